This design comes from an exercise in tuning for small area on the open sky130 flow, not from production work.
Where RTL was checked, it was by simulation tests only, not by an equivalence proof against the original.
Runs are listed by start time; runs that overlapped did not see each other's results, and the first one shown may already differ from the original design.
Not every run is shown, and edits may drop behaviour that the tests do not exercise.
Only the layout flow was run in runs 4 to 7 and 11 to 14; the RTL was not checked for function there.
No activity file was given, so power comes from the tool's default toggle rates.

===== flow/design.v =====
module finalproject(clk,rst,keypad_row,keypad_col,dot_row,dot_col,seven_seg);
	input clk,rst;
	output [3:0] keypad_row;
	input [3:0] keypad_col;
	output reg [7:0] dot_row,dot_col;
	output reg [6:0] seven_seg;
	reg [31:0] cnt_div,cnt_dot;
	reg [7:0] dot_col_buf[0:7];
	reg [3:0] keypad_buf;
	reg [2:0] row_count;
	wire clk_div, clk_dot, clk_spn;  
	clk_divide div(.clk(clk), .rst(rst), .div_clk(clk_div), .frequency(32'd24));
	clk_divide dot(.clk(clk), .rst(rst), .div_clk(clk_dot), .frequency(32'd4));
	clk_divide spn(.clk(clk), .rst(rst), .div_clk(clk_spn), .frequency(32'd2499));
	assign keypad_row = 4'b0000;
	reg [7:0] rnd_seq;
	reg [7:0] rnd_num;
	always @(rnd_seq) begin
		rnd_num = (rnd_seq[6:3] * rnd_seq[4:1]);
		rnd_num[3:0] = {rnd_seq[7], rnd_num[3], rnd_num[5], rnd_seq[0]};
	end
	always @(posedge clk or negedge rst) begin		
	if (~rst)
		rnd_seq <= 8'd1; 
	else if (clk_spn)
		rnd_seq <= {rnd_seq[6:0], rnd_seq[7] ^ rnd_seq[5] ^ rnd_seq[4] ^ rnd_seq[3]};
	end
	integer it;
	always@ (posedge clk or negedge rst)
	begin
		if (~rst)
		begin
			dot_row <= 8'd0;
			dot_col <= 8'd0;
			row_count <= 3'd0;
		end
		else if (clk_dot)
		begin
		    row_count <= row_count + 1;
		    dot_col <= dot_col_buf[row_count];
		    case (row_count)
				3'd0: dot_row <= 8'b01111111;
				3'd1: dot_row <= 8'b10111111;
				3'd2: dot_row <= 8'b11011111;
				3'd3: dot_row <= 8'b11101111;
				3'd4: dot_row <= 8'b11110111;
				3'd5: dot_row <= 8'b11111011;
				3'd6: dot_row <= 8'b11111101;
				3'd7: dot_row <= 8'b11111110;
			endcase
		end
	end
	reg [15:0] signal;
	reg [31:0] count [15:0];
	always@(posedge clk or negedge rst)
	begin
		if (~rst)
		begin
			signal <= 16'd0;
			for(it=0;it<16;it=it+1)
				count[it] <= 32'd0;
			dot_col_buf[0] <= 8'd0;
			dot_col_buf[1] <= 8'd0;
			dot_col_buf[2] <= 8'd0;
			dot_col_buf[3] <= 8'd0;
			dot_col_buf[4] <= 8'd0;
			dot_col_buf[5] <= 8'd0;
			dot_col_buf[6] <= 8'd0;
			dot_col_buf[7] <= 8'd0;
		end
		else if (clk_div)
		begin
			case(rnd_num[5:2])
				4'hf:begin
					signal[0]<=1'b1;
					dot_col_buf[0]<=8'b11000000|dot_col_buf[0];
					dot_col_buf[1]<=8'b11000000|dot_col_buf[1];
				end
				4'he:begin
					signal[1]<=1'b1;
					dot_col_buf[0]<=8'b00110000|dot_col_buf[0];
					dot_col_buf[1]<=8'b00110000|dot_col_buf[1];
				end
				4'hd:begin
					signal[2]<=1'b1;
					dot_col_buf[0]<=8'b00001100|dot_col_buf[0];
					dot_col_buf[1]<=8'b00001100|dot_col_buf[1];
				end
				4'hc:begin
					signal[3]<=1'b1;
					dot_col_buf[0]<=8'b00000011|dot_col_buf[0];
					dot_col_buf[1]<=8'b00000011|dot_col_buf[1];
				end
				4'hb:begin
					signal[4]<=1'b1;
					dot_col_buf[2]<=8'b11000000|dot_col_buf[2];
					dot_col_buf[3]<=8'b11000000|dot_col_buf[3];
				end
				4'h3:begin
					signal[5]<=1'b1;
					dot_col_buf[2]<=8'b00110000|dot_col_buf[2];
					dot_col_buf[3]<=8'b00110000|dot_col_buf[3];
				end
				4'h6:begin
					signal[6]<=1'b1;
					dot_col_buf[2]<=8'b00001100|dot_col_buf[2];
					dot_col_buf[3]<=8'b00001100|dot_col_buf[3];
				end
				4'h9:begin
					signal[7]<=1'b1;
					dot_col_buf[2]<=8'b00000011|dot_col_buf[2];
					dot_col_buf[3]<=8'b00000011|dot_col_buf[3];
				end
				4'ha:begin
					signal[8]<=1'b1;
					dot_col_buf[4]<=8'b11000000|dot_col_buf[4];
					dot_col_buf[5]<=8'b11000000|dot_col_buf[5];
				end
				4'h2:begin
					signal[9]<=1'b1;
					dot_col_buf[4]<=8'b00110000|dot_col_buf[4];
					dot_col_buf[5]<=8'b00110000|dot_col_buf[5];
				end
				4'h5:begin
					signal[10]<=1'b1;
					dot_col_buf[4]<=8'b00001100|dot_col_buf[4];
					dot_col_buf[5]<=8'b00001100|dot_col_buf[5];
				end
				4'h8:begin
					signal[11]<=1'b1;
					dot_col_buf[4]<=8'b00000011|dot_col_buf[4];
					dot_col_buf[5]<=8'b00000011|dot_col_buf[5];
				end
				4'h0:begin
					signal[12]<=1'b1;
					dot_col_buf[6]<=8'b11000000|dot_col_buf[6];
					dot_col_buf[7]<=8'b11000000|dot_col_buf[7];
				end
				4'h1:begin
					signal[13]<=1'b1;
					dot_col_buf[6]<=8'b00110000|dot_col_buf[6];
					dot_col_buf[7]<=8'b00110000|dot_col_buf[7];
				end
				4'h4:begin
					signal[14]<=1'b1;
					dot_col_buf[6]<=8'b00001100|dot_col_buf[6];
					dot_col_buf[7]<=8'b00001100|dot_col_buf[7];
				end
				4'h7:begin
					signal[15]<=1'b1;
					dot_col_buf[6]<=8'b00000011|dot_col_buf[6];
					dot_col_buf[7]<=8'b00000011|dot_col_buf[7];
				end
			endcase
			for(it=0;it<16;it=it+1) begin
				if(signal[it]==1'b1) begin
					if(count[it]==32'd500) begin
						count[it]<=32'd0;
						case(it)
							0:begin
								signal[0]<=1'b0;
								dot_col_buf[0]<=8'b00111111&dot_col_buf[0];
								dot_col_buf[1]<=8'b00111111&dot_col_buf[1];
							end
							1:begin
								signal[1]<=1'b0;
								dot_col_buf[0]<=8'b11001111&dot_col_buf[0];
								dot_col_buf[1]<=8'b11001111&dot_col_buf[1];
							end
							2:begin
								signal[2]<=1'b0;
								dot_col_buf[0]<=8'b11110011&dot_col_buf[0];
								dot_col_buf[1]<=8'b11110011&dot_col_buf[1];
							end
							3:begin
								signal[3]<=1'b0;
								dot_col_buf[0]<=8'b11111100&dot_col_buf[0];
								dot_col_buf[1]<=8'b11111100&dot_col_buf[1];
							end
							4:begin
								signal[4]<=1'b0;
								dot_col_buf[2]<=8'b00111111&dot_col_buf[2];
								dot_col_buf[3]<=8'b00111111&dot_col_buf[3];
							end
							5:begin
								signal[5]<=1'b0;
								dot_col_buf[2]<=8'b11001111&dot_col_buf[2];
								dot_col_buf[3]<=8'b11001111&dot_col_buf[3];
							end
							6:begin
								signal[6]<=1'b0;
								dot_col_buf[2]<=8'b11110011&dot_col_buf[2];
								dot_col_buf[3]<=8'b11110011&dot_col_buf[3];
							end
							7:begin
								signal[7]<=1'b0;
								dot_col_buf[2]<=8'b11111100&dot_col_buf[2];
								dot_col_buf[3]<=8'b11111100&dot_col_buf[3];
							end
							8:begin
								signal[8]<=1'b0;
								dot_col_buf[4]<=8'b00111111&dot_col_buf[4];
								dot_col_buf[5]<=8'b00111111&dot_col_buf[5];
							end
							9:begin
								signal[9]<=1'b0;
								dot_col_buf[4]<=8'b11001111&dot_col_buf[4];
								dot_col_buf[5]<=8'b11001111&dot_col_buf[5];
							end
							10:begin
								signal[10]<=1'b0;
								dot_col_buf[4]<=8'b11110011&dot_col_buf[4];
								dot_col_buf[5]<=8'b11110011&dot_col_buf[5];
							end
							11:begin
								signal[11]<=1'b0;
								dot_col_buf[4]<=8'b11111100&dot_col_buf[4];
								dot_col_buf[5]<=8'b11111100&dot_col_buf[5];
							end
							12:begin
								signal[12]<=1'b0;
								dot_col_buf[6]<=8'b00111111&dot_col_buf[6];
								dot_col_buf[7]<=8'b00111111&dot_col_buf[7];
							end
							13:begin
								signal[13]<=1'b0;
								dot_col_buf[6]<=8'b11001111&dot_col_buf[6];
								dot_col_buf[7]<=8'b11001111&dot_col_buf[7];
							end
							14:begin
								signal[14]<=1'b0;
								dot_col_buf[6]<=8'b11110011&dot_col_buf[6];
								dot_col_buf[7]<=8'b11110011&dot_col_buf[7];
							end
							15:begin
								signal[15]<=1'b0;
								dot_col_buf[6]<=8'b11111100&dot_col_buf[6];
								dot_col_buf[7]<=8'b11111100&dot_col_buf[7];
							end
						endcase
					end	
					else begin
						count[it] <= count[it] + 32'd1;
					end
				end
				else begin end
			end
		end
	end
	always@(*)
	begin
		case(rnd_num[5:2])
		4'h0:seven_seg = 7'b1000000;
		4'h1:seven_seg = 7'b1111001;
		4'h2:seven_seg = 7'b0100100;
		4'h3:seven_seg = 7'b0110000;
		4'h4:seven_seg = 7'b0011001;
		4'h5:seven_seg = 7'b0010010;
		4'h6:seven_seg = 7'b0000010;
		4'h7:seven_seg = 7'b1111000;
		4'h8:seven_seg = 7'b0000000;
		4'h9:seven_seg = 7'b0010000;
		4'ha:seven_seg = 7'b0001000;
		4'hb:seven_seg = 7'b0000011;
		4'hc:seven_seg = 7'b1000110;
		4'hd:seven_seg = 7'b0100001;
		4'he:seven_seg = 7'b0000110;
		4'hf:seven_seg = 7'b0001110;
		endcase
	end
endmodule
module clk_divide(clk, rst, div_clk, frequency);
input clk, rst;
input [31:0] frequency;
output div_clk;
reg div_q;
reg [31:0] count;
assign div_clk = (count==frequency) & ~div_q;
always@(posedge clk)
begin
	if(!rst)
	begin
		count <= 32'd0;
		div_q <= 1'b0;
	end
	else
	begin
		if(count==frequency)
		begin
			count <= 32'd0;
			div_q <= ~div_q;
		end
		else
		begin
			count <= count + 32'd1;
		end
	end
end
endmodule

===== flow/run.sh =====
#!/bin/bash
# synth_recipe.tcl (not shown) runs the flow's synth.tcl, then flattens the netlist and writes it again
# the make line also repeats each setting of config.mk as NAME=value (left out here)
make -C /OpenROAD-flow-scripts/flow DESIGN_CONFIG=/design/flow/config.mk WORK_HOME=/design/flow/orfs CLKGATE_MAP_FILE= SYNTH_SCRIPT=/design/flow/synth_recipe.tcl finish

===== flow/config.mk =====
export PLATFORM = sky130hd
export DESIGN_NAME = finalproject
export DESIGN_NICKNAME = finalproject
export VERILOG_FILES = /design/flow/design.v
export SDC_FILE = /design/flow/constraint.sdc
export NUM_CORES = 4
export LEC_CHECK = 0
export CAP_MARGIN = 20
export CORE_MARGIN = 2
export CORE_UTILIZATION = 40
export PLACE_DENSITY = 0.6
export SLEW_MARGIN = 20

===== flow/constraint.sdc =====
create_clock -name core_clock -period 10.0 [get_ports {clk}]
set_input_delay 2.0000 -clock core_clock [delete_from_list [all_inputs] [get_ports {clk}]]
set_output_delay 2.0000 -clock core_clock [all_outputs]
set_load 0.01 [all_outputs]

==> key figures, run 1 <==
Final layout
  – Final nets: 3644
  – Share of layout cells above drive strength 1: 6.91%
  – Antenna Diode Count: 0
  – P&R area growth vs syn: 12.6%
  – Commonest non-fill, non-tap cell in the layout: dfrtp_1
  – Most frequent cells in the layout: dfrtp_1 (618), nand2_1 (331), xnor2_1 (324), nor2_1 (301), nand3_1 (232)

Yosys
  – Netlist cell types: 77
  – Top cell type by total area after synthesis: dfrtp_1
  – Mean Syn Cell Area: 9.90 µm²
  – Async SR Flop Fraction: 86.2%
  – Synth Flop Type: dfrtp_1
  – Ys Warns: 4
  – Number of flops mapped to enable cells by yosys: 0
  – Cell area after synthesis: 35100 µm²
  – Flops & latches, synth: 718
  – Sequential area share after synthesis: 49.8%
  – Synth area leaders: dfrtp_1 (44%), xnor2_1 (8.1%), dfxtp_1 (5.7%)
  – Mapped Cells: 3542
  – Share of the synthesized area in the top cell type: 44.1%

Routing
  – DRT antenna net count: 0
  – Drt drc: 0
  – DRT Wirelength: 77300 µm
  – Pre-antenna DRT Iters: 6
  – Detailed-route via count: 26.0k
  – WL/cell: 16.1 µm
  – Post-DR vias/cell: 5.40
  – Initial drt markers: 1834

Die
  – Initial Utilization: 40.4%
  – Die height: 300 µm
  – Rows: 108
  – Core Area: 86800 µm²
  – DIE WIDTH: 300 µm
  – Io pins: 33
  – Die area: 90000 µm²

Critical path
  – Startpoint Class: flop
  – Crit. path cell count: 12
  – Worst path buffer plus inverter count: 2
  – Critical Path Most Common Cell: ha_1
  – Crit path max-delay cell type: clkdlybuf4s50_1
  – Cell family with most CP delay: adder cells
  – WS Path Type: flop to primary output
  – Worst r2r dst: dot_col_buf[4][0]
  – Worst R2R Path Depth: 11
  – Crit path from: rnd_seq[3]
  – Worst reg2reg setup slack: 5820 ps
  – Max FO, Critical Path: 7
  – Crit-path max cell delay: 670 ps
  – Worst endpoint data arrival time: 5040 ps
  – R2r startpoint: rnd_seq[3]
  – Critical path capture point type: primary output
  – Critical path cell sequence: nand2_1, fa_1, inv_1, ha_1, ha_1, a21o_1, a41o_1, xnor2_1, nor2_1, nor3_1, a221oi_1, clkdlybuf4s50_1
  – CP required: 8000 ps

CTS
  – Clock Tree Buf Depth: 3
  – Post-CTS setup buffer count: 0
  – H-tree lvl count: 3
  – CTS tree: built
  – Root Driver: clkbuf_16
  – Clk latency of the worst-skew pair: 650 ps
  – Resize count post-CTS: 0
  – Hold-fix buffers, CTS: 0
  – CTS clk-pin slew, worst paths: 60 ps
  – Clock sink count: 718
  – Num CTS Buffers: 79

Placed design
  – Post-DP HPWL: 51800 µm
  – Final weighted congestion in routability-driven placement: 0.828
  – # port buffers: 24
  – Placement Setup Slack: 3780 ps

STA
  – Final Critical Period: 7040 ps
  – Normalized max-slew margin: 26.9%
  – Fin Clk Skew: 34.0 ps
  – Final period util: 70.4%
  – FMAX: 142 MHz
  – Worst-Margin Slew: 1090 ps
  – Setup TNS: 0 ps
  – Final hold violation count: 0
  – Final setup vio count: 0
  – Pins Over Slew Limit: 0
  – RSZ-0062 raised after global routing: no
  – Slack of the critical path: 2960 ps

Power and ir drop
  – Peak VDD IR: 0.171 mV
  – Switching share of power: 23.2%
  – Combinational fraction of design power: 4.5%
  – Internal: 4.95 mW
  – Switch Pwr: 1.50 mW
  – Pwr Density: 163 nW/µm²
  – Leak: 16.6 nW
  – Clock Power Share: 49.2%
  – Register share of total power: 46.3%

Worst hold path
  – Hold_sp: spn.count[0]
  – Min-delay worst type: flop to flop
  – Hold path depth: 1
  – WHS Endpoint: spn.count[0]

Global route
  – Initial antenna violation count: 0
  – Global-route wire length before repair: 129000 µm
  – Vias in the first global route: 24.5k
  – Largest net degree at the start of global routing: 130
  – GRT Residual Overflow: 0
  – GRT Resource Usage Total: 17.3%

Outcome
  – Outcome: finished clean

Job
  – Max Cap Violations: 0
==> kinds of logic after synthesis <==
| family | Yosys count | share of synthesized area [%] |
|---|---|---|
| AOI/OAI and AO/OA | 378 | 6.53 |
| xor gates and xnor gates | 490 | 12.3 |
| adders and majority gates | 56 | 2.06 |
| buffers and inverters | 216 | 2.46 |
| DFF | 718 | 49.8 |
| muxes | 16 | 0.539 |
| other | 1 | 0.0107 |
| and+or+nand+nor | 1667 | 26.3 |
==> registers in the layout, indices dropped and copies added, names as in the netlist <==
signal	count
rnd_seq	8
signal	16
spn.count	32
div.div_q	1
row_count	3
div.count	32
dot.count	32
spn.div_q	1
count	512
dot.div_q	1
dot_col_buf	64
dot_col	8
dot_row	8
==> layer usage <==
| metal | track usage (%) | wire [µm] | part of all wire [%] |
|---|---|---|---|
| met4 | 4.67 | 1610 | 2.1 |
| met1 | 25.8 | 38200 | 49 |
| met3 | 2.62 | 3620 | 4.7 |
| met5 | 0 | 0 | 0 |
| met2 | 26.1 | 33800 | 44 |
==> cell type report <==
type	instances	area, µm²
clock buffer	102	2180
clock inverter	45	683
fill	8283	47300
inverter	118	443
multi-input combinational	2611	16800
sequential	718	17500
tap	1155	1450
timing repair buffer	54	483
==> power groups by stage <==
stage          logic [mW]  clock network, mW  registers (mW)
2_1_floorplan       0.123                  0            3.03
3_3_place_gp        0.296                  0            3.03
3_5_place_dp        0.298                  0            3.04
4_1_cts             0.300               3.26            2.98
5_1_grt             0.328               3.38            2.99
6_report            0.293               3.17            2.98
==> worst max path at each step <==
| stage | slack [ps] | end |
|---|---|---|
| floorplan | 4740 | seven_seg[3] |
| global placement | 3750 | seven_seg[2] |
| detailed placement | 3780 | seven_seg[0] |
| CTS | 3080 | seven_seg[0] |
| global route | 2730 | seven_seg[2] |
| finish | 2960 | seven_seg[0] |
==> through the flow <==
step | instance area, µm² | std cells | hold slack [ps] | util (%) | total power [mW]
floorplan | 35100 | 3545 | 418 | - | 3.16
global placement | 36600 | 4656 | 431 | 42.2 | 3.33
detailed placement | 36600 | 4656 | 441 | 42.2 | 3.34
CTS | 39500 | 4803 | 449 | 45.5 | 6.54
global route | 39500 | 4803 | 473 | 45.5 | 6.70
finish | 39500 | 4803 | 448 | 45.5 | 6.45
==> cell usage after synthesis, types with 31 or more instances <==
master / n
nor4b_1: 34
o21ai_0: 140
and3_1: 89
nand3_1: 232
clkbuf_1: 66
ha_1: 53
nor3_1: 103
nand4_1: 192
or3_1: 31
xor2_1: 165
inv_1: 118
nand2_1: 331
and2_1: 40
nor4_1: 108
and4_1: 71
xnor2_1: 324
nor2_1: 301
dfrtp_1: 618
dfxtp_1: 99
a21oi_1: 84
o21a_1: 34
==> run 2: changes to the inputs <==
==> flow/design.v (replaced) <==
module finalproject(clk,rst,keypad_row,keypad_col,dot_row,dot_col,seven_seg);
	input clk,rst;
	output [3:0] keypad_row;
	input [3:0] keypad_col;
	output [7:0] dot_row,dot_col;
	output [6:0] seven_seg;
	assign keypad_row = 4'b0000;
	function [3:0] dig(input [7:0] x);
		reg [7:0] p;
		begin
			p = x[6:3] * x[4:1];
			dig = {p[5], p[4], x[7], p[3]};
		end
	endfunction
	function [3:0] hole(input [3:0] d);
		case (d)
			4'hf: hole = 4'd0;  4'he: hole = 4'd1;  4'hd: hole = 4'd2;  4'hc: hole = 4'd3;
			4'hb: hole = 4'd4;  4'h3: hole = 4'd5;  4'h6: hole = 4'd6;  4'h9: hole = 4'd7;
			4'ha: hole = 4'd8;  4'h2: hole = 4'd9;  4'h5: hole = 4'd10; 4'h8: hole = 4'd11;
			4'h0: hole = 4'd12; 4'h1: hole = 4'd13; 4'h4: hole = 4'd14; default: hole = 4'd15;
		endcase
	endfunction
	function [7:0] back(input [7:0] x);
		back = {x[0] ^ x[6] ^ x[5] ^ x[4], x[7:1]};
	endfunction
	reg [3:0] c10;		 
	reg [2:0] c5;		 
	reg [6:0] ph;		 
	reg [2:0] q;		 
	reg started;
	reg [7:0] r;
	reg [15:0] f;
	reg [2:0] e0, e1, e2, e3, e4, e5;
	wire scan = (c10 == 4'd4);
	wire upd = scan & (c5 == 3'd3);
	wire step = (c10 == 4'd9) & (c5 == 3'd0) & (ph == 7'd0);
	wire [3:0] d = dig(r);
	wire [3:0] k = hole(d);
	wire [3:0] x = hole(dig(back(back(back(back(back(r)))))));
	wire clr = ~(e5[1] & e5[0]) & ph[0] & (ph[2:1] == e5[1:0]) & (ph[6:3] == {1'b0, e5[2], e5[2], 1'b0});
	wire setnow = ~f[k];
	always @(posedge clk or negedge rst) begin
		if (~rst) begin
			c10 <= 4'd0;
			c5 <= 3'd0;
			ph <= 7'd50;
			q <= 3'd7;
			started <= 1'b0;
			r <= 8'd1;
			f <= 16'd0;
			e0 <= 3'd3; e1 <= 3'd3; e2 <= 3'd3; e3 <= 3'd3; e4 <= 3'd3; e5 <= 3'd3;
		end else begin
			c10 <= (c10 == 4'd9) ? 4'd0 : c10 + 4'd1;
			if (scan) begin
				c5 <= (c5 == 3'd4) ? 3'd0 : c5 + 3'd1;
				q <= q + 3'd1;
				started <= 1'b1;
			end
			if (upd) begin
				ph <= (ph == 7'd99) ? 7'd0 : ph + 7'd1;
				if (setnow) e0 <= {ph[5], ph[2:1]};
			end
			if (step) begin
				r <= {r[6:0], r[7] ^ r[5] ^ r[4] ^ r[3]};
				e0 <= 3'd3; e1 <= e0; e2 <= e1; e3 <= e2; e4 <= e3; e5 <= e4;
			end
			if (upd) f <= (f & ~({15'd0, clr} << x)) | ({15'd0, setnow} << k);
		end
	end
	assign dot_row = started ? ~(8'h80 >> q) : 8'h00;
	wire [3:0] g = f >> {q[2:1], 2'b00};
	assign dot_col = {g[0], g[0], g[1], g[1], g[2], g[2], g[3], g[3]};
	reg [6:0] seg;
	always @(*) begin
		case (d)
		4'h0: seg = 7'b1000000;
		4'h1: seg = 7'b1111001;
		4'h2: seg = 7'b0100100;
		4'h3: seg = 7'b0110000;
		4'h4: seg = 7'b0011001;
		4'h5: seg = 7'b0010010;
		4'h6: seg = 7'b0000010;
		4'h7: seg = 7'b1111000;
		4'h8: seg = 7'b0000000;
		4'h9: seg = 7'b0010000;
		4'ha: seg = 7'b0001000;
		4'hb: seg = 7'b0000011;
		4'hc: seg = 7'b1000110;
		4'hd: seg = 7'b0100001;
		4'he: seg = 7'b0000110;
		default: seg = 7'b0001110;
		endcase
	end
	assign seven_seg = seg;
endmodule
==> key figures, run 2 <==
Yosys
  – Number of flops mapped to enable cells by yosys: 0 (unchanged)
  – Mapped Cells: 459 (-87%)
  – Mean Syn Cell Area: 9.13 µm² (-7.8%)
  – Synth Flop Type: dfrtp_1
  – Share of the synthesized area in the top cell type: 24.5% (-20 points)
  – Sequential area share after synthesis: 36.4% (-13 points)
  – Synth top cells by count: nand2_1 (106), dfrtp_1 (41), o21ai_0 (35)
  – Ys Warns: 1 (-3)
  – Cell with the most instances after synthesis: nand2_1
  – Flops & latches, synth: 60 (-92%)
  – Synth area leaders: dfrtp_1 (24%), dfstp_2 (12%), nand2_1 (9.5%)
  – Async SR Flop Fraction: 100% (+14 points)
  – Cell area after synthesis: 4190 µm² (-88%)
  – Netlist cell types: 53 (-31%)
  – Top cell type by total area after synthesis: dfrtp_1

Global route
  – GRT Residual Overflow: 0 (unchanged)
  – Global-route met3 utilization: 3.49% (+0.87 points)
  – Vias in the first global route: 3125 (-87%)
  – Met2 usage: 26.8% (+0.70 points)
  – Largest net degree at the start of global routing: 61 (-53%)
  – GRT Max-Usage Layer: met2
  – Global-route wire length before repair: 14800 µm (-89%)
  – GRT Resource Usage Total: 16.1% (-1.2 points)
  – Initial antenna violation count: 0 (unchanged)
  – M1 GR Usage: 21.2% (-4.6 points)

CTS
  – CTS clk-pin slew, worst paths: 70 ps (about the same)
  – Clock Tree Buf Depth: 2 (-1)
  – H-tree lvl count: 3 (unchanged)
  – Clock sink count: 60 (-92%)
  – Clk latency of the worst-skew pair: 330 ps (-320 ps)
  – Num CTS Buffers: 9 (-89%)
  – CTS tree: built
  – Resize count post-CTS: 0 (unchanged)
  – Hold-fix buffers, CTS: 0 (unchanged)
  – Root Driver: clkbuf_8
  – Post-CTS setup buffer count: 0 (unchanged)

Placed design
  – # port buffers: 24 (unchanged)
  – Final weighted congestion in routability-driven placement: 0.827 (-0.21%)
  – Placement Setup Slack: 4260 ps (+485 ps)
  – Post-DP HPWL: 5860 µm (-89%)

Critical path
  – Worst path buffer plus inverter count: 1 (-1)
  – Worst R2R Path Depth: 14 (+3)
  – Cell family with most CP delay: adder cells
  – WS Path Type: flop to primary output
  – Worst reg2reg setup slack: 4860 ps (-960 ps)
  – Critical path capture point type: primary output
  – Crit path max-delay cell type: dfrtp_1
  – Worst endpoint data arrival time: 4070 ps (-970 ps)
  – Critical Path Most Common Cell: ha_1
  – Crit. path cell count: 11 (-1)
  – Crit-path max cell delay: 500 ps (-170 ps)
  – Startpoint Class: flop
  – Max FO, Critical Path: 16 (+9)
  – Critical path cell sequence: and2_1, fa_1, ha_1, ha_1, nand4_1, o21ai_1, xor2_4, nor2_1, o21a_1, a221o_1, clkdlybuf4s50_1
  – CP required: 8000 ps (about the same)

Final layout
  – P&R area growth vs syn: 11.7%
  – Share of layout cells above drive strength 1: 13.0% (+6.1 points)
  – Antenna Diode Count: 0 (unchanged)
  – Biggest register: f
  – Max reg flops: 16 (-97%)
  – Final nets: 512 (-86%)
  – Most frequent cells in the layout: nand2_1 (106), dfrtp_1 (41), o21ai_0 (35), ha_1 (28), inv_1 (27)
  – Fillcell total: 1009 (-88%)
  – Largest regs: f x16, r x8, ph x7
  – Commonest non-fill, non-tap cell in the layout: nand2_1

STA
  – Normalized max-slew margin: 39.0% (+12 points)
  – Worst hold slack: 452 ps (+4.11 ps)
  – Slack of the critical path: 3930 ps (+971 ps)
  – RSZ-0062 raised after global routing: no
  – Worst-Margin Slew: 915 ps (-178 ps)
  – Final hold violation count: 0 (unchanged)
  – Pins Over Slew Limit: 0 (unchanged)
  – Final Critical Period: 6070 ps (-971 ps)
  – Fin Clk Skew: 3.86 ps (-30.2 ps)
  – Final period util: 60.7% (-9.7 points)
  – Setup TNS: 0 ps (unchanged)
  – Final setup vio count: 0 (unchanged)
  – FMAX: 165 MHz (+16%)

Worst hold path
  – Hold path depth: 2 (+1)
  – Min-delay worst type: flop to flop

Outcome
  – Outcome: finished clean

Die
  – DIE WIDTH: 106 µm (-65%)
  – Io pins: 33 (unchanged)
  – Die height: 106 µm (-65%)
  – Rows: 37 (-66%)
  – Die area: 11300 µm² (-87%)
  – Core Area: 10200 µm² (-88%)
  – Initial Utilization: 40.9% (+0.54 points)

Routing
  – WL/cell: 13.5 µm (-16%)
  – Post-DR vias/cell: 5.09 (-5.8%)
  – Initial drt markers: 105 (-94%)
  – DRT antenna net count: 0 (unchanged)
  – DRT Wirelength: 8260 µm (-89%)
  – Drt drc: 0 (unchanged)
  – Pre-antenna DRT Iters: 4 (-2)
  – Detailed-route via count: 3122 (-88%)

Job
  – Max Cap Violations: 0 (unchanged)
[run 2: cell count changes after synthesis, moves of 105 or more]
cell,previous run,this run
nor2_1,301,18
nand2_1,331,106
xor2_1,165,7
o21ai_0,140,35
nand3_1,232,9
nand4_1,192,3
xnor2_1,324,20
dfrtp_1,618,41
[run 2: routing by layer]
metal / wire, µm / vias up
met5: 0 / -
met4: 115 / 0
met3: 296 / 14
met2: 3960 / 61
met1: 3890 / 1485
li1: - / 1562
[run 2: worst min-delay path, stage by stage, from the launching register on]
cell and delay [ps]:
dfstp_2 370, nand2_1 40, nand2_1 40
[run 2: per-stage QoR]
stage / cells / cell area, µm² / utilization (%)
after CTS: 613 / 4680 / 45.7
after floorplan: 462 / 4200 / -
after global placement: 597 / 4480 / 43.8
after detailed placement: 597 / 4480 / 43.8
final: 613 / 4680 / 45.7
after global routing: 613 / 4680 / 45.7
[run 2: final cells by class]
type	count	area [µm²]	area share (%)
Multi-Input combinational cell	348	2430	52.0
Sequential cell	60	1530	32.6
Timing Repair Buffer	26	250	5.35
Tap cell	136	170	3.64
Clock buffer	14	163	3.48
Inverter	27	101	2.17
Clock inverter	2	35.0	0.749
[run 2: logic make-up after synthesis]
family,share of synthesized area [%]
other,0.0895
XOR/XNOR,7.41
AND/OR/NAND/NOR,19.3
adder cells (fa/ha/maj),11.2
AO/OA/AOI/OAI,13.3
flip-flops,36.4
buffers and inverters,5.88
multiplexers,6.42
[run 2: worst paths after layout]
kind,startpoint,to
setup / recovery,r[3],seven_seg[0]
hold / removal,e4[1],e4[1]
setup reg to reg,r[4],f[12]
hold reg to reg,e4[1],e4[1]
max in group asynchronous,rst,f[4]
min in group asynchronous,rst,r[5]
Power of run 2 is not shown: the default activity estimate is doubtful for this run.
==> run 3: changes to the inputs <==
==> flow/design.v (replaced) <==
module finalproject(clk,rst,keypad_row,keypad_col,dot_row,dot_col,seven_seg);
	input clk,rst;
	output [3:0] keypad_row;
	input [3:0] keypad_col;
	output [7:0] dot_row,dot_col;
	output [6:0] seven_seg;
	assign keypad_row = 4'b0000;
	function [3:0] dig(input [7:0] x);
		reg [7:0] p;
		begin
			p = x[6:3] * x[4:1];
			dig = {p[5], p[4], x[7], p[3]};
		end
	endfunction
	function [7:0] back(input [7:0] x);
		back = {x[0] ^ x[6] ^ x[5] ^ x[4], x[7:1]};
	endfunction
	reg [3:0] c10;		 
	reg [2:0] c5;		 
	reg [6:0] ph;		 
	reg [2:0] q;		 
	reg [7:0] r;
	reg [15:0] f;
	reg fp;			 
	wire scan = (c10 == 4'd4);
	wire upd = scan & (c5 == 3'd3);
	wire step = (c10 == 4'd9) & (c5 == 3'd5) & (ph == 7'd0);
	wire [3:0] d = dig(r);
	wire [3:0] x = dig(back(back(back(back(back(r))))));
	wire [7:0] y = {r[7], r[6], r[5], r[4], r[3], r[2], r[1], r[0]};
	wire ta = (y[0] & y[2] & ~y[3] & ~y[4] & y[6] & y[7]) | (y[1] & ~y[3] & y[4] & ~y[5] & ~y[6] & ~y[7]) | (~y[0] & y[1] & y[2] & ~y[3] & y[4] & y[5] & y[6]) | (~y[0] & y[2] & y[3] & y[4] & ~y[5] & ~y[6] & ~y[7]) | (y[1] & y[2] & y[3] & ~y[4] & ~y[5] & ~y[6] & y[7]) | (y[0] & y[1] & y[2] & ~y[3] & ~y[4] & y[6]) | (y[0] & ~y[1] & ~y[2] & ~y[3] & y[4] & ~y[5] & ~y[7]) | (~y[0] & y[1] & ~y[2] & y[4] & y[5] & y[6] & y[7]) | (y[0] & y[1] & ~y[2] & ~y[4] & y[5] & ~y[6] & ~y[7]) | (y[0] & y[1] & y[2] & ~y[4] & y[5] & y[6] & ~y[7]) | (y[0] & ~y[1] & ~y[2] & ~y[3] & y[5] & y[6] & ~y[7]) | (y[0] & y[1] & ~y[2] & ~y[3] & ~y[4] & ~y[5] & ~y[6]) | (~y[0] & ~y[1] & ~y[3] & ~y[4] & ~y[5] & ~y[6] & ~y[7]) | (~y[0] & ~y[1] & y[2] & y[3] & ~y[4] & y[5] & y[7]) | (~y[0] & y[1] & y[2] & y[3] & y[4] & ~y[6] & ~y[7]) | (y[0] & ~y[2] & ~y[3] & y[4] & y[5] & ~y[6] & y[7]) | (~y[0] & y[1] & y[2] & y[3] & ~y[4] & ~y[6] & y[7]) | (~y[0] & y[1] & y[2] & y[3] & ~y[4] & y[6] & ~y[7]) | (~y[0] & y[1] & ~y[2] & ~y[3] & ~y[4] & ~y[5] & y[6]) | (~y[0] & ~y[1] & ~y[2] & ~y[3] & ~y[4] & y[5] & y[6] & y[7]) | (y[0] & ~y[1] & y[2] & y[3] & ~y[4] & ~y[5] & ~y[6] & ~y[7]) | (~y[0] & ~y[1] & ~y[2] & y[3] & ~y[4] & ~y[5] & y[6] & ~y[7]);
	wire tb = (~y[0] & y[1] & y[2] & y[3] & ~y[4] & ~y[6] & y[7]) | (y[0] & ~y[2] & y[4] & ~y[5] & ~y[6] & ~y[7]) | (y[0] & y[1] & y[2] & ~y[3] & ~y[4] & y[6] & ~y[7]) | (~y[0] & ~y[1] & y[2] & y[3] & y[4] & ~y[5] & y[6]) | (y[0] & ~y[1] & ~y[2] & ~y[3] & y[4] & ~y[5] & ~y[7]) | (y[0] & y[1] & ~y[2] & ~y[4] & y[5] & ~y[6] & ~y[7]) | (y[0] & y[1] & ~y[2] & ~y[3] & ~y[4] & ~y[5] & ~y[6]) | (y[0] & ~y[2] & ~y[3] & y[4] & y[5] & ~y[6] & y[7]) | (~y[0] & y[1] & y[2] & y[3] & ~y[4] & y[6] & ~y[7]) | (~y[0] & y[1] & y[2] & ~y[3] & y[4] & y[5] & y[6] & ~y[7]) | (~y[0] & y[1] & y[2] & y[3] & y[4] & y[5] & ~y[6] & ~y[7]) | (y[0] & ~y[1] & y[2] & y[3] & ~y[4] & ~y[5] & ~y[6] & ~y[7]);
	wire ov_n = fp & ((r == 8'd8) | (r == 8'd28));
	wire ov_51 = fp & (r == 8'd35);
	wire ov_53 = fp & (r == 8'd113);
	wire hi = ov_51 | ov_53;
	wire t1 = ov_n | ov_51 | (~ov_53 & ta);
	wire t2 = ov_n | ov_53 | (~ov_51 & tb);
	wire clr = ~(t1 & t2) & ph[0] & (ph[2:1] == {t2, t1}) & (ph[6:3] == {1'b0, hi, hi, 1'b0});
	wire [15:0] sel = 16'd1 << d;
	wire [15:0] xs = 16'd1 << x;
	always @(posedge clk or negedge rst) begin
		if (~rst) begin
			c10 <= 4'd0;
			c5 <= 3'd0;
			ph <= 7'd50;
			q <= 3'd7;
			r <= 8'd1;
			f <= 16'd0;
			fp <= 1'b1;
		end else begin
			c10 <= (c10 == 4'd9) ? 4'd0 : c10 + 4'd1;
			if (scan) begin
				c5 <= (c5 == 3'd5) ? 3'd1 : c5 + 3'd1;
				q <= q + 3'd1;
			end
			if (upd) begin
				ph <= (ph == 7'd99) ? 7'd0 : ph + 7'd1;
				f <= (f & ~(xs & {16{clr}})) | (sel & ~f);
			end
			if (step) begin
				r <= {r[6:0], r[7] ^ r[5] ^ r[4] ^ r[3]};
				if (ov_53) fp <= 1'b0;
			end
		end
	end
	assign dot_row = (c5 != 3'd0) ? ~(8'h80 >> q) : 8'h00;
	wire [3:0] cg0 = {f[0], f[10], f[11], f[15]};
	wire [3:0] cg1 = {f[1], f[2], f[3], f[14]};
	wire [3:0] cg2 = {f[4], f[5], f[6], f[13]};
	wire [3:0] cg3 = {f[7], f[8], f[9], f[12]};
	wire [3:0] g = {cg0[q[2:1]], cg1[q[2:1]], cg2[q[2:1]], cg3[q[2:1]]};
	assign dot_col = {g[3], g[3], g[2], g[2], g[1], g[1], g[0], g[0]};
	reg [6:0] seg;
	always @(*) begin
		case (d)
		4'h0: seg = 7'b1000000;
		4'h1: seg = 7'b1111001;
		4'h2: seg = 7'b0100100;
		4'h3: seg = 7'b0110000;
		4'h4: seg = 7'b0011001;
		4'h5: seg = 7'b0010010;
		4'h6: seg = 7'b0000010;
		4'h7: seg = 7'b1111000;
		4'h8: seg = 7'b0000000;
		4'h9: seg = 7'b0010000;
		4'ha: seg = 7'b0001000;
		4'hb: seg = 7'b0000011;
		4'hc: seg = 7'b1000110;
		4'hd: seg = 7'b0100001;
		4'he: seg = 7'b0000110;
		default: seg = 7'b0001110;
		endcase
	end
	assign seven_seg = seg;
endmodule
==> key figures, run 3 <==
Outcome
  – Outcome: finished clean

Routing
  – DRT antenna net count: 0 (unchanged)
  – WL/cell: 15.7 µm (+16%)
  – Initial drt markers: 146 (+39%)
  – Pre-antenna DRT Iters: 4 (unchanged)
  – DRT Wirelength: 8180 µm (-1.1%)
  – Detailed-route via count: 2989 (-4.3%)
  – Drt drc: 0 (unchanged)
  – Post-DR vias/cell: 5.74 (+13%)

Yosys
  – Ys Warns: 1 (unchanged)
  – Flops & latches, synth: 42 (-30%)
  – Share of the synthesized area in the top cell type: 22.7% (-1.8 points)
  – Number of flops mapped to enable cells by yosys: 0 (unchanged)
  – Top cell type by total area after synthesis: dfrtp_1
  – Netlist cell types: 60 (+13%)
  – Async SR Flop Fraction: 100% (unchanged)
  – Mapped Cells: 406 (-12%)
  – Synth area leaders: dfrtp_1 (23%), ha_1 (9.0%), dfstp_2 (5.6%)
  – Synth Flop Type: dfrtp_1
  – Mean Syn Cell Area: 9.22 µm² (+1.1%)
  – Synth top cells by count: dfrtp_1 (34), nor2_1 (31), ha_1 (27)
  – Cell with the most instances after synthesis: dfrtp_1
  – Sequential area share after synthesis: 28.3% (-8.1 points)
  – Cell area after synthesis: 3740 µm² (-11%)

Critical path
  – Crit path from: r[2]
  – WS Path Type: flop to primary output
  – Max FO, Critical Path: 27 (+11)
  – R2r startpoint: r[5]
  – Worst r2r dst: f[3]
  – Startpoint Class: flop
  – Worst R2R Path Depth: 13 (-1)
  – Worst reg2reg setup slack: 4960 ps (+100 ps)
  – Critical path capture point type: primary output
  – Worst endpoint data arrival time: 4160 ps (+90 ps)
  – CP required: 8000 ps (about the same)

Final layout
  – Antenna Diode Count: 0 (unchanged)
  – Register area: 1060 µm² (-30%)
  – Largest regs: f x16, r x8, ph x7
  – Commonest non-fill, non-tap cell in the layout: dfrtp_1
  – Max reg flops: 16 (unchanged)
  – Share of layout cells above drive strength 1: 11.2% (-1.8 points)
  – Multi-input gate area: 2440 µm² (+0.31%)
  – Most frequent cells in the layout: dfrtp_1 (34), nor2_1 (31), ha_1 (27), clkdlybuf4s50_1 (23)
  – Final nets: 448 (-13%)
  – P&R area growth vs syn: 8.99%
  – Post-layout util: 44.6% (-1.1 points)
  – Fillcell total: 884 (-12%)
  – Biggest register: f

CTS
  – Clock Tree Buf Depth: 2 (unchanged)
  – Clock sink count: 42 (-30%)
  – Num CTS Buffers: 5 (-4)
  – Clk latency of the worst-skew pair: 300 ps (-30 ps)
  – CTS clk-pin slew, worst paths: 80 ps (about the same)
  – CTS tree: built
  – Hold-fix buffers, CTS: 0 (unchanged)
  – Post-CTS setup buffer count: 0 (unchanged)
  – Resize count post-CTS: 0 (unchanged)
  – Root Driver: clkbuf_8
  – H-tree lvl count: 2 (-1)

Worst hold path
  – WHS Endpoint: fp
  – Hold path depth: 1 (-1)
  – Hold_sp: fp
  – Min-delay worst type: flop to flop

Die
  – Die area: 10200 µm² (-10%)
  – Io pins: 33 (unchanged)
  – Initial Utilization: 40.9% (about the same)
  – DIE WIDTH: 101 µm (-5.2%)
  – Die height: 101 µm (-5.2%)
  – Core Area: 9150 µm² (-11%)
  – Rows: 35 (-5.4%)

Global route
  – Vias in the first global route: 2814 (-10%)
  – Initial antenna violation count: 0 (unchanged)
  – Global-route wire length before repair: 14000 µm (-4.9%)
  – GRT Resource Usage Total: 16.9% (+0.78 points)
  – Largest net degree at the start of global routing: 43 (-30%)
  – GRT Residual Overflow: 0 (unchanged)

STA
  – Final hold violation count: 0 (unchanged)
  – FMAX: 162 MHz (-1.4%)
  – Final setup vio count: 0 (unchanged)
  – Pins Over Slew Limit: 0 (unchanged)
  – Setup TNS: 0 ps (unchanged)
  – Normalized max-slew margin: 35.3% (-3.6 points)
  – RSZ-0062 raised after global routing: no
  – Final period util: 61.6% (+0.85 points)
  – Final Critical Period: 6160 ps (+85.5 ps)
  – Worst-Margin Slew: 968 ps (+52.1 ps)
  – Fin Clk Skew: 7.61 ps (+3.75 ps)

Placed design
  – Post-DP HPWL: 5640 µm (-3.9%)
  – Final weighted congestion in routability-driven placement: 0.807 (-2.4%)
  – # port buffers: 24 (unchanged)

Job
  – Max Cap Violations: 0 (unchanged)
run 3: cell count changes in the layout (fill, tap and decap cells not counted), sizes merged, moves of 11 or more:
| cell | previous run | this run |
|---|---|---|
| nor2 | 18 | 32 |
| o21ai | 46 | 13 |
| a31oi | 0 | 14 |
| dfstp | 19 | 8 |
| a41oi | 0 | 12 |
| nand2 | 106 | 20 |
run 3: critical path: stages, from the launching register on:
cell,delay [ps]
dfrtp_1,830
and2_1,270
fa_1,430
ha_1,290
ha_1,370
a21oi_1,180
xor2_1,160
buf_4,220
and2_0,310
inv_1,80
o22ai_1,150
clkdlybuf4s50_1,550
run 3: area by class of cell:
cell class                      count  share of cell area (%)
Multi-Input combinational cell    311                    59.8
Sequential cell                    42                    26.0
Timing Repair Buffer               29                    6.68
Tap cell                          111                    3.40
Clock buffer                        7                    2.12
Inverter                           20                    1.84
Clock inverter                      1                   0.123
run 3: cell families after synthesis:
kind of cell,count (synthesis),synth area share (%)
AO/OA/AOI/OAI,86,16.3
XOR/XNOR,33,8.49
adder cells (fa/ha/maj),33,12.2
buffers and inverters,56,6.95
flip-flops,42,28.3
multiplexers,15,5.91
other,1,0.100
AND/OR/NAND/NOR,140,21.7
run 3: worst max path at each step:
stage / depth (start not counted) / slack [ps] / endpoint
floorplan: 11 / 4780 / seven_seg[3]
detailed placement: 9 / 3990 / seven_seg[1]
global route: 12 / 3520 / seven_seg[2]
finish: 11 / 3840 / seven_seg[2]
CTS: 9 / 3660 / seven_seg[1]
global placement: 9 / 4030 / seven_seg[1]
run 3: metrics by stage:
| stage | hold WS (ps) | setup WS, ps | cells | instance area [µm²] |
|---|---|---|---|---|
| finish | 494 | 3840 | 521 | 4080 |
| global route | 516 | 3520 | 521 | 4080 |
| CTS | 492 | 3660 | 521 | 4070 |
| detailed placement | 480 | 3990 | 513 | 3980 |
| global placement | 476 | 4030 | 513 | 3980 |
| floorplan | 463 | 4780 | 409 | 3760 |
run 3: layer usage:
layer	share of wire, %	wire [µm]	vias to the layer above	GRT usage [%]
li1	-	-	1469	-
met1	48	3950	1451	24.1
met2	48	3890	62	27.1
met3	3.3	272	7	2.70
met4	0.72	59	0	3.90
met5	0	0	-	0
Power of run 3 is not shown: the default activity estimate is doubtful for this run.
==> run 4: changes to the inputs <==
==> flow/design.v (replaced) <==
module finalproject(clk,rst,keypad_row,keypad_col,dot_row,dot_col,seven_seg);
	input clk,rst;
	output [3:0] keypad_row;
	input [3:0] keypad_col;
	output [7:0] dot_row,dot_col;
	output [6:0] seven_seg;
	assign keypad_row = 4'b0000;
	function [3:0] dig(input [7:0] x);
		reg [7:0] p;
		begin
			p = x[6:3] * x[4:1];
			dig = {p[5], p[4], x[7], p[3]};
		end
	endfunction
	function [7:0] back(input [7:0] x);
		back = {x[0] ^ x[6] ^ x[5] ^ x[4], x[7:1]};
	endfunction
	reg [3:0] c10;		 
	reg [2:0] c5;		 
	reg [6:0] ph;		 
	reg [2:0] q;		 
	reg [7:0] r;
	reg [15:0] f;
	reg fp;			 
	wire scan = (c10 == 4'd4);
	wire upd = scan & (c5 == 3'd3);
	wire step = (c10 == 4'd9) & (c5 == 3'd5) & (ph == 7'd0);
	wire [3:0] d = dig(r);
	wire [3:0] x = dig(back(back(back(back(back(r))))));
	wire [8:0] y = {fp, r[7], r[6], r[5], r[4], r[3], r[2], r[1], r[0]};
	wire ta = (~y[4] & y[8]) |
		(~y[0] & y[2] & y[3] & y[4] & ~y[5] & ~y[6] & ~y[7]) |
		(y[0] & y[1] & y[2] & ~y[3] & ~y[4] & y[6]) |
		(y[1] & ~y[3] & y[4] & ~y[5] & ~y[6] & ~y[7]) |
		(y[1] & y[2] & y[3] & ~y[4] & ~y[5] & ~y[6] & y[7]) |
		(~y[0] & y[1] & y[2] & ~y[3] & y[4] & y[5] & y[6]) |
		(y[0] & ~y[1] & y[2] & ~y[3] & y[6] & y[7]) |
		(~y[0] & y[2] & y[3] & ~y[4] & y[5] & ~y[6] & y[7]) |
		(~y[0] & y[1] & ~y[2] & y[4] & y[5] & y[6] & y[7]) |
		(y[0] & y[1] & ~y[2] & ~y[4] & y[5] & ~y[6] & ~y[7]) |
		(y[0] & y[1] & y[2] & ~y[4] & y[5] & y[6] & ~y[7]) |
		(y[0] & y[1] & ~y[2] & ~y[3] & ~y[4] & ~y[5] & ~y[6]) |
		(~y[0] & ~y[1] & y[2] & y[3] & ~y[4] & y[5] & y[7]) |
		(~y[0] & y[1] & y[2] & y[3] & ~y[4] & y[6] & ~y[7]) |
		(~y[0] & y[1] & ~y[2] & ~y[3] & ~y[4] & ~y[5] & y[6]) |
		(y[0] & ~y[1] & ~y[2] & ~y[3] & y[4] & ~y[5] & ~y[7]) |
		(~y[0] & ~y[1] & ~y[3] & ~y[4] & ~y[5] & ~y[6] & ~y[7]) |
		(~y[0] & y[1] & y[2] & y[3] & y[4] & ~y[6] & ~y[7]) |
		(y[0] & ~y[2] & ~y[3] & y[4] & y[5] & ~y[6] & y[7]) |
		(~y[0] & ~y[1] & ~y[2] & y[3] & ~y[4] & ~y[5] & y[6] & ~y[7]) |
		(y[0] & ~y[1] & y[2] & y[3] & ~y[4] & ~y[5] & ~y[6] & ~y[7]) |
		(y[0] & ~y[1] & ~y[2] & ~y[3] & y[5] & y[6] & ~y[7] & ~y[8]) |
		(~y[0] & ~y[1] & ~y[2] & ~y[3] & ~y[4] & y[5] & y[6] & y[7]);
	wire tb = (~y[5] & y[8]) |
		(y[0] & ~y[1] & ~y[2] & ~y[3] & y[4] & y[6] & ~y[7]) |
		(~y[0] & y[1] & y[2] & y[3] & ~y[4] & ~y[6] & y[7]) |
		(y[0] & ~y[2] & y[4] & ~y[5] & ~y[6] & ~y[7]) |
		(y[0] & y[1] & y[2] & ~y[3] & ~y[4] & y[6] & ~y[7]) |
		(~y[0] & ~y[1] & y[2] & y[3] & y[4] & ~y[5] & y[6]) |
		(y[0] & y[1] & ~y[2] & ~y[3] & ~y[4] & ~y[5] & ~y[6]) |
		(y[0] & ~y[2] & ~y[3] & y[4] & y[5] & ~y[6] & y[7]) |
		(~y[0] & y[1] & y[2] & y[3] & ~y[4] & y[6] & ~y[7]) |
		(~y[0] & y[1] & y[2] & ~y[3] & y[4] & y[5] & y[6] & ~y[7]) |
		(y[0] & y[1] & ~y[2] & ~y[4] & y[5] & ~y[6] & ~y[7] & ~y[8]) |
		(~y[0] & y[1] & y[2] & y[3] & y[4] & y[5] & ~y[6] & ~y[7]) |
		(y[0] & ~y[1] & y[2] & y[3] & ~y[4] & ~y[5] & ~y[6] & ~y[7]);
	wire hi = (~y[3] & y[8]);
	wire clr = ~(ta & tb) & ph[0] & (ph[2:1] == {tb, ta}) & (ph[6:3] == {1'b0, hi, hi, 1'b0});
	wire [15:0] sel = 16'd1 << d;
	wire [15:0] xs = 16'd1 << x;
	always @(posedge clk or negedge rst) begin
		if (~rst) begin
			c10 <= 4'd0;
			c5 <= 3'd0;
			ph <= 7'd50;
			q <= 3'd7;
			r <= 8'd1;
			f <= 16'd0;
			fp <= 1'b1;
		end else begin
			c10 <= (c10 == 4'd9) ? 4'd0 : c10 + 4'd1;
			if (scan) begin
				c5 <= (c5 == 3'd5) ? 3'd1 : c5 + 3'd1;
				q <= q + 3'd1;
			end
			if (upd) begin
				ph <= (ph == 7'd99) ? 7'd0 : ph + 7'd1;
				f <= (f | sel) & ~(xs & {16{clr}});
				if (clr & hi & ph[2]) fp <= 1'b0;
			end
			if (step)
				r <= {r[6:0], r[7] ^ r[5] ^ r[4] ^ r[3]};
		end
	end
	assign dot_row = (c5 != 3'd0) ? ~(8'h80 >> q) : 8'h00;
	wire [3:0] cg0 = {f[0], f[10], f[11], f[15]};
	wire [3:0] cg1 = {f[1], f[2], f[3], f[14]};
	wire [3:0] cg2 = {f[4], f[5], f[6], f[13]};
	wire [3:0] cg3 = {f[7], f[8], f[9], f[12]};
	wire [3:0] g = {cg0[q[2:1]], cg1[q[2:1]], cg2[q[2:1]], cg3[q[2:1]]};
	assign dot_col = {g[3], g[3], g[2], g[2], g[1], g[1], g[0], g[0]};
	reg [6:0] seg;
	always @(*) begin
		case (d)
		4'h0: seg = 7'b1000000;
		4'h1: seg = 7'b1111001;
		4'h2: seg = 7'b0100100;
		4'h3: seg = 7'b0110000;
		4'h4: seg = 7'b0011001;
		4'h5: seg = 7'b0010010;
		4'h6: seg = 7'b0000010;
		4'h7: seg = 7'b1111000;
		4'h8: seg = 7'b0000000;
		4'h9: seg = 7'b0010000;
		4'ha: seg = 7'b0001000;
		4'hb: seg = 7'b0000011;
		4'hc: seg = 7'b1000110;
		4'hd: seg = 7'b0100001;
		4'he: seg = 7'b0000110;
		default: seg = 7'b0001110;
		endcase
	end
	assign seven_seg = seg;
endmodule
==> flow/flow/run.sh (new file) <==
#!/bin/bash
set -euo pipefail
bash standard.sh "BUFFER_PORTS_ARGS=-buffer_cell sky130_fd_sc_hd__buf_1" finish > standard_flow.log 2>&1
==> flow/standard.sh (new file) <==
#!/bin/bash
# synth_recipe.tcl (not shown) runs the flow's synth.tcl, then flattens the netlist and writes it again
# the make line also repeats each setting of config.mk as NAME=value (left out here)
make -C /OpenROAD-flow-scripts/flow DESIGN_CONFIG=/design/flow/config.mk WORK_HOME=/design/flow/orfs CLKGATE_MAP_FILE= SYNTH_SCRIPT=/design/flow/synth_recipe.tcl "${@:-finish}"
removed: flow/run.sh
==> key figures, run 4 <==
Outcome
  – Outcome: finished clean

Die
  – Core Area: 9150 µm² (unchanged)
  – Die height: 101 µm (-0.14%)
  – Rows: 35 (unchanged)
  – Io pins: 33 (unchanged)
  – Die area: 10100 µm² (-0.29%)
  – Initial Utilization: 40.8% (-0.12 points)
  – DIE WIDTH: 101 µm (-0.14%)

Critical path
  – Worst path buffer plus inverter count: 1 (-2)
  – WS Path Type: flop to primary output
  – Critical path cell sequence: and2_1, ha_1, ha_1, and3_1, nand3_1, fa_1, xor2_2, nor2_1, a22o_1, buf_1
  – Crit-path max cell delay: 850 ps (+20 ps)
  – Critical path capture point type: primary output
  – Critical Path Most Common Cell: ha_1
  – Worst endpoint data arrival time: 3950 ps (-210 ps)
  – CP required: 8000 ps (about the same)
  – Max FO, Critical Path: 23 (-15%)
  – Cell family with most CP delay: adder cells
  – Startpoint Class: flop
  – Crit path max-delay cell type: dfrtp_1

STA
  – Final setup vio count: 0 (unchanged)
  – Normalized max-slew margin: 43.2% (+7.8 points)
  – Final Critical Period: 5950 ps (-208 ps)
  – Pins Over Slew Limit: 0 (unchanged)
  – FMAX: 168 MHz (+3.5%)
  – Fin Clk Skew: 14.3 ps (+6.71 ps)
  – Final period util: 59.5% (-2.1 points)
  – Final hold violation count: 0 (unchanged)
  – Slack of the critical path: 4050 ps (+208 ps)
  – Setup TNS: 0 ps (unchanged)
  – RSZ-0062 raised after global routing: no
  – Worst-Margin Slew: 853 ps (-115 ps)

CTS
  – Clock Tree Buf Depth: 2 (unchanged)
  – CTS tree: built
  – Resize count post-CTS: 0 (unchanged)
  – Post-CTS setup buffer count: 0 (unchanged)
  – Clk latency of the worst-skew pair: 300 ps (about the same)
  – Num CTS Buffers: 5 (unchanged)
  – Clock sink count: 42 (unchanged)
  – H-tree lvl count: 2 (unchanged)
  – Hold-fix buffers, CTS: 0 (unchanged)
  – Root Driver: clkbuf_8
  – CTS clk-pin slew, worst paths: 80 ps (about the same)

Routing
  – DRT antenna net count: 0 (unchanged)
  – Drt drc: 0 (unchanged)
  – Pre-antenna DRT Iters: 4 (unchanged)
  – Post-DR vias/cell: 5.77 (+0.62%)
  – DRT Wirelength: 8010 µm (-2.0%)
  – Initial drt markers: 108 (-26%)
  – Detailed-route via count: 2996 (+0.23%)
  – WL/cell: 15.4 µm (-1.7%)

Final layout
  – Final nets: 446 (-0.45%)
  – Post-layout util: 42.5% (-2.1 points)
  – Largest regs: f x16, r x8, ph x7
  – Share of layout cells above drive strength 1: 12.0% (+0.79 points)
  – Most frequent cells in the layout: a31oi_1 (35), nand2_1 (34), dfrtp_1 (34), ha_1 (27)
  – Max reg flops: 16 (unchanged)
  – P&R area growth vs syn: 4.26%
  – Fin cells: 519 (-0.38%)
  – Fillcell total: 916 (+3.6%)
  – Biggest register: f
  – Antenna Diode Count: 0 (unchanged)
  – Commonest non-fill, non-tap cell in the layout: a31oi_1

Yosys
  – Mean Syn Cell Area: 9.17 µm² (-0.55%)
  – Synth Flop Type: dfrtp_1
  – Netlist cell types: 64 (+6.7%)
  – Share of the synthesized area in the top cell type: 22.8% (+0.069 points)
  – Synth area leaders: dfrtp_1 (23%), ha_1 (9.0%), a31oi_1 (5.9%)
  – Synth top cells by count: a31oi_1 (35), dfrtp_1 (34), nand2_1 (34)
  – Cell with the most instances after synthesis: a31oi_1
  – Sequential area share after synthesis: 28.4% (+0.085 points)
  – Flops & latches, synth: 42 (unchanged)
  – Mapped Cells: 407 (+0.25%)
  – Number of flops mapped to enable cells by yosys: 0 (unchanged)
  – Ys Warns: 1 (unchanged)
  – Top cell type by total area after synthesis: dfrtp_1
  – Async SR Flop Fraction: 100% (unchanged)
  – Cell area after synthesis: 3730 µm² (-0.30%)

Global route
  – GRT Residual Overflow: 0 (unchanged)
  – Largest net degree at the start of global routing: 43 (unchanged)
  – Initial antenna violation count: 0 (unchanged)
  – Vias in the first global route: 2723 (-3.2%)
  – Global-route wire length before repair: 13300 µm (-5.3%)
  – GRT Resource Usage Total: 16.0% (-0.88 points)

Placed design
  – Final weighted congestion in routability-driven placement: 0.809 (+0.24%)
  – Post-DP HPWL: 5760 µm (+2.3%)
  – Placed Cells: 511 (-0.39%)
  – # port buffers: 24 (unchanged)
  – Placement Setup Slack: 4080 ps (+95.8 ps)

Job
  – Max Cap Violations: 0 (unchanged)

Worst hold path
  – Min-delay worst type: flop to flop
-- run 4: cell count changes in the layout (fill, tap and decap cells not counted), moves of 5 or more --
cell	previous run	this run
a21oi_1	16	11
nand2_1	20	34
buf_1	0	23
clkdlybuf4s50_1	23	0
xnor2_2	2	7
xor2_1	10	3
a31oi_1	14	35
a41oi_1	12	0
nand2b_1	1	6
nor2_1	31	23
-- run 4: cells by family (layout without fill, tap and decap cells) --
group / Yosys count / in the layout / synth area share [%]
DFF: 42 / 42 / 28.4
AOI/OAI and AO/OA: 97 / 97 / 18.2
muxes: 13 / 13 / 5.16
xor gates and xnor gates: 32 / 32 / 9.32
and+or+nand+nor: 133 / 133 / 19.1
buffers and inverters: 56 / 54 / 7.44
other: 1 / 4 / 0.100
adders and majority gates: 33 / 33 / 12.3
-- run 4: worst paths after layout --
| kind | startpoint | endpoint | slack (ps) | cells past startpoint |
|---|---|---|---|---|
| worst max register to register | r[4] | f[3] | 5360 | 13 |
| worst min-delay path | c10[2] | c10[2] | 520 | 1 |
| max in group asynchronous | rst | r[0] | 7840 | 2 |
| worst max-delay path | r[4] | seven_seg[5] | 4050 | 10 |
| min in group asynchronous | rst | f[15] | 1760 | 2 |
| worst min register to register | c10[2] | c10[2] | 520 | 1 |
-- run 4: routing by layer --
| layer | up-vias | track usage, % | wire length, µm |
|---|---|---|---|
| met3 | 5 | 2.57 | 305 |
| li1 | 1458 | - | - |
| met4 | 0 | 3.16 | 40 |
| met5 | - | 0 | 0 |
| met1 | 1469 | 22.5 | 3900 |
| met2 | 64 | 26.3 | 3770 |
-- run 4: stage by stage --
step           instance area (µm²)  hold slack (ps)
3_3_place_gp                  3790              502
6_report                      3890              522
3_5_place_dp                  3790              511
2_1_floorplan                 3740              479
4_1_cts                       3880              528
5_1_grt                       3890              548
-- run 4: final cells by class --
cell class                 count  area [µm²]  share of cell area (%)
tap                          111         139                    3.57
clock buffer                   5        68.8                    1.77
sequential                    42        1060                    27.3
inverter                      20        75.1                    1.93
timing repair buffer          26         106                    2.73
multi-input combinational    312        2420                    62.2
clock inverter                 3        21.3                   0.546
Power of run 4 is not shown: the default activity estimate is doubtful for this run.
==> run 5: changes to the inputs <==
==> flow/run.sh (new file) <==
#!/bin/bash
# synth_recipe.tcl (not shown) runs the flow's synth.tcl, then flattens the netlist and writes it again
# the make line also repeats each setting of config.mk as NAME=value (left out here)
make -C /OpenROAD-flow-scripts/flow DESIGN_CONFIG=/design/flow/config.mk WORK_HOME=/design/flow/orfs CLKGATE_MAP_FILE= SYNTH_SCRIPT=/design/flow/synth_recipe.tcl finish
removed: flow/flow/run.sh
removed: flow/standard.sh
==> key figures, run 5 <==
CTS
  – Clk latency of the worst-skew pair: 300 ps (about the same)
  – CTS clk-pin slew, worst paths: 90 ps (about the same)
  – Clock Tree Buf Depth: 2 (unchanged)
  – Num CTS Buffers: 5 (unchanged)
  – Hold-fix buffers, CTS: 0 (unchanged)
  – Root Driver: clkbuf_8
  – Post-CTS setup buffer count: 0 (unchanged)
  – CTS tree: built
  – Resize count post-CTS: 0 (unchanged)
  – Clock sink count: 42 (unchanged)
  – H-tree lvl count: 2 (unchanged)

Yosys
  – Share of the synthesized area in the top cell type: 22.8% (unchanged)
  – Top cell type by total area after synthesis: dfrtp_1
  – Ys Warns: 1 (unchanged)
  – Mean Syn Cell Area: 9.17 µm² (unchanged)
  – Sequential area share after synthesis: 28.4% (unchanged)
  – Netlist cell types: 64 (unchanged)
  – Synth area leaders: dfrtp_1 (23%), ha_1 (9.0%), a31oi_1 (5.9%)
  – Async SR Flop Fraction: 100% (unchanged)
  – Number of flops mapped to enable cells by yosys: 0 (unchanged)
  – Cell area after synthesis: 3730 µm² (unchanged)
  – Cell with the most instances after synthesis: a31oi_1
  – Mapped Cells: 407 (unchanged)
  – Synth top cells by count: a31oi_1 (35), dfrtp_1 (34), nand2_1 (34)
  – Synth Flop Type: dfrtp_1
  – Flops & latches, synth: 42 (unchanged)

STA
  – Pins Over Slew Limit: 0 (unchanged)
  – Final hold violation count: 0 (unchanged)
  – Normalized max-slew margin: 28.3% (-15 points)
  – RSZ-0062 raised after global routing: no
  – FMAX: 153 MHz (-9.1%)
  – Final setup vio count: 0 (unchanged)
  – Worst-Margin Slew: 1070 ps (+215 ps)
  – Setup TNS: 0 ps (unchanged)
  – Final Critical Period: 6550 ps (+596 ps)
  – Fin Clk Skew: 12.0 ps (-2.32 ps)
  – Final period util: 65.5% (+6.0 points)

Die
  – DIE WIDTH: 101 µm (unchanged)
  – Initial Utilization: 40.8% (unchanged)
  – Die area: 10100 µm² (unchanged)
  – Rows: 35 (unchanged)
  – Io pins: 33 (unchanged)
  – Die height: 101 µm (unchanged)
  – Core Area: 9150 µm² (unchanged)

Critical path
  – Critical path capture point type: primary output
  – Max FO, Critical Path: 24 (+4.3%)
  – CP required: 8000 ps (about the same)
  – Startpoint Class: flop
  – R2r startpoint: r[5]
  – WS Path Type: flop to primary output
  – Critical path cell sequence: and2_1, ha_1, ha_1, and3_1, nand3_1, fa_1, xnor2_1, nand2_1, and3_1, a31oi_1, clkdlybuf4s50_1
  – Worst endpoint data arrival time: 4550 ps (+600 ps)
  – Crit-path max cell delay: 880 ps (+30 ps)
  – Crit path max-delay cell type: xnor2_1
  – Worst path buffer plus inverter count: 1 (unchanged)
  – Crit path from: r[2]
  – Cell family with most CP delay: adder cells

Routing
  – WL/cell: 15.4 µm (about the same)
  – Initial drt markers: 152 (+41%)
  – Drt drc: 0 (unchanged)
  – DRT Wirelength: 8020 µm (+0.12%)
  – Post-DR vias/cell: 5.74 (-0.63%)
  – Detailed-route via count: 2983 (-0.43%)
  – Pre-antenna DRT Iters: 5 (+1)
  – DRT antenna net count: 0 (unchanged)

Final layout
  – Most frequent cells in the layout: a31oi_1 (35), nand2_1 (34), dfrtp_1 (34), ha_1 (27)
  – Biggest register: f
  – Final nets: 447 (+0.22%)
  – Share of layout cells above drive strength 1: 12.0% (-0.029 points)
  – Commonest non-fill, non-tap cell in the layout: a31oi_1
  – Fillcell total: 895 (-2.3%)
  – Max reg flops: 16 (unchanged)
  – Antenna Diode Count: 0 (unchanged)
  – Largest regs: f x16, r x8, ph x7
  – P&R area growth vs syn: 8.71%

Placed design
  – # port buffers: 24 (unchanged)
  – Post-DP HPWL: 5790 µm (+0.39%)
  – Final weighted congestion in routability-driven placement: 0.824 (+1.9%)

Global route
  – GRT Residual Overflow: 0 (unchanged)
  – GRT Resource Usage Total: 16.9% (+0.82 points)
  – Global-route wire length before repair: 13900 µm (+4.8%)
  – Initial antenna violation count: 0 (unchanged)
  – Largest net degree at the start of global routing: 43 (unchanged)
  – Vias in the first global route: 2815 (+3.4%)

Worst hold path
  – Min-delay worst type: flop to flop
  – Hold_sp: c10[2]

Outcome
  – Outcome: finished clean

Job
  – Max Cap Violations: 0 (unchanged)
[run 5: worst register-to-register path, cell delays in order (launching register included)]
cell and delay, ps:
dfrtp_1 800, xor2_2 220, xnor2_2 390, xnor2_1 130, ha_1 340, or2_2 330, fa_1 500, inv_1 40
ha_1 270, ha_1 340, xnor2_1 330, nand2_1 120, nor4_1 360, a31oi_1 150
[run 5: logic make-up (layout without fill, tap and decap cells)]
| group | after synthesis | count (layout) | share of synthesized area [%] |
|---|---|---|---|
| DFF | 42 | 42 | 28.4 |
| muxes | 13 | 13 | 5.16 |
| adders and majority gates | 33 | 33 | 12.3 |
| and+or+nand+nor | 133 | 133 | 19.1 |
| buffers and inverters | 56 | 55 | 7.44 |
| xor gates and xnor gates | 32 | 32 | 9.32 |
| other | 1 | 4 | 0.100 |
| AOI/OAI and AO/OA | 97 | 97 | 18.2 |
[run 5: layout make-up]
| cell class | instances | area (µm²) | share of cell area [%] |
|---|---|---|---|
| clock buffers | 5 | 68.8 | 1.70 |
| clock inverters | 3 | 43.8 | 1.08 |
| inverters | 20 | 75.1 | 1.85 |
| multi-input cells | 312 | 2410 | 59.5 |
| flip-flops and latches | 42 | 1060 | 26.1 |
| well taps | 111 | 139 | 3.42 |
| repair buffers | 27 | 258 | 6.35 |
[run 5: final timing paths]
path | end | slack, ps | cells after the start
max reg2reg | f[3] | 5530 | 13
min in group asynchronous | f[1] | 1830 | 1
max in group asynchronous | r[2] | 7590 | 1
min | c10[2] | 520 | 1
min reg2reg | c10[2] | 520 | 1
max | seven_seg[3] | 3450 | 11
[run 5: layer usage]
metal  vias up  share of wire [%]  wire (µm)  track usage (%)
met5         -                  0          0                0
met1      1443                 48       3890             23.7
met4         0               0.71         57             4.11
met3         6                3.9        312             2.36
met2        78                 47       3760             27.4
li1       1456                  -          -                -
[run 5: through the flow]
stage	util [%]	hold WS (ps)	instance area, µm²	worst slack [ps]	std cells
6_report	44.3	523	4060	3450	520
5_1_grt	44.3	559	4060	3180	520
4_1_cts	44.3	528	4050	3470	520
3_5_place_dp	43.0	512	3940	3820	512
3_3_place_gp	43.0	502	3940	3840	512
2_1_floorplan	-	479	3740	4800	410
Power of run 5 is not shown: the default activity estimate is doubtful for this run.
==> run 6: changes to the inputs <==
==> flow/flow/run.sh (new file) <==
#!/bin/bash
set -euo pipefail
bash standard.sh "BUFFER_PORTS_ARGS=-buffer_cell sky130_fd_sc_hd__buf_1" finish > standard_flow.log 2>&1
==> flow/standard.sh (new file) <==
#!/bin/bash
# synth_recipe.tcl (not shown) runs the flow's synth.tcl, then flattens the netlist and writes it again
# the make line also repeats each setting of config.mk as NAME=value (left out here)
make -C /OpenROAD-flow-scripts/flow DESIGN_CONFIG=/design/flow/config.mk WORK_HOME=/design/flow/orfs CLKGATE_MAP_FILE= SYNTH_SCRIPT=/design/flow/synth_recipe.tcl "${@:-finish}"
--- a/flow/config.mk
+++ b/flow/config.mk
@@ -10,2 +10,5 @@
 export CORE_UTILIZATION = 40
+export CTS_BUF_LIST = sky130_fd_sc_hd__clkbuf_16
+export CTS_CLUSTER_DIAMETER = 200
+export CTS_CLUSTER_SIZE = 50
 export PLACE_DENSITY = 0.6
removed: flow/run.sh
==> key figures, run 6 <==
Die
  – Io pins: 33 (unchanged)
  – Rows: 35 (unchanged)
  – Initial Utilization: 40.8% (unchanged)
  – Die area: 10100 µm² (unchanged)
  – Die height: 101 µm (unchanged)
  – DIE WIDTH: 101 µm (unchanged)
  – Core Area: 9150 µm² (unchanged)

Critical path
  – Max FO, Critical Path: 23 (-4.2%)
  – WS Path Type: flop to primary output
  – Worst r2r dst: f[3]
  – R2r startpoint: r[4]
  – Worst endpoint data arrival time: 3940 ps (-610 ps)
  – Startpoint Class: flop
  – Worst reg2reg setup slack: 5370 ps (-160 ps)
  – CP required: 8000 ps (about the same)
  – Critical path capture point type: primary output
  – Worst R2R Path Depth: 13 (unchanged)

Yosys
  – Share of the synthesized area in the top cell type: 22.8% (unchanged)
  – Sequential area share after synthesis: 28.4% (unchanged)
  – Cell area after synthesis: 3730 µm² (unchanged)
  – Mapped Cells: 407 (unchanged)
  – Ys Warns: 1 (unchanged)
  – Synth Flop Type: dfrtp_1
  – Async SR Flop Fraction: 100% (unchanged)
  – Synth top cells by count: a31oi_1 (35), dfrtp_1 (34), nand2_1 (34)
  – Synth area leaders: dfrtp_1 (23%), ha_1 (9.0%), a31oi_1 (5.9%)
  – Netlist cell types: 64 (unchanged)
  – Mean Syn Cell Area: 9.17 µm² (unchanged)
  – Number of flops mapped to enable cells by yosys: 0 (unchanged)
  – Top cell type by total area after synthesis: dfrtp_1
  – Flops & latches, synth: 42 (unchanged)
  – Cell with the most instances after synthesis: a31oi_1

CTS
  – Clock Tree Buf Depth: 2 (unchanged)
  – Hold-fix buffers, CTS: 0 (unchanged)
  – Root Driver: clkbuf_16
  – H-tree lvl count: 2 (unchanged)
  – Clock sink count: 42 (unchanged)
  – Resize count post-CTS: 0 (unchanged)
  – CTS tree: built
  – Num CTS Buffers: 5 (unchanged)
  – Clk latency of the worst-skew pair: 280 ps (-20 ps)
  – Post-CTS setup buffer count: 0 (unchanged)
  – CTS clk-pin slew, worst paths: 60 ps (-30 ps)

Global route
  – Vias in the first global route: 2747 (-2.4%)
  – Global-route met3 utilization: 2.43% (+0.069 points)
  – Initial antenna violation count: 0 (unchanged)
  – Met2 usage: 26.7% (-0.72 points)
  – GRT Residual Overflow: 0 (unchanged)
  – GRT Max-Usage Layer: met2
  – Global-route wire length before repair: 13400 µm (-4.0%)
  – GRT Resource Usage Total: 16.1% (-0.76 points)
  – M1 GR Usage: 22.4% (-1.3 points)
  – Largest net degree at the start of global routing: 43 (unchanged)

STA
  – FMAX: 168 MHz (+10%)
  – Final hold violation count: 0 (unchanged)
  – Final period util: 59.4% (-6.1 points)
  – Worst-Margin Slew: 855 ps (-213 ps)
  – Final Critical Period: 5940 ps (-606 ps)
  – Fin Clk Skew: 6.66 ps (-5.34 ps)
  – RSZ-0062 raised after global routing: no
  – Final setup vio count: 0 (unchanged)
  – Setup TNS: 0 ps (unchanged)
  – Pins Over Slew Limit: 0 (unchanged)
  – Normalized max-slew margin: 43.0% (+15 points)
  – Worst hold slack: 519 ps (-4.08 ps)

Routing
  – WL/cell: 15.4 µm (-0.17%)
  – Initial drt markers: 111 (-27%)
  – Drt drc: 0 (unchanged)
  – Pre-antenna DRT Iters: 4 (-1)
  – Post-DR vias/cell: 5.78 (+0.70%)
  – DRT Wirelength: 7990 µm (-0.36%)
  – DRT antenna net count: 0 (unchanged)
  – Detailed-route via count: 2998 (+0.50%)

Final layout
  – Register area: 1060 µm² (unchanged)
  – Biggest register: f
  – P&R area growth vs syn: 5.76%
  – Most frequent cells in the layout: a31oi_1 (35), nand2_1 (34), dfrtp_1 (34), ha_1 (27)
  – Fillcell total: 909 (+1.6%)
  – Antenna Diode Count: 0 (unchanged)
  – Multi-input gate area: 2420 µm² (+0.31%)
  – Commonest non-fill, non-tap cell in the layout: a31oi_1
  – Max reg flops: 16 (unchanged)
  – Final nets: 446 (-0.22%)
  – Post-layout util: 43.1% (-1.2 points)
  – Share of layout cells above drive strength 1: 12.0% (+0.029 points)
  – Largest regs: f x16, r x8, ph x7

Placed design
  – Post-DP HPWL: 5760 µm (-0.39%)
  – # port buffers: 24 (unchanged)
  – Final weighted congestion in routability-driven placement: 0.809 (-1.9%)

Outcome
  – Outcome: finished clean

Worst hold path
  – Hold_sp: c10[2]
  – WHS Endpoint: c10[2]
  – Hold path depth: 1 (unchanged)
  – Min-delay worst type: flop to flop

Job
  – Max Cap Violations: 0 (unchanged)
[run 6: kinds of logic after synthesis]
logic type	share of synthesized area, %
AO/OA/AOI/OAI	18.2
XOR/XNOR	9.32
adder cells (fa/ha/maj)	12.3
buffers and inverters	7.44
flip-flops	28.4
multiplexers	5.16
other	0.100
AND/OR/NAND/NOR	19.1
[run 6: cell type report]
type                       count  share of cell area, %
clock buffer                   5                   3.17
inverter                      20                   1.90
multi-input combinational    312                   61.3
tap                          111                   3.52
clock inverter                 3                  0.539
sequential                    42                   26.9
timing repair buffer          26                   2.69
[run 6: routing by layer]
metal  vias to the layer above  routed length, µm
li1                       1459                  -
met1                      1472               3770
met2                        63               3850
met3                         4                330
met4                         0                 40
met5                         -                  0
[run 6: worst max path at each step]
stage | from | endpoint | slack (ps) | cells past startpoint
2_1_floorplan | r[2] | seven_seg[4] | 4800 | 12
3_3_place_gp | r[4] | seven_seg[6] | 4140 | 10
3_5_place_dp | r[4] | seven_seg[3] | 4080 | 11
4_1_cts | r[4] | seven_seg[3] | 3760 | 11
5_1_grt | r[4] | seven_seg[5] | 3800 | 10
6_report | r[4] | seven_seg[5] | 4060 | 10
[run 6: worst max-delay path, stage by stage (launching register included)]
cell and delay [ps]:
dfrtp_1 840, and2_1 230, ha_1 230, ha_1 270, and3_1 170, nand3_1 100, fa_1 510, xor2_2 600
nor2_1 240, a22o_1 320, buf_1 140
[run 6: metrics by stage]
| stage | setup slack [ps] | area [µm²] | std cells |
|---|---|---|---|
| finish | 4060 | 3950 | 519 |
| CTS | 3760 | 3930 | 519 |
| detailed placement | 4080 | 3790 | 511 |
| floorplan | 4800 | 3740 | 410 |
| global placement | 4140 | 3790 | 511 |
| global route | 3800 | 3950 | 519 |
Power of run 6 is not shown: the default activity estimate is doubtful for this run.
==> run 7: changes to the inputs <==
--- a/flow/config.mk
+++ b/flow/config.mk
@@ -10,5 +10,5 @@
 export CORE_UTILIZATION = 40
-export CTS_BUF_LIST = sky130_fd_sc_hd__clkbuf_16
+export CTS_BUF_LIST = sky130_fd_sc_hd__clkbuf_8
 export CTS_CLUSTER_DIAMETER = 200
-export CTS_CLUSTER_SIZE = 50
+export CTS_CLUSTER_SIZE = 25
 export PLACE_DENSITY = 0.6
==> key figures, run 7 <==
STA
  – Setup TNS: 0 ps (unchanged)
  – Worst hold slack: 522 ps (+3.18 ps)
  – RSZ-0062 raised after global routing: no
  – FMAX: 168 MHz (-0.17%)
  – Fin Clk Skew: 14.3 ps (+7.66 ps)
  – Final hold violation count: 0 (unchanged)
  – Final Critical Period: 5950 ps (+9.93 ps)
  – Worst-Margin Slew: 853 ps (-2.04 ps)
  – Normalized max-slew margin: 43.2% (+0.14 points)
  – Final setup vio count: 0 (unchanged)
  – Pins Over Slew Limit: 0 (unchanged)
  – Final period util: 59.5% (+0.099 points)

Routing
  – DRT antenna net count: 0 (unchanged)
  – Post-DR vias/cell: 5.77 (about the same)
  – Pre-antenna DRT Iters: 4 (unchanged)
  – Detailed-route via count: 2996 (-0.067%)
  – Drt drc: 0 (unchanged)
  – DRT Wirelength: 8010 µm (+0.24%)
  – Initial drt markers: 108 (-2.7%)
  – WL/cell: 15.4 µm (+0.24%)

Yosys
  – Mean Syn Cell Area: 9.17 µm² (unchanged)
  – Flops & latches, synth: 42 (unchanged)
  – Async SR Flop Fraction: 100% (unchanged)
  – Ys Warns: 1 (unchanged)
  – Mapped Cells: 407 (unchanged)
  – Number of flops mapped to enable cells by yosys: 0 (unchanged)
  – Cell with the most instances after synthesis: a31oi_1
  – Netlist cell types: 64 (unchanged)
  – Synth top cells by count: a31oi_1 (35), dfrtp_1 (34), nand2_1 (34)
  – Sequential area share after synthesis: 28.4% (unchanged)
  – Share of the synthesized area in the top cell type: 22.8% (unchanged)
  – Top cell type by total area after synthesis: dfrtp_1
  – Cell area after synthesis: 3730 µm² (unchanged)
  – Synth Flop Type: dfrtp_1
  – Synth area leaders: dfrtp_1 (23%), ha_1 (9.0%), a31oi_1 (5.9%)

Critical path
  – Worst r2r dst: f[3]
  – Startpoint Class: flop
  – Max FO, Critical Path: 23 (unchanged)
  – CP required: 8000 ps (about the same)
  – Worst R2R Path Depth: 13 (unchanged)
  – Worst reg2reg setup slack: 5360 ps (about the same)
  – Critical path capture point type: primary output
  – R2r startpoint: r[4]
  – WS Path Type: flop to primary output
  – Worst endpoint data arrival time: 3950 ps (about the same)

Die
  – Core Area: 9150 µm² (unchanged)
  – DIE WIDTH: 101 µm (unchanged)
  – Initial Utilization: 40.8% (unchanged)
  – Die height: 101 µm (unchanged)
  – Die area: 10100 µm² (unchanged)
  – Io pins: 33 (unchanged)
  – Rows: 35 (unchanged)

CTS
  – Clock sink count: 42 (unchanged)
  – Clk latency of the worst-skew pair: 300 ps (+20 ps)
  – Root Driver: clkbuf_8
  – Hold-fix buffers, CTS: 0 (unchanged)
  – CTS clk-pin slew, worst paths: 80 ps (+20 ps)
  – CTS tree: built
  – Post-CTS setup buffer count: 0 (unchanged)
  – H-tree lvl count: 2 (unchanged)
  – Resize count post-CTS: 0 (unchanged)
  – Clock Tree Buf Depth: 2 (unchanged)
  – Num CTS Buffers: 5 (unchanged)

Global route
  – GRT Residual Overflow: 0 (unchanged)
  – Global-route wire length before repair: 13300 µm (-0.57%)
  – Initial antenna violation count: 0 (unchanged)
  – GRT Resource Usage Total: 16.0% (-0.059 points)
  – Largest net degree at the start of global routing: 43 (unchanged)
  – Vias in the first global route: 2723 (-0.87%)

Final layout
  – Fin cells: 519 (unchanged)
  – P&R area growth vs syn: 4.26%
  – Multi-input gate area: 2420 µm² (unchanged)
  – Commonest non-fill, non-tap cell in the layout: a31oi_1
  – Fillcell total: 916 (+0.77%)
  – Biggest register: f
  – Share of layout cells above drive strength 1: 12.0% (unchanged)
  – Register area: 1060 µm² (unchanged)
  – Most frequent cells in the layout: a31oi_1 (35), nand2_1 (34), dfrtp_1 (34), ha_1 (27)
  – Antenna Diode Count: 0 (unchanged)
  – Final nets: 446 (unchanged)
  – Final Cell Area: 3890 µm² (-1.4%)
  – Max reg flops: 16 (unchanged)
  – Largest regs: f x16, r x8, ph x7

Placed design
  – Final weighted congestion in routability-driven placement: 0.809 (unchanged)
  – # port buffers: 24 (unchanged)
  – Post-DP HPWL: 5760 µm (unchanged)
  – Dpl cell area: 3790 µm² (unchanged)
  – Placed Cells: 511 (unchanged)

Worst hold path
  – Hold_sp: c10[2]
  – Min-delay worst type: flop to flop
  – WHS Endpoint: c10[2]
  – Hold path depth: 1 (unchanged)

Job
  – Max Cap Violations: 0 (unchanged)

Outcome
  – Outcome: finished clean
==> run 7: how the worst max path moves through the flow <==
stage               startpoint  depth (start not counted)           end  slack [ps]
finish                    r[4]                         10  seven_seg[5]        4050
global route              r[4]                         10  seven_seg[5]        3770
CTS                       r[4]                         11  seven_seg[3]        3730
detailed placement        r[4]                         11  seven_seg[3]        4080
global placement          r[4]                         10  seven_seg[6]        4140
floorplan                 r[2]                         12  seven_seg[4]        4800
==> run 7: per-layer routing <==
metal	vias to the layer above	GRT usage, %	share of wire [%]
met1	1469	22.5	49
li1	1458	-	-
met2	64	26.3	47
met4	0	3.16	0.50
met3	5	2.57	3.8
met5	-	0	0
==> run 7: worst max-delay path, stage by stage, from the launching register on <==
cell	delay [ps]
dfrtp_1	850
and2_1	230
ha_1	230
ha_1	270
and3_1	170
nand3_1	100
fa_1	510
xor2_2	590
nor2_1	240
a22o_1	320
buf_1	140
==> run 7: kinds of logic after synthesis <==
family                   share of synthesized area (%)
other                                            0.100
AO/OA/AOI/OAI                                     18.2
XOR/XNOR                                          9.32
flip-flops                                        28.4
multiplexers                                      5.16
buffers and inverters                             7.44
AND/OR/NAND/NOR                                   19.1
adder cells (fa/ha/maj)                           12.3
==> run 7: final cells by class <==
type / count / area share, %
inverters: 20 / 1.93
multi-input cells: 312 / 62.2
clock buffers: 5 / 1.77
well taps: 111 / 3.57
repair buffers: 26 / 2.73
clock inverters: 3 / 0.546
flip-flops and latches: 42 / 27.3
==> run 7: through the flow <==
step / worst slack [ps] / utilization (%)
final: 4050 / 42.5
after global routing: 3770 / 42.5
after CTS: 3730 / 42.4
after detailed placement: 4080 / 41.4
after global placement: 4140 / 41.4
after floorplan: 4800 / -
Power of run 7 is not shown: the default activity estimate is doubtful for this run.
==> run 8: changes to the inputs <==
==> flow/design.v (replaced) <==
module finalproject(clk,rst,keypad_row,keypad_col,dot_row,dot_col,seven_seg);
	input clk,rst;
	output [3:0] keypad_row;
	input [3:0] keypad_col;
	output [7:0] dot_row,dot_col;
	output [6:0] seven_seg;
	assign keypad_row = 4'b0000;
	reg [3:0] c10;		 
	reg [2:0] c5;		 
	reg [6:0] ph;		 
	reg [2:0] q;		 
	reg [7:0] r;		 
	reg [15:0] f;		 
	reg fp;			 
	wire [3:0] n_c10;
	wire [2:0] n_c5;
	wire [6:0] n_ph;
	wire [2:0] n_q;
	wire [7:0] n_r;
	wire [15:0] n_f;
	wire n_fp;
	fp_next nx(.c10(c10), .c5(c5), .ph(ph), .q(q), .r(r), .f(f), .fp(fp),
		.n_c10(n_c10), .n_c5(n_c5), .n_ph(n_ph), .n_q(n_q), .n_r(n_r), .n_f(n_f), .n_fp(n_fp),
		.dot_row(dot_row), .dot_col(dot_col), .seven_seg(seven_seg));
	always @(posedge clk or negedge rst) begin
		if (~rst) begin
			c10 <= 4'd0;
			c5 <= 3'd0;
			ph <= 7'd50;
			q <= 3'd7;
			r <= 8'd1;
			f <= 16'd0;
			fp <= 1'b1;
		end else begin
			c10 <= n_c10;
			c5 <= n_c5;
			ph <= n_ph;
			q <= n_q;
			r <= n_r;
			f <= n_f;
			fp <= n_fp;
		end
	end
endmodule
module fp_next(c10, c5, ph, q, r, f, fp,
	n_c10, n_c5, n_ph, n_q, n_r, n_f, n_fp, dot_row, dot_col, seven_seg);
	input [3:0] c10;
	input [2:0] c5;
	input [6:0] ph;
	input [2:0] q;
	input [7:0] r;
	input [15:0] f;
	input fp;
	output [3:0] n_c10;
	output [2:0] n_c5;
	output [6:0] n_ph;
	output [2:0] n_q;
	output [7:0] n_r;
	output [15:0] n_f;
	output n_fp;
	output [7:0] dot_row;
	output [7:0] dot_col;
	output [6:0] seven_seg;
	wire w0, w1, w2, w3, w4, w5, w6, w7, w8, w9, w10, w11, w12, w13, w14, w15, w16, w17, w18, w19, w20, w21, w22, w23, w24, w25, w26, w27, w28, w29, w30, w31, w32, w33, w34, w35, w36, w37, w38, w39, w40, w41, w42, w43, w44, w45, w46, w47, w48, w49, w50, w51, w52, w53, w54, w55, w56, w57, w58, w59, w60, w61, w62, w63, w64, w65, w66, w67, w68, w69, w70, w71, w72, w73, w74, w75, w76, w77, w78, w79, w80, w81, w82, w83, w84, w85, w86, w87, w88, w89, w90, w91, w92, w93, w94, w95, w96, w97, w98, w99, w100, w101, w102, w103, w104, w105, w106, w107, w108, w109, w110, w111, w112, w113, w114, w115, w116, w117, w118, w119, w120, w121, w122, w123, w124, w125, w126, w127, w128, w129, w130, w131, w132, w133, w134, w135, w136, w137, w138, w139, w140, w141, w142, w143, w144, w145, w146, w147, w148, w149, w150, w151, w152, w153, w154, w155, w156, w157, w158, w159, w160, w161, w162, w163, w164, w165, w166, w167, w168, w169, w170, w171, w172, w173, w174, w175, w176, w177, w178, w179, w180, w181, w182, w183, w184, w185, w186, w187, w188, w189, w190, w191, w192, w193, w194, w195, w196, w197, w198, w199, w200, w201, w202, w203, w204, w205, w206, w207, w208, w209, w210, w211, w212, w213, w214, w215, w216, w217, w218, w219, w220, w221, w222, w223, w224, w225, w226, w227, w228, w229, w230, w231, w232, w233, w234, w235, w236, w237, w238, w239, w240, w241, w242, w243, w244, w245, w246, w247, w248, w249, w250, w251, w252, w253, w254, w255, w256, w257, w258, w259, w260, w261, w262, w263, w264, w265, w266, w267, w268, w269, w270, w271, w272, w273, w274, w275, w276, w277, w278, w279, w280, w281, w282, w283, w284, w285, w286, w287, w288, w289, w290, w291, w292, w293, w294, w295, w296, w297, w298, w299, w300, w301, w302, w303, w304, w305, w306, w307, w308, w309, w310, w311, w312, w313, w314, w315, w316, w317, w318, w319, w320, w321, w322, w323, w324, w325, w326, w327, w328, w329, w330, w331, w332, w333, w334, w335, w336, w337, w338, w339, w340, w341, w342, w343, w344, w345, w346, w347, w348, w349, w350, w351, w352, w353, w354, w355, w356, w357, w358, w359, w360, w361, w362, w363, w364, w365, w366, w367, w368, w369, w370, w371, w372, w373, w374, w375, w376, w377, w378, w379, w380, w381, w382, w383, w384, w385, w386, w387, w388, w389, w390, w391, w392, w393, w394, w395, w396, w397, w398, w399, w400, w401, w402, w403, w404, w405, w406, w407, w408, w409, w410, w411, w412, w413, w414, w415, w416, w417, w418, w419, w420, w421, w422, w423, w424, w425, w426, w427, w428, w429, w430, w431, w432, w433, w434, w435, w436, w437, w438, w439, w440, w441, w442, w443, w444, w445, w446, w447, w448, w449, w450, w451, w452, w453, w454, w455, w456, w457, w458, w459, w460, w461, w462;
	assign w0 = ~c10[2] & c10[3];
	assign w1 = ~c10[1] & w0;
	assign w2 = ~c10[0] & ~c10[1];
	assign w3 = c10[0] & c10[1];
	assign w4 = ~w2 & ~w3;
	assign n_c10[1] = ~w1 & w4;
	assign w5 = c10[2] & ~w3;
	assign w6 = ~c10[2] & w3;
	assign n_c10[2] = ~(~w5 & ~w6);
	assign w7 = c10[2] & ~c10[3];
	assign w8 = c10[0] & w7;
	assign w9 = ~w0 & ~w8;
	assign w10 = c10[1] & ~w9;
	assign w11 = c10[0] & ~w5;
	assign w12 = c10[3] & ~w11;
	assign n_c10[3] = ~(~w10 & ~w12);
	assign w13 = c5[0] & ~c5[1];
	assign w14 = c5[2] & w13;
	assign w15 = w2 & w7;
	assign w16 = ~c5[0] & ~w15;
	assign w17 = c5[0] & w15;
	assign w18 = ~w16 & ~w17;
	assign n_c5[0] = ~(~w14 & ~w18);
	assign w19 = ~c5[1] & ~c5[2];
	assign w20 = w17 & ~w19;
	assign w21 = ~c5[1] & ~w17;
	assign n_c5[1] = ~w20 & ~w21;
	assign w22 = c5[2] & ~w17;
	assign w23 = c5[1] & ~c5[2];
	assign w24 = w17 & w23;
	assign n_c5[2] = ~(~w22 & ~w24);
	assign w25 = ph[0] & w24;
	assign w26 = ~ph[0] & ~w24;
	assign n_ph[0] = ~w25 & ~w26;
	assign w27 = ph[1] & w25;
	assign w28 = ~ph[1] & ~w25;
	assign n_ph[1] = ~w27 & ~w28;
	assign w29 = ~ph[2] & ~w27;
	assign w30 = ~ph[2] & ~ph[3];
	assign w31 = ~ph[4] & w30;
	assign w32 = ph[5] & ph[6];
	assign w33 = w31 & w32;
	assign w34 = w27 & w33;
	assign w35 = ph[2] & w27;
	assign w36 = ~w34 & ~w35;
	assign n_ph[2] = ~w29 & w36;
	assign w37 = ph[3] & w35;
	assign w38 = ~ph[3] & ~w35;
	assign n_ph[3] = ~w37 & ~w38;
	assign w39 = ph[4] & w37;
	assign w40 = ~ph[4] & ~w37;
	assign n_ph[4] = ~w39 & ~w40;
	assign w41 = ph[5] & w39;
	assign w42 = ~ph[5] & ~w39;
	assign w43 = ~w34 & ~w42;
	assign n_ph[5] = ~w41 & w43;
	assign w44 = ph[6] & w41;
	assign w45 = ~ph[6] & ~w41;
	assign w46 = ~w34 & ~w45;
	assign n_ph[6] = ~w44 & w46;
	assign w47 = q[0] & w15;
	assign w48 = ~q[0] & ~w15;
	assign n_q[0] = ~w47 & ~w48;
	assign w49 = q[1] & w47;
	assign w50 = ~q[1] & ~w47;
	assign n_q[1] = ~w49 & ~w50;
	assign w51 = q[2] & ~w49;
	assign w52 = q[1] & ~q[2];
	assign w53 = q[0] & w52;
	assign w54 = w15 & w53;
	assign n_q[2] = ~(~w51 & ~w54);
	assign w55 = c10[0] & ~ph[0];
	assign w56 = ~ph[1] & ~ph[5];
	assign w57 = ~ph[6] & w56;
	assign w58 = w55 & w57;
	assign w59 = w1 & w14;
	assign w60 = w31 & w59;
	assign w61 = w58 & w60;
	assign w62 = r[3] & ~r[7];
	assign w63 = ~r[3] & r[7];
	assign w64 = ~w62 & ~w63;
	assign w65 = ~r[4] & ~r[5];
	assign w66 = r[4] & r[5];
	assign w67 = ~w65 & ~w66;
	assign w68 = w64 & w67;
	assign w69 = ~w64 & ~w67;
	assign w70 = ~w68 & ~w69;
	assign w71 = w61 & ~w70;
	assign w72 = r[0] & ~w61;
	assign n_r[0] = ~(~w71 & ~w72);
	assign w73 = r[1] & ~w61;
	assign w74 = r[0] & w61;
	assign n_r[1] = ~(~w73 & ~w74);
	assign w75 = r[2] & ~w61;
	assign w76 = r[1] & w61;
	assign n_r[2] = ~(~w75 & ~w76);
	assign w77 = r[3] & ~w61;
	assign w78 = r[2] & w61;
	assign n_r[3] = ~(~w77 & ~w78);
	assign w79 = r[4] & ~w61;
	assign w80 = r[3] & w61;
	assign n_r[4] = ~(~w79 & ~w80);
	assign w81 = r[5] & ~w61;
	assign w82 = r[4] & w61;
	assign n_r[5] = ~(~w81 & ~w82);
	assign w83 = r[6] & ~w61;
	assign w84 = r[5] & w61;
	assign n_r[6] = ~(~w83 & ~w84);
	assign w85 = r[7] & ~w61;
	assign w86 = r[6] & w61;
	assign n_r[7] = ~(~w85 & ~w86);
	assign w87 = r[1] & r[5];
	assign w88 = r[2] & r[4];
	assign w89 = ~r[3] & ~w88;
	assign w90 = w87 & ~w89;
	assign w91 = r[1] & r[6];
	assign w92 = r[3] & r[5];
	assign w93 = r[4] & w92;
	assign w94 = r[3] & r[4];
	assign w95 = ~r[5] & ~w94;
	assign w96 = r[2] & ~w95;
	assign w97 = ~w93 & w96;
	assign w98 = ~w91 & ~w97;
	assign w99 = w91 & w97;
	assign w100 = ~w98 & ~w99;
	assign w101 = w90 & w100;
	assign w102 = r[2] & r[6];
	assign w103 = ~r[4] & ~w102;
	assign w104 = r[4] & w102;
	assign w105 = ~w103 & ~w104;
	assign w106 = ~w92 & w105;
	assign w107 = w92 & ~w105;
	assign w108 = ~w106 & ~w107;
	assign w109 = w94 & ~w108;
	assign w110 = ~w94 & w108;
	assign w111 = ~w109 & ~w110;
	assign w112 = r[2] & r[3];
	assign w113 = w66 & w112;
	assign w114 = ~w99 & ~w113;
	assign w115 = w111 & ~w114;
	assign w116 = ~w101 & ~w115;
	assign w117 = r[3] & r[6];
	assign w118 = ~r[3] & r[4];
	assign w119 = r[5] & w118;
	assign w120 = ~w117 & ~w119;
	assign w121 = w102 & w108;
	assign w122 = ~w120 & ~w121;
	assign w123 = w95 & w104;
	assign w124 = ~w122 & ~w123;
	assign w125 = w109 & ~w124;
	assign w126 = ~w109 & w124;
	assign w127 = ~w125 & ~w126;
	assign w128 = w116 & w127;
	assign w129 = ~w116 & ~w127;
	assign w130 = ~w128 & ~w129;
	assign w131 = w24 & w130;
	assign w132 = ~w90 & ~w100;
	assign w133 = ~w101 & ~w132;
	assign w134 = ~w111 & w114;
	assign w135 = w116 & ~w134;
	assign w136 = ~r[7] & ~w135;
	assign w137 = ~w133 & w136;
	assign w138 = w131 & w137;
	assign w139 = ~f[0] & ~w138;
	assign w140 = ~r[6] & r[7];
	assign w141 = r[6] & ~r[7];
	assign w142 = ~w140 & ~w141;
	assign w143 = ~r[1] & ~r[5];
	assign w144 = ~w87 & ~w143;
	assign w145 = w142 & w144;
	assign w146 = ~w142 & ~w144;
	assign w147 = ~w145 & ~w146;
	assign w148 = r[0] & ~r[4];
	assign w149 = ~r[0] & r[4];
	assign w150 = ~w148 & ~w149;
	assign w151 = ~r[5] & ~r[6];
	assign w152 = r[5] & r[6];
	assign w153 = ~w151 & ~w152;
	assign w154 = w150 & w153;
	assign w155 = ~w150 & ~w153;
	assign w156 = ~w154 & ~w155;
	assign w157 = ~w147 & ~w156;
	assign w158 = ~r[2] & ~w142;
	assign w159 = r[2] & w142;
	assign w160 = ~w158 & ~w159;
	assign w161 = ~w156 & ~w160;
	assign w162 = w156 & w160;
	assign w163 = ~w161 & ~w162;
	assign w164 = ~w157 & ~w163;
	assign w165 = w147 & w156;
	assign w166 = ~w157 & ~w165;
	assign w167 = w64 & w166;
	assign w168 = ~w64 & ~w166;
	assign w169 = ~w167 & ~w168;
	assign w170 = r[6] & ~w169;
	assign w171 = w157 & w163;
	assign w172 = ~w170 & ~w171;
	assign w173 = ~w164 & ~w172;
	assign w174 = r[7] & w173;
	assign w175 = r[7] & ~w169;
	assign w176 = ~w161 & ~w165;
	assign w177 = w175 & ~w176;
	assign w178 = ~w175 & w176;
	assign w179 = ~w177 & ~w178;
	assign w180 = w174 & ~w179;
	assign w181 = r[7] & ~w164;
	assign w182 = ~w171 & w181;
	assign w183 = ~w170 & ~w182;
	assign w184 = w173 & w182;
	assign w185 = ~w183 & ~w184;
	assign w186 = ~w145 & w156;
	assign w187 = r[6] & ~w186;
	assign w188 = w163 & w187;
	assign w189 = w185 & w188;
	assign w190 = ~w180 & ~w189;
	assign w191 = ~w165 & w175;
	assign w192 = ~w164 & w191;
	assign w193 = ~w147 & w163;
	assign w194 = w64 & ~w156;
	assign w195 = ~w193 & ~w194;
	assign w196 = w193 & w194;
	assign w197 = ~w195 & ~w196;
	assign w198 = ~w191 & ~w197;
	assign w199 = ~w192 & ~w198;
	assign w200 = ~w190 & w199;
	assign w201 = w190 & ~w199;
	assign w202 = ~w200 & ~w201;
	assign w203 = ~r[0] & ~r[1];
	assign w204 = w110 & w203;
	assign w205 = w122 & w204;
	assign w206 = ~r[3] & w151;
	assign w207 = r[1] & r[4];
	assign w208 = ~r[4] & w203;
	assign w209 = ~w207 & ~w208;
	assign w210 = w206 & ~w209;
	assign w211 = r[0] & ~r[1];
	assign w212 = r[2] & w211;
	assign w213 = r[3] & ~r[6];
	assign w214 = w65 & w213;
	assign w215 = w212 & w214;
	assign w216 = r[1] & ~r[4];
	assign w217 = r[0] & ~r[2];
	assign w218 = w216 & w217;
	assign w219 = r[5] & ~r[6];
	assign w220 = w218 & w219;
	assign w221 = ~r[7] & ~w220;
	assign w222 = ~w215 & w221;
	assign w223 = ~w210 & w222;
	assign w224 = r[4] & ~r[5];
	assign w225 = ~r[0] & w112;
	assign w226 = ~r[6] & w225;
	assign w227 = ~r[1] & ~r[3];
	assign w228 = w217 & w227;
	assign w229 = ~w226 & ~w228;
	assign w230 = w224 & ~w229;
	assign w231 = ~fp & w228;
	assign w232 = r[1] & r[2];
	assign w233 = w148 & w232;
	assign w234 = ~w231 & ~w233;
	assign w235 = w152 & ~w234;
	assign w236 = ~w230 & ~w235;
	assign w237 = w223 & w236;
	assign w238 = ~w205 & w237;
	assign w239 = ~w91 & w225;
	assign w240 = ~r[3] & r[6];
	assign w241 = ~r[2] & w240;
	assign w242 = w203 & w241;
	assign w243 = ~w239 & ~w242;
	assign w244 = ~r[4] & r[5];
	assign w245 = ~w243 & w244;
	assign w246 = w212 & w240;
	assign w247 = ~r[0] & r[1];
	assign w248 = ~r[2] & r[6];
	assign w249 = w66 & w248;
	assign w250 = w247 & w249;
	assign w251 = r[7] & ~w250;
	assign w252 = ~w246 & w251;
	assign w253 = ~w245 & w252;
	assign w254 = ~w238 & ~w253;
	assign w255 = ~r[7] & w207;
	assign w256 = w226 & w255;
	assign w257 = ~w224 & w240;
	assign w258 = w232 & w257;
	assign w259 = ~w150 & w258;
	assign w260 = ~w142 & w216;
	assign w261 = w225 & w260;
	assign w262 = ~w259 & ~w261;
	assign w263 = ~w256 & w262;
	assign w264 = w241 & w247;
	assign w265 = r[1] & w112;
	assign w266 = w140 & w265;
	assign w267 = ~w264 & ~w266;
	assign w268 = w65 & ~w267;
	assign w269 = w206 & w218;
	assign w270 = w140 & w217;
	assign w271 = w119 & w270;
	assign w272 = ~w269 & ~w271;
	assign w273 = ~r[4] & fp;
	assign w274 = w272 & ~w273;
	assign w275 = ~w268 & w274;
	assign w276 = w263 & w275;
	assign w277 = ~w254 & w276;
	assign w278 = w94 & w203;
	assign w279 = w121 & w278;
	assign w280 = ~fp & w220;
	assign w281 = ~w215 & ~w280;
	assign w282 = r[4] & w151;
	assign w283 = ~r[1] & r[6];
	assign w284 = w118 & w283;
	assign w285 = ~w282 & ~w284;
	assign w286 = w217 & ~w285;
	assign w287 = ~w259 & ~w286;
	assign w288 = w281 & w287;
	assign w289 = ~r[7] & ~w288;
	assign w290 = r[5] & w256;
	assign w291 = ~r[5] & fp;
	assign w292 = w272 & ~w291;
	assign w293 = ~w261 & w292;
	assign w294 = ~w290 & w293;
	assign w295 = ~w289 & w294;
	assign w296 = ~w279 & w295;
	assign w297 = ph[1] & w296;
	assign w298 = ~w277 & ~w297;
	assign w299 = ph[1] & w277;
	assign w300 = ph[2] & ~w296;
	assign w301 = ~ph[2] & w296;
	assign w302 = ~w300 & ~w301;
	assign w303 = ~r[3] & fp;
	assign w304 = ph[4] & ph[5];
	assign w305 = w303 & ~w304;
	assign w306 = ~ph[4] & ~ph[5];
	assign w307 = ~w303 & ~w306;
	assign w308 = ~ph[3] & ~ph[6];
	assign w309 = ~w307 & w308;
	assign w310 = ~w305 & w309;
	assign w311 = w25 & w310;
	assign w312 = ~w302 & w311;
	assign w313 = ~w299 & w312;
	assign w314 = ~w298 & w313;
	assign w315 = ~w202 & w314;
	assign w316 = ~w174 & w179;
	assign w317 = w190 & ~w316;
	assign w318 = ~w185 & ~w188;
	assign w319 = ~w189 & ~w318;
	assign w320 = r[4] & ~w147;
	assign w321 = ~r[4] & w147;
	assign w322 = ~w320 & ~w321;
	assign w323 = w160 & w322;
	assign w324 = ~w160 & ~w322;
	assign w325 = ~w323 & ~w324;
	assign w326 = ~w319 & w325;
	assign w327 = ~w317 & w326;
	assign w328 = w315 & w327;
	assign n_f[0] = ~w139 & ~w328;
	assign w329 = w319 & w325;
	assign w330 = ~w317 & w329;
	assign w331 = w315 & w330;
	assign w332 = w133 & w136;
	assign w333 = w131 & w332;
	assign w334 = ~f[1] & ~w333;
	assign n_f[1] = ~w331 & ~w334;
	assign w335 = ~w319 & ~w325;
	assign w336 = ~w317 & w335;
	assign w337 = w315 & w336;
	assign w338 = r[7] & ~w133;
	assign w339 = ~w135 & w338;
	assign w340 = w131 & w339;
	assign w341 = ~f[2] & ~w340;
	assign n_f[2] = ~w337 & ~w341;
	assign w342 = w319 & ~w325;
	assign w343 = ~w317 & w342;
	assign w344 = w315 & w343;
	assign w345 = r[7] & w133;
	assign w346 = ~w135 & w345;
	assign w347 = w131 & w346;
	assign w348 = ~f[3] & ~w347;
	assign n_f[3] = ~w344 & ~w348;
	assign w349 = ~w130 & ~w136;
	assign w350 = ~w137 & ~w338;
	assign seven_seg[4] = ~w349 & w350;
	assign w351 = w132 & seven_seg[4];
	assign w352 = w24 & w351;
	assign w353 = ~f[4] & ~w352;
	assign w354 = w317 & w326;
	assign w355 = w315 & w354;
	assign n_f[4] = ~w353 & ~w355;
	assign w356 = ~r[7] & w133;
	assign w357 = w135 & w356;
	assign w358 = w131 & w357;
	assign w359 = ~f[5] & ~w358;
	assign w360 = w317 & w329;
	assign w361 = w315 & w360;
	assign n_f[5] = ~w359 & ~w361;
	assign w362 = w314 & w317;
	assign w363 = w335 & w362;
	assign w364 = ~w199 & w363;
	assign w365 = w135 & w338;
	assign w366 = w131 & w365;
	assign w367 = ~f[6] & ~w366;
	assign n_f[6] = ~w364 & ~w367;
	assign w368 = w135 & w345;
	assign w369 = w131 & w368;
	assign w370 = ~f[7] & ~w369;
	assign w371 = w317 & w342;
	assign w372 = w315 & w371;
	assign n_f[7] = ~w370 & ~w372;
	assign w373 = w24 & ~w130;
	assign w374 = w137 & w373;
	assign w375 = ~f[8] & ~w374;
	assign w376 = w202 & w314;
	assign w377 = w327 & w376;
	assign n_f[8] = ~w375 & ~w377;
	assign w378 = w332 & w373;
	assign w379 = ~f[9] & ~w378;
	assign w380 = w330 & w376;
	assign n_f[9] = ~w379 & ~w380;
	assign w381 = w336 & w376;
	assign w382 = ~w130 & w339;
	assign w383 = w24 & w382;
	assign w384 = ~f[10] & ~w383;
	assign n_f[10] = ~w381 & ~w384;
	assign w385 = w343 & w376;
	assign w386 = ~w130 & w346;
	assign w387 = w24 & w386;
	assign w388 = ~f[11] & ~w387;
	assign n_f[11] = ~w385 & ~w388;
	assign w389 = ~r[7] & ~w133;
	assign w390 = w127 & w135;
	assign w391 = w389 & w390;
	assign w392 = w24 & w391;
	assign w393 = ~f[12] & ~w392;
	assign w394 = w354 & w376;
	assign n_f[12] = ~w393 & ~w394;
	assign w395 = w357 & w373;
	assign w396 = ~f[13] & ~w395;
	assign w397 = w360 & w376;
	assign n_f[13] = ~w396 & ~w397;
	assign w398 = w199 & w363;
	assign w399 = w365 & w373;
	assign w400 = ~f[14] & ~w399;
	assign n_f[14] = ~w398 & ~w400;
	assign w401 = w368 & w373;
	assign w402 = ~f[15] & ~w401;
	assign w403 = w371 & w376;
	assign n_f[15] = ~w402 & ~w403;
	assign w404 = ph[2] & ~r[3];
	assign w405 = w314 & w404;
	assign n_fp = fp & ~w405;
	assign w406 = ~c5[0] & w19;
	assign w407 = q[1] & q[2];
	assign w408 = q[0] & w407;
	assign dot_row[0] = ~w406 & ~w408;
	assign w409 = ~q[0] & w407;
	assign dot_row[1] = ~w406 & ~w409;
	assign w410 = ~q[1] & q[2];
	assign w411 = q[0] & w410;
	assign dot_row[2] = ~w406 & ~w411;
	assign w412 = ~q[0] & w410;
	assign dot_row[3] = ~w406 & ~w412;
	assign dot_row[4] = ~w53 & ~w406;
	assign w413 = ~q[0] & w52;
	assign dot_row[5] = ~w406 & ~w413;
	assign w414 = ~q[1] & ~q[2];
	assign w415 = q[0] & w414;
	assign dot_row[6] = ~w406 & ~w415;
	assign w416 = ~q[0] & w414;
	assign dot_row[7] = ~w406 & ~w416;
	assign w417 = q[1] & ~f[7];
	assign w418 = ~q[1] & ~f[8];
	assign w419 = q[2] & ~w418;
	assign w420 = ~w417 & w419;
	assign w421 = q[1] & ~f[9];
	assign w422 = ~q[1] & ~f[12];
	assign w423 = ~q[2] & ~w422;
	assign w424 = ~w421 & w423;
	assign dot_col[0] = ~(~w420 & ~w424);
	assign w425 = q[1] & ~f[4];
	assign w426 = ~q[1] & ~f[5];
	assign w427 = q[2] & ~w426;
	assign w428 = ~w425 & w427;
	assign w429 = q[1] & ~f[6];
	assign w430 = ~q[1] & ~f[13];
	assign w431 = ~q[2] & ~w430;
	assign w432 = ~w429 & w431;
	assign dot_col[2] = ~(~w428 & ~w432);
	assign w433 = q[1] & ~f[1];
	assign w434 = ~q[1] & ~f[2];
	assign w435 = q[2] & ~w434;
	assign w436 = ~w433 & w435;
	assign w437 = q[1] & ~f[3];
	assign w438 = ~q[1] & ~f[14];
	assign w439 = ~q[2] & ~w438;
	assign w440 = ~w437 & w439;
	assign dot_col[4] = ~(~w436 & ~w440);
	assign w441 = q[1] & ~f[0];
	assign w442 = ~q[1] & ~f[10];
	assign w443 = q[2] & ~w442;
	assign w444 = ~w441 & w443;
	assign w445 = q[1] & ~f[11];
	assign w446 = ~q[1] & ~f[15];
	assign w447 = ~q[2] & ~w446;
	assign w448 = ~w445 & w447;
	assign dot_col[6] = ~(~w444 & ~w448);
	assign w449 = w130 & w332;
	assign w450 = ~w351 & ~w449;
	assign w451 = w127 & w357;
	assign w452 = ~w386 & ~w451;
	assign seven_seg[0] = ~(w450 & w452);
	assign w453 = ~w357 & ~w365;
	assign w454 = w130 & ~w453;
	assign w455 = ~w356 & w390;
	assign w456 = ~w386 & ~w455;
	assign seven_seg[1] = ~(~w454 & w456);
	assign w457 = w130 & w339;
	assign seven_seg[2] = ~(~w455 & ~w457);
	assign w458 = ~w368 & ~w382;
	assign seven_seg[3] = ~(w450 & w458);
	assign w459 = w130 & ~w389;
	assign w460 = w453 & w459;
	assign seven_seg[5] = ~(~w451 & ~w460);
	assign w461 = ~w136 & ~w368;
	assign w462 = w130 & ~w461;
	assign seven_seg[6] = ~(~w391 & ~w462);
	assign n_c10[0] = ~c10[0];
	assign dot_col[1] = dot_col[0];
	assign dot_col[3] = dot_col[2];
	assign dot_col[5] = dot_col[4];
	assign dot_col[7] = dot_col[6];
endmodule
--- a/flow/config.mk
+++ b/flow/config.mk
@@ -10,5 +10,2 @@
 export CORE_UTILIZATION = 40
-export CTS_BUF_LIST = sky130_fd_sc_hd__clkbuf_8
-export CTS_CLUSTER_DIAMETER = 200
-export CTS_CLUSTER_SIZE = 25
 export PLACE_DENSITY = 0.6
==> key figures, run 8 <==
Outcome
  – Outcome: finished clean

STA
  – Worst-Margin Slew: 962 ps (+109 ps)
  – Normalized max-slew margin: 35.9% (-7.3 points)
  – Setup TNS: 0 ps (unchanged)
  – Final setup vio count: 0 (unchanged)
  – Slack of the critical path: 3950 ps (-104 ps)
  – Final Critical Period: 6050 ps (+104 ps)
  – Final hold violation count: 0 (unchanged)
  – Pins Over Slew Limit: 0 (unchanged)
  – Final period util: 60.5% (+1.0 points)
  – Fin Clk Skew: 7.13 ps (-7.19 ps)
  – FMAX: 165 MHz (-1.7%)
  – RSZ-0062 raised after global routing: no

Routing
  – Detailed-route via count: 3290 (+9.8%)
  – Initial drt markers: 224 (+110%)
  – Max Used Layer: met4
  – WL/cell: 16.8 µm (+9.1%)
  – Pre-antenna DRT Iters: 5 (+1)
  – Metal1 wirelength: 4170 µm (+6.9%)
  – DRT Wirelength: 9060 µm (+13%)
  – Met3 wire length: 480 µm (+57%)
  – Drt drc: 0 (unchanged)
  – Post-DR vias/cell: 6.12 (+5.9%)
  – Routed length on met2: 4330 µm (+15%)
  – DRT antenna net count: 0 (unchanged)

CTS
  – CTS tree: built
  – Clk latency of the worst-skew pair: 300 ps (about the same)
  – H-tree lvl count: 2 (unchanged)
  – Clock Tree Buf Depth: 2 (unchanged)
  – Resize count post-CTS: 0 (unchanged)
  – Root Driver: clkbuf_8
  – Post-CTS setup buffer count: 0 (unchanged)
  – Hold-fix buffers, CTS: 0 (unchanged)
  – Clock sink count: 42 (unchanged)
  – Num CTS Buffers: 5 (unchanged)
  – CTS clk-pin slew, worst paths: 90 ps (about the same)

Yosys
  – Flops & latches, synth: 42 (unchanged)
  – Netlist cell types: 75 (+17%)
  – Ys Warns: 1 (unchanged)
  – Mean Syn Cell Area: 8.68 µm² (-5.4%)
  – Synth area leaders: dfrtp_1 (23%), ha_1 (9.5%), a31oi_1 (5.9%)
  – Cell with the most instances after synthesis: a31oi_1
  – Top cell type by total area after synthesis: dfrtp_1
  – Number of flops mapped to enable cells by yosys: 0 (unchanged)
  – Cell area after synthesis: 3680 µm² (-1.4%)
  – Mapped Cells: 424 (+4.2%)
  – Synth top cells by count: a31oi_1 (35), dfrtp_1 (34), nand2_1 (32)
  – Sequential area share after synthesis: 28.8% (+0.41 points)
  – Synth Flop Type: dfrtp_1
  – Share of the synthesized area in the top cell type: 23.1% (+0.33 points)
  – Async SR Flop Fraction: 100% (unchanged)

Worst hold path
  – Hold_sp: ph[0]
  – Min-delay worst type: flop to flop

Critical path
  – Worst endpoint data arrival time: 4050 ps (+100 ps)
  – Max FO, Critical Path: 27 (+17%)
  – Startpoint Class: flop
  – WS Path Type: flop to primary output
  – Crit path max-delay cell type: dfrtp_1
  – Crit-path max cell delay: 910 ps (+60 ps)
  – CP required: 8000 ps (about the same)
  – Critical path capture point type: primary output
  – Critical Path Most Common Cell: inv_1
  – Critical path cell sequence: nand2_1, inv_1, xnor2_1, and2_1, ha_1, inv_1, ha_1, inv_1, nor2_1, a41oi_1, a21oi_1, a211o_1, buf_1

Global route
  – Largest net degree at the start of global routing: 43 (unchanged)
  – GRT Residual Overflow: 0 (unchanged)
  – Vias in the first global route: 2984 (+9.6%)
  – GRT Resource Usage Total: 18.6% (+2.6 points)
  – Initial antenna violation count: 0 (unchanged)
  – Global-route wire length before repair: 15000 µm (+13%)

Die
  – Io pins: 33 (unchanged)
  – Core Area: 9060 µm² (-0.96%)
  – DIE WIDTH: 99.9 µm (-0.68%)
  – Initial Utilization: 40.6% (-0.19 points)
  – Rows: 35 (unchanged)
  – Die area: 9990 µm² (-1.3%)
  – Die height: 99.9 µm (-0.68%)

Final layout
  – Final Cell Area: 3850 µm² (-1.1%)
  – Share of layout cells above drive strength 1: 9.37% (-2.6 points)
  – Antenna Diode Count: 0 (unchanged)
  – Post-layout util: 42.5% (-0.045 points)
  – Most frequent cells in the layout: a31oi_1 (35), dfrtp_1 (34), nand2_1 (32), nor2_1 (29), ha_1 (28)
  – Fillcell total: 919 (+0.33%)
  – P&R area growth vs syn: 4.62%
  – Final nets: 460 (+3.1%)
  – Commonest non-fill, non-tap cell in the layout: a31oi_1

Placed design
  – Post-DP HPWL: 6470 µm (+12%)
  – Dpl cell area: 3710 µm² (-1.9%)
  – # port buffers: 24 (unchanged)
  – Placement Setup Slack: 4350 ps (+268 ps)
  – Final weighted congestion in routability-driven placement: 0.891 (+10%)

Job
  – Max Cap Violations: 0 (unchanged)
[run 8: cell types whose count changed after synthesis, sizes merged, moves of 4 or more]
cell    before  now
inv         20   27
nor2        23   29
nand4        8    4
xor2         7    3
xnor2       25   14
nand3        8   12
a41oi        0    4
nor3         8   13
fa           6    0
nor4bb       4    0
o21ai       18   24
a21oi       13   19
[run 8: cell type report]
type,instances,area [µm²],area share (%)
flip-flops and latches,42,1060,27.6
clock inverters,3,68.8,1.79
inverters,27,101,2.63
well taps,111,139,3.61
repair buffers,24,91.3,2.37
multi-input cells,326,2320,60.3
clock buffers,5,68.8,1.79
[run 8: per-stage QoR]
stage	hold WS, ps	instances
global route	542	538
CTS	517	538
floorplan	463	427
global placement	493	530
finish	509	538
detailed placement	498	530
[run 8: logic make-up after synthesis]
family | Yosys count | share of synthesized area (%)
other | 1 | 0.102
AOI/OAI and AO/OA | 127 | 23.5
xor gates and xnor gates | 18 | 5.27
muxes | 11 | 4.49
DFF | 42 | 28.8
buffers and inverters | 59 | 8.43
adders and majority gates | 28 | 9.52
and+or+nand+nor | 138 | 19.9
[run 8: path summary, 6_finish.rpt]
path | endpoint | slack, ps | depth (start not counted)
worst max-delay path | seven_seg[3] | 3950 | 13
worst min-delay path | ph[0] | 510 | 1
worst max register to register | f[7] | 5880 | 12
worst min register to register | ph[0] | 510 | 1
max in group asynchronous | f[14] | 7560 | 1
min in group asynchronous | ph[3] | 1850 | 1
[run 8: metal layers]
layer | GRT usage [%] | vias to the layer above
met5 | 0 | -
met4 | 4.32 | 0
met3 | 2.51 | 9
met2 | 30.2 | 92
met1 | 26.6 | 1619
li1 | - | 1570
[run 8: critical path, delay by kind of cell (launching register included)]
family | cells | cell delay [ps]
buf+inv | 4 | 630
compound gates | 3 | 430
xor+xnor | 1 | 70
fa+ha+maj | 2 | 970
flops | 1 | 910
simple gates | 3 | 750
Power of run 8 is not shown: the default activity estimate is doubtful for this run.
==> run 9: changes to the inputs <==
==> flow/flow/run.sh (replaced) <==
#!/bin/bash
set -euo pipefail
bash standard.sh "BUFFER_PORTS_ARGS=-buffer_cell sky130_fd_sc_hd__buf_1" "CTS_ARGS=-sink_clustering_enable -repair_clock_nets -dont_use_dummy_load" finish > standard_flow.log 2>&1
==> key figures, run 9 <==
Die
  – Die area: 9990 µm² (unchanged)
  – Io pins: 33 (unchanged)
  – Core Area: 9060 µm² (unchanged)
  – Rows: 35 (unchanged)
  – Die height: 99.9 µm (unchanged)
  – Initial Utilization: 40.6% (unchanged)
  – DIE WIDTH: 99.9 µm (unchanged)

Final layout
  – Register area: 1060 µm² (unchanged)
  – Post-layout util: 41.7% (-0.76 points)
  – P&R area growth vs syn: 2.75%
  – Antenna Diode Count: 0 (unchanged)
  – Final nets: 460 (unchanged)
  – Multi-input gate area: 2320 µm² (unchanged)
  – Most frequent cells in the layout: a31oi_1 (35), dfrtp_1 (34), nand2_1 (32), nor2_1 (29), ha_1 (28)
  – Fillcell total: 927 (+0.87%)
  – Share of layout cells above drive strength 1: 8.73% (-0.64 points)
  – Commonest non-fill, non-tap cell in the layout: a31oi_1

Yosys
  – Sequential area share after synthesis: 28.8% (unchanged)
  – Synth area leaders: dfrtp_1 (23%), ha_1 (9.5%), a31oi_1 (5.9%)
  – Cell area after synthesis: 3680 µm² (unchanged)
  – Ys Warns: 1 (unchanged)
  – Number of flops mapped to enable cells by yosys: 0 (unchanged)
  – Synth top cells by count: a31oi_1 (35), dfrtp_1 (34), nand2_1 (32)
  – Async SR Flop Fraction: 100% (unchanged)
  – Flops & latches, synth: 42 (unchanged)
  – Share of the synthesized area in the top cell type: 23.1% (unchanged)
  – Mapped Cells: 424 (unchanged)
  – Netlist cell types: 75 (unchanged)
  – Top cell type by total area after synthesis: dfrtp_1
  – Cell with the most instances after synthesis: a31oi_1
  – Mean Syn Cell Area: 8.68 µm² (unchanged)
  – Synth Flop Type: dfrtp_1

CTS
  – Resize count post-CTS: 0 (unchanged)
  – Post-CTS setup buffer count: 0 (unchanged)
  – Root Driver: clkbuf_8
  – Clk latency of the worst-skew pair: 300 ps (about the same)
  – Hold-fix buffers, CTS: 0 (unchanged)
  – Clock sink count: 42 (unchanged)
  – H-tree lvl count: 2 (unchanged)
  – Clock Tree Buf Depth: 2 (unchanged)
  – CTS clk-pin slew, worst paths: 70 ps (-20 ps)
  – Num CTS Buffers: 5 (unchanged)
  – CTS tree: built

Critical path
  – WS Path Type: flop to primary output
  – Worst path buffer plus inverter count: 4 (unchanged)
  – Crit. path cell count: 13 (unchanged)
  – CP required: 8000 ps (about the same)
  – Cell family with most CP delay: adder cells
  – Crit path max-delay cell type: dfrtp_1
  – Startpoint Class: flop
  – Worst R2R Path Depth: 12 (unchanged)
  – Crit-path max cell delay: 890 ps (-20 ps)
  – Critical path cell sequence: nand2_1, inv_1, xnor2_1, and2_1, ha_1, inv_1, ha_1, inv_1, nor2_1, a41oi_1, a21oi_1, a211o_1, buf_1
  – Worst endpoint data arrival time: 3990 ps (-60 ps)
  – Critical Path Most Common Cell: inv_1
  – Max FO, Critical Path: 27 (unchanged)
  – Critical path capture point type: primary output

Routing
  – Post-DR vias/cell: 6.11 (-0.14%)
  – Initial drt markers: 238 (+6.3%)
  – Drt drc: 0 (unchanged)
  – WL/cell: 16.9 µm (+0.12%)
  – DRT antenna net count: 0 (unchanged)
  – DRT Wirelength: 9020 µm (-0.44%)
  – Detailed-route via count: 3267 (-0.70%)
  – Pre-antenna DRT Iters: 5 (unchanged)

Global route
  – Vias in the first global route: 2987 (+0.10%)
  – GRT Residual Overflow: 0 (unchanged)
  – GRT Resource Usage Total: 18.6% (-0.091 points)
  – Largest net degree at the start of global routing: 43 (unchanged)
  – Global-route wire length before repair: 15000 µm (-0.41%)
  – Initial antenna violation count: 0 (unchanged)

STA
  – Fin Clk Skew: 16.2 ps (+9.08 ps)
  – Final period util: 59.9% (-0.66 points)
  – Pins Over Slew Limit: 0 (unchanged)
  – RSZ-0062 raised after global routing: no
  – Final hold violation count: 0 (unchanged)
  – Slack of the critical path: 4010 ps (+66.4 ps)
  – FMAX: 167 MHz (+1.1%)
  – Worst-Margin Slew: 959 ps (-2.17 ps)
  – Normalized max-slew margin: 36.0% (+0.14 points)
  – Final Critical Period: 5990 ps (-66.4 ps)
  – Setup TNS: 0 ps (unchanged)
  – Final setup vio count: 0 (unchanged)

Placed design
  – Final weighted congestion in routability-driven placement: 0.891 (unchanged)
  – # port buffers: 24 (unchanged)
  – Post-DP HPWL: 6470 µm (unchanged)
  – Placement Setup Slack: 4350 ps (unchanged)

Worst hold path
  – Hold path depth: 1 (unchanged)
  – Min-delay worst type: flop to flop

Outcome
  – Outcome: finished clean

Job
  – Max Cap Violations: 0 (unchanged)
run 9: logic make-up (layout without fill, tap and decap cells):
group,Yosys count,count (layout),synth area share [%]
muxes,11,11,4.49
AOI/OAI and AO/OA,127,127,23.5
and+or+nand+nor,138,138,19.9
xor gates and xnor gates,18,18,5.27
buffers and inverters,59,56,8.43
DFF,42,42,28.8
adders and majority gates,28,28,9.52
other,1,4,0.102
run 9: metrics by stage:
stage          cells  hold WS [ps]  area [µm²]
3_5_place_dp     530           498        3710
6_report         535           504        3780
5_1_grt          535           537        3780
3_3_place_gp     530           493        3710
4_1_cts          535           513        3780
2_1_floorplan    427           463        3690
run 9: routing by layer:
layer | vias to the layer above | global-route usage [%] | routed length (µm)
met5 | - | 0 | 0
met4 | 0 | 4.00 | 87
met1 | 1603 | 26.5 | 4140
met3 | 8 | 2.51 | 481
met2 | 90 | 30.2 | 4310
li1 | 1566 | - | -
run 9: cell type report:
cell class | count | area share (%)
Tap cell | 111 | 3.67
Sequential cell | 42 | 28.1
Multi-Input combinational cell | 326 | 61.4
Timing Repair Buffer | 24 | 2.41
Inverter | 27 | 2.68
Clock buffer | 5 | 1.82
run 9: final timing paths:
kind	to	slack [ps]	start
setup / recovery	seven_seg[3]	4010	flop
hold reg to reg	ph[0]	500	ph[0]
hold / removal	ph[0]	500	ph[0]
setup reg to reg	f[7]	5830	flop
max in group asynchronous	f[14]	7560	rst
min in group asynchronous	c10[3]	1850	rst
run 9: worst register-to-register path, stage by stage, from the launching register on:
cell and delay, ps:
dfrtp_1 720, inv_1 360, ha_1 490, ha_1 470
xnor3_1 410, xnor2_1 150, o22ai_1 90, a22o_1 230
ha_1 320, inv_1 40, or2_2 290, nor2_1 310
a31oi_1 150
Power of run 9 is not shown: the default activity estimate is doubtful for this run.
==> run 10: changes to the inputs <==
==> flow/flow/run.sh (replaced) <==
#!/bin/bash
set -euo pipefail
bash standard.sh "BUFFER_PORTS_ARGS=-buffer_cell sky130_fd_sc_hd__buf_1" "CTS_ARGS=-sink_clustering_enable -repair_clock_nets -dont_use_dummy_load -buf_list sky130_fd_sc_hd__clkbuf_8 -sink_clustering_size 30 -sink_clustering_max_diameter 150" finish > standard_flow.log 2>&1
==> key figures, run 10 <==
Outcome
  – Outcome: finished clean

Final layout
  – Antenna Diode Count: 0 (unchanged)
  – P&R area growth vs syn: 2.75% (unchanged)
  – Final nets: 460 (unchanged)
  – Share of layout cells above drive strength 1: 8.73% (unchanged)
  – Commonest non-fill, non-tap cell in the layout: a31oi_1
  – Most frequent cells in the layout: a31oi_1 (35), dfrtp_1 (34), nand2_1 (32), nor2_1 (29), ha_1 (28)

Routing
  – Drt drc: 0 (unchanged)
  – Detailed-route via count: 3267 (unchanged)
  – WL/cell: 16.9 µm (unchanged)
  – Pre-antenna DRT Iters: 5 (unchanged)
  – DRT antenna net count: 0 (unchanged)
  – DRT Wirelength: 9020 µm (unchanged)
  – Initial drt markers: 238 (unchanged)
  – Post-DR vias/cell: 6.11 (unchanged)

Critical path
  – Critical path cell sequence: nand2_1, inv_1, xnor2_1, and2_1, ha_1, inv_1, ha_1, inv_1, nor2_1, a41oi_1, a21oi_1, a211o_1, buf_1
  – WS Path Type: flop to primary output
  – Crit path max-delay cell type: dfrtp_1
  – Max FO, Critical Path: 27 (unchanged)
  – Cell family with most CP delay: adder cells
  – Startpoint Class: flop
  – CP required: 8000 ps (about the same)
  – Critical path capture point type: primary output
  – Crit-path max cell delay: 890 ps (about the same)
  – Worst endpoint data arrival time: 3990 ps (about the same)
  – Worst path buffer plus inverter count: 4 (unchanged)
  – Critical Path Most Common Cell: inv_1

Yosys
  – Share of the synthesized area in the top cell type: 23.1% (unchanged)
  – Synth top cells by count: a31oi_1 (35), dfrtp_1 (34), nand2_1 (32)
  – Synth area leaders: dfrtp_1 (23%), ha_1 (9.5%), a31oi_1 (5.9%)
  – Cell area after synthesis: 3680 µm² (unchanged)
  – Top cell type by total area after synthesis: dfrtp_1
  – Netlist cell types: 75 (unchanged)
  – Sequential area share after synthesis: 28.8% (unchanged)
  – Flops & latches, synth: 42 (unchanged)
  – Mapped Cells: 424 (unchanged)
  – Synth Flop Type: dfrtp_1
  – Cell with the most instances after synthesis: a31oi_1
  – Mean Syn Cell Area: 8.68 µm² (unchanged)
  – Number of flops mapped to enable cells by yosys: 0 (unchanged)
  – Ys Warns: 1 (unchanged)
  – Async SR Flop Fraction: 100% (unchanged)

CTS
  – Clk latency of the worst-skew pair: 300 ps (about the same)
  – Clock Tree Buf Depth: 2 (unchanged)
  – Resize count post-CTS: 0 (unchanged)
  – Root Driver: clkbuf_8
  – Num CTS Buffers: 5 (unchanged)
  – H-tree lvl count: 2 (unchanged)
  – CTS tree: built
  – Clock sink count: 42 (unchanged)
  – Hold-fix buffers, CTS: 0 (unchanged)
  – Post-CTS setup buffer count: 0 (unchanged)
  – CTS clk-pin slew, worst paths: 70 ps (about the same)

Worst hold path
  – Min-delay worst type: flop to flop

STA
  – Worst-Margin Slew: 959 ps (unchanged)
  – Final setup vio count: 0 (unchanged)
  – FMAX: 167 MHz (unchanged)
  – RSZ-0062 raised after global routing: no
  – Pins Over Slew Limit: 0 (unchanged)
  – Setup TNS: 0 ps (unchanged)
  – Final period util: 59.9% (unchanged)
  – Fin Clk Skew: 16.2 ps (unchanged)
  – Final Critical Period: 5990 ps (unchanged)
  – Final hold violation count: 0 (unchanged)
  – Normalized max-slew margin: 36.0% (unchanged)

Die
  – Core Area: 9060 µm² (unchanged)
  – Io pins: 33 (unchanged)
  – Die height: 99.9 µm (unchanged)
  – Initial Utilization: 40.6% (unchanged)
  – Rows: 35 (unchanged)
  – Die area: 9990 µm² (unchanged)
  – DIE WIDTH: 99.9 µm (unchanged)

Global route
  – GRT Residual Overflow: 0 (unchanged)
  – Vias in the first global route: 2987 (unchanged)
  – Largest net degree at the start of global routing: 43 (unchanged)
  – GRT Resource Usage Total: 18.6% (unchanged)
  – Initial antenna violation count: 0 (unchanged)
  – Global-route wire length before repair: 15000 µm (unchanged)

Placed design
  – # port buffers: 24 (unchanged)
  – Final weighted congestion in routability-driven placement: 0.891 (unchanged)
  – Post-DP HPWL: 6470 µm (unchanged)

Job
  – Max Cap Violations: 0 (unchanged)
## run 10: cell counts in the layout (fill, tap and decap cells not counted)
No cell type changed its count.
## run 10: cells by family after synthesis
group,after synthesis,synth area share (%)
multiplexers,11,4.49
other,1,0.102
adder cells (fa/ha/maj),28,9.52
AND/OR/NAND/NOR,138,19.9
flip-flops,42,28.8
AO/OA/AOI/OAI,127,23.5
buffers and inverters,59,8.43
XOR/XNOR,18,5.27
## run 10: through the flow
step | area, µm² | worst slack, ps | utilization [%] | std cells | hold slack [ps]
6_report | 3780 | 4010 | 41.7 | 535 | 504
5_1_grt | 3780 | 3710 | 41.7 | 535 | 537
4_1_cts | 3780 | 4050 | 41.7 | 535 | 513
3_5_place_dp | 3710 | 4350 | 41.0 | 530 | 498
3_3_place_gp | 3710 | 4390 | 41.0 | 530 | 493
2_1_floorplan | 3690 | 5260 | - | 427 | 463
## run 10: layout make-up
| type | instances | area, µm² |
|---|---|---|
| Inverter | 27 | 101 |
| Fill cell | 927 | 5280 |
| Multi-Input combinational cell | 326 | 2320 |
| Sequential cell | 42 | 1060 |
| Timing Repair Buffer | 24 | 91.3 |
| Clock buffer | 5 | 68.8 |
| Tap cell | 111 | 139 |
## run 10: final timing paths
path | endpoint | cells past startpoint | startpoint | slack, ps
worst max-delay path | seven_seg[3] | 13 | flop | 4010
worst min-delay path | ph[0] | 1 | ph[0] | 500
worst max register to register | f[7] | 12 | flop | 5830
worst min register to register | ph[0] | 1 | ph[0] | 500
max in group asynchronous | f[14] | 1 | rst | 7560
min in group asynchronous | c10[3] | 1 | rst | 1850
## run 10: worst register-to-register path, delay by kind of cell (launching register included)
kind            cells  cell delay, ps
fa+ha+maj           3            1280
simple gates        2             600
compound gates      3             470
flops               1             720
xor+xnor            2             560
buf+inv             2             400
## run 10: metal layers
| metal | GRT usage [%] | up-vias | routed length (µm) |
|---|---|---|---|
| met2 | 30.2 | 90 | 4310 |
| li1 | - | 1566 | - |
| met1 | 26.5 | 1603 | 4140 |
| met3 | 2.51 | 8 | 481 |
| met4 | 4.00 | 0 | 87 |
| met5 | 0 | - | 0 |
Power of run 10 is not shown: the default activity estimate is doubtful for this run.
==> run 11: changes to the inputs <==
==> flow/design.v (replaced) <==
module finalproject(clk,rst,keypad_row,keypad_col,dot_row,dot_col,seven_seg);
	input clk,rst;
	output [3:0] keypad_row;
	input [3:0] keypad_col;
	output [7:0] dot_row,dot_col;
	output [6:0] seven_seg;
	assign keypad_row = 4'b0000;
	reg [3:0] c10;		 
	reg [2:0] c5;		 
	reg [6:0] ph;		 
	reg [2:0] q;		 
	reg [7:0] r;		 
	reg [15:0] f;		 
	reg fp;			 
	wire [3:0] n_c10;
	wire [2:0] n_c5;
	wire [6:0] n_ph;
	wire [2:0] n_q;
	wire [7:0] n_r;
	wire [15:0] n_f;
	wire n_fp;
	fp_next nx(.c10(c10), .c5(c5), .ph(ph), .q(q), .r(r), .f(f), .fp(fp),
		.n_c10(n_c10), .n_c5(n_c5), .n_ph(n_ph), .n_q(n_q), .n_r(n_r), .n_f(n_f), .n_fp(n_fp),
		.dot_row(dot_row), .dot_col(dot_col), .seven_seg(seven_seg));
	always @(posedge clk or negedge rst) begin
		if (~rst) begin
			c10 <= 4'd0;
			c5 <= 3'd0;
			ph <= 7'd50;
			q <= 3'd7;
			r <= 8'd1;
			f <= 16'd0;
			fp <= 1'b1;
		end else begin
			c10 <= n_c10;
			c5 <= n_c5;
			ph <= n_ph;
			q <= n_q;
			r <= n_r;
			f <= n_f;
			fp <= n_fp;
		end
	end
endmodule
module fp_next(c10, c5, ph, q, r, f, fp,
	n_c10, n_c5, n_ph, n_q, n_r, n_f, n_fp, dot_row, dot_col, seven_seg);
	input [3:0] c10;
	input [2:0] c5;
	input [6:0] ph;
	input [2:0] q;
	input [7:0] r;
	input [15:0] f;
	input fp;
	output [3:0] n_c10;
	output [2:0] n_c5;
	output [6:0] n_ph;
	output [2:0] n_q;
	output [7:0] n_r;
	output [15:0] n_f;
	output n_fp;
	output [7:0] dot_row;
	output [7:0] dot_col;
	output [6:0] seven_seg;
	wire w0, w1, w2, w3, w4, w5, w6, w7, w8, w9, w10, w11, w12, w13, w14, w15, w16, w17, w18, w19, w20, w21, w22, w23, w24, w25, w26, w27, w28, w29, w30, w31, w32, w33, w34, w35, w36, w37, w38, w39, w40, w41, w42, w43, w44, w45, w46, w47, w48, w49, w50, w51, w52, w53, w54, w55, w56, w57, w58, w59, w60, w61, w62, w63, w64, w65, w66, w67, w68, w69, w70, w71, w72, w73, w74, w75, w76, w77, w78, w79, w80, w81, w82, w83, w84, w85, w86, w87, w88, w89, w90, w91, w92, w93, w94, w95, w96, w97, w98, w99, w100, w101, w102, w103, w104, w105, w106, w107, w108, w109, w110, w111, w112, w113, w114, w115, w116, w117, w118, w119, w120, w121, w122, w123, w124, w125, w126, w127, w128, w129, w130, w131, w132, w133, w134, w135, w136, w137, w138, w139, w140, w141, w142, w143, w144, w145, w146, w147, w148, w149, w150, w151, w152, w153, w154, w155, w156, w157, w158, w159, w160, w161, w162, w163, w164, w165, w166, w167, w168, w169, w170, w171, w172, w173, w174, w175, w176, w177, w178, w179, w180, w181, w182, w183, w184, w185, w186, w187, w188, w189, w190, w191, w192, w193, w194, w195, w196, w197, w198, w199, w200, w201, w202, w203, w204, w205, w206, w207, w208, w209, w210, w211, w212, w213, w214, w215, w216, w217, w218, w219, w220, w221, w222, w223, w224, w225, w226, w227, w228, w229, w230, w231, w232, w233, w234, w235, w236, w237, w238, w239, w240, w241, w242, w243, w244, w245, w246, w247, w248, w249, w250, w251, w252, w253, w254, w255, w256, w257, w258, w259, w260, w261, w262, w263, w264, w265, w266, w267, w268, w269, w270, w271, w272, w273, w274, w275, w276, w277, w278, w279, w280, w281, w282, w283, w284, w285, w286, w287, w288, w289, w290, w291, w292, w293, w294, w295, w296, w297, w298, w299, w300, w301, w302, w303, w304, w305, w306, w307, w308, w309, w310, w311, w312, w313, w314, w315, w316, w317, w318, w319, w320, w321, w322, w323, w324, w325, w326, w327, w328, w329, w330, w331, w332, w333, w334, w335, w336, w337, w338, w339, w340, w341, w342, w343, w344, w345, w346, w347, w348, w349, w350, w351, w352, w353, w354, w355, w356, w357, w358, w359, w360, w361, w362, w363, w364, w365, w366, w367, w368, w369, w370, w371, w372, w373, w374, w375, w376, w377, w378, w379, w380, w381, w382, w383, w384, w385, w386, w387, w388, w389, w390, w391, w392, w393, w394, w395, w396, w397, w398, w399, w400, w401, w402, w403, w404, w405, w406, w407, w408, w409, w410, w411, w412, w413, w414, w415, w416, w417, w418, w419, w420, w421, w422, w423, w424, w425, w426, w427, w428, w429, w430, w431, w432, w433, w434, w435, w436, w437, w438, w439, w440, w441, w442, w443;
	assign w0 = ~c10[1] & ~c10[2];
	assign w1 = c10[3] & w0;
	assign w2 = c10[0] & c10[1];
	assign w3 = ~c10[0] & ~c10[1];
	assign w4 = ~w2 & ~w3;
	assign n_c10[1] = ~w1 & w4;
	assign w5 = ~c10[2] & ~w2;
	assign w6 = c10[2] & w2;
	assign n_c10[2] = ~w5 & ~w6;
	assign w7 = c10[0] & ~n_c10[2];
	assign w8 = c10[3] & ~w7;
	assign w9 = c10[2] & ~c10[3];
	assign w10 = w2 & w9;
	assign n_c10[3] = ~(~w8 & ~w10);
	assign w11 = w3 & w9;
	assign w12 = ~c5[0] & ~w11;
	assign w13 = ~c5[1] & c5[2];
	assign w14 = c5[0] & w11;
	assign w15 = ~w13 & w14;
	assign n_c5[0] = ~w12 & ~w15;
	assign w16 = c5[1] & w14;
	assign w17 = ~c5[1] & ~w15;
	assign n_c5[1] = ~w16 & ~w17;
	assign w18 = c5[2] & ~w14;
	assign w19 = ~c5[2] & w16;
	assign n_c5[2] = ~(~w18 & ~w19);
	assign w20 = ph[0] & w19;
	assign w21 = ~ph[0] & ~w19;
	assign n_ph[0] = ~w20 & ~w21;
	assign w22 = ph[1] & w20;
	assign w23 = ~ph[1] & ~w20;
	assign n_ph[1] = ~w22 & ~w23;
	assign w24 = ~ph[2] & ~w22;
	assign w25 = ph[2] & w22;
	assign w26 = ~ph[2] & ~ph[3];
	assign w27 = ~ph[4] & w26;
	assign w28 = ph[6] & w27;
	assign w29 = ph[5] & w28;
	assign w30 = ~w25 & ~w29;
	assign n_ph[2] = ~w24 & w30;
	assign w31 = ph[3] & w25;
	assign w32 = ~ph[3] & ~w25;
	assign n_ph[3] = ~w31 & ~w32;
	assign w33 = ph[4] & w31;
	assign w34 = ~ph[4] & ~w31;
	assign n_ph[4] = ~w33 & ~w34;
	assign w35 = ~ph[5] & ~w33;
	assign w36 = w22 & w28;
	assign w37 = ph[5] & w33;
	assign w38 = ~w36 & ~w37;
	assign n_ph[5] = ~w35 & w38;
	assign w39 = ~ph[6] & ~w37;
	assign w40 = ph[5] & ph[6];
	assign w41 = ~w38 & w40;
	assign n_ph[6] = ~w39 & ~w41;
	assign w42 = q[0] & w11;
	assign w43 = ~q[0] & ~w11;
	assign n_q[0] = ~w42 & ~w43;
	assign w44 = q[1] & w42;
	assign w45 = ~q[1] & ~w42;
	assign n_q[1] = ~w44 & ~w45;
	assign w46 = q[2] & ~w44;
	assign w47 = q[1] & ~q[2];
	assign w48 = q[0] & w47;
	assign w49 = w11 & w48;
	assign n_q[2] = ~(~w46 & ~w49);
	assign w50 = ~ph[0] & ~ph[1];
	assign w51 = ~ph[5] & ~ph[6];
	assign w52 = w50 & w51;
	assign w53 = c10[0] & c5[0];
	assign w54 = w13 & w53;
	assign w55 = w52 & w54;
	assign w56 = w1 & w27;
	assign w57 = w55 & w56;
	assign w58 = ~r[0] & ~w57;
	assign w59 = ~r[4] & ~r[5];
	assign w60 = r[4] & r[5];
	assign w61 = ~w59 & ~w60;
	assign w62 = ~r[3] & ~r[7];
	assign w63 = r[3] & r[7];
	assign w64 = ~w62 & ~w63;
	assign w65 = w61 & ~w64;
	assign w66 = ~w61 & w64;
	assign w67 = ~w65 & ~w66;
	assign w68 = w57 & w67;
	assign n_r[0] = ~w58 & ~w68;
	assign w69 = r[1] & ~w57;
	assign w70 = r[0] & w57;
	assign n_r[1] = ~(~w69 & ~w70);
	assign w71 = r[2] & ~w57;
	assign w72 = r[1] & w57;
	assign n_r[2] = ~(~w71 & ~w72);
	assign w73 = r[3] & ~w57;
	assign w74 = r[2] & w57;
	assign n_r[3] = ~(~w73 & ~w74);
	assign w75 = r[4] & ~w57;
	assign w76 = r[3] & w57;
	assign n_r[4] = ~(~w75 & ~w76);
	assign w77 = r[5] & ~w57;
	assign w78 = r[4] & w57;
	assign n_r[5] = ~(~w77 & ~w78);
	assign w79 = r[6] & ~w57;
	assign w80 = r[5] & w57;
	assign n_r[6] = ~(~w79 & ~w80);
	assign w81 = r[7] & ~w57;
	assign w82 = r[6] & w57;
	assign n_r[7] = ~(~w81 & ~w82);
	assign w83 = ~r[3] & r[6];
	assign w84 = r[3] & ~r[6];
	assign w85 = r[5] & ~w84;
	assign w86 = ~r[2] & r[6];
	assign w87 = ~r[5] & ~w86;
	assign w88 = ~w85 & ~w87;
	assign w89 = ~w83 & ~w88;
	assign w90 = r[1] & ~w89;
	assign w91 = ~r[3] & r[5];
	assign w92 = r[3] & w61;
	assign w93 = ~w91 & ~w92;
	assign w94 = ~r[1] & ~w93;
	assign w95 = ~r[3] & ~r[6];
	assign w96 = ~r[4] & r[5];
	assign w97 = w95 & w96;
	assign w98 = r[4] & ~r[6];
	assign w99 = ~r[4] & r[6];
	assign w100 = ~w98 & ~w99;
	assign w101 = r[1] & r[3];
	assign w102 = ~w100 & w101;
	assign w103 = ~w97 & ~w102;
	assign w104 = ~w94 & w103;
	assign w105 = r[2] & ~w104;
	assign w106 = ~w90 & ~w105;
	assign w107 = r[4] & w101;
	assign w108 = ~w60 & w83;
	assign w109 = ~w84 & ~w108;
	assign w110 = ~w107 & w109;
	assign w111 = r[1] & r[5];
	assign w112 = ~r[4] & ~w111;
	assign w113 = r[2] & ~w112;
	assign w114 = ~w110 & w113;
	assign w115 = r[2] & r[6];
	assign w116 = ~r[3] & r[4];
	assign w117 = r[3] & ~r[4];
	assign w118 = ~w116 & ~w117;
	assign w119 = ~w111 & ~w118;
	assign w120 = w115 & ~w119;
	assign w121 = r[3] & ~r[5];
	assign w122 = ~w59 & ~w121;
	assign w123 = ~w85 & w122;
	assign w124 = ~w120 & ~w123;
	assign w125 = ~w114 & ~w124;
	assign w126 = ~w86 & ~w116;
	assign w127 = w104 & w126;
	assign w128 = ~w125 & w127;
	assign w129 = ~w106 & ~w128;
	assign w130 = ~r[7] & ~w129;
	assign w131 = w19 & w130;
	assign w132 = ~r[1] & r[5];
	assign w133 = ~w83 & w132;
	assign w134 = ~w126 & w133;
	assign w135 = ~r[2] & ~r[3];
	assign w136 = w60 & w135;
	assign w137 = ~r[4] & w115;
	assign w138 = w121 & w137;
	assign w139 = ~w136 & ~w138;
	assign w140 = ~w134 & w139;
	assign w141 = ~w125 & w140;
	assign w142 = ~w115 & w121;
	assign w143 = ~w100 & w142;
	assign w144 = ~w114 & ~w143;
	assign w145 = w141 & w144;
	assign w146 = w131 & w145;
	assign w147 = ~f[0] & ~w146;
	assign w148 = r[1] & ~r[5];
	assign w149 = ~w132 & ~w148;
	assign w150 = r[7] & ~w149;
	assign w151 = r[6] & w150;
	assign w152 = ~r[2] & w83;
	assign w153 = ~w151 & ~w152;
	assign w154 = ~r[0] & ~w61;
	assign w155 = r[0] & w61;
	assign w156 = ~w154 & ~w155;
	assign w157 = ~r[7] & ~w149;
	assign w158 = r[2] & ~r[6];
	assign w159 = w157 & w158;
	assign w160 = r[7] & w149;
	assign w161 = r[2] & r[3];
	assign w162 = ~w135 & ~w161;
	assign w163 = w160 & ~w162;
	assign w164 = ~w159 & ~w163;
	assign w165 = ~w156 & w164;
	assign w166 = w153 & w165;
	assign w167 = r[2] & w83;
	assign w168 = ~w84 & ~w167;
	assign w169 = w160 & ~w168;
	assign w170 = ~r[7] & w158;
	assign w171 = ~r[3] & w170;
	assign w172 = w156 & ~w171;
	assign w173 = ~w169 & w172;
	assign w174 = ~w166 & ~w173;
	assign w175 = ~r[7] & w149;
	assign w176 = ~w84 & w175;
	assign w177 = r[3] & ~w149;
	assign w178 = ~w176 & ~w177;
	assign w179 = ~r[2] & w156;
	assign w180 = r[6] & w157;
	assign w181 = w179 & ~w180;
	assign w182 = ~w178 & w181;
	assign w183 = ~w174 & ~w182;
	assign w184 = w129 & w144;
	assign w185 = r[7] & ~w184;
	assign w186 = ~w125 & ~w129;
	assign w187 = w140 & ~w186;
	assign seven_seg[4] = ~w185 & w187;
	assign w188 = ~r[6] & seven_seg[4];
	assign w189 = r[0] & w59;
	assign w190 = w111 & w154;
	assign w191 = ~w189 & ~w190;
	assign w192 = r[7] & ~w179;
	assign w193 = ~w191 & w192;
	assign w194 = ~w188 & ~w193;
	assign w195 = ~r[6] & ~w148;
	assign w196 = w156 & ~w195;
	assign w197 = ~w194 & w196;
	assign w198 = w83 & w193;
	assign w199 = ~r[1] & w175;
	assign w200 = r[3] & w86;
	assign w201 = ~r[4] & ~w95;
	assign w202 = ~w200 & w201;
	assign w203 = ~fp & w161;
	assign w204 = r[4] & ~w203;
	assign w205 = ~w202 & ~w204;
	assign w206 = w199 & w205;
	assign w207 = ~w149 & w152;
	assign w208 = w132 & w161;
	assign w209 = ~w207 & ~w208;
	assign w210 = r[5] & ~r[7];
	assign w211 = ~r[4] & ~w210;
	assign w212 = ~w209 & w211;
	assign w213 = ~w206 & ~w212;
	assign w214 = ~r[0] & ~w213;
	assign w215 = ~w137 & ~w152;
	assign w216 = ~r[1] & ~r[2];
	assign w217 = r[1] & r[2];
	assign w218 = ~w216 & ~w217;
	assign w219 = r[0] & w210;
	assign w220 = ~w218 & w219;
	assign w221 = ~w215 & w220;
	assign w222 = fp & w91;
	assign w223 = ~w221 & ~w222;
	assign w224 = ~w214 & w223;
	assign w225 = ~w198 & w224;
	assign w226 = ~w197 & w225;
	assign w227 = ~ph[1] & ~w226;
	assign w228 = ph[1] & w226;
	assign w229 = w115 & w156;
	assign w230 = w94 & w229;
	assign w231 = ~fp & ~w230;
	assign w232 = ~r[5] & ~w231;
	assign w233 = ~r[0] & ~r[3];
	assign w234 = r[6] & ~w233;
	assign w235 = w191 & ~w234;
	assign w236 = w116 & w216;
	assign w237 = r[1] & ~r[4];
	assign w238 = r[0] & ~w237;
	assign w239 = w83 & ~w238;
	assign w240 = ~r[0] & w237;
	assign w241 = w84 & ~w237;
	assign w242 = ~w240 & ~w241;
	assign w243 = ~w239 & w242;
	assign w244 = r[2] & ~w243;
	assign w245 = ~w236 & ~w244;
	assign w246 = ~r[7] & ~w245;
	assign w247 = ~w235 & w246;
	assign w248 = r[7] & ~w91;
	assign w249 = r[4] & ~w210;
	assign w250 = ~w248 & w249;
	assign w251 = ~fp & ~w121;
	assign w252 = w237 & w251;
	assign w253 = ~w160 & w252;
	assign w254 = ~w250 & ~w253;
	assign w255 = ~r[2] & ~r[6];
	assign w256 = r[0] & w255;
	assign w257 = ~w254 & w256;
	assign w258 = w63 & w158;
	assign w259 = w240 & w258;
	assign w260 = ~w257 & ~w259;
	assign w261 = ~w247 & w260;
	assign w262 = ~w232 & w261;
	assign w263 = ~ph[2] & w262;
	assign w264 = ~w228 & w263;
	assign w265 = ~w227 & w264;
	assign w266 = ph[2] & ~w262;
	assign w267 = w227 & w266;
	assign w268 = ~w265 & ~w267;
	assign w269 = ph[4] & ph[5];
	assign w270 = w222 & ~w269;
	assign w271 = ~ph[4] & ~ph[5];
	assign w272 = ~w222 & ~w271;
	assign w273 = ~ph[3] & ~ph[6];
	assign w274 = ~w272 & w273;
	assign w275 = ~w270 & w274;
	assign w276 = w20 & w275;
	assign w277 = ~w268 & w276;
	assign w278 = w183 & w277;
	assign w279 = w61 & ~w218;
	assign w280 = ~w61 & w218;
	assign w281 = ~w279 & ~w280;
	assign w282 = w278 & w281;
	assign w283 = ~r[2] & ~w156;
	assign w284 = r[2] & r[7];
	assign w285 = ~w157 & ~w284;
	assign w286 = ~w283 & w285;
	assign w287 = w157 & w283;
	assign w288 = ~w286 & ~w287;
	assign w289 = w83 & w288;
	assign w290 = w64 & ~w160;
	assign w291 = w285 & w290;
	assign w292 = w95 & w291;
	assign w293 = ~w288 & w292;
	assign w294 = w160 & w200;
	assign w295 = ~w170 & ~w294;
	assign w296 = w156 & ~w295;
	assign w297 = r[6] & ~w161;
	assign w298 = w175 & ~w297;
	assign w299 = w157 & w200;
	assign w300 = ~w258 & ~w299;
	assign w301 = ~w298 & w300;
	assign w302 = ~w173 & ~w301;
	assign w303 = ~w296 & ~w302;
	assign w304 = ~w293 & w303;
	assign w305 = ~w289 & w304;
	assign w306 = w282 & ~w305;
	assign n_f[0] = ~w147 & ~w306;
	assign w307 = r[6] & w284;
	assign w308 = ~r[6] & ~w284;
	assign w309 = ~w149 & ~w308;
	assign w310 = ~w307 & w309;
	assign w311 = w156 & ~w310;
	assign w312 = w150 & ~w158;
	assign w313 = w86 & w175;
	assign w314 = ~w156 & ~w313;
	assign w315 = ~w312 & w314;
	assign w316 = ~w311 & ~w315;
	assign w317 = ~w229 & ~w255;
	assign w318 = w160 & ~w317;
	assign w319 = ~w316 & ~w318;
	assign w320 = ~w207 & w319;
	assign w321 = ~r[3] & ~w319;
	assign w322 = ~w320 & ~w321;
	assign w323 = w282 & w322;
	assign w324 = ~r[7] & w129;
	assign w325 = w19 & w324;
	assign w326 = w145 & w325;
	assign w327 = ~f[1] & ~w326;
	assign n_f[1] = ~w323 & ~w327;
	assign w328 = r[7] & ~w129;
	assign w329 = w19 & w328;
	assign w330 = w145 & w329;
	assign w331 = ~f[2] & ~w330;
	assign w332 = w278 & ~w281;
	assign w333 = ~w305 & w332;
	assign n_f[2] = ~w331 & ~w333;
	assign w334 = r[7] & w129;
	assign w335 = w19 & w334;
	assign w336 = w145 & w335;
	assign w337 = ~f[3] & ~w336;
	assign w338 = w322 & w332;
	assign n_f[3] = ~w337 & ~w338;
	assign w339 = w125 & w131;
	assign w340 = ~f[4] & ~w339;
	assign w341 = ~r[6] & w319;
	assign w342 = w156 & w291;
	assign w343 = ~w341 & ~w342;
	assign w344 = w305 & ~w343;
	assign w345 = w282 & w344;
	assign n_f[4] = ~w340 & ~w345;
	assign w346 = w125 & w325;
	assign w347 = ~f[5] & ~w346;
	assign w348 = w305 & ~w322;
	assign w349 = w343 & w348;
	assign w350 = w282 & w349;
	assign n_f[5] = ~w347 & ~w350;
	assign w351 = w125 & w329;
	assign w352 = ~f[6] & ~w351;
	assign w353 = w332 & w344;
	assign n_f[6] = ~w352 & ~w353;
	assign w354 = w332 & w349;
	assign w355 = w125 & w335;
	assign w356 = ~f[7] & ~w355;
	assign n_f[7] = ~w354 & ~w356;
	assign w357 = w131 & ~w144;
	assign w358 = ~f[8] & ~w357;
	assign w359 = ~w183 & w277;
	assign w360 = w281 & w359;
	assign w361 = ~w305 & w360;
	assign n_f[8] = ~w358 & ~w361;
	assign w362 = ~w144 & w325;
	assign w363 = ~f[9] & ~w362;
	assign w364 = w322 & w360;
	assign n_f[9] = ~w363 & ~w364;
	assign w365 = ~w144 & w329;
	assign w366 = ~f[10] & ~w365;
	assign w367 = ~w281 & w359;
	assign w368 = ~w305 & w367;
	assign n_f[10] = ~w366 & ~w368;
	assign w369 = ~w144 & w335;
	assign w370 = ~f[11] & ~w369;
	assign w371 = w322 & w367;
	assign n_f[11] = ~w370 & ~w371;
	assign w372 = w131 & ~w140;
	assign w373 = ~f[12] & ~w372;
	assign w374 = w344 & w360;
	assign n_f[12] = ~w373 & ~w374;
	assign w375 = ~w140 & w325;
	assign w376 = ~f[13] & ~w375;
	assign w377 = w349 & w360;
	assign n_f[13] = ~w376 & ~w377;
	assign w378 = ~w140 & w329;
	assign w379 = ~f[14] & ~w378;
	assign w380 = w344 & w367;
	assign n_f[14] = ~w379 & ~w380;
	assign w381 = ~w140 & w335;
	assign w382 = ~f[15] & ~w381;
	assign w383 = w349 & w367;
	assign n_f[15] = ~w382 & ~w383;
	assign w384 = ~w261 & w277;
	assign n_fp = fp & ~w384;
	assign w385 = ~c5[0] & ~c5[1];
	assign w386 = ~c5[2] & w385;
	assign w387 = q[1] & q[2];
	assign w388 = q[0] & w387;
	assign dot_row[0] = ~w386 & ~w388;
	assign w389 = ~q[0] & w387;
	assign dot_row[1] = ~w386 & ~w389;
	assign w390 = ~q[1] & q[2];
	assign w391 = q[0] & w390;
	assign dot_row[2] = ~w386 & ~w391;
	assign w392 = ~q[0] & w390;
	assign dot_row[3] = ~w386 & ~w392;
	assign dot_row[4] = ~w48 & ~w386;
	assign w393 = ~q[0] & w47;
	assign dot_row[5] = ~w386 & ~w393;
	assign w394 = ~q[1] & ~q[2];
	assign w395 = q[0] & w394;
	assign dot_row[6] = ~w386 & ~w395;
	assign w396 = ~q[0] & w394;
	assign dot_row[7] = ~w386 & ~w396;
	assign w397 = ~f[8] & w390;
	assign w398 = ~f[12] & w394;
	assign w399 = ~w397 & ~w398;
	assign w400 = ~f[9] & w47;
	assign w401 = ~f[7] & w387;
	assign w402 = ~w400 & ~w401;
	assign dot_col[0] = w399 & w402;
	assign w403 = f[4] & w387;
	assign w404 = f[13] & w394;
	assign w405 = ~w403 & ~w404;
	assign w406 = f[6] & w47;
	assign w407 = f[5] & w390;
	assign w408 = ~w406 & ~w407;
	assign dot_col[2] = ~(w405 & w408);
	assign w409 = f[1] & w387;
	assign w410 = f[2] & w390;
	assign w411 = ~w409 & ~w410;
	assign w412 = f[3] & w47;
	assign w413 = f[14] & w394;
	assign w414 = ~w412 & ~w413;
	assign dot_col[4] = ~(w411 & w414);
	assign w415 = ~f[15] & w394;
	assign w416 = ~f[11] & w47;
	assign w417 = ~w415 & ~w416;
	assign w418 = ~f[10] & w390;
	assign w419 = ~f[0] & w387;
	assign w420 = ~w418 & ~w419;
	assign dot_col[6] = w417 & w420;
	assign w421 = ~w184 & ~w334;
	assign w422 = ~w125 & w421;
	assign w423 = r[7] & w144;
	assign w424 = w125 & ~w421;
	assign w425 = ~w423 & ~w424;
	assign seven_seg[0] = ~w422 & w425;
	assign w426 = w129 & ~w144;
	assign w427 = w140 & ~w426;
	assign w428 = ~w324 & ~w427;
	assign w429 = w144 & w324;
	assign w430 = ~w185 & ~w429;
	assign w431 = w125 & ~w430;
	assign seven_seg[1] = ~(~w428 & ~w431);
	assign w432 = ~w130 & w144;
	assign seven_seg[5] = ~seven_seg[1] & w432;
	assign w433 = w140 & ~seven_seg[5];
	assign w434 = w184 & ~seven_seg[1];
	assign seven_seg[2] = ~w433 & ~w434;
	assign w435 = ~w125 & ~w328;
	assign w436 = ~w432 & ~w435;
	assign w437 = w145 & w324;
	assign w438 = ~w141 & w334;
	assign w439 = ~w437 & ~w438;
	assign seven_seg[3] = ~(~w436 & w439);
	assign w440 = w125 & w334;
	assign w441 = ~w140 & w186;
	assign w442 = ~w145 & ~w441;
	assign w443 = ~r[7] & ~w442;
	assign seven_seg[6] = ~(~w440 & ~w443);
	assign n_c10[0] = ~c10[0];
	assign dot_col[1] = dot_col[0];
	assign dot_col[3] = dot_col[2];
	assign dot_col[5] = dot_col[4];
	assign dot_col[7] = dot_col[6];
endmodule
==> flow/flow/run.sh (replaced) <==
#!/bin/bash
# The standard layout (standard.sh), with three changes:
#  - synthesis maps the logic with an area-oriented ABC script (flow/abc_map.script) in place of
#    ORFS's speed script; everything else in synthesis is the standard flow's own script (synth_recipe.tcl),
#  - port buffers are the smallest buffer cell,
#  - CTS inserts no dummy loads.
set -euo pipefail
W=$PWD
cat > $W/flow_synth.tcl <<EOT
proc abc {args} {
  set i [lsearch -exact \$args -script]
  if {\$i >= 0} { set args [lreplace \$args [expr {\$i+1}] [expr {\$i+1}] $W/flow/abc_map.script] }
  yosys abc {*}\$args
}
source $W/synth_recipe.tcl
EOT
bash standard.sh "SYNTH_SCRIPT=$W/flow_synth.tcl" \
  "BUFFER_PORTS_ARGS=-buffer_cell sky130_fd_sc_hd__buf_1" \
  "CTS_ARGS=-sink_clustering_enable -repair_clock_nets -dont_use_dummy_load" \
  finish > standard_flow.log 2>&1
==> flow/flow/abc_map.script (new file) <==
strash
dch -f
amap
topo
==> key figures, run 11 <==
CTS
  – Post-CTS setup buffer count: 0 (unchanged)
  – Root Driver: clkbuf_8
  – CTS tree: built
  – Clk latency of the worst-skew pair: 300 ps (about the same)
  – Hold-fix buffers, CTS: 0 (unchanged)
  – Clock sink count: 42 (unchanged)
  – Num CTS Buffers: 5 (unchanged)
  – Resize count post-CTS: 0 (unchanged)
  – H-tree lvl count: 2 (unchanged)
  – Clock Tree Buf Depth: 2 (unchanged)
  – CTS clk-pin slew, worst paths: 70 ps (about the same)

Placed design
  – Placement Setup Slack: 3700 ps (-653 ps)
  – # port buffers: 24 (unchanged)
  – Post-DP HPWL: 5840 µm (-9.7%)
  – Placed Cells: 486 (-8.3%)
  – Final weighted congestion in routability-driven placement: 0.899 (+0.86%)

Worst hold path
  – WHS Endpoint: fp
  – Hold path depth: 2 (+1)
  – Hold_sp: fp
  – Min-delay worst type: flop to flop

STA
  – FMAX: 149 MHz (-11%)
  – RSZ-0062 raised after global routing: no
  – Final setup vio count: 0 (unchanged)
  – Final Critical Period: 6700 ps (+718 ps)
  – Setup TNS: 0 ps (unchanged)
  – Final hold violation count: 0 (unchanged)
  – Pins Over Slew Limit: 0 (unchanged)
  – Worst-Margin Slew: 942 ps (-17.3 ps)
  – Final period util: 67.0% (+7.2 points)
  – Normalized max-slew margin: 37.2% (+1.2 points)
  – Fin Clk Skew: 25.7 ps (+9.53 ps)
  – Worst hold slack: 506 ps (+1.44 ps)
  – Slack of the critical path: 3300 ps (-718 ps)

Outcome
  – Outcome: finished clean

Die
  – Die height: 89.4 µm (-11%)
  – Io pins: 33 (unchanged)
  – Rows: 31 (-11%)
  – Die area: 7990 µm² (-20%)
  – Initial Utilization: 40.8% (+0.24 points)
  – Core Area: 7140 µm² (-21%)
  – DIE WIDTH: 89.4 µm (-11%)

Yosys
  – Mapped Cells: 367 (-13%)
  – Sequential area share after synthesis: 36.4% (+7.6 points)
  – Cell with the most instances after synthesis: nor2_1
  – Mean Syn Cell Area: 7.94 µm² (-8.5%)
  – Synth top cells by count: nor2_1 (70), clkinv_1 (48), dfrtp_1 (34)
  – Cell area after synthesis: 2920 µm² (-21%)
  – Synth area leaders: dfrtp_1 (29%), nor2_1 (9.0%), ha_1 (8.6%)
  – Number of flops mapped to enable cells by yosys: 0 (unchanged)
  – Flops & latches, synth: 42 (unchanged)
  – Async SR Flop Fraction: 100% (unchanged)
  – Share of the synthesized area in the top cell type: 29.2% (+6.1 points)
  – Ys Warns: 1 (unchanged)
  – Netlist cell types: 39 (-48%)
  – Synth Flop Type: dfrtp_1
  – Top cell type by total area after synthesis: dfrtp_1

Critical path
  – CP required: 8000 ps (about the same)
  – Worst R2R Path Depth: 18 (+6)
  – Critical path capture point type: primary output
  – WS Path Type: flop to primary output
  – Worst endpoint data arrival time: 4700 ps (+710 ps)
  – Worst reg2reg setup slack: 4460 ps (-1370 ps)
  – Worst r2r dst: f[7]
  – Startpoint Class: flop
  – Max FO, Critical Path: 16 (-41%)

Global route
  – GRT Residual Overflow: 0 (unchanged)
  – Global-route wire length before repair: 12500 µm (-17%)
  – GRT Resource Usage Total: 20.3% (+1.7 points)
  – Largest net degree at the start of global routing: 43 (unchanged)
  – Vias in the first global route: 2617 (-12%)
  – Initial antenna violation count: 0 (unchanged)

Routing
  – Drt drc: 0 (unchanged)
  – DRT antenna net count: 0 (unchanged)
  – Initial drt markers: 255 (+7.1%)
  – Detailed-route via count: 2801 (-14%)
  – DRT Wirelength: 7710 µm (-15%)
  – WL/cell: 15.7 µm (-6.9%)
  – Post-DR vias/cell: 5.70 (-6.6%)
  – Pre-antenna DRT Iters: 5 (unchanged)

Final layout
  – P&R area growth vs syn: 8.33%
  – Commonest non-fill, non-tap cell in the layout: nor2_1
  – Antenna Diode Count: 0 (unchanged)
  – Fin cells: 491 (-8.2%)
  – Share of layout cells above drive strength 1: 3.83% (-4.9 points)
  – Final nets: 420 (-8.7%)
  – Most frequent cells in the layout: nor2_1 (70), clkinv_1 (48), dfrtp_1 (34), o21ai_0 (26), buf_1 (23)

Job
  – Max Cap Violations: 0 (unchanged)
==> run 11: cell count changes in the layout (fill, tap and decap cells not counted), sizes merged, moves of 8 or more <==
| cell | before | now |
|---|---|---|
| clkinv | 0 | 48 |
| nor2 | 29 | 70 |
| a31oi | 36 | 8 |
| inv | 27 | 0 |
| o22ai | 3 | 20 |
| xnor2 | 14 | 0 |
| o21a | 2 | 15 |
| nand2 | 32 | 20 |
| o22a | 1 | 13 |
| ha | 28 | 20 |
| nand2b | 9 | 1 |
==> run 11: area by class of cell <==
class / instances / area [µm²]
Clock buffer: 5 / 68.8
Sequential cell: 42 / 1060
Tap cell: 99 / 124
Timing Repair Buffer: 25 / 98.8
Inverter: 48 / 180
Fill cell: 754 / 3980
Multi-Input combinational cell: 272 / 1630
==> run 11: through the flow <==
step / utilization (%) / cell area (µm²)
after global placement: 43.3 / 3090
final: 44.2 / 3160
after global routing: 44.2 / 3160
after CTS: 44.2 / 3160
after detailed placement: 43.3 / 3090
after floorplan: - / 2930
==> run 11: metal layers <==
| layer | vias up | global-route usage [%] | wire, µm |
|---|---|---|---|
| met3 | 19 | 3.60 | 374 |
| met2 | 98 | 33.3 | 3700 |
| met4 | 0 | 8.68 | 192 |
| li1 | 1364 | - | - |
| met5 | - | 0 | 0 |
| met1 | 1320 | 26.3 | 3440 |
==> run 11: worst max path at each step <==
stage	startpoint	endpoint	slack (ps)	cells past startpoint
floorplan	flop	seven_seg[2]	4590	14
global placement	flop	seven_seg[2]	3810	16
detailed placement	flop	seven_seg[2]	3700	16
CTS	flop	seven_seg[2]	3360	16
global route	flop	seven_seg[2]	2830	16
finish	flop	seven_seg[2]	3300	16
==> run 11: cells by family after synthesis <==
| kind of cell | Yosys count | share of synthesized area (%) |
|---|---|---|
| AOI/OAI and AO/OA | 117 | 26.8 |
| adders and majority gates | 20 | 8.58 |
| buffers and inverters | 56 | 8.24 |
| DFF | 42 | 36.4 |
| other | 1 | 0.129 |
| and+or+nand+nor | 131 | 19.8 |
==> run 11: worst max-delay path, cell delays in order, from the launching register on <==
cell      delay, ps
dfrtp_1         690
clkinv_1        490
ha_1            430
nor2_1           40
o22a_1          190
nor2_1          310
clkinv_1        340
a31oi_1         450
clkinv_1        240
nor2_1          280
clkinv_1        130
nor2_1          100
o21ai_0          80
o21ai_0         170
nor2_1          120
o22a_1          210
buf_1           130
Power of run 11 is not shown: the default activity estimate is doubtful for this run.
==> run 12: changes to the inputs <==
==> flow/flow/abc_map.script (replaced) <==
strash
&get -n
&dch -f
&nf -R 1000
&put
topo
==> key figures, run 12 <==
Outcome
  – Outcome: finished clean

Final layout
  – Post-layout util: 45.3% (+1.1 points)
  – P&R area growth vs syn: 8.60%
  – Most frequent cells in the layout: a21oi_1 (59), nor2_1 (41), dfrtp_1 (34), nand2_1 (30), o21ai_0 (27)
  – Share of layout cells above drive strength 1: 5.41% (+1.6 points)
  – Antenna Diode Count: 0 (unchanged)
  – Commonest non-fill, non-tap cell in the layout: a21oi_1
  – Final nets: 398 (-5.2%)

Placed design
  – Final weighted congestion in routability-driven placement: 0.909 (+1.1%)
  – Post-DP HPWL: 5290 µm (-9.4%)
  – # port buffers: 24 (unchanged)

Critical path
  – Critical path capture point type: primary output
  – Crit path max-delay cell type: dfrtp_1
  – WS Path Type: flop to primary output
  – Cell family with most CP delay: compound AO/OA/AOI/OAI gates
  – Crit-path max cell delay: 620 ps (-70 ps)
  – Worst endpoint data arrival time: 4190 ps (-510 ps)
  – CP required: 8000 ps (about the same)
  – Startpoint Class: flop
  – Worst path buffer plus inverter count: 3 (-2)
  – Critical path cell sequence: clkinv_1, ha_1, clkinv_1, a211oi_1, nor2_1, a2bb2oi_1, a31oi_1, nand2_1, xor2_1, o21ai_0, nor2_1, o22a_1, buf_1
  – Max FO, Critical Path: 11 (-5)

STA
  – Final Critical Period: 6190 ps (-511 ps)
  – FMAX: 161 MHz (+8.3%)
  – RSZ-0062 raised after global routing: no
  – Final hold violation count: 0 (unchanged)
  – Final period util: 61.9% (-5.1 points)
  – Final setup vio count: 0 (unchanged)
  – Pins Over Slew Limit: 0 (unchanged)
  – Worst-Margin Slew: 777 ps (-165 ps)
  – Worst hold slack: 498 ps (-7.69 ps)
  – Setup TNS: 0 ps (unchanged)
  – Fin Clk Skew: 20.0 ps (-5.75 ps)
  – Normalized max-slew margin: 48.2% (+11 points)

Yosys
  – Top cell type by total area after synthesis: dfrtp_1
  – Synth top cells by count: a21oi_1 (59), nor2_1 (41), dfrtp_1 (34)
  – Mean Syn Cell Area: 8.34 µm² (+4.9%)
  – Synth Flop Type: dfrtp_1
  – Sequential area share after synthesis: 37.0% (+0.60 points)
  – Number of flops mapped to enable cells by yosys: 0 (unchanged)
  – Synth area leaders: dfrtp_1 (30%), a21oi_1 (10%), ha_1 (8.7%)
  – Flops & latches, synth: 42 (unchanged)
  – Mapped Cells: 344 (-6.3%)
  – Async SR Flop Fraction: 100% (unchanged)
  – Ys Warns: 1 (unchanged)
  – Cell area after synthesis: 2870 µm² (-1.6%)
  – Share of the synthesized area in the top cell type: 29.7% (+0.48 points)
  – Cell with the most instances after synthesis: a21oi_1
  – Netlist cell types: 45 (+15%)

CTS
  – Hold-fix buffers, CTS: 0 (unchanged)
  – Num CTS Buffers: 5 (unchanged)
  – Clk latency of the worst-skew pair: 300 ps (about the same)
  – Resize count post-CTS: 0 (unchanged)
  – Clock sink count: 42 (unchanged)
  – Clock Tree Buf Depth: 2 (unchanged)
  – Post-CTS setup buffer count: 0 (unchanged)
  – H-tree lvl count: 2 (unchanged)
  – CTS clk-pin slew, worst paths: 70 ps (about the same)
  – Root Driver: clkbuf_8
  – CTS tree: built

Job
  – Max Cap Violations: 0 (unchanged)

Routing
  – DRT Wirelength: 7350 µm (-4.7%)
  – Drt drc: 0 (unchanged)
  – Initial drt markers: 315 (+24%)
  – Detailed-route via count: 2786 (-0.54%)
  – Post-DR vias/cell: 5.98 (+4.8%)
  – Pre-antenna DRT Iters: 7 (+2)
  – DRT antenna net count: 0 (unchanged)
  – WL/cell: 15.8 µm (+0.38%)

Die
  – DIE WIDTH: 88.7 µm (-0.78%)
  – Initial Utilization: 41.7% (+0.90 points)
  – Die height: 88.7 µm (-0.78%)
  – Io pins: 33 (unchanged)
  – Rows: 30 (-3.2%)
  – Die area: 7860 µm² (-1.6%)
  – Core Area: 6870 µm² (-3.8%)

Global route
  – Global-route wire length before repair: 12200 µm (-2.3%)
  – GRT Residual Overflow: 0 (unchanged)
  – Vias in the first global route: 2507 (-4.2%)
  – GRT Resource Usage Total: 19.7% (-0.63 points)
  – Largest net degree at the start of global routing: 43 (unchanged)
  – Initial antenna violation count: 0 (unchanged)

Worst hold path
  – Min-delay worst type: flop to flop
run 12: cell types whose count changed in the layout (fill, tap and decap cells not counted), moves of 10 or more:
cell      previous run  this run
a21oi_1             12        59
clkinv_1            48        21
nand2_1             20        30
nor2_1              70        41
o21a_1              15         5
o22a_1              13         1
o22ai_1             20         5
run 12: metrics by stage:
step	worst slack (ps)	std cells	area (µm²)
floorplan	4750	347	2880
CTS	3890	466	3110
finish	3810	466	3110
global route	3490	466	3110
global placement	4290	461	3050
detailed placement	4220	461	3050
run 12: final cells by class:
type | instances | area, µm²
Multi-Input combinational cell | 276 | 1680
Fill cell | 697 | 3750
Timing Repair Buffer | 26 | 106
Tap cell | 96 | 120
Clock buffer | 5 | 68.8
Sequential cell | 42 | 1060
Inverter | 21 | 78.8
run 12: cell families (layout without fill, tap and decap cells):
kind of cell | Yosys count | after routing | synth area share, %
AO/OA/AOI/OAI | 131 | 131 | 26.8
AND/OR/NAND/NOR | 112 | 112 | 17.8
flip-flops | 42 | 42 | 37.0
buffers and inverters | 29 | 52 | 4.84
adder cells (fa/ha/maj) | 20 | 20 | 8.73
XOR/XNOR | 5 | 5 | 1.53
multiplexers | 4 | 4 | 3.14
other | 1 | 4 | 0.131
run 12: final timing paths:
kind / startpoint / end / slack [ps] / depth (start not counted)
worst max-delay path: flop / seven_seg[2] / 3810 / 13
worst min-delay path: fp / fp / 500 / 1
worst max register to register: flop / f[10] / 4900 / 18
worst min register to register: fp / fp / 500 / 1
max in group asynchronous: rst / q[1] / 7840 / 2
min in group asynchronous: rst / async pin / 1760 / 2
run 12: worst reg2reg max path, delay by kind of cell (launching register included):
family / cells / cell delay (ps)
flip-flops: 1 / 620
adder cells (fa/ha/maj): 1 / 460
AND/OR/NAND/NOR: 8 / 1540
buffers and inverters: 2 / 470
AO/OA/AOI/OAI: 7 / 1880
run 12: metal layers:
| layer | up-vias | share of wire (%) | GRT usage, % |
|---|---|---|---|
| li1 | 1315 | - | - |
| met1 | 1338 | 46 | 27.7 |
| met2 | 107 | 46 | 30.7 |
| met3 | 26 | 5.2 | 3.73 |
| met4 | 0 | 2.5 | 6.06 |
| met5 | - | 0 | 0 |
Power of run 12 is not shown: the default activity estimate is doubtful for this run.
==> run 13: changes to the inputs <==
--- a/flow/flow/run.sh
+++ b/flow/flow/run.sh
@@ -18,3 +18,3 @@
   "BUFFER_PORTS_ARGS=-buffer_cell sky130_fd_sc_hd__buf_1" \
-  "CTS_ARGS=-sink_clustering_enable -repair_clock_nets -dont_use_dummy_load" \
+  "CTS_ARGS=-sink_clustering_enable -sink_clustering_size 50 -sink_clustering_max_diameter 400 -sink_clustering_levels 1 -buf_list sky130_fd_sc_hd__clkbuf_16 -root_buf sky130_fd_sc_hd__clkbuf_16 -repair_clock_nets -dont_use_dummy_load" \
   finish > standard_flow.log 2>&1
==> key figures, run 13 <==
Final layout
  – P&R area growth vs syn: 10.6%
  – Commonest non-fill, non-tap cell in the layout: a21oi_1
  – Register area: 1060 µm² (unchanged)
  – Multi-input gate area: 1680 µm² (unchanged)
  – Most frequent cells in the layout: a21oi_1 (59), nor2_1 (41), dfrtp_1 (34), nand2_1 (30), o21ai_0 (27)
  – Share of layout cells above drive strength 1: 5.41% (unchanged)
  – Antenna Diode Count: 0 (unchanged)
  – Final nets: 398 (unchanged)
  – Fillcell total: 693 (-0.57%)

Placed design
  – # port buffers: 24 (unchanged)
  – Post-DP HPWL: 5290 µm (unchanged)
  – Final weighted congestion in routability-driven placement: 0.909 (unchanged)

STA
  – Worst-Margin Slew: 763 ps (-13.5 ps)
  – RSZ-0062 raised after global routing: no
  – Final hold violation count: 0 (unchanged)
  – Setup TNS: 0 ps (unchanged)
  – Worst hold slack: 497 ps (-0.736 ps)
  – FMAX: 162 MHz (+0.11%)
  – Pins Over Slew Limit: 0 (unchanged)
  – Fin Clk Skew: 12.2 ps (-7.76 ps)
  – Final setup vio count: 0 (unchanged)
  – Final Critical Period: 6190 ps (-6.65 ps)
  – Final period util: 61.9% (-0.067 points)
  – Normalized max-slew margin: 48.7% (+0.51 points)

Yosys
  – Top cell type by total area after synthesis: dfrtp_1
  – Flops & latches, synth: 42 (unchanged)
  – Synth Flop Type: dfrtp_1
  – Synth area leaders: dfrtp_1 (30%), a21oi_1 (10%), ha_1 (8.7%)
  – Mapped Cells: 344 (unchanged)
  – Netlist cell types: 45 (unchanged)
  – Mean Syn Cell Area: 8.34 µm² (unchanged)
  – Sequential area share after synthesis: 37.0% (unchanged)
  – Synth top cells by count: a21oi_1 (59), nor2_1 (41), dfrtp_1 (34)
  – Cell area after synthesis: 2870 µm² (unchanged)
  – Share of the synthesized area in the top cell type: 29.7% (unchanged)
  – Async SR Flop Fraction: 100% (unchanged)
  – Ys Warns: 1 (unchanged)
  – Cell with the most instances after synthesis: a21oi_1
  – Number of flops mapped to enable cells by yosys: 0 (unchanged)

CTS
  – Hold-fix buffers, CTS: 0 (unchanged)
  – Num CTS Buffers: 5 (unchanged)
  – Clock Tree Buf Depth: 2 (unchanged)
  – H-tree lvl count: 2 (unchanged)
  – Post-CTS setup buffer count: 0 (unchanged)
  – CTS clk-pin slew, worst paths: 50 ps (-20 ps)
  – Clock sink count: 42 (unchanged)
  – CTS tree: built
  – Root Driver: clkbuf_16
  – Clk latency of the worst-skew pair: 280 ps (-20 ps)
  – Resize count post-CTS: 0 (unchanged)

Worst hold path
  – Min-delay worst type: flop to flop
  – Hold path depth: 1 (unchanged)
  – WHS Endpoint: fp
  – Hold_sp: fp

Routing
  – DRT antenna net count: 0 (unchanged)
  – Post-DR vias/cell: 5.93 (-0.83%)
  – Detailed-route via count: 2763 (-0.83%)
  – Pre-antenna DRT Iters: 6 (-1)
  – DRT Wirelength: 7370 µm (+0.30%)
  – Drt drc: 0 (unchanged)
  – WL/cell: 15.8 µm (+0.30%)
  – Initial drt markers: 343 (+8.9%)

Outcome
  – Outcome: finished clean

Global route
  – Initial antenna violation count: 0 (unchanged)
  – Global-route wire length before repair: 12200 µm (+0.11%)
  – GRT Resource Usage Total: 19.6% (about the same)
  – GRT Residual Overflow: 0 (unchanged)
  – Vias in the first global route: 2500 (-0.28%)
  – Largest net degree at the start of global routing: 43 (unchanged)

Die
  – Die height: 88.7 µm (unchanged)
  – Die area: 7860 µm² (unchanged)
  – Rows: 30 (unchanged)
  – Core Area: 6870 µm² (unchanged)
  – Io pins: 33 (unchanged)
  – DIE WIDTH: 88.7 µm (unchanged)
  – Initial Utilization: 41.7% (unchanged)

Job
  – Max Cap Violations: 0 (unchanged)

Critical path
  – Worst reg2reg setup slack: 4920 ps (+20 ps)
  – Startpoint Class: flop
  – WS Path Type: flop to primary output
  – Max FO, Critical Path: 11 (unchanged)
  – Worst R2R Path Depth: 18 (unchanged)
  – CP required: 8000 ps (about the same)
  – Critical path capture point type: primary output
  – Worst r2r dst: f[11]
  – Worst endpoint data arrival time: 4190 ps (about the same)
==> run 13: cell types whose count changed in the layout (fill, tap and decap cells not counted) <==
cell | previous run | this run
clkbuf_8 | 5 | 0
clkbuf_16 | 0 | 5
==> run 13: layout make-up <==
cell class | count | area share, %
multi-input cells | 276 | 53.0
well taps | 96 | 3.79
inverters | 21 | 2.49
flip-flops and latches | 42 | 33.5
clock buffers | 5 | 3.95
repair buffers | 26 | 3.35
==> run 13: cell families (layout without fill, tap and decap cells) <==
| family | after synthesis | after routing | share of synthesized area [%] |
|---|---|---|---|
| adder cells (fa/ha/maj) | 20 | 20 | 8.73 |
| AO/OA/AOI/OAI | 131 | 131 | 26.8 |
| buffers and inverters | 29 | 52 | 4.84 |
| flip-flops | 42 | 42 | 37.0 |
| XOR/XNOR | 5 | 5 | 1.53 |
| AND/OR/NAND/NOR | 112 | 112 | 17.8 |
| multiplexers | 4 | 4 | 3.14 |
| other | 1 | 4 | 0.131 |
==> run 13: critical path, cell delays in order (launching register included) <==
cell,delay (ps)
dfrtp_1,610
clkinv_1,350
ha_1,450
clkinv_1,110
a211oi_1,410
nor2_1,130
a2bb2oi_1,150
a31oi_1,550
nand2_1,240
xor2_1,200
o21ai_0,300
nor2_1,110
o22a_1,190
buf_1,120
==> run 13: routing by layer <==
layer  global-route usage [%]  vias to the layer above  share of wire, %
met5                        0                        -                 0
li1                         -                     1319                 -
met2                     31.1                      121                47
met3                     3.54                       16               6.1
met1                     27.4                     1307                45
met4                     5.92                        0               2.0
==> run 13: metrics by stage <==
stage	area (µm²)	utilization (%)	cells	setup slack, ps
2_1_floorplan	2880	-	347	4750
3_3_place_gp	3050	44.3	461	4290
3_5_place_dp	3050	44.3	461	4220
4_1_cts	3170	46.2	466	3910
5_1_grt	3170	46.2	466	3510
6_report	3170	46.2	466	3810
==> run 13: worst max-delay path by stage <==
stage | start | end | slack (ps)
finish | flop | seven_seg[2] | 3810
global route | flop | seven_seg[2] | 3510
CTS | flop | seven_seg[2] | 3910
detailed placement | flop | seven_seg[2] | 4220
global placement | flop | seven_seg[2] | 4290
floorplan | flop | seven_seg[2] | 4750
Power of run 13 is not shown: the default activity estimate is doubtful for this run.
==> run 14: changes to the inputs <==
--- a/flow/flow/run.sh
+++ b/flow/flow/run.sh
@@ -18,3 +18,3 @@
   "BUFFER_PORTS_ARGS=-buffer_cell sky130_fd_sc_hd__buf_1" \
-  "CTS_ARGS=-sink_clustering_enable -sink_clustering_size 50 -sink_clustering_max_diameter 400 -sink_clustering_levels 1 -buf_list sky130_fd_sc_hd__clkbuf_16 -root_buf sky130_fd_sc_hd__clkbuf_16 -repair_clock_nets -dont_use_dummy_load" \
+  "CTS_ARGS=-buf_list sky130_fd_sc_hd__clkbuf_16 -root_buf sky130_fd_sc_hd__clkbuf_16 -repair_clock_nets -dont_use_dummy_load" \
   finish > standard_flow.log 2>&1
==> key figures, run 14 <==
Outcome
  – Outcome: finished clean

CTS
  – Clock Tree Buf Depth: 2 (unchanged)
  – Hold-fix buffers, CTS: 0 (unchanged)
  – Num CTS Buffers: 5 (unchanged)
  – CTS clk-pin slew, worst paths: 50 ps (about the same)
  – Resize count post-CTS: 0 (unchanged)
  – CTS tree: built
  – Clk latency of the worst-skew pair: 280 ps (about the same)
  – Clock sink count: 42 (unchanged)
  – Post-CTS setup buffer count: 0 (unchanged)
  – H-tree lvl count: 2 (unchanged)
  – Root Driver: clkbuf_16

Final layout
  – Antenna Diode Count: 0 (unchanged)
  – P&R area growth vs syn: 10.6% (unchanged)
  – Final nets: 398 (unchanged)
  – Post-layout util: 46.2% (unchanged)
  – Commonest non-fill, non-tap cell in the layout: a21oi_1
  – Share of layout cells above drive strength 1: 5.41% (unchanged)
  – Most frequent cells in the layout: a21oi_1 (59), nor2_1 (41), dfrtp_1 (34), nand2_1 (30), o21ai_0 (27)

Yosys
  – Cell with the most instances after synthesis: a21oi_1
  – Synth top cells by count: a21oi_1 (59), nor2_1 (41), dfrtp_1 (34)
  – Synth Area in Compound Gates: 26.8% (unchanged)
  – Mean Syn Cell Area: 8.34 µm² (unchanged)
  – Mux contribution to synthesized area: 3.14% (unchanged)
  – Share of the synthesized area in the top cell type: 29.7% (unchanged)
  – XOR/XNOR Fraction of Synth Area: 1.53% (unchanged)
  – Number of flops mapped to enable cells by yosys: 0 (unchanged)
  – Top cell type by total area after synthesis: dfrtp_1
  – Main combinational cell family by area after synthesis: compound AO/OA/AOI/OAI gates
  – Synth Flop Type: dfrtp_1
  – Netlist cell types: 45 (unchanged)
  – Ys Warns: 1 (unchanged)
  – Sequential area share after synthesis: 37.0% (unchanged)
  – Synth area leaders: dfrtp_1 (30%), a21oi_1 (10%), ha_1 (8.7%)
  – Cell area after synthesis: 2870 µm² (unchanged)
  – Area share of fa/ha/maj cells after synthesis: 8.73% (unchanged)
  – Mapped Cells: 344 (unchanged)
  – Simple-gate share of the synthesized area: 17.8% (unchanged)
  – Async SR Flop Fraction: 100% (unchanged)
  – Flops & latches, synth: 42 (unchanged)

Routing
  – WL/cell: 15.8 µm (unchanged)
  – Initial drt markers: 343 (unchanged)
  – Pre-antenna DRT Iters: 6 (unchanged)
  – Detailed-route via count: 2763 (unchanged)
  – Post-DR vias/cell: 5.93 (unchanged)
  – Met3 wire length: 448 µm (unchanged)
  – Metal1 wirelength: 3330 µm (unchanged)
  – DRT antenna net count: 0 (unchanged)
  – Routed length on met2: 3450 µm (unchanged)
  – DRT Wirelength: 7370 µm (unchanged)
  – Max Used Layer: met4
  – Drt drc: 0 (unchanged)

Worst hold path
  – Min-delay worst type: flop to flop
  – Hold path depth: 1 (unchanged)

STA
  – Final period util: 61.9% (unchanged)
  – Final Critical Period: 6190 ps (unchanged)
  – Slack of the critical path: 3810 ps (unchanged)
  – Worst-Margin Slew: 763 ps (unchanged)
  – Fin Clk Skew: 12.2 ps (unchanged)
  – FMAX: 162 MHz (unchanged)
  – Pins Over Slew Limit: 0 (unchanged)
  – RSZ-0062 raised after global routing: no
  – Setup TNS: 0 ps (unchanged)
  – Final setup vio count: 0 (unchanged)
  – Final hold violation count: 0 (unchanged)
  – Normalized max-slew margin: 48.7% (unchanged)

Global route
  – Largest net degree at the start of global routing: 43 (unchanged)
  – Vias in the first global route: 2500 (unchanged)
  – GRT Resource Usage Total: 19.6% (unchanged)
  – Initial antenna violation count: 0 (unchanged)
  – Global-route wire length before repair: 12200 µm (unchanged)
  – GRT Residual Overflow: 0 (unchanged)

Critical path
  – Critical path cell sequence: clkinv_1, ha_1, clkinv_1, a211oi_1, nor2_1, a2bb2oi_1, a31oi_1, nand2_1, xor2_1, o21ai_0, nor2_1, o22a_1, buf_1
  – WS Path Type: flop to primary output
  – Crit path max-delay cell type: dfrtp_1
  – CP required: 8000 ps (about the same)
  – Worst path buffer plus inverter count: 3 (unchanged)
  – Worst R2R Path Depth: 18 (unchanged)
  – Max FO, Critical Path: 11 (unchanged)
  – Critical path capture point type: primary output
  – Crit-path max cell delay: 610 ps (about the same)
  – Worst endpoint data arrival time: 4190 ps (about the same)
  – Crit. path cell count: 13 (unchanged)
  – Cell family with most CP delay: compound AO/OA/AOI/OAI gates
  – Startpoint Class: flop

Die
  – Die height: 88.7 µm (unchanged)
  – DIE WIDTH: 88.7 µm (unchanged)
  – Io pins: 33 (unchanged)
  – Die area: 7860 µm² (unchanged)
  – Initial Utilization: 41.7% (unchanged)
  – Rows: 30 (unchanged)
  – Core Area: 6870 µm² (unchanged)

Placed design
  – Placement Setup Slack: 4220 ps (unchanged)
  – # port buffers: 24 (unchanged)
  – Post-DP HPWL: 5290 µm (unchanged)
  – Final weighted congestion in routability-driven placement: 0.909 (unchanged)

Job
  – Max Cap Violations: 0 (unchanged)
[run 14: layer usage]
layer,vias to the layer above,global-route usage [%]
met2,121,31.1
met4,0,5.92
met1,1307,27.4
met5,-,0
li1,1319,-
met3,16,3.54
[run 14: cells by family after synthesis]
family / Yosys count
flops: 42
mux: 4
other cells: 1
xor+xnor: 5
simple gates: 112
compound gates: 131
buf+inv: 29
fa+ha+maj: 20
[run 14: final timing paths]
check	slack [ps]	to	startpoint
max in group asynchronous	7820	q[0]	rst
min reg2reg	500	fp	fp
max reg2reg	4920	f[11]	flop
min	500	fp	fp
min in group asynchronous	1780	async pin	rst
max	3810	seven_seg[2]	flop
[run 14: through the flow]
step                      std cells  area [µm²]  hold WS [ps]
final                           466        3170           497
after detailed placement        461        3050           488
after global routing            466        3170           512
after CTS                       466        3170           496
after global placement          461        3050           484
after floorplan                 347        2880           461
[run 14: layout make-up]
type                       count  area, µm²
clock buffer                   5        125
fill                         693       3700
inverter                      21       78.8
multi-input combinational    276       1680
sequential                    42       1060
tap                           96        120
timing repair buffer          26        106
Power of run 14 is not shown: the default activity estimate is doubtful for this run.
==> run 15: changes to the inputs <==
==> flow/design.v (replaced) <==
module finalproject(clk,rst,keypad_row,keypad_col,dot_row,dot_col,seven_seg);
	input clk,rst;
	output [3:0] keypad_row;
	input [3:0] keypad_col;
	output [7:0] dot_row,dot_col;
	output [6:0] seven_seg;
	assign keypad_row = 4'b0000;
	reg [3:0] c10;		 
	reg [2:0] c5;		 
	reg [6:0] ph;		 
	reg [2:0] q;		 
	reg [7:0] r;		 
	reg [15:0] f;		 
	reg fp;			 
	wire [3:0] n_c10;
	wire [2:0] n_c5;
	wire [6:0] n_ph;
	wire [2:0] n_q;
	wire [7:0] n_r;
	wire [15:0] n_f;
	wire n_fp;
	fp_next nx(.rst(rst), .c10(c10), .c5(c5), .ph(ph), .q(q), .r(r), .f(f), .fp(fp),
		.n_c10(n_c10), .n_c5(n_c5), .n_ph(n_ph), .n_q(n_q), .n_r(n_r), .n_f(n_f), .n_fp(n_fp),
		.dot_row(dot_row), .dot_col(dot_col), .seven_seg(seven_seg));
	always @(posedge clk) begin
		c10 <= n_c10;
		c5 <= n_c5;
		ph <= n_ph;
		q <= n_q;
		r <= n_r;
		f <= n_f;
		fp <= n_fp;
	end
endmodule
module fp_next(rst, c10, c5, ph, q, r, f, fp,
	n_c10, n_c5, n_ph, n_q, n_r, n_f, n_fp, dot_row, dot_col, seven_seg);
	input rst;
	input [3:0] c10;
	input [2:0] c5;
	input [6:0] ph;
	input [2:0] q;
	input [7:0] r;
	input [15:0] f;
	input fp;
	output [3:0] n_c10;
	output [2:0] n_c5;
	output [6:0] n_ph;
	output [2:0] n_q;
	output [7:0] n_r;
	output [15:0] n_f;
	output n_fp;
	output [7:0] dot_row;
	output [7:0] dot_col;
	output [6:0] seven_seg;
	wire w0, w1, w2, w3, w4, w5, w6, w7, w8, w9, w10, w11, w12, w13, w14, w15, w16, w17, w18, w19, w20, w21, w22, w23, w24, w25, w26, w27, w28, w29, w30, w31, w32, w33, w34, w35, w36, w37, w38, w39, w40, w41, w42, w43, w44, w45, w46, w47, w48, w49, w50, w51, w52, w53, w54, w55, w56, w57, w58, w59, w60, w61, w62, w63, w64, w65, w66, w67, w68, w69, w70, w71, w72, w73, w74, w75, w76, w77, w78, w79, w80, w81, w82, w83, w84, w85, w86, w87, w88, w89, w90, w91, w92, w93, w94, w95, w96, w97, w98, w99, w100, w101, w102, w103, w104, w105, w106, w107, w108, w109, w110, w111, w112, w113, w114, w115, w116, w117, w118, w119, w120, w121, w122, w123, w124, w125, w126, w127, w128, w129, w130, w131, w132, w133, w134, w135, w136, w137, w138, w139, w140, w141, w142, w143, w144, w145, w146, w147, w148, w149, w150, w151, w152, w153, w154, w155, w156, w157, w158, w159, w160, w161, w162, w163, w164, w165, w166, w167, w168, w169, w170, w171, w172, w173, w174, w175, w176, w177, w178, w179, w180, w181, w182, w183, w184, w185, w186, w187, w188, w189, w190, w191, w192, w193, w194, w195, w196, w197, w198, w199, w200, w201, w202, w203, w204, w205, w206, w207, w208, w209, w210, w211, w212, w213, w214, w215, w216, w217, w218, w219, w220, w221, w222, w223, w224, w225, w226, w227, w228, w229, w230, w231, w232, w233, w234, w235, w236, w237, w238, w239, w240, w241, w242, w243, w244, w245, w246, w247, w248, w249, w250, w251, w252, w253, w254, w255, w256, w257, w258, w259, w260, w261, w262, w263, w264, w265, w266, w267, w268, w269, w270, w271, w272, w273, w274, w275, w276, w277, w278, w279, w280, w281, w282, w283, w284, w285, w286, w287, w288, w289, w290, w291, w292, w293, w294, w295, w296, w297, w298, w299, w300, w301, w302, w303, w304, w305, w306, w307, w308, w309, w310, w311, w312, w313, w314, w315, w316, w317, w318, w319, w320, w321, w322, w323, w324, w325, w326, w327, w328, w329, w330, w331, w332, w333, w334, w335, w336, w337, w338, w339, w340, w341, w342, w343, w344, w345, w346, w347, w348, w349, w350, w351, w352, w353, w354, w355, w356, w357, w358, w359, w360, w361, w362, w363, w364, w365, w366, w367, w368, w369, w370, w371, w372, w373, w374, w375, w376, w377, w378, w379, w380, w381, w382, w383, w384, w385, w386, w387, w388, w389, w390, w391, w392, w393, w394, w395, w396, w397, w398, w399, w400, w401, w402, w403, w404, w405, w406, w407, w408, w409, w410, w411, w412, w413, w414, w415, w416, w417, w418, w419, w420, w421, w422, w423, w424, w425, w426, w427, w428, w429, w430, w431, w432, w433, w434, w435, w436, w437, w438, w439, w440, w441, w442, w443, w444, w445, w446, w447, w448, w449, w450, w451, w452, w453, w454, w455, w456, w457, w458, w459, w460, w461, w462, w463, w464, w465, w466, w467, w468, w469, w470, w471, w472;
	assign n_c10[0] = rst & ~c10[0];
	assign w0 = c10[0] & c10[1];
	assign w1 = ~c10[2] & ~w0;
	assign w2 = c10[2] & w0;
	assign w3 = rst & ~w2;
	assign n_c10[2] = ~w1 & w3;
	assign w4 = c10[0] & c10[3];
	assign w5 = rst & ~w4;
	assign w6 = ~n_c10[2] & ~w5;
	assign w7 = ~c10[0] & ~c10[1];
	assign w8 = ~w0 & ~w7;
	assign n_c10[1] = ~w6 & w8;
	assign w9 = ~c10[3] & ~w2;
	assign n_c10[3] = ~w6 & ~w9;
	assign w10 = c5[0] & ~c5[1];
	assign w11 = c5[2] & w10;
	assign w12 = c10[2] & ~c10[3];
	assign w13 = w7 & w12;
	assign w14 = c5[0] & w13;
	assign w15 = ~c5[0] & ~w13;
	assign w16 = ~w14 & ~w15;
	assign w17 = ~w11 & ~w16;
	assign n_c5[0] = rst & ~w17;
	assign w18 = ~c5[2] & w14;
	assign w19 = ~c5[1] & ~w18;
	assign w20 = c5[1] & w14;
	assign w21 = rst & ~w20;
	assign n_c5[1] = ~w19 & w21;
	assign w22 = c5[2] & ~w14;
	assign w23 = c5[1] & w18;
	assign w24 = ~w22 & ~w23;
	assign n_c5[2] = rst & ~w24;
	assign w25 = ~ph[0] & ~w23;
	assign w26 = ph[0] & w23;
	assign w27 = rst & ~w26;
	assign n_ph[0] = ~w25 & w27;
	assign w28 = ph[1] & w26;
	assign w29 = ~ph[1] & ~w26;
	assign w30 = ~w28 & ~w29;
	assign n_ph[1] = ~(rst & ~w30);
	assign w31 = ph[2] & w28;
	assign w32 = ph[1] & ~ph[2];
	assign w33 = ~ph[3] & ~ph[4];
	assign w34 = ph[5] & ph[6];
	assign w35 = w33 & w34;
	assign w36 = w32 & w35;
	assign w37 = w26 & w36;
	assign w38 = rst & ~w37;
	assign w39 = ~ph[2] & ~w28;
	assign w40 = w38 & ~w39;
	assign n_ph[2] = ~w31 & w40;
	assign w41 = ~ph[3] & ~w31;
	assign w42 = ph[3] & w31;
	assign w43 = rst & ~w42;
	assign n_ph[3] = ~w41 & w43;
	assign w44 = ph[4] & w42;
	assign w45 = ~ph[4] & ~w42;
	assign w46 = ~w44 & ~w45;
	assign n_ph[4] = ~(rst & ~w46);
	assign w47 = ~ph[5] & ~w44;
	assign w48 = ph[5] & w44;
	assign w49 = ~w37 & ~w48;
	assign w50 = ~w47 & w49;
	assign n_ph[5] = ~(rst & ~w50);
	assign w51 = ~ph[6] & ~w48;
	assign w52 = ph[6] & w48;
	assign w53 = w38 & ~w52;
	assign n_ph[6] = ~w51 & w53;
	assign w54 = q[0] & w13;
	assign w55 = ~q[0] & ~w13;
	assign w56 = ~w54 & ~w55;
	assign n_q[0] = ~(rst & ~w56);
	assign w57 = ~q[1] & ~w54;
	assign w58 = q[1] & w54;
	assign w59 = ~w57 & ~w58;
	assign n_q[1] = ~(rst & ~w59);
	assign w60 = q[2] & ~w58;
	assign w61 = q[1] & ~q[2];
	assign w62 = q[0] & w61;
	assign w63 = w13 & w62;
	assign w64 = rst & ~w63;
	assign n_q[2] = ~(~w60 & w64);
	assign w65 = ~ph[4] & ~ph[5];
	assign w66 = w4 & w65;
	assign w67 = ~ph[3] & ~ph[6];
	assign w68 = ~ph[1] & ~ph[2];
	assign w69 = w67 & w68;
	assign w70 = w66 & w69;
	assign w71 = ~c10[1] & ~c10[2];
	assign w72 = ~ph[0] & w71;
	assign w73 = w11 & w72;
	assign w74 = w70 & w73;
	assign w75 = rst & w74;
	assign w76 = ~r[4] & r[5];
	assign w77 = r[4] & ~r[5];
	assign w78 = ~w76 & ~w77;
	assign w79 = r[3] & r[7];
	assign w80 = ~r[3] & ~r[7];
	assign w81 = ~w79 & ~w80;
	assign w82 = w78 & w81;
	assign w83 = ~w78 & ~w81;
	assign w84 = ~w82 & ~w83;
	assign w85 = w75 & w84;
	assign w86 = rst & ~w74;
	assign w87 = ~r[0] & w86;
	assign n_r[0] = ~w85 & ~w87;
	assign w88 = r[1] & w86;
	assign w89 = r[0] & w75;
	assign n_r[1] = ~(~w88 & ~w89);
	assign w90 = r[2] & w86;
	assign w91 = r[1] & w75;
	assign n_r[2] = ~(~w90 & ~w91);
	assign w92 = r[3] & w86;
	assign w93 = r[2] & w75;
	assign n_r[3] = ~(~w92 & ~w93);
	assign w94 = r[4] & w86;
	assign w95 = r[3] & w75;
	assign n_r[4] = ~(~w94 & ~w95);
	assign w96 = r[5] & w86;
	assign w97 = r[4] & w75;
	assign n_r[5] = ~(~w96 & ~w97);
	assign w98 = r[6] & w86;
	assign w99 = r[5] & w75;
	assign n_r[6] = ~(~w98 & ~w99);
	assign w100 = r[7] & w86;
	assign w101 = r[6] & w75;
	assign n_r[7] = ~(~w100 & ~w101);
	assign w102 = ~r[0] & ~w78;
	assign w103 = r[0] & w78;
	assign w104 = ~w102 & ~w103;
	assign w105 = r[1] & r[5];
	assign w106 = ~r[1] & ~r[5];
	assign w107 = ~w105 & ~w106;
	assign w108 = r[6] & w107;
	assign w109 = r[2] & r[3];
	assign w110 = ~r[2] & ~r[3];
	assign w111 = ~w109 & ~w110;
	assign w112 = w108 & ~w111;
	assign w113 = ~w104 & w112;
	assign w114 = ~r[2] & w104;
	assign w115 = r[3] & w104;
	assign w116 = r[2] & ~r[6];
	assign w117 = ~w108 & ~w116;
	assign w118 = ~w115 & w117;
	assign w119 = ~w114 & w118;
	assign w120 = ~r[3] & ~r[6];
	assign w121 = r[3] & r[6];
	assign w122 = ~w120 & ~w121;
	assign w123 = r[3] & w107;
	assign w124 = ~w122 & ~w123;
	assign w125 = ~w119 & w124;
	assign w126 = ~w113 & ~w125;
	assign w127 = r[7] & ~w126;
	assign w128 = ~r[3] & ~w107;
	assign w129 = ~w123 & ~w128;
	assign w130 = ~r[2] & ~w129;
	assign w131 = w119 & w130;
	assign w132 = r[6] & ~w109;
	assign w133 = w107 & ~w132;
	assign w134 = w104 & w133;
	assign w135 = ~w119 & ~w134;
	assign w136 = ~r[7] & ~w135;
	assign w137 = ~w131 & ~w136;
	assign w138 = ~w127 & w137;
	assign w139 = r[1] & ~r[2];
	assign w140 = ~r[1] & r[2];
	assign w141 = ~w139 & ~w140;
	assign w142 = ~w78 & w141;
	assign w143 = w78 & ~w141;
	assign w144 = ~w142 & ~w143;
	assign w145 = w138 & w144;
	assign w146 = ~r[2] & ~w107;
	assign w147 = ~w114 & ~w146;
	assign w148 = ~r[7] & ~w107;
	assign w149 = w147 & ~w148;
	assign w150 = w80 & ~w149;
	assign w151 = ~w146 & ~w150;
	assign w152 = ~r[3] & ~w104;
	assign w153 = ~w115 & w146;
	assign w154 = ~w152 & w153;
	assign w155 = r[6] & ~w154;
	assign w156 = ~w151 & w155;
	assign w157 = r[6] & ~w115;
	assign w158 = ~w147 & ~w157;
	assign w159 = w107 & w116;
	assign w160 = ~w104 & w159;
	assign w161 = ~w158 & ~w160;
	assign w162 = r[7] & ~w161;
	assign w163 = w121 & w149;
	assign w164 = ~w162 & ~w163;
	assign w165 = ~w156 & w164;
	assign w166 = w145 & w165;
	assign w167 = ~w107 & ~w111;
	assign w168 = ~w108 & ~w167;
	assign w169 = r[7] & ~w168;
	assign w170 = ~r[7] & w159;
	assign w171 = r[6] & w110;
	assign w172 = w104 & ~w171;
	assign w173 = ~w170 & w172;
	assign w174 = ~w169 & w173;
	assign w175 = w122 & ~w128;
	assign w176 = w148 & ~w175;
	assign w177 = ~w123 & ~w176;
	assign w178 = r[6] & ~r[7];
	assign w179 = ~r[2] & ~w178;
	assign w180 = ~w146 & ~w179;
	assign w181 = ~w177 & ~w180;
	assign w182 = ~w110 & w122;
	assign w183 = r[7] & ~w107;
	assign w184 = w182 & w183;
	assign w185 = w80 & w116;
	assign w186 = ~w104 & ~w185;
	assign w187 = ~w184 & w186;
	assign w188 = ~w181 & w187;
	assign w189 = ~w174 & ~w188;
	assign w190 = r[2] & r[4];
	assign w191 = r[5] & r[6];
	assign w192 = ~w190 & w191;
	assign w193 = w141 & w192;
	assign w194 = r[0] & ~w193;
	assign w195 = ~r[2] & r[3];
	assign w196 = r[3] & ~fp;
	assign w197 = ~r[1] & ~w196;
	assign w198 = r[1] & r[6];
	assign w199 = w77 & ~w198;
	assign w200 = ~w197 & w199;
	assign w201 = ~r[0] & ~w200;
	assign w202 = ~r[7] & ~w201;
	assign w203 = r[2] & ~r[4];
	assign w204 = r[1] & w203;
	assign w205 = w122 & w204;
	assign w206 = ~r[1] & ~r[6];
	assign w207 = r[2] & ~w206;
	assign w208 = ~w203 & ~w207;
	assign w209 = ~w205 & ~w208;
	assign w210 = ~r[1] & w121;
	assign w211 = ~r[2] & ~r[4];
	assign w212 = ~w195 & ~w211;
	assign w213 = ~w210 & ~w212;
	assign w214 = r[5] & ~w213;
	assign w215 = ~w209 & w214;
	assign w216 = w77 & w182;
	assign w217 = ~r[4] & ~r[5];
	assign w218 = w121 & w217;
	assign w219 = r[1] & w109;
	assign w220 = r[4] & w219;
	assign w221 = ~w218 & ~w220;
	assign w222 = ~w216 & w221;
	assign w223 = ~w215 & w222;
	assign w224 = ~r[7] & w223;
	assign w225 = r[3] & r[5];
	assign w226 = w198 & ~w225;
	assign w227 = w213 & w226;
	assign w228 = ~r[1] & w122;
	assign w229 = ~w129 & w228;
	assign w230 = r[4] & w175;
	assign w231 = ~w229 & w230;
	assign w232 = w76 & ~w198;
	assign w233 = ~w122 & w232;
	assign w234 = ~w231 & ~w233;
	assign w235 = r[2] & ~w234;
	assign w236 = ~w227 & ~w235;
	assign w237 = r[3] & ~r[5];
	assign w238 = ~r[3] & ~r[4];
	assign w239 = ~w237 & ~w238;
	assign w240 = ~r[2] & w239;
	assign w241 = ~w77 & ~w240;
	assign w242 = w120 & ~w241;
	assign w243 = ~r[5] & r[6];
	assign w244 = ~w121 & ~w243;
	assign w245 = w78 & ~w211;
	assign w246 = ~w244 & w245;
	assign w247 = ~w240 & ~w246;
	assign w248 = ~r[1] & ~w247;
	assign w249 = ~w242 & ~w248;
	assign w250 = w236 & w249;
	assign w251 = ~w224 & ~w250;
	assign w252 = r[7] & ~w223;
	assign w253 = w224 & w250;
	assign w254 = ~w252 & ~w253;
	assign w255 = w249 & w254;
	assign w256 = w251 & ~w255;
	assign w257 = ~w105 & ~w198;
	assign w258 = ~w122 & ~w257;
	assign w259 = ~w229 & ~w258;
	assign w260 = w190 & ~w259;
	assign w261 = ~w205 & ~w217;
	assign w262 = ~w243 & ~w261;
	assign w263 = ~w198 & w239;
	assign w264 = ~r[2] & ~w226;
	assign w265 = ~w263 & w264;
	assign w266 = ~w262 & ~w265;
	assign w267 = ~w260 & w266;
	assign w268 = ~w223 & w236;
	assign w269 = w267 & ~w268;
	assign seven_seg[4] = ~w256 & w269;
	assign w270 = ~w79 & ~w211;
	assign w271 = w107 & ~w270;
	assign w272 = seven_seg[4] & w271;
	assign w273 = ~w202 & ~w272;
	assign w274 = ~w195 & ~w273;
	assign w275 = w106 & w109;
	assign w276 = ~r[7] & ~w77;
	assign w277 = ~w275 & w276;
	assign w278 = w106 & ~w122;
	assign w279 = w277 & w278;
	assign w280 = ~w274 & ~w279;
	assign w281 = ~w194 & ~w280;
	assign w282 = ~r[3] & r[5];
	assign w283 = fp & w282;
	assign w284 = r[6] & ~w203;
	assign w285 = w282 & w284;
	assign w286 = w250 & w285;
	assign w287 = ~r[0] & ~w286;
	assign w288 = w207 & w217;
	assign w289 = r[0] & ~w288;
	assign w290 = r[7] & ~w289;
	assign w291 = ~w287 & w290;
	assign w292 = ~w283 & ~w291;
	assign w293 = ~w281 & w292;
	assign w294 = ~r[0] & ~w219;
	assign w295 = ~w190 & ~w277;
	assign w296 = ~w294 & w295;
	assign w297 = r[6] & w296;
	assign w298 = ~r[6] & ~w296;
	assign w299 = ~w297 & ~w298;
	assign w300 = w287 & w299;
	assign w301 = r[7] & w223;
	assign w302 = r[7] & ~w120;
	assign w303 = w296 & ~w302;
	assign w304 = ~w301 & w303;
	assign w305 = r[0] & r[1];
	assign w306 = ~w220 & ~w305;
	assign w307 = ~fp & w211;
	assign w308 = r[0] & ~w307;
	assign w309 = r[5] & r[7];
	assign w310 = ~w237 & ~w309;
	assign w311 = ~w308 & w310;
	assign w312 = ~w306 & w311;
	assign w313 = ~w178 & ~w312;
	assign w314 = ~w304 & w313;
	assign w315 = ~w300 & w314;
	assign w316 = w250 & w267;
	assign w317 = ~r[3] & ~w190;
	assign w318 = ~w211 & w317;
	assign w319 = ~r[0] & ~w318;
	assign w320 = w316 & w319;
	assign w321 = r[0] & w141;
	assign w322 = w318 & w321;
	assign w323 = r[6] & ~w322;
	assign w324 = ~w320 & w323;
	assign w325 = ~w315 & ~w324;
	assign w326 = ~r[5] & fp;
	assign w327 = ~w325 & ~w326;
	assign w328 = ~ph[1] & ph[2];
	assign w329 = ~w327 & w328;
	assign w330 = w32 & w327;
	assign w331 = ~w329 & ~w330;
	assign w332 = ~w293 & w331;
	assign w333 = w68 & w327;
	assign w334 = w293 & ~w333;
	assign w335 = ph[4] & w283;
	assign w336 = ~w65 & ~w335;
	assign w337 = ~ph[5] & w283;
	assign w338 = w67 & ~w337;
	assign w339 = ~w336 & w338;
	assign w340 = w26 & w339;
	assign w341 = ~w334 & w340;
	assign w342 = ~w332 & w341;
	assign w343 = ~w189 & w342;
	assign w344 = w166 & w343;
	assign w345 = w23 & w224;
	assign w346 = ~w267 & w345;
	assign w347 = ~f[0] & ~w346;
	assign w348 = rst & ~w347;
	assign n_f[0] = ~w344 & w348;
	assign w349 = ~w236 & w345;
	assign w350 = ~f[1] & ~w349;
	assign w351 = rst & ~w343;
	assign w352 = w145 & ~w165;
	assign w353 = rst & ~w352;
	assign w354 = ~w351 & ~w353;
	assign n_f[1] = ~w350 & ~w354;
	assign w355 = w138 & ~w144;
	assign w356 = w165 & w355;
	assign w357 = rst & ~w356;
	assign w358 = ~w351 & ~w357;
	assign w359 = w23 & w301;
	assign w360 = ~w267 & w359;
	assign w361 = ~f[2] & ~w360;
	assign n_f[2] = ~w358 & ~w361;
	assign w362 = ~w236 & w359;
	assign w363 = ~f[3] & ~w362;
	assign w364 = ~w165 & w355;
	assign w365 = rst & ~w364;
	assign w366 = ~w351 & ~w365;
	assign n_f[3] = ~w363 & ~w366;
	assign w367 = ~w249 & w345;
	assign w368 = ~f[4] & ~w367;
	assign w369 = ~w138 & w144;
	assign w370 = w165 & w369;
	assign w371 = rst & ~w370;
	assign w372 = ~w351 & ~w371;
	assign n_f[4] = ~w368 & ~w372;
	assign w373 = w316 & w345;
	assign w374 = ~f[5] & ~w373;
	assign w375 = ~w165 & w369;
	assign w376 = rst & ~w375;
	assign w377 = ~w351 & ~w376;
	assign n_f[5] = ~w374 & ~w377;
	assign w378 = ~w249 & w359;
	assign w379 = ~f[6] & ~w378;
	assign w380 = ~w138 & ~w144;
	assign w381 = w165 & w380;
	assign w382 = rst & ~w381;
	assign w383 = ~w351 & ~w382;
	assign n_f[6] = ~w379 & ~w383;
	assign w384 = ~w165 & w380;
	assign w385 = rst & ~w384;
	assign w386 = ~w351 & ~w385;
	assign w387 = w316 & w359;
	assign w388 = ~f[7] & ~w387;
	assign n_f[7] = ~w386 & ~w388;
	assign w389 = w189 & w342;
	assign w390 = w166 & w389;
	assign w391 = ~r[7] & ~w223;
	assign w392 = w23 & w391;
	assign w393 = ~w267 & w392;
	assign w394 = ~f[8] & ~w393;
	assign w395 = rst & ~w394;
	assign n_f[8] = ~w390 & w395;
	assign w396 = ~w236 & w392;
	assign w397 = ~f[9] & ~w396;
	assign w398 = rst & ~w389;
	assign w399 = ~w353 & ~w398;
	assign n_f[9] = ~w397 & ~w399;
	assign w400 = w23 & w252;
	assign w401 = ~w267 & w400;
	assign w402 = ~f[10] & ~w401;
	assign w403 = ~w357 & ~w398;
	assign n_f[10] = ~w402 & ~w403;
	assign w404 = ~w236 & w400;
	assign w405 = ~f[11] & ~w404;
	assign w406 = ~w365 & ~w398;
	assign n_f[11] = ~w405 & ~w406;
	assign w407 = ~w371 & ~w398;
	assign w408 = ~w249 & w392;
	assign w409 = ~f[12] & ~w408;
	assign n_f[12] = ~w407 & ~w409;
	assign w410 = w316 & w392;
	assign w411 = ~f[13] & ~w410;
	assign w412 = ~w376 & ~w398;
	assign n_f[13] = ~w411 & ~w412;
	assign w413 = ~w249 & w400;
	assign w414 = ~f[14] & ~w413;
	assign w415 = ~w382 & ~w398;
	assign n_f[14] = ~w414 & ~w415;
	assign w416 = w316 & w400;
	assign w417 = ~f[15] & ~w416;
	assign w418 = ~w385 & ~w398;
	assign n_f[15] = ~w417 & ~w418;
	assign w419 = w325 & w342;
	assign w420 = fp & ~w419;
	assign n_fp = ~(rst & ~w420);
	assign w421 = ~c5[0] & ~c5[1];
	assign w422 = ~c5[2] & w421;
	assign w423 = q[1] & q[2];
	assign w424 = q[0] & w423;
	assign dot_row[0] = ~w422 & ~w424;
	assign w425 = ~q[0] & w423;
	assign dot_row[1] = ~w422 & ~w425;
	assign w426 = ~q[1] & q[2];
	assign w427 = q[0] & w426;
	assign dot_row[2] = ~w422 & ~w427;
	assign w428 = ~q[0] & w426;
	assign dot_row[3] = ~w422 & ~w428;
	assign dot_row[4] = ~w62 & ~w422;
	assign w429 = ~q[0] & w61;
	assign dot_row[5] = ~w422 & ~w429;
	assign w430 = ~q[1] & ~q[2];
	assign w431 = q[0] & w430;
	assign dot_row[6] = ~w422 & ~w431;
	assign w432 = ~q[0] & w430;
	assign dot_row[7] = ~w422 & ~w432;
	assign w433 = f[8] & w426;
	assign w434 = f[7] & w423;
	assign w435 = ~w433 & ~w434;
	assign w436 = f[9] & w61;
	assign w437 = f[12] & w430;
	assign w438 = ~w436 & ~w437;
	assign dot_col[0] = ~(w435 & w438);
	assign w439 = ~f[13] & w430;
	assign w440 = ~f[5] & w426;
	assign w441 = ~w439 & ~w440;
	assign w442 = ~f[4] & w423;
	assign w443 = ~f[6] & w61;
	assign w444 = ~w442 & ~w443;
	assign dot_col[2] = w441 & w444;
	assign w445 = ~f[2] & w426;
	assign w446 = ~f[14] & w430;
	assign w447 = ~w445 & ~w446;
	assign w448 = ~f[3] & w61;
	assign w449 = ~f[1] & w423;
	assign w450 = ~w448 & ~w449;
	assign dot_col[4] = w447 & w450;
	assign w451 = ~f[11] & w61;
	assign w452 = ~f[15] & w430;
	assign w453 = ~w451 & ~w452;
	assign w454 = ~f[0] & w423;
	assign w455 = ~f[10] & w426;
	assign w456 = ~w454 & ~w455;
	assign dot_col[6] = w453 & w456;
	assign w457 = w236 & ~w254;
	assign w458 = ~w316 & w391;
	assign w459 = ~w301 & ~w458;
	assign seven_seg[0] = ~w457 & w459;
	assign w460 = ~w254 & w267;
	assign seven_seg[1] = ~(~w256 & ~w460);
	assign w461 = ~w223 & ~w249;
	assign w462 = ~w223 & ~w267;
	assign w463 = r[7] & ~w462;
	assign w464 = ~w269 & w463;
	assign seven_seg[2] = ~(~w461 & ~w464);
	assign w465 = r[7] & w267;
	assign w466 = ~w252 & ~w465;
	assign w467 = w250 & w466;
	assign seven_seg[3] = ~w251 & ~w467;
	assign seven_seg[5] = w255 & ~w458;
	assign w468 = w223 & w249;
	assign w469 = ~w461 & ~w468;
	assign w470 = ~r[7] & ~w469;
	assign w471 = ~w316 & w470;
	assign w472 = w301 & w316;
	assign seven_seg[6] = ~(~w471 & ~w472);
	assign dot_col[1] = dot_col[0];
	assign dot_col[3] = dot_col[2];
	assign dot_col[5] = dot_col[4];
	assign dot_col[7] = dot_col[6];
endmodule
==> flow/flow/run.sh (replaced) <==
#!/bin/bash
# The standard layout (standard.sh), with these changes:
#  - synthesis maps the logic with an area-oriented ABC script (flow/abc_map.script) in place
#    of ORFS's speed script, and skips ORFS's half/full-adder extraction (extract_fa), so ABC
#    maps those gates too; everything else in synthesis is the standard flow's own script (synth_recipe.tcl),
#    registers included,
#  - port buffers are the smallest buffer cell (sky130_fd_sc_hd__buf_1),
#  - CTS inserts no dummy loads.
# The whole make output goes to standard_flow.log; ORFS keeps each step's log under orfs/logs.
set -euo pipefail
W=$PWD
cat > $W/flow_synth.tcl <<EOT
proc abc {args} {
  set i [lsearch -exact \$args -script]
  if {\$i >= 0} { set args [lreplace \$args [expr {\$i+1}] [expr {\$i+1}] $W/flow/abc_map.script] }
  yosys abc {*}\$args
}
proc extract_fa {args} {}
source $W/synth_recipe.tcl
EOT
bash standard.sh "SYNTH_SCRIPT=$W/flow_synth.tcl" \
  "BUFFER_PORTS_ARGS=-buffer_cell sky130_fd_sc_hd__buf_1" \
  "CTS_ARGS=-sink_clustering_enable -repair_clock_nets -dont_use_dummy_load" \
  finish > standard_flow.log 2>&1
==> key figures, run 15 <==
Routing
  – Pre-antenna DRT Iters: 5 (-1)
  – DRT antenna net count: 0 (unchanged)
  – WL/cell: 14.9 µm (-5.5%)
  – DRT Wirelength: 7250 µm (-1.6%)
  – Drt drc: 0 (unchanged)
  – Detailed-route via count: 2836 (+2.6%)
  – Initial drt markers: 208 (-39%)
  – Post-DR vias/cell: 5.85 (-1.4%)

Critical path
  – Cell family with most CP delay: simple AND/OR/NAND/NOR gates
  – CP required: 8000 ps (about the same)
  – Worst R2R Path Depth: 17 (-1)
  – R2r startpoint: r[1]
  – Worst reg2reg setup slack: 5110 ps (+190 ps)
  – Startpoint Class: flop
  – Crit-path max cell delay: 820 ps (+210 ps)
  – Worst endpoint data arrival time: 3670 ps (-520 ps)
  – Max FO, Critical Path: 20 (+9)
  – Crit path max-delay cell type: dfxtp_1
  – Worst r2r dst: f[5]
  – Critical path capture point type: primary output
  – WS Path Type: flop to primary output
  – Critical path cell sequence: xnor2_1, xnor2_1, nor3_1, o32ai_1, a21o_1, nor3_1, nor2_1, a21oi_1, buf_1
  – Worst path buffer plus inverter count: 1 (-2)

Power and ir drop
  – Pwr Density: 97.2 nW/µm²
  – Final Power: 0.285 mW
  – Peak VDD IR: 0.0561 mV
  – Leak: 1.07 nW

Final layout
  – Max reg flops: 16
  – Biggest register: f
  – Most frequent cells in the layout: nor2_1 (57), a21oi_1 (53), nand2_1 (43), dfxtp_1 (42), o21ai_0 (30)
  – Final Cell Area: 2930 µm² (-7.5%)
  – Largest regs: f x16, r x8, ph x7
  – Antenna Diode Count: 0 (unchanged)
  – Final nets: 416 (+4.5%)
  – Share of layout cells above drive strength 1: 2.70% (-2.7 points)
  – P&R area growth vs syn: 9.07%
  – Commonest non-fill, non-tap cell in the layout: nor2_1

Yosys
  – Ys Warns: 1 (unchanged)
  – Flops & latches, synth: 42 (unchanged)
  – Synth Flop Type: dfxtp_1
  – Sequential area share after synthesis: 31.3% (-5.7 points)
  – Number of flops mapped to enable cells by yosys: 0 (unchanged)
  – Mapped Cells: 379 (+10%)
  – Share of the synthesized area in the top cell type: 31.3% (+1.6 points)
  – Mux contribution to synthesized area: 1.26% (-1.9 points)
  – Netlist cell types: 44 (-2.2%)
  – Synth Area in Compound Gates: 29.4% (+2.6 points)
  – Main combinational cell family by area after synthesis: compound AO/OA/AOI/OAI gates
  – Cell area after synthesis: 2690 µm² (-6.2%)
  – Mean Syn Cell Area: 7.10 µm² (-15%)
  – Async SR Flop Fraction: 0% (-100 points)
  – Simple-gate share of the synthesized area: 28.7% (+11 points)
  – Cell with the most instances after synthesis: nor2_1
  – Synth area leaders: dfxtp_1 (31%), a21oi_1 (9.9%), nor2_1 (8.0%)
  – Top cell type by total area after synthesis: dfxtp_1
  – XOR/XNOR Fraction of Synth Area: 5.86% (+4.3 points)
  – Area share of fa/ha/maj cells after synthesis: 0% (-8.7 points)
  – Synth top cells by count: nor2_1 (57), a21oi_1 (53), nand2_1 (43)

Placed design
  – Placement Setup Slack: 4740 ps (+515 ps)
  – Dpl cell area: 2870 µm² (-5.9%)
  – Post-DP HPWL: 5290 µm (-0.12%)
  – Final weighted congestion in routability-driven placement: 0.866 (-4.7%)
  – # port buffers: 24 (unchanged)

STA
  – Slack of the critical path: 4330 ps (+521 ps)
  – Final period util: 56.7% (-5.2 points)
  – Final Critical Period: 5670 ps (-521 ps)
  – Worst hold slack: 450 ps (-47.0 ps)
  – Worst-Margin Slew: 947 ps (+183 ps)
  – Fin Clk Skew: 19.4 ps (+7.14 ps)
  – Setup TNS: 0 ps (unchanged)
  – RSZ-0062 raised after global routing: no
  – FMAX: 176 MHz (+9.2%)
  – Pins Over Slew Limit: 0 (unchanged)
  – Final setup vio count: 0 (unchanged)
  – Final hold violation count: 0 (unchanged)
  – Normalized max-slew margin: 36.4% (-12 points)

Die
  – Io pins: 33 (unchanged)
  – Core Area: 6420 µm² (-6.5%)
  – Die area: 7400 µm² (-5.9%)
  – Initial Utilization: 41.9% (+0.14 points)
  – DIE WIDTH: 86.0 µm (-3.0%)
  – Rows: 29 (-3.3%)
  – Die height: 86.0 µm (-3.0%)

CTS
  – Resize count post-CTS: 0 (unchanged)
  – Clock sink count: 42 (unchanged)
  – Root Driver: clkbuf_8
  – H-tree lvl count: 2 (unchanged)
  – Hold-fix buffers, CTS: 0 (unchanged)
  – Post-CTS setup buffer count: 0 (unchanged)
  – Clk latency of the worst-skew pair: 290 ps (about the same)
  – Clock Tree Buf Depth: 2 (unchanged)
  – CTS tree: built
  – CTS clk-pin slew, worst paths: 80 ps (+30 ps)
  – Num CTS Buffers: 5 (unchanged)

Job
  – Max Cap Violations: 0 (unchanged)

Worst hold path
  – Min-delay worst type: flop to flop
  – Hold path depth: 1 (unchanged)
  – WHS Endpoint: c10[0]
  – Hold_sp: c10[0]

Outcome
  – Outcome: finished clean

Global route
  – GRT Resource Usage Total: 19.9% (+0.20 points)
  – Vias in the first global route: 2422 (-3.1%)
  – GRT Residual Overflow: 0 (unchanged)
  – Global-route wire length before repair: 11900 µm (-2.1%)
  – Initial antenna violation count: 0 (unchanged)
  – Largest net degree at the start of global routing: 26 (-40%)
-- run 15: cell types whose count changed after synthesis, moves of 8 or more --
cell / previous run / this run
xnor2_1: 2 / 14
dfxtp_1: 0 / 42
dfrtp_1: 34 / 0
ha_1: 20 / 0
nand2_1: 30 / 43
clkinv_1: 21 / 8
dfstp_2: 8 / 0
nor2_1: 41 / 57
nor3_1: 10 / 20
-- run 15: where the power goes --
group          switching (mW)  total [mW]  leakage [nW]  internal (mW)
clock network          0.0501      0.0951        0.0359         0.0450
logic                  0.0126      0.0184         0.693        0.00582
registers             0.00263       0.172         0.339          0.169
-- run 15: cells by family after synthesis --
group,after synthesis
and+or+nand+nor,169
AOI/OAI and AO/OA,131
DFF,42
xor gates and xnor gates,18
buffers and inverters,16
muxes,2
other,1
-- run 15: per-stage QoR --
step,instances,util (%)
3_3_place_gp,480,44.6
6_report,485,45.7
5_1_grt,485,45.7
4_1_cts,485,45.7
2_1_floorplan,382,-
3_5_place_dp,480,44.6
-- run 15: worst max-delay path by stage --
stage / startpoint / depth (start not counted) / slack [ps] / end
after floorplan: r[5] / 10 / 5420 / seven_seg[4]
after global placement: r[1] / 9 / 4790 / seven_seg[6]
after detailed placement: r[1] / 9 / 4740 / seven_seg[6]
after CTS: r[1] / 9 / 4420 / seven_seg[6]
after global routing: r[1] / 9 / 4090 / seven_seg[6]
final: r[1] / 9 / 4330 / seven_seg[6]
-- run 15: area by class of cell --
cell class                      count  area (µm²)
Clock buffer                        5        68.8
Fill cell                         677        3490
Inverter                            8        30.0
Timing Repair Buffer               29         128
Sequential cell                    42         841
Tap cell                           77        96.3
Multi-Input combinational cell    324        1770
-- run 15: routing by layer --
metal  track usage [%]  vias to the layer above  share of wire [%]
met5                 0                        -                  0
met4              4.04                        0               0.58
met1              29.7                     1319                 48
li1                  -                     1434                  -
met2              30.2                       79                 46
met3              3.08                        4                5.4
==> run 16: changes to the inputs <==
--- a/flow/config.mk
+++ b/flow/config.mk
@@ -7,3 +7,3 @@
 export LEC_CHECK = 0
-export CAP_MARGIN = 20
+export CAP_MARGIN = 0
 export CORE_MARGIN = 2
@@ -11,2 +11,2 @@
 export PLACE_DENSITY = 0.6
-export SLEW_MARGIN = 20
+export SLEW_MARGIN = 0
==> key figures, run 16 <==
Outcome
  – Outcome: finished clean

Die
  – Rows: 29 (unchanged)
  – Io pins: 33 (unchanged)
  – Initial Utilization: 41.9% (unchanged)
  – Core Area: 6420 µm² (unchanged)
  – DIE WIDTH: 86.0 µm (unchanged)
  – Die area: 7400 µm² (unchanged)
  – Die height: 86.0 µm (unchanged)

Worst hold path
  – Min-delay worst type: flop to flop
  – Hold_sp: c10[0]
  – Hold path depth: 1 (unchanged)
  – WHS Endpoint: c10[0]

Power and ir drop
  – Pwr Density: 97.2 nW/µm² (unchanged)
  – Combinational fraction of design power: 6.5% (about the same)
  – Switching share of power: 22.9% (unchanged)
  – Switch Pwr: 0.0654 mW (unchanged)
  – Register share of total power: 60.2% (about the same)
  – Clock Power Share: 33.4% (about the same)
  – Final Power: 0.285 mW (unchanged)
  – Internal: 0.220 mW (unchanged)
  – Peak VDD IR: 0.0561 mV (unchanged)
  – Leak: 1.07 nW (unchanged)

CTS
  – Clk latency of the worst-skew pair: 290 ps (about the same)
  – H-tree lvl count: 2 (unchanged)
  – Clock Tree Buf Depth: 2 (unchanged)
  – Hold-fix buffers, CTS: 0 (unchanged)
  – CTS tree: built
  – Num CTS Buffers: 5 (unchanged)
  – Post-CTS setup buffer count: 0 (unchanged)
  – Root Driver: clkbuf_8
  – Resize count post-CTS: 0 (unchanged)
  – Clock sink count: 42 (unchanged)
  – CTS clk-pin slew, worst paths: 80 ps (about the same)

Yosys
  – Synth area leaders: dfxtp_1 (31%), a21oi_1 (9.9%), nor2_1 (8.0%)
  – Number of flops mapped to enable cells by yosys: 0 (unchanged)
  – Cell with the most instances after synthesis: nor2_1
  – Synth Flop Type: dfxtp_1
  – Netlist cell types: 44 (unchanged)
  – Mapped Cells: 379 (unchanged)
  – Cell area after synthesis: 2690 µm² (unchanged)
  – Top cell type by total area after synthesis: dfxtp_1
  – Async SR Flop Fraction: 0% (unchanged)
  – Mean Syn Cell Area: 7.10 µm² (unchanged)
  – Flops & latches, synth: 42 (unchanged)
  – Synth top cells by count: nor2_1 (57), a21oi_1 (53), nand2_1 (43)
  – Ys Warns: 1 (unchanged)
  – Share of the synthesized area in the top cell type: 31.3% (unchanged)
  – Sequential area share after synthesis: 31.3% (unchanged)

Routing
  – Detailed-route via count: 2836 (unchanged)
  – Initial drt markers: 208 (unchanged)
  – Pre-antenna DRT Iters: 5 (unchanged)
  – Drt drc: 0 (unchanged)
  – DRT Wirelength: 7250 µm (unchanged)
  – WL/cell: 14.9 µm (unchanged)
  – DRT antenna net count: 0 (unchanged)
  – Post-DR vias/cell: 5.85 (unchanged)

Critical path
  – Worst endpoint data arrival time: 3670 ps (about the same)
  – Critical path cell sequence: xnor2_1, xnor2_1, nor3_1, o32ai_1, a21o_1, nor3_1, nor2_1, a21oi_1, buf_1
  – R2r startpoint: r[1]
  – Worst R2R Path Depth: 17 (unchanged)
  – Max FO, Critical Path: 20 (unchanged)
  – Critical path capture point type: primary output
  – Worst r2r dst: f[5]
  – WS Path Type: flop to primary output
  – Worst reg2reg setup slack: 5110 ps (about the same)
  – Crit-path max cell delay: 820 ps (about the same)
  – Startpoint Class: flop
  – Crit path max-delay cell type: dfxtp_1
  – CP required: 8000 ps (about the same)

Global route
  – Vias in the first global route: 2422 (unchanged)
  – GRT Resource Usage Total: 19.9% (unchanged)
  – Global-route wire length before repair: 11900 µm (unchanged)
  – GRT Residual Overflow: 0 (unchanged)
  – Initial antenna violation count: 0 (unchanged)
  – Largest net degree at the start of global routing: 26 (unchanged)

Final layout
  – Largest regs: f x16, r x8, ph x7
  – Fin cells: 485 (unchanged)
  – Commonest non-fill, non-tap cell in the layout: nor2_1
  – Antenna Diode Count: 0 (unchanged)
  – Register area: 841 µm² (unchanged)
  – Share of layout cells above drive strength 1: 2.70% (unchanged)
  – Max reg flops: 16 (unchanged)
  – Final nets: 416 (unchanged)
  – Biggest register: f
  – Most frequent cells in the layout: nor2_1 (57), a21oi_1 (53), nand2_1 (43), dfxtp_1 (42), o21ai_0 (30)
  – Fillcell total: 677 (unchanged)
  – P&R area growth vs syn: 9.07% (unchanged)
  – Multi-input gate area: 1770 µm² (unchanged)

Placed design
  – # port buffers: 24 (unchanged)
  – Post-DP HPWL: 5290 µm (unchanged)
  – Final weighted congestion in routability-driven placement: 0.866 (unchanged)
  – Placed Cells: 480 (unchanged)

STA
  – Final hold violation count: 0 (unchanged)
  – Worst hold slack: 450 ps (unchanged)
  – Final setup vio count: 0 (unchanged)
  – Final period util: 56.7% (unchanged)
  – Normalized max-slew margin: 36.4% (unchanged)
  – Setup TNS: 0 ps (unchanged)
  – Pins Over Slew Limit: 0 (unchanged)
  – Fin Clk Skew: 19.4 ps (unchanged)
  – RSZ-0062 raised after global routing: no
  – Final Critical Period: 5670 ps (unchanged)
  – Worst-Margin Slew: 947 ps (unchanged)
  – FMAX: 176 MHz (unchanged)

Job
  – Max Cap Violations: 0 (unchanged)
-- run 16: worst max path at each step --
stage	from	endpoint	slack [ps]	depth (start not counted)
2_1_floorplan	r[5]	seven_seg[4]	5420	10
3_3_place_gp	r[1]	seven_seg[6]	4790	9
3_5_place_dp	r[1]	seven_seg[6]	4740	9
4_1_cts	r[1]	seven_seg[6]	4420	9
5_1_grt	r[1]	seven_seg[6]	4090	9
6_report	r[1]	seven_seg[6]	4330	9
-- run 16: logic make-up (layout without fill, tap and decap cells) --
| logic type | Yosys count | after routing | share of synthesized area, % |
|---|---|---|---|
| AO/OA/AOI/OAI | 131 | 131 | 29.4 |
| AND/OR/NAND/NOR | 169 | 169 | 28.7 |
| multiplexers | 2 | 2 | 1.26 |
| buffers and inverters | 16 | 42 | 3.35 |
| XOR/XNOR | 18 | 18 | 5.86 |
| flip-flops | 42 | 42 | 31.3 |
| other | 1 | 4 | 0.139 |
-- run 16: metrics by stage --
| stage | instance area, µm² | setup WS [ps] | utilization, % |
|---|---|---|---|
| floorplan | 2700 | 5420 | - |
| CTS | 2930 | 4420 | 45.7 |
| global placement | 2870 | 4790 | 44.6 |
| finish | 2930 | 4330 | 45.7 |
| global route | 2930 | 4090 | 45.7 |
| detailed placement | 2870 | 4740 | 44.6 |
-- run 16: power by group through the flow --
stage | Clock, mW | Combinational (mW) | Sequential (mW)
after CTS | 0.0985 | 0.0185 | 0.172
after detailed placement | 0 | 0.0185 | 0.175
final | 0.0951 | 0.0184 | 0.172
after global placement | 0 | 0.0184 | 0.175
after global routing | 0.104 | 0.0207 | 0.172
after floorplan | 0 | 0.0148 | 0.175
-- run 16: final cells by class --
class	count	area share (%)
timing repair buffer	29	4.35
clock buffer	5	2.35
tap	77	3.28
inverter	8	1.02
sequential	42	28.7
multi-input combinational	324	60.3
-- run 16: critical path, delay by kind of cell (launching register included) --
kind                   cells  cell delay [ps]
AND/OR/NAND/NOR            3             1160
flip-flops                 1              820
AO/OA/AOI/OAI              3              680
XOR/XNOR                   2              540
buffers and inverters      1              180
-- run 16: metal layers --
| metal | global-route usage, % | share of wire (%) | up-vias |
|---|---|---|---|
| li1 | - | - | 1434 |
| met1 | 29.7 | 48 | 1319 |
| met2 | 30.2 | 46 | 79 |
| met3 | 3.08 | 5.4 | 4 |
| met4 | 4.04 | 0.58 | 0 |
| met5 | 0 | 0 | - |
==> run 17: changes to the inputs <==
--- a/flow/config.mk
+++ b/flow/config.mk
@@ -10,2 +10,4 @@
 export CORE_UTILIZATION = 40
+export GPL_ROUTABILITY_DRIVEN = 0
+export GPL_TIMING_DRIVEN = 0
 export PLACE_DENSITY = 0.6
==> key figures, run 17 <==
Routing
  – Detailed-route via count: 2787 (-1.7%)
  – WL/cell: 14.7 µm (-1.5%)
  – DRT Wirelength: 7180 µm (-0.92%)
  – Post-DR vias/cell: 5.71 (-2.3%)
  – DRT antenna net count: 0 (unchanged)
  – Drt drc: 0 (unchanged)
  – Pre-antenna DRT Iters: 4 (-1)
  – Initial drt markers: 165 (-21%)

CTS
  – H-tree lvl count: 2 (unchanged)
  – Hold-fix buffers, CTS: 0 (unchanged)
  – CTS clk-pin slew, worst paths: 80 ps (about the same)
  – Num CTS Buffers: 5 (unchanged)
  – Post-CTS setup buffer count: 0 (unchanged)
  – CTS tree: built
  – Clock Tree Buf Depth: 2 (unchanged)
  – Clock sink count: 42 (unchanged)
  – Clk latency of the worst-skew pair: 280 ps (about the same)
  – Resize count post-CTS: 0 (unchanged)
  – Root Driver: clkbuf_8

STA
  – FMAX: 176 MHz (-0.44%)
  – Final period util: 56.9% (+0.25 points)
  – Final Critical Period: 5690 ps (+24.9 ps)
  – Pins Over Slew Limit: 0 (unchanged)
  – Final setup vio count: 0 (unchanged)
  – Setup TNS: 0 ps (unchanged)
  – Fin Clk Skew: 8.55 ps (-10.8 ps)
  – RSZ-0062 raised after global routing: no
  – Worst hold slack: 457 ps (+6.84 ps)
  – Normalized max-slew margin: 35.3% (-1.1 points)
  – Worst-Margin Slew: 969 ps (+22.2 ps)
  – Final hold violation count: 0 (unchanged)

Placed design
  – Placed Cells: 483 (+0.63%)
  – Dpl cell area: 2890 µm² (+0.79%)
  – Post-DP HPWL: 5170 µm (-2.3%)
  – # port buffers: 24 (unchanged)

Power and ir drop
  – Register share of total power: 59.3% (-0.9 points)
  – Pwr Density: 97.6 nW/µm² (+0.45%)
  – Leak: 1.09 nW (+1.9%)
  – Switching share of power: 23.4% (+0.46 points)
  – Switch Pwr: 0.0676 mW (+3.5%)
  – Combinational fraction of design power: 7.2% (+0.7 points)
  – Internal: 0.222 mW (+0.88%)
  – Peak VDD IR: 0.0629 mV (+12%)
  – Clock Power Share: 33.5% (about the same)

Yosys
  – Mapped Cells: 379 (unchanged)
  – Share of the synthesized area in the top cell type: 31.3% (unchanged)
  – Synth top cells by count: nor2_1 (57), a21oi_1 (53), nand2_1 (43)
  – Flops & latches, synth: 42 (unchanged)
  – Synth Flop Type: dfxtp_1
  – Async SR Flop Fraction: 0% (unchanged)
  – Ys Warns: 1 (unchanged)
  – Cell area after synthesis: 2690 µm² (unchanged)
  – Top cell type by total area after synthesis: dfxtp_1
  – Netlist cell types: 44 (unchanged)
  – Sequential area share after synthesis: 31.3% (unchanged)
  – Mean Syn Cell Area: 7.10 µm² (unchanged)
  – Number of flops mapped to enable cells by yosys: 0 (unchanged)
  – Synth area leaders: dfxtp_1 (31%), a21oi_1 (9.9%), nor2_1 (8.0%)
  – Cell with the most instances after synthesis: nor2_1

Critical path
  – Startpoint Class: flop
  – Worst endpoint data arrival time: 3690 ps (+20 ps)
  – Critical path capture point type: primary output
  – CP required: 8000 ps (about the same)
  – Max FO, Critical Path: 28 (+40%)
  – WS Path Type: flop to primary output

Die
  – Core Area: 6420 µm² (unchanged)
  – Io pins: 33 (unchanged)
  – Initial Utilization: 41.9% (unchanged)
  – Die area: 7400 µm² (unchanged)
  – DIE WIDTH: 86.0 µm (unchanged)
  – Die height: 86.0 µm (unchanged)
  – Rows: 29 (unchanged)

Job
  – Max Cap Violations: 0 (unchanged)

Worst hold path
  – Min-delay worst type: flop to flop

Final layout
  – Fin cells: 488 (+0.62%)
  – Share of layout cells above drive strength 1: 3.65% (+0.95 points)
  – Biggest register: f
  – Final Cell Area: 2960 µm² (+1.0%)
  – Most frequent cells in the layout: nor2_1 (57), a21oi_1 (53), nand2_1 (43), dfxtp_1 (42), o21ai_0 (30)
  – Largest regs: f x16, r x8, ph x7
  – Max reg flops: 16 (unchanged)
  – Fillcell total: 695 (+2.7%)
  – Antenna Diode Count: 0 (unchanged)
  – Commonest non-fill, non-tap cell in the layout: nor2_1
  – Final nets: 419 (+0.72%)
  – P&R area growth vs syn: 10.2%

Global route
  – Vias in the first global route: 2492 (+2.9%)
  – Initial antenna violation count: 0 (unchanged)
  – GRT Residual Overflow: 0 (unchanged)
  – GRT Resource Usage Total: 20.2% (+0.38 points)
  – Global-route wire length before repair: 12300 µm (+2.8%)
  – Largest net degree at the start of global routing: 29 (+12%)

Outcome
  – Outcome: finished clean
[run 17: cell counts after synthesis]
No cell type changed its count.
[run 17: stage by stage]
step	setup WS [ps]	power, mW	util (%)
detailed placement	4270	0.196	45.0
global route	3910	0.303	46.2
floorplan	5420	0.190	-
finish	4310	0.289	46.2
global placement	4300	0.196	45.0
CTS	3940	0.293	46.0
[run 17: cells by family after synthesis]
group                  Yosys count  share of synthesized area, %
other                            1                         0.139
multiplexers                     2                          1.26
XOR/XNOR                        18                          5.86
AO/OA/AOI/OAI                  131                          29.4
flip-flops                      42                          31.3
buffers and inverters           16                          3.35
AND/OR/NAND/NOR                169                          28.7
[run 17: layout make-up]
cell class	count	area (µm²)	share of cell area [%]
Timing Repair Buffer	24	90.1	3.04
Buffer	8	60.1	2.03
Multi-Input combinational cell	324	1780	60.0
Sequential cell	42	841	28.4
Inverter	8	30.0	1.01
Tap cell	77	96.3	3.25
Clock buffer	5	68.8	2.32
[run 17: critical path, stage by stage, from the launching register on]
cell and delay, ps:
dfxtp_1 960, nor2_1 130, or2_0 300, nor3_1 260, o32ai_1 120, a21o_1 320
nor3_1 810, nor2_1 110, a21oi_1 210, buf_1 180
[run 17: final timing paths]
kind	startpoint	to	slack, ps	cells after the start
hold reg to reg	c10[0]	c10[0]	460	1
setup reg to reg	r[3]	f[2]	4970	18
setup / recovery	r[3]	seven_seg[6]	4310	9
hold / removal	c10[0]	c10[0]	460	1
[run 17: power by group through the flow]
stage          combinational (mW)  clock [mW]  sequential (mW)
2_1_floorplan              0.0148           0            0.175
3_3_place_gp               0.0207           0            0.175
3_5_place_dp               0.0209           0            0.175
4_1_cts                    0.0210       0.100            0.172
5_1_grt                    0.0236       0.108            0.172
6_report                   0.0209      0.0969            0.172
[run 17: layer usage]
metal | wire length (µm) | track usage (%)
met1 | 3620 | 29.9
met2 | 3290 | 31.4
met3 | 250 | 3.66
met4 | 16 | 2.74
met5 | 0 | 0
==> run 18: changes to the inputs <==
==> flow/design.v (replaced) <==
module finalproject(clk,rst,keypad_row,keypad_col,dot_row,dot_col,seven_seg);
	input clk,rst;
	output [3:0] keypad_row;
	input [3:0] keypad_col;
	output [7:0] dot_row,dot_col;
	output [6:0] seven_seg;
	assign keypad_row = 4'b0000;
	reg [3:0] c10;		 
	reg [2:0] c5;		 
	reg [6:0] ph;		 
	reg [2:0] q;		 
	reg [7:0] r;		 
	reg [15:0] f;		 
	reg fp;			 
	wire [3:0] n_c10;
	wire [2:0] n_c5;
	wire [6:0] n_ph;
	wire [2:0] n_q;
	wire [7:0] n_r;
	wire [15:0] n_f;
	wire n_fp;
	fp_next nx(.rst(rst), .c10(c10), .c5(c5), .ph(ph), .q(q), .r(r), .f(f), .fp(fp),
		.n_c10(n_c10), .n_c5(n_c5), .n_ph(n_ph), .n_q(n_q), .n_r(n_r), .n_f(n_f), .n_fp(n_fp),
		.dot_row(dot_row), .dot_col(dot_col), .seven_seg(seven_seg));
	always @(posedge clk) begin
		c10 <= n_c10;
		c5 <= n_c5;
		ph <= n_ph;
		q <= n_q;
		r <= n_r;
		f <= n_f;
		fp <= n_fp;
	end
endmodule
module fp_next(rst, c10, c5, ph, q, r, f, fp,
	n_c10, n_c5, n_ph, n_q, n_r, n_f, n_fp, dot_row, dot_col, seven_seg);
	input rst;
	input [3:0] c10;
	input [2:0] c5;
	input [6:0] ph;
	input [2:0] q;
	input [7:0] r;
	input [15:0] f;
	input fp;
	output [3:0] n_c10;
	output [2:0] n_c5;
	output [6:0] n_ph;
	output [2:0] n_q;
	output [7:0] n_r;
	output [15:0] n_f;
	output n_fp;
	output [7:0] dot_row;
	output [7:0] dot_col;
	output [6:0] seven_seg;
	wire w0, w1, w2, w3, w4, w5, w6, w7, w8, w9, w10, w11, w12, w13, w14, w15, w16, w17, w18, w19, w20, w21, w22, w23, w24, w25, w26, w27, w28, w29, w30, w31, w32, w33, w34, w35, w36, w37, w38, w39, w40, w41, w42, w43, w44, w45, w46, w47, w48, w49, w50, w51, w52, w53, w54, w55, w56, w57, w58, w59, w60, w61, w62, w63, w64, w65, w66, w67, w68, w69, w70, w71, w72, w73, w74, w75, w76, w77, w78, w79, w80, w81, w82, w83, w84, w85, w86, w87, w88, w89, w90, w91, w92, w93, w94, w95, w96, w97, w98, w99, w100, w101, w102, w103, w104, w105, w106, w107, w108, w109, w110, w111, w112, w113, w114, w115, w116, w117, w118, w119, w120, w121, w122, w123, w124, w125, w126, w127, w128, w129, w130, w131, w132, w133, w134, w135, w136, w137, w138, w139, w140, w141, w142, w143, w144, w145, w146, w147, w148, w149, w150, w151, w152, w153, w154, w155, w156, w157, w158, w159, w160, w161, w162, w163, w164, w165, w166, w167, w168, w169, w170, w171, w172, w173, w174, w175, w176, w177, w178, w179, w180, w181, w182, w183, w184, w185, w186, w187, w188, w189, w190, w191, w192, w193, w194, w195, w196, w197, w198, w199, w200, w201, w202, w203, w204, w205, w206, w207, w208, w209, w210, w211, w212, w213, w214, w215, w216, w217, w218, w219, w220, w221, w222, w223, w224, w225, w226, w227, w228, w229, w230, w231, w232, w233, w234, w235, w236, w237, w238, w239, w240, w241, w242, w243, w244, w245, w246, w247, w248, w249, w250, w251, w252, w253, w254, w255, w256, w257, w258, w259, w260, w261, w262, w263, w264, w265, w266, w267, w268, w269, w270, w271, w272, w273, w274, w275, w276, w277, w278, w279, w280, w281, w282, w283, w284, w285, w286, w287, w288, w289, w290, w291, w292, w293, w294, w295, w296, w297, w298, w299, w300, w301, w302, w303, w304, w305, w306, w307, w308, w309, w310, w311, w312, w313, w314, w315, w316, w317, w318, w319, w320, w321, w322, w323, w324, w325, w326, w327, w328, w329, w330, w331, w332, w333, w334, w335, w336, w337, w338, w339, w340, w341, w342, w343, w344, w345, w346, w347, w348, w349, w350, w351, w352, w353, w354, w355, w356, w357, w358, w359, w360, w361, w362, w363, w364, w365, w366, w367, w368, w369, w370, w371, w372, w373, w374, w375, w376, w377, w378, w379, w380, w381, w382, w383, w384, w385, w386, w387, w388, w389, w390, w391, w392, w393, w394, w395, w396, w397, w398, w399, w400, w401, w402, w403, w404, w405, w406, w407, w408, w409, w410, w411, w412, w413, w414, w415, w416, w417, w418, w419, w420, w421, w422, w423, w424, w425, w426, w427, w428, w429, w430, w431, w432, w433, w434, w435, w436, w437, w438, w439, w440, w441, w442, w443, w444, w445, w446, w447, w448, w449, w450, w451, w452, w453, w454, w455, w456, w457, w458, w459, w460, w461, w462, w463, w464, w465, w466, w467, w468, w469;
	assign n_c10[0] = rst & ~c10[0];
	assign w0 = c10[0] & c10[1];
	assign w1 = ~c10[2] & ~w0;
	assign w2 = c10[0] & c10[3];
	assign w3 = w1 & w2;
	assign w4 = rst & ~w3;
	assign w5 = ~c10[0] & ~c10[1];
	assign w6 = ~w0 & ~w5;
	assign n_c10[1] = w4 & w6;
	assign w7 = c10[2] & w0;
	assign w8 = rst & ~w1;
	assign n_c10[2] = ~w7 & w8;
	assign w9 = ~c10[3] & ~w7;
	assign w10 = c10[3] & w7;
	assign w11 = ~w9 & ~w10;
	assign n_c10[3] = w4 & w11;
	assign w12 = c5[0] & ~c5[1];
	assign w13 = c5[2] & w12;
	assign w14 = c10[2] & ~c10[3];
	assign w15 = w5 & w14;
	assign w16 = c5[0] & w15;
	assign w17 = ~c5[0] & ~w15;
	assign w18 = ~w16 & ~w17;
	assign w19 = ~w13 & ~w18;
	assign n_c5[0] = rst & ~w19;
	assign w20 = ~c5[2] & w16;
	assign w21 = ~c5[1] & ~w20;
	assign w22 = c5[1] & w16;
	assign w23 = rst & ~w22;
	assign n_c5[1] = ~w21 & w23;
	assign w24 = c5[1] & w20;
	assign w25 = rst & w24;
	assign w26 = rst & c5[2];
	assign w27 = ~w16 & w26;
	assign n_c5[2] = ~(~w25 & ~w27);
	assign w28 = ~ph[0] & ~w24;
	assign w29 = ph[0] & w24;
	assign w30 = rst & ~w29;
	assign n_ph[0] = ~w28 & w30;
	assign w31 = ph[1] & w29;
	assign w32 = ~ph[1] & ~w29;
	assign w33 = ~w31 & ~w32;
	assign n_ph[1] = ~(rst & ~w33);
	assign w34 = ~ph[2] & ~ph[3];
	assign w35 = ~ph[4] & w34;
	assign w36 = ph[5] & ph[6];
	assign w37 = w35 & w36;
	assign w38 = w31 & w37;
	assign w39 = rst & ~w38;
	assign w40 = ph[2] & w31;
	assign w41 = ~ph[2] & ~w31;
	assign w42 = ~w40 & ~w41;
	assign n_ph[2] = w39 & w42;
	assign w43 = ph[3] & w40;
	assign w44 = ~ph[3] & ~w40;
	assign w45 = rst & ~w44;
	assign n_ph[3] = ~w43 & w45;
	assign w46 = ph[4] & w43;
	assign w47 = ~ph[4] & ~w43;
	assign w48 = ~w46 & ~w47;
	assign n_ph[4] = ~(rst & ~w48);
	assign w49 = ph[5] & w46;
	assign w50 = ~ph[5] & ~w46;
	assign w51 = ~w38 & ~w50;
	assign w52 = ~w49 & w51;
	assign n_ph[5] = ~(rst & ~w52);
	assign w53 = ~ph[6] & ~w49;
	assign w54 = ph[6] & w49;
	assign w55 = w39 & ~w54;
	assign n_ph[6] = ~w53 & w55;
	assign w56 = q[0] & w15;
	assign w57 = ~q[0] & ~w15;
	assign w58 = ~w56 & ~w57;
	assign n_q[0] = ~(rst & ~w58);
	assign w59 = ~q[1] & ~w56;
	assign w60 = q[1] & w56;
	assign w61 = ~w59 & ~w60;
	assign n_q[1] = ~(rst & ~w61);
	assign w62 = ~q[2] & ~w60;
	assign w63 = q[0] & q[1];
	assign w64 = q[2] & w63;
	assign w65 = w15 & w64;
	assign w66 = ~w62 & ~w65;
	assign n_q[2] = ~(rst & ~w66);
	assign w67 = ~ph[0] & ~ph[1];
	assign w68 = ~ph[5] & ~ph[6];
	assign w69 = w67 & w68;
	assign w70 = w13 & w69;
	assign w71 = w35 & w70;
	assign w72 = w3 & w71;
	assign w73 = rst & ~w72;
	assign w74 = ~r[0] & w73;
	assign w75 = rst & w72;
	assign w76 = ~r[3] & ~r[7];
	assign w77 = r[3] & r[7];
	assign w78 = ~w76 & ~w77;
	assign w79 = r[4] & ~r[5];
	assign w80 = ~r[4] & r[5];
	assign w81 = ~w79 & ~w80;
	assign w82 = ~w78 & ~w81;
	assign w83 = w78 & w81;
	assign w84 = ~w82 & ~w83;
	assign w85 = w75 & w84;
	assign n_r[0] = ~w74 & ~w85;
	assign w86 = r[1] & w73;
	assign w87 = r[0] & w75;
	assign n_r[1] = ~(~w86 & ~w87);
	assign w88 = r[2] & w73;
	assign w89 = r[1] & w75;
	assign n_r[2] = ~(~w88 & ~w89);
	assign w90 = r[3] & w73;
	assign w91 = r[2] & w75;
	assign n_r[3] = ~(~w90 & ~w91);
	assign w92 = r[4] & w73;
	assign w93 = r[3] & w75;
	assign n_r[4] = ~(~w92 & ~w93);
	assign w94 = r[5] & w73;
	assign w95 = r[4] & w75;
	assign n_r[5] = ~(~w94 & ~w95);
	assign w96 = r[6] & w73;
	assign w97 = r[5] & w75;
	assign n_r[6] = ~(~w96 & ~w97);
	assign w98 = r[7] & w73;
	assign w99 = r[6] & w75;
	assign n_r[7] = ~(~w98 & ~w99);
	assign w100 = r[0] & r[6];
	assign w101 = ~r[0] & ~r[6];
	assign w102 = ~w100 & ~w101;
	assign w103 = ~w81 & ~w102;
	assign w104 = w81 & w102;
	assign w105 = ~w103 & ~w104;
	assign w106 = r[2] & r[6];
	assign w107 = ~r[2] & ~r[6];
	assign w108 = ~w106 & ~w107;
	assign w109 = ~r[7] & w108;
	assign w110 = ~w105 & w109;
	assign w111 = r[1] & r[5];
	assign w112 = ~r[1] & ~r[5];
	assign w113 = ~w111 & ~w112;
	assign w114 = r[2] & r[4];
	assign w115 = ~r[2] & ~r[4];
	assign w116 = ~w114 & ~w115;
	assign w117 = w113 & ~w116;
	assign w118 = ~w113 & w116;
	assign w119 = ~w117 & ~w118;
	assign w120 = ~r[6] & ~w113;
	assign w121 = r[6] & w113;
	assign w122 = ~w120 & ~w121;
	assign w123 = ~w105 & w122;
	assign w124 = r[7] & ~w108;
	assign w125 = ~w109 & ~w124;
	assign w126 = w123 & ~w125;
	assign w127 = w108 & ~w123;
	assign w128 = r[7] & ~w127;
	assign w129 = ~w126 & w128;
	assign w130 = w105 & ~w122;
	assign w131 = ~w123 & ~w130;
	assign w132 = r[3] & ~w131;
	assign w133 = ~r[3] & w131;
	assign w134 = ~w132 & ~w133;
	assign w135 = r[6] & ~w134;
	assign w136 = ~w105 & w125;
	assign w137 = w124 & w130;
	assign w138 = ~w136 & ~w137;
	assign w139 = r[6] & ~w138;
	assign w140 = w135 & ~w139;
	assign w141 = ~w135 & w139;
	assign w142 = ~w140 & ~w141;
	assign w143 = w129 & w142;
	assign w144 = ~w129 & ~w142;
	assign w145 = ~w143 & ~w144;
	assign w146 = ~w119 & ~w145;
	assign w147 = w110 & w146;
	assign w148 = ~w100 & ~w132;
	assign w149 = w105 & ~w125;
	assign w150 = ~w136 & ~w149;
	assign w151 = r[2] & r[7];
	assign w152 = ~w150 & w151;
	assign w153 = ~w148 & w152;
	assign w154 = w134 & w150;
	assign w155 = ~r[2] & w154;
	assign w156 = w76 & w120;
	assign w157 = ~w155 & ~w156;
	assign w158 = ~r[0] & w105;
	assign w159 = ~w157 & w158;
	assign w160 = ~w153 & ~w159;
	assign w161 = ~w147 & w160;
	assign w162 = ~r[4] & ~w161;
	assign w163 = r[7] & ~w105;
	assign w164 = ~r[3] & w114;
	assign w165 = w163 & w164;
	assign w166 = r[4] & ~r[7];
	assign w167 = ~r[0] & r[2];
	assign w168 = w166 & w167;
	assign w169 = r[3] & ~fp;
	assign w170 = w168 & w169;
	assign w171 = ~w165 & ~w170;
	assign w172 = w154 & ~w171;
	assign w173 = ~r[0] & w110;
	assign w174 = w132 & w173;
	assign w175 = r[0] & ~r[2];
	assign w176 = fp & w175;
	assign w177 = r[0] & r[2];
	assign w178 = r[3] & ~r[4];
	assign w179 = w177 & w178;
	assign w180 = ~r[3] & r[4];
	assign w181 = ~r[0] & ~r[2];
	assign w182 = w180 & w181;
	assign w183 = ~w179 & ~w182;
	assign w184 = w122 & w136;
	assign w185 = ~w183 & w184;
	assign w186 = ~w176 & ~w185;
	assign w187 = ~w174 & w186;
	assign w188 = ~w172 & w187;
	assign w189 = ~w162 & w188;
	assign w190 = fp & ~w155;
	assign w191 = r[3] & r[4];
	assign w192 = r[3] & r[5];
	assign w193 = ~w180 & ~w192;
	assign w194 = w106 & ~w193;
	assign w195 = ~w106 & w193;
	assign w196 = ~w194 & ~w195;
	assign w197 = w191 & ~w196;
	assign w198 = r[3] & ~w197;
	assign w199 = w125 & w167;
	assign w200 = w198 & w199;
	assign w201 = ~r[7] & ~fp;
	assign w202 = w105 & w201;
	assign w203 = ~w163 & ~w202;
	assign w204 = r[0] & ~r[3];
	assign w205 = ~w108 & w204;
	assign w206 = ~w203 & w205;
	assign w207 = w136 & w168;
	assign w208 = w110 & w179;
	assign w209 = ~w207 & ~w208;
	assign w210 = ~w206 & w209;
	assign w211 = ~w200 & w210;
	assign w212 = w134 & ~w211;
	assign w213 = ~w105 & ~w134;
	assign w214 = w166 & w175;
	assign w215 = w150 & w214;
	assign w216 = ~w213 & w215;
	assign w217 = w168 & w192;
	assign w218 = ~w122 & w217;
	assign w219 = ~w216 & ~w218;
	assign w220 = ~w212 & w219;
	assign w221 = ~w190 & w220;
	assign w222 = ~w189 & w221;
	assign w223 = ~ph[1] & ~w222;
	assign w224 = ph[1] & w222;
	assign w225 = ~w223 & ~w224;
	assign w226 = ~w189 & ~w221;
	assign w227 = ph[2] & ~w226;
	assign w228 = ~ph[2] & ~w221;
	assign w229 = r[4] & ~w150;
	assign w230 = w115 & w134;
	assign w231 = ~w229 & ~w230;
	assign w232 = fp & ~w231;
	assign w233 = ph[4] & ph[5];
	assign w234 = w232 & ~w233;
	assign w235 = ~ph[4] & ~ph[5];
	assign w236 = ~w232 & ~w235;
	assign w237 = ~ph[3] & ~ph[6];
	assign w238 = w29 & w237;
	assign w239 = ~w236 & w238;
	assign w240 = ~w234 & w239;
	assign w241 = ~w228 & w240;
	assign w242 = ~w227 & w241;
	assign w243 = ~w225 & w242;
	assign w244 = w129 & w135;
	assign w245 = r[7] & ~w122;
	assign w246 = w136 & w245;
	assign w247 = ~w244 & ~w246;
	assign w248 = r[7] & ~w134;
	assign w249 = ~r[7] & w122;
	assign w250 = ~w245 & ~w249;
	assign w251 = w105 & ~w250;
	assign w252 = ~w136 & ~w251;
	assign w253 = ~w248 & w252;
	assign w254 = w248 & ~w252;
	assign w255 = ~w253 & ~w254;
	assign w256 = ~w247 & w255;
	assign w257 = w139 & w145;
	assign w258 = ~w256 & ~w257;
	assign w259 = ~w105 & ~w248;
	assign w260 = ~w149 & ~w259;
	assign w261 = ~w250 & ~w260;
	assign w262 = w258 & ~w261;
	assign w263 = ~w258 & w261;
	assign w264 = ~w262 & ~w263;
	assign w265 = ~w128 & w136;
	assign w266 = w134 & ~w265;
	assign w267 = ~w184 & ~w245;
	assign w268 = ~w213 & ~w267;
	assign w269 = ~w266 & w268;
	assign w270 = w213 & w267;
	assign w271 = ~w269 & ~w270;
	assign w272 = w264 & ~w271;
	assign w273 = ~w264 & w271;
	assign w274 = ~w272 & ~w273;
	assign w275 = w243 & ~w274;
	assign w276 = w247 & ~w255;
	assign w277 = w258 & ~w276;
	assign w278 = w119 & w145;
	assign w279 = ~w277 & w278;
	assign w280 = w275 & w279;
	assign w281 = r[1] & r[6];
	assign w282 = w191 & w192;
	assign w283 = ~r[5] & ~w191;
	assign w284 = r[2] & ~w283;
	assign w285 = ~w282 & w284;
	assign w286 = w281 & w285;
	assign w287 = w114 & w192;
	assign w288 = ~w286 & ~w287;
	assign w289 = ~w196 & w288;
	assign w290 = w196 & ~w288;
	assign w291 = ~r[3] & ~w114;
	assign w292 = w111 & ~w291;
	assign w293 = ~w281 & ~w285;
	assign w294 = ~w286 & ~w293;
	assign w295 = w292 & w294;
	assign w296 = ~w290 & ~w295;
	assign w297 = ~w289 & w296;
	assign w298 = ~w292 & ~w294;
	assign w299 = ~w295 & ~w298;
	assign w300 = ~r[7] & ~w299;
	assign w301 = ~w297 & w300;
	assign w302 = ~r[6] & ~w197;
	assign w303 = r[6] & ~w198;
	assign w304 = ~w302 & ~w303;
	assign w305 = ~w81 & ~w291;
	assign w306 = w106 & ~w305;
	assign w307 = r[5] & w180;
	assign w308 = ~w106 & ~w307;
	assign w309 = ~w306 & ~w308;
	assign w310 = w304 & ~w309;
	assign w311 = ~w304 & w309;
	assign w312 = ~w310 & ~w311;
	assign w313 = w296 & ~w312;
	assign w314 = ~w296 & w312;
	assign w315 = ~w313 & ~w314;
	assign w316 = w24 & w315;
	assign w317 = w301 & w316;
	assign w318 = ~f[0] & ~w317;
	assign w319 = rst & ~w318;
	assign n_f[0] = ~w280 & w319;
	assign w320 = w119 & ~w145;
	assign w321 = ~w277 & w320;
	assign w322 = w275 & w321;
	assign w323 = ~r[7] & w299;
	assign w324 = ~w297 & w323;
	assign w325 = w316 & w324;
	assign w326 = ~f[1] & ~w325;
	assign w327 = rst & ~w326;
	assign n_f[1] = ~w322 & w327;
	assign w328 = ~w119 & w145;
	assign w329 = ~w277 & w328;
	assign w330 = w275 & w329;
	assign w331 = r[7] & ~w297;
	assign w332 = ~w299 & w331;
	assign w333 = w315 & w332;
	assign w334 = w24 & w333;
	assign w335 = ~f[2] & ~w334;
	assign w336 = rst & ~w335;
	assign n_f[2] = ~w330 & w336;
	assign w337 = w146 & ~w277;
	assign w338 = w275 & w337;
	assign w339 = w299 & w331;
	assign w340 = w316 & w339;
	assign w341 = ~f[3] & ~w340;
	assign w342 = rst & ~w341;
	assign n_f[3] = ~w338 & w342;
	assign w343 = w277 & w278;
	assign w344 = w275 & w343;
	assign w345 = w297 & w300;
	assign w346 = w24 & w345;
	assign w347 = w312 & w346;
	assign w348 = ~f[4] & ~w347;
	assign w349 = rst & ~w348;
	assign n_f[4] = ~w344 & w349;
	assign w350 = w277 & w320;
	assign w351 = w275 & w350;
	assign w352 = w297 & w323;
	assign w353 = w316 & w352;
	assign w354 = ~f[5] & ~w353;
	assign w355 = rst & ~w354;
	assign n_f[5] = ~w351 & w355;
	assign w356 = w277 & w328;
	assign w357 = w275 & w356;
	assign w358 = r[7] & w297;
	assign w359 = ~w299 & w358;
	assign w360 = w316 & w359;
	assign w361 = ~f[6] & ~w360;
	assign w362 = rst & ~w361;
	assign n_f[6] = ~w357 & w362;
	assign w363 = w146 & w277;
	assign w364 = w275 & w363;
	assign w365 = rst & f[7];
	assign w366 = w299 & w358;
	assign w367 = w25 & w366;
	assign w368 = w315 & w367;
	assign w369 = ~w365 & ~w368;
	assign n_f[7] = ~w364 & ~w369;
	assign w370 = w25 & ~w315;
	assign w371 = w301 & w370;
	assign w372 = rst & f[8];
	assign w373 = ~w371 & ~w372;
	assign w374 = w243 & w274;
	assign w375 = w279 & w374;
	assign n_f[8] = ~w373 & ~w375;
	assign w376 = w324 & w370;
	assign w377 = rst & f[9];
	assign w378 = ~w376 & ~w377;
	assign w379 = w321 & w374;
	assign n_f[9] = ~w378 & ~w379;
	assign w380 = w329 & w374;
	assign w381 = rst & f[10];
	assign w382 = ~w315 & w332;
	assign w383 = w25 & w382;
	assign w384 = ~w381 & ~w383;
	assign n_f[10] = ~w380 & ~w384;
	assign w385 = w337 & w374;
	assign w386 = ~w315 & w339;
	assign w387 = w24 & w386;
	assign w388 = ~f[11] & ~w387;
	assign w389 = rst & ~w388;
	assign n_f[11] = ~w385 & w389;
	assign w390 = w343 & w374;
	assign w391 = ~w312 & w346;
	assign w392 = ~f[12] & ~w391;
	assign w393 = rst & ~w392;
	assign n_f[12] = ~w390 & w393;
	assign w394 = w350 & w374;
	assign w395 = ~w312 & w352;
	assign w396 = w24 & w395;
	assign w397 = ~f[13] & ~w396;
	assign w398 = rst & ~w397;
	assign n_f[13] = ~w394 & w398;
	assign w399 = w359 & w370;
	assign w400 = rst & f[14];
	assign w401 = ~w399 & ~w400;
	assign w402 = w356 & w374;
	assign n_f[14] = ~w401 & ~w402;
	assign w403 = w366 & w370;
	assign w404 = rst & f[15];
	assign w405 = ~w403 & ~w404;
	assign w406 = w363 & w374;
	assign n_f[15] = ~w405 & ~w406;
	assign w407 = ph[2] & ~w231;
	assign w408 = w243 & w407;
	assign w409 = fp & ~w408;
	assign n_fp = ~(rst & ~w409);
	assign w410 = ~c5[0] & ~c5[1];
	assign w411 = ~c5[2] & w410;
	assign dot_row[0] = ~w64 & ~w411;
	assign w412 = ~q[0] & q[1];
	assign w413 = q[2] & w412;
	assign dot_row[1] = ~w411 & ~w413;
	assign w414 = q[0] & ~q[1];
	assign w415 = q[2] & w414;
	assign dot_row[2] = ~w411 & ~w415;
	assign w416 = ~q[0] & ~q[1];
	assign w417 = q[2] & w416;
	assign dot_row[3] = ~w411 & ~w417;
	assign w418 = ~q[2] & w63;
	assign dot_row[4] = ~w411 & ~w418;
	assign w419 = ~q[2] & w412;
	assign dot_row[5] = ~w411 & ~w419;
	assign w420 = ~q[2] & w414;
	assign dot_row[6] = ~w411 & ~w420;
	assign w421 = ~q[2] & w416;
	assign dot_row[7] = ~w411 & ~w421;
	assign w422 = q[1] & ~f[7];
	assign w423 = ~q[1] & ~f[8];
	assign w424 = q[2] & ~w423;
	assign w425 = ~w422 & w424;
	assign w426 = q[1] & ~f[9];
	assign w427 = ~q[1] & ~f[12];
	assign w428 = ~q[2] & ~w427;
	assign w429 = ~w426 & w428;
	assign dot_col[0] = ~(~w425 & ~w429);
	assign w430 = q[1] & ~f[4];
	assign w431 = ~q[1] & ~f[5];
	assign w432 = q[2] & ~w431;
	assign w433 = ~w430 & w432;
	assign w434 = q[1] & ~f[6];
	assign w435 = ~q[1] & ~f[13];
	assign w436 = ~q[2] & ~w435;
	assign w437 = ~w434 & w436;
	assign dot_col[2] = ~(~w433 & ~w437);
	assign w438 = q[1] & ~f[1];
	assign w439 = ~q[1] & ~f[2];
	assign w440 = q[2] & ~w439;
	assign w441 = ~w438 & w440;
	assign w442 = q[1] & ~f[3];
	assign w443 = ~q[1] & ~f[14];
	assign w444 = ~q[2] & ~w443;
	assign w445 = ~w442 & w444;
	assign dot_col[4] = ~(~w441 & ~w445);
	assign w446 = q[1] & ~f[0];
	assign w447 = ~q[1] & ~f[10];
	assign w448 = q[2] & ~w447;
	assign w449 = ~w446 & w448;
	assign w450 = q[1] & ~f[11];
	assign w451 = ~q[1] & ~f[15];
	assign w452 = ~q[2] & ~w451;
	assign w453 = ~w450 & w452;
	assign dot_col[6] = ~(~w449 & ~w453);
	assign w454 = ~w324 & ~w345;
	assign w455 = w315 & ~w454;
	assign w456 = ~w386 & ~w395;
	assign seven_seg[0] = ~(~w455 & w456);
	assign w457 = ~w366 & ~w382;
	assign seven_seg[3] = ~(~w455 & w457);
	assign w458 = w297 & w312;
	assign w459 = ~seven_seg[3] & w458;
	assign w460 = w297 & ~w312;
	assign w461 = ~w323 & w460;
	assign w462 = ~w386 & ~w461;
	assign seven_seg[1] = ~(~w459 & w462);
	assign seven_seg[2] = ~(~w333 & ~w461);
	assign w463 = ~w299 & ~w345;
	assign w464 = w315 & ~w463;
	assign seven_seg[4] = ~(~w324 & ~w464);
	assign w465 = w297 & ~w366;
	assign w466 = w315 & ~w465;
	assign w467 = ~w300 & w466;
	assign seven_seg[5] = ~(~w395 & ~w467);
	assign w468 = ~w331 & w466;
	assign w469 = w300 & w460;
	assign seven_seg[6] = ~(~w468 & ~w469);
	assign dot_col[1] = dot_col[0];
	assign dot_col[3] = dot_col[2];
	assign dot_col[5] = dot_col[4];
	assign dot_col[7] = dot_col[6];
endmodule
==> flow/flow/abc_map.script (replaced) <==
strash
dch -f
amap
topo
--- a/flow/config.mk
+++ b/flow/config.mk
@@ -7,8 +7,6 @@
 export LEC_CHECK = 0
-export CAP_MARGIN = 0
+export CAP_MARGIN = 20
 export CORE_MARGIN = 2
 export CORE_UTILIZATION = 40
-export GPL_ROUTABILITY_DRIVEN = 0
-export GPL_TIMING_DRIVEN = 0
 export PLACE_DENSITY = 0.6
-export SLEW_MARGIN = 0
+export SLEW_MARGIN = 20
==> key figures, run 18 <==
Final layout
  – Antenna Diode Count: 0 (unchanged)
  – Max reg flops: 16 (unchanged)
  – Most frequent cells in the layout: nor2_1 (66), clkinv_1 (50), dfxtp_1 (42), nand2_1 (41), o21ai_0 (27)
  – P&R area growth vs syn: 8.45%
  – Final Cell Area: 2840 µm² (-4.1%)
  – Share of layout cells above drive strength 1: 1.69% (-2.0 points)
  – Biggest register: f
  – Largest regs: f x16, r x8, ph x7
  – Commonest non-fill, non-tap cell in the layout: nor2_1
  – Fin cells: 492 (+0.82%)
  – Final nets: 423 (+0.95%)
  – Fillcell total: 638 (-8.2%)
  – Post-layout util: 44.8% (-1.4 points)

STA
  – Final Critical Period: 6310 ps (+617 ps)
  – Worst-Margin Slew: 733 ps (-236 ps)
  – RSZ-0062 raised after global routing: no
  – Pins Over Slew Limit: 0 (unchanged)
  – Worst hold slack: 441 ps (-15.7 ps)
  – Fin Clk Skew: 22.1 ps (+13.5 ps)
  – Final setup vio count: 0 (unchanged)
  – Setup TNS: 0 ps (unchanged)
  – Final hold violation count: 0 (unchanged)
  – Final period util: 63.1% (+6.2 points)
  – Slack of the critical path: 3690 ps (-617 ps)
  – FMAX: 159 MHz (-9.8%)
  – Normalized max-slew margin: 50.8% (+15 points)

Critical path
  – WS Path Type: flop to primary output
  – CP required: 8000 ps (about the same)
  – Critical Path Most Common Cell: nor2_1
  – Crit-path max cell delay: 510 ps (-450 ps)
  – Crit path from: r[3]
  – Worst R2R Path Depth: 23 (+5)
  – Critical path cell sequence: clkinv_1, nor2_1, nor2_1, nand2_1, o21ai_0, nor3_1, nor2_1, o22ai_1, nor2_1, a21oi_1, nor2_1, a21oi_1, clkinv_1, nor2_1, a31oi_1, o31ai_1, buf_1
  – Crit path max-delay cell type: a21oi_1
  – Worst reg2reg setup slack: 4450 ps (-520 ps)
  – Critical path capture point type: primary output
  – Worst r2r dst: f[12]
  – Startpoint Class: flop
  – Worst endpoint data arrival time: 4310 ps (+620 ps)
  – Max FO, Critical Path: 10 (-64%)
  – R2r startpoint: r[6]

Yosys
  – Synth area leaders: dfxtp_1 (32%), nor2_1 (9.5%), clkinv_1 (7.2%)
  – Ys Warns: 1 (unchanged)
  – Number of flops mapped to enable cells by yosys: 0 (unchanged)
  – Async SR Flop Fraction: 0% (unchanged)
  – Mean Syn Cell Area: 6.74 µm² (-5.1%)
  – Top cell type by total area after synthesis: dfxtp_1
  – Cell area after synthesis: 2620 µm² (-2.6%)
  – Share of the synthesized area in the top cell type: 32.1% (+0.82 points)
  – Mapped Cells: 389 (+2.6%)
  – Synth Flop Type: dfxtp_1
  – Netlist cell types: 35 (-20%)
  – Cell with the most instances after synthesis: nor2_1
  – Sequential area share after synthesis: 32.1% (+0.82 points)
  – Flops & latches, synth: 42 (unchanged)
  – Synth top cells by count: nor2_1 (66), clkinv_1 (50), dfxtp_1 (42)

Power and ir drop
  – Final Power: 0.286 mW (-1.1%)
  – Peak VDD IR: 0.0502 mV (-20%)
  – Pwr Density: 101 nW/µm² (+3.1%)
  – Leak: 0.886 nW (-19%)

Die
  – Core Area: 6350 µm² (-1.1%)
  – Die area: 7220 µm² (-2.4%)
  – Rows: 29 (unchanged)
  – Io pins: 33 (unchanged)
  – DIE WIDTH: 85.0 µm (-1.2%)
  – Initial Utilization: 41.3% (-0.61 points)
  – Die height: 85.0 µm (-1.2%)

Routing
  – DRT antenna net count: 0 (unchanged)
  – DRT Wirelength: 7280 µm (+1.4%)
  – Drt drc: 0 (unchanged)
  – WL/cell: 14.8 µm (+0.55%)
  – Initial drt markers: 156 (-5.5%)
  – Detailed-route via count: 2907 (+4.3%)
  – Pre-antenna DRT Iters: 4 (unchanged)
  – Post-DR vias/cell: 5.91 (+3.5%)

CTS
  – CTS tree: built
  – Clock sink count: 42 (unchanged)
  – Root Driver: clkbuf_8
  – Clock Tree Buf Depth: 2 (unchanged)
  – Hold-fix buffers, CTS: 0 (unchanged)
  – Clk latency of the worst-skew pair: 300 ps (+20 ps)
  – CTS clk-pin slew, worst paths: 70 ps (about the same)
  – Resize count post-CTS: 0 (unchanged)
  – Post-CTS setup buffer count: 0 (unchanged)
  – Num CTS Buffers: 5 (unchanged)
  – H-tree lvl count: 2 (unchanged)

Placed design
  – Final weighted congestion in routability-driven placement: 0.947
  – # port buffers: 24 (unchanged)
  – Placed Cells: 487 (+0.83%)
  – Post-DP HPWL: 5520 µm (+6.7%)
  – Placement Setup Slack: 4060 ps (-205 ps)
  – Dpl cell area: 2770 µm² (-3.9%)

Global route
  – GRT Resource Usage Total: 21.5% (+1.2 points)
  – Initial antenna violation count: 0 (unchanged)
  – Vias in the first global route: 2586 (+3.8%)
  – Global-route wire length before repair: 12700 µm (+3.7%)
  – Largest net degree at the start of global routing: 24 (-17%)
  – GRT Residual Overflow: 0 (unchanged)

Outcome
  – Outcome: finished clean

Worst hold path
  – Hold path depth: 1 (unchanged)
  – Min-delay worst type: flop to flop
  – Hold_sp: c10[0]
  – WHS Endpoint: c10[0]

Job
  – Max Cap Violations: 0 (unchanged)
run 18: how the worst max path moves through the flow:
stage                              end  slack, ps  cells past startpoint
after floorplan           seven_seg[1]       4900                     15
after global placement    seven_seg[1]       4130                     17
after detailed placement  seven_seg[1]       4060                     17
after CTS                 seven_seg[1]       3770                     17
after global routing      seven_seg[1]       3210                     17
final                     seven_seg[1]       3690                     17
run 18: final cells by class:
class	count	area, µm²	area share, %
clock buffer	5	68.8	2.42
inverter	50	188	6.60
multi-input combinational	292	1540	54.3
sequential	42	841	29.6
tap	77	96.3	3.39
timing repair buffer	26	105	3.70
run 18: logic make-up after synthesis:
| logic type | synth area share (%) |
|---|---|
| xor+xnor | 0.334 |
| other cells | 0.143 |
| flops | 32.1 |
| buf+inv | 9.45 |
| simple gates | 27.1 |
| compound gates | 30.9 |
run 18: worst max-delay path, delay by kind of cell (launching register included):
kind | cells | cell delay, ps
AND/OR/NAND/NOR | 8 | 1270
buffers and inverters | 3 | 810
AO/OA/AOI/OAI | 6 | 1470
flip-flops | 1 | 470
run 18: where the power goes:
part	internal [mW]	switching (mW)	leakage, nW
Combinational	0.00424	0.0101	0.511
Clock	0.0451	0.0558	0.0359
Sequential	0.169	0.00235	0.339
Total	0.218	0.0682	0.886
run 18: metal layers:
metal	part of all wire [%]	global-route usage, %	vias to the layer above
met2	45	32.9	120
met3	6.3	3.40	17
li1	-	-	1461
met4	2.7	8.66	0
met1	46	30.1	1309
met5	0	0	-
==> run 19: changes to the inputs <==
==> flow/design.v (replaced) <==
module finalproject(clk,rst,keypad_row,keypad_col,dot_row,dot_col,seven_seg);
	input clk,rst;
	output [3:0] keypad_row;
	input [3:0] keypad_col;
	output [7:0] dot_row,dot_col;
	output [6:0] seven_seg;
	assign keypad_row = 4'b0000;
	reg [3:0] c10;		 
	reg [2:0] c5;		 
	reg [6:0] ph;		 
	reg [2:0] q;		 
	reg [7:0] r;		 
	reg [15:0] f;		 
	reg fp;			 
	wire [3:0] n_c10;
	wire [2:0] n_c5;
	wire [6:0] n_ph;
	wire [2:0] n_q;
	wire [7:0] n_r;
	wire [15:0] n_f;
	wire n_fp;
	fp_next nx(.rst(rst), .c10(c10), .c5(c5), .ph(ph), .q(q), .r(r), .f(f), .fp(fp),
		.n_c10(n_c10), .n_c5(n_c5), .n_ph(n_ph), .n_q(n_q), .n_r(n_r), .n_f(n_f), .n_fp(n_fp),
		.dot_row(dot_row), .dot_col(dot_col), .seven_seg(seven_seg));
	always @(posedge clk) begin
		c10 <= n_c10;
		c5 <= n_c5;
		ph <= n_ph;
		q <= n_q;
		r <= n_r;
		f <= n_f;
		fp <= n_fp;
	end
endmodule
module fp_next(rst, c10, c5, ph, q, r, f, fp,
	n_c10, n_c5, n_ph, n_q, n_r, n_f, n_fp, dot_row, dot_col, seven_seg);
	input rst;
	input [3:0] c10;
	input [2:0] c5;
	input [6:0] ph;
	input [2:0] q;
	input [7:0] r;
	input [15:0] f;
	input fp;
	output [3:0] n_c10;
	output [2:0] n_c5;
	output [6:0] n_ph;
	output [2:0] n_q;
	output [7:0] n_r;
	output [15:0] n_f;
	output n_fp;
	output [7:0] dot_row;
	output [7:0] dot_col;
	output [6:0] seven_seg;
	wire w0, w1, w2, w3, w4, w5, w6, w7, w8, w9, w10, w11, w12, w13, w14, w15, w16, w17, w18, w19, w20, w21, w22, w23, w24, w25, w26, w27, w28, w29, w30, w31, w32, w33, w34, w35, w36, w37, w38, w39, w40, w41, w42, w43, w44, w45, w46, w47, w48, w49, w50, w51, w52, w53, w54, w55, w56, w57, w58, w59, w60, w61, w62, w63, w64, w65, w66, w67, w68, w69, w70, w71, w72, w73, w74, w75, w76, w77, w78, w79, w80, w81, w82, w83, w84, w85, w86, w87, w88, w89, w90, w91, w92, w93, w94, w95, w96, w97, w98, w99, w100, w101, w102, w103, w104, w105, w106, w107, w108, w109, w110, w111, w112, w113, w114, w115, w116, w117, w118, w119, w120, w121, w122, w123, w124, w125, w126, w127, w128, w129, w130, w131, w132, w133, w134, w135, w136, w137, w138, w139, w140, w141, w142, w143, w144, w145, w146, w147, w148, w149, w150, w151, w152, w153, w154, w155, w156, w157, w158, w159, w160, w161, w162, w163, w164, w165, w166, w167, w168, w169, w170, w171, w172, w173, w174, w175, w176, w177, w178, w179, w180, w181, w182, w183, w184, w185, w186, w187, w188, w189, w190, w191, w192, w193, w194, w195, w196, w197, w198, w199, w200, w201, w202, w203, w204, w205, w206, w207, w208, w209, w210, w211, w212, w213, w214, w215, w216, w217, w218, w219, w220, w221, w222, w223, w224, w225, w226, w227, w228, w229, w230, w231, w232, w233, w234, w235, w236, w237, w238, w239, w240, w241, w242, w243, w244, w245, w246, w247, w248, w249, w250, w251, w252, w253, w254, w255, w256, w257, w258, w259, w260, w261, w262, w263, w264, w265, w266, w267, w268, w269, w270, w271, w272, w273, w274, w275, w276, w277, w278, w279, w280, w281, w282, w283, w284, w285, w286, w287, w288, w289, w290, w291, w292, w293, w294, w295, w296, w297, w298, w299, w300, w301, w302, w303, w304, w305, w306, w307, w308, w309, w310, w311, w312, w313, w314, w315, w316, w317, w318, w319, w320, w321, w322, w323, w324, w325, w326, w327, w328, w329, w330, w331, w332, w333, w334, w335, w336, w337, w338, w339, w340, w341, w342, w343, w344, w345, w346, w347, w348, w349, w350, w351, w352, w353, w354, w355, w356, w357, w358, w359, w360, w361, w362, w363, w364, w365, w366, w367, w368, w369, w370, w371, w372, w373, w374, w375, w376, w377, w378, w379, w380, w381, w382, w383, w384, w385, w386, w387, w388, w389, w390, w391, w392, w393, w394, w395, w396, w397, w398, w399, w400, w401, w402, w403, w404, w405, w406, w407, w408, w409, w410, w411, w412, w413, w414, w415, w416, w417, w418, w419, w420, w421, w422, w423, w424, w425, w426, w427, w428, w429, w430, w431, w432, w433, w434, w435, w436, w437, w438, w439, w440, w441, w442, w443, w444, w445, w446, w447, w448, w449, w450, w451, w452, w453, w454, w455, w456, w457, w458, w459, w460, w461, w462, w463;
	assign n_c10[0] = rst & ~c10[0];
	assign w0 = c10[0] & c10[1];
	assign w1 = ~c10[2] & ~w0;
	assign w2 = c10[0] & c10[3];
	assign w3 = w1 & w2;
	assign w4 = rst & ~w3;
	assign w5 = ~c10[0] & ~c10[1];
	assign w6 = ~w0 & ~w5;
	assign n_c10[1] = w4 & w6;
	assign w7 = c10[2] & w0;
	assign w8 = rst & ~w1;
	assign n_c10[2] = ~w7 & w8;
	assign w9 = ~c10[3] & ~w7;
	assign w10 = c10[3] & w7;
	assign w11 = ~w9 & ~w10;
	assign n_c10[3] = w4 & w11;
	assign w12 = c5[0] & ~c5[1];
	assign w13 = c5[2] & w12;
	assign w14 = c10[2] & ~c10[3];
	assign w15 = w5 & w14;
	assign w16 = c5[0] & w15;
	assign w17 = ~c5[0] & ~w15;
	assign w18 = ~w16 & ~w17;
	assign w19 = ~w13 & ~w18;
	assign n_c5[0] = rst & ~w19;
	assign w20 = ~c5[2] & w16;
	assign w21 = ~c5[1] & ~w20;
	assign w22 = c5[1] & w16;
	assign w23 = rst & ~w22;
	assign n_c5[1] = ~w21 & w23;
	assign w24 = c5[2] & ~w16;
	assign w25 = ~c5[2] & w22;
	assign w26 = ~w24 & ~w25;
	assign n_c5[2] = rst & ~w26;
	assign w27 = ph[0] & w25;
	assign w28 = ~ph[0] & ~w25;
	assign w29 = rst & ~w28;
	assign n_ph[0] = ~w27 & w29;
	assign w30 = ph[1] & w27;
	assign w31 = ~ph[1] & ~w27;
	assign w32 = ~w30 & ~w31;
	assign n_ph[1] = ~(rst & ~w32);
	assign w33 = ~ph[2] & ~ph[3];
	assign w34 = ~ph[4] & w33;
	assign w35 = ph[5] & ph[6];
	assign w36 = w34 & w35;
	assign w37 = w30 & w36;
	assign w38 = rst & ~w37;
	assign w39 = ph[2] & w30;
	assign w40 = ~ph[2] & ~w30;
	assign w41 = ~w39 & ~w40;
	assign n_ph[2] = w38 & w41;
	assign w42 = ph[3] & w39;
	assign w43 = ~ph[3] & ~w39;
	assign w44 = rst & ~w43;
	assign n_ph[3] = ~w42 & w44;
	assign w45 = ph[4] & w42;
	assign w46 = ~ph[4] & ~w42;
	assign w47 = ~w45 & ~w46;
	assign n_ph[4] = ~(rst & ~w47);
	assign w48 = ph[5] & w45;
	assign w49 = ~ph[5] & ~w45;
	assign w50 = ~w37 & ~w49;
	assign w51 = ~w48 & w50;
	assign n_ph[5] = ~(rst & ~w51);
	assign w52 = ~ph[6] & ~w48;
	assign w53 = ph[6] & w48;
	assign w54 = w38 & ~w53;
	assign n_ph[6] = ~w52 & w54;
	assign w55 = q[0] & w15;
	assign w56 = ~q[0] & ~w15;
	assign w57 = ~w55 & ~w56;
	assign n_q[0] = ~(rst & ~w57);
	assign w58 = ~q[1] & ~w55;
	assign w59 = q[0] & q[1];
	assign w60 = w15 & w59;
	assign w61 = ~w58 & ~w60;
	assign n_q[1] = ~(rst & ~w61);
	assign w62 = q[2] & ~w60;
	assign w63 = ~q[2] & w59;
	assign w64 = w15 & w63;
	assign w65 = rst & ~w64;
	assign n_q[2] = ~(~w62 & w65);
	assign w66 = ~ph[0] & ~ph[1];
	assign w67 = ~ph[5] & ~ph[6];
	assign w68 = w66 & w67;
	assign w69 = w13 & w68;
	assign w70 = w34 & w69;
	assign w71 = w3 & w70;
	assign w72 = rst & ~w71;
	assign w73 = ~r[0] & w72;
	assign w74 = rst & w71;
	assign w75 = ~r[3] & ~r[7];
	assign w76 = r[3] & r[7];
	assign w77 = ~w75 & ~w76;
	assign w78 = ~r[4] & ~r[5];
	assign w79 = r[4] & r[5];
	assign w80 = ~w78 & ~w79;
	assign w81 = w77 & ~w80;
	assign w82 = ~w77 & w80;
	assign w83 = ~w81 & ~w82;
	assign w84 = w74 & w83;
	assign n_r[0] = ~w73 & ~w84;
	assign w85 = r[0] & w74;
	assign w86 = r[1] & w72;
	assign n_r[1] = ~(~w85 & ~w86);
	assign w87 = r[1] & w74;
	assign w88 = r[2] & w72;
	assign n_r[2] = ~(~w87 & ~w88);
	assign w89 = r[2] & w74;
	assign w90 = r[3] & w72;
	assign n_r[3] = ~(~w89 & ~w90);
	assign w91 = r[3] & w74;
	assign w92 = r[4] & w72;
	assign n_r[4] = ~(~w91 & ~w92);
	assign w93 = r[4] & w74;
	assign w94 = r[5] & w72;
	assign n_r[5] = ~(~w93 & ~w94);
	assign w95 = r[5] & w74;
	assign w96 = r[6] & w72;
	assign n_r[6] = ~(~w95 & ~w96);
	assign w97 = r[6] & w74;
	assign w98 = r[7] & w72;
	assign n_r[7] = ~(~w97 & ~w98);
	assign w99 = r[1] & r[5];
	assign w100 = ~r[1] & ~r[5];
	assign w101 = ~w99 & ~w100;
	assign w102 = ~r[6] & ~w101;
	assign w103 = r[6] & w101;
	assign w104 = ~w102 & ~w103;
	assign w105 = r[7] & ~w104;
	assign w106 = ~r[7] & w104;
	assign w107 = ~w105 & ~w106;
	assign w108 = r[0] & r[6];
	assign w109 = ~r[0] & ~r[6];
	assign w110 = ~w108 & ~w109;
	assign w111 = ~w80 & w110;
	assign w112 = w80 & ~w110;
	assign w113 = ~w111 & ~w112;
	assign w114 = r[2] & r[6];
	assign w115 = ~r[2] & ~r[6];
	assign w116 = ~w114 & ~w115;
	assign w117 = ~r[7] & w116;
	assign w118 = r[7] & ~w116;
	assign w119 = ~w117 & ~w118;
	assign w120 = w113 & ~w119;
	assign w121 = w104 & ~w113;
	assign w122 = ~w104 & w113;
	assign w123 = ~w121 & ~w122;
	assign w124 = r[3] & ~w123;
	assign w125 = ~r[3] & w123;
	assign w126 = ~w124 & ~w125;
	assign w127 = r[7] & ~w126;
	assign w128 = ~w113 & ~w127;
	assign w129 = ~w120 & ~w128;
	assign w130 = ~w107 & ~w129;
	assign w131 = ~w113 & w119;
	assign w132 = ~w107 & w113;
	assign w133 = ~w131 & ~w132;
	assign w134 = ~w127 & w133;
	assign w135 = w127 & ~w133;
	assign w136 = ~w134 & ~w135;
	assign w137 = w105 & w131;
	assign w138 = r[6] & ~w126;
	assign w139 = w104 & w131;
	assign w140 = r[7] & w139;
	assign w141 = w118 & ~w121;
	assign w142 = ~w140 & ~w141;
	assign w143 = w138 & ~w142;
	assign w144 = ~w137 & ~w143;
	assign w145 = w136 & ~w144;
	assign w146 = w118 & w122;
	assign w147 = ~w131 & ~w146;
	assign w148 = r[6] & ~w147;
	assign w149 = ~w126 & ~w147;
	assign w150 = ~w138 & ~w148;
	assign w151 = ~w149 & ~w150;
	assign w152 = w142 & w151;
	assign w153 = ~w142 & ~w151;
	assign w154 = ~w152 & ~w153;
	assign w155 = w148 & w154;
	assign w156 = ~w145 & ~w155;
	assign w157 = w130 & ~w156;
	assign w158 = ~w130 & w156;
	assign w159 = ~w157 & ~w158;
	assign w160 = ~w113 & ~w126;
	assign w161 = ~w105 & ~w139;
	assign w162 = ~w160 & w161;
	assign w163 = w131 & ~w140;
	assign w164 = w126 & ~w163;
	assign w165 = ~w160 & ~w164;
	assign w166 = ~w161 & ~w165;
	assign w167 = ~w162 & ~w166;
	assign w168 = w159 & ~w167;
	assign w169 = ~w159 & w167;
	assign w170 = ~w168 & ~w169;
	assign w171 = ~w113 & w117;
	assign w172 = r[2] & r[4];
	assign w173 = ~r[2] & ~r[4];
	assign w174 = ~w172 & ~w173;
	assign w175 = w101 & ~w174;
	assign w176 = ~w101 & w174;
	assign w177 = ~w175 & ~w176;
	assign w178 = ~w154 & ~w177;
	assign w179 = w171 & w178;
	assign w180 = ~w120 & ~w131;
	assign w181 = w126 & w180;
	assign w182 = ~r[2] & w181;
	assign w183 = w75 & w102;
	assign w184 = ~w182 & ~w183;
	assign w185 = ~r[0] & w113;
	assign w186 = ~w184 & w185;
	assign w187 = ~w108 & ~w124;
	assign w188 = r[2] & r[7];
	assign w189 = ~w180 & w188;
	assign w190 = ~w187 & w189;
	assign w191 = ~w186 & ~w190;
	assign w192 = ~w179 & w191;
	assign w193 = ~r[4] & ~w192;
	assign w194 = r[4] & ~r[7];
	assign w195 = ~r[0] & r[2];
	assign w196 = w194 & w195;
	assign w197 = r[3] & ~fp;
	assign w198 = w196 & w197;
	assign w199 = ~r[3] & r[4];
	assign w200 = w188 & w199;
	assign w201 = ~w113 & w200;
	assign w202 = ~w198 & ~w201;
	assign w203 = w181 & ~w202;
	assign w204 = ~r[0] & w171;
	assign w205 = w124 & w204;
	assign w206 = r[0] & r[2];
	assign w207 = r[3] & ~r[4];
	assign w208 = w206 & w207;
	assign w209 = ~r[0] & ~r[2];
	assign w210 = w199 & w209;
	assign w211 = ~w208 & ~w210;
	assign w212 = w139 & ~w211;
	assign w213 = r[0] & ~r[2];
	assign w214 = fp & w213;
	assign w215 = ~w212 & ~w214;
	assign w216 = ~w205 & w215;
	assign w217 = ~w203 & w216;
	assign w218 = ~w193 & w217;
	assign w219 = ~ph[1] & ~w218;
	assign w220 = ph[1] & w218;
	assign w221 = ~r[3] & ~w172;
	assign w222 = w80 & w114;
	assign w223 = ~w221 & w222;
	assign w224 = r[5] & ~w114;
	assign w225 = w199 & w224;
	assign w226 = ~w223 & ~w225;
	assign w227 = w196 & w226;
	assign w228 = w165 & w227;
	assign w229 = fp & ~w182;
	assign w230 = w194 & w213;
	assign w231 = w180 & w230;
	assign w232 = ~w160 & w231;
	assign w233 = r[3] & r[4];
	assign w234 = r[3] & r[5];
	assign w235 = ~w199 & ~w234;
	assign w236 = w114 & ~w235;
	assign w237 = ~w114 & w235;
	assign w238 = ~w236 & ~w237;
	assign w239 = w233 & ~w238;
	assign w240 = r[3] & ~w239;
	assign w241 = w119 & w195;
	assign w242 = w240 & w241;
	assign w243 = w171 & w208;
	assign w244 = ~r[7] & ~fp;
	assign w245 = w113 & ~w244;
	assign w246 = r[0] & ~r[3];
	assign w247 = ~w116 & w246;
	assign w248 = ~w131 & w247;
	assign w249 = ~w245 & w248;
	assign w250 = ~w243 & ~w249;
	assign w251 = ~w242 & w250;
	assign w252 = w126 & ~w251;
	assign w253 = ~w232 & ~w252;
	assign w254 = ~w229 & w253;
	assign w255 = ~w228 & w254;
	assign w256 = ~ph[2] & w255;
	assign w257 = ~w220 & w256;
	assign w258 = ~w219 & w257;
	assign w259 = ph[2] & ~w255;
	assign w260 = w219 & w259;
	assign w261 = ~w258 & ~w260;
	assign w262 = ~ph[4] & ~ph[5];
	assign w263 = w126 & w173;
	assign w264 = r[4] & ~w180;
	assign w265 = ~w263 & ~w264;
	assign w266 = fp & ~w265;
	assign w267 = ph[4] & w266;
	assign w268 = ~w262 & ~w267;
	assign w269 = ~ph[5] & w266;
	assign w270 = ~ph[3] & ~ph[6];
	assign w271 = w27 & w270;
	assign w272 = ~w269 & w271;
	assign w273 = ~w268 & w272;
	assign w274 = ~w261 & w273;
	assign w275 = w170 & w274;
	assign w276 = ~w136 & w144;
	assign w277 = w156 & ~w276;
	assign w278 = w154 & w177;
	assign w279 = ~w277 & w278;
	assign w280 = w275 & w279;
	assign w281 = r[1] & r[6];
	assign w282 = ~r[5] & ~w233;
	assign w283 = r[5] & w233;
	assign w284 = r[2] & ~w283;
	assign w285 = ~w282 & w284;
	assign w286 = w281 & w285;
	assign w287 = ~w281 & ~w285;
	assign w288 = ~w286 & ~w287;
	assign w289 = w99 & ~w221;
	assign w290 = w288 & w289;
	assign w291 = w172 & w234;
	assign w292 = ~w286 & ~w291;
	assign w293 = w238 & ~w292;
	assign w294 = ~w290 & ~w293;
	assign w295 = ~r[6] & ~w239;
	assign w296 = r[6] & ~w240;
	assign w297 = ~w295 & ~w296;
	assign w298 = w226 & ~w297;
	assign w299 = ~w226 & w297;
	assign w300 = ~w298 & ~w299;
	assign w301 = w294 & w300;
	assign w302 = ~w294 & ~w300;
	assign w303 = ~w301 & ~w302;
	assign w304 = w25 & w303;
	assign w305 = ~w238 & w292;
	assign w306 = w294 & ~w305;
	assign w307 = ~w288 & ~w289;
	assign w308 = ~w290 & ~w307;
	assign w309 = ~r[7] & ~w308;
	assign w310 = ~w306 & w309;
	assign w311 = w304 & w310;
	assign w312 = ~f[0] & ~w311;
	assign w313 = rst & ~w312;
	assign n_f[0] = ~w280 & w313;
	assign w314 = ~w154 & w177;
	assign w315 = ~w277 & w314;
	assign w316 = w275 & w315;
	assign w317 = ~r[7] & w308;
	assign w318 = ~w306 & w317;
	assign w319 = w304 & w318;
	assign w320 = ~f[1] & ~w319;
	assign w321 = rst & ~w320;
	assign n_f[1] = ~w316 & w321;
	assign w322 = w154 & ~w177;
	assign w323 = ~w277 & w322;
	assign w324 = w275 & w323;
	assign w325 = r[7] & ~w306;
	assign w326 = ~w308 & w325;
	assign w327 = w304 & w326;
	assign w328 = ~f[2] & ~w327;
	assign w329 = rst & ~w328;
	assign n_f[2] = ~w324 & w329;
	assign w330 = w178 & ~w277;
	assign w331 = w275 & w330;
	assign w332 = w308 & w325;
	assign w333 = w304 & w332;
	assign w334 = ~f[3] & ~w333;
	assign w335 = rst & ~w334;
	assign n_f[3] = ~w331 & w335;
	assign w336 = w306 & w309;
	assign w337 = rst & w25;
	assign w338 = ~w300 & w337;
	assign w339 = w336 & w338;
	assign w340 = rst & f[4];
	assign w341 = ~w339 & ~w340;
	assign w342 = w277 & w278;
	assign w343 = w275 & w342;
	assign n_f[4] = ~w341 & ~w343;
	assign w344 = w277 & w314;
	assign w345 = w275 & w344;
	assign w346 = w306 & w317;
	assign w347 = w304 & w346;
	assign w348 = ~f[5] & ~w347;
	assign w349 = rst & ~w348;
	assign n_f[5] = ~w345 & w349;
	assign w350 = w277 & w322;
	assign w351 = w275 & w350;
	assign w352 = r[7] & w306;
	assign w353 = ~w308 & w352;
	assign w354 = w304 & w353;
	assign w355 = ~f[6] & ~w354;
	assign w356 = rst & ~w355;
	assign n_f[6] = ~w351 & w356;
	assign w357 = w308 & w352;
	assign w358 = w338 & w357;
	assign w359 = rst & f[7];
	assign w360 = ~w358 & ~w359;
	assign w361 = w178 & w277;
	assign w362 = w275 & w361;
	assign n_f[7] = ~w360 & ~w362;
	assign w363 = ~w303 & w337;
	assign w364 = w310 & w363;
	assign w365 = rst & f[8];
	assign w366 = ~w364 & ~w365;
	assign w367 = ~w170 & w274;
	assign w368 = w279 & w367;
	assign n_f[8] = ~w366 & ~w368;
	assign w369 = rst & f[9];
	assign w370 = w318 & w363;
	assign w371 = ~w369 & ~w370;
	assign w372 = w315 & w367;
	assign n_f[9] = ~w371 & ~w372;
	assign w373 = w323 & w367;
	assign w374 = rst & f[10];
	assign w375 = w326 & w363;
	assign w376 = ~w374 & ~w375;
	assign n_f[10] = ~w373 & ~w376;
	assign w377 = w330 & w367;
	assign w378 = ~w303 & w332;
	assign w379 = w25 & w378;
	assign w380 = ~f[11] & ~w379;
	assign w381 = rst & ~w380;
	assign n_f[11] = ~w377 & w381;
	assign w382 = w342 & w367;
	assign w383 = w300 & w306;
	assign w384 = w309 & w383;
	assign w385 = w25 & w384;
	assign w386 = ~f[12] & ~w385;
	assign w387 = rst & ~w386;
	assign n_f[12] = ~w382 & w387;
	assign w388 = w344 & w367;
	assign w389 = w317 & w383;
	assign w390 = w25 & w389;
	assign w391 = ~f[13] & ~w390;
	assign w392 = rst & ~w391;
	assign n_f[13] = ~w388 & w392;
	assign w393 = rst & f[14];
	assign w394 = w353 & w363;
	assign w395 = ~w393 & ~w394;
	assign w396 = w350 & w367;
	assign n_f[14] = ~w395 & ~w396;
	assign w397 = rst & f[15];
	assign w398 = w357 & w363;
	assign w399 = ~w397 & ~w398;
	assign w400 = w361 & w367;
	assign n_f[15] = ~w399 & ~w400;
	assign w401 = ph[2] & ~w265;
	assign w402 = w274 & w401;
	assign w403 = fp & ~w402;
	assign n_fp = ~(rst & ~w403);
	assign w404 = ~c5[0] & ~c5[1];
	assign w405 = ~c5[2] & w404;
	assign w406 = q[2] & w59;
	assign dot_row[0] = ~w405 & ~w406;
	assign w407 = ~q[0] & q[1];
	assign w408 = q[2] & w407;
	assign dot_row[1] = ~w405 & ~w408;
	assign w409 = q[0] & ~q[1];
	assign w410 = q[2] & w409;
	assign dot_row[2] = ~w405 & ~w410;
	assign w411 = ~q[0] & ~q[1];
	assign w412 = q[2] & w411;
	assign dot_row[3] = ~w405 & ~w412;
	assign dot_row[4] = ~w63 & ~w405;
	assign w413 = ~q[2] & w407;
	assign dot_row[5] = ~w405 & ~w413;
	assign w414 = ~q[2] & w409;
	assign dot_row[6] = ~w405 & ~w414;
	assign w415 = ~q[2] & w411;
	assign dot_row[7] = ~w405 & ~w415;
	assign w416 = q[1] & f[7];
	assign w417 = ~q[1] & f[8];
	assign w418 = q[2] & ~w417;
	assign w419 = ~w416 & w418;
	assign w420 = q[1] & f[9];
	assign w421 = ~q[1] & f[12];
	assign w422 = ~q[2] & ~w421;
	assign w423 = ~w420 & w422;
	assign dot_col[0] = ~w419 & ~w423;
	assign w424 = q[1] & f[4];
	assign w425 = ~q[1] & f[5];
	assign w426 = q[2] & ~w425;
	assign w427 = ~w424 & w426;
	assign w428 = q[1] & f[6];
	assign w429 = ~q[1] & f[13];
	assign w430 = ~q[2] & ~w429;
	assign w431 = ~w428 & w430;
	assign dot_col[2] = ~w427 & ~w431;
	assign w432 = q[1] & f[1];
	assign w433 = ~q[1] & f[2];
	assign w434 = q[2] & ~w433;
	assign w435 = ~w432 & w434;
	assign w436 = q[1] & f[3];
	assign w437 = ~q[1] & f[14];
	assign w438 = ~q[2] & ~w437;
	assign w439 = ~w436 & w438;
	assign dot_col[4] = ~w435 & ~w439;
	assign w440 = q[1] & f[0];
	assign w441 = ~q[1] & f[10];
	assign w442 = q[2] & ~w441;
	assign w443 = ~w440 & w442;
	assign w444 = q[1] & f[11];
	assign w445 = ~q[1] & f[15];
	assign w446 = ~q[2] & ~w445;
	assign w447 = ~w444 & w446;
	assign dot_col[6] = ~w443 & ~w447;
	assign w448 = ~w318 & ~w336;
	assign w449 = w303 & ~w448;
	assign w450 = ~w378 & ~w389;
	assign seven_seg[0] = ~(~w449 & w450);
	assign w451 = ~w303 & w326;
	assign w452 = ~w357 & ~w449;
	assign seven_seg[3] = ~(~w451 & w452);
	assign w453 = ~w300 & w306;
	assign w454 = ~seven_seg[3] & w453;
	assign w455 = ~w317 & w383;
	assign w456 = ~w378 & ~w455;
	assign seven_seg[1] = ~(~w454 & w456);
	assign w457 = w303 & w326;
	assign seven_seg[2] = ~(~w455 & ~w457);
	assign w458 = ~w308 & ~w336;
	assign w459 = ~w303 & ~w318;
	assign seven_seg[4] = ~w458 & ~w459;
	assign w460 = w306 & ~w357;
	assign w461 = w303 & ~w460;
	assign w462 = ~w309 & w461;
	assign seven_seg[5] = ~(~w389 & ~w462);
	assign w463 = ~w325 & w461;
	assign seven_seg[6] = ~(~w384 & ~w463);
	assign dot_col[1] = dot_col[0];
	assign dot_col[3] = dot_col[2];
	assign dot_col[5] = dot_col[4];
	assign dot_col[7] = dot_col[6];
endmodule
==> flow/flow/abc_map.script (replaced) <==
strash
dch -f
amap -m -A 10 -F 10
topo
==> key figures, run 19 <==
Critical path
  – Max FO, Critical Path: 9 (-1)
  – Crit path max-delay cell type: o311ai_0
  – Worst endpoint data arrival time: 4300 ps (about the same)
  – Worst path buffer plus inverter count: 4 (+1)
  – Crit path from: r[4]
  – WS Path Type: flop to primary output
  – R2r startpoint: r[4]
  – Startpoint Class: flop
  – Crit-path max cell delay: 510 ps (about the same)
  – Worst R2R Path Depth: 21 (-8.7%)
  – Cell family with most CP delay: compound AO/OA/AOI/OAI gates
  – CP required: 8000 ps (about the same)
  – Critical path cell sequence: clkinv_1, nor2_1, clkinv_1, o21ai_0, o21ai_0, nor3_1, nor2_1, o22ai_1, nor2_1, a21oi_1, clkinv_1, o21ai_0, o211ai_1, o311ai_0, buf_1
  – Crit. path cell count: 15 (-2)
  – Critical path capture point type: primary output

Global route
  – GRT Resource Usage Total: 20.2% (-1.3 points)
  – Vias in the first global route: 2505 (-3.1%)
  – GRT Residual Overflow: 0 (unchanged)
  – Largest net degree at the start of global routing: 27 (+13%)
  – Initial antenna violation count: 0 (unchanged)
  – Global-route wire length before repair: 11800 µm (-7.2%)

Yosys
  – Netlist cell types: 35 (unchanged)
  – Cell with the most instances after synthesis: nor2_1
  – Mean Syn Cell Area: 6.98 µm² (+3.6%)
  – Sequential area share after synthesis: 32.7% (+0.58 points)
  – Number of flops mapped to enable cells by yosys: 0 (unchanged)
  – Mapped Cells: 369 (-5.1%)
  – Ys Warns: 1 (unchanged)
  – Async SR Flop Fraction: 0% (unchanged)
  – Synth area leaders: dfxtp_1 (33%), o21ai_0 (7.0%), nor2_1 (7.0%)
  – Top cell type by total area after synthesis: dfxtp_1
  – Synth Flop Type: dfxtp_1
  – Synth top cells by count: nor2_1 (48), clkinv_1 (46), dfxtp_1 (42)
  – Flops & latches, synth: 42 (unchanged)
  – Cell area after synthesis: 2570 µm² (-1.8%)
  – Share of the synthesized area in the top cell type: 32.7% (+0.58 points)

Power and ir drop
  – Pwr Density: 101 nW/µm² (+0.41%)
  – Leak: 0.885 nW (-0.13%)
  – Peak VDD IR: 0.0539 mV (+7.5%)

CTS
  – Clock Tree Buf Depth: 2 (unchanged)
  – Clock sink count: 42 (unchanged)
  – CTS clk-pin slew, worst paths: 90 ps (+20 ps)
  – Hold-fix buffers, CTS: 0 (unchanged)
  – CTS tree: built
  – Root Driver: clkbuf_8
  – Clk latency of the worst-skew pair: 290 ps (about the same)
  – Resize count post-CTS: 0 (unchanged)
  – H-tree lvl count: 2 (unchanged)
  – Post-CTS setup buffer count: 0 (unchanged)
  – Num CTS Buffers: 5 (unchanged)

STA
  – Setup TNS: 0 ps (unchanged)
  – Fin Clk Skew: 22.2 ps (+0.121 ps)
  – Final Critical Period: 6300 ps (-9.69 ps)
  – Pins Over Slew Limit: 0 (unchanged)
  – Final setup vio count: 0 (unchanged)
  – Final period util: 63.0% (-0.097 points)
  – Normalized max-slew margin: 37.3% (-13 points)
  – RSZ-0062 raised after global routing: no
  – Worst-Margin Slew: 931 ps (+198 ps)
  – FMAX: 159 MHz (+0.15%)
  – Final hold violation count: 0 (unchanged)

Routing
  – DRT Wirelength: 7220 µm (-0.77%)
  – Post-DR vias/cell: 6.03 (+2.1%)
  – WL/cell: 15.3 µm (+3.7%)
  – Initial drt markers: 233 (+49%)
  – Drt drc: 0 (unchanged)
  – Detailed-route via count: 2840 (-2.3%)
  – Pre-antenna DRT Iters: 5 (+1)
  – DRT antenna net count: 0 (unchanged)

Final layout
  – Biggest register: f
  – Share of layout cells above drive strength 1: 1.52% (-0.16 points)
  – Multi-input gate area: 1510 µm² (-2.0%)
  – P&R area growth vs syn: 8.31%
  – Antenna Diode Count: 0 (unchanged)
  – Fillcell total: 663 (+3.9%)
  – Register area: 841 µm² (unchanged)
  – Commonest non-fill, non-tap cell in the layout: nor2_1
  – Fin cells: 471 (-4.3%)
  – Largest regs: f x16, r x8, ph x7
  – Final nets: 402 (-5.0%)
  – Most frequent cells in the layout: nor2_1 (48), clkinv_1 (46), dfxtp_1 (42), nand2_1 (37), o21ai_0 (36)
  – Max reg flops: 16 (unchanged)

Die
  – Rows: 29 (unchanged)
  – Io pins: 33 (unchanged)
  – Initial Utilization: 41.0% (-0.26 points)
  – Die height: 84.2 µm (-0.84%)
  – Core Area: 6280 µm² (-1.1%)
  – DIE WIDTH: 84.2 µm (-0.84%)
  – Die area: 7100 µm² (-1.7%)

Job
  – Max Cap Violations: 0 (unchanged)

Worst hold path
  – Hold_sp: f[7]
  – Min-delay worst type: flop to flop
  – Hold path depth: 2 (+1)

Placed design
  – Final weighted congestion in routability-driven placement: 0.930 (-1.8%)
  – # port buffers: 24 (unchanged)
  – Placed Cells: 466 (-4.3%)
  – Post-DP HPWL: 5390 µm (-2.4%)

Outcome
  – Outcome: finished clean
run 19: cell count changes after synthesis, sizes merged, moves of 3 or more:
cell	previous run	this run
nor4	4	9
nor2	66	48
a22oi	3	6
o31ai	5	2
nor3	22	14
o21ai	27	36
clkinv	50	46
nand2	41	37
run 19: tightest hold or removal path: cells and delay by family (launching register included):
kind | cells | cell delay, ps
DFF | 1 | 320
AOI/OAI and AO/OA | 1 | 50
and+or+nand+nor | 1 | 70
run 19: power by group:
group	total, mW	switching (mW)	internal [mW]	leakage (nW)
registers	0.171	0.00228	0.169	0.339
clock network	0.0973	0.0522	0.0450	0.0359
logic	0.0137	0.00986	0.00384	0.510
total	0.282	0.0644	0.218	0.885
run 19: area by class of cell:
cell class              count  area share [%]
multi-input cells         276            54.2
clock buffers               5            2.47
flip-flops and latches     42            30.1
inverters                  46            6.19
well taps                  77            3.45
repair buffers             25            3.50
run 19: worst paths after layout:
kind,end,slack [ps]
worst min-delay path,f[7],480
worst max-delay path,seven_seg[1],3700
worst min register to register,f[7],480
worst max register to register,f[1],4190
run 19: through the flow:
step	worst slack [ps]	total power, mW	hold slack, ps	utilization [%]	area, µm²
2_1_floorplan	4840	0.185	437	-	2590
3_3_place_gp	4140	0.188	457	43.3	2720
6_report	3700	0.282	479	44.4	2790
3_5_place_dp	4170	0.188	460	43.3	2720
4_1_cts	3860	0.285	472	44.4	2790
5_1_grt	3150	0.295	509	44.4	2790
run 19: layer usage:
layer	GRT usage, %	part of all wire (%)	vias up	wire length (µm)
li1	-	-	1421	-
met1	28.6	48	1301	3480
met2	31.0	44	107	3180
met3	4.13	6.5	11	467
met4	5.87	1.4	0	102
met5	0	0	-	0
run 19: cells by family (layout without fill, tap and decap cells):
group	after synthesis	in the layout	synth area share [%]
AO/OA/AOI/OAI	138	138	35.0
AND/OR/NAND/NOR	134	134	23.1
flip-flops	42	42	32.7
buffers and inverters	54	76	9.04
other	1	4	0.146
==> run 20: changes to the inputs <==
--- a/flow/config.mk
+++ b/flow/config.mk
@@ -9,4 +9,4 @@
 export CORE_MARGIN = 2
-export CORE_UTILIZATION = 40
-export PLACE_DENSITY = 0.6
+export CORE_UTILIZATION = 60
+export PLACE_DENSITY = 0.75
 export SLEW_MARGIN = 20
==> key figures, run 20 <==
Outcome
  – Outcome: finished clean

Final layout
  – Most frequent cells in the layout: nor2_1 (48), clkinv_1 (46), dfxtp_1 (42), nand2_1 (37), o21ai_0 (36)
  – Fillcell total: 354 (-47%)
  – Largest regs: f x16, r x8, ph x7
  – Share of layout cells above drive strength 1: 1.52% (unchanged)
  – Commonest non-fill, non-tap cell in the layout: nor2_1
  – Register area: 841 µm² (unchanged)
  – Fin cells: 444 (-5.7%)
  – Final nets: 402 (unchanged)
  – Antenna Diode Count: 0 (unchanged)
  – Post-layout util: 67.9% (+23 points)
  – Multi-input gate area: 1510 µm² (unchanged)
  – Biggest register: f
  – P&R area growth vs syn: 7.00%
  – Max reg flops: 16 (unchanged)

Die
  – Die area: 4830 µm² (-32%)
  – Io pins: 33 (unchanged)
  – Initial Utilization: 63.5% (+22 points)
  – Die height: 69.5 µm (-17%)
  – DIE WIDTH: 69.5 µm (-17%)
  – Core Area: 4060 µm² (-35%)
  – Rows: 23 (-21%)

Global route
  – Largest net degree at the start of global routing: 27 (unchanged)
  – Global-route wire length before repair: 11500 µm (-2.4%)
  – Initial antenna violation count: 0 (unchanged)
  – GRT Resource Usage Total: 28.7% (+8.6 points)
  – GRT Residual Overflow: 0 (unchanged)
  – Vias in the first global route: 2544 (+1.6%)

STA
  – Setup TNS: 0 ps (unchanged)
  – Worst-Margin Slew: 817 ps (-114 ps)
  – Fin Clk Skew: 15.5 ps (-6.70 ps)
  – Final hold violation count: 0 (unchanged)
  – RSZ-0062 raised after global routing: no
  – Final period util: 60.6% (-2.3 points)
  – Pins Over Slew Limit: 0 (unchanged)
  – Final Critical Period: 6060 ps (-234 ps)
  – Normalized max-slew margin: 44.9% (+7.6 points)
  – FMAX: 165 MHz (+3.9%)
  – Final setup vio count: 0 (unchanged)

Routing
  – WL/cell: 15.4 µm (+0.32%)
  – Pre-antenna DRT Iters: 5 (unchanged)
  – DRT Wirelength: 6830 µm (-5.4%)
  – Post-DR vias/cell: 6.38 (+5.8%)
  – Initial drt markers: 220 (-5.6%)
  – Drt drc: 0 (unchanged)
  – Detailed-route via count: 2833 (-0.25%)
  – DRT antenna net count: 0 (unchanged)

CTS
  – Clock Tree Buf Depth: 2 (unchanged)
  – Num CTS Buffers: 5 (unchanged)
  – Clock sink count: 42 (unchanged)
  – Hold-fix buffers, CTS: 0 (unchanged)
  – H-tree lvl count: 2 (unchanged)
  – CTS tree: built
  – Post-CTS setup buffer count: 0 (unchanged)
  – Resize count post-CTS: 0 (unchanged)
  – Clk latency of the worst-skew pair: 290 ps (about the same)
  – CTS clk-pin slew, worst paths: 80 ps (about the same)
  – Root Driver: clkbuf_8

Placed design
  – Post-DP HPWL: 5010 µm (-7.0%)
  – Final weighted congestion in routability-driven placement: 0.978 (+5.2%)
  – Placed Cells: 439 (-5.8%)
  – # port buffers: 24 (unchanged)

Critical path
  – WS Path Type: flop to primary output
  – Crit path max-delay cell type: dfxtp_1
  – Max FO, Critical Path: 9 (unchanged)
  – Critical path cell sequence: clkinv_1, nor2_1, clkinv_1, o21ai_0, o21ai_0, nor3_1, nor2_1, o22ai_1, nor2_1, a21oi_1, clkinv_1, o21ai_0, o211ai_1, o311ai_0, buf_1
  – Crit-path max cell delay: 500 ps (about the same)
  – Startpoint Class: flop
  – Cell family with most CP delay: compound AO/OA/AOI/OAI gates
  – Worst endpoint data arrival time: 4060 ps (-240 ps)
  – Worst path buffer plus inverter count: 4 (unchanged)
  – Critical path capture point type: primary output
  – CP required: 8000 ps (about the same)

Yosys
  – Top cell type by total area after synthesis: dfxtp_1
  – Mapped Cells: 369 (unchanged)
  – Mean Syn Cell Area: 6.98 µm² (unchanged)
  – Synth Flop Type: dfxtp_1
  – Cell area after synthesis: 2570 µm² (unchanged)
  – Ys Warns: 1 (unchanged)
  – Async SR Flop Fraction: 0% (unchanged)
  – Synth area leaders: dfxtp_1 (33%), o21ai_0 (7.0%), nor2_1 (7.0%)
  – Flops & latches, synth: 42 (unchanged)
  – Sequential area share after synthesis: 32.7% (unchanged)
  – Synth top cells by count: nor2_1 (48), clkinv_1 (46), dfxtp_1 (42)
  – Cell with the most instances after synthesis: nor2_1
  – Share of the synthesized area in the top cell type: 32.7% (unchanged)
  – Netlist cell types: 35 (unchanged)
  – Number of flops mapped to enable cells by yosys: 0 (unchanged)

Job
  – Max Cap Violations: 0 (unchanged)

Worst hold path
  – Min-delay worst type: flop to flop

Power and ir drop
  – Peak VDD IR: 0.0508 mV (-5.8%)
  – Pwr Density: 103 nW/µm² (+1.6%)
  – Leak: 0.885 nW (unchanged)
[run 20: per-stage QoR]
| stage | setup slack [ps] | area, µm² | hold slack [ps] | power (mW) |
|---|---|---|---|---|
| 2_1_floorplan | 4840 | 2590 | 437 | 0.185 |
| 3_3_place_gp | 4300 | 2690 | 456 | 0.188 |
| 4_1_cts | 4030 | 2760 | 469 | 0.284 |
| 3_5_place_dp | 4330 | 2690 | 458 | 0.188 |
| 5_1_grt | 3530 | 2760 | 489 | 0.292 |
| 6_report | 3940 | 2760 | 470 | 0.283 |
[run 20: logic make-up after synthesis]
group / share of synthesized area [%]
compound gates: 35.0
simple gates: 23.1
buf+inv: 9.04
flops: 32.7
other cells: 0.146
[run 20: worst paths after layout]
kind | startpoint | endpoint | slack (ps) | depth (start not counted)
worst max register to register | r[4] | f[0] | 4250 | 21
worst min register to register | f[7] | f[7] | 470 | 2
worst max-delay path | r[4] | seven_seg[1] | 3940 | 15
worst min-delay path | f[7] | f[7] | 470 | 2
[run 20: worst register-to-register path: cells and delay by family, from the launching register on]
kind	cells	cell delay (ps)
simple gates	7	2050
compound gates	9	1970
flops	1	500
buf+inv	5	1120
[run 20: power by group]
| part | internal [mW] | switching (mW) |
|---|---|---|
| Sequential | 0.169 | 0.00222 |
| Clock | 0.0451 | 0.0534 |
| Combinational | 0.00384 | 0.00963 |
| Total | 0.218 | 0.0653 |
[run 20: layout make-up]
type,instances,area share (%)
multi-input combinational,276,54.9
timing repair buffer,25,3.54
inverter,46,6.27
tap,50,2.27
clock buffer,5,2.50
sequential,42,30.5
[run 20: metal layers]
metal | GRT usage (%) | up-vias | part of all wire (%)
li1 | - | 1431 | -
met1 | 37.0 | 1250 | 44
met2 | 48.3 | 136 | 47
met3 | 4.65 | 16 | 6.9
met4 | 10.7 | 0 | 2.1
met5 | 0 | - | 0
==> run 21: changes to the inputs <==
--- a/flow/config.mk
+++ b/flow/config.mk
@@ -9,4 +9,4 @@
 export CORE_MARGIN = 2
-export CORE_UTILIZATION = 60
-export PLACE_DENSITY = 0.75
+export CORE_UTILIZATION = 25
+export PLACE_DENSITY = 0.45
 export SLEW_MARGIN = 20
==> key figures, run 21 <==
Final layout
  – Biggest register: f
  – Share of layout cells above drive strength 1: 1.52% (unchanged)
  – Commonest non-fill, non-tap cell in the layout: nor2_1
  – Largest regs: f x16, r x8, ph x7
  – Final nets: 402 (unchanged)
  – P&R area growth vs syn: 11.2%
  – Most frequent cells in the layout: nor2_1 (48), clkinv_1 (46), dfxtp_1 (42), nand2_1 (37), o21ai_0 (36)
  – Max reg flops: 16 (unchanged)
  – Antenna Diode Count: 0 (unchanged)

Yosys
  – Main combinational cell family by area after synthesis: compound AO/OA/AOI/OAI gates
  – Netlist cell types: 35 (unchanged)
  – Cell with the most instances after synthesis: nor2_1
  – Async SR Flop Fraction: 0% (unchanged)
  – Share of the synthesized area in the top cell type: 32.7% (unchanged)
  – Mean Syn Cell Area: 6.98 µm² (unchanged)
  – Ys Warns: 1 (unchanged)
  – Flops & latches, synth: 42 (unchanged)
  – Area share of fa/ha/maj cells after synthesis: 0% (unchanged)
  – XOR/XNOR Fraction of Synth Area: 0% (unchanged)
  – Synth area leaders: dfxtp_1 (33%), o21ai_0 (7.0%), nor2_1 (7.0%)
  – Synth Area in Compound Gates: 35.0% (unchanged)
  – Synth top cells by count: nor2_1 (48), clkinv_1 (46), dfxtp_1 (42)
  – Sequential area share after synthesis: 32.7% (unchanged)
  – Mapped Cells: 369 (unchanged)
  – Top cell type by total area after synthesis: dfxtp_1
  – Synth Flop Type: dfxtp_1
  – Number of flops mapped to enable cells by yosys: 0 (unchanged)
  – Mux contribution to synthesized area: 0% (unchanged)
  – Simple-gate share of the synthesized area: 23.1% (unchanged)
  – Cell area after synthesis: 2570 µm² (unchanged)

CTS
  – Clock sink count: 42 (unchanged)
  – Clk latency of the worst-skew pair: 300 ps (about the same)
  – Resize count post-CTS: 0 (unchanged)
  – Hold-fix buffers, CTS: 0 (unchanged)
  – Clock Tree Buf Depth: 2 (unchanged)
  – H-tree lvl count: 2 (unchanged)
  – Post-CTS setup buffer count: 0 (unchanged)
  – Num CTS Buffers: 5 (unchanged)
  – Root Driver: clkbuf_8
  – CTS clk-pin slew, worst paths: 80 ps (about the same)
  – CTS tree: built

Die
  – DIE WIDTH: 105 µm (+52%)
  – Core Area: 10100 µm² (+150%)
  – Io pins: 33 (unchanged)
  – Rows: 37 (+61%)
  – Die height: 105 µm (+52%)
  – Initial Utilization: 25.4% (-38 points)
  – Die area: 11100 µm² (+130%)

Routing
  – Detailed-route via count: 2749 (-3.0%)
  – Drt drc: 0 (unchanged)
  – Initial drt markers: 249 (+13%)
  – DRT Wirelength: 7520 µm (+10%)
  – Pre-antenna DRT Iters: 4 (-1)
  – Post-DR vias/cell: 5.19 (-19%)
  – WL/cell: 14.2 µm (-7.8%)
  – DRT antenna net count: 0 (unchanged)

STA
  – Final hold violation count: 0 (unchanged)
  – Fin Clk Skew: 17.8 ps (+2.30 ps)
  – Normalized max-slew margin: 40.1% (-4.8 points)
  – Worst hold slack: 465 ps (-5.62 ps)
  – Pins Over Slew Limit: 0 (unchanged)
  – Worst-Margin Slew: 890 ps (+72.9 ps)
  – Final Critical Period: 6330 ps (+260 ps)
  – Final period util: 63.3% (+2.6 points)
  – Final setup vio count: 0 (unchanged)
  – FMAX: 158 MHz (-4.1%)
  – Setup TNS: 0 ps (unchanged)
  – RSZ-0062 raised after global routing: no

Critical path
  – Max FO, Critical Path: 9 (unchanged)
  – Worst r2r dst: f[6]
  – Critical path capture point type: primary output
  – Worst reg2reg setup slack: 4310 ps (+60 ps)
  – Worst endpoint data arrival time: 4330 ps (+270 ps)
  – R2r startpoint: r[4]
  – Worst Setup EP: seven_seg[1]
  – CP required: 8000 ps (about the same)
  – Crit path from: r[4]
  – WS Path Type: flop to primary output
  – Worst R2R Path Depth: 21 (unchanged)
  – Startpoint Class: flop

Worst hold path
  – Min-delay worst type: flop to flop
  – Hold_sp: f[4]
  – Hold path depth: 2 (unchanged)

Global route
  – GRT Residual Overflow: 0 (unchanged)
  – GRT Resource Usage Total: 13.8% (-15 points)
  – Vias in the first global route: 2563 (+0.75%)
  – Global-route wire length before repair: 12600 µm (+9.1%)
  – Largest net degree at the start of global routing: 27 (unchanged)
  – Initial antenna violation count: 0 (unchanged)

Power and ir drop
  – Leak: 0.885 nW (unchanged)
  – Peak VDD IR: 0.0452 mV (-11%)
  – Pwr Density: 99.0 nW/µm² (-3.6%)

Placed design
  – Post-DP HPWL: 5660 µm (+13%)
  – Final weighted congestion in routability-driven placement: 0.841 (-14%)
  – # port buffers: 24 (unchanged)

Job
  – Max Cap Violations: 0 (unchanged)

Outcome
  – Outcome: finished clean
run 21: where the power goes:
| part | total [mW] | leakage, nW | switching [mW] | internal [mW] |
|---|---|---|---|---|
| Combinational | 0.0138 | 0.510 | 0.00994 | 0.00384 |
| Clock | 0.0985 | 0.0359 | 0.0535 | 0.0450 |
| Sequential | 0.171 | 0.339 | 0.00231 | 0.169 |
| Total | 0.283 | 0.885 | 0.0658 | 0.218 |
run 21: critical path: stages, from the launching register on:
cell,delay [ps]
dfxtp_1,470
clkinv_1,310
nor2_1,260
clkinv_1,120
o21ai_0,110
o21ai_0,170
nor3_1,220
nor2_1,100
o22ai_1,200
nor2_1,60
a21oi_1,410
clkinv_1,240
o21ai_0,470
o211ai_1,220
o311ai_0,460
buf_1,210
run 21: area by class of cell:
| type | count | area (µm²) |
|---|---|---|
| fill | 1144 | 7280 |
| multi-input combinational | 276 | 1510 |
| sequential | 42 | 841 |
| inverter | 46 | 173 |
| tap | 136 | 170 |
| timing repair buffer | 25 | 97.6 |
| clock buffer | 5 | 68.8 |
run 21: kinds of logic (layout without fill, tap and decap cells):
| family | after synthesis | after routing |
|---|---|---|
| flops | 42 | 42 |
| buf+inv | 54 | 76 |
| compound gates | 138 | 138 |
| simple gates | 134 | 134 |
| other cells | 1 | 4 |
run 21: worst min-delay path by stage:
| stage | slack [ps] | end |
|---|---|---|
| after floorplan | 440 | f[4] |
| after global placement | 460 | f[4] |
| after detailed placement | 450 | f[4] |
| after CTS | 470 | f[4] |
| after global routing | 510 | f[4] |
| final | 460 | f[4] |
run 21: metrics by stage:
stage | power (mW) | area (µm²) | util [%] | cells | setup slack, ps
detailed placement | 0.189 | 2790 | 27.6 | 525 | 4060
CTS | 0.288 | 2860 | 28.2 | 530 | 3740
floorplan | 0.185 | 2590 | - | 372 | 4840
finish | 0.283 | 2860 | 28.2 | 530 | 3670
global placement | 0.189 | 2790 | 27.6 | 525 | 4040
global route | 0.299 | 2860 | 28.2 | 530 | 3100
run 21: per-layer routing:
layer  track usage [%]  part of all wire [%]  vias up
met4              4.23                   1.7        0
met2              21.6                    44       68
met3              3.03                   5.3       11
met5                 0                     0        -
met1              19.1                    49     1245
li1                  -                     -     1425

## what the ideal ports hide
The flow's constraints put no driver on any port. The routed layouts listed below were extracted and timed again, unchanged, in two steps.
Step 1: set_driving_cell puts a clkbuf_16 on clk and a buf_2 on each other input, an assumption about the parent block.
Step 2 adds t to the input delays and takes it off the output delays; t is the mean of the earliest and latest rising clock arrival at the registers after step 1. Input paths then give back, and output paths get back, about the clock's delay inside the block.
Three values: ideal ports, drivers, drivers and shift; two values: the first two.
run	shift t [ns]	setup slack, ns	hold slack, ns	worst setup path after step 2	worst data-port slew with drivers (ns)
run 1	0.699	2.957 / 2.893 / 3.592	0.448 / 0.448 / 0.448	register to output	0.06
run 2	0.355	3.928 / 3.898 / 4.254	0.452 / 0.452 / 0.452	register to output	0.02
run 3	0.322	3.843 / 3.815 / 4.137	0.494 / 0.494 / 0.494	register to output	0.03
run 4	0.326	4.051 / 4.022 / 4.347	0.522 / 0.522 / 0.522	register to output	0.03
run 5	0.327	3.455 / 3.423 / 3.750	0.523 / 0.523 / 0.523	register to output	0.03
run 6	0.314	4.061 / 4.027 / 4.341	0.519 / 0.519 / 0.519	register to output	0.03
run 7	0.326	4.051 / 4.022 / 4.347	0.522 / 0.522 / 0.522	register to output	0.03
run 8	0.326	3.947 / 3.916 / 4.242	0.509 / 0.509 / 0.509	register to output	0.03
run 9	0.320	4.013 / 3.982 / 4.301	0.504 / 0.504 / 0.504	register to output	0.03
run 10	0.320	4.013 / 3.982 / 4.301	0.504 / 0.504 / 0.504	register to output	0.03
run 11	0.319	3.295 / 3.265 / 3.584	0.506 / 0.506 / 0.506	register to output	0.03
run 12	0.321	3.807 / 3.779 / 4.100	0.498 / 0.498 / 0.498	register to output	0.03
run 13	0.310	3.813 / 3.782 / 4.092	0.497 / 0.497 / 0.497	register to output	0.03
run 14	0.310	3.813 / 3.782 / 4.092	0.497 / 0.497 / 0.497	register to output	0.03
run 15	0.304	4.334 / 4.305 / 4.609	0.450 / 0.450 / 0.450	register to output	0.03
run 16	0.304	4.334 / 4.305 / 4.609	0.450 / 0.450 / 0.450	register to output	0.03
run 17	0.304	4.309 / 4.283 / 4.587	0.457 / 0.457 / 0.457	register to output	0.03
run 18	0.322	3.692 / 3.662 / 3.984	0.441 / 0.441 / 0.441	register to output	0.03
run 19	0.311	3.701 / 3.674 / 3.985	0.479 / 0.479 / 0.479	register to output	0.03
run 20	0.310	3.935 / 3.906 / 4.216	0.470 / 0.470 / 0.470	register to output	0.03
run 21	0.322	3.675 / 3.644 / 3.966	0.465 / 0.465 / 0.465	register to output	0.03
After both steps every run listed still meets setup and hold.
